Context: an optimization exercise on an open-source flow, tuned for small area and a short achievable clock period. The choices shown serve that exercise and are no tape-out recipe.
At most, simulation tests tie the RTL to the original design; equivalence was not proved.
Runs are listed by start time; runs that overlapped did not see each other's results, and the first one shown may already differ from the original design.
Some runs may be left out. An edit can pass the tests and still lose a function that they never use.
No functional check of the RTL was part of runs 1 to 3, 8, 9, 16, 24 and 26.

==> design/flow/design.v <==
module fir_filter (
    input wire clk,
    input wire rst,
    input wire valid_in,
    input wire load,               
    input wire [63:0] coeff_in,    
    input wire [15:0] signal_in,   
    output reg valid_out,          
    output reg [31:0] signal_out   
);
    reg [15:0] coeffs [3:0];
    reg [15:0] signal_pipeline [3:0];
    reg [31:0] tap_out [3:0];
    always @(posedge clk or posedge rst) begin
        if (rst) begin
            coeffs[0] <= 16'd0;
            coeffs[1] <= 16'd0;
            coeffs[2] <= 16'd0;
            coeffs[3] <= 16'd0;
        end else if (load) begin
            coeffs[0] <= coeff_in[15:0];
            coeffs[1] <= coeff_in[31:16];
            coeffs[2] <= coeff_in[47:32];
            coeffs[3] <= coeff_in[63:48];
        end
    end
    always @(posedge clk or posedge rst) begin
        if (rst) begin
            signal_pipeline[0] <= 16'd0;
            signal_pipeline[1] <= 16'd0;
            signal_pipeline[2] <= 16'd0;
            signal_pipeline[3] <= 16'd0;
            tap_out[0] <= 32'd0;
            tap_out[1] <= 32'd0;
            tap_out[2] <= 32'd0;
            tap_out[3] <= 32'd0;
        end else if (valid_in) begin
            signal_pipeline[0] <= signal_in;
            signal_pipeline[1] <= signal_pipeline[0];
            signal_pipeline[2] <= signal_pipeline[1];
            signal_pipeline[3] <= signal_pipeline[2];
            tap_out[0] <= coeffs[0] * signal_pipeline[0];
            tap_out[1] <= coeffs[1] * signal_pipeline[1];
            tap_out[2] <= coeffs[2] * signal_pipeline[2];
            tap_out[3] <= coeffs[3] * signal_pipeline[3];
        end
    end
    always @(posedge clk or posedge rst) begin
        if (rst) begin
            signal_out <= 32'd0;
            valid_out <= 1'b0;
        end else if (valid_in) begin
            signal_out <= tap_out[0] + tap_out[1] + tap_out[2] + tap_out[3];
            valid_out <= 1'b1;
        end else begin
            valid_out <= 1'b0;
        end
    end
endmodule
==> design/flow/run.sh <==
#!/bin/bash
# synth_recipe.tcl (not shown) runs the flow's synth.tcl, then flattens the netlist and writes it again
# the make line also repeats each setting of config.mk as NAME=value (left out here)
make -C /OpenROAD-flow-scripts/flow DESIGN_CONFIG=/design/flow/config.mk WORK_HOME=/design/flow/orfs CLKGATE_MAP_FILE= SYNTH_SCRIPT=/design/flow/synth_recipe.tcl finish
==> design/flow/config.mk <==
export PLATFORM = sky130hd
export DESIGN_NAME = fir_filter
export DESIGN_NICKNAME = fir_filter
export VERILOG_FILES = /design/flow/design.v
export SDC_FILE = /design/flow/constraint.sdc
export NUM_CORES = 4
export LEC_CHECK = 0
export CAP_MARGIN = 20
export CORE_MARGIN = 2
export CORE_UTILIZATION = 40
export SLEW_MARGIN = 20
==> design/flow/constraint.sdc <==
create_clock -name core_clock -period 6.5 [get_ports {clk}]
set_input_delay 1.3000 -clock core_clock [delete_from_list [all_inputs] [get_ports {clk}]]
set_output_delay 1.3000 -clock core_clock [all_outputs]
set_load 0.01 [all_outputs]
==> results by group, run 1 <==
Floorplan
  • Die width: 346.7 microns
  • Die H: 346.7 microns
  • Starting Density: 40.37%
  • CORE AREA: 0.1164 sq mm
  • Cell Rows: 125
  • Die ar.: 0.1202 sq mm
  • Top Ports: 117

Yosys
  • Synth Area in Simple Gates: 13.77%
  • Ys async rst share: 100.0%
  • Post-Syn Instances: 4,832
  • Most frequent cell after synthesis: inv_1
  • Post-Syn Area: 0.04698 sq mm
  • Synth top area cells: fa_1 36%, dfrtp_1 15%, ha_1 12%
  • Synth Warn #: 4
  • Commonest register cell after synthesis: dfrtp_1
  • Largest family of logic cells by synthesized area: adder cells
  • #FFs+latches synth: 289
  • Post-synth top area share: 35.71%
  • Sequential area share after synthesis: 15.39%
  • Compound-gate portion of the synthesized area: 5.966%
  • Most frequent cells after synthesis: 924 x inv_1, 838 x fa_1, 646 x nand2_1, 465 x and2_1, 447 x ha_1
  • Area leader, netlist: fa_1
  • Mapped Avg Cell Area: 9.723 sq um
  • Xor and xnor area share after synthesis: 2.405%
  • Number of synthesized flops with an enable pin: 0
  • Synth cell types: 65
  • Multiplexer share of the synthesized area: 5.918%
  • Synth Area in Adders: 47.61%

Job
  • Max-cap violations: 0

Clock tree
  • Root Driver: clkbuf_16
  • H-tree lvl count: 2
  • CTS max path bufs: 3
  • TritonCTS clock tree: built
  • Clock latency on the worst-skew pair: 0.64 ns
  • # hold bufs at CTS: 0
  • Total CTS buffers: 42
  • Clk sinks: 289
  • CTS clk-pin slew, worst paths: 0.06 ns

Worst hold path
  • Hold WC Path Type: reg2reg

Placed design
  • Port Buffers: 116
  • Gpl congestion: 0.8835
  • Post-DP HPWL: 101.8 mm

Setup path
  • Crit-path max FO: 16
  • Largest stage delay, worst path: 0.59 ns
  • Worst setup EP type: flop
  • WP data arrival: 6.77 ns
  • Req. time, crit path: 6.98 ns
  • WS Path Type: reg2reg
  • Slowest-stage cell, CP: fa_1
  • Critical path, cell by cell: buf_4, nand2_1, fa_1, fa_1, fa_1, fa_1, inv_1, fa_1, inv_1, fa_1, inv_1, ha_1, and3_1, a221o_1, a31oi_2, o211ai_1, a31oi_2, o21bai_1, o31a_1, xnor2_1, a21oi_1
  • Critical path launch point type: flop
  • CP dominant cell by count: fa_1

Cells and area
  • Reg area: 0.007277 sq mm
  • # fillers: 11,220
  • Share of layout cells above drive strength 1: 11.30%
  • Ant diodes: 0
  • Area grow syn2layout: 11.37%
  • Final core occ: 44.97%
  • Nets: 6,357
  • Multi-input logic area: 0.03563 sq mm

GRT
  • GRT Total Usage: 21.09%
  • Largest net degree at the start of global routing: 102
  • Initial antenna violation count: 2
  • Global route total overflow: 0
  • Vias in the first global route: 35,600
  • First-pass GRT wire length: 200.9 mm

Drt
  • Wire per inst: 18.76 microns
  • Drt drc: 0
  • DR vias: 33,190
  • DR iter-0 viols: 1,889
  • First-pass DRT Iterations: 7
  • Final ANT Viol Nets: 0
  • Routed vias/inst: 5.073
  • Routed wire length: 122.8 mm

Timing
  • Final max-slew violation count: 0
  • Final setup vio count: 0
  • Slew at the pin closest to its max-slew limit: 0.9362 ns
  • Fin crit share: 96.79%
  • Final Critical Period: 6.291 ns
  • WHS: 0.4846 ns
  • Final hold vios: 0
  • Fmax: 0.1590 GHz
  • Clock Skews: 0.04716 ns
  • Slew HR: 37.59%

Status
  • Status: timing/DRC/antenna clean
flip-flops by register name (all words and copies together), names as in the netlist:
register and count:
coeffs 64, signal_out 32, signal_pipeline 64, tap_out 128, valid_out 1
final timing paths:
check,depth (start not counted),slack [ns],from,endpoint
max,21,0.21,coeffs[2][7],tap_out[2][29]
min,2,0.48,signal_out[27],signal_out[27]
max reg2reg,21,0.21,coeffs[2][7],tap_out[2][29]
min reg2reg,2,0.48,signal_out[27],signal_out[27]
max in group asynchronous,3,4.25,rst,signal_pipeline[1][7]
min in group asynchronous,2,1.16,rst,signal_out[19]
cell type report:
type                            count  share of cell area (%)
Multi-Input combinational cell   3428                   68.10
Sequential cell                   289                   13.91
Inverter                          924                   6.636
Timing Repair Buffer              303                   5.027
Tap cell                         1524                   3.644
Clock buffer                       53                   2.202
Clock inverter                     22                  0.4830
cell usage in the layout (no fill, tap or decap), drive strengths merged, types with 5 or more instances in the layout:
cell type,n
inv,924
fa,838
nand2,646
and2,465
ha,447
dfrtp,289
mux2,243
buf,189
a21oi,141
clkdlybuf4s50,114
xnor2,102
o21ai,77
nor2,75
a21o,62
clkbuf,53
nand3,29
xor2,27
nor3,23
a31oi,22
o21bai,20
nand2b,19
o21a,17
a211oi,17
and3,16
clkinv,16
nand4,15
nor2b,14
o31ai,13
or3,11
a211o,8
o211ai,6
o31a,5
a31o,5
through the flow:
stage / setup slack, ns / std cells / area (sq um) / TNS (ns)
after floorplan: 0.3761 / 4832 / 46980 / 0
after global placement: 0.09397 / 6462 / 50750 / 0
after detailed placement: 0.1168 / 6462 / 50750 / 0
after CTS: 0.09081 / 6537 / 52150 / 0
after global routing: -0.04180 / 6543 / 52320 / -0.06284
final: 0.2089 / 6543 / 52320 / 0
critical path: cells and delay by family (launching register included):
kind | cells | cell delay (ns)
AO/OA/AOI/OAI | 7 | 1.54
XOR/XNOR | 1 | 0.14
adder cells (fa/ha/maj) | 7 | 3.36
buffers and inverters | 4 | 0.43
flip-flops | 1 | 0.38
AND/OR/NAND/NOR | 2 | 0.30
repair_timing:
action | in CTS | in global routing
buffers inserted | 0 | 6
resized for setup | 0 | 56
endpoints found under the setup margin | 0 | 35
logic make-up after synthesis:
group,Yosys count
xor+xnor,129
mux,247
flops,289
compound gates,437
fa+ha+maj,1285
simple gates,1330
buf+inv,1115
routing by layer:
| metal | wire length (microns) | GRT usage [%] |
|---|---|---|
| met1 | 54860 | 29.02 |
| met2 | 60460 | 36.04 |
| met3 | 5061 | 2.127 |
| met4 | 2396 | 4.490 |
| met5 | 0 | 0 |
Power of run 1 is left out: the tool's default activity adds up to more than one toggle a clock period on the data nets, which glitch-free logic cannot reach.
## Run 2: large edit since run 1, in outline
design/flow/design.v: 59 -> 2041 lines; modules unchanged: 0
  fir_fa: new, 10 lines
  fir_ha: new, 9 lines
  fir_filter: edited, 59 -> 2022 lines, shown in part
==> module fir_fa as of run 2 <==
module fir_fa (
    input wire a,
    input wire b,
    input wire ci,
    output wire s,
    output wire co
);
    assign s = a ^ b ^ ci;
    assign co = (a & b) | (a & ci) | (b & ci);
endmodule
==> module fir_ha as of run 2 <==
module fir_ha (
    input wire a,
    input wire b,
    output wire s,
    output wire co
);
    assign s = a ^ b;
    assign co = a & b;
endmodule
==> module fir_filter, changes in run 2, first 53 of 2060 lines <==
@@ -4,22 +4,23 @@
     input wire valid_in,
-    input wire load,               
-    input wire [63:0] coeff_in,    
-    input wire [15:0] signal_in,   
-    output reg valid_out,          
-    output reg [31:0] signal_out   
+    input wire load,
+    input wire [63:0] coeff_in,
+    input wire [15:0] signal_in,
+    output reg valid_out,
+    output reg [31:0] signal_out
 );
-    reg [15:0] coeffs [3:0];
-    reg [15:0] signal_pipeline [3:0];
-    reg [31:0] tap_out [3:0];
+    reg [15:0] c0, c1, c2, c3;
+    reg [15:0] x0, x1, x2, x3;
+    reg [120:0] mid;
+    reg started;
     always @(posedge clk or posedge rst) begin
         if (rst) begin
-            coeffs[0] <= 16'd0;
-            coeffs[1] <= 16'd0;
-            coeffs[2] <= 16'd0;
-            coeffs[3] <= 16'd0;
+            c0 <= 16'd0;
+            c1 <= 16'd0;
+            c2 <= 16'd0;
+            c3 <= 16'd0;
         end else if (load) begin
-            coeffs[0] <= coeff_in[15:0];
-            coeffs[1] <= coeff_in[31:16];
-            coeffs[2] <= coeff_in[47:32];
-            coeffs[3] <= coeff_in[63:48];
+            c0 <= coeff_in[15:0];
+            c1 <= coeff_in[31:16];
+            c2 <= coeff_in[47:32];
+            c3 <= coeff_in[63:48];
         end
@@ -28,31 +29,1993 @@
         if (rst) begin
-            signal_pipeline[0] <= 16'd0;
-            signal_pipeline[1] <= 16'd0;
-            signal_pipeline[2] <= 16'd0;
-            signal_pipeline[3] <= 16'd0;
-            tap_out[0] <= 32'd0;
-            tap_out[1] <= 32'd0;
-            tap_out[2] <= 32'd0;
-            tap_out[3] <= 32'd0;
-        end else if (valid_in) begin
-            signal_pipeline[0] <= signal_in;
-            signal_pipeline[1] <= signal_pipeline[0];
==> run 2 against run 1 <==
Net effect: via count shrank 19%; setup slack gained 1.5 ns; critical endpoint is now mid[39]; first-iteration DRC count grew 35%; register-to-register slack gained 1.5 ns; flip-flop and latch count shrank 6; die area shrank 15%; sequential share of layout area grew 3.5 points; largest cell class unchanged; synthesized area shrank 16%; cell count shrank 21%; routed wire length grew 6.5%.
==> results by group, run 2 <==
Yosys
  • Ys async rst share: 45.94%
  • #FFs+latches synth: 283
  • Mapped Avg Cell Area: 10.37 sq um
  • Commonest register cell after synthesis: dfrtp_1
  • Sequential area share after synthesis: 19.00%
  • Most frequent cells after synthesis: 958 x fa_1, 951 x inv_1, 565 x nand2_1, 505 x and2_1, 152 x clkbuf_1
  • Synth Warn #: 1
  • Largest family of logic cells by synthesized area: adder cells
  • Synth top area cells: fa_1 48%, edfxtp_1 9.2%, inv_1 9.0%
  • Xor and xnor area share after synthesis: 0.4200%
  • Multiplexer share of the synthesized area: 3.891%
  • Post-synth top area share: 48.41%
  • Most frequent cell after synthesis: fa_1
  • Post-Syn Area: 0.03962 sq mm
  • Area leader, netlist: fa_1
  • Synth cell types: 46
  • Synth Area in Adders: 49.86%
  • Compound-gate portion of the synthesized area: 1.705%
  • Synth Area in Simple Gates: 14.52%
  • Number of synthesized flops with an enable pin: 121
  • Post-Syn Instances: 3,821

Drt
  • Wire per inst: 25.32 microns
  • Drt drc: 0
  • DR iter-0 viols: 2,547
  • DR vias: 26,800
  • Routed vias/inst: 5.191
  • Final ANT Viol Nets: 0
  • Routed wire length: 130.7 mm
  • First-pass DRT Iterations: 5

Clock tree
  • H-tree lvl count: 2
  • TritonCTS clock tree: built
  • Clk sinks: 283
  • Total CTS buffers: 38
  • # hold bufs at CTS: 0
  • Gates resized, CTS repair: 0
  • CTS clk-pin slew, worst paths: 0.06 ns
  • Root Driver: clkbuf_16
  • Post-CTS Setup Bufs: 0
  • CTS max path bufs: 3
  • Clock latency on the worst-skew pair: 0.59 ns

GRT
  • M1 GR Usage: 36.46%
  • Global route total overflow: 0
  • Vias in the first global route: 29,000
  • GR peak layer: met2
  • Initial antenna violation count: 2
  • First-pass GRT wire length: 196.5 mm
  • Met3 GRT Util: 9.438%
  • GRT Total Usage: 26.65%
  • Largest net degree at the start of global routing: 103
  • Met2 Use GR: 39.90%

Setup path
  • Critical path, cell by cell: nand2_1, fa_1, fa_1, fa_1, fa_1, fa_1, inv_1, fa_1
  • Crit-path max FO: 17
  • Worst setup EP type: flop
  • Critical path launch point type: flop
  • Slowest-stage cell, CP: dfrtp_1
  • WP data arrival: 5.15 ns
  • Largest stage delay, worst path: 1.08 ns
  • CP dominant cell by count: fa_1
  • Crit path buffers/inverters: 1
  • CP delay by family, top: adder cells
  • WS Path Type: reg2reg
  • Req. time, crit path: 6.81 ns
  • R2R Setup Slk: 1.66 ns

Cells and area
  • Final core occ: 43.96%
  • Largest register FFs: 121
  • Most frequent cells in the layout: 958 x fa_1, 950 x inv_1, 565 x nand2_1
  • Most common cell after layout, fill and taps aside: fa_1
  • Non-filler instance count after layout: 5,163
  • Share of layout cells above drive strength 1: 5.935%
  • Largest Register: mid
  • Largest registers: mid: 121 flops, signal_out: 32 flops
  • Area grow syn2layout: 9.061%
  • Nets: 4,936

Floorplan
  • Cell Rows: 115
  • Die ar.: 0.1016 sq mm
  • Die width: 318.7 microns
  • Starting Density: 40.31%
  • CORE AREA: 0.09828 sq mm
  • Top Ports: 117
  • Die H: 318.7 microns

Job
  • Max-cap violations: 0

Timing
  • Slew HR: 24.37%
  • Fin Setup TNS: 0 ns
  • Fin crit share: 74.45%
  • Final setup vio count: 0
  • Slew at the pin closest to its max-slew limit: 1.134 ns
  • Fmax: 0.2066 GHz
  • Clock Skews: 0.02952 ns
  • RSZ-0062 raised after global routing: no
  • Final max-slew violation count: 0
  • Final Critical Period: 4.839 ns
  • Final hold vios: 0

Worst hold path
  • Hold WC Path Type: reg2reg

Placed design
  • Gpl congestion: 0.9485
  • Post-Place Cells: 5,095
  • Post-DP HPWL: 103.2 mm
  • Port Buffers: 116

Status
  • Status: timing/DRC/antenna clean
## run 2: layer usage
metal  share of wire (%)  routed length, microns  up-vias
met4                 3.5                    4575        4
met1                  40                   52870    14020
met3                  13                   16890      296
met5               0.021                      27        -
met2                  43                   56350     1498
li1                    -                       -    10980
## run 2: cells by family (layout without fill, tap and decap cells)
group / Yosys count / in the layout
flip-flops: 283 / 283
other: 0 / 1
adder cells (fa/ha/maj): 1004 / 1004
AO/OA/AOI/OAI: 102 / 102
buffers and inverters: 1111 / 1165
XOR/XNOR: 19 / 19
AND/OR/NAND/NOR: 1164 / 1164
multiplexers: 138 / 138
## run 2: layout make-up
type	count	area, sq um
diodes	1	2.502
clock buffers	48	1039
flip-flops and latches	283	7527
repair buffers	147	1408
well taps	1287	1610
multi-input cells	2427	27900
fillers	9378	55070
inverters	951	3575
clock inverters	19	146.4
## run 2: path summary, 6_finish.rpt
| path | cells after the start | from | to |
|---|---|---|---|
| worst max-delay path | 8 | c3[9] | mid[39] |
| worst min-delay path | 1 | x2[3] | x2[3] |
| worst max register to register | 8 | c3[9] | mid[39] |
| worst min register to register | 1 | x2[3] | x2[3] |
| max in group asynchronous | 3 | rst | c3[2] |
| min in group asynchronous | 2 | rst | c0[0] |
## run 2: stage by stage
step / worst slack [ns] / hold WS (ns) / cell area, sq um
floorplan: 1.731 / 0.5391 / 39620
global placement: 1.796 / 0.4949 / 42010
detailed placement: 1.708 / 0.5028 / 42010
CTS: 1.688 / 0.5163 / 43200
global route: 1.552 / 0.5235 / 43200
finish: 1.661 / 0.5150 / 43210
Power of run 2 is left out for the same reason.
## Run 3: large edit since run 2, in outline
design/flow/design.v: 2041 -> 2045 lines; modules unchanged: 2
  fir_filter: edited, 2022 -> 2026 lines, shown in part
==> module fir_filter, changes in run 3, first 33 of 2731 lines <==
@@ -12,3 +12,3 @@
     reg [15:0] x0, x1, x2, x3;
-    reg [120:0] mid;
+    reg [93:0] mid;
     reg started;
@@ -216,1799 +216,1803 @@
     fir_fa u_fa75 (.a(fc110), .b(fs153), .ci(fc112), .s(fs157), .co(fc158));
-    wire fs159, fc160;
-    fir_fa u_fa76 (.a(pp0[112]), .b(pp0[22]), .ci(pp0[37]), .s(fs159), .co(fc160));
+    wire hs159, hc160;
+    fir_ha u_ha5 (.a(fs155), .b(hc114), .s(hs159), .co(hc160));
     wire fs161, fc162;
-    fir_fa u_fa77 (.a(pp0[52]), .b(pp0[67]), .ci(pp0[7]), .s(fs161), .co(fc162));
+    fir_fa u_fa76 (.a(pp0[112]), .b(pp0[22]), .ci(pp0[37]), .s(fs161), .co(fc162));
     wire fs163, fc164;
-    fir_fa u_fa78 (.a(pp0[82]), .b(pp0[97]), .ci(pp1[112]), .s(fs163), .co(fc164));
+    fir_fa u_fa77 (.a(pp0[52]), .b(pp0[67]), .ci(pp0[7]), .s(fs163), .co(fc164));
     wire fs165, fc166;
-    fir_fa u_fa79 (.a(pp1[22]), .b(pp1[37]), .ci(pp1[52]), .s(fs165), .co(fc166));
+    fir_fa u_fa78 (.a(pp0[82]), .b(pp0[97]), .ci(pp1[112]), .s(fs165), .co(fc166));
     wire fs167, fc168;
-    fir_fa u_fa80 (.a(pp1[67]), .b(pp1[7]), .ci(pp1[82]), .s(fs167), .co(fc168));
+    fir_fa u_fa79 (.a(pp1[22]), .b(pp1[37]), .ci(pp1[52]), .s(fs167), .co(fc168));
     wire fs169, fc170;
-    fir_fa u_fa81 (.a(pp1[97]), .b(pp2[112]), .ci(pp2[22]), .s(fs169), .co(fc170));
+    fir_fa u_fa80 (.a(pp1[67]), .b(pp1[7]), .ci(pp1[82]), .s(fs169), .co(fc170));
     wire fs171, fc172;
-    fir_fa u_fa82 (.a(pp2[37]), .b(pp2[52]), .ci(pp2[67]), .s(fs171), .co(fc172));
+    fir_fa u_fa81 (.a(pp1[97]), .b(pp2[112]), .ci(pp2[22]), .s(fs171), .co(fc172));
     wire fs173, fc174;
-    fir_fa u_fa83 (.a(pp2[7]), .b(pp2[82]), .ci(pp2[97]), .s(fs173), .co(fc174));
+    fir_fa u_fa82 (.a(pp2[37]), .b(pp2[52]), .ci(pp2[67]), .s(fs173), .co(fc174));
     wire fs175, fc176;
==> run 3 against run 2 <==
Net effect: clock-buffer cell count is 1 higher; core utilization is 0.39 points higher; clock skew is 0.0068 ns higher; critical endpoint is now mid[35]; non-clock buffer count is 10 higher; critical path depth is 4 higher; global-route usage is 0.38 points higher; setup slack worse by 0.44 ns; routed wire length is 1.9% lower; register-to-register slack worse by 0.44 ns; die area is 2.7% lower; flip-flop and latch count is 27 lower.
==> results by group, run 3 <==
Setup path
  • WP data arrival: 5.60 ns
  • Worst setup EP type: flop
  • Req. time, crit path: 6.82 ns
  • Critical path launch point type: flop
  • R2R Setup Slk: 1.22 ns
  • Crit-path max FO: 17
  • WS Path Type: reg2reg

Floorplan
  • Starting Density: 40.46%
  • Die ar.: 0.09888 sq mm
  • Cell Rows: 113
  • Die width: 314.5 microns
  • Die H: 314.5 microns
  • Top Ports: 117
  • CORE AREA: 0.09529 sq mm

GRT
  • Initial antenna violation count: 2
  • First-pass GRT wire length: 192.6 mm
  • Vias in the first global route: 28,570
  • Global route total overflow: 0
  • GRT Total Usage: 27.03%
  • Largest net degree at the start of global routing: 91

Drt
  • Drt drc: 0
  • Final ANT Viol Nets: 0
  • Wire per inst: 25.31 microns
  • Routed wire length: 128.3 mm
  • First-pass DRT Iterations: 5
  • DR iter-0 viols: 2,323
  • DR vias: 26,250
  • Routed vias/inst: 5.180

Cells and area
  • Share of layout cells above drive strength 1: 6.181%
  • Largest register FFs: 94
  • Final instance area: 0.04227 sq mm
  • Largest Register: mid
  • Largest registers: mid: 94 flops, signal_out: 32 flops
  • Most frequent cells in the layout: 956 x fa_1, 924 x inv_1, 555 x nand2_1
  • Nets: 4,866
  • Area grow syn2layout: 9.645%
  • Most common cell after layout, fill and taps aside: fa_1

Yosys
  • Synth Warn #: 1
  • Synth top area cells: fa_1 50%, inv_1 9.0%, dfrtp_1 8.4%
  • Most frequent cells after synthesis: 956 x fa_1, 925 x inv_1, 555 x nand2_1, 499 x and2_1, 159 x clkbuf_1
  • Post-synth top area share: 49.64%
  • Most frequent cell after synthesis: fa_1
  • #FFs+latches synth: 256
  • Number of synthesized flops with an enable pin: 94
  • Area leader, netlist: fa_1
  • Mapped Avg Cell Area: 10.31 sq um
  • Synth cell types: 46
  • Post-Syn Instances: 3,740
  • Ys async rst share: 50.78%
  • Commonest register cell after synthesis: dfrtp_1
  • Sequential area share after synthesis: 17.42%
  • Post-Syn Area: 0.03855 sq mm

Timing
  • Final hold vios: 0
  • Fin Setup TNS: 0 ns
  • Worst setup margin: 1.219 ns
  • Final Critical Period: 5.281 ns
  • Fin crit share: 81.25%
  • Fmax: 0.1893 GHz
  • Final max-slew violation count: 0
  • WHS: 0.7045 ns
  • RSZ-0062 raised after global routing: no
  • Final setup vio count: 0
  • Slew at the pin closest to its max-slew limit: 1.146 ns
  • Clock Skews: 0.03631 ns
  • Slew HR: 23.58%

Clock tree
  • Total CTS buffers: 36
  • Clock latency on the worst-skew pair: 0.61 ns
  • # hold bufs at CTS: 0
  • CTS clk-pin slew, worst paths: 0.06 ns
  • Post-CTS Setup Bufs: 0
  • CTS max path bufs: 3
  • Clk sinks: 256
  • Root Driver: clkbuf_16
  • TritonCTS clock tree: built
  • Gates resized, CTS repair: 0
  • H-tree lvl count: 2

Placed design
  • Port Buffers: 116
  • Post-DP HPWL: 101.9 mm
  • Placed Instance Area: 0.04102 sq mm
  • Gpl congestion: 0.9477
  • Post-place setup slack: 1.269 ns

Status
  • Status: timing/DRC/antenna clean

Job
  • Max-cap violations: 0

Worst hold path
  • Hold WC Path Type: reg2reg
## run 3: path summary, 6_finish.rpt
| path | cells after the start | from | to |
|---|---|---|---|
| min in group asynchronous | 2 | rst | x1[9] |
| worst min-delay path | 3 | mid[5] | signal_out[2] |
| max in group asynchronous | 3 | rst | x3[14] |
| worst max register to register | 12 | x3[4] | mid[35] |
| worst max-delay path | 12 | x3[4] | mid[35] |
| worst min register to register | 3 | mid[5] | signal_out[2] |
## run 3: cell type report
type / instances / area, sq um
Multi-Input combinational cell: 2399 / 27760
Antenna cell: 1 / 2.502
Clock inverter: 15 / 158.9
Clock buffer: 49 / 1086
Tap cell: 1265 / 1583
Fill cell: 9149 / 53020
Inverter: 926 / 3481
Sequential cell: 256 / 6716
Timing Repair Buffer: 157 / 1480
## run 3: worst max-delay path, stage by stage (launching register included)
cell and delay [ns]:
dfrtp_1 1.10, and2_1 0.28, fa_1 0.42, inv_1 0.08, fa_1 0.45, fa_1 0.53
fa_1 0.57, inv_1 0.07, fa_1 0.54, inv_1 0.06, fa_1 0.42, inv_1 0.09
fa_1 0.40
## run 3: logic make-up (layout without fill, tap and decap cells)
kind of cell | count (synthesis) | after routing | share of synthesized area [%]
adder cells (fa/ha/maj) | 1006 | 1006 | 51.26
flip-flops | 256 | 256 | 17.42
multiplexers | 134 | 134 | 3.894
AO/OA/AOI/OAI | 104 | 104 | 1.766
AND/OR/NAND/NOR | 1132 | 1132 | 14.57
buffers and inverters | 1085 | 1147 | 10.56
other | 0 | 1 | 0
XOR/XNOR | 23 | 23 | 0.5225
## run 3: metrics by stage
step | utilization (%) | std cells
finish | 44.36 | 5068
global route | 44.36 | 5068
CTS | 44.36 | 5067
detailed placement | 43.05 | 5003
global placement | 43.05 | 5003
floorplan | - | 3740
## run 3: routing by layer
layer	routed length (microns)	GRT usage (%)	part of all wire [%]
met1	52930	37.20	41
met3	16460	10.34	13
met2	54930	39.90	43
met4	3961	7.587	3.1
met5	0	0	0
Power of run 3 is left out for the same reason.
## Run 4: large edit since run 3, in outline
design/flow/design.v: 2045 -> 2036 lines; modules unchanged: 1
  fir_filter: edited, 2026 -> 2026 lines, shown in part
  removed: fir_ha
==> module fir_filter, changes in run 4, first 55 of 2802 lines <==
@@ -12,11 +12,6 @@
     reg [15:0] x0, x1, x2, x3;
-    reg [93:0] mid;
-    reg started;
-    always @(posedge clk or posedge rst) begin
-        if (rst) begin
-            c0 <= 16'd0;
-            c1 <= 16'd0;
-            c2 <= 16'd0;
-            c3 <= 16'd0;
-        end else if (load) begin
+    reg [120:0] mid;
+    reg loaded, loaded_mid;
+    always @(posedge clk) begin
+        if (load) begin
             c0 <= coeff_in[15:0];
@@ -29,2 +24,13 @@
         if (rst) begin
+            loaded <= 1'b0;
+            loaded_mid <= 1'b0;
+        end else begin
+            if (load)
+                loaded <= 1'b1;
+            if (valid_in)
+                loaded_mid <= loaded;
+        end
+    end
+    always @(posedge clk or posedge rst) begin
+        if (rst) begin
             x0 <= 16'd0;
@@ -33,3 +39,2 @@
             x3 <= 16'd0;
-            started <= 1'b0;
             valid_out <= 1'b0;
@@ -41,3 +46,2 @@
                 x3 <= x2;
-                started <= 1'b1;
             end
@@ -51,6 +55,6 @@
             for (gb = 0; gb < 16; gb = gb + 1) begin : g_b
-                assign pp0[ga*16+gb] = c0[ga] & x0[gb];
-                assign pp1[ga*16+gb] = c1[ga] & x1[gb];
-                assign pp2[ga*16+gb] = c2[ga] & x2[gb];
-                assign pp3[ga*16+gb] = c3[ga] & x3[gb];
+                assign pp0[ga*16+gb] = ~(c0[ga] & x0[gb]);
+                assign pp1[ga*16+gb] = ~(c1[ga] & x1[gb]);
+                assign pp2[ga*16+gb] = ~(c2[ga] & x2[gb]);
+                assign pp3[ga*16+gb] = ~(c3[ga] & x3[gb]);
             end
@@ -67,3 +71,3 @@
     wire hs9, hc10;
-    fir_ha u_ha1 (.a(fs3), .b(fs5), .s(hs9), .co(hc10));
+    fir_fa u_ha1 (.a(fs3), .b(fs5), .ci(1'b1), .s(hs9), .co(hc10));
     wire fs11, fc12;
@@ -103,3 +107,3 @@
--- a/design/flow/config.mk
+++ b/design/flow/config.mk
@@ -10,2 +10,4 @@
 export CORE_UTILIZATION = 40
+export SETUP_SLACK_MARGIN = 2.5
 export SLEW_MARGIN = 20
+export SYNTH_HIERARCHICAL = 1
==> run 4 against run 3 <==
Net effect: die area shrank 9.0%; routed wire length grew 5.1%; cell area grew 4.3%; core utilization grew 6.5 points; global-route usage grew 2.5 points; first-iteration DRC count grew 52%; synthesized cell count shrank 22%; via count shrank 1.1%.
==> results by group, run 4 <==
Status
  • Status: timing/DRC/antenna clean

Placed design
  • Port Buffers: 116
  • Post-DP HPWL: 91.02 mm
  • Gpl congestion: 1.007

Drt
  • Routed wire length: 134.8 mm
  • DR vias: 25,980
  • DR iter-0 viols: 3,532
  • Drt drc: 0
  • First-pass DRT Iterations: 7
  • Final ANT Viol Nets: 0
  • Routed vias/inst: 5.890
  • Wire per inst: 30.56 microns

Yosys
  • Post-Syn Area: 0.03504 sq mm
  • Synth cell types: 59
  • Post-synth top area share: 55.82%
  • Mapped Avg Cell Area: 12.00 sq um
  • Most frequent cell after synthesis: nand2_1
  • #FFs+latches synth: 284
  • Post-Syn Instances: 2,920
  • Synth Warn #: 7
  • Area leader, netlist: fa_1
  • Most frequent cells after synthesis: 1,061 x nand2_1, 977 x fa_1, 252 x clkbuf_1, 185 x edfxtp_1, 67 x dfrtp_1
  • Synth top area cells: fa_1 56%, edfxtp_1 16%, nand2_1 11%
  • Commonest register cell after synthesis: edfxtp_1
  • Ys async rst share: 23.59%
  • Sequential area share after synthesis: 22.47%
  • Number of synthesized flops with an enable pin: 185

Clock tree
  • TritonCTS clock tree: built
  • H-tree lvl count: 2
  • Clk sinks: 284
  • CTS max path bufs: 3
  • Total CTS buffers: 38
  • Clock latency on the worst-skew pair: 0.61 ns
  • Root Driver: clkbuf_16
  • CTS clk-pin slew, worst paths: 0.07 ns
  • # hold bufs at CTS: 0

Setup path
  • WP data arrival: 4.56 ns
  • Crit-path max FO: 7
  • Largest stage delay, worst path: 0.62 ns
  • Critical path, cell by cell: clkbuf_4, nand2_1, fa_1, fa_2, fa_2, fa_2, fa_1, fa_2
  • Worst setup EP type: flop
  • Crit path buffers/inverters: 1
  • CP dominant cell by count: fa_2
  • Critical path launch point type: flop
  • Levels on crit path: 8
  • Slowest-stage cell, CP: fa_2
  • R2R Setup Slk: 2.27 ns
  • CP delay by family, top: adder cells
  • Req. time, crit path: 6.83 ns
  • R2R depth: 8
  • WS Path Type: reg2reg

Job
  • Max-cap violations: 0

Timing
  • Final max-slew violation count: 0
  • Final Critical Period: 4.227 ns
  • Final setup vio count: 0
  • Fmax: 0.2366 GHz
  • RSZ-0062 raised after global routing: yes
  • Slew HR: 15.88%
  • Final hold vios: 0
  • Fin Setup TNS: 0 ns
  • Slew at the pin closest to its max-slew limit: 1.259 ns
  • Clock Skews: 0.02713 ns
  • Fin crit share: 65.03%

Cells and area
  • Area grow syn2layout: 25.82%
  • Largest Register: mid
  • Multi-input logic area: 0.02705 sq mm
  • Most frequent cells in the layout: 1,047 x nand2_1, 754 x fa_1, 223 x fa_2
  • Reg area: 0.008093 sq mm
  • Share of layout cells above drive strength 1: 26.99%
  • Largest registers: mid: 121 flops, signal_out: 32 flops
  • Nets: 4,315
  • # fillers: 7,300
  • Most common cell after layout, fill and taps aside: nand2_1
  • Largest register FFs: 121

Floorplan
  • Top Ports: 117
  • CORE AREA: 0.08675 sq mm
  • Starting Density: 40.39%
  • Die ar.: 0.08998 sq mm
  • Cell Rows: 108
  • Die width: 300.0 microns
  • Die H: 300.0 microns

GRT
  • GRT Total Usage: 29.56%
  • Vias in the first global route: 27,270
  • Largest net degree at the start of global routing: 134
  • First-pass GRT wire length: 189.3 mm
  • Global route total overflow: 0
  • Initial antenna violation count: 1

Worst hold path
  • Hold WC Path Type: reg2reg
  • Hold depth: 1
## run 4: cell families after synthesis
family	count (synthesis)	share of synthesized area [%]
fa+ha+maj	1008	56.93
mux	73	2.314
compound gates	119	2.318
simple gates	1141	12.60
other cells	1	0.01070
buf+inv	282	3.067
flops	284	22.47
xor+xnor	12	0.2999
## run 4: timing repair
| action | CTS | global route |
|---|---|---|
| setup endpoints to repair | 114 | 71 |
| pin swaps | 33 | 123 |
| gates cloned | 1 | 3 |
| setup buffers | 311 | 58 |
| gates resized for setup | 227 | 246 |
## run 4: final timing paths
path                            to    from
setup / recovery           mid[55]  x1[13]
hold / removal              loaded  loaded
setup reg to reg           mid[55]  x1[13]
hold reg to reg             loaded  loaded
max in group asynchronous    x3[2]     rst
min in group asynchronous    x0[6]     rst
## run 4: Yosys stat by module, one instance, submodules excluded
module | cell area [sq um] | cells inside | flops+latches
fir_fa | 20.02 | 1 | 0
fir_filter | 15500 | 1944 | 284
## run 4: layout make-up
class / count / share of cell area (%)
flip-flops and latches: 284 / 18.36
multi-input cells: 2371 / 61.37
clock buffers: 47 / 2.282
clock inverters: 23 / 0.6982
diodes: 2 / 0.01135
repair buffers: 522 / 13.95
well taps: 1155 / 3.278
inverters: 6 / 0.05392
## run 4: stage by stage
step | area, sq um | instances | utilization [%] | setup slack (ns) | hold WS [ns]
after floorplan | 35240 | 2937 | - | 2.498 | 0.4399
after global placement | 36950 | 3964 | 42.59 | 1.954 | 0.4556
after detailed placement | 36980 | 3965 | 42.62 | 1.883 | 0.4570
after CTS | 42690 | 4347 | 49.21 | 2.287 | 0.4716
after global routing | 44080 | 4408 | 50.81 | 2.218 | 0.4904
final | 44090 | 4410 | 50.82 | 2.273 | 0.4675
## run 4: routing by layer
metal	global-route usage, %	routed length [microns]	vias to the layer above
met5	0	56	-
met4	13.24	9108	4
met3	15.40	23850	659
met2	41.28	54150	2544
met1	38.19	47600	13120
li1	-	-	9649
Power of run 4 is left out for the same reason.
==> inputs of run 5 (changes only) <==
--- a/design/flow/config.mk
+++ b/design/flow/config.mk
@@ -7,2 +7,3 @@
 export LEC_CHECK = 0
+export ABC_CLOCK_PERIOD_IN_PS = 2000
 export CAP_MARGIN = 20
@@ -10,3 +11,3 @@
 export CORE_UTILIZATION = 40
-export SETUP_SLACK_MARGIN = 2.5
+export SETUP_SLACK_MARGIN = 1.2
 export SLEW_MARGIN = 20
==> run 5 against run 4 <==
Net effect: fmax down 12%; die area unchanged; cell count down 8.7%; non-clock buffer count down 376; global-route usage down 2.1 points; still clean on timing, DRC and antenna.
==> results by group, run 5 <==
Status
  • Status: timing/DRC/antenna clean

Timing
  • Final max-slew violation count: 0
  • Slew at the pin closest to its max-slew limit: 1.270 ns
  • RSZ-0062 raised after global routing: no
  • Final Critical Period: 4.812 ns
  • Clock Skews: 0.03045 ns
  • Fin crit share: 74.02%
  • Final hold vios: 0
  • Fin Setup TNS: 0 ns
  • Fmax: 0.2078 GHz
  • Final setup vio count: 0
  • Slew HR: 15.31%

Drt
  • Routed vias/inst: 5.851
  • Routed wire length: 121.1 mm
  • DR iter-0 viols: 2,834
  • Drt drc: 0
  • Final ANT Viol Nets: 0
  • First-pass DRT Iterations: 7
  • Wire per inst: 30.09 microns
  • DR vias: 23,560

Setup path
  • Critical path, cell by cell: nand2_1, fa_1, fa_1, fa_1, fa_1, fa_1, fa_1
  • CP delay by family, top: adder cells
  • Crit-path max FO: 18
  • WS Path Type: reg2reg
  • Slowest-stage cell, CP: dfrtp_1
  • Crit path buffers/inverters: 0
  • R2R Setup Slk: 1.69 ns
  • Worst setup EP type: flop
  • Critical path launch point type: flop
  • WP data arrival: 5.13 ns
  • Largest stage delay, worst path: 1.11 ns
  • CP dominant cell by count: fa_1
  • Req. time, crit path: 6.82 ns

Yosys
  • Synth top area cells: fa_1 56%, edfxtp_1 16%, nand2_1 11%
  • Post-Syn Instances: 2,920
  • Sequential area share after synthesis: 22.47%
  • #FFs+latches synth: 284
  • Synth cell types: 59
  • Synth Warn #: 7
  • Post-synth top area share: 55.82%
  • Area leader, netlist: fa_1
  • Mapped Avg Cell Area: 12.00 sq um
  • Most frequent cells after synthesis: 1,061 x nand2_1, 977 x fa_1, 252 x clkbuf_1, 185 x edfxtp_1, 67 x dfrtp_1
  • Most frequent cell after synthesis: nand2_1
  • Commonest register cell after synthesis: edfxtp_1
  • Post-Syn Area: 0.03504 sq mm
  • Ys async rst share: 23.59%
  • Number of synthesized flops with an enable pin: 185

Placed design
  • Gpl congestion: 0.9730
  • Port Buffers: 116
  • Post-DP HPWL: 90.85 mm

Cells and area
  • Largest registers: mid: 121 flops, signal_out: 32 flops
  • Share of layout cells above drive strength 1: 5.784%
  • Largest register FFs: 121
  • Nets: 3,936
  • Most common cell after layout, fill and taps aside: nand2_1
  • # fillers: 7,938
  • Largest Register: mid
  • Most frequent cells in the layout: 1,061 x nand2_1, 977 x fa_1, 185 x edfxtp_1
  • Area grow syn2layout: 8.552%

Floorplan
  • Die H: 300.0 microns
  • Cell Rows: 108
  • Die ar.: 0.08998 sq mm
  • Top Ports: 117
  • Die width: 300.0 microns
  • Starting Density: 40.39%
  • CORE AREA: 0.08675 sq mm

Clock tree
  • TritonCTS clock tree: built
  • Root Driver: clkbuf_16
  • Post-CTS Setup Bufs: 0
  • Clock latency on the worst-skew pair: 0.59 ns
  • # hold bufs at CTS: 0
  • CTS max path bufs: 3
  • Total CTS buffers: 35
  • Gates resized, CTS repair: 0
  • CTS clk-pin slew, worst paths: 0.06 ns
  • H-tree lvl count: 2
  • Clk sinks: 284

GRT
  • Vias in the first global route: 25,220
  • First-pass GRT wire length: 176.4 mm
  • Global route total overflow: 0
  • Initial antenna violation count: 5
  • Largest net degree at the start of global routing: 125
  • GRT Total Usage: 27.42%

Job
  • Max-cap violations: 0

Worst hold path
  • Hold WC Path Type: reg2reg
## run 5: cell counts after synthesis
No cell type changed its count.
## run 5: through the flow
| step | utilization [%] | hold WS [ns] | instances | worst slack, ns | area (sq um) |
|---|---|---|---|---|---|
| 3_5_place_dp | 42.53 | 0.4617 | 3962 | 1.869 | 36900 |
| 6_report | 43.84 | 0.4756 | 4026 | 1.688 | 38040 |
| 5_1_grt | 43.84 | 0.4903 | 4025 | 1.627 | 38030 |
| 3_3_place_gp | 42.53 | 0.4601 | 3962 | 1.913 | 36900 |
| 2_1_floorplan | - | 0.4399 | 2937 | 2.403 | 35100 |
| 4_1_cts | 43.84 | 0.4743 | 4025 | 1.871 | 38030 |
## run 5: area by class of cell
class	count	area, sq um	share of cell area [%]
diodes	1	2.502	0.006579
clock buffers	40	925.9	2.434
clock inverters	23	206.4	0.5428
inverters	6	23.77	0.06250
multi-input cells	2371	26160	68.77
flip-flops and latches	284	7873	20.70
well taps	1155	1445	3.799
repair buffers	146	1404	3.691
## run 5: kinds of logic after synthesis
group	after synthesis	share of synthesized area (%)
xor gates and xnor gates	12	0.2999
AOI/OAI and AO/OA	119	2.318
adders and majority gates	1008	56.93
other	1	0.01070
and+or+nand+nor	1141	12.60
buffers and inverters	282	3.067
DFF	284	22.47
muxes	73	2.314
## run 5: worst paths after layout
check,from,end,depth (start not counted)
max,x0[12],mid[39],7
min,loaded,loaded,1
max reg2reg,x0[12],mid[39],7
min reg2reg,loaded,loaded,1
max in group asynchronous,rst,valid_out,3
min in group asynchronous,rst,x0[2],3
## run 5: per-module statistics from Yosys (local to each module, per instance)
module      times used  area, sq um
fir_filter           1        15500
fir_fa             976        20.02
## run 5: metal layers
metal  part of all wire, %  GRT usage [%]
met5                  0.15          1.005
met4                   4.0          8.738
met3                    17          14.30
met2                    40          37.35
met1                    38          37.63
Power of run 5 is left out for the same reason.
==> inputs of run 6 (changes only) <==
--- a/design/flow/config.mk
+++ b/design/flow/config.mk
@@ -7,3 +7,2 @@
 export LEC_CHECK = 0
-export ABC_CLOCK_PERIOD_IN_PS = 2000
 export CAP_MARGIN = 20
@@ -11,3 +10,2 @@
 export CORE_UTILIZATION = 40
-export SETUP_SLACK_MARGIN = 1.2
 export SLEW_MARGIN = 20
==> run 6 against run 5 <==
Net effect: still clean on timing, DRC and antenna; core utilization is the same; cell count unchanged; fmax unchanged; clock-buffer cell count stayed put; synthesized area stayed put; global-route usage did not move; hold slack unchanged; routed wire length is the same; via count unchanged; setup slack unchanged; highest routed layer unchanged.
==> results by group, run 6 <==
Setup path
  • Slowest-stage cell, CP: dfrtp_1
  • Worst setup EP type: flop
  • Critical path, cell by cell: nand2_1, fa_1, fa_1, fa_1, fa_1, fa_1, fa_1
  • WS Path Type: reg2reg
  • CP dominant cell by count: fa_1
  • Crit-path max FO: 18
  • Largest stage delay, worst path: 1.11 ns
  • WP data arrival: 5.13 ns
  • Req. time, crit path: 6.82 ns
  • Critical path launch point type: flop

Yosys
  • Ys async rst share: 23.59%
  • Largest family of logic cells by synthesized area: adder cells
  • Number of synthesized flops with an enable pin: 185
  • Most frequent cells after synthesis: 1,061 x nand2_1, 977 x fa_1, 252 x clkbuf_1, 185 x edfxtp_1, 67 x dfrtp_1
  • Post-Syn Area: 0.03504 sq mm
  • Post-synth top area share: 55.82%
  • Sequential area share after synthesis: 22.47%
  • Compound-gate portion of the synthesized area: 2.317%
  • #FFs+latches synth: 284
  • Synth Area in Adders: 56.93%
  • Synth Area in Simple Gates: 12.60%
  • Most frequent cell after synthesis: nand2_1
  • Multiplexer share of the synthesized area: 2.314%
  • Commonest register cell after synthesis: edfxtp_1
  • Mapped Avg Cell Area: 12.00 sq um
  • Synth top area cells: fa_1 56%, edfxtp_1 16%, nand2_1 11%
  • Xor and xnor area share after synthesis: 0.2999%
  • Area leader, netlist: fa_1
  • Post-Syn Instances: 2,920
  • Synth cell types: 59
  • Synth Warn #: 7

Timing
  • Final hold vios: 0
  • RSZ-0062 raised after global routing: no
  • Fin Setup TNS: 0 ns
  • Final Critical Period: 4.812 ns
  • Slew HR: 15.31%
  • Final setup vio count: 0
  • Fmax: 0.2078 GHz
  • Final max-slew violation count: 0
  • Slew at the pin closest to its max-slew limit: 1.270 ns
  • Clock Skews: 0.03045 ns
  • Fin crit share: 74.02%
  • Worst setup margin: 1.688 ns

GRT
  • Largest net degree at the start of global routing: 125
  • Vias in the first global route: 25,220
  • First-pass GRT wire length: 176.4 mm
  • GRT Total Usage: 27.42%
  • Global route total overflow: 0
  • Initial antenna violation count: 5

Cells and area
  • Final instance area: 0.03804 sq mm
  • Largest registers: mid: 121 flops, signal_out: 32 flops
  • Most frequent cells in the layout: 1,061 x nand2_1, 977 x fa_1, 185 x edfxtp_1
  • Share of layout cells above drive strength 1: 5.784%
  • Area grow syn2layout: 8.552%
  • Nets: 3,936
  • Largest Register: mid
  • Most common cell after layout, fill and taps aside: nand2_1
  • Largest register FFs: 121

Clock tree
  • Root Driver: clkbuf_16
  • Gates resized, CTS repair: 0
  • TritonCTS clock tree: built
  • Clk sinks: 284
  • CTS clk-pin slew, worst paths: 0.06 ns
  • Total CTS buffers: 35
  • # hold bufs at CTS: 0
  • H-tree lvl count: 2
  • CTS max path bufs: 3
  • Post-CTS Setup Bufs: 0
  • Clock latency on the worst-skew pair: 0.59 ns

Floorplan
  • CORE AREA: 0.08675 sq mm
  • Die width: 300.0 microns
  • Cell Rows: 108
  • Starting Density: 40.39%
  • Die ar.: 0.08998 sq mm
  • Top Ports: 117
  • Die H: 300.0 microns

Drt
  • Drt drc: 0
  • First-pass DRT Iterations: 7
  • Routed wire length: 121.1 mm
  • Final ANT Viol Nets: 0
  • Wire per inst: 30.09 microns
  • DR vias: 23,560
  • DR iter-0 viols: 2,834
  • Routed vias/inst: 5.851

Placed design
  • Post-place setup slack: 1.869 ns
  • Gpl congestion: 0.9730
  • Placed Instance Area: 0.03690 sq mm
  • Post-DP HPWL: 90.85 mm
  • Port Buffers: 116

Job
  • Max-cap violations: 0

Worst hold path
  • Hold WC Path Type: reg2reg

Status
  • Status: timing/DRC/antenna clean
==> run 6: cell counts after synthesis <==
Identical to the previous run, type by type.
==> run 6: final cells by class <==
class                   count  area (sq um)
well taps                1155          1445
clock inverters            23         206.4
flip-flops and latches    284          7873
clock buffers              40         925.9
fillers                  7938         48720
multi-input cells        2371         26160
diodes                      1         2.502
inverters                   6         23.77
repair buffers            146          1404
==> run 6: per-module statistics from Yosys (local to each module, per instance) <==
module / times used / flops+latches / cell area, sq um
fir_filter: 1 / 284 / 15500
fir_fa: 976 / 0 / 20.02
==> run 6: final timing paths <==
path                             end  cells after the start   start  slack [ns]
setup / recovery             mid[39]                      7  x0[12]        1.69
hold / removal                loaded                      1  loaded        0.48
setup reg to reg             mid[39]                      7  x0[12]        1.69
hold reg to reg               loaded                      1  loaded        0.48
max in group asynchronous  valid_out                      3     rst        4.70
min in group asynchronous      x0[2]                      3     rst        1.23
==> run 6: critical path: cells and delay by family (launching register included) <==
kind                       cells  cell delay, ns
adders and majority gates      6            3.23
DFF                            1            1.11
and+or+nand+nor                1            0.19
==> run 6: per-stage QoR <==
step	hold slack, ns	utilization, %	cells
2_1_floorplan	0.4399	-	2937
3_3_place_gp	0.4601	42.53	3962
3_5_place_dp	0.4617	42.53	3962
4_1_cts	0.4743	43.84	4025
5_1_grt	0.4903	43.84	4025
6_report	0.4756	43.84	4026
==> run 6: cell families (layout without fill, tap and decap cells) <==
logic type | Yosys count | after routing
AND/OR/NAND/NOR | 1141 | 1141
multiplexers | 73 | 73
other | 1 | 19
AO/OA/AOI/OAI | 119 | 119
adder cells (fa/ha/maj) | 1008 | 1008
flip-flops | 284 | 284
buffers and inverters | 282 | 215
XOR/XNOR | 12 | 12
==> run 6: routing by layer <==
metal  share of wire [%]  GRT usage [%]  wire (microns)
met3                  17          14.30           20890
met2                  40          37.35           48680
met5                0.15          1.005             176
met1                  38          37.63           46600
met4                 4.0          8.738            4795
Power of run 6 is left out for the same reason.
==> inputs of run 7 (changes only) <==
--- a/design/flow/config.mk
+++ b/design/flow/config.mk
@@ -10,2 +10,3 @@
 export CORE_UTILIZATION = 40
+export SETUP_SLACK_MARGIN = 2.0
 export SLEW_MARGIN = 20
==> run 7 against run 6 <==
Net effect: critical path depth is the same; still clean; first-iteration DRC count grew 3.1%; cell area up 4.4%; highest routed layer unchanged.
==> results by group, run 7 <==
Yosys
  • Most frequent cells after synthesis: 1,061 x nand2_1, 977 x fa_1, 252 x clkbuf_1, 185 x edfxtp_1, 67 x dfrtp_1
  • Ys async rst share: 23.59%
  • Most frequent cell after synthesis: nand2_1
  • Post-Syn Area: 0.03504 sq mm
  • Commonest register cell after synthesis: edfxtp_1
  • Post-Syn Instances: 2,920
  • #FFs+latches synth: 284
  • Number of synthesized flops with an enable pin: 185
  • Mapped Avg Cell Area: 12.00 sq um
  • Area leader, netlist: fa_1
  • Post-synth top area share: 55.82%
  • Synth cell types: 59
  • Sequential area share after synthesis: 22.47%
  • Synth top area cells: fa_1 56%, edfxtp_1 16%, nand2_1 11%
  • Synth Warn #: 7

Cells and area
  • Most common cell after layout, fill and taps aside: nand2_1
  • Share of layout cells above drive strength 1: 11.46%
  • Final core occ: 45.76%
  • Most frequent cells in the layout: 1,061 x nand2_1, 976 x fa_1, 185 x edfxtp_1
  • Largest register FFs: 121
  • # fillers: 7,806
  • Area grow syn2layout: 13.30%
  • Final instance area: 0.03970 sq mm
  • Reg area: 0.007941 sq mm
  • Largest Register: mid
  • Largest registers: mid: 121 flops, signal_out: 32 flops
  • Multi-input logic area: 0.02618 sq mm
  • Nets: 4,051
  • Ant diodes: 0

Clock tree
  • CTS clk-pin slew, worst paths: 0.06 ns
  • Clock latency on the worst-skew pair: 0.58 ns
  • Clk sinks: 284
  • H-tree lvl count: 2
  • TritonCTS clock tree: built
  • CTS max path bufs: 3
  • Total CTS buffers: 35
  • Root Driver: clkbuf_16

Timing
  • Final max-slew violation count: 0
  • Fin crit share: 68.83%
  • Slew at the pin closest to its max-slew limit: 0.9373 ns
  • WHS: 0.4756 ns
  • Final Critical Period: 4.474 ns
  • Fin Setup TNS: 0 ns
  • Clock Skews: 0.02977 ns
  • Slew HR: 37.51%
  • RSZ-0062 raised after global routing: no
  • Fmax: 0.2235 GHz
  • Final hold vios: 0
  • Final setup vio count: 0

Worst hold path
  • Hold Crit Start: loaded
  • Hold depth: 1
  • Hold WC Path Type: reg2reg

Setup path
  • Req. time, crit path: 6.77 ns
  • WS Path Type: reg2reg
  • Worst setup EP type: flop
  • Reg-to-reg startpoint: c3[15]
  • WP data arrival: 4.74 ns
  • Crit-path max FO: 11
  • Critical path launch point type: flop
  • R2R Setup Slk: 2.03 ns
  • R2R depth: 7
  • Crit path from: c3[15]

Floorplan
  • Die width: 300.0 microns
  • Cell Rows: 108
  • Top Ports: 117
  • Die H: 300.0 microns
  • CORE AREA: 0.08675 sq mm
  • Starting Density: 40.39%
  • Die ar.: 0.08998 sq mm

GRT
  • First-pass GRT wire length: 177.2 mm
  • Largest net degree at the start of global routing: 125
  • GRT Total Usage: 27.56%
  • Global route total overflow: 0
  • Vias in the first global route: 25,400
  • Initial antenna violation count: 4

Drt
  • DR vias: 24,070
  • Routed vias/inst: 5.814
  • First-pass DRT Iterations: 6
  • Drt drc: 0
  • Wire per inst: 29.54 microns
  • Routed wire length: 122.3 mm
  • DR iter-0 viols: 2,923
  • Final ANT Viol Nets: 0

Status
  • Status: timing/DRC/antenna clean

Placed design
  • Post-DP HPWL: 90.85 mm
  • Gpl congestion: 0.9730
  • Port Buffers: 116
  • Placed Instance Area: 0.03690 sq mm

Job
  • Max-cap violations: 0
-- run 7: changes by cell type in the layout (fill, tap and decap cells not counted), moves of 3 or more --
cell,previous run,this run
buf_12,1,58
buf_4,29,87
dfrtp_1,67,12
dfrtp_2,0,55
ha_1,31,28
ha_2,0,3
-- run 7: stage by stage --
step	instances	setup slack (ns)
final	4140	2.026
after detailed placement	3962	1.869
after floorplan	2937	2.403
after global placement	3962	1.913
after CTS	4059	1.982
after global routing	4140	2.004
-- run 7: area by class of cell --
class                   count  share of cell area [%]
repair buffers            261                   7.507
clock inverters            23                  0.5200
inverters                   6                 0.05988
clock buffers              40                   2.332
well taps                1155                   3.640
flip-flops and latches    284                   20.00
multi-input cells        2371                   65.94
-- run 7: cell families after synthesis --
kind of cell / after synthesis / synth area share (%)
xor+xnor: 12 / 0.2999
mux: 73 / 2.314
compound gates: 119 / 2.318
simple gates: 1141 / 12.60
buf+inv: 282 / 3.067
fa+ha+maj: 1008 / 56.93
flops: 284 / 22.47
other cells: 1 / 0.01070
-- run 7: per-layer routing --
layer / global-route usage (%) / part of all wire, % / vias to the layer above
met2: 38.01 / 40 / 2064
met5: 0 / 0.060 / -
met1: 37.64 / 38 / 12460
li1: - / - / 9110
met3: 14.02 / 18 / 426
met4: 9.000 / 4.5 / 8
-- run 7: Yosys stat by module, one instance, submodules excluded --
module | cells | flops+latches
fir_fa | 1 | 0
fir_filter | 1944 | 284
-- run 7: final timing paths --
kind | endpoint
setup / recovery | mid[78]
hold / removal | loaded
setup reg to reg | mid[78]
hold reg to reg | loaded
max in group asynchronous | x3[9]
min in group asynchronous | x0[2]
-- run 7: worst max-delay path, cell delays in order, from the launching register on --
cell,delay [ns]
edfxtp_1,0.88
nand2_1,0.18
fa_1,0.56
fa_1,0.47
fa_1,0.47
fa_1,0.52
fa_1,0.47
fa_1,0.60
-- run 7: timing repair --
item / CTS / global route
gates resized for setup: 31 / 32
hold buffers: 0 / 0
buffers inserted: 34 / 81
setup endpoints to repair: 41 / 60
Power of run 7 is left out for the same reason.
==> run 8: too many edits to list; what changed since run 7 <==
design/flow/design.v: 2036 -> 2103 lines; modules unchanged: 1
  fir_ks: new, 30 lines
  fir_filter: edited, 2026 -> 2063 lines, shown in part
==> module fir_ks as of run 8 <==
module fir_ks #(
    parameter N = 24
) (
    input wire [N-1:0] a,
    input wire [N-1:0] b,
    input wire ci,
    output wire [N-1:0] s
);
    localparam L = $clog2(N);
    wire [N-1:0] p = a ^ b;
    wire [N-1:0] g [0:L];
    wire [N-1:0] q [0:L];
    assign g[0] = (a & b) | {{(N-1){1'b0}}, p[0] & ci};
    assign q[0] = p;
    genvar l, i;
    generate
        for (l = 0; l < L; l = l + 1) begin : g_l
            for (i = 0; i < N; i = i + 1) begin : g_i
                if (i >= (1 << l)) begin : g_c
                    assign g[l+1][i] = g[l][i] | (q[l][i] & g[l][i-(1<<l)]);
                    assign q[l+1][i] = q[l][i] & q[l][i-(1<<l)];
                end else begin : g_p
                    assign g[l+1][i] = g[l][i];
                    assign q[l+1][i] = q[l][i];
                end
            end
        end
    endgenerate
    assign s = p ^ {g[L][N-2:0], ci};
endmodule
==> module fir_filter, changes in run 8, first 53 of 3032 lines <==
@@ -8,3 +8,3 @@
     output reg valid_out,
-    output reg [31:0] signal_out
+    output wire [31:0] signal_out
 );
@@ -12,4 +12,6 @@
     reg [15:0] x0, x1, x2, x3;
-    reg [120:0] mid;
-    reg loaded, loaded_mid;
+    reg loaded, loaded_mid, loaded_row;
+    reg [224:0] mid;
+    reg [16:0] lo;
+    reg [31:16] rowa, rowb;
     always @(posedge clk) begin
@@ -24,13 +26,2 @@
         if (rst) begin
-            loaded <= 1'b0;
-            loaded_mid <= 1'b0;
-        end else begin
-            if (load)
-                loaded <= 1'b1;
-            if (valid_in)
-                loaded_mid <= loaded;
-        end
-    end
-    always @(posedge clk or posedge rst) begin
-        if (rst) begin
             x0 <= 16'd0;
@@ -39,2 +30,4 @@
             x3 <= 16'd0;
+            loaded <= 1'b0;
+            loaded_mid <= 1'b0;
             valid_out <= 1'b0;
@@ -46,3 +39,6 @@
                 x3 <= x2;
+                loaded_mid <= loaded;
             end
+            if (load)
+                loaded <= 1'b1;
             valid_out <= valid_in;
@@ -70,1950 +66,1950 @@
     fir_fa u_fa4 (.a(pp3[16]), .b(pp3[1]), .ci(fc2), .s(fs7), .co(fc8));
-    wire hs9, hc10;
-    fir_fa u_ha1 (.a(fs3), .b(fs5), .ci(1'b1), .s(hs9), .co(hc10));
+    wire fs9, fc10;
+    fir_fa u_fa5 (.a(fs3), .b(fs5), .ci(1'b1), .s(fs9), .co(fc10));
     wire fs11, fc12;
-    fir_fa u_fa5 (.a(pp0[17]), .b(pp0[2]), .ci(pp0[32]), .s(fs11), .co(fc12));
+    fir_fa u_fa6 (.a(pp0[17]), .b(pp0[2]), .ci(pp0[32]), .s(fs11), .co(fc12));
     wire fs13, fc14;
-    fir_fa u_fa6 (.a(pp1[17]), .b(pp1[2]), .ci(pp1[32]), .s(fs13), .co(fc14));
+    fir_fa u_fa7 (.a(pp1[17]), .b(pp1[2]), .ci(pp1[32]), .s(fs13), .co(fc14));
     wire fs15, fc16;
--- a/design/flow/config.mk
+++ b/design/flow/config.mk
@@ -10,3 +10,2 @@
 export CORE_UTILIZATION = 40
-export SETUP_SLACK_MARGIN = 2.0
 export SLEW_MARGIN = 20
==> run 8 against run 7 <==
Net effect: still clean on timing, DRC and antenna; hold slack lost 0.11 ns; first-iteration DRC count is 4.4% lower; routed wire length is 1.2% higher; non-clock buffer count decreased by 123; die area increased by 9.1%; critical path depth increased by 4; clock skew shrank 0.00075 ns; global-route usage is 1.7 points lower; sequential share of layout area is 7.1 points higher.
==> results by group, run 8 <==
GRT
  • GRT Total Usage: 25.86%
  • Vias in the first global route: 26,870
  • Largest net degree at the start of global routing: 116
  • Initial antenna violation count: 5
  • Global route total overflow: 0
  • First-pass GRT wire length: 181.7 mm

Timing
  • Final Critical Period: 4.974 ns
  • Fin crit share: 76.52%
  • Fin Setup TNS: 0 ns
  • Final max-slew violation count: 0
  • Final setup vio count: 0
  • WHS: 0.3649 ns
  • Final hold vios: 0
  • Slew at the pin closest to its max-slew limit: 1.310 ns
  • Clock Skews: 0.02902 ns
  • Fmax: 0.2010 GHz
  • RSZ-0062 raised after global routing: no
  • Slew HR: 12.69%

Worst hold path
  • Hold WC Path Type: reg2reg
  • Hold depth: 0

Placed design
  • Gpl congestion: 0.9677
  • Post-Place Cells: 4,149
  • Port Buffers: 116
  • Post-DP HPWL: 90.15 mm

Yosys
  • Post-Syn Area: 0.03829 sq mm
  • Most frequent cells after synthesis: 1,035 x nand2_1, 980 x fa_1, 289 x edfxtp_1, 251 x clkbuf_1, 67 x dfrtp_1
  • Sequential area share after synthesis: 29.66%
  • #FFs+latches synth: 406
  • Area leader, netlist: fa_1
  • Number of synthesized flops with an enable pin: 289
  • Ys async rst share: 16.50%
  • Commonest register cell after synthesis: edfxtp_1
  • Post-Syn Instances: 3,001
  • Synth top area cells: fa_1 51%, edfxtp_1 23%, nand2_1 10%
  • Synth Warn #: 8
  • Mapped Avg Cell Area: 12.76 sq um
  • Synth cell types: 58
  • Post-synth top area share: 51.24%
  • Most frequent cell after synthesis: nand2_1

Setup path
  • R2R depth: 12
  • Crit-path max FO: 3
  • Worst setup EP type: output port
  • WS Path Type: reg2out
  • Req. time, crit path: 5.20 ns
  • WP data arrival: 3.67 ns
  • Critical path launch point type: flop

Clock tree
  • H-tree lvl count: 2
  • Post-CTS Setup Bufs: 0
  • Gates resized, CTS repair: 0
  • # hold bufs at CTS: 0
  • CTS max path bufs: 3
  • Clock latency on the worst-skew pair: 0.63 ns
  • Total CTS buffers: 45
  • TritonCTS clock tree: built
  • Root Driver: clkbuf_16
  • Clk sinks: 406
  • CTS clk-pin slew, worst paths: 0.06 ns

Drt
  • Wire per inst: 29.21 microns
  • Routed wire length: 123.8 mm
  • DR vias: 24,310
  • Final ANT Viol Nets: 0
  • DR iter-0 viols: 2,795
  • First-pass DRT Iterations: 6
  • Routed vias/inst: 5.736
  • Drt drc: 0

Cells and area
  • Non-filler instance count after layout: 4,239
  • Most common cell after layout, fill and taps aside: nand2_1
  • Largest registers: mid: 225 flops, lo: 17 flops
  • Largest register FFs: 225
  • Nets: 4,025
  • Most frequent cells in the layout: 1,035 x nand2_1, 980 x fa_1, 289 x edfxtp_1
  • Area grow syn2layout: 9.470%
  • Share of layout cells above drive strength 1: 6.292%
  • Largest Register: mid

Status
  • Status: timing/DRC/antenna clean

Floorplan
  • Top Ports: 117
  • CORE AREA: 0.09487 sq mm
  • Die H: 313.4 microns
  • Die width: 313.4 microns
  • Starting Density: 40.36%
  • Die ar.: 0.09821 sq mm
  • Cell Rows: 113

Job
  • Max-cap violations: 0
[run 8: cell type report]
type | count | area, sq um
diodes | 2 | 5.005
clock buffers | 55 | 1194
clock inverters | 29 | 416.7
fillers | 8576 | 52950
inverters | 65 | 245.2
multi-input cells | 2279 | 25740
flip-flops and latches | 406 | 11360
well taps | 1265 | 1583
repair buffers | 138 | 1371
[run 8: path summary, 6_finish.rpt]
check	startpoint	endpoint	slack (ns)
worst max register to register	mid[46]	lo[14]	2.36
worst max-delay path	rowa[16]	signal_out[26]	1.53
max in group asynchronous	rst	x3[2]	4.50
worst min-delay path	loaded_mid	loaded_row	0.36
min in group asynchronous	rst	x0[14]	1.30
worst min register to register	loaded_mid	loaded_row	0.36
[run 8: logic make-up after synthesis]
family	Yosys count	synth area share, %
AO/OA/AOI/OAI	62	1.193
AND/OR/NAND/NOR	1105	11.30
flip-flops	406	29.66
XOR/XNOR	24	0.5490
multiplexers	66	1.938
adder cells (fa/ha/maj)	1006	52.09
other	1	0.009794
buffers and inverters	331	3.264
[run 8: through the flow]
stage | cell area [sq um] | utilization, % | setup WS, ns
after detailed placement | 40230 | 42.41 | 2.066
final | 41920 | 44.18 | 1.526
after global routing | 41910 | 44.18 | 1.245
after CTS | 41850 | 44.11 | 1.392
after global placement | 40230 | 42.41 | 2.055
after floorplan | 38350 | - | 2.512
[run 8: critical path: stages (launching register included)]
cell	delay, ns
dfxtp_1	0.30
inv_1	0.05
fa_1	0.55
inv_1	0.11
fa_1	0.20
nor2b_1	0.07
o2111ai_1	0.42
nand2_1	0.19
a31oi_1	0.35
xnor2_1	0.15
and2_1	0.13
clkdlybuf4s50_1	0.53
[run 8: per-module statistics from Yosys (local to each module, per instance), excerpt]
| module | cell area (sq um) | cells inside | flops+latches |
|---|---|---|---|
| fir_filter | 17970 | 1927 | 406 |
| fir_fa | 20.02 | 1 | 0 |
[run 8: metal layers]
metal | vias to the layer above | GRT usage, % | wire, microns
met2 | 1954 | 38.11 | 53490
met3 | 476 | 10.98 | 18190
met5 | - | 0 | 70
met1 | 12790 | 33.73 | 45780
met4 | 10 | 10.71 | 6290
li1 | 9084 | - | -
Power of run 8 is left out for the same reason.
--- run 9: outline of the changes from run 8 ---
design/flow/design.v: 2103 -> 2107 lines; modules unchanged: 2
  fir_filter: edited, 2063 -> 2067 lines, shown in part
==> module fir_filter, changes in run 9, first 33 of 2897 lines <==
@@ -13,3 +13,3 @@
     reg loaded, loaded_mid, loaded_row;
-    reg [224:0] mid;
+    reg [160:0] mid;
     reg [16:0] lo;
@@ -133,951 +133,951 @@
     wire fs75, fc76;
-    fir_fa u_fa38 (.a(pp0[20]), .b(pp0[35]), .ci(pp0[50]), .s(fs75), .co(fc76));
+    fir_fa u_fa38 (.a(fc46), .b(fs71), .ci(1'b1), .s(fs75), .co(fc76));
     wire fs77, fc78;
-    fir_fa u_fa39 (.a(pp0[5]), .b(pp0[65]), .ci(pp0[80]), .s(fs77), .co(fc78));
+    fir_fa u_fa39 (.a(pp0[20]), .b(pp0[35]), .ci(pp0[50]), .s(fs77), .co(fc78));
     wire fs79, fc80;
-    fir_fa u_fa40 (.a(pp1[20]), .b(pp1[35]), .ci(pp1[50]), .s(fs79), .co(fc80));
+    fir_fa u_fa40 (.a(pp0[5]), .b(pp0[65]), .ci(pp0[80]), .s(fs79), .co(fc80));
     wire fs81, fc82;
-    fir_fa u_fa41 (.a(pp1[5]), .b(pp1[65]), .ci(pp1[80]), .s(fs81), .co(fc82));
+    fir_fa u_fa41 (.a(pp1[20]), .b(pp1[35]), .ci(pp1[50]), .s(fs81), .co(fc82));
     wire fs83, fc84;
-    fir_fa u_fa42 (.a(pp2[20]), .b(pp2[35]), .ci(pp2[50]), .s(fs83), .co(fc84));
+    fir_fa u_fa42 (.a(pp1[5]), .b(pp1[65]), .ci(pp1[80]), .s(fs83), .co(fc84));
     wire fs85, fc86;
-    fir_fa u_fa43 (.a(pp2[5]), .b(pp2[65]), .ci(pp2[80]), .s(fs85), .co(fc86));
+    fir_fa u_fa43 (.a(pp2[20]), .b(pp2[35]), .ci(pp2[50]), .s(fs85), .co(fc86));
     wire fs87, fc88;
-    fir_fa u_fa44 (.a(pp3[20]), .b(pp3[35]), .ci(pp3[50]), .s(fs87), .co(fc88));
+    fir_fa u_fa44 (.a(pp2[5]), .b(pp2[65]), .ci(pp2[80]), .s(fs87), .co(fc88));
     wire fs89, fc90;
-    fir_fa u_fa45 (.a(pp3[5]), .b(pp3[65]), .ci(pp3[80]), .s(fs89), .co(fc90));
+    fir_fa u_fa45 (.a(pp3[20]), .b(pp3[35]), .ci(pp3[50]), .s(fs89), .co(fc90));
     wire fs91, fc92;
-    fir_fa u_fa46 (.a(fc48), .b(fc50), .ci(fc52), .s(fs91), .co(fc92));
+    fir_fa u_fa46 (.a(pp3[5]), .b(pp3[65]), .ci(pp3[80]), .s(fs91), .co(fc92));
==> run 9 against run 8 <==
Net effect: setup slack improved by 0.18 ns; first-iteration DRC count is 7.8% lower; non-clock buffer count increased by 18; synthesized area fell by 4.4%; critical endpoint is now signal_out[28]; cell count decreased by 2.5%; highest routed layer unchanged; core utilization about the same; clock skew up 0.0096 ns; via count shrank 4.6%.
==> results by group, run 9 <==
Yosys
  • Post-Syn Instances: 2,979
  • Synth Warn #: 8
  • Compound-gate portion of the synthesized area: 1.343%
  • Post-Syn Area: 0.03660 sq mm
  • Mapped Avg Cell Area: 12.29 sq um
  • Multiplexer share of the synthesized area: 2.085%
  • Synth Area in Adders: 54.70%
  • Most frequent cell after synthesis: nand2_1
  • Xor and xnor area share after synthesis: 0.5743%
  • Commonest register cell after synthesis: edfxtp_1
  • Synth cell types: 60
  • Largest family of logic cells by synthesized area: adder cells
  • Ys async rst share: 19.59%
  • #FFs+latches synth: 342
  • Number of synthesized flops with an enable pin: 225
  • Area leader, netlist: fa_1
  • Most frequent cells after synthesis: 1,041 x nand2_1, 982 x fa_1, 252 x clkbuf_1, 225 x edfxtp_1, 73 x inv_1
  • Post-synth top area share: 53.71%
  • Sequential area share after synthesis: 25.77%
  • Synth Area in Simple Gates: 11.98%
  • Synth top area cells: fa_1 54%, edfxtp_1 18%, nand2_1 11%

Drt
  • Routed wire length: 116.6 mm
  • DR iter-0 viols: 2,577
  • First-pass DRT Iterations: 6
  • Final ANT Viol Nets: 0
  • DR vias: 23,210
  • Drt drc: 0
  • Routed vias/inst: 5.615
  • Wire per inst: 28.20 microns

Clock tree
  • H-tree lvl count: 2
  • # hold bufs at CTS: 0
  • TritonCTS clock tree: built
  • CTS clk-pin slew, worst paths: 0.06 ns
  • CTS max path bufs: 3
  • Gates resized, CTS repair: 0
  • Post-CTS Setup Bufs: 0
  • Clk sinks: 342
  • Clock latency on the worst-skew pair: 0.60 ns
  • Total CTS buffers: 39
  • Root Driver: clkbuf_16

Floorplan
  • Die width: 306.5 microns
  • CORE AREA: 0.09029 sq mm
  • Top Ports: 117
  • Cell Rows: 110
  • Starting Density: 40.54%
  • Die ar.: 0.09395 sq mm
  • Die H: 306.5 microns

Cells and area
  • Share of layout cells above drive strength 1: 6.290%
  • Largest register FFs: 161
  • Largest Register: mid
  • Nets: 4,022
  • Most common cell after layout, fill and taps aside: nand2_1
  • Final instance area: 0.03985 sq mm
  • Most frequent cells in the layout: 1,041 x nand2_1, 982 x fa_1, 225 x edfxtp_1
  • # fillers: 8,266
  • Largest registers: mid: 161 flops, lo: 17 flops
  • Area grow syn2layout: 8.877%
  • Ant diodes: 0

Setup path
  • WP data arrival: 3.49 ns
  • CP dominant cell by count: fa_1
  • Critical path, cell by cell: fa_1, inv_1, fa_1, nor2b_1, o2111ai_1, nand2_1, a31oi_1, a311oi_1, and2_1, clkdlybuf4s50_1
  • Critical path launch point type: flop
  • Worst setup EP type: output port
  • Slowest-stage cell, CP: clkdlybuf4s50_1
  • WS Path Type: reg2out
  • Req. time, crit path: 5.20 ns
  • Largest stage delay, worst path: 0.53 ns
  • Crit-path max FO: 3

Placed design
  • Port Buffers: 116
  • Gpl congestion: 1.011
  • Placed Instance Area: 0.03861 sq mm
  • Post-DP HPWL: 91.34 mm

Timing
  • Clock Skews: 0.03862 ns
  • Fmax: 0.2087 GHz
  • Fin crit share: 73.73%
  • RSZ-0062 raised after global routing: no
  • Slew at the pin closest to its max-slew limit: 1.237 ns
  • Fin Setup TNS: 0 ns
  • Final Critical Period: 4.792 ns
  • WHS: 0.3674 ns
  • Final setup vio count: 0
  • Final max-slew violation count: 0
  • Slew HR: 17.50%
  • Final hold vios: 0

Status
  • Status: timing/DRC/antenna clean

GRT
  • First-pass GRT wire length: 172.1 mm
  • Largest net degree at the start of global routing: 131
  • Global route total overflow: 0
  • GRT Total Usage: 25.49%
  • Vias in the first global route: 25,370
  • Initial antenna violation count: 3

Worst hold path
  • Hold WC Path Type: reg2reg

Job
  • Max-cap violations: 0
-- run 9: changes by cell type after synthesis, moves of 5 or more --
cell | previous run | this run
a21oi_1 | 17 | 27
edfxtp_1 | 289 | 225
inv_1 | 65 | 73
nand2_1 | 1035 | 1041
nor2_1 | 8 | 14
o21ai_1 | 1 | 6
-- run 9: cell families after synthesis --
| group | count (synthesis) |
|---|---|
| buffers and inverters | 342 |
| flip-flops | 342 |
| XOR/XNOR | 24 |
| other | 1 |
| AO/OA/AOI/OAI | 70 |
| AND/OR/NAND/NOR | 1121 |
| adder cells (fa/ha/maj) | 1011 |
| multiplexers | 68 |
-- run 9: final timing paths --
kind / end / slack [ns] / from / cells past startpoint
worst max-delay path: signal_out[28] / 1.71 / lo[16] / 10
worst min-delay path: loaded_row / 0.37 / loaded_mid / 0
worst max register to register: mid[151] / 2.15 / x2[10] / 7
worst min register to register: loaded_row / 0.37 / loaded_mid / 0
max in group asynchronous: x3[7] / 4.62 / rst / 3
min in group asynchronous: x0[9] / 1.29 / rst / 3
-- run 9: modules after synthesis (local to each module, per instance), excerpt --
module      area, sq um  flops+latches  times used  cells
fir_filter        16250            342           1   1903
fir_fa            20.02              0         979      1
-- run 9: critical path: cells and delay by family, from the launching register on --
family          cells  cell delay (ns)
flops               1             0.45
simple gates        3             0.53
buf+inv             2             0.58
compound gates      3             0.69
fa+ha+maj           2             0.63
-- run 9: final cells by class --
class / instances / area [sq um] / share of cell area, %
Tap cell: 1176 / 1471 / 3.692
Multi-Input combinational cell: 2315 / 25950 / 65.12
Clock buffer: 50 / 1027 / 2.578
Inverter: 73 / 275.3 / 0.6907
Timing Repair Buffer: 156 / 1476 / 3.705
Clock inverter: 21 / 216.5 / 0.5431
Sequential cell: 342 / 9435 / 23.68
-- run 9: per-layer routing --
layer / vias to the layer above / global-route usage, % / wire [microns]
li1: 8983 / - / -
met1: 12220 / 35.38 / 45570
met2: 1680 / 36.03 / 48640
met3: 317 / 10.26 / 17140
met4: 4 / 9.508 / 5172
met5: - / 0 / 43
-- run 9: through the flow --
stage               utilization, %  worst slack, ns  cells
CTS                          44.14            1.459   4133
detailed placement           42.76            2.105   4062
global route                 44.14            1.344   4133
finish                       44.14            1.708   4133
floorplan                        -            2.546   2999
global placement             42.76            2.077   4062
Power of run 9 is not shown: the default activity estimate is doubtful for this run.
==> inputs of run 10 (changes only) <==
==> design/flow/design.v: back to that of run 4 <==
==> design/flow/flow/run.sh (new file) <==
#!/bin/bash
# Own layout flow: the standard layout (standard.sh), with smaller port
# buffers and stronger drivers on the registers that feed the partial products.
set -euo pipefail
here=$(pwd)
export FIX_FANOUT=12
bash standard.sh finish \
  "BUFFER_PORTS_ARGS=-buffer_cell sky130_fd_sc_hd__buf_2" \
  "POST_RESIZE_TCL=$here/flow/post_resize.tcl" \
  > "$here/standard.log" 2>&1
==> design/flow/flow/post_resize.tcl (new file) <==
# Give the registers that drive the partial products (16 or more loads each)
# a stronger output: a larger flip-flop where the library has one, else a buffer.
set nfix 0
foreach inst [get_cells *] {
  set ref [get_property $inst ref_name]
  if {![string match "sky130_fd_sc_hd__*df*" $ref]} { continue }
  set q [get_pins -quiet [get_full_name $inst]/Q]
  if {[llength $q] == 0} { continue }
  set net [get_nets -of_objects $q]
  set loads [get_pins -of_objects $net -filter "direction==input"]
  if {[llength $loads] < $::env(FIX_FANOUT)} { continue }
  if {$ref eq "sky130_fd_sc_hd__dfrtp_1"} {
    replace_cell $inst sky130_fd_sc_hd__dfrtp_4
  } elseif {$ref eq "sky130_fd_sc_hd__dfxtp_1"} {
    replace_cell $inst sky130_fd_sc_hd__dfxtp_4
  } else {
    insert_buffer -buffer_cell sky130_fd_sc_hd__buf_4 -net [get_full_name $net]
  }
  incr nfix
}
puts "post_resize: strengthened $nfix register outputs"
==> design/flow/standard.sh (new file) <==
#!/bin/bash
# synth_recipe.tcl (not shown) runs the flow's synth.tcl, then flattens the netlist and writes it again
# the make line also repeats each setting of config.mk as NAME=value (left out here)
make -C /OpenROAD-flow-scripts/flow DESIGN_CONFIG=/design/flow/config.mk WORK_HOME=/design/flow/orfs CLKGATE_MAP_FILE= SYNTH_SCRIPT=/design/flow/synth_recipe.tcl "${@:-finish}"
removed: design/flow/run.sh
==> run 10 against run 9 <==
Net effect: still clean on timing, DRC and antenna; first-iteration DRC count is 2.6% higher; register-to-register slack worse by 0.22 ns; global-route usage is 2.0 points higher; clock-buffer cell count is 1 lower; die area is 4.2% lower; via count is 2.5% higher; routed wire length is 4.1% higher; critical path depth is 2 lower; core utilization hardly changed; flip-flop and latch count is 58 lower; critical path type is now reg2reg.
==> results by group, run 10 <==
Drt
  • Final ANT Viol Nets: 0
  • DR iter-0 viols: 2,644
  • First-pass DRT Iterations: 6
  • Routed vias/inst: 5.812
  • Wire per inst: 29.63 microns
  • Drt drc: 0
  • DR vias: 23,790
  • Routed wire length: 121.3 mm

Setup path
  • Worst setup EP type: flop
  • CP dominant cell by count: fa_1
  • R2r endpoint: mid[73]
  • Reg-to-reg startpoint: c3[14]
  • WS Path Type: reg2reg
  • Largest stage delay, worst path: 0.89 ns
  • R2R depth: 8
  • Crit-path max FO: 11
  • R2R Setup Slk: 1.93 ns
  • Critical path, cell by cell: buf_4, nand2_1, fa_1, fa_1, fa_1, fa_1, fa_1, fa_1
  • Req. time, crit path: 6.80 ns
  • WP data arrival: 4.87 ns
  • CP delay by family, top: adder cells
  • Crit path buffers/inverters: 1
  • Critical path launch point type: flop
  • Slowest-stage cell, CP: edfxtp_1

Yosys
  • Post-Syn Area: 0.03504 sq mm
  • Ys async rst share: 23.59%
  • Sequential area share after synthesis: 22.47%
  • Synth top area cells: fa_1 56%, edfxtp_1 16%, nand2_1 11%
  • Synth cell types: 59
  • Largest family of logic cells by synthesized area: adder cells
  • Xor and xnor area share after synthesis: 0.2999%
  • Multiplexer share of the synthesized area: 2.314%
  • Mapped Avg Cell Area: 12.00 sq um
  • Area leader, netlist: fa_1
  • Synth Warn #: 7
  • Commonest register cell after synthesis: edfxtp_1
  • Post-synth top area share: 55.82%
  • Most frequent cell after synthesis: nand2_1
  • Synth Area in Simple Gates: 12.60%
  • #FFs+latches synth: 284
  • Compound-gate portion of the synthesized area: 2.317%
  • Most frequent cells after synthesis: 1,061 x nand2_1, 977 x fa_1, 252 x clkbuf_1, 185 x edfxtp_1, 67 x dfrtp_1
  • Number of synthesized flops with an enable pin: 185
  • Post-Syn Instances: 2,920
  • Synth Area in Adders: 56.93%

Status
  • Status: timing/DRC/antenna clean

Cells and area
  • Most frequent cells in the layout: 1,061 x nand2_1, 977 x fa_1, 185 x edfxtp_1
  • Most common cell after layout, fill and taps aside: nand2_1
  • Share of layout cells above drive strength 1: 13.51%
  • Largest register FFs: 121
  • Ant diodes: 0
  • # fillers: 7,996
  • Area grow syn2layout: 9.256%
  • Largest registers: mid: 121 flops, signal_out: 32 flops
  • Nets: 4,003
  • Largest Register: mid
  • Final core occ: 44.13%

Floorplan
  • Starting Density: 40.39%
  • CORE AREA: 0.08675 sq mm
  • Cell Rows: 108
  • Top Ports: 117
  • Die ar.: 0.08998 sq mm
  • Die width: 300.0 microns
  • Die H: 300.0 microns

Clock tree
  • Total CTS buffers: 39
  • Root Driver: clkbuf_16
  • Clock latency on the worst-skew pair: 0.59 ns
  • CTS clk-pin slew, worst paths: 0.06 ns
  • CTS max path bufs: 3
  • # hold bufs at CTS: 0
  • H-tree lvl count: 2
  • Clk sinks: 284
  • TritonCTS clock tree: built
  • Post-CTS Setup Bufs: 0
  • Gates resized, CTS repair: 0

Timing
  • Slew at the pin closest to its max-slew limit: 0.9033 ns
  • Final hold vios: 0
  • Fin Setup TNS: 0 ns
  • Final Critical Period: 4.567 ns
  • Fmax: 0.2190 GHz
  • RSZ-0062 raised after global routing: no
  • Final max-slew violation count: 0
  • Fin crit share: 70.26%
  • Final setup vio count: 0
  • Clock Skews: 0.03538 ns
  • Slew HR: 39.78%

Placed design
  • Gpl congestion: 0.9933
  • Port Buffers: 116
  • Post-DP HPWL: 92.97 mm

Worst hold path
  • Hold depth: 1
  • Hold WC Path Type: reg2reg
  • Hold Crit Start: loaded
  • Hold EP: loaded

GRT
  • Global route total overflow: 0
  • First-pass GRT wire length: 177.1 mm
  • Largest net degree at the start of global routing: 134
  • Initial antenna violation count: 1
  • Vias in the first global route: 25,450
  • GRT Total Usage: 27.51%

Job
  • Max-cap violations: 0
[run 10: changes by cell type in the layout (fill, tap and decap cells not counted), sizes merged, moves of 20 or more]
cell,before,now
edfxtp,225,185
clkdlybuf4s50,114,0
nand2,1041,1061
buf,42,208
and2,34,4
inv,76,10
[run 10: area by class of cell]
cell class	instances	area, sq um	share of cell area, %
repair buffers	209	1323	3.455
clock inverters	20	232.7	0.6079
inverters	6	23.77	0.06210
well taps	1155	1445	3.775
multi-input cells	2371	26160	68.32
flip-flops and latches	284	8079	21.10
clock buffers	49	1023	2.673
[run 10: kinds of logic (layout without fill, tap and decap cells)]
| kind of cell | count (synthesis) | after routing |
|---|---|---|
| buffers and inverters | 282 | 284 |
| flip-flops | 284 | 284 |
| adder cells (fa/ha/maj) | 1008 | 1008 |
| AO/OA/AOI/OAI | 119 | 119 |
| other | 1 | 18 |
| multiplexers | 73 | 73 |
| XOR/XNOR | 12 | 12 |
| AND/OR/NAND/NOR | 1141 | 1141 |
[run 10: metrics by stage]
stage	cells	area, sq um	hold WS [ns]	worst slack, ns
6_report	4094	38280	0.4866	1.933
5_1_grt	4094	38280	0.5115	1.782
4_1_cts	4094	38280	0.4930	1.971
3_5_place_dp	4025	37030	0.4807	1.993
3_3_place_gp	3963	36330	0.4539	1.906
2_1_floorplan	2937	35100	0.4399	2.403
[run 10: worst register-to-register path: cells and delay by family, from the launching register on]
family,cells,cell delay [ns]
fa+ha+maj,6,3.00
flops,1,0.89
simple gates,1,0.08
buf+inv,1,0.30
[run 10: worst max-delay path by stage]
| stage | startpoint | slack (ns) | cells after the start | to |
|---|---|---|---|---|
| 3_5_place_dp | mid[56] | 1.99 | 11 | signal_out[28] |
| 6_report | c3[14] | 1.93 | 8 | mid[73] |
| 5_1_grt | mid[56] | 1.78 | 11 | signal_out[28] |
| 2_1_floorplan | x0[8] | 2.40 | 9 | mid[55] |
| 3_3_place_gp | c0[8] | 1.91 | 7 | mid[50] |
| 4_1_cts | mid[56] | 1.97 | 11 | signal_out[28] |
[run 10: per-module statistics from Yosys, one instance, submodules excluded]
| module | area [sq um] | copies in the design | cells |
|---|---|---|---|
| fir_filter | 15500 | 1 | 1944 |
| fir_fa | 20.02 | 976 | 1 |
[run 10: layer usage]
metal	track usage, %	share of wire [%]	vias to the layer above
met1	37.95	39	12500
li1	-	-	9003
met2	37.49	40	1962
met3	14.61	17	327
met4	7.845	3.4	4
met5	0.9524	0.11	-
Power of run 10 is left out: the tool's default activity adds up to more than one toggle a clock period on the data nets, which glitch-free logic cannot reach.
==> inputs of run 11 (changes only) <==
--- a/design/flow/flow/run.sh
+++ b/design/flow/flow/run.sh
@@ -5,3 +5,3 @@
 here=$(pwd)
-export FIX_FANOUT=12
+export FIX_FANOUT=6
 bash standard.sh finish \
==> run 11 against run 10 <==
Net effect: via count shrank 0.15%; synthesized area is the same; sequential share of layout area is essentially flat; register-to-register slack gained 0.06 ns; cell area grew 0.20%; hold slack lost 0.0090 ns; critical path type unchanged; highest routed layer unchanged.
==> results by group, run 11 <==
Placed design
  • Post-Place Cells: 4,028
  • Port Buffers: 116
  • Post-DP HPWL: 92.70 mm
  • Gpl congestion: 0.9933
  • Post-place setup slack: 1.939 ns
  • Placed Instance Area: 0.03708 sq mm

Yosys
  • Sequential area share after synthesis: 22.47%
  • Post-Syn Instances: 2,920
  • Commonest register cell after synthesis: edfxtp_1
  • Synth cell types: 59
  • Post-synth top area share: 55.82%
  • Synth Warn #: 7
  • #FFs+latches synth: 284
  • Number of synthesized flops with an enable pin: 185
  • Area leader, netlist: fa_1
  • Ys async rst share: 23.59%
  • Mapped Avg Cell Area: 12.00 sq um
  • Post-Syn Area: 0.03504 sq mm
  • Synth top area cells: fa_1 56%, edfxtp_1 16%, nand2_1 11%
  • Most frequent cells after synthesis: 1,061 x nand2_1, 977 x fa_1, 252 x clkbuf_1, 185 x edfxtp_1, 67 x dfrtp_1
  • Most frequent cell after synthesis: nand2_1

Cells and area
  • Share of layout cells above drive strength 1: 14.00%
  • Largest register FFs: 121
  • Area grow syn2layout: 9.477%
  • Nets: 4,005
  • Ant diodes: 0
  • Largest Register: mid
  • Non-filler instance count after layout: 4,097
  • Largest registers: mid: 121 flops, signal_out: 32 flops
  • Final instance area: 0.03836 sq mm
  • Most common cell after layout, fill and taps aside: nand2_1
  • Most frequent cells in the layout: 1,061 x nand2_1, 977 x fa_1, 185 x edfxtp_1

Clock tree
  • # hold bufs at CTS: 0
  • Post-CTS Setup Bufs: 0
  • Total CTS buffers: 38
  • CTS clk-pin slew, worst paths: 0.06 ns
  • H-tree lvl count: 2
  • TritonCTS clock tree: built
  • Clock latency on the worst-skew pair: 0.60 ns
  • Root Driver: clkbuf_16
  • Clk sinks: 284
  • Gates resized, CTS repair: 0
  • CTS max path bufs: 3

Floorplan
  • CORE AREA: 0.08675 sq mm
  • Starting Density: 40.39%
  • Cell Rows: 108
  • Die H: 300.0 microns
  • Die ar.: 0.08998 sq mm
  • Die width: 300.0 microns
  • Top Ports: 117

GRT
  • Vias in the first global route: 25,460
  • GRT Total Usage: 27.41%
  • Initial antenna violation count: 2
  • Global route total overflow: 0
  • Largest net degree at the start of global routing: 134
  • First-pass GRT wire length: 176.7 mm

Setup path
  • Req. time, crit path: 6.99 ns
  • Worst setup EP type: flop
  • Critical path launch point type: flop
  • CP delay by family, top: adder cells
  • WP data arrival: 5.00 ns
  • CP dominant cell by count: fa_1
  • WS Path Type: reg2reg
  • Largest stage delay, worst path: 0.65 ns
  • R2R Setup Slk: 1.99 ns
  • Critical path, cell by cell: fa_1, fa_1, fa_1, fa_1, ha_1, a21oi_1, o21bai_1, a2111oi_0, o31ai_1, a21oi_1, mux2i_1
  • Slowest-stage cell, CP: a2111oi_0
  • Crit path buffers/inverters: 0
  • Crit-path max FO: 7

Drt
  • Routed wire length: 120.7 mm
  • First-pass DRT Iterations: 5
  • DR vias: 23,760
  • Routed vias/inst: 5.799
  • Final ANT Viol Nets: 0
  • DR iter-0 viols: 2,934
  • Wire per inst: 29.46 microns
  • Drt drc: 0

Timing
  • Final Critical Period: 4.509 ns
  • RSZ-0062 raised after global routing: no
  • Slew at the pin closest to its max-slew limit: 0.9002 ns
  • Fmax: 0.2218 GHz
  • Final hold vios: 0
  • Fin crit share: 69.37%
  • Slew HR: 39.99%
  • Final max-slew violation count: 0
  • Fin Setup TNS: 0 ns
  • Clock Skews: 0.04252 ns
  • Final setup vio count: 0
  • Worst setup margin: 1.991 ns

Status
  • Status: timing/DRC/antenna clean

Worst hold path
  • Hold WC Path Type: reg2reg

Job
  • Max-cap violations: 0
==> run 11: cells by family after synthesis <==
family,count (synthesis),synth area share (%)
AOI/OAI and AO/OA,119,2.318
xor gates and xnor gates,12,0.2999
adders and majority gates,1008,56.93
buffers and inverters,282,3.067
DFF,284,22.47
muxes,73,2.314
other,1,0.01070
and+or+nand+nor,1141,12.60
==> run 11: worst reg2reg max path: cells and delay by family, from the launching register on <==
kind                     cells  cell delay [ns]
flip-flops                   1             0.39
adder cells (fa/ha/maj)      5             2.31
AO/OA/AOI/OAI                5             1.50
multiplexers                 1             0.24
==> run 11: area by class of cell <==
class                   count  area [sq um]
fillers                  8008         48390
multi-input cells        2371         26160
flip-flops and latches    284          8109
well taps                1155          1445
repair buffers            212          1345
clock buffers              44         994.7
clock inverters            25         286.5
inverters                   6         23.77
==> run 11: final timing paths <==
check / from / end / cells after the start
min in group asynchronous: rst / x0[1] / 3
min reg2reg: loaded / loaded / 1
max reg2reg: mid[56] / signal_out[28] / 11
max: mid[56] / signal_out[28] / 11
min: loaded / loaded / 1
max in group asynchronous: rst / x3[11] / 4
==> run 11: per-module statistics from Yosys, one instance, submodules excluded <==
| module | flip-flops and latches | times used |
|---|---|---|
| fir_fa | 0 | 976 |
| fir_filter | 284 | 1 |
==> run 11: through the flow <==
stage | hold WS [ns] | util (%)
finish | 0.4776 | 44.22
detailed placement | 0.4729 | 42.74
global route | 0.5137 | 44.22
global placement | 0.4539 | 41.88
floorplan | 0.4399 | -
CTS | 0.4856 | 44.22
==> run 11: metal layers <==
| metal | GRT usage (%) | part of all wire (%) | wire length, microns | vias up |
|---|---|---|---|---|
| met5 | 0.6349 | 0.094 | 113 | - |
| met4 | 7.488 | 3.4 | 4141 | 6 |
| met3 | 14.73 | 18 | 21720 | 337 |
| met2 | 37.52 | 40 | 48150 | 2045 |
| met1 | 37.69 | 39 | 46580 | 12360 |
| li1 | - | - | - | 9009 |
Power of run 11 is left out for the same reason.
==> inputs of run 12 (changes only) <==
--- a/design/flow/flow/run.sh
+++ b/design/flow/flow/run.sh
@@ -6,2 +6,3 @@
 export FIX_FANOUT=6
+export FIX_MARGIN=3.0
 bash standard.sh finish \
--- a/design/flow/flow/post_resize.tcl
+++ b/design/flow/flow/post_resize.tcl
@@ -21 +21,5 @@
 puts "post_resize: strengthened $nfix register outputs"
+if {[info exists ::env(FIX_MARGIN)]} {
+  estimate_parasitics -placement
+  repair_timing -setup -setup_margin $::env(FIX_MARGIN) -sequence "sizeup,swap" -skip_buffering -match_cell_footprint -verbose
+}
==> run 12 against run 11 <==
Net effect: core utilization rose by 2.8 points; first-iteration DRC count fell by 2.4%; setup slack improved by 0.32 ns; die area did not move; global-route usage rose by 0.40 points; clock-buffer cell count rose by 1; fmax rose by 7.6%; routed wire length rose by 1.6%; via count rose by 0.67%; clock skew fell by 0.0075 ns; non-clock buffer count did not move; critical endpoint is now signal_out[31]; largest cell class unchanged.
==> results by group, run 12 <==
Cells and area
  • Nets: 4,006
  • Non-filler instance count after layout: 4,095
  • Share of layout cells above drive strength 1: 41.70%
  • Final instance area: 0.04075 sq mm
  • Largest register FFs: 121
  • Largest registers: mid: 121 flops, signal_out: 32 flops
  • Largest Register: mid
  • Most frequent cells in the layout: 804 x nand2_1, 526 x fa_2, 451 x fa_1
  • Most common cell after layout, fill and taps aside: nand2_1
  • Ant diodes: 0
  • # fillers: 7,653
  • Area grow syn2layout: 16.29%

Yosys
  • Commonest register cell after synthesis: edfxtp_1
  • Number of synthesized flops with an enable pin: 185
  • Synth Area in Simple Gates: 12.60%
  • Post-synth top area share: 55.82%
  • Ys async rst share: 23.59%
  • Multiplexer share of the synthesized area: 2.314%
  • Largest family of logic cells by synthesized area: adder cells
  • Most frequent cells after synthesis: 1,061 x nand2_1, 977 x fa_1, 252 x clkbuf_1, 185 x edfxtp_1, 67 x dfrtp_1
  • Synth top area cells: fa_1 56%, edfxtp_1 16%, nand2_1 11%
  • Synth Area in Adders: 56.93%
  • Compound-gate portion of the synthesized area: 2.317%
  • #FFs+latches synth: 284
  • Most frequent cell after synthesis: nand2_1
  • Xor and xnor area share after synthesis: 0.2999%
  • Post-Syn Instances: 2,920
  • Sequential area share after synthesis: 22.47%
  • Mapped Avg Cell Area: 12.00 sq um
  • Synth Warn #: 7
  • Area leader, netlist: fa_1
  • Post-Syn Area: 0.03504 sq mm
  • Synth cell types: 59

Clock tree
  • H-tree lvl count: 2
  • # hold bufs at CTS: 0
  • Post-CTS Setup Bufs: 0
  • Clk sinks: 284
  • Root Driver: clkbuf_16
  • CTS max path bufs: 3
  • Gates resized, CTS repair: 0
  • Total CTS buffers: 39
  • TritonCTS clock tree: built
  • Clock latency on the worst-skew pair: 0.60 ns
  • CTS clk-pin slew, worst paths: 0.06 ns

Timing
  • Final setup vio count: 0
  • Slew HR: 43.36%
  • Final Critical Period: 4.189 ns
  • Fmax: 0.2387 GHz
  • Final hold vios: 0
  • Clock Skews: 0.03506 ns
  • Fin crit share: 64.44%
  • Slew at the pin closest to its max-slew limit: 0.8496 ns
  • Final max-slew violation count: 0
  • RSZ-0062 raised after global routing: no
  • Fin Setup TNS: 0 ns

Drt
  • Drt drc: 0
  • Final ANT Viol Nets: 0
  • Routed wire length: 122.6 mm
  • DR vias: 23,920
  • First-pass DRT Iterations: 6
  • DR iter-0 viols: 2,865
  • Routed vias/inst: 5.841
  • Wire per inst: 29.94 microns

Setup path
  • Worst setup EP type: flop
  • Slowest-stage cell, CP: fa_1
  • Critical path launch point type: flop
  • Crit path buffers/inverters: 0
  • Largest stage delay, worst path: 0.53 ns
  • Req. time, crit path: 6.99 ns
  • Critical path, cell by cell: fa_1, fa_1, fa_1, fa_1, ha_4, and2_4, a2111oi_4, o31ai_2, a2111o_1, o311a_1, a31oi_1
  • Crit-path max FO: 7
  • WS Path Type: reg2reg
  • CP dominant cell by count: fa_1
  • CP delay by family, top: adder cells
  • WP data arrival: 4.68 ns

Floorplan
  • Die width: 300.0 microns
  • Die ar.: 0.08998 sq mm
  • Die H: 300.0 microns
  • Cell Rows: 108
  • Top Ports: 117
  • Starting Density: 40.39%
  • CORE AREA: 0.08675 sq mm

GRT
  • First-pass GRT wire length: 178.9 mm
  • Vias in the first global route: 25,610
  • Largest net degree at the start of global routing: 134
  • Global route total overflow: 0
  • Initial antenna violation count: 2
  • GRT Total Usage: 27.81%

Status
  • Status: timing/DRC/antenna clean

Worst hold path
  • Hold WC Path Type: reg2reg

Placed design
  • Gpl congestion: 0.9933
  • Port Buffers: 116
  • Post-DP HPWL: 94.33 mm
  • Post-Place Cells: 4,028
  • Placed Instance Area: 0.03955 sq mm

Job
  • Max-cap violations: 0
run 12: cell counts after synthesis:
No cell type changed its count.
run 12: cells by family after synthesis:
| family | Yosys count |
|---|---|
| fa+ha+maj | 1008 |
| buf+inv | 282 |
| other cells | 1 |
| simple gates | 1141 |
| xor+xnor | 12 |
| compound gates | 119 |
| flops | 284 |
| mux | 73 |
run 12: Yosys stat by module (local to each module, per instance):
| module | flip-flops and latches | copies in the design | cells inside |
|---|---|---|---|
| fir_filter | 284 | 1 | 1944 |
| fir_fa | 0 | 976 | 1 |
run 12: worst paths after layout:
kind,slack (ns),from,cells past startpoint,endpoint
worst max register to register,2.31,mid[61],11,signal_out[31]
worst max-delay path,2.31,mid[61],11,signal_out[31]
worst min register to register,0.48,loaded,1,loaded
max in group asynchronous,4.97,rst,4,x3[8]
min in group asynchronous,0.84,rst,3,x2[8]
worst min-delay path,0.48,loaded,1,loaded
run 12: metal layers:
layer / track usage, % / vias to the layer above / routed length [microns]
met5: 0 / - / 30
met4: 6.893 / 4 / 4048
met3: 13.79 / 330 / 20360
met2: 38.92 / 1966 / 50050
met1: 38.61 / 12600 / 48110
li1: - / 9015 / -
run 12: per-stage QoR:
stage	worst slack (ns)	hold slack [ns]	util [%]
floorplan	2.403	0.4399	-
global placement	1.906	0.4539	41.88
detailed placement	2.287	0.4666	45.59
CTS	2.277	0.4784	46.97
global route	2.105	0.5042	46.97
finish	2.311	0.4763	46.97
run 12: cell type report:
type | count | area (sq um) | area share [%]
Clock buffer | 45 | 1040 | 2.552
Clock inverter | 22 | 156.4 | 0.3838
Inverter | 6 | 23.77 | 0.05834
Multi-Input combinational cell | 2371 | 28360 | 69.60
Sequential cell | 284 | 8109 | 19.90
Tap cell | 1155 | 1445 | 3.547
Timing Repair Buffer | 212 | 1614 | 3.961
Power of run 12 is left out for the same reason.
==> inputs of run 13 (changes only) <==
--- a/design/flow/config.mk
+++ b/design/flow/config.mk
@@ -10,2 +10,3 @@
 export CORE_UTILIZATION = 40
+export CTS_BUF_LIST = sky130_fd_sc_hd__clkbuf_4 sky130_fd_sc_hd__clkbuf_8
 export SLEW_MARGIN = 20
==> run 13 against run 12 <==
Net effect: clock-buffer cell count rose by 24; die area did not move; critical endpoint is now mid[39]; clock skew increased by 0.028 ns; via count rose by 0.16%; routed wire length increased by 0.57%; setup slack worse by 0.068 ns.
==> results by group, run 13 <==
Drt
  • Routed vias/inst: 5.791
  • Final ANT Viol Nets: 0
  • DR vias: 23,960
  • First-pass DRT Iterations: 5
  • DR iter-0 viols: 3,100
  • Drt drc: 0
  • Wire per inst: 29.80 microns
  • Routed wire length: 123.3 mm

Yosys
  • Mapped Avg Cell Area: 12.00 sq um
  • Post-Syn Area: 0.03504 sq mm
  • Most frequent cell after synthesis: nand2_1
  • Synth cell types: 59
  • Post-synth top area share: 55.82%
  • Ys async rst share: 23.59%
  • Commonest register cell after synthesis: edfxtp_1
  • Post-Syn Instances: 2,920
  • Area leader, netlist: fa_1
  • Sequential area share after synthesis: 22.47%
  • Synth top area cells: fa_1 56%, edfxtp_1 16%, nand2_1 11%
  • #FFs+latches synth: 284
  • Most frequent cells after synthesis: 1,061 x nand2_1, 977 x fa_1, 252 x clkbuf_1, 185 x edfxtp_1, 67 x dfrtp_1
  • Synth Warn #: 7
  • Number of synthesized flops with an enable pin: 185

Floorplan
  • CORE AREA: 0.08675 sq mm
  • Cell Rows: 108
  • Top Ports: 117
  • Die H: 300.0 microns
  • Die ar.: 0.08998 sq mm
  • Die width: 300.0 microns
  • Starting Density: 40.39%

Clock tree
  • CTS max path bufs: 3
  • Root Driver: clkbuf_8
  • Gates resized, CTS repair: 0
  • Post-CTS Setup Bufs: 0
  • TritonCTS clock tree: built
  • CTS clk-pin slew, worst paths: 0.06 ns
  • Clock latency on the worst-skew pair: 0.73 ns
  • H-tree lvl count: 2
  • Total CTS buffers: 57
  • Clk sinks: 284
  • # hold bufs at CTS: 0

Cells and area
  • Non-filler instance count after layout: 4,137
  • Reg area: 0.008109 sq mm
  • Share of layout cells above drive strength 1: 42.50%
  • Most frequent cells in the layout: 804 x nand2_1, 526 x fa_2, 451 x fa_1
  • Largest register FFs: 121
  • Largest Register: mid
  • # fillers: 7,660
  • Nets: 4,024
  • Multi-input logic area: 0.02836 sq mm
  • Area grow syn2layout: 16.56%
  • Most common cell after layout, fill and taps aside: nand2_1
  • Largest registers: mid: 121 flops, signal_out: 32 flops

Setup path
  • Crit path from: x1[13]
  • Crit-path max FO: 18
  • R2r endpoint: mid[39]
  • R2R depth: 7
  • WS Path Type: reg2reg
  • Worst setup EP type: flop
  • Req. time, crit path: 6.93 ns
  • WP data arrival: 4.69 ns
  • Reg-to-reg startpoint: x1[13]
  • Critical path launch point type: flop
  • R2R Setup Slk: 2.24 ns

Timing
  • Final hold vios: 0
  • Final max-slew violation count: 0
  • RSZ-0062 raised after global routing: no
  • Clock Skews: 0.06274 ns
  • Final Critical Period: 4.257 ns
  • Fin Setup TNS: 0 ns
  • Final setup vio count: 0
  • Fmax: 0.2349 GHz
  • Slew at the pin closest to its max-slew limit: 0.8833 ns
  • Slew HR: 41.12%
  • Fin crit share: 65.49%

Worst hold path
  • Hold depth: 1
  • Hold Crit Start: loaded
  • Hold WC Path Type: reg2reg
  • Hold EP: loaded

Placed design
  • Post-Place Cells: 4,028
  • Post-DP HPWL: 94.33 mm
  • Gpl congestion: 0.9933
  • Port Buffers: 116

GRT
  • Vias in the first global route: 25,870
  • Global route total overflow: 0
  • First-pass GRT wire length: 180.0 mm
  • Initial antenna violation count: 2
  • GRT Total Usage: 27.93%
  • Largest net degree at the start of global routing: 134

Job
  • Max-cap violations: 0

Status
  • Status: timing/DRC/antenna clean
## run 13: cell counts after synthesis
Identical to the previous run, type by type.
## run 13: cell families (layout without fill, tap and decap cells)
family | after synthesis | in the layout | synth area share, %
AO/OA/AOI/OAI | 119 | 119 | 2.318
AND/OR/NAND/NOR | 1141 | 1141 | 12.60
flip-flops | 284 | 284 | 22.47
XOR/XNOR | 12 | 12 | 0.2999
other | 1 | 19 | 0.01070
multiplexers | 73 | 73 | 2.314
buffers and inverters | 282 | 326 | 3.067
adder cells (fa/ha/maj) | 1008 | 1008 | 56.93
## run 13: metrics by stage
| stage | hold slack, ns | area [sq um] | setup WS (ns) | utilization [%] |
|---|---|---|---|---|
| floorplan | 0.4399 | 35100 | 2.403 | - |
| global placement | 0.4539 | 36330 | 1.906 | 41.88 |
| detailed placement | 0.4666 | 39550 | 2.287 | 45.59 |
| CTS | 0.4804 | 40840 | 2.249 | 47.08 |
| global route | 0.5068 | 40840 | 2.102 | 47.08 |
| finish | 0.4750 | 40840 | 2.243 | 47.08 |
## run 13: final cells by class
class | count | share of cell area (%)
Clock buffer | 69 | 2.203
Timing Repair Buffer | 212 | 3.952
Sequential cell | 284 | 19.85
Multi-Input combinational cell | 2371 | 69.43
Antenna cell | 1 | 0.006127
Clock inverter | 39 | 0.9588
Tap cell | 1155 | 3.538
Inverter | 6 | 0.05820
## run 13: metal layers
layer	routed length, microns	vias to the layer above	GRT usage, %
met1	48170	12580	38.42
met3	20600	347	14.09
met4	4330	2	7.417
met5	16	-	0
li1	-	9054	-
met2	50180	1976	39.08
## run 13: Yosys stat by module, one instance, submodules excluded
module | flip-flops and latches | cells inside | area (sq um)
fir_filter | 284 | 1944 | 15500
fir_fa | 0 | 1 | 20.02
## run 13: worst max-delay path: stages (launching register included)
cell,delay [ns]
dfrtp_4,0.66
nand2_2,0.10
fa_1,0.64
fa_2,0.50
fa_2,0.63
fa_2,0.45
fa_2,0.54
fa_2,0.42
## run 13: worst max-delay path by stage
| stage | to | slack (ns) | cells past startpoint |
|---|---|---|---|
| floorplan | mid[55] | 2.40 | 9 |
| global placement | mid[50] | 1.91 | 7 |
| finish | mid[39] | 2.24 | 7 |
| global route | signal_out[29] | 2.10 | 11 |
| CTS | signal_out[31] | 2.25 | 11 |
| detailed placement | signal_out[31] | 2.29 | 11 |
Power of run 13 is left out for the same reason.
==> inputs of run 14 (changes only) <==
--- a/design/flow/flow/run.sh
+++ b/design/flow/flow/run.sh
@@ -6,3 +6,3 @@
 export FIX_FANOUT=6
-export FIX_MARGIN=3.0
+export FIX_MARGIN=2.3
 bash standard.sh finish \
--- a/design/flow/config.mk
+++ b/design/flow/config.mk
@@ -10,3 +10,2 @@
 export CORE_UTILIZATION = 40
-export CTS_BUF_LIST = sky130_fd_sc_hd__clkbuf_4 sky130_fd_sc_hd__clkbuf_8
 export SLEW_MARGIN = 20
==> run 14 against run 13 <==
Net effect: register-to-register slack worse by 0.02 ns; synthesized area unchanged; global-route usage down 0.49 points; clock-buffer cell count down 23; setup slack worse by 0.016 ns; non-clock buffer count unchanged; fmax down 0.38%; routed wire length down 1.9%; die area unchanged; critical path depth unchanged; largest cell class unchanged.
==> results by group, run 14 <==
Clock tree
  • TritonCTS clock tree: built
  • CTS clk-pin slew, worst paths: 0.06 ns
  • Gates resized, CTS repair: 0
  • Root Driver: clkbuf_16
  • Clock latency on the worst-skew pair: 0.59 ns
  • Clk sinks: 284
  • # hold bufs at CTS: 0
  • Total CTS buffers: 38
  • CTS max path bufs: 3
  • Post-CTS Setup Bufs: 0
  • H-tree lvl count: 2

GRT
  • GRT Total Usage: 27.44%
  • Initial antenna violation count: 2
  • Vias in the first global route: 25,520
  • Global route total overflow: 0
  • Largest net degree at the start of global routing: 134
  • First-pass GRT wire length: 176.8 mm

Cells and area
  • Largest Register: mid
  • Nets: 4,005
  • Area grow syn2layout: 9.595%
  • Largest register FFs: 121
  • Most common cell after layout, fill and taps aside: nand2_1
  • Ant diodes: 0
  • # fillers: 8,009
  • Largest registers: mid: 121 flops, signal_out: 32 flops
  • Final core occ: 44.27%
  • Most frequent cells in the layout: 1,061 x nand2_1, 974 x fa_1, 185 x edfxtp_1
  • Share of layout cells above drive strength 1: 14.32%

Timing
  • Final max-slew violation count: 0
  • Final Critical Period: 4.273 ns
  • Clock Skews: 0.03478 ns
  • Slew at the pin closest to its max-slew limit: 0.8681 ns
  • Worst setup margin: 2.227 ns
  • WHS: 0.4879 ns
  • Final setup vio count: 0
  • Fin crit share: 65.74%
  • Final hold vios: 0
  • Fmax: 0.2340 GHz
  • Fin Setup TNS: 0 ns
  • RSZ-0062 raised after global routing: no
  • Slew HR: 42.13%

Floorplan
  • Top Ports: 117
  • Cell Rows: 108
  • CORE AREA: 0.08675 sq mm
  • Starting Density: 40.39%
  • Die ar.: 0.08998 sq mm
  • Die H: 300.0 microns
  • Die width: 300.0 microns

Yosys
  • Synth Area in Simple Gates: 12.60%
  • Post-Syn Instances: 2,920
  • Synth cell types: 59
  • Largest family of logic cells by synthesized area: adder cells
  • Ys async rst share: 23.59%
  • Synth Area in Adders: 56.93%
  • Synth Warn #: 7
  • #FFs+latches synth: 284
  • Commonest register cell after synthesis: edfxtp_1
  • Xor and xnor area share after synthesis: 0.2999%
  • Mapped Avg Cell Area: 12.00 sq um
  • Synth top area cells: fa_1 56%, edfxtp_1 16%, nand2_1 11%
  • Post-Syn Area: 0.03504 sq mm
  • Compound-gate portion of the synthesized area: 2.317%
  • Post-synth top area share: 55.82%
  • Area leader, netlist: fa_1
  • Multiplexer share of the synthesized area: 2.314%
  • Most frequent cell after synthesis: nand2_1
  • Number of synthesized flops with an enable pin: 185
  • Most frequent cells after synthesis: 1,061 x nand2_1, 977 x fa_1, 252 x clkbuf_1, 185 x edfxtp_1, 67 x dfrtp_1
  • Sequential area share after synthesis: 22.47%

Drt
  • Routed vias/inst: 5.794
  • Wire per inst: 29.54 microns
  • First-pass DRT Iterations: 5
  • Routed wire length: 121.0 mm
  • DR iter-0 viols: 2,613
  • Final ANT Viol Nets: 0
  • Drt drc: 0
  • DR vias: 23,730

Worst hold path
  • Hold EP: loaded
  • Hold Crit Start: loaded
  • Hold depth: 1
  • Hold WC Path Type: reg2reg

Placed design
  • Post-place setup slack: 2.286 ns
  • Port Buffers: 116
  • Post-DP HPWL: 93.06 mm
  • Gpl congestion: 0.9933

Setup path
  • WP data arrival: 4.57 ns
  • WS Path Type: reg2reg
  • R2r endpoint: mid[78]
  • Critical path launch point type: flop
  • Reg-to-reg startpoint: x0[12]
  • Crit path from: x0[12]
  • R2R Setup Slk: 2.23 ns
  • Req. time, crit path: 6.80 ns
  • R2R depth: 7
  • Crit-path max FO: 18
  • Worst setup EP type: flop

Job
  • Max-cap violations: 0

Status
  • Status: timing/DRC/antenna clean
-- run 14: how the worst max path moves through the flow --
stage,to,slack [ns],cells after the start
6_report,mid[78],2.23,7
5_1_grt,signal_out[29],1.98,11
4_1_cts,signal_out[29],2.29,11
3_5_place_dp,signal_out[29],2.29,11
3_3_place_gp,mid[50],1.91,7
2_1_floorplan,mid[55],2.40,9
-- run 14: logic make-up (layout without fill, tap and decap cells) --
family                   count (synthesis)  count (layout)
AND/OR/NAND/NOR                       1141            1141
flip-flops                             284             284
buffers and inverters                  282             285
adder cells (fa/ha/maj)               1008            1008
multiplexers                            73              73
other                                    1              18
XOR/XNOR                                12              12
AO/OA/AOI/OAI                          119             119
-- run 14: worst max-delay path: stages (launching register included) --
cell,delay (ns)
dfrtp_4,0.66
nand2_1,0.14
fa_1,0.47
fa_1,0.58
fa_1,0.66
fa_1,0.47
fa_1,0.52
fa_1,0.47
-- run 14: per-module statistics from Yosys (local to each module, per instance) --
| module | times used | flops+latches |
|---|---|---|
| fir_fa | 976 | 0 |
| fir_filter | 1 | 284 |
-- run 14: layer usage --
layer  routed length (microns)  global-route usage [%]  up-vias
met5                        87                  0.4762        -
met1                     47290                   37.97    12460
met3                     20830                   13.89      311
li1                          -                       -     9002
met4                      3987                   7.488        6
met2                     48790                   37.98     1945
-- run 14: stage by stage --
step,cells,area [sq um]
2_1_floorplan,2937,35100
6_report,4095,38400
4_1_cts,4095,38400
3_5_place_dp,4028,37150
3_3_place_gp,3963,36330
5_1_grt,4095,38400
-- run 14: final cells by class --
type                       count  area, sq um  area share (%)
clock inverter                21        244.0          0.6353
timing repair buffer         212         1345           3.503
sequential                   284         8109           21.12
tap                         1155         1445           3.763
clock buffer                  46         1012           2.636
inverter                       6        23.77         0.06191
multi-input combinational   2371        26220           68.28
Power of run 14 is left out for the same reason.
==> inputs of run 15 (changes only) <==
--- a/design/flow/config.mk
+++ b/design/flow/config.mk
@@ -9,3 +9,4 @@
 export CORE_MARGIN = 2
-export CORE_UTILIZATION = 40
+export CORE_UTILIZATION = 55
+export PLACE_DENSITY = 0.72
 export SLEW_MARGIN = 20
==> run 15 against run 14 <==
Net effect: critical path depth is 1 higher; hold slack worse by 0.011 ns; core utilization is 16 points higher; sequential share of layout area is 0.25 points higher; global-route usage is 12 points higher; clock-buffer cell count is 4 lower; flip-flop and latch count stayed put; synthesized cell count stayed put; cell count is 7.5% lower; routed wire length is 4.8% higher; setup slack worse by 0.085 ns.
==> results by group, run 15 <==
Status
  • Status: timing/DRC/antenna clean

Clock tree
  • Total CTS buffers: 37
  • CTS clk-pin slew, worst paths: 0.06 ns
  • Clock latency on the worst-skew pair: 0.59 ns
  • Root Driver: clkbuf_16
  • H-tree lvl count: 2
  • TritonCTS clock tree: built
  • # hold bufs at CTS: 0
  • CTS max path bufs: 3
  • Clk sinks: 284
  • Gates resized, CTS repair: 0
  • Post-CTS Setup Bufs: 0

Placed design
  • Gpl congestion: 1.070
  • Post-DP HPWL: 96.14 mm
  • Port Buffers: 116

Yosys
  • Mapped Avg Cell Area: 12.00 sq um
  • Commonest register cell after synthesis: edfxtp_1
  • Xor and xnor area share after synthesis: 0.2999%
  • Number of synthesized flops with an enable pin: 185
  • Ys async rst share: 23.59%
  • Compound-gate portion of the synthesized area: 2.317%
  • #FFs+latches synth: 284
  • Area leader, netlist: fa_1
  • Multiplexer share of the synthesized area: 2.314%
  • Synth Warn #: 7
  • Post-synth top area share: 55.82%
  • Largest family of logic cells by synthesized area: adder cells
  • Synth Area in Adders: 56.93%
  • Synth top area cells: fa_1 56%, edfxtp_1 16%, nand2_1 11%
  • Sequential area share after synthesis: 22.47%
  • Most frequent cell after synthesis: nand2_1
  • Synth cell types: 59
  • Post-Syn Instances: 2,920
  • Synth Area in Simple Gates: 12.60%
  • Post-Syn Area: 0.03504 sq mm
  • Most frequent cells after synthesis: 1,061 x nand2_1, 977 x fa_1, 252 x clkbuf_1, 185 x edfxtp_1, 67 x dfrtp_1

Setup path
  • WP data arrival: 4.65 ns
  • Crit path buffers/inverters: 1
  • Slowest-stage cell, CP: fa_1
  • Levels on crit path: 8
  • Worst setup EP type: flop
  • Req. time, crit path: 6.79 ns
  • Largest stage delay, worst path: 0.59 ns
  • Critical path launch point type: flop
  • CP dominant cell by count: fa_1
  • CP delay by family, top: adder cells
  • R2R depth: 8
  • Critical path, cell by cell: buf_4, nand2_1, fa_1, fa_1, fa_1, fa_1, fa_1, fa_1
  • WS Path Type: reg2reg
  • Crit-path max FO: 11

Timing
  • RSZ-0062 raised after global routing: no
  • Fin Setup TNS: 0 ns
  • Fmax: 0.2294 GHz
  • Final hold vios: 0
  • Slew HR: 35.78%
  • WHS: 0.4773 ns
  • Final max-slew violation count: 0
  • Slew at the pin closest to its max-slew limit: 0.9615 ns
  • Clock Skews: 0.04691 ns
  • Final setup vio count: 0
  • Final Critical Period: 4.358 ns
  • Fin crit share: 67.05%

GRT
  • Largest net degree at the start of global routing: 93
  • Vias in the first global route: 26,650
  • GRT Total Usage: 39.53%
  • Initial antenna violation count: 2
  • Global route total overflow: 0
  • First-pass GRT wire length: 183.5 mm

Floorplan
  • Starting Density: 55.55%
  • Die ar.: 0.06574 sq mm
  • Die width: 256.4 microns
  • Cell Rows: 92
  • CORE AREA: 0.06308 sq mm
  • Die H: 256.4 microns
  • Top Ports: 117

Cells and area
  • Largest registers: mid: 121 flops, signal_out: 32 flops
  • Most common cell after layout, fill and taps aside: nand2_1
  • Area grow syn2layout: 8.234%
  • Largest register FFs: 121
  • Most frequent cells in the layout: 1,061 x nand2_1, 972 x fa_1, 185 x edfxtp_1
  • # fillers: 5,160
  • Largest Register: mid
  • Ant diodes: 0
  • Nets: 4,005
  • Share of layout cells above drive strength 1: 14.28%

Drt
  • DR vias: 24,730
  • Drt drc: 0
  • First-pass DRT Iterations: 8
  • Routed wire length: 126.7 mm
  • Routed vias/inst: 6.529
  • Wire per inst: 33.46 microns
  • DR iter-0 viols: 3,815
  • Final ANT Viol Nets: 0

Worst hold path
  • Hold WC Path Type: reg2reg
  • Hold depth: 1

Job
  • Max-cap violations: 0
## run 15: stage by stage
stage / worst slack, ns / util, % / area (sq um) / std cells
CTS: 2.147 / 60.12 / 37920 / 3788
global route: 1.985 / 60.12 / 37930 / 3788
global placement: 1.892 / 57.02 / 35970 / 3658
floorplan: 2.403 / - / 35100 / 2937
detailed placement: 2.173 / 58.22 / 36730 / 3720
finish: 2.142 / 60.12 / 37930 / 3788
## run 15: area by class of cell
| class | count | area, sq um | area share (%) |
|---|---|---|---|
| clock buffer | 42 | 944.7 | 2.491 |
| clock inverter | 26 | 250.2 | 0.6598 |
| inverter | 6 | 23.77 | 0.06268 |
| multi-input combinational | 2371 | 26220 | 69.13 |
| sequential | 284 | 8102 | 21.36 |
| tap | 846 | 1059 | 2.791 |
| timing repair buffer | 213 | 1328 | 3.500 |
## run 15: logic make-up (layout without fill, tap and decap cells)
logic type	after synthesis	in the layout
AOI/OAI and AO/OA	119	119
adders and majority gates	1008	1008
muxes	73	73
other	1	18
xor gates and xnor gates	12	12
and+or+nand+nor	1141	1141
buffers and inverters	282	287
DFF	284	284
## run 15: path summary, 6_finish.rpt
check / startpoint / endpoint / slack [ns]
max: x2[7] / mid[68] / 2.14
min: loaded / loaded / 0.48
max reg2reg: x2[7] / mid[68] / 2.14
min reg2reg: loaded / loaded / 0.48
max in group asynchronous: rst / x3[12] / 4.88
min in group asynchronous: rst / x2[8] / 0.94
## run 15: layer usage
layer	track usage, %	wire (microns)	vias to the layer above
met1	51.68	44280	12960
met3	25.02	25430	438
met4	10.16	4756	6
met5	0	57	-
li1	-	-	9016
met2	55.32	52220	2314
## run 15: worst register-to-register path, cell delays in order, from the launching register on
cell and delay (ns):
dfrtp_4 0.56, buf_4 0.29, nand2_1 0.12, fa_1 0.57, fa_1 0.42, fa_1 0.59
fa_1 0.56, fa_1 0.54, fa_1 0.42
## run 15: modules after synthesis, one instance, submodules excluded
module	cell area [sq um]	copies in the design	flip-flops and latches
fir_fa	20.02	976	0
fir_filter	15500	1	284
Power of run 15 is left out for the same reason.
--- run 16: outline of the changes from run 15 ---
design/flow/design.v: 2036 -> 2038 lines; modules unchanged: 1
  fir_filter: edited, 2026 -> 2028 lines, shown in part
==> module fir_filter, changes in run 16, first 35 of 2570 lines <==
@@ -12,3 +12,3 @@
     reg [15:0] x0, x1, x2, x3;
-    reg [120:0] mid;
+    reg [111:0] mid;
     reg loaded, loaded_mid;
@@ -85,3 +85,3 @@
     wire fs23, fc24;
-    fir_fa u_fa11 (.a(hc10), .b(fc8), .ci(fs19), .s(fs23), .co(fc24));
+    fir_fa u_fa11 (.a(fc8), .b(hc10), .ci(fs19), .s(fs23), .co(fc24));
     wire fs25, fc26;
@@ -271,3 +271,3 @@
     wire fs209, fc210;
-    fir_fa u_fa101 (.a(fs205), .b(fc156), .ci(fs207), .s(fs209), .co(fc210));
+    fir_fa u_fa101 (.a(fc156), .b(fs205), .ci(fs207), .s(fs209), .co(fc210));
     wire fs211, fc212;
@@ -331,1287 +331,1287 @@
     wire fs269, fc270;
-    fir_fa u_fa131 (.a(pp0[114]), .b(pp0[129]), .ci(pp0[144]), .s(fs269), .co(fc270));
+    fir_fa u_fa131 (.a(fc208), .b(fs265), .ci(fs267), .s(fs269), .co(fc270));
     wire fs271, fc272;
-    fir_fa u_fa132 (.a(pp0[24]), .b(pp0[39]), .ci(pp0[54]), .s(fs271), .co(fc272));
+    fir_fa u_fa132 (.a(pp0[114]), .b(pp0[129]), .ci(pp0[144]), .s(fs271), .co(fc272));
     wire fs273, fc274;
-    fir_fa u_fa133 (.a(pp0[69]), .b(pp0[84]), .ci(pp0[99]), .s(fs273), .co(fc274));
+    fir_fa u_fa133 (.a(pp0[24]), .b(pp0[39]), .ci(pp0[54]), .s(fs273), .co(fc274));
     wire fs275, fc276;
-    fir_fa u_fa134 (.a(pp0[9]), .b(pp1[114]), .ci(pp1[129]), .s(fs275), .co(fc276));
+    fir_fa u_fa134 (.a(pp0[69]), .b(pp0[84]), .ci(pp0[99]), .s(fs275), .co(fc276));
     wire fs277, fc278;
-    fir_fa u_fa135 (.a(pp1[144]), .b(pp1[24]), .ci(pp1[39]), .s(fs277), .co(fc278));
+    fir_fa u_fa135 (.a(pp0[9]), .b(pp1[114]), .ci(pp1[129]), .s(fs277), .co(fc278));
     wire fs279, fc280;
-    fir_fa u_fa136 (.a(pp1[54]), .b(pp1[69]), .ci(pp1[84]), .s(fs279), .co(fc280));
+    fir_fa u_fa136 (.a(pp1[144]), .b(pp1[24]), .ci(pp1[39]), .s(fs279), .co(fc280));
     wire fs281, fc282;
--- a/design/flow/config.mk
+++ b/design/flow/config.mk
@@ -9,4 +9,3 @@
 export CORE_MARGIN = 2
-export CORE_UTILIZATION = 55
-export PLACE_DENSITY = 0.72
+export CORE_UTILIZATION = 40
 export SLEW_MARGIN = 20
==> run 16 against run 15 <==
Net effect: fmax grew 0.41%; critical path depth grew 3; first-iteration DRC count is 19% lower; still clean; setup slack gained 0.018 ns; critical endpoint is now signal_out[28]; flip-flop and latch count down 9.
==> results by group, run 16 <==
Cells and area
  • Largest registers: mid: 112 flops, signal_out: 32 flops
  • Share of layout cells above drive strength 1: 17.28%
  • Largest register FFs: 112
  • # fillers: 7,989
  • Most common cell after layout, fill and taps aside: nand2_1
  • Ant diodes: 0
  • Final instance area: 0.03847 sq mm
  • Area grow syn2layout: 10.46%
  • Most frequent cells in the layout: 1,051 x nand2_1, 900 x fa_1, 176 x edfxtp_1
  • Largest Register: mid
  • Nets: 3,994

Yosys
  • Synth top area cells: fa_1 56%, edfxtp_1 15%, nand2_1 11%
  • Number of synthesized flops with an enable pin: 176
  • Most frequent cells after synthesis: 1,062 x nand2_1, 978 x fa_1, 262 x clkbuf_1, 176 x edfxtp_1, 67 x dfrtp_1
  • Most frequent cell after synthesis: nand2_1
  • Sequential area share after synthesis: 21.83%
  • Area leader, netlist: fa_1
  • Ys async rst share: 24.36%
  • Synth Warn #: 7
  • Post-Syn Instances: 2,912
  • #FFs+latches synth: 275
  • Synth cell types: 59
  • Commonest register cell after synthesis: edfxtp_1
  • Post-synth top area share: 56.22%
  • Mapped Avg Cell Area: 11.96 sq um
  • Post-Syn Area: 0.03482 sq mm

Floorplan
  • Die width: 299.1 microns
  • Top Ports: 117
  • Die H: 299.1 microns
  • Starting Density: 40.27%
  • Die ar.: 0.08944 sq mm
  • Cell Rows: 108
  • CORE AREA: 0.08648 sq mm

Drt
  • DR vias: 23,900
  • Routed wire length: 122.9 mm
  • Routed vias/inst: 5.853
  • Final ANT Viol Nets: 0
  • DR iter-0 viols: 3,108
  • Wire per inst: 30.11 microns
  • First-pass DRT Iterations: 6
  • Drt drc: 0

Timing
  • Fin Setup TNS: 0 ns
  • RSZ-0062 raised after global routing: no
  • Final Critical Period: 4.340 ns
  • Final hold vios: 0
  • Fin crit share: 66.78%
  • Final max-slew violation count: 0
  • Fmax: 0.2304 GHz
  • Slew HR: 26.40%
  • Final setup vio count: 0
  • Clock Skews: 0.03001 ns
  • Slew at the pin closest to its max-slew limit: 1.104 ns

Placed design
  • Port Buffers: 116
  • Placed Instance Area: 0.03718 sq mm
  • Gpl congestion: 0.9742
  • Post-DP HPWL: 93.84 mm

Setup path
  • WS Path Type: reg2reg
  • Crit-path max FO: 9
  • End point of the critical path: signal_out[28]
  • Critical path launch point type: flop
  • WP data arrival: 4.78 ns
  • Reg-to-reg startpoint: mid[41]
  • Worst setup EP type: flop
  • Req. time, crit path: 6.94 ns
  • Crit path from: mid[41]
  • R2r endpoint: signal_out[28]
  • R2R depth: 11
  • R2R Setup Slk: 2.16 ns

Clock tree
  • Root Driver: clkbuf_16
  • Gates resized, CTS repair: 0
  • Clk sinks: 275
  • CTS clk-pin slew, worst paths: 0.06 ns
  • Clock latency on the worst-skew pair: 0.58 ns
  • Total CTS buffers: 36
  • TritonCTS clock tree: built
  • CTS max path bufs: 3
  • Post-CTS Setup Bufs: 0
  • # hold bufs at CTS: 0
  • H-tree lvl count: 2

GRT
  • Global route total overflow: 0
  • Largest net degree at the start of global routing: 114
  • Initial antenna violation count: 1
  • Vias in the first global route: 25,770
  • GRT Total Usage: 28.03%
  • First-pass GRT wire length: 179.3 mm

Worst hold path
  • Hold WC Path Type: reg2reg

Job
  • Max-cap violations: 0

Status
  • Status: timing/DRC/antenna clean
## run 16: cell count changes after synthesis, sizes merged
cell / before / now
and2b: 1 / 0
buf: 24 / 14
clkbuf: 252 / 262
edfxtp: 185 / 176
fa: 977 / 978
nand2: 1061 / 1062
nand4: 7 / 6
nor2b: 0 / 1
## run 16: per-module statistics from Yosys, one instance, submodules excluded
module	cells inside	flops+latches	area, sq um	times used
fir_fa	1	0	20.02	977
fir_filter	1935	275	15270	1
## run 16: how the worst min path moves through the flow
stage / cells past startpoint / startpoint / to
2_1_floorplan: 1 / loaded / loaded
3_3_place_gp: 1 / loaded / loaded
3_5_place_dp: 1 / loaded / loaded
4_1_cts: 1 / loaded / loaded
5_1_grt: 1 / loaded / loaded
6_report: 1 / loaded / loaded
## run 16: layer usage
layer | routed length (microns) | track usage, % | vias to the layer above
met5 | 8 | 0 | -
met4 | 5068 | 9.060 | 2
met3 | 19390 | 12.50 | 386
met2 | 51630 | 40.22 | 1957
met1 | 46860 | 38.16 | 12590
li1 | - | - | 8964
## run 16: cell families after synthesis
logic type / synth area share (%)
simple gates: 12.66
flops: 21.83
fa+ha+maj: 57.33
compound gates: 2.407
buf+inv: 3.126
xor+xnor: 0.3018
other cells: 0.01077
mux: 2.328
## run 16: critical path: stages (launching register included)
cell	delay (ns)
edfxtp_1	0.39
fa_1	0.57
fa_1	0.44
fa_1	0.44
fa_2	0.46
ha_1	0.47
nand2_1	0.16
nor2_1	0.18
nand4_1	0.11
o21ai_1	0.60
a21oi_1	0.22
mux2i_1	0.18
## run 16: per-stage QoR
step | setup slack [ns] | cells | hold slack (ns) | util (%)
floorplan | 2.136 | 2930 | 0.4399 | -
finish | 2.160 | 4083 | 0.4763 | 44.48
global placement | 1.608 | 3956 | 0.4601 | 41.75
global route | 2.024 | 4083 | 0.5074 | 44.48
CTS | 2.174 | 4083 | 0.4803 | 44.48
detailed placement | 2.168 | 4018 | 0.4656 | 43.00
## run 16: cell type report
class                   instances  area, sq um  area share [%]
multi-input cells            2373        26480           68.83
flip-flops and latches        275         7840           20.38
well taps                    1155         1445           3.757
repair buffers                209         1396           3.630
clock buffers                  46        979.7           2.547
clock inverters                19        304.0          0.7904
inverters                       6        23.77         0.06180
Power of run 16 is left out for the same reason.
==> inputs of run 17 (changes only) <==
==> design/flow/design.v: back to that of run 4 <==
--- a/design/flow/flow/run.sh
+++ b/design/flow/flow/run.sh
@@ -6,3 +6,3 @@
 export FIX_FANOUT=6
-export FIX_MARGIN=2.3
+export FIX_MARGIN=2.6
 bash standard.sh finish \
==> run 17 against run 16 <==
Net effect: synthesized cell count is 0.27% higher; clock-buffer cell count up 6; setup slack better by 0.12 ns; die area increased by 0.61%; sequential share of layout area is 0.17 points higher; cell count is 0.39% higher; critical path type unchanged; critical endpoint is now signal_out[31]; largest cell class unchanged.
==> results by group, run 17 <==
Status
  • Status: timing/DRC/antenna clean

Clock tree
  • Total CTS buffers: 39
  • CTS clk-pin slew, worst paths: 0.06 ns
  • Post-CTS Setup Bufs: 0
  • Root Driver: clkbuf_16
  • Clock latency on the worst-skew pair: 0.61 ns
  • CTS max path bufs: 3
  • TritonCTS clock tree: built
  • Gates resized, CTS repair: 0
  • H-tree lvl count: 2
  • Clk sinks: 284
  • # hold bufs at CTS: 0

Timing
  • Final setup vio count: 0
  • Final hold vios: 0
  • Fin Setup TNS: 0 ns
  • Fmax: 0.2370 GHz
  • RSZ-0062 raised after global routing: no
  • Fin crit share: 64.93%
  • Final max-slew violation count: 0
  • Slew HR: 41.38%
  • Final Critical Period: 4.220 ns
  • Slew at the pin closest to its max-slew limit: 0.8793 ns
  • Clock Skews: 0.04232 ns

Drt
  • Routed wire length: 121.7 mm
  • Wire per inst: 29.69 microns
  • DR vias: 23,880
  • DR iter-0 viols: 3,126
  • Drt drc: 0
  • Routed vias/inst: 5.826
  • First-pass DRT Iterations: 6
  • Final ANT Viol Nets: 0

GRT
  • Global route total overflow: 0
  • Vias in the first global route: 25,460
  • Largest net degree at the start of global routing: 134
  • First-pass GRT wire length: 178.3 mm
  • GRT Total Usage: 27.65%
  • Initial antenna violation count: 1

Yosys
  • Most frequent cells after synthesis: 1,061 x nand2_1, 977 x fa_1, 252 x clkbuf_1, 185 x edfxtp_1, 67 x dfrtp_1
  • Ys async rst share: 23.59%
  • Synth Warn #: 7
  • Commonest register cell after synthesis: edfxtp_1
  • Synth cell types: 59
  • Mapped Avg Cell Area: 12.00 sq um
  • Area leader, netlist: fa_1
  • Number of synthesized flops with an enable pin: 185
  • Sequential area share after synthesis: 22.47%
  • Post-Syn Instances: 2,920
  • #FFs+latches synth: 284
  • Most frequent cell after synthesis: nand2_1
  • Post-synth top area share: 55.82%
  • Post-Syn Area: 0.03504 sq mm
  • Synth top area cells: fa_1 56%, edfxtp_1 16%, nand2_1 11%

Cells and area
  • Area grow syn2layout: 12.62%
  • Final core occ: 45.49%
  • Nets: 4,006
  • Most frequent cells in the layout: 965 x nand2_1, 759 x fa_1, 218 x fa_2
  • Non-filler instance count after layout: 4,099
  • Largest Register: mid
  • Most common cell after layout, fill and taps aside: nand2_1
  • Largest register FFs: 121
  • Largest registers: mid: 121 flops, signal_out: 32 flops
  • Final instance area: 0.03946 sq mm
  • Ant diodes: 0
  • Share of layout cells above drive strength 1: 25.41%

Floorplan
  • Top Ports: 117
  • Starting Density: 40.39%
  • CORE AREA: 0.08675 sq mm
  • Die ar.: 0.08998 sq mm
  • Cell Rows: 108
  • Die H: 300.0 microns
  • Die width: 300.0 microns

Worst hold path
  • Hold WC Path Type: reg2reg

Setup path
  • R2R depth: 11
  • Reg-to-reg startpoint: mid[56]
  • Critical path launch point type: flop
  • R2r endpoint: signal_out[31]
  • WS Path Type: reg2reg
  • Req. time, crit path: 6.98 ns
  • Crit-path max FO: 7
  • End point of the critical path: signal_out[31]
  • R2R Setup Slk: 2.28 ns
  • Worst setup EP type: flop
  • WP data arrival: 4.70 ns
  • Crit path from: mid[56]

Placed design
  • Post-DP HPWL: 93.10 mm
  • Placed Instance Area: 0.03818 sq mm
  • Gpl congestion: 0.9933
  • Port Buffers: 116
  • Post-Place Cells: 4,028

Job
  • Max-cap violations: 0
==> run 17: cells by family after synthesis <==
logic type / Yosys count / share of synthesized area (%)
fa+ha+maj: 1008 / 56.93
xor+xnor: 12 / 0.2999
buf+inv: 282 / 3.067
simple gates: 1141 / 12.60
flops: 284 / 22.47
compound gates: 119 / 2.318
mux: 73 / 2.314
other cells: 1 / 0.01070
==> run 17: area by class of cell <==
cell class	instances	area, sq um
Clock buffer	52	1086
Inverter	6	23.77
Clock inverter	19	191.4
Sequential cell	284	8109
Multi-Input combinational cell	2371	27080
Fill cell	7845	47290
Timing Repair Buffer	212	1525
Tap cell	1155	1445
==> run 17: how the worst min path moves through the flow <==
stage / startpoint / end / slack, ns / cells past startpoint
floorplan: loaded / loaded / 0.44 / 1
global placement: loaded / loaded / 0.45 / 1
detailed placement: loaded / loaded / 0.48 / 1
CTS: loaded / loaded / 0.49 / 1
global route: loaded / loaded / 0.50 / 1
finish: loaded / loaded / 0.49 / 1
==> run 17: modules after synthesis, one instance, submodules excluded <==
module / cells inside / flops+latches / copies in the design / cell area [sq um]
fir_fa: 1 / 0 / 976 / 20.02
fir_filter: 1944 / 284 / 1 / 15500
==> run 17: metal layers <==
layer | vias to the layer above | part of all wire, % | GRT usage [%]
li1 | 9018 | - | -
met1 | 12520 | 39 | 38.40
met2 | 1994 | 40 | 38.02
met3 | 343 | 17 | 14.26
met4 | 2 | 3.5 | 7.333
met5 | - | 0.011 | 0.05291
==> run 17: critical path, stage by stage (launching register included) <==
cell and delay [ns]:
edfxtp_1 0.39, fa_1 0.56, fa_1 0.43, fa_1 0.46, fa_1 0.54, ha_4 0.24, and2_4 0.17, a2111oi_4 0.35
o31ai_2 0.10, a2111o_1 0.39, o311a_1 0.30, a31oi_1 0.19
==> run 17: metrics by stage <==
step,hold slack (ns),setup WS (ns)
6_report,0.4877,2.280
5_1_grt,0.5037,2.051
4_1_cts,0.4940,2.231
3_5_place_dp,0.4820,2.257
3_3_place_gp,0.4539,1.906
2_1_floorplan,0.4399,2.403
Power of run 17 is left out for the same reason.
==> inputs of run 18 (changes only) <==
--- a/design/flow/flow/run.sh
+++ b/design/flow/flow/run.sh
@@ -6,3 +6,3 @@
 export FIX_FANOUT=6
-export FIX_MARGIN=2.6
+export FIX_MARGIN=2.3
 bash standard.sh finish \
@@ -10,2 +10,3 @@
   "POST_RESIZE_TCL=$here/flow/post_resize.tcl" \
+  "SETUP_SLACK_MARGIN=2.3" "SETUP_MOVE_SEQUENCE=sizeup,swap" \
   > "$here/standard.log" 2>&1
==> run 18 against run 17 <==
Net effect: still clean on timing, DRC and antenna; global-route usage decreased by 0.20 points; via count is 0.46% lower; flip-flop and latch count stayed put; register-to-register slack gained 0.04 ns; fmax increased by 1.0%; die area unchanged; setup slack improved by 0.043 ns; first-iteration DRC count decreased by 14%; non-clock buffer count did not move.
==> results by group, run 18 <==
Yosys
  • Most frequent cells after synthesis: 1,061 x nand2_1, 977 x fa_1, 252 x clkbuf_1, 185 x edfxtp_1, 67 x dfrtp_1
  • Post-Syn Instances: 2,920
  • Sequential area share after synthesis: 22.47%
  • Synth top area cells: fa_1 56%, edfxtp_1 16%, nand2_1 11%
  • Post-Syn Area: 0.03504 sq mm
  • Largest family of logic cells by synthesized area: adder cells
  • Compound-gate portion of the synthesized area: 2.317%
  • Synth Warn #: 7
  • Post-synth top area share: 55.82%
  • Commonest register cell after synthesis: edfxtp_1
  • #FFs+latches synth: 284
  • Most frequent cell after synthesis: nand2_1
  • Mapped Avg Cell Area: 12.00 sq um
  • Xor and xnor area share after synthesis: 0.2999%
  • Number of synthesized flops with an enable pin: 185
  • Synth Area in Adders: 56.93%
  • Synth Area in Simple Gates: 12.60%
  • Multiplexer share of the synthesized area: 2.314%
  • Area leader, netlist: fa_1
  • Ys async rst share: 23.59%
  • Synth cell types: 59

Drt
  • Routed wire length: 121.0 mm
  • DR iter-0 viols: 2,702
  • Routed vias/inst: 5.804
  • Drt drc: 0
  • First-pass DRT Iterations: 6
  • Wire per inst: 29.55 microns
  • DR vias: 23,770
  • Final ANT Viol Nets: 0

GRT
  • GRT Total Usage: 27.44%
  • Initial antenna violation count: 1
  • Largest net degree at the start of global routing: 134
  • First-pass GRT wire length: 176.8 mm
  • Vias in the first global route: 25,520
  • Global route total overflow: 0

Timing
  • Final Critical Period: 4.177 ns
  • Fmax: 0.2394 GHz
  • Slew HR: 41.85%
  • RSZ-0062 raised after global routing: yes
  • Final hold vios: 0
  • Slew at the pin closest to its max-slew limit: 0.8722 ns
  • Clock Skews: 0.03348 ns
  • Fin Setup TNS: 0 ns
  • Final setup vio count: 0
  • Final max-slew violation count: 0
  • Fin crit share: 64.26%

Setup path
  • Largest stage delay, worst path: 0.78 ns
  • R2R depth: 7
  • Critical path, cell by cell: nand2_1, fa_1, fa_1, fa_1, fa_1, fa_1, fa_1
  • Worst setup EP type: flop
  • CP dominant cell by count: fa_1
  • WP data arrival: 4.48 ns
  • Levels on crit path: 7
  • R2R Setup Slk: 2.32 ns
  • Crit path buffers/inverters: 0
  • Critical path launch point type: flop
  • WS Path Type: reg2reg
  • Crit-path max FO: 18
  • CP delay by family, top: adder cells
  • Req. time, crit path: 6.80 ns
  • Slowest-stage cell, CP: fa_1

Cells and area
  • Most frequent cells in the layout: 1,058 x nand2_1, 945 x fa_1, 185 x edfxtp_1
  • Final instance area: 0.03861 sq mm
  • Non-filler instance count after layout: 4,095
  • Share of layout cells above drive strength 1: 15.78%
  • Ant diodes: 0
  • Most common cell after layout, fill and taps aside: nand2_1
  • Nets: 4,005
  • Largest registers: mid: 121 flops, signal_out: 32 flops
  • Area grow syn2layout: 10.19%
  • Largest Register: mid
  • Largest register FFs: 121

Floorplan
  • Starting Density: 40.39%
  • Die H: 300.0 microns
  • Die ar.: 0.08998 sq mm
  • CORE AREA: 0.08675 sq mm
  • Die width: 300.0 microns
  • Cell Rows: 108
  • Top Ports: 117

Clock tree
  • TritonCTS clock tree: built
  • CTS clk-pin slew, worst paths: 0.06 ns
  • CTS max path bufs: 3
  • Post-CTS Setup Bufs: 0
  • Clk sinks: 284
  • Root Driver: clkbuf_16
  • # hold bufs at CTS: 0
  • Total CTS buffers: 38
  • Clock latency on the worst-skew pair: 0.59 ns
  • H-tree lvl count: 2

Worst hold path
  • Hold depth: 1
  • Hold WC Path Type: reg2reg

Placed design
  • Post-DP HPWL: 93.06 mm
  • Post-Place Cells: 4,028
  • Gpl congestion: 0.9933
  • Placed Instance Area: 0.03715 sq mm
  • Port Buffers: 116

Status
  • Status: timing/DRC/antenna clean

Job
  • Max-cap violations: 0
[run 18: cell counts after synthesis]
Identical to the previous run, type by type.
[run 18: logic make-up (layout without fill, tap and decap cells)]
family,after synthesis,in the layout
mux,73,73
flops,284,284
buf+inv,282,285
xor+xnor,12,12
compound gates,119,119
simple gates,1141,1141
fa+ha+maj,1008,1008
other cells,1,18
[run 18: modules after synthesis (local to each module, per instance)]
| module | cells | cell area, sq um | copies in the design |
|---|---|---|---|
| fir_fa | 1 | 20.02 | 976 |
| fir_filter | 1944 | 15500 | 1 |
[run 18: layer usage]
| layer | GRT usage [%] | wire (microns) |
|---|---|---|
| met4 | 7.488 | 4152 |
| met3 | 13.89 | 20810 |
| met2 | 37.98 | 48940 |
| met1 | 37.97 | 46950 |
| met5 | 0.4762 | 172 |
[run 18: through the flow]
stage / hold slack, ns / setup WS (ns) / utilization, %
after detailed placement: 0.4818 / 2.286 / 42.82
after CTS: 0.4944 / 2.302 / 44.27
after global routing: 0.5091 / 2.206 / 44.51
after global placement: 0.4539 / 1.906 / 41.88
final: 0.4880 / 2.323 / 44.51
after floorplan: 0.4399 / 2.403 / -
[run 18: area by class of cell]
cell class	instances	area [sq um]
Tap cell	1155	1445
Multi-Input combinational cell	2371	26360
Clock inverter	21	244.0
Timing Repair Buffer	212	1420
Clock buffer	46	1012
Fill cell	7988	48140
Inverter	6	23.77
Sequential cell	284	8109
[run 18: repair_timing]
| item | 4_1_cts | 5_1_grt |
|---|---|---|
| endpoints found under the setup margin | 1 | 35 |
| resized for setup | 1 | 66 |
| pin swaps | 0 | 10 |
| cloned | 0 | 0 |
[run 18: worst reg2reg max path, cell delays in order, from the launching register on]
cell     delay (ns)
dfrtp_4        0.63
nand2_1        0.16
fa_1           0.53
fa_1           0.46
fa_1           0.78
fa_1           0.48
fa_1           0.42
fa_1           0.43
[run 18: worst paths after layout]
check | start | to
max | x0[13] | mid[68]
min | loaded | loaded
max reg2reg | x0[13] | mid[68]
min reg2reg | loaded | loaded
max in group asynchronous | rst | x3[14]
min in group asynchronous | rst | x0[1]
Power of run 18 is left out for the same reason.
==> inputs of run 19 (changes only) <==
--- a/design/flow/flow/run.sh
+++ b/design/flow/flow/run.sh
@@ -6,3 +6,3 @@
 export FIX_FANOUT=6
-export FIX_MARGIN=2.3
+export FIX_MARGIN=2.0
 bash standard.sh finish \
@@ -10,3 +10,2 @@
   "POST_RESIZE_TCL=$here/flow/post_resize.tcl" \
-  "SETUP_SLACK_MARGIN=2.3" "SETUP_MOVE_SEQUENCE=sizeup,swap" \
   > "$here/standard.log" 2>&1
==> run 19 against run 18 <==
Net effect: synthesized area unchanged; flip-flop and latch count unchanged; synthesized cell count unchanged; global-route usage hardly changed; die area unchanged; setup slack lost 0.33 ns; clock-buffer cell count down 2; hold slack lost 0.010 ns; critical endpoint is now signal_out[28]; non-clock buffer count is the same; core utilization down 0.29 points; cell area shrank 0.65%.
==> results by group, run 19 <==
Yosys
  • Most frequent cell after synthesis: nand2_1
  • Sequential area share after synthesis: 22.47%
  • Ys async rst share: 23.59%
  • Post-Syn Instances: 2,920
  • Synth cell types: 59
  • #FFs+latches synth: 284
  • Area leader, netlist: fa_1
  • Most frequent cells after synthesis: 1,061 x nand2_1, 977 x fa_1, 252 x clkbuf_1, 185 x edfxtp_1, 67 x dfrtp_1
  • Synth Warn #: 7
  • Synth top area cells: fa_1 56%, edfxtp_1 16%, nand2_1 11%
  • Mapped Avg Cell Area: 12.00 sq um
  • Post-synth top area share: 55.82%
  • Commonest register cell after synthesis: edfxtp_1
  • Post-Syn Area: 0.03504 sq mm
  • Number of synthesized flops with an enable pin: 185

Setup path
  • Levels on crit path: 11
  • WP data arrival: 5.00 ns
  • Worst setup EP type: flop
  • R2R depth: 11
  • Crit path buffers/inverters: 0
  • Largest stage delay, worst path: 0.65 ns
  • Crit-path max FO: 7
  • Req. time, crit path: 6.99 ns
  • WS Path Type: reg2reg
  • Critical path launch point type: flop
  • CP delay by family, top: adder cells
  • Reg-to-reg startpoint: mid[56]
  • Slowest-stage cell, CP: a2111oi_0
  • R2r endpoint: signal_out[28]
  • R2R Setup Slk: 1.99 ns
  • CP dominant cell by count: fa_1
  • Critical path, cell by cell: fa_1, fa_1, fa_1, fa_1, ha_1, a21oi_1, o21bai_1, a2111oi_0, o31ai_1, a21oi_1, mux2i_1

Placed design
  • Post-DP HPWL: 92.70 mm
  • Port Buffers: 116
  • Placed Instance Area: 0.03708 sq mm
  • Gpl congestion: 0.9933

Drt
  • Drt drc: 0
  • DR iter-0 viols: 2,934
  • First-pass DRT Iterations: 5
  • Routed wire length: 120.7 mm
  • DR vias: 23,760
  • Wire per inst: 29.46 microns
  • Final ANT Viol Nets: 0
  • Routed vias/inst: 5.799

GRT
  • GRT Total Usage: 27.41%
  • Vias in the first global route: 25,460
  • Largest net degree at the start of global routing: 134
  • Global route total overflow: 0
  • First-pass GRT wire length: 176.7 mm
  • Initial antenna violation count: 2

Clock tree
  • Clk sinks: 284
  • CTS clk-pin slew, worst paths: 0.06 ns
  • H-tree lvl count: 2
  • Total CTS buffers: 38
  • TritonCTS clock tree: built
  • Root Driver: clkbuf_16
  • Clock latency on the worst-skew pair: 0.60 ns
  • CTS max path bufs: 3
  • # hold bufs at CTS: 0
  • Post-CTS Setup Bufs: 0
  • Gates resized, CTS repair: 0

Floorplan
  • Die H: 300.0 microns
  • Starting Density: 40.39%
  • Top Ports: 117
  • Die ar.: 0.08998 sq mm
  • Die width: 300.0 microns
  • Cell Rows: 108
  • CORE AREA: 0.08675 sq mm

Cells and area
  • # fillers: 8,008
  • Most common cell after layout, fill and taps aside: nand2_1
  • Ant diodes: 0
  • Most frequent cells in the layout: 1,061 x nand2_1, 977 x fa_1, 185 x edfxtp_1
  • Largest registers: mid: 121 flops, signal_out: 32 flops
  • Nets: 4,005
  • Largest register FFs: 121
  • Largest Register: mid
  • Area grow syn2layout: 9.477%
  • Final core occ: 44.22%
  • Final instance area: 0.03836 sq mm
  • Share of layout cells above drive strength 1: 14.00%

Worst hold path
  • Hold EP: loaded
  • Hold WC Path Type: reg2reg
  • Hold Crit Start: loaded
  • Hold depth: 1

Timing
  • RSZ-0062 raised after global routing: no
  • Final hold vios: 0
  • Slew HR: 39.99%
  • Fin Setup TNS: 0 ns
  • Clock Skews: 0.04252 ns
  • Fin crit share: 69.37%
  • Final max-slew violation count: 0
  • Fmax: 0.2218 GHz
  • Final Critical Period: 4.509 ns
  • Slew at the pin closest to its max-slew limit: 0.9002 ns
  • Final setup vio count: 0

Job
  • Max-cap violations: 0

Status
  • Status: timing/DRC/antenna clean
run 19: cell counts after synthesis:
Identical to the previous run, type by type.
run 19: worst max-delay path by stage:
stage               startpoint             end
floorplan                x0[8]         mid[55]
global placement         c0[8]         mid[50]
detailed placement     mid[56]  signal_out[28]
CTS                    mid[56]  signal_out[28]
global route           mid[56]  signal_out[28]
finish                 mid[56]  signal_out[28]
run 19: layout make-up:
class                           instances  area (sq um)  share of cell area, %
Multi-Input combinational cell       2371         26160                  68.19
Clock buffer                           44         994.7                  2.593
Sequential cell                       284          8109                  21.14
Inverter                                6         23.77                0.06197
Clock inverter                         25         286.5                 0.7469
Tap cell                             1155          1445                  3.767
Timing Repair Buffer                  212          1345                  3.506
run 19: stage by stage:
step | std cells | setup WS (ns) | hold WS (ns)
2_1_floorplan | 2937 | 2.403 | 0.4399
3_3_place_gp | 3963 | 1.906 | 0.4539
3_5_place_dp | 4028 | 1.939 | 0.4729
4_1_cts | 4097 | 1.922 | 0.4856
5_1_grt | 4097 | 1.721 | 0.5137
6_report | 4097 | 1.991 | 0.4776
run 19: cell families after synthesis:
family | Yosys count | share of synthesized area [%]
AOI/OAI and AO/OA | 119 | 2.318
xor gates and xnor gates | 12 | 0.2999
adders and majority gates | 1008 | 56.93
buffers and inverters | 282 | 3.067
DFF | 284 | 22.47
muxes | 73 | 2.314
other | 1 | 0.01070
and+or+nand+nor | 1141 | 12.60
run 19: Yosys stat by module, one instance, submodules excluded:
| module | times used | area [sq um] |
|---|---|---|
| fir_filter | 1 | 15500 |
| fir_fa | 976 | 20.02 |
run 19: worst reg2reg max path, stage by stage (launching register included):
cell	delay, ns
edfxtp_1	0.39
fa_1	0.56
fa_1	0.42
fa_1	0.52
fa_1	0.43
ha_1	0.38
a21oi_1	0.29
o21bai_1	0.16
a2111oi_0	0.65
o31ai_1	0.19
a21oi_1	0.21
mux2i_1	0.24
run 19: per-layer routing:
layer / GRT usage, % / up-vias / routed length [microns]
li1: - / 9009 / -
met1: 37.69 / 12360 / 46580
met2: 37.52 / 2045 / 48150
met3: 14.73 / 337 / 21720
met4: 7.488 / 6 / 4141
met5: 0.6349 / - / 113
Power of run 19 is left out for the same reason.
==> inputs of run 20 (changes only) <==
--- a/design/flow/flow/run.sh
+++ b/design/flow/flow/run.sh
@@ -6,3 +6,3 @@
 export FIX_FANOUT=6
-export FIX_MARGIN=2.0
+export FIX_MARGIN=2.3
 bash standard.sh finish \
@@ -10,2 +10,3 @@
   "POST_RESIZE_TCL=$here/flow/post_resize.tcl" \
+  "SETUP_SLACK_MARGIN=2.6" "SETUP_MOVE_SEQUENCE=sizeup,swap" \
   > "$here/standard.log" 2>&1
==> run 20 against run 19 <==
Net effect: clock-buffer cell count increased by 2; die area unchanged; synthesized cell count unchanged; routed wire length increased by 0.82%; critical path depth shrank 4; flip-flop and latch count unchanged; cell count fell by 0.15%; setup slack better by 0.30 ns; sequential share of layout area decreased by 1.3 points; global-route usage grew 0.34 points; hold slack lost 0.0061 ns; synthesized area stayed put; critical endpoint is now mid[39]; largest cell class unchanged.
==> results by group, run 20 <==
Yosys
  • Synth cell types: 59
  • #FFs+latches synth: 284
  • Commonest register cell after synthesis: edfxtp_1
  • Number of synthesized flops with an enable pin: 185
  • Synth Warn #: 7
  • Most frequent cell after synthesis: nand2_1
  • Post-Syn Area: 0.03504 sq mm
  • Post-Syn Instances: 2,920
  • Ys async rst share: 23.59%
  • Area leader, netlist: fa_1
  • Most frequent cells after synthesis: 1,061 x nand2_1, 977 x fa_1, 252 x clkbuf_1, 185 x edfxtp_1, 67 x dfrtp_1
  • Post-synth top area share: 55.82%
  • Sequential area share after synthesis: 22.47%
  • Synth top area cells: fa_1 56%, edfxtp_1 16%, nand2_1 11%
  • Mapped Avg Cell Area: 12.00 sq um

Placed design
  • Gpl congestion: 0.9712
  • Port Buffers: 116
  • Placed Instance Area: 0.03709 sq mm
  • Post-DP HPWL: 93.57 mm

Timing
  • Fin Setup TNS: 0 ns
  • Final max-slew violation count: 0
  • Final Critical Period: 4.207 ns
  • Slew HR: 28.72%
  • Fmax: 0.2377 GHz
  • Clock Skews: 0.05582 ns
  • Final hold vios: 0
  • Final setup vio count: 0
  • Fin crit share: 64.73%
  • Slew at the pin closest to its max-slew limit: 1.067 ns
  • RSZ-0062 raised after global routing: yes

GRT
  • Global route total overflow: 0
  • GRT Total Usage: 27.75%
  • Largest net degree at the start of global routing: 123
  • First-pass GRT wire length: 179.1 mm
  • Initial antenna violation count: 2
  • Vias in the first global route: 25,670

Drt
  • DR iter-0 viols: 2,731
  • Routed wl met2: 50.45 mm
  • Met1 Routed Length: 47.73 mm
  • Final ANT Viol Nets: 0
  • Met3 WL: 19.80 mm
  • Drt drc: 0
  • DR vias: 23,600
  • First-pass DRT Iterations: 6
  • Routed wire length: 121.7 mm
  • Top Layer Used: met5
  • Routed vias/inst: 5.768
  • Wire per inst: 29.74 microns

Cells and area
  • Largest Register: mid
  • Ant diodes: 0
  • Largest registers: mid: 121 flops, signal_out: 32 flops
  • Final core occ: 46.99%
  • Most common cell after layout, fill and taps aside: nand2_1
  • # fillers: 7,789
  • Area grow syn2layout: 16.35%
  • Final instance area: 0.04077 sq mm
  • Share of layout cells above drive strength 1: 38.66%
  • Largest register FFs: 121
  • Most frequent cells in the layout: 808 x nand2_1, 529 x fa_1, 448 x fa_2
  • Nets: 4,000

Floorplan
  • Top Ports: 117
  • Die H: 300.0 microns
  • Die width: 300.0 microns
  • Die ar.: 0.08998 sq mm
  • Cell Rows: 108
  • CORE AREA: 0.08675 sq mm
  • Starting Density: 40.39%

Clock tree
  • # hold bufs at CTS: 0
  • Clock latency on the worst-skew pair: 0.62 ns
  • CTS clk-pin slew, worst paths: 0.07 ns
  • Root Driver: clkbuf_16
  • Clk sinks: 284
  • CTS max path bufs: 3
  • TritonCTS clock tree: built
  • Post-CTS Setup Bufs: 0
  • Total CTS buffers: 38
  • H-tree lvl count: 2

Setup path
  • Critical path launch point type: flop
  • Worst setup EP type: flop
  • Crit-path max FO: 18
  • WP data arrival: 4.53 ns
  • Req. time, crit path: 6.82 ns
  • WS Path Type: reg2reg

Status
  • Status: timing/DRC/antenna clean

Job
  • Max-cap violations: 0

Worst hold path
  • Hold WC Path Type: reg2reg
## run 20: cell counts after synthesis
Identical to the previous run, type by type.
## run 20: worst max-delay path, stage by stage, from the launching register on
cell and delay [ns]:
dfrtp_4 0.76, nand2_4 0.08, fa_2 0.60, fa_2 0.46, fa_2 0.62, fa_1 0.43, fa_1 0.52, fa_2 0.44
## run 20: repair_timing
action / 4_1_cts / 5_1_grt
pin swaps: 209 / 167
gates resized for setup: 537 / 318
cloned: 0 / 0
setup endpoints to repair: 91 / 86
## run 20: layer usage
metal	GRT usage (%)	vias to the layer above
li1	-	8994
met1	38.78	12430
met2	38.89	1887
met3	12.89	285
met4	7.595	2
met5	0	-
## run 20: logic make-up after synthesis
logic type                 count (synthesis)  synth area share [%]
and+or+nand+nor                         1141                 12.60
other                                      1               0.01070
buffers and inverters                    282                 3.067
AOI/OAI and AO/OA                        119                 2.318
xor gates and xnor gates                  12                0.2999
adders and majority gates               1008                 56.93
DFF                                      284                 22.47
muxes                                     73                 2.314
## run 20: final timing paths
check                            start  endpoint  slack [ns]  cells after the start
worst max-delay path             x0[7]   mid[39]        2.29                      7
worst min-delay path            loaded    loaded        0.47                      1
worst max register to register   x0[7]   mid[39]        2.29                      7
worst min register to register  loaded    loaded        0.47                      1
max in group asynchronous          rst     x3[8]        5.00                      4
min in group asynchronous          rst     x1[8]        0.82                      3
## run 20: area by class of cell
cell class	instances	area (sq um)	share of cell area (%)
Sequential cell	284	8103	19.87
Timing Repair Buffer	207	1655	4.060
Tap cell	1155	1445	3.545
Clock inverter	22	252.7	0.6199
Multi-Input combinational cell	2371	28290	69.39
Inverter	6	23.77	0.05831
Clock buffer	46	1001	2.455
## run 20: per-module statistics from Yosys (local to each module, per instance)
| module | area [sq um] | cells | copies in the design | flops+latches |
|---|---|---|---|---|
| fir_filter | 15500 | 1944 | 1 | 284 |
| fir_fa | 20.02 | 1 | 976 | 0 |
## run 20: through the flow
stage               hold WS [ns]  cells  setup WS [ns]
floorplan                 0.4399   2937          2.594
global route              0.4892   4091          2.227
finish                    0.4715   4091          2.293
detailed placement        0.4592   4023          2.270
global placement          0.4521   3958          1.945
CTS                       0.4720   4091          2.317
Power of run 20 is left out for the same reason.
==> inputs of run 21 (changes only) <==
--- a/design/flow/flow/run.sh
+++ b/design/flow/flow/run.sh
@@ -6,3 +6,3 @@
 export FIX_FANOUT=6
-export FIX_MARGIN=2.3
+export FIX_MARGIN=2.6
 bash standard.sh finish \
==> run 21 against run 20 <==
Net effect: still clean; synthesized area stayed put; clock-buffer cell count fell by 2; cell count is essentially flat; fmax rose by 0.34%; core utilization rose by 0.21 points; cell area rose by 0.45%; die area unchanged; setup slack gained 0.014 ns; synthesized cell count did not move; hold slack better by 0.0042 ns; routed wire length grew 0.48%; critical path type unchanged; critical endpoint unchanged.
==> results by group, run 21 <==
Timing
  • Fmax: 0.2385 GHz
  • Final max-slew violation count: 0
  • Final setup vio count: 0
  • Final Critical Period: 4.193 ns
  • Fin Setup TNS: 0 ns
  • Fin crit share: 64.51%
  • Final hold vios: 0
  • RSZ-0062 raised after global routing: yes
  • Slew HR: 26.63%
  • Clock Skews: 0.04525 ns
  • Slew at the pin closest to its max-slew limit: 1.098 ns

Status
  • Status: timing/DRC/antenna clean

Worst hold path
  • Hold EP: loaded
  • Hold WC Path Type: reg2reg
  • Hold Crit Start: loaded
  • Hold depth: 1

Yosys
  • Commonest register cell after synthesis: edfxtp_1
  • Post-Syn Area: 0.03504 sq mm
  • #FFs+latches synth: 284
  • Sequential area share after synthesis: 22.47%
  • Synth top area cells: fa_1 56%, edfxtp_1 16%, nand2_1 11%
  • Synth cell types: 59
  • Area leader, netlist: fa_1
  • Most frequent cell after synthesis: nand2_1
  • Ys async rst share: 23.59%
  • Post-synth top area share: 55.82%
  • Most frequent cells after synthesis: 1,061 x nand2_1, 977 x fa_1, 252 x clkbuf_1, 185 x edfxtp_1, 67 x dfrtp_1
  • Post-Syn Instances: 2,920
  • Number of synthesized flops with an enable pin: 185
  • Synth Warn #: 7
  • Mapped Avg Cell Area: 12.00 sq um

Drt
  • First-pass DRT Iterations: 6
  • Drt drc: 0
  • DR vias: 23,700
  • Routed vias/inst: 5.794
  • Wire per inst: 29.89 microns
  • Final ANT Viol Nets: 0
  • DR iter-0 viols: 2,709
  • Routed wire length: 122.3 mm

Setup path
  • Critical path launch point type: flop
  • R2R Setup Slk: 2.31 ns
  • CP dominant cell by count: fa_2
  • CP delay by family, top: adder cells
  • WS Path Type: reg2reg
  • Reg-to-reg startpoint: x0[8]
  • Largest stage delay, worst path: 0.71 ns
  • Slowest-stage cell, CP: dfrtp_4
  • Req. time, crit path: 6.80 ns
  • R2R depth: 7
  • Crit path buffers/inverters: 0
  • Worst setup EP type: flop
  • WP data arrival: 4.49 ns
  • Crit-path max FO: 18
  • Critical path, cell by cell: nand2_2, fa_2, fa_2, fa_2, fa_2, fa_1, fa_2
  • R2r endpoint: mid[39]

Clock tree
  • Clk sinks: 284
  • H-tree lvl count: 2
  • Root Driver: clkbuf_16
  • CTS max path bufs: 3
  • Clock latency on the worst-skew pair: 0.59 ns
  • Total CTS buffers: 37
  • TritonCTS clock tree: built
  • # hold bufs at CTS: 0
  • CTS clk-pin slew, worst paths: 0.06 ns
  • Post-CTS Setup Bufs: 0

Floorplan
  • Cell Rows: 108
  • Starting Density: 40.39%
  • Top Ports: 117
  • Die H: 300.0 microns
  • Die ar.: 0.08998 sq mm
  • CORE AREA: 0.08675 sq mm
  • Die width: 300.0 microns

GRT
  • Initial antenna violation count: 1
  • GRT Total Usage: 27.69%
  • Largest net degree at the start of global routing: 123
  • Vias in the first global route: 25,690
  • Global route total overflow: 0
  • First-pass GRT wire length: 179.0 mm

Cells and area
  • Most frequent cells in the layout: 753 x nand2_1, 520 x fa_1, 457 x fa_2
  • Final instance area: 0.04095 sq mm
  • Area grow syn2layout: 16.88%
  • Most common cell after layout, fill and taps aside: nand2_1
  • Nets: 3,999
  • Largest Register: mid
  • Share of layout cells above drive strength 1: 41.09%
  • Ant diodes: 0
  • Largest registers: mid: 121 flops, signal_out: 32 flops
  • Final core occ: 47.21%
  • Largest register FFs: 121

Placed design
  • Placed Instance Area: 0.03824 sq mm
  • Port Buffers: 116
  • Post-DP HPWL: 94.30 mm
  • Gpl congestion: 0.9712

Job
  • Max-cap violations: 0
==> run 21: cell count changes in the layout (fill, tap and decap cells not counted), moves of 6 or more <==
cell / previous run / this run
nand2_1: 808 / 753
nand2_2: 227 / 275
fa_1: 529 / 520
fa_2: 448 / 457
buf_6: 44 / 51
nand2_4: 26 / 33
buf_12: 9 / 3
==> run 21: worst register-to-register path: cells and delay by family, from the launching register on <==
| family | cells | cell delay (ns) |
|---|---|---|
| adders and majority gates | 6 | 3.07 |
| DFF | 1 | 0.71 |
| and+or+nand+nor | 1 | 0.13 |
==> run 21: metrics by stage <==
step,std cells,worst slack (ns),hold WS [ns]
after floorplan,2937,2.594,0.4399
after global placement,3958,1.945,0.4521
after detailed placement,4023,2.305,0.4592
after CTS,4090,2.339,0.4722
after global routing,4090,2.233,0.4892
final,4090,2.307,0.4757
==> run 21: routing by layer <==
metal | track usage [%] | vias to the layer above | part of all wire, %
met5 | 0.9524 | - | 0.096
met4 | 6.762 | 2 | 3.2
met3 | 14.23 | 312 | 17
met2 | 39.18 | 1960 | 41
met1 | 37.70 | 12430 | 38
li1 | - | 8999 | -
==> run 21: layout make-up <==
type	instances	area (sq um)
tap	1155	1445
timing repair buffer	207	1599
fill	7726	45800
inverter	6	23.77
clock buffer	44	983.4
multi-input combinational	2371	28550
clock inverter	23	251.5
sequential	284	8103
==> run 21: kinds of logic after synthesis <==
| group | after synthesis | share of synthesized area [%] |
|---|---|---|
| xor gates and xnor gates | 12 | 0.2999 |
| other | 1 | 0.01070 |
| muxes | 73 | 2.314 |
| adders and majority gates | 1008 | 56.93 |
| AOI/OAI and AO/OA | 119 | 2.318 |
| and+or+nand+nor | 1141 | 12.60 |
| DFF | 284 | 22.47 |
| buffers and inverters | 282 | 3.067 |
==> run 21: how the worst max path moves through the flow <==
stage,end,start,cells after the start,slack (ns)
6_report,mid[39],x0[8],7,2.31
3_5_place_dp,signal_out[31],mid[56],11,2.31
4_1_cts,signal_out[31],mid[48],11,2.34
3_3_place_gp,mid[73],x3[2],7,1.95
5_1_grt,signal_out[29],mid[63],11,2.23
2_1_floorplan,mid[55],x0[8],9,2.59
==> run 21: Yosys stat by module (local to each module, per instance) <==
| module | cells inside | flip-flops and latches | times used | area [sq um] |
|---|---|---|---|---|
| fir_filter | 1944 | 284 | 1 | 15500 |
| fir_fa | 1 | 0 | 976 | 20.02 |
==> run 21: what timing repair did <==
| item | 4_1_cts | 5_1_grt |
|---|---|---|
| cloned | 0 | 0 |
| resized for setup | 224 | 291 |
| setup endpoints to repair | 61 | 86 |
| pin swaps | 159 | 169 |
Power of run 21 is left out for the same reason.
==> inputs of run 22 (changes only) <==
--- a/design/flow/flow/run.sh
+++ b/design/flow/flow/run.sh
@@ -6,3 +6,3 @@
 export FIX_FANOUT=6
-export FIX_MARGIN=2.6
+export FIX_MARGIN=2.3
 bash standard.sh finish \
@@ -10,3 +10,3 @@
   "POST_RESIZE_TCL=$here/flow/post_resize.tcl" \
-  "SETUP_SLACK_MARGIN=2.6" "SETUP_MOVE_SEQUENCE=sizeup,swap" \
+  "SETUP_SLACK_MARGIN=2.3" "SETUP_MOVE_SEQUENCE=sizeup,swap" \
   > "$here/standard.log" 2>&1
--- a/design/flow/config.mk
+++ b/design/flow/config.mk
@@ -10,2 +10,4 @@
 export CORE_UTILIZATION = 40
+export CTS_CLUSTER_DIAMETER = 80
+export CTS_CLUSTER_SIZE = 30
 export SLEW_MARGIN = 20
==> run 22 against run 21 <==
Net effect: synthesized area unchanged; critical endpoint is now signal_out[31]; cell count down 0.24%; hold slack better by 0.019 ns; global-route usage down 0.47 points; clock skew down 0.010 ns.
==> results by group, run 22 <==
Yosys
  • Post-Syn Area: 0.03504 sq mm
  • Synth Warn #: 7
  • Mapped Avg Cell Area: 12.00 sq um
  • Area leader, netlist: fa_1
  • Number of synthesized flops with an enable pin: 185
  • Commonest register cell after synthesis: edfxtp_1
  • Most frequent cells after synthesis: 1,061 x nand2_1, 977 x fa_1, 252 x clkbuf_1, 185 x edfxtp_1, 67 x dfrtp_1
  • #FFs+latches synth: 284
  • Ys async rst share: 23.59%
  • Post-Syn Instances: 2,920
  • Most frequent cell after synthesis: nand2_1
  • Post-synth top area share: 55.82%
  • Sequential area share after synthesis: 22.47%
  • Synth top area cells: fa_1 56%, edfxtp_1 16%, nand2_1 11%
  • Synth cell types: 59

GRT
  • Global route total overflow: 0
  • Initial antenna violation count: 1
  • GRT Total Usage: 27.23%
  • First-pass GRT wire length: 176.1 mm
  • Largest net degree at the start of global routing: 134
  • Vias in the first global route: 25,380

Placed design
  • Post-place setup slack: 2.286 ns
  • Gpl congestion: 0.9933
  • Port Buffers: 116
  • Post-DP HPWL: 93.06 mm

Drt
  • DR iter-0 viols: 2,752
  • Routed wire length: 120.6 mm
  • Drt drc: 0
  • First-pass DRT Iterations: 6
  • Wire per inst: 29.56 microns
  • DR vias: 23,720
  • Final ANT Viol Nets: 0
  • Routed vias/inst: 5.813

Timing
  • Final setup vio count: 0
  • RSZ-0062 raised after global routing: yes
  • Fmax: 0.2381 GHz
  • Final max-slew violation count: 0
  • Worst setup margin: 2.300 ns
  • Clock Skews: 0.03492 ns
  • Final hold vios: 0
  • Slew at the pin closest to its max-slew limit: 0.8781 ns
  • Final Critical Period: 4.200 ns
  • Slew HR: 41.46%
  • Fin crit share: 64.61%
  • Fin Setup TNS: 0 ns

Floorplan
  • Die H: 300.0 microns
  • Top Ports: 117
  • CORE AREA: 0.08675 sq mm
  • Starting Density: 40.39%
  • Die width: 300.0 microns
  • Die ar.: 0.08998 sq mm
  • Cell Rows: 108

Worst hold path
  • Hold WC Path Type: reg2reg

Clock tree
  • Root Driver: clkbuf_16
  • Clock latency on the worst-skew pair: 0.64 ns
  • CTS clk-pin slew, worst paths: 0.09 ns
  • Total CTS buffers: 28
  • H-tree lvl count: 1
  • Clk sinks: 284
  • # hold bufs at CTS: 0
  • CTS max path bufs: 3
  • Post-CTS Setup Bufs: 0
  • TritonCTS clock tree: built

Setup path
  • Crit-path max FO: 7
  • Req. time, crit path: 7.04 ns
  • WP data arrival: 4.74 ns
  • Largest stage delay, worst path: 0.56 ns
  • Worst setup EP type: flop
  • Slowest-stage cell, CP: fa_1
  • Critical path, cell by cell: fa_1, fa_1, fa_1, fa_1, ha_4, and2_4, a2111oi_4, o31ai_2, a2111o_1, o311a_1, a31oi_1
  • Critical path launch point type: flop
  • WS Path Type: reg2reg
  • CP dominant cell by count: fa_1

Cells and area
  • Most frequent cells in the layout: 1,059 x nand2_1, 944 x fa_1, 185 x edfxtp_1
  • Ant diodes: 0
  • Largest registers: mid: 121 flops, signal_out: 32 flops
  • Area grow syn2layout: 10.06%
  • Nets: 3,995
  • Largest Register: mid
  • Final core occ: 44.45%
  • Share of layout cells above drive strength 1: 15.66%
  • Most common cell after layout, fill and taps aside: nand2_1
  • Largest register FFs: 121
  • # fillers: 7,975

Job
  • Max-cap violations: 0

Status
  • Status: timing/DRC/antenna clean
run 22: cell counts after synthesis:
Identical to the previous run, type by type.
run 22: cell families (layout without fill, tap and decap cells):
kind of cell	count (synthesis)	count (layout)	synth area share, %
AOI/OAI and AO/OA	119	119	2.318
adders and majority gates	1008	1008	56.93
xor gates and xnor gates	12	12	0.2999
DFF	284	284	22.47
muxes	73	73	2.314
buffers and inverters	282	270	3.067
other	1	18	0.01070
and+or+nand+nor	1141	1141	12.60
run 22: worst paths after layout:
kind                          from             end  slack, ns  cells after the start
max                        mid[56]  signal_out[31]       2.30                     11
min                         loaded          loaded       0.49                      1
max reg2reg                mid[56]  signal_out[31]       2.30                     11
min reg2reg                 loaded          loaded       0.49                      1
max in group asynchronous      rst          x3[14]       5.00                      4
min in group asynchronous      rst           x0[1]       0.79                      3
run 22: final cells by class:
cell class,instances,area (sq um),share of cell area [%]
multi-input combinational,2371,26370,68.38
sequential,284,8109,21.03
clock inverter,23,490.5,1.272
inverter,6,23.77,0.06165
clock buffer,29,725.7,1.882
timing repair buffer,212,1401,3.634
tap,1155,1445,3.747
run 22: worst max-delay path, delay by kind of cell (launching register included):
family | cells | cell delay (ns)
AOI/OAI and AO/OA | 5 | 1.30
adders and majority gates | 5 | 2.22
and+or+nand+nor | 1 | 0.18
DFF | 1 | 0.40
run 22: Yosys stat by module (local to each module, per instance):
module / cell area (sq um) / times used / cells / flip-flops and latches
fir_filter: 15500 / 1 / 1944 / 284
fir_fa: 20.02 / 976 / 1 / 0
run 22: through the flow:
step           area, sq um  cells  hold WS (ns)
2_1_floorplan        35100   2937        0.4399
3_3_place_gp         36330   3963        0.4539
3_5_place_dp         37150   4028        0.4818
4_1_cts              38380   4080        0.4999
5_1_grt              38560   4080        0.5146
6_report             38560   4080        0.4946
run 22: what timing repair did:
action | 4_1_cts | 5_1_grt
resized for setup | 2 | 62
pin swaps | 1 | 3
setup endpoints to repair | 3 | 35
run 22: layer usage:
metal  vias up  routed length [microns]  GRT usage (%)
met1     12470                    46890          38.14
met5         -                      145         0.2646
met2      1971                    48710          37.64
met4         6                     3937          6.940
li1       8963                        -              -
met3       310                    20920          13.46
Power of run 22 is left out for the same reason.
==> inputs of run 23 (changes only) <==
==> design/flow/design.v (replaced) <==
module fir_fa (
    input wire a,
    input wire b,
    input wire ci,
    output wire s,
    output wire co
);
    assign s = a ^ b ^ ci;
    assign co = (a & b) | (a & ci) | (b & ci);
endmodule
module fir_dec (
    input wire [1:0] d,
    output wire one,
    output wire two,
    output wire three
);
    assign one = d[0] & ~d[1];
    assign two = d[1] & ~d[0];
    assign three = d[1] & d[0];
endmodule
module fir_filter (
    input wire clk,
    input wire rst,
    input wire valid_in,
    input wire load,
    input wire [63:0] coeff_in,
    input wire [15:0] signal_in,
    output reg valid_out,
    output reg [31:0] signal_out
);
    reg [15:0] c0, c1, c2, c3;
    reg [17:0] t0, t1, t2, t3;
    reg [15:0] x0, x1, x2, x3;
    reg loaded, loaded_mid;
    reg [113:0] mid;
    always @(posedge clk) begin
        if (load) begin
            c0 <= coeff_in[15:0];
            c1 <= coeff_in[31:16];
            c2 <= coeff_in[47:32];
            c3 <= coeff_in[63:48];
            t0 <= {2'b00, coeff_in[15:0]} + {1'b0, coeff_in[15:0], 1'b0};
            t1 <= {2'b00, coeff_in[31:16]} + {1'b0, coeff_in[31:16], 1'b0};
            t2 <= {2'b00, coeff_in[47:32]} + {1'b0, coeff_in[47:32], 1'b0};
            t3 <= {2'b00, coeff_in[63:48]} + {1'b0, coeff_in[63:48], 1'b0};
        end
    end
    always @(posedge clk or posedge rst) begin
        if (rst) begin
            loaded <= 1'b0;
            loaded_mid <= 1'b0;
        end else begin
            if (load)
                loaded <= 1'b1;
            if (valid_in)
                loaded_mid <= loaded;
        end
    end
    always @(posedge clk or posedge rst) begin
        if (rst) begin
            x0 <= 16'd0;
            x1 <= 16'd0;
            x2 <= 16'd0;
            x3 <= 16'd0;
            valid_out <= 1'b0;
        end else begin
            if (valid_in) begin
                x0 <= signal_in;
                x1 <= x0;
                x2 <= x1;
                x3 <= x2;
            end
            valid_out <= valid_in;
        end
    end
    wire [17:0] pp0_0, pp0_1, pp0_2, pp0_3, pp0_4, pp0_5, pp0_6, pp0_7;
    wire [17:0] pp1_0, pp1_1, pp1_2, pp1_3, pp1_4, pp1_5, pp1_6, pp1_7;
    wire [17:0] pp2_0, pp2_1, pp2_2, pp2_3, pp2_4, pp2_5, pp2_6, pp2_7;
    wire [17:0] pp3_0, pp3_1, pp3_2, pp3_3, pp3_4, pp3_5, pp3_6, pp3_7;
    wire [7:0] one0, two0, three0;
    wire [7:0] one1, two1, three1;
    wire [7:0] one2, two2, three2;
    wire [7:0] one3, two3, three3;
    fir_dec u_dec0_0 (.d(x0[1:0]), .one(one0[0]), .two(two0[0]), .three(three0[0]));
    assign pp0_0 = ~(({18{one0[0]}} & {2'b00, c0}) | ({18{two0[0]}} & {1'b0, c0, 1'b0}) | ({18{three0[0]}} & t0));
    fir_dec u_dec0_1 (.d(x0[3:2]), .one(one0[1]), .two(two0[1]), .three(three0[1]));
    assign pp0_1 = ~(({18{one0[1]}} & {2'b00, c0}) | ({18{two0[1]}} & {1'b0, c0, 1'b0}) | ({18{three0[1]}} & t0));
    fir_dec u_dec0_2 (.d(x0[5:4]), .one(one0[2]), .two(two0[2]), .three(three0[2]));
    assign pp0_2 = ~(({18{one0[2]}} & {2'b00, c0}) | ({18{two0[2]}} & {1'b0, c0, 1'b0}) | ({18{three0[2]}} & t0));
    fir_dec u_dec0_3 (.d(x0[7:6]), .one(one0[3]), .two(two0[3]), .three(three0[3]));
    assign pp0_3 = ~(({18{one0[3]}} & {2'b00, c0}) | ({18{two0[3]}} & {1'b0, c0, 1'b0}) | ({18{three0[3]}} & t0));
    fir_dec u_dec0_4 (.d(x0[9:8]), .one(one0[4]), .two(two0[4]), .three(three0[4]));
    assign pp0_4 = ~(({18{one0[4]}} & {2'b00, c0}) | ({18{two0[4]}} & {1'b0, c0, 1'b0}) | ({18{three0[4]}} & t0));
    fir_dec u_dec0_5 (.d(x0[11:10]), .one(one0[5]), .two(two0[5]), .three(three0[5]));
    assign pp0_5 = ~(({18{one0[5]}} & {2'b00, c0}) | ({18{two0[5]}} & {1'b0, c0, 1'b0}) | ({18{three0[5]}} & t0));
    fir_dec u_dec0_6 (.d(x0[13:12]), .one(one0[6]), .two(two0[6]), .three(three0[6]));
    assign pp0_6 = ~(({18{one0[6]}} & {2'b00, c0}) | ({18{two0[6]}} & {1'b0, c0, 1'b0}) | ({18{three0[6]}} & t0));
    fir_dec u_dec0_7 (.d(x0[15:14]), .one(one0[7]), .two(two0[7]), .three(three0[7]));
    assign pp0_7 = ~(({18{one0[7]}} & {2'b00, c0}) | ({18{two0[7]}} & {1'b0, c0, 1'b0}) | ({18{three0[7]}} & t0));
    fir_dec u_dec1_0 (.d(x1[1:0]), .one(one1[0]), .two(two1[0]), .three(three1[0]));
    assign pp1_0 = ~(({18{one1[0]}} & {2'b00, c1}) | ({18{two1[0]}} & {1'b0, c1, 1'b0}) | ({18{three1[0]}} & t1));
    fir_dec u_dec1_1 (.d(x1[3:2]), .one(one1[1]), .two(two1[1]), .three(three1[1]));
    assign pp1_1 = ~(({18{one1[1]}} & {2'b00, c1}) | ({18{two1[1]}} & {1'b0, c1, 1'b0}) | ({18{three1[1]}} & t1));
    fir_dec u_dec1_2 (.d(x1[5:4]), .one(one1[2]), .two(two1[2]), .three(three1[2]));
    assign pp1_2 = ~(({18{one1[2]}} & {2'b00, c1}) | ({18{two1[2]}} & {1'b0, c1, 1'b0}) | ({18{three1[2]}} & t1));
    fir_dec u_dec1_3 (.d(x1[7:6]), .one(one1[3]), .two(two1[3]), .three(three1[3]));
    assign pp1_3 = ~(({18{one1[3]}} & {2'b00, c1}) | ({18{two1[3]}} & {1'b0, c1, 1'b0}) | ({18{three1[3]}} & t1));
    fir_dec u_dec1_4 (.d(x1[9:8]), .one(one1[4]), .two(two1[4]), .three(three1[4]));
    assign pp1_4 = ~(({18{one1[4]}} & {2'b00, c1}) | ({18{two1[4]}} & {1'b0, c1, 1'b0}) | ({18{three1[4]}} & t1));
    fir_dec u_dec1_5 (.d(x1[11:10]), .one(one1[5]), .two(two1[5]), .three(three1[5]));
    assign pp1_5 = ~(({18{one1[5]}} & {2'b00, c1}) | ({18{two1[5]}} & {1'b0, c1, 1'b0}) | ({18{three1[5]}} & t1));
    fir_dec u_dec1_6 (.d(x1[13:12]), .one(one1[6]), .two(two1[6]), .three(three1[6]));
    assign pp1_6 = ~(({18{one1[6]}} & {2'b00, c1}) | ({18{two1[6]}} & {1'b0, c1, 1'b0}) | ({18{three1[6]}} & t1));
    fir_dec u_dec1_7 (.d(x1[15:14]), .one(one1[7]), .two(two1[7]), .three(three1[7]));
    assign pp1_7 = ~(({18{one1[7]}} & {2'b00, c1}) | ({18{two1[7]}} & {1'b0, c1, 1'b0}) | ({18{three1[7]}} & t1));
    fir_dec u_dec2_0 (.d(x2[1:0]), .one(one2[0]), .two(two2[0]), .three(three2[0]));
    assign pp2_0 = ~(({18{one2[0]}} & {2'b00, c2}) | ({18{two2[0]}} & {1'b0, c2, 1'b0}) | ({18{three2[0]}} & t2));
    fir_dec u_dec2_1 (.d(x2[3:2]), .one(one2[1]), .two(two2[1]), .three(three2[1]));
    assign pp2_1 = ~(({18{one2[1]}} & {2'b00, c2}) | ({18{two2[1]}} & {1'b0, c2, 1'b0}) | ({18{three2[1]}} & t2));
    fir_dec u_dec2_2 (.d(x2[5:4]), .one(one2[2]), .two(two2[2]), .three(three2[2]));
    assign pp2_2 = ~(({18{one2[2]}} & {2'b00, c2}) | ({18{two2[2]}} & {1'b0, c2, 1'b0}) | ({18{three2[2]}} & t2));
    fir_dec u_dec2_3 (.d(x2[7:6]), .one(one2[3]), .two(two2[3]), .three(three2[3]));
    assign pp2_3 = ~(({18{one2[3]}} & {2'b00, c2}) | ({18{two2[3]}} & {1'b0, c2, 1'b0}) | ({18{three2[3]}} & t2));
    fir_dec u_dec2_4 (.d(x2[9:8]), .one(one2[4]), .two(two2[4]), .three(three2[4]));
    assign pp2_4 = ~(({18{one2[4]}} & {2'b00, c2}) | ({18{two2[4]}} & {1'b0, c2, 1'b0}) | ({18{three2[4]}} & t2));
    fir_dec u_dec2_5 (.d(x2[11:10]), .one(one2[5]), .two(two2[5]), .three(three2[5]));
    assign pp2_5 = ~(({18{one2[5]}} & {2'b00, c2}) | ({18{two2[5]}} & {1'b0, c2, 1'b0}) | ({18{three2[5]}} & t2));
    fir_dec u_dec2_6 (.d(x2[13:12]), .one(one2[6]), .two(two2[6]), .three(three2[6]));
    assign pp2_6 = ~(({18{one2[6]}} & {2'b00, c2}) | ({18{two2[6]}} & {1'b0, c2, 1'b0}) | ({18{three2[6]}} & t2));
    fir_dec u_dec2_7 (.d(x2[15:14]), .one(one2[7]), .two(two2[7]), .three(three2[7]));
    assign pp2_7 = ~(({18{one2[7]}} & {2'b00, c2}) | ({18{two2[7]}} & {1'b0, c2, 1'b0}) | ({18{three2[7]}} & t2));
    fir_dec u_dec3_0 (.d(x3[1:0]), .one(one3[0]), .two(two3[0]), .three(three3[0]));
    assign pp3_0 = ~(({18{one3[0]}} & {2'b00, c3}) | ({18{two3[0]}} & {1'b0, c3, 1'b0}) | ({18{three3[0]}} & t3));
    fir_dec u_dec3_1 (.d(x3[3:2]), .one(one3[1]), .two(two3[1]), .three(three3[1]));
    assign pp3_1 = ~(({18{one3[1]}} & {2'b00, c3}) | ({18{two3[1]}} & {1'b0, c3, 1'b0}) | ({18{three3[1]}} & t3));
    fir_dec u_dec3_2 (.d(x3[5:4]), .one(one3[2]), .two(two3[2]), .three(three3[2]));
    assign pp3_2 = ~(({18{one3[2]}} & {2'b00, c3}) | ({18{two3[2]}} & {1'b0, c3, 1'b0}) | ({18{three3[2]}} & t3));
    fir_dec u_dec3_3 (.d(x3[7:6]), .one(one3[3]), .two(two3[3]), .three(three3[3]));
    assign pp3_3 = ~(({18{one3[3]}} & {2'b00, c3}) | ({18{two3[3]}} & {1'b0, c3, 1'b0}) | ({18{three3[3]}} & t3));
    fir_dec u_dec3_4 (.d(x3[9:8]), .one(one3[4]), .two(two3[4]), .three(three3[4]));
    assign pp3_4 = ~(({18{one3[4]}} & {2'b00, c3}) | ({18{two3[4]}} & {1'b0, c3, 1'b0}) | ({18{three3[4]}} & t3));
    fir_dec u_dec3_5 (.d(x3[11:10]), .one(one3[5]), .two(two3[5]), .three(three3[5]));
    assign pp3_5 = ~(({18{one3[5]}} & {2'b00, c3}) | ({18{two3[5]}} & {1'b0, c3, 1'b0}) | ({18{three3[5]}} & t3));
    fir_dec u_dec3_6 (.d(x3[13:12]), .one(one3[6]), .two(two3[6]), .three(three3[6]));
    assign pp3_6 = ~(({18{one3[6]}} & {2'b00, c3}) | ({18{two3[6]}} & {1'b0, c3, 1'b0}) | ({18{three3[6]}} & t3));
    fir_dec u_dec3_7 (.d(x3[15:14]), .one(one3[7]), .two(two3[7]), .three(three3[7]));
    assign pp3_7 = ~(({18{one3[7]}} & {2'b00, c3}) | ({18{two3[7]}} & {1'b0, c3, 1'b0}) | ({18{three3[7]}} & t3));
    wire fs1, fc2;
    fir_fa u_fa1 (.a(pp0_0[0]), .b(pp1_0[0]), .ci(pp2_0[0]), .s(fs1), .co(fc2));
    wire fs3, fc4;
    fir_fa u_fa2 (.a(pp0_0[1]), .b(pp1_0[1]), .ci(pp2_0[1]), .s(fs3), .co(fc4));
    wire fs5, fc6;
    fir_fa u_fa3 (.a(pp3_0[1]), .b(fc2), .ci(1'b1), .s(fs5), .co(fc6));
    wire fs7, fc8;
    fir_fa u_fa4 (.a(pp0_0[2]), .b(pp0_1[0]), .ci(pp1_0[2]), .s(fs7), .co(fc8));
    wire fs9, fc10;
    fir_fa u_fa5 (.a(pp1_1[0]), .b(pp2_0[2]), .ci(pp2_1[0]), .s(fs9), .co(fc10));
    wire fs11, fc12;
    fir_fa u_fa6 (.a(pp3_0[2]), .b(pp3_1[0]), .ci(fc4), .s(fs11), .co(fc12));
    wire fs13, fc14;
    fir_fa u_fa7 (.a(fs7), .b(fs9), .ci(fc6), .s(fs13), .co(fc14));
    wire fs15, fc16;
    fir_fa u_fa8 (.a(pp0_0[3]), .b(pp0_1[1]), .ci(pp1_0[3]), .s(fs15), .co(fc16));
    wire fs17, fc18;
    fir_fa u_fa9 (.a(pp1_1[1]), .b(pp2_0[3]), .ci(pp2_1[1]), .s(fs17), .co(fc18));
    wire fs19, fc20;
    fir_fa u_fa10 (.a(pp3_0[3]), .b(pp3_1[1]), .ci(fc10), .s(fs19), .co(fc20));
    wire fs21, fc22;
    fir_fa u_fa11 (.a(fc8), .b(fs15), .ci(fs17), .s(fs21), .co(fc22));
    wire fs23, fc24;
    fir_fa u_fa12 (.a(fc12), .b(fs19), .ci(fs21), .s(fs23), .co(fc24));
    wire fs25, fc26;
    fir_fa u_fa13 (.a(pp0_0[4]), .b(pp0_1[2]), .ci(pp0_2[0]), .s(fs25), .co(fc26));
    wire fs27, fc28;
    fir_fa u_fa14 (.a(pp1_0[4]), .b(pp1_1[2]), .ci(pp1_2[0]), .s(fs27), .co(fc28));
    wire fs29, fc30;
    fir_fa u_fa15 (.a(pp2_0[4]), .b(pp2_1[2]), .ci(pp2_2[0]), .s(fs29), .co(fc30));
    wire fs31, fc32;
    fir_fa u_fa16 (.a(pp3_0[4]), .b(pp3_1[2]), .ci(pp3_2[0]), .s(fs31), .co(fc32));
    wire fs33, fc34;
    fir_fa u_fa17 (.a(fc16), .b(fc18), .ci(fs25), .s(fs33), .co(fc34));
    wire fs35, fc36;
    fir_fa u_fa18 (.a(fs27), .b(fs29), .ci(fs31), .s(fs35), .co(fc36));
    wire fs37, fc38;
    fir_fa u_fa19 (.a(fc20), .b(fc22), .ci(fs33), .s(fs37), .co(fc38));
    wire fs39, fc40;
    fir_fa u_fa20 (.a(fs35), .b(fc24), .ci(1'b1), .s(fs39), .co(fc40));
    wire fs41, fc42;
    fir_fa u_fa21 (.a(pp0_0[5]), .b(pp0_1[3]), .ci(pp0_2[1]), .s(fs41), .co(fc42));
    wire fs43, fc44;
    fir_fa u_fa22 (.a(pp1_0[5]), .b(pp1_1[3]), .ci(pp1_2[1]), .s(fs43), .co(fc44));
    wire fs45, fc46;
    fir_fa u_fa23 (.a(pp2_0[5]), .b(pp2_1[3]), .ci(pp2_2[1]), .s(fs45), .co(fc46));
    wire fs47, fc48;
    fir_fa u_fa24 (.a(pp3_0[5]), .b(pp3_1[3]), .ci(pp3_2[1]), .s(fs47), .co(fc48));
    wire fs49, fc50;
    fir_fa u_fa25 (.a(fc26), .b(fc28), .ci(fc30), .s(fs49), .co(fc50));
    wire fs51, fc52;
    fir_fa u_fa26 (.a(fc32), .b(fs41), .ci(fs43), .s(fs51), .co(fc52));
    wire fs53, fc54;
    fir_fa u_fa27 (.a(fs45), .b(fs47), .ci(fc34), .s(fs53), .co(fc54));
    wire fs55, fc56;
    fir_fa u_fa28 (.a(fc36), .b(fs49), .ci(fs51), .s(fs55), .co(fc56));
    wire fs57, fc58;
    fir_fa u_fa29 (.a(fc38), .b(fs53), .ci(fs55), .s(fs57), .co(fc58));
    wire fs59, fc60;
    fir_fa u_fa30 (.a(pp0_0[6]), .b(pp0_1[4]), .ci(pp0_2[2]), .s(fs59), .co(fc60));
    wire fs61, fc62;
    fir_fa u_fa31 (.a(pp0_3[0]), .b(pp1_0[6]), .ci(pp1_1[4]), .s(fs61), .co(fc62));
    wire fs63, fc64;
    fir_fa u_fa32 (.a(pp1_2[2]), .b(pp1_3[0]), .ci(pp2_0[6]), .s(fs63), .co(fc64));
    wire fs65, fc66;
    fir_fa u_fa33 (.a(pp2_1[4]), .b(pp2_2[2]), .ci(pp2_3[0]), .s(fs65), .co(fc66));
    wire fs67, fc68;
    fir_fa u_fa34 (.a(pp3_0[6]), .b(pp3_1[4]), .ci(pp3_2[2]), .s(fs67), .co(fc68));
    wire fs69, fc70;
    fir_fa u_fa35 (.a(pp3_3[0]), .b(fc42), .ci(fc44), .s(fs69), .co(fc70));
    wire fs71, fc72;
    fir_fa u_fa36 (.a(fc46), .b(fc48), .ci(fs59), .s(fs71), .co(fc72));
    wire fs73, fc74;
    fir_fa u_fa37 (.a(fs61), .b(fs63), .ci(fs65), .s(fs73), .co(fc74));
    wire fs75, fc76;
    fir_fa u_fa38 (.a(fs67), .b(fc50), .ci(fc52), .s(fs75), .co(fc76));
    wire fs77, fc78;
    fir_fa u_fa39 (.a(fs69), .b(fs71), .ci(fs73), .s(fs77), .co(fc78));
    wire fs79, fc80;
    fir_fa u_fa40 (.a(fc54), .b(fc56), .ci(fs75), .s(fs79), .co(fc80));
    wire fs81, fc82;
    fir_fa u_fa41 (.a(pp0_0[7]), .b(pp0_1[5]), .ci(pp0_2[3]), .s(fs81), .co(fc82));
    wire fs83, fc84;
    fir_fa u_fa42 (.a(pp0_3[1]), .b(pp1_0[7]), .ci(pp1_1[5]), .s(fs83), .co(fc84));
    wire fs85, fc86;
    fir_fa u_fa43 (.a(pp1_2[3]), .b(pp1_3[1]), .ci(pp2_0[7]), .s(fs85), .co(fc86));
    wire fs87, fc88;
    fir_fa u_fa44 (.a(pp2_1[5]), .b(pp2_2[3]), .ci(pp2_3[1]), .s(fs87), .co(fc88));
    wire fs89, fc90;
    fir_fa u_fa45 (.a(pp3_0[7]), .b(pp3_1[5]), .ci(pp3_2[3]), .s(fs89), .co(fc90));
    wire fs91, fc92;
    fir_fa u_fa46 (.a(pp3_3[1]), .b(fc60), .ci(fc62), .s(fs91), .co(fc92));
    wire fs93, fc94;
    fir_fa u_fa47 (.a(fc64), .b(fc66), .ci(fc68), .s(fs93), .co(fc94));
    wire fs95, fc96;
    fir_fa u_fa48 (.a(fs81), .b(fs83), .ci(fs85), .s(fs95), .co(fc96));
    wire fs97, fc98;
    fir_fa u_fa49 (.a(fs87), .b(fs89), .ci(fc70), .s(fs97), .co(fc98));
    wire fs99, fc100;
    fir_fa u_fa50 (.a(fc72), .b(fc74), .ci(fs91), .s(fs99), .co(fc100));
    wire fs101, fc102;
    fir_fa u_fa51 (.a(fs93), .b(fs95), .ci(fc76), .s(fs101), .co(fc102));
    wire fs103, fc104;
    fir_fa u_fa52 (.a(fs97), .b(fc78), .ci(fs99), .s(fs103), .co(fc104));
    wire fs105, fc106;
    fir_fa u_fa53 (.a(fc80), .b(fs101), .ci(1'b1), .s(fs105), .co(fc106));
    wire fs107, fc108;
    fir_fa u_fa54 (.a(pp0_0[8]), .b(pp0_1[6]), .ci(pp0_2[4]), .s(fs107), .co(fc108));
    wire fs109, fc110;
    fir_fa u_fa55 (.a(pp0_3[2]), .b(pp0_4[0]), .ci(pp1_0[8]), .s(fs109), .co(fc110));
    wire fs111, fc112;
    fir_fa u_fa56 (.a(pp1_1[6]), .b(pp1_2[4]), .ci(pp1_3[2]), .s(fs111), .co(fc112));
    wire fs113, fc114;
    fir_fa u_fa57 (.a(pp1_4[0]), .b(pp2_0[8]), .ci(pp2_1[6]), .s(fs113), .co(fc114));
    wire fs115, fc116;
    fir_fa u_fa58 (.a(pp2_2[4]), .b(pp2_3[2]), .ci(pp2_4[0]), .s(fs115), .co(fc116));
    wire fs117, fc118;
    fir_fa u_fa59 (.a(pp3_0[8]), .b(pp3_1[6]), .ci(pp3_2[4]), .s(fs117), .co(fc118));
    wire fs119, fc120;
    fir_fa u_fa60 (.a(pp3_3[2]), .b(pp3_4[0]), .ci(fc82), .s(fs119), .co(fc120));
    wire fs121, fc122;
    fir_fa u_fa61 (.a(fc84), .b(fc86), .ci(fc88), .s(fs121), .co(fc122));
    wire fs123, fc124;
    fir_fa u_fa62 (.a(fc90), .b(fs107), .ci(fs109), .s(fs123), .co(fc124));
    wire fs125, fc126;
    fir_fa u_fa63 (.a(fs111), .b(fs113), .ci(fs115), .s(fs125), .co(fc126));
    wire fs127, fc128;
    fir_fa u_fa64 (.a(fs117), .b(fc92), .ci(fc94), .s(fs127), .co(fc128));
    wire fs129, fc130;
    fir_fa u_fa65 (.a(fc96), .b(fs119), .ci(fs121), .s(fs129), .co(fc130));
    wire fs131, fc132;
    fir_fa u_fa66 (.a(fs123), .b(fs125), .ci(fc98), .s(fs131), .co(fc132));
    wire fs133, fc134;
    fir_fa u_fa67 (.a(fc100), .b(fs127), .ci(fs129), .s(fs133), .co(fc134));
    wire fs135, fc136;
    fir_fa u_fa68 (.a(fc102), .b(fs131), .ci(fc104), .s(fs135), .co(fc136));
    wire fs137, fc138;
    fir_fa u_fa69 (.a(pp0_0[9]), .b(pp0_1[7]), .ci(pp0_2[5]), .s(fs137), .co(fc138));
    wire fs139, fc140;
    fir_fa u_fa70 (.a(pp0_3[3]), .b(pp0_4[1]), .ci(pp1_0[9]), .s(fs139), .co(fc140));
    wire fs141, fc142;
    fir_fa u_fa71 (.a(pp1_1[7]), .b(pp1_2[5]), .ci(pp1_3[3]), .s(fs141), .co(fc142));
    wire fs143, fc144;
    fir_fa u_fa72 (.a(pp1_4[1]), .b(pp2_0[9]), .ci(pp2_1[7]), .s(fs143), .co(fc144));
    wire fs145, fc146;
    fir_fa u_fa73 (.a(pp2_2[5]), .b(pp2_3[3]), .ci(pp2_4[1]), .s(fs145), .co(fc146));
    wire fs147, fc148;
    fir_fa u_fa74 (.a(pp3_0[9]), .b(pp3_1[7]), .ci(pp3_2[5]), .s(fs147), .co(fc148));
    wire fs149, fc150;
    fir_fa u_fa75 (.a(pp3_3[3]), .b(pp3_4[1]), .ci(fc108), .s(fs149), .co(fc150));
    wire fs151, fc152;
    fir_fa u_fa76 (.a(fc110), .b(fc112), .ci(fc114), .s(fs151), .co(fc152));
    wire fs153, fc154;
    fir_fa u_fa77 (.a(fc116), .b(fc118), .ci(fs137), .s(fs153), .co(fc154));
    wire fs155, fc156;
    fir_fa u_fa78 (.a(fs139), .b(fs141), .ci(fs143), .s(fs155), .co(fc156));
    wire fs157, fc158;
    fir_fa u_fa79 (.a(fs145), .b(fs147), .ci(fc120), .s(fs157), .co(fc158));
    wire fs159, fc160;
    fir_fa u_fa80 (.a(fc122), .b(fc124), .ci(fc126), .s(fs159), .co(fc160));
    wire fs161, fc162;
    fir_fa u_fa81 (.a(fs149), .b(fs151), .ci(fs153), .s(fs161), .co(fc162));
    wire fs163, fc164;
    fir_fa u_fa82 (.a(fs155), .b(fc128), .ci(fc130), .s(fs163), .co(fc164));
    wire fs165, fc166;
    fir_fa u_fa83 (.a(fs157), .b(fs159), .ci(fs161), .s(fs165), .co(fc166));
    wire fs167, fc168;
    fir_fa u_fa84 (.a(fc132), .b(fc134), .ci(fs163), .s(fs167), .co(fc168));
    wire fs169, fc170;
    fir_fa u_fa85 (.a(pp0_0[10]), .b(pp0_1[8]), .ci(pp0_2[6]), .s(fs169), .co(fc170));
    wire fs171, fc172;
    fir_fa u_fa86 (.a(pp0_3[4]), .b(pp0_4[2]), .ci(pp0_5[0]), .s(fs171), .co(fc172));
    wire fs173, fc174;
    fir_fa u_fa87 (.a(pp1_0[10]), .b(pp1_1[8]), .ci(pp1_2[6]), .s(fs173), .co(fc174));
    wire fs175, fc176;
    fir_fa u_fa88 (.a(pp1_3[4]), .b(pp1_4[2]), .ci(pp1_5[0]), .s(fs175), .co(fc176));
    wire fs177, fc178;
    fir_fa u_fa89 (.a(pp2_0[10]), .b(pp2_1[8]), .ci(pp2_2[6]), .s(fs177), .co(fc178));
    wire fs179, fc180;
    fir_fa u_fa90 (.a(pp2_3[4]), .b(pp2_4[2]), .ci(pp2_5[0]), .s(fs179), .co(fc180));
    wire fs181, fc182;
    fir_fa u_fa91 (.a(pp3_0[10]), .b(pp3_1[8]), .ci(pp3_2[6]), .s(fs181), .co(fc182));
    wire fs183, fc184;
    fir_fa u_fa92 (.a(pp3_3[4]), .b(pp3_4[2]), .ci(pp3_5[0]), .s(fs183), .co(fc184));
    wire fs185, fc186;
    fir_fa u_fa93 (.a(fc138), .b(fc140), .ci(fc142), .s(fs185), .co(fc186));
    wire fs187, fc188;
    fir_fa u_fa94 (.a(fc144), .b(fc146), .ci(fc148), .s(fs187), .co(fc188));
    wire fs189, fc190;
    fir_fa u_fa95 (.a(fs169), .b(fs171), .ci(fs173), .s(fs189), .co(fc190));
    wire fs191, fc192;
    fir_fa u_fa96 (.a(fs175), .b(fs177), .ci(fs179), .s(fs191), .co(fc192));
    wire fs193, fc194;
    fir_fa u_fa97 (.a(fs181), .b(fs183), .ci(fc150), .s(fs193), .co(fc194));
    wire fs195, fc196;
    fir_fa u_fa98 (.a(fc152), .b(fc154), .ci(fc156), .s(fs195), .co(fc196));
    wire fs197, fc198;
    fir_fa u_fa99 (.a(fs185), .b(fs187), .ci(fs189), .s(fs197), .co(fc198));
    wire fs199, fc200;
    fir_fa u_fa100 (.a(fs191), .b(fc158), .ci(fc160), .s(fs199), .co(fc200));
    wire fs201, fc202;
    fir_fa u_fa101 (.a(fs193), .b(fc162), .ci(fs195), .s(fs201), .co(fc202));
    wire fs203, fc204;
    fir_fa u_fa102 (.a(fs197), .b(fc164), .ci(fs199), .s(fs203), .co(fc204));
    wire fs205, fc206;
    fir_fa u_fa103 (.a(pp0_0[11]), .b(pp0_1[9]), .ci(pp0_2[7]), .s(fs205), .co(fc206));
    wire fs207, fc208;
    fir_fa u_fa104 (.a(pp0_3[5]), .b(pp0_4[3]), .ci(pp0_5[1]), .s(fs207), .co(fc208));
    wire fs209, fc210;
    fir_fa u_fa105 (.a(pp1_0[11]), .b(pp1_1[9]), .ci(pp1_2[7]), .s(fs209), .co(fc210));
    wire fs211, fc212;
    fir_fa u_fa106 (.a(pp1_3[5]), .b(pp1_4[3]), .ci(pp1_5[1]), .s(fs211), .co(fc212));
    wire fs213, fc214;
    fir_fa u_fa107 (.a(pp2_0[11]), .b(pp2_1[9]), .ci(pp2_2[7]), .s(fs213), .co(fc214));
    wire fs215, fc216;
    fir_fa u_fa108 (.a(pp2_3[5]), .b(pp2_4[3]), .ci(pp2_5[1]), .s(fs215), .co(fc216));
    wire fs217, fc218;
    fir_fa u_fa109 (.a(pp3_0[11]), .b(pp3_1[9]), .ci(pp3_2[7]), .s(fs217), .co(fc218));
    wire fs219, fc220;
    fir_fa u_fa110 (.a(pp3_3[5]), .b(pp3_4[3]), .ci(pp3_5[1]), .s(fs219), .co(fc220));
    wire fs221, fc222;
    fir_fa u_fa111 (.a(fc170), .b(fc172), .ci(fc174), .s(fs221), .co(fc222));
    wire fs223, fc224;
    fir_fa u_fa112 (.a(fc176), .b(fc178), .ci(fc180), .s(fs223), .co(fc224));
    wire fs225, fc226;
    fir_fa u_fa113 (.a(fc182), .b(fc184), .ci(fs205), .s(fs225), .co(fc226));
    wire fs227, fc228;
    fir_fa u_fa114 (.a(fs207), .b(fs209), .ci(fs211), .s(fs227), .co(fc228));
    wire fs229, fc230;
    fir_fa u_fa115 (.a(fs213), .b(fs215), .ci(fs217), .s(fs229), .co(fc230));
    wire fs231, fc232;
    fir_fa u_fa116 (.a(fs219), .b(fc186), .ci(fc188), .s(fs231), .co(fc232));
    wire fs233, fc234;
    fir_fa u_fa117 (.a(fc190), .b(fc192), .ci(fs221), .s(fs233), .co(fc234));
    wire fs235, fc236;
    fir_fa u_fa118 (.a(fs223), .b(fs225), .ci(fs227), .s(fs235), .co(fc236));
    wire fs237, fc238;
    fir_fa u_fa119 (.a(fs229), .b(fc194), .ci(fc196), .s(fs237), .co(fc238));
    wire fs239, fc240;
    fir_fa u_fa120 (.a(fs231), .b(fc198), .ci(fs233), .s(fs239), .co(fc240));
    wire fs241, fc242;
    fir_fa u_fa121 (.a(fs235), .b(fc200), .ci(fc202), .s(fs241), .co(fc242));
    wire fs243, fc244;
    fir_fa u_fa122 (.a(pp0_0[12]), .b(pp0_1[10]), .ci(pp0_2[8]), .s(fs243), .co(fc244));
    wire fs245, fc246;
    fir_fa u_fa123 (.a(pp0_3[6]), .b(pp0_4[4]), .ci(pp0_5[2]), .s(fs245), .co(fc246));
    wire fs247, fc248;
    fir_fa u_fa124 (.a(pp0_6[0]), .b(pp1_0[12]), .ci(pp1_1[10]), .s(fs247), .co(fc248));
    wire fs249, fc250;
    fir_fa u_fa125 (.a(pp1_2[8]), .b(pp1_3[6]), .ci(pp1_4[4]), .s(fs249), .co(fc250));
    wire fs251, fc252;
    fir_fa u_fa126 (.a(pp1_5[2]), .b(pp1_6[0]), .ci(pp2_0[12]), .s(fs251), .co(fc252));
    wire fs253, fc254;
    fir_fa u_fa127 (.a(pp2_1[10]), .b(pp2_2[8]), .ci(pp2_3[6]), .s(fs253), .co(fc254));
    wire fs255, fc256;
    fir_fa u_fa128 (.a(pp2_4[4]), .b(pp2_5[2]), .ci(pp2_6[0]), .s(fs255), .co(fc256));
    wire fs257, fc258;
    fir_fa u_fa129 (.a(pp3_0[12]), .b(pp3_1[10]), .ci(pp3_2[8]), .s(fs257), .co(fc258));
    wire fs259, fc260;
    fir_fa u_fa130 (.a(pp3_3[6]), .b(pp3_4[4]), .ci(pp3_5[2]), .s(fs259), .co(fc260));
    wire fs261, fc262;
    fir_fa u_fa131 (.a(pp3_6[0]), .b(fc206), .ci(fc208), .s(fs261), .co(fc262));
    wire fs263, fc264;
    fir_fa u_fa132 (.a(fc210), .b(fc212), .ci(fc214), .s(fs263), .co(fc264));
    wire fs265, fc266;
    fir_fa u_fa133 (.a(fc216), .b(fc218), .ci(fc220), .s(fs265), .co(fc266));
    wire fs267, fc268;
    fir_fa u_fa134 (.a(fs243), .b(fs245), .ci(fs247), .s(fs267), .co(fc268));
    wire fs269, fc270;
    fir_fa u_fa135 (.a(fs249), .b(fs251), .ci(fs253), .s(fs269), .co(fc270));
    wire fs271, fc272;
    fir_fa u_fa136 (.a(fs255), .b(fs257), .ci(fs259), .s(fs271), .co(fc272));
    wire fs273, fc274;
    fir_fa u_fa137 (.a(fc222), .b(fc224), .ci(fc226), .s(fs273), .co(fc274));
    wire fs275, fc276;
    fir_fa u_fa138 (.a(fc228), .b(fc230), .ci(fs261), .s(fs275), .co(fc276));
    wire fs277, fc278;
    fir_fa u_fa139 (.a(fs263), .b(fs265), .ci(fs267), .s(fs277), .co(fc278));
    wire fs279, fc280;
    fir_fa u_fa140 (.a(fs269), .b(fs271), .ci(fc232), .s(fs279), .co(fc280));
    wire fs281, fc282;
    fir_fa u_fa141 (.a(fc234), .b(fc236), .ci(fs273), .s(fs281), .co(fc282));
    wire fs283, fc284;
    fir_fa u_fa142 (.a(fs275), .b(fs277), .ci(fc238), .s(fs283), .co(fc284));
    wire fs285, fc286;
    fir_fa u_fa143 (.a(pp0_0[13]), .b(pp0_1[11]), .ci(pp0_2[9]), .s(fs285), .co(fc286));
    wire fs287, fc288;
    fir_fa u_fa144 (.a(pp0_3[7]), .b(pp0_4[5]), .ci(pp0_5[3]), .s(fs287), .co(fc288));
    wire fs289, fc290;
    fir_fa u_fa145 (.a(pp0_6[1]), .b(pp1_0[13]), .ci(pp1_1[11]), .s(fs289), .co(fc290));
    wire fs291, fc292;
    fir_fa u_fa146 (.a(pp1_2[9]), .b(pp1_3[7]), .ci(pp1_4[5]), .s(fs291), .co(fc292));
    wire fs293, fc294;
    fir_fa u_fa147 (.a(pp1_5[3]), .b(pp1_6[1]), .ci(pp2_0[13]), .s(fs293), .co(fc294));
    wire fs295, fc296;
    fir_fa u_fa148 (.a(pp2_1[11]), .b(pp2_2[9]), .ci(pp2_3[7]), .s(fs295), .co(fc296));
    wire fs297, fc298;
    fir_fa u_fa149 (.a(pp2_4[5]), .b(pp2_5[3]), .ci(pp2_6[1]), .s(fs297), .co(fc298));
    wire fs299, fc300;
    fir_fa u_fa150 (.a(pp3_0[13]), .b(pp3_1[11]), .ci(pp3_2[9]), .s(fs299), .co(fc300));
    wire fs301, fc302;
    fir_fa u_fa151 (.a(pp3_3[7]), .b(pp3_4[5]), .ci(pp3_5[3]), .s(fs301), .co(fc302));
    wire fs303, fc304;
    fir_fa u_fa152 (.a(pp3_6[1]), .b(fc244), .ci(fc246), .s(fs303), .co(fc304));
    wire fs305, fc306;
    fir_fa u_fa153 (.a(fc248), .b(fc250), .ci(fc252), .s(fs305), .co(fc306));
    wire fs307, fc308;
    fir_fa u_fa154 (.a(fc254), .b(fc256), .ci(fc258), .s(fs307), .co(fc308));
    wire fs309, fc310;
    fir_fa u_fa155 (.a(fc260), .b(fs285), .ci(fs287), .s(fs309), .co(fc310));
    wire fs311, fc312;
    fir_fa u_fa156 (.a(fs289), .b(fs291), .ci(fs293), .s(fs311), .co(fc312));
    wire fs313, fc314;
    fir_fa u_fa157 (.a(fs295), .b(fs297), .ci(fs299), .s(fs313), .co(fc314));
    wire fs315, fc316;
    fir_fa u_fa158 (.a(fs301), .b(fc262), .ci(fc264), .s(fs315), .co(fc316));
    wire fs317, fc318;
    fir_fa u_fa159 (.a(fc266), .b(fc268), .ci(fc270), .s(fs317), .co(fc318));
    wire fs319, fc320;
    fir_fa u_fa160 (.a(fc272), .b(fs303), .ci(fs305), .s(fs319), .co(fc320));
    wire fs321, fc322;
    fir_fa u_fa161 (.a(fs307), .b(fs309), .ci(fs311), .s(fs321), .co(fc322));
    wire fs323, fc324;
    fir_fa u_fa162 (.a(fs313), .b(fc274), .ci(fc276), .s(fs323), .co(fc324));
    wire fs325, fc326;
    fir_fa u_fa163 (.a(fs315), .b(fc278), .ci(fs317), .s(fs325), .co(fc326));
    wire fs327, fc328;
    fir_fa u_fa164 (.a(fs319), .b(fs321), .ci(fc280), .s(fs327), .co(fc328));
    wire fs329, fc330;
    fir_fa u_fa165 (.a(pp0_0[14]), .b(pp0_1[12]), .ci(pp0_2[10]), .s(fs329), .co(fc330));
    wire fs331, fc332;
    fir_fa u_fa166 (.a(pp0_3[8]), .b(pp0_4[6]), .ci(pp0_5[4]), .s(fs331), .co(fc332));
    wire fs333, fc334;
    fir_fa u_fa167 (.a(pp0_6[2]), .b(pp0_7[0]), .ci(pp1_0[14]), .s(fs333), .co(fc334));
    wire fs335, fc336;
    fir_fa u_fa168 (.a(pp1_1[12]), .b(pp1_2[10]), .ci(pp1_3[8]), .s(fs335), .co(fc336));
    wire fs337, fc338;
    fir_fa u_fa169 (.a(pp1_4[6]), .b(pp1_5[4]), .ci(pp1_6[2]), .s(fs337), .co(fc338));
    wire fs339, fc340;
    fir_fa u_fa170 (.a(pp1_7[0]), .b(pp2_0[14]), .ci(pp2_1[12]), .s(fs339), .co(fc340));
    wire fs341, fc342;
    fir_fa u_fa171 (.a(pp2_2[10]), .b(pp2_3[8]), .ci(pp2_4[6]), .s(fs341), .co(fc342));
    wire fs343, fc344;
    fir_fa u_fa172 (.a(pp2_5[4]), .b(pp2_6[2]), .ci(pp2_7[0]), .s(fs343), .co(fc344));
    wire fs345, fc346;
    fir_fa u_fa173 (.a(pp3_0[14]), .b(pp3_1[12]), .ci(pp3_2[10]), .s(fs345), .co(fc346));
    wire fs347, fc348;
    fir_fa u_fa174 (.a(pp3_3[8]), .b(pp3_4[6]), .ci(pp3_5[4]), .s(fs347), .co(fc348));
    wire fs349, fc350;
    fir_fa u_fa175 (.a(pp3_6[2]), .b(pp3_7[0]), .ci(fc286), .s(fs349), .co(fc350));
    wire fs351, fc352;
    fir_fa u_fa176 (.a(fc288), .b(fc290), .ci(fc292), .s(fs351), .co(fc352));
    wire fs353, fc354;
    fir_fa u_fa177 (.a(fc294), .b(fc296), .ci(fc298), .s(fs353), .co(fc354));
    wire fs355, fc356;
    fir_fa u_fa178 (.a(fc300), .b(fc302), .ci(fs329), .s(fs355), .co(fc356));
    wire fs357, fc358;
    fir_fa u_fa179 (.a(fs331), .b(fs333), .ci(fs335), .s(fs357), .co(fc358));
    wire fs359, fc360;
    fir_fa u_fa180 (.a(fs337), .b(fs339), .ci(fs341), .s(fs359), .co(fc360));
    wire fs361, fc362;
    fir_fa u_fa181 (.a(fs343), .b(fs345), .ci(fs347), .s(fs361), .co(fc362));
    wire fs363, fc364;
    fir_fa u_fa182 (.a(fc304), .b(fc306), .ci(fc308), .s(fs363), .co(fc364));
    wire fs365, fc366;
    fir_fa u_fa183 (.a(fc310), .b(fc312), .ci(fc314), .s(fs365), .co(fc366));
    wire fs367, fc368;
    fir_fa u_fa184 (.a(fs349), .b(fs351), .ci(fs353), .s(fs367), .co(fc368));
    wire fs369, fc370;
    fir_fa u_fa185 (.a(fs355), .b(fs357), .ci(fs359), .s(fs369), .co(fc370));
    wire fs371, fc372;
    fir_fa u_fa186 (.a(fs361), .b(fc316), .ci(fc318), .s(fs371), .co(fc372));
    wire fs373, fc374;
    fir_fa u_fa187 (.a(fc320), .b(fs363), .ci(fc322), .s(fs373), .co(fc374));
    wire fs375, fc376;
    fir_fa u_fa188 (.a(fs365), .b(fs367), .ci(fs369), .s(fs375), .co(fc376));
    wire fs377, fc378;
    fir_fa u_fa189 (.a(fc324), .b(fc326), .ci(fs371), .s(fs377), .co(fc378));
    wire fs379, fc380;
    fir_fa u_fa190 (.a(pp0_0[15]), .b(pp0_1[13]), .ci(pp0_2[11]), .s(fs379), .co(fc380));
    wire fs381, fc382;
    fir_fa u_fa191 (.a(pp0_3[9]), .b(pp0_4[7]), .ci(pp0_5[5]), .s(fs381), .co(fc382));
    wire fs383, fc384;
    fir_fa u_fa192 (.a(pp0_6[3]), .b(pp0_7[1]), .ci(pp1_0[15]), .s(fs383), .co(fc384));
    wire fs385, fc386;
    fir_fa u_fa193 (.a(pp1_1[13]), .b(pp1_2[11]), .ci(pp1_3[9]), .s(fs385), .co(fc386));
    wire fs387, fc388;
    fir_fa u_fa194 (.a(pp1_4[7]), .b(pp1_5[5]), .ci(pp1_6[3]), .s(fs387), .co(fc388));
    wire fs389, fc390;
    fir_fa u_fa195 (.a(pp1_7[1]), .b(pp2_0[15]), .ci(pp2_1[13]), .s(fs389), .co(fc390));
    wire fs391, fc392;
    fir_fa u_fa196 (.a(pp2_2[11]), .b(pp2_3[9]), .ci(pp2_4[7]), .s(fs391), .co(fc392));
    wire fs393, fc394;
    fir_fa u_fa197 (.a(pp2_5[5]), .b(pp2_6[3]), .ci(pp2_7[1]), .s(fs393), .co(fc394));
    wire fs395, fc396;
    fir_fa u_fa198 (.a(pp3_0[15]), .b(pp3_1[13]), .ci(pp3_2[11]), .s(fs395), .co(fc396));
    wire fs397, fc398;
    fir_fa u_fa199 (.a(pp3_3[9]), .b(pp3_4[7]), .ci(pp3_5[5]), .s(fs397), .co(fc398));
    wire fs399, fc400;
    fir_fa u_fa200 (.a(pp3_6[3]), .b(pp3_7[1]), .ci(fc330), .s(fs399), .co(fc400));
    wire fs401, fc402;
    fir_fa u_fa201 (.a(fc332), .b(fc334), .ci(fc336), .s(fs401), .co(fc402));
    wire fs403, fc404;
    fir_fa u_fa202 (.a(fc338), .b(fc340), .ci(fc342), .s(fs403), .co(fc404));
    wire fs405, fc406;
    fir_fa u_fa203 (.a(fc344), .b(fc346), .ci(fc348), .s(fs405), .co(fc406));
    wire fs407, fc408;
    fir_fa u_fa204 (.a(fs379), .b(fs381), .ci(fs383), .s(fs407), .co(fc408));
    wire fs409, fc410;
    fir_fa u_fa205 (.a(fs385), .b(fs387), .ci(fs389), .s(fs409), .co(fc410));
    wire fs411, fc412;
    fir_fa u_fa206 (.a(fs391), .b(fs393), .ci(fs395), .s(fs411), .co(fc412));
    wire fs413, fc414;
    fir_fa u_fa207 (.a(fs397), .b(fc350), .ci(fc352), .s(fs413), .co(fc414));
    wire fs415, fc416;
    fir_fa u_fa208 (.a(fc354), .b(fc356), .ci(fc358), .s(fs415), .co(fc416));
    wire fs417, fc418;
    fir_fa u_fa209 (.a(fc360), .b(fc362), .ci(fs399), .s(fs417), .co(fc418));
    wire fs419, fc420;
    fir_fa u_fa210 (.a(fs401), .b(fs403), .ci(fs405), .s(fs419), .co(fc420));
    wire fs421, fc422;
    fir_fa u_fa211 (.a(fs407), .b(fs409), .ci(fs411), .s(fs421), .co(fc422));
    wire fs423, fc424;
    fir_fa u_fa212 (.a(fc364), .b(fc366), .ci(fc368), .s(fs423), .co(fc424));
    wire fs425, fc426;
    fir_fa u_fa213 (.a(fs413), .b(fc370), .ci(fs415), .s(fs425), .co(fc426));
    wire fs427, fc428;
    fir_fa u_fa214 (.a(fs417), .b(fs419), .ci(fs421), .s(fs427), .co(fc428));
    wire fs429, fc430;
    fir_fa u_fa215 (.a(fc372), .b(fc374), .ci(fs423), .s(fs429), .co(fc430));
    wire fs431, fc432;
    fir_fa u_fa216 (.a(pp0_0[16]), .b(pp0_1[14]), .ci(pp0_2[12]), .s(fs431), .co(fc432));
    wire fs433, fc434;
    fir_fa u_fa217 (.a(pp0_3[10]), .b(pp0_4[8]), .ci(pp0_5[6]), .s(fs433), .co(fc434));
    wire fs435, fc436;
    fir_fa u_fa218 (.a(pp0_6[4]), .b(pp0_7[2]), .ci(pp1_0[16]), .s(fs435), .co(fc436));
    wire fs437, fc438;
    fir_fa u_fa219 (.a(pp1_1[14]), .b(pp1_2[12]), .ci(pp1_3[10]), .s(fs437), .co(fc438));
    wire fs439, fc440;
    fir_fa u_fa220 (.a(pp1_4[8]), .b(pp1_5[6]), .ci(pp1_6[4]), .s(fs439), .co(fc440));
    wire fs441, fc442;
    fir_fa u_fa221 (.a(pp1_7[2]), .b(pp2_0[16]), .ci(pp2_1[14]), .s(fs441), .co(fc442));
    wire fs443, fc444;
    fir_fa u_fa222 (.a(pp2_2[12]), .b(pp2_3[10]), .ci(pp2_4[8]), .s(fs443), .co(fc444));
    wire fs445, fc446;
    fir_fa u_fa223 (.a(pp2_5[6]), .b(pp2_6[4]), .ci(pp2_7[2]), .s(fs445), .co(fc446));
    wire fs447, fc448;
    fir_fa u_fa224 (.a(pp3_0[16]), .b(pp3_1[14]), .ci(pp3_2[12]), .s(fs447), .co(fc448));
    wire fs449, fc450;
    fir_fa u_fa225 (.a(pp3_3[10]), .b(pp3_4[8]), .ci(pp3_5[6]), .s(fs449), .co(fc450));
    wire fs451, fc452;
    fir_fa u_fa226 (.a(pp3_6[4]), .b(pp3_7[2]), .ci(fc380), .s(fs451), .co(fc452));
    wire fs453, fc454;
    fir_fa u_fa227 (.a(fc382), .b(fc384), .ci(fc386), .s(fs453), .co(fc454));
    wire fs455, fc456;
    fir_fa u_fa228 (.a(fc388), .b(fc390), .ci(fc392), .s(fs455), .co(fc456));
    wire fs457, fc458;
    fir_fa u_fa229 (.a(fc394), .b(fc396), .ci(fc398), .s(fs457), .co(fc458));
    wire fs459, fc460;
    fir_fa u_fa230 (.a(fs431), .b(fs433), .ci(fs435), .s(fs459), .co(fc460));
    wire fs461, fc462;
    fir_fa u_fa231 (.a(fs437), .b(fs439), .ci(fs441), .s(fs461), .co(fc462));
    wire fs463, fc464;
    fir_fa u_fa232 (.a(fs443), .b(fs445), .ci(fs447), .s(fs463), .co(fc464));
    wire fs465, fc466;
    fir_fa u_fa233 (.a(fs449), .b(fc400), .ci(fc402), .s(fs465), .co(fc466));
    wire fs467, fc468;
    fir_fa u_fa234 (.a(fc404), .b(fc406), .ci(fc408), .s(fs467), .co(fc468));
    wire fs469, fc470;
    fir_fa u_fa235 (.a(fc410), .b(fc412), .ci(fs451), .s(fs469), .co(fc470));
    wire fs471, fc472;
    fir_fa u_fa236 (.a(fs453), .b(fs455), .ci(fs457), .s(fs471), .co(fc472));
    wire fs473, fc474;
    fir_fa u_fa237 (.a(fs459), .b(fs461), .ci(fs463), .s(fs473), .co(fc474));
    wire fs475, fc476;
    fir_fa u_fa238 (.a(fc414), .b(fc416), .ci(fc418), .s(fs475), .co(fc476));
    wire fs477, fc478;
    fir_fa u_fa239 (.a(fc420), .b(fs465), .ci(fc422), .s(fs477), .co(fc478));
    wire fs479, fc480;
    fir_fa u_fa240 (.a(fs467), .b(fs469), .ci(fs471), .s(fs479), .co(fc480));
    wire fs481, fc482;
    fir_fa u_fa241 (.a(fs473), .b(fc424), .ci(fc426), .s(fs481), .co(fc482));
    wire fs483, fc484;
    fir_fa u_fa242 (.a(pp0_0[17]), .b(pp0_1[15]), .ci(pp0_2[13]), .s(fs483), .co(fc484));
    wire fs485, fc486;
    fir_fa u_fa243 (.a(pp0_3[11]), .b(pp0_4[9]), .ci(pp0_5[7]), .s(fs485), .co(fc486));
    wire fs487, fc488;
    fir_fa u_fa244 (.a(pp0_6[5]), .b(pp0_7[3]), .ci(pp1_0[17]), .s(fs487), .co(fc488));
    wire fs489, fc490;
    fir_fa u_fa245 (.a(pp1_1[15]), .b(pp1_2[13]), .ci(pp1_3[11]), .s(fs489), .co(fc490));
    wire fs491, fc492;
    fir_fa u_fa246 (.a(pp1_4[9]), .b(pp1_5[7]), .ci(pp1_6[5]), .s(fs491), .co(fc492));
    wire fs493, fc494;
    fir_fa u_fa247 (.a(pp1_7[3]), .b(pp2_0[17]), .ci(pp2_1[15]), .s(fs493), .co(fc494));
    wire fs495, fc496;
    fir_fa u_fa248 (.a(pp2_2[13]), .b(pp2_3[11]), .ci(pp2_4[9]), .s(fs495), .co(fc496));
    wire fs497, fc498;
    fir_fa u_fa249 (.a(pp2_5[7]), .b(pp2_6[5]), .ci(pp2_7[3]), .s(fs497), .co(fc498));
    wire fs499, fc500;
    fir_fa u_fa250 (.a(pp3_0[17]), .b(pp3_1[15]), .ci(pp3_2[13]), .s(fs499), .co(fc500));
    wire fs501, fc502;
    fir_fa u_fa251 (.a(pp3_3[11]), .b(pp3_4[9]), .ci(pp3_5[7]), .s(fs501), .co(fc502));
    wire fs503, fc504;
    fir_fa u_fa252 (.a(pp3_6[5]), .b(pp3_7[3]), .ci(fc432), .s(fs503), .co(fc504));
    wire fs505, fc506;
    fir_fa u_fa253 (.a(fc434), .b(fc436), .ci(fc438), .s(fs505), .co(fc506));
    wire fs507, fc508;
    fir_fa u_fa254 (.a(fc440), .b(fc442), .ci(fc444), .s(fs507), .co(fc508));
    wire fs509, fc510;
    fir_fa u_fa255 (.a(fc446), .b(fc448), .ci(fc450), .s(fs509), .co(fc510));
    wire fs511, fc512;
    fir_fa u_fa256 (.a(fs483), .b(fs485), .ci(fs487), .s(fs511), .co(fc512));
    wire fs513, fc514;
    fir_fa u_fa257 (.a(fs489), .b(fs491), .ci(fs493), .s(fs513), .co(fc514));
    wire fs515, fc516;
    fir_fa u_fa258 (.a(fs495), .b(fs497), .ci(fs499), .s(fs515), .co(fc516));
    wire fs517, fc518;
    fir_fa u_fa259 (.a(fs501), .b(fc452), .ci(fc454), .s(fs517), .co(fc518));
    wire fs519, fc520;
    fir_fa u_fa260 (.a(fc456), .b(fc458), .ci(fc460), .s(fs519), .co(fc520));
    wire fs521, fc522;
    fir_fa u_fa261 (.a(fc462), .b(fc464), .ci(fs503), .s(fs521), .co(fc522));
    wire fs523, fc524;
    fir_fa u_fa262 (.a(fs505), .b(fs507), .ci(fs509), .s(fs523), .co(fc524));
    wire fs525, fc526;
    fir_fa u_fa263 (.a(fs511), .b(fs513), .ci(fs515), .s(fs525), .co(fc526));
    wire fs527, fc528;
    fir_fa u_fa264 (.a(fc466), .b(fc468), .ci(fc470), .s(fs527), .co(fc528));
    wire fs529, fc530;
    fir_fa u_fa265 (.a(fc472), .b(fs517), .ci(fc474), .s(fs529), .co(fc530));
    wire fs531, fc532;
    fir_fa u_fa266 (.a(fs519), .b(fs521), .ci(fs523), .s(fs531), .co(fc532));
    wire fs533, fc534;
    fir_fa u_fa267 (.a(fs525), .b(fc476), .ci(fc478), .s(fs533), .co(fc534));
    wire fs535, fc536;
    fir_fa u_fa268 (.a(pp0_1[16]), .b(pp0_2[14]), .ci(pp0_3[12]), .s(fs535), .co(fc536));
    wire fs537, fc538;
    fir_fa u_fa269 (.a(pp0_4[10]), .b(pp0_5[8]), .ci(pp0_6[6]), .s(fs537), .co(fc538));
    wire fs539, fc540;
    fir_fa u_fa270 (.a(pp0_7[4]), .b(pp1_1[16]), .ci(pp1_2[14]), .s(fs539), .co(fc540));
    wire fs541, fc542;
    fir_fa u_fa271 (.a(pp1_3[12]), .b(pp1_4[10]), .ci(pp1_5[8]), .s(fs541), .co(fc542));
    wire fs543, fc544;
    fir_fa u_fa272 (.a(pp1_6[6]), .b(pp1_7[4]), .ci(pp2_1[16]), .s(fs543), .co(fc544));
    wire fs545, fc546;
    fir_fa u_fa273 (.a(pp2_2[14]), .b(pp2_3[12]), .ci(pp2_4[10]), .s(fs545), .co(fc546));
    wire fs547, fc548;
    fir_fa u_fa274 (.a(pp2_5[8]), .b(pp2_6[6]), .ci(pp2_7[4]), .s(fs547), .co(fc548));
    wire fs549, fc550;
    fir_fa u_fa275 (.a(pp3_1[16]), .b(pp3_2[14]), .ci(pp3_3[12]), .s(fs549), .co(fc550));
    wire fs551, fc552;
    fir_fa u_fa276 (.a(pp3_4[10]), .b(pp3_5[8]), .ci(pp3_6[6]), .s(fs551), .co(fc552));
    wire fs553, fc554;
    fir_fa u_fa277 (.a(pp3_7[4]), .b(fc484), .ci(fc486), .s(fs553), .co(fc554));
    wire fs555, fc556;
    fir_fa u_fa278 (.a(fc488), .b(fc490), .ci(fc492), .s(fs555), .co(fc556));
    wire fs557, fc558;
    fir_fa u_fa279 (.a(fc494), .b(fc496), .ci(fc498), .s(fs557), .co(fc558));
    wire fs559, fc560;
    fir_fa u_fa280 (.a(fc500), .b(fc502), .ci(fs535), .s(fs559), .co(fc560));
    wire fs561, fc562;
    fir_fa u_fa281 (.a(fs537), .b(fs539), .ci(fs541), .s(fs561), .co(fc562));
    wire fs563, fc564;
    fir_fa u_fa282 (.a(fs543), .b(fs545), .ci(fs547), .s(fs563), .co(fc564));
    wire fs565, fc566;
    fir_fa u_fa283 (.a(fs549), .b(fs551), .ci(fc504), .s(fs565), .co(fc566));
    wire fs567, fc568;
    fir_fa u_fa284 (.a(fc506), .b(fc508), .ci(fc510), .s(fs567), .co(fc568));
    wire fs569, fc570;
    fir_fa u_fa285 (.a(fc512), .b(fc514), .ci(fc516), .s(fs569), .co(fc570));
    wire fs571, fc572;
    fir_fa u_fa286 (.a(fs553), .b(fs555), .ci(fs557), .s(fs571), .co(fc572));
    wire fs573, fc574;
    fir_fa u_fa287 (.a(fs559), .b(fs561), .ci(fs563), .s(fs573), .co(fc574));
    wire fs575, fc576;
    fir_fa u_fa288 (.a(fc518), .b(fc520), .ci(fc522), .s(fs575), .co(fc576));
    wire fs577, fc578;
    fir_fa u_fa289 (.a(fc524), .b(fs565), .ci(fs567), .s(fs577), .co(fc578));
    wire fs579, fc580;
    fir_fa u_fa290 (.a(fc526), .b(fs569), .ci(fs571), .s(fs579), .co(fc580));
    wire fs581, fc582;
    fir_fa u_fa291 (.a(fs573), .b(fc528), .ci(fc530), .s(fs581), .co(fc582));
    wire fs583, fc584;
    fir_fa u_fa292 (.a(fc532), .b(fs575), .ci(fs577), .s(fs583), .co(fc584));
    wire fs585, fc586;
    fir_fa u_fa293 (.a(pp0_1[17]), .b(pp0_2[15]), .ci(pp0_3[13]), .s(fs585), .co(fc586));
    wire fs587, fc588;
    fir_fa u_fa294 (.a(pp0_4[11]), .b(pp0_5[9]), .ci(pp0_6[7]), .s(fs587), .co(fc588));
    wire fs589, fc590;
    fir_fa u_fa295 (.a(pp0_7[5]), .b(pp1_1[17]), .ci(pp1_2[15]), .s(fs589), .co(fc590));
    wire fs591, fc592;
    fir_fa u_fa296 (.a(pp1_3[13]), .b(pp1_4[11]), .ci(pp1_5[9]), .s(fs591), .co(fc592));
    wire fs593, fc594;
    fir_fa u_fa297 (.a(pp1_6[7]), .b(pp1_7[5]), .ci(pp2_1[17]), .s(fs593), .co(fc594));
    wire fs595, fc596;
    fir_fa u_fa298 (.a(pp2_2[15]), .b(pp2_3[13]), .ci(pp2_4[11]), .s(fs595), .co(fc596));
    wire fs597, fc598;
    fir_fa u_fa299 (.a(pp2_5[9]), .b(pp2_6[7]), .ci(pp2_7[5]), .s(fs597), .co(fc598));
    wire fs599, fc600;
    fir_fa u_fa300 (.a(pp3_1[17]), .b(pp3_2[15]), .ci(pp3_3[13]), .s(fs599), .co(fc600));
    wire fs601, fc602;
    fir_fa u_fa301 (.a(pp3_4[11]), .b(pp3_5[9]), .ci(pp3_6[7]), .s(fs601), .co(fc602));
    wire fs603, fc604;
    fir_fa u_fa302 (.a(pp3_7[5]), .b(fc536), .ci(fc538), .s(fs603), .co(fc604));
    wire fs605, fc606;
    fir_fa u_fa303 (.a(fc540), .b(fc542), .ci(fc544), .s(fs605), .co(fc606));
    wire fs607, fc608;
    fir_fa u_fa304 (.a(fc546), .b(fc548), .ci(fc550), .s(fs607), .co(fc608));
    wire fs609, fc610;
    fir_fa u_fa305 (.a(fc552), .b(fs585), .ci(fs587), .s(fs609), .co(fc610));
    wire fs611, fc612;
    fir_fa u_fa306 (.a(fs589), .b(fs591), .ci(fs593), .s(fs611), .co(fc612));
    wire fs613, fc614;
    fir_fa u_fa307 (.a(fs595), .b(fs597), .ci(fs599), .s(fs613), .co(fc614));
    wire fs615, fc616;
    fir_fa u_fa308 (.a(fs601), .b(fc554), .ci(fc556), .s(fs615), .co(fc616));
    wire fs617, fc618;
    fir_fa u_fa309 (.a(fc558), .b(fc560), .ci(fc562), .s(fs617), .co(fc618));
    wire fs619, fc620;
    fir_fa u_fa310 (.a(fc564), .b(fs603), .ci(fs605), .s(fs619), .co(fc620));
    wire fs621, fc622;
    fir_fa u_fa311 (.a(fs607), .b(fs609), .ci(fs611), .s(fs621), .co(fc622));
    wire fs623, fc624;
    fir_fa u_fa312 (.a(fs613), .b(fc566), .ci(fc568), .s(fs623), .co(fc624));
    wire fs625, fc626;
    fir_fa u_fa313 (.a(fc570), .b(fc572), .ci(fs615), .s(fs625), .co(fc626));
    wire fs627, fc628;
    fir_fa u_fa314 (.a(fc574), .b(fs617), .ci(fs619), .s(fs627), .co(fc628));
    wire fs629, fc630;
    fir_fa u_fa315 (.a(fs621), .b(fc576), .ci(fc578), .s(fs629), .co(fc630));
    wire fs631, fc632;
    fir_fa u_fa316 (.a(fs623), .b(fc580), .ci(fs625), .s(fs631), .co(fc632));
    wire fs633, fc634;
    fir_fa u_fa317 (.a(pp0_2[16]), .b(pp0_3[14]), .ci(pp0_4[12]), .s(fs633), .co(fc634));
    wire fs635, fc636;
    fir_fa u_fa318 (.a(pp0_5[10]), .b(pp0_6[8]), .ci(pp0_7[6]), .s(fs635), .co(fc636));
    wire fs637, fc638;
    fir_fa u_fa319 (.a(pp1_2[16]), .b(pp1_3[14]), .ci(pp1_4[12]), .s(fs637), .co(fc638));
    wire fs639, fc640;
    fir_fa u_fa320 (.a(pp1_5[10]), .b(pp1_6[8]), .ci(pp1_7[6]), .s(fs639), .co(fc640));
    wire fs641, fc642;
    fir_fa u_fa321 (.a(pp2_2[16]), .b(pp2_3[14]), .ci(pp2_4[12]), .s(fs641), .co(fc642));
    wire fs643, fc644;
    fir_fa u_fa322 (.a(pp2_5[10]), .b(pp2_6[8]), .ci(pp2_7[6]), .s(fs643), .co(fc644));
    wire fs645, fc646;
    fir_fa u_fa323 (.a(pp3_2[16]), .b(pp3_3[14]), .ci(pp3_4[12]), .s(fs645), .co(fc646));
    wire fs647, fc648;
    fir_fa u_fa324 (.a(pp3_5[10]), .b(pp3_6[8]), .ci(pp3_7[6]), .s(fs647), .co(fc648));
    wire fs649, fc650;
    fir_fa u_fa325 (.a(fc586), .b(fc588), .ci(fc590), .s(fs649), .co(fc650));
    wire fs651, fc652;
    fir_fa u_fa326 (.a(fc592), .b(fc594), .ci(fc596), .s(fs651), .co(fc652));
    wire fs653, fc654;
    fir_fa u_fa327 (.a(fc598), .b(fc600), .ci(fc602), .s(fs653), .co(fc654));
    wire fs655, fc656;
    fir_fa u_fa328 (.a(fs633), .b(fs635), .ci(fs637), .s(fs655), .co(fc656));
    wire fs657, fc658;
    fir_fa u_fa329 (.a(fs639), .b(fs641), .ci(fs643), .s(fs657), .co(fc658));
    wire fs659, fc660;
    fir_fa u_fa330 (.a(fs645), .b(fs647), .ci(fc604), .s(fs659), .co(fc660));
    wire fs661, fc662;
    fir_fa u_fa331 (.a(fc606), .b(fc608), .ci(fc610), .s(fs661), .co(fc662));
    wire fs663, fc664;
    fir_fa u_fa332 (.a(fc612), .b(fc614), .ci(fs649), .s(fs663), .co(fc664));
    wire fs665, fc666;
    fir_fa u_fa333 (.a(fs651), .b(fs653), .ci(fs655), .s(fs665), .co(fc666));
    wire fs667, fc668;
    fir_fa u_fa334 (.a(fs657), .b(fc616), .ci(fc618), .s(fs667), .co(fc668));
    wire fs669, fc670;
    fir_fa u_fa335 (.a(fc620), .b(fs659), .ci(fc622), .s(fs669), .co(fc670));
    wire fs671, fc672;
    fir_fa u_fa336 (.a(fs661), .b(fs663), .ci(fs665), .s(fs671), .co(fc672));
    wire fs673, fc674;
    fir_fa u_fa337 (.a(fc624), .b(fc626), .ci(fc628), .s(fs673), .co(fc674));
    wire fs675, fc676;
    fir_fa u_fa338 (.a(pp0_2[17]), .b(pp0_3[15]), .ci(pp0_4[13]), .s(fs675), .co(fc676));
    wire fs677, fc678;
    fir_fa u_fa339 (.a(pp0_5[11]), .b(pp0_6[9]), .ci(pp0_7[7]), .s(fs677), .co(fc678));
    wire fs679, fc680;
    fir_fa u_fa340 (.a(pp1_2[17]), .b(pp1_3[15]), .ci(pp1_4[13]), .s(fs679), .co(fc680));
    wire fs681, fc682;
    fir_fa u_fa341 (.a(pp1_5[11]), .b(pp1_6[9]), .ci(pp1_7[7]), .s(fs681), .co(fc682));
    wire fs683, fc684;
    fir_fa u_fa342 (.a(pp2_2[17]), .b(pp2_3[15]), .ci(pp2_4[13]), .s(fs683), .co(fc684));
    wire fs685, fc686;
    fir_fa u_fa343 (.a(pp2_5[11]), .b(pp2_6[9]), .ci(pp2_7[7]), .s(fs685), .co(fc686));
    wire fs687, fc688;
    fir_fa u_fa344 (.a(pp3_2[17]), .b(pp3_3[15]), .ci(pp3_4[13]), .s(fs687), .co(fc688));
    wire fs689, fc690;
    fir_fa u_fa345 (.a(pp3_5[11]), .b(pp3_6[9]), .ci(pp3_7[7]), .s(fs689), .co(fc690));
    wire fs691, fc692;
    fir_fa u_fa346 (.a(fc634), .b(fc636), .ci(fc638), .s(fs691), .co(fc692));
    wire fs693, fc694;
    fir_fa u_fa347 (.a(fc640), .b(fc642), .ci(fc644), .s(fs693), .co(fc694));
    wire fs695, fc696;
    fir_fa u_fa348 (.a(fc646), .b(fc648), .ci(fs675), .s(fs695), .co(fc696));
    wire fs697, fc698;
    fir_fa u_fa349 (.a(fs677), .b(fs679), .ci(fs681), .s(fs697), .co(fc698));
    wire fs699, fc700;
    fir_fa u_fa350 (.a(fs683), .b(fs685), .ci(fs687), .s(fs699), .co(fc700));
    wire fs701, fc702;
    fir_fa u_fa351 (.a(fs689), .b(fc650), .ci(fc652), .s(fs701), .co(fc702));
    wire fs703, fc704;
    fir_fa u_fa352 (.a(fc654), .b(fc656), .ci(fc658), .s(fs703), .co(fc704));
    wire fs705, fc706;
    fir_fa u_fa353 (.a(fs691), .b(fs693), .ci(fs695), .s(fs705), .co(fc706));
    wire fs707, fc708;
    fir_fa u_fa354 (.a(fs697), .b(fs699), .ci(fc660), .s(fs707), .co(fc708));
    wire fs709, fc710;
    fir_fa u_fa355 (.a(fc662), .b(fc664), .ci(fs701), .s(fs709), .co(fc710));
    wire fs711, fc712;
    fir_fa u_fa356 (.a(fc666), .b(fs703), .ci(fs705), .s(fs711), .co(fc712));
    wire fs713, fc714;
    fir_fa u_fa357 (.a(fc668), .b(fs707), .ci(fc670), .s(fs713), .co(fc714));
    wire fs715, fc716;
    fir_fa u_fa358 (.a(pp0_3[16]), .b(pp0_4[14]), .ci(pp0_5[12]), .s(fs715), .co(fc716));
    wire fs717, fc718;
    fir_fa u_fa359 (.a(pp0_6[10]), .b(pp0_7[8]), .ci(pp1_3[16]), .s(fs717), .co(fc718));
    wire fs719, fc720;
    fir_fa u_fa360 (.a(pp1_4[14]), .b(pp1_5[12]), .ci(pp1_6[10]), .s(fs719), .co(fc720));
    wire fs721, fc722;
    fir_fa u_fa361 (.a(pp1_7[8]), .b(pp2_3[16]), .ci(pp2_4[14]), .s(fs721), .co(fc722));
    wire fs723, fc724;
    fir_fa u_fa362 (.a(pp2_5[12]), .b(pp2_6[10]), .ci(pp2_7[8]), .s(fs723), .co(fc724));
    wire fs725, fc726;
    fir_fa u_fa363 (.a(pp3_3[16]), .b(pp3_4[14]), .ci(pp3_5[12]), .s(fs725), .co(fc726));
    wire fs727, fc728;
    fir_fa u_fa364 (.a(pp3_6[10]), .b(pp3_7[8]), .ci(fc676), .s(fs727), .co(fc728));
    wire fs729, fc730;
    fir_fa u_fa365 (.a(fc678), .b(fc680), .ci(fc682), .s(fs729), .co(fc730));
    wire fs731, fc732;
    fir_fa u_fa366 (.a(fc684), .b(fc686), .ci(fc688), .s(fs731), .co(fc732));
    wire fs733, fc734;
    fir_fa u_fa367 (.a(fc690), .b(fs715), .ci(fs717), .s(fs733), .co(fc734));
    wire fs735, fc736;
    fir_fa u_fa368 (.a(fs719), .b(fs721), .ci(fs723), .s(fs735), .co(fc736));
    wire fs737, fc738;
    fir_fa u_fa369 (.a(fs725), .b(fc692), .ci(fc694), .s(fs737), .co(fc738));
    wire fs739, fc740;
    fir_fa u_fa370 (.a(fc696), .b(fc698), .ci(fc700), .s(fs739), .co(fc740));
    wire fs741, fc742;
    fir_fa u_fa371 (.a(fs727), .b(fs729), .ci(fs731), .s(fs741), .co(fc742));
    wire fs743, fc744;
    fir_fa u_fa372 (.a(fs733), .b(fs735), .ci(fc702), .s(fs743), .co(fc744));
    wire fs745, fc746;
    fir_fa u_fa373 (.a(fc704), .b(fs737), .ci(fc706), .s(fs745), .co(fc746));
    wire fs747, fc748;
    fir_fa u_fa374 (.a(fs739), .b(fs741), .ci(fc708), .s(fs747), .co(fc748));
    wire fs749, fc750;
    fir_fa u_fa375 (.a(pp0_3[17]), .b(pp0_4[15]), .ci(pp0_5[13]), .s(fs749), .co(fc750));
    wire fs751, fc752;
    fir_fa u_fa376 (.a(pp0_6[11]), .b(pp0_7[9]), .ci(pp1_3[17]), .s(fs751), .co(fc752));
    wire fs753, fc754;
    fir_fa u_fa377 (.a(pp1_4[15]), .b(pp1_5[13]), .ci(pp1_6[11]), .s(fs753), .co(fc754));
    wire fs755, fc756;
    fir_fa u_fa378 (.a(pp1_7[9]), .b(pp2_3[17]), .ci(pp2_4[15]), .s(fs755), .co(fc756));
    wire fs757, fc758;
    fir_fa u_fa379 (.a(pp2_5[13]), .b(pp2_6[11]), .ci(pp2_7[9]), .s(fs757), .co(fc758));
    wire fs759, fc760;
    fir_fa u_fa380 (.a(pp3_3[17]), .b(pp3_4[15]), .ci(pp3_5[13]), .s(fs759), .co(fc760));
    wire fs761, fc762;
    fir_fa u_fa381 (.a(pp3_6[11]), .b(pp3_7[9]), .ci(fc716), .s(fs761), .co(fc762));
    wire fs763, fc764;
    fir_fa u_fa382 (.a(fc718), .b(fc720), .ci(fc722), .s(fs763), .co(fc764));
    wire fs765, fc766;
    fir_fa u_fa383 (.a(fc724), .b(fc726), .ci(fs749), .s(fs765), .co(fc766));
    wire fs767, fc768;
    fir_fa u_fa384 (.a(fs751), .b(fs753), .ci(fs755), .s(fs767), .co(fc768));
    wire fs769, fc770;
    fir_fa u_fa385 (.a(fs757), .b(fs759), .ci(fc728), .s(fs769), .co(fc770));
    wire fs771, fc772;
    fir_fa u_fa386 (.a(fc730), .b(fc732), .ci(fc734), .s(fs771), .co(fc772));
    wire fs773, fc774;
    fir_fa u_fa387 (.a(fc736), .b(fs761), .ci(fs763), .s(fs773), .co(fc774));
    wire fs775, fc776;
    fir_fa u_fa388 (.a(fs765), .b(fs767), .ci(fc738), .s(fs775), .co(fc776));
    wire fs777, fc778;
    fir_fa u_fa389 (.a(fc740), .b(fc742), .ci(fs769), .s(fs777), .co(fc778));
    wire fs779, fc780;
    fir_fa u_fa390 (.a(fs771), .b(fs773), .ci(fc744), .s(fs779), .co(fc780));
    wire fs781, fc782;
    fir_fa u_fa391 (.a(fs775), .b(fc746), .ci(fs777), .s(fs781), .co(fc782));
    wire fs783, fc784;
    fir_fa u_fa392 (.a(pp0_4[16]), .b(pp0_5[14]), .ci(pp0_6[12]), .s(fs783), .co(fc784));
    wire fs785, fc786;
    fir_fa u_fa393 (.a(pp0_7[10]), .b(pp1_4[16]), .ci(pp1_5[14]), .s(fs785), .co(fc786));
    wire fs787, fc788;
    fir_fa u_fa394 (.a(pp1_6[12]), .b(pp1_7[10]), .ci(pp2_4[16]), .s(fs787), .co(fc788));
    wire fs789, fc790;
    fir_fa u_fa395 (.a(pp2_5[14]), .b(pp2_6[12]), .ci(pp2_7[10]), .s(fs789), .co(fc790));
    wire fs791, fc792;
    fir_fa u_fa396 (.a(pp3_4[16]), .b(pp3_5[14]), .ci(pp3_6[12]), .s(fs791), .co(fc792));
    wire fs793, fc794;
    fir_fa u_fa397 (.a(pp3_7[10]), .b(fc750), .ci(fc752), .s(fs793), .co(fc794));
    wire fs795, fc796;
    fir_fa u_fa398 (.a(fc754), .b(fc756), .ci(fc758), .s(fs795), .co(fc796));
    wire fs797, fc798;
    fir_fa u_fa399 (.a(fc760), .b(fs783), .ci(fs785), .s(fs797), .co(fc798));
    wire fs799, fc800;
    fir_fa u_fa400 (.a(fs787), .b(fs789), .ci(fs791), .s(fs799), .co(fc800));
    wire fs801, fc802;
    fir_fa u_fa401 (.a(fc762), .b(fc764), .ci(fc766), .s(fs801), .co(fc802));
    wire fs803, fc804;
    fir_fa u_fa402 (.a(fc768), .b(fs793), .ci(fs795), .s(fs803), .co(fc804));
    wire fs805, fc806;
    fir_fa u_fa403 (.a(fs797), .b(fs799), .ci(fc770), .s(fs805), .co(fc806));
    wire fs807, fc808;
    fir_fa u_fa404 (.a(fc772), .b(fc774), .ci(fs801), .s(fs807), .co(fc808));
    wire fs809, fc810;
    fir_fa u_fa405 (.a(fs803), .b(fc776), .ci(fc778), .s(fs809), .co(fc810));
    wire fs811, fc812;
    fir_fa u_fa406 (.a(pp0_4[17]), .b(pp0_5[15]), .ci(pp0_6[13]), .s(fs811), .co(fc812));
    wire fs813, fc814;
    fir_fa u_fa407 (.a(pp0_7[11]), .b(pp1_4[17]), .ci(pp1_5[15]), .s(fs813), .co(fc814));
    wire fs815, fc816;
    fir_fa u_fa408 (.a(pp1_6[13]), .b(pp1_7[11]), .ci(pp2_4[17]), .s(fs815), .co(fc816));
    wire fs817, fc818;
    fir_fa u_fa409 (.a(pp2_5[15]), .b(pp2_6[13]), .ci(pp2_7[11]), .s(fs817), .co(fc818));
    wire fs819, fc820;
    fir_fa u_fa410 (.a(pp3_4[17]), .b(pp3_5[15]), .ci(pp3_6[13]), .s(fs819), .co(fc820));
    wire fs821, fc822;
    fir_fa u_fa411 (.a(pp3_7[11]), .b(fc784), .ci(fc786), .s(fs821), .co(fc822));
    wire fs823, fc824;
    fir_fa u_fa412 (.a(fc788), .b(fc790), .ci(fc792), .s(fs823), .co(fc824));
    wire fs825, fc826;
    fir_fa u_fa413 (.a(fs811), .b(fs813), .ci(fs815), .s(fs825), .co(fc826));
    wire fs827, fc828;
    fir_fa u_fa414 (.a(fs817), .b(fs819), .ci(fc794), .s(fs827), .co(fc828));
    wire fs829, fc830;
    fir_fa u_fa415 (.a(fc796), .b(fc798), .ci(fc800), .s(fs829), .co(fc830));
    wire fs831, fc832;
    fir_fa u_fa416 (.a(fs821), .b(fs823), .ci(fs825), .s(fs831), .co(fc832));
    wire fs833, fc834;
    fir_fa u_fa417 (.a(fc802), .b(fc804), .ci(fs827), .s(fs833), .co(fc834));
    wire fs835, fc836;
    fir_fa u_fa418 (.a(fs829), .b(fs831), .ci(fc806), .s(fs835), .co(fc836));
    wire fs837, fc838;
    fir_fa u_fa419 (.a(pp0_5[16]), .b(pp0_6[14]), .ci(pp0_7[12]), .s(fs837), .co(fc838));
    wire fs839, fc840;
    fir_fa u_fa420 (.a(pp1_5[16]), .b(pp1_6[14]), .ci(pp1_7[12]), .s(fs839), .co(fc840));
    wire fs841, fc842;
    fir_fa u_fa421 (.a(pp2_5[16]), .b(pp2_6[14]), .ci(pp2_7[12]), .s(fs841), .co(fc842));
    wire fs843, fc844;
    fir_fa u_fa422 (.a(pp3_5[16]), .b(pp3_6[14]), .ci(pp3_7[12]), .s(fs843), .co(fc844));
    wire fs845, fc846;
    fir_fa u_fa423 (.a(fc812), .b(fc814), .ci(fc816), .s(fs845), .co(fc846));
    wire fs847, fc848;
    fir_fa u_fa424 (.a(fc818), .b(fc820), .ci(fs837), .s(fs847), .co(fc848));
    wire fs849, fc850;
    fir_fa u_fa425 (.a(fs839), .b(fs841), .ci(fs843), .s(fs849), .co(fc850));
    wire fs851, fc852;
    fir_fa u_fa426 (.a(fc822), .b(fc824), .ci(fc826), .s(fs851), .co(fc852));
    wire fs853, fc854;
    fir_fa u_fa427 (.a(fs845), .b(fs847), .ci(fs849), .s(fs853), .co(fc854));
    wire fs855, fc856;
    fir_fa u_fa428 (.a(fc828), .b(fc830), .ci(fc832), .s(fs855), .co(fc856));
    wire fs857, fc858;
    fir_fa u_fa429 (.a(fs851), .b(fs853), .ci(fc834), .s(fs857), .co(fc858));
    wire fs859, fc860;
    fir_fa u_fa430 (.a(fs855), .b(fc836), .ci(1'b1), .s(fs859), .co(fc860));
    wire fs861, fc862;
    fir_fa u_fa431 (.a(pp0_5[17]), .b(pp0_6[15]), .ci(pp0_7[13]), .s(fs861), .co(fc862));
    wire fs863, fc864;
    fir_fa u_fa432 (.a(pp1_5[17]), .b(pp1_6[15]), .ci(pp1_7[13]), .s(fs863), .co(fc864));
    wire fs865, fc866;
    fir_fa u_fa433 (.a(pp2_5[17]), .b(pp2_6[15]), .ci(pp2_7[13]), .s(fs865), .co(fc866));
    wire fs867, fc868;
    fir_fa u_fa434 (.a(pp3_5[17]), .b(pp3_6[15]), .ci(pp3_7[13]), .s(fs867), .co(fc868));
    wire fs869, fc870;
    fir_fa u_fa435 (.a(fc838), .b(fc840), .ci(fc842), .s(fs869), .co(fc870));
    wire fs871, fc872;
    fir_fa u_fa436 (.a(fc844), .b(fs861), .ci(fs863), .s(fs871), .co(fc872));
    wire fs873, fc874;
    fir_fa u_fa437 (.a(fs865), .b(fs867), .ci(fc846), .s(fs873), .co(fc874));
    wire fs875, fc876;
    fir_fa u_fa438 (.a(fc848), .b(fc850), .ci(fs869), .s(fs875), .co(fc876));
    wire fs877, fc878;
    fir_fa u_fa439 (.a(fs871), .b(fc852), .ci(fs873), .s(fs877), .co(fc878));
    wire fs879, fc880;
    fir_fa u_fa440 (.a(fc854), .b(fs875), .ci(fc856), .s(fs879), .co(fc880));
    wire fs881, fc882;
    fir_fa u_fa441 (.a(pp0_6[16]), .b(pp0_7[14]), .ci(pp1_6[16]), .s(fs881), .co(fc882));
    wire fs883, fc884;
    fir_fa u_fa442 (.a(pp1_7[14]), .b(pp2_6[16]), .ci(pp2_7[14]), .s(fs883), .co(fc884));
    wire fs885, fc886;
    fir_fa u_fa443 (.a(pp3_6[16]), .b(pp3_7[14]), .ci(fc862), .s(fs885), .co(fc886));
    wire fs887, fc888;
    fir_fa u_fa444 (.a(fc864), .b(fc866), .ci(fc868), .s(fs887), .co(fc888));
    wire fs889, fc890;
    fir_fa u_fa445 (.a(fs881), .b(fs883), .ci(fc870), .s(fs889), .co(fc890));
    wire fs891, fc892;
    fir_fa u_fa446 (.a(fc872), .b(fs885), .ci(fs887), .s(fs891), .co(fc892));
    wire fs893, fc894;
    fir_fa u_fa447 (.a(fc874), .b(fc876), .ci(fs889), .s(fs893), .co(fc894));
    wire fs895, fc896;
    fir_fa u_fa448 (.a(fs891), .b(fc878), .ci(fs893), .s(fs895), .co(fc896));
    wire fs897, fc898;
    fir_fa u_fa449 (.a(pp0_6[17]), .b(pp0_7[15]), .ci(pp1_6[17]), .s(fs897), .co(fc898));
    wire fs899, fc900;
    fir_fa u_fa450 (.a(pp1_7[15]), .b(pp2_6[17]), .ci(pp2_7[15]), .s(fs899), .co(fc900));
    wire fs901, fc902;
    fir_fa u_fa451 (.a(pp3_6[17]), .b(pp3_7[15]), .ci(fc882), .s(fs901), .co(fc902));
    wire fs903, fc904;
    fir_fa u_fa452 (.a(fc884), .b(fs897), .ci(fs899), .s(fs903), .co(fc904));
    wire fs905, fc906;
    fir_fa u_fa453 (.a(fc886), .b(fc888), .ci(fs901), .s(fs905), .co(fc906));
    wire fs907, fc908;
    fir_fa u_fa454 (.a(fs903), .b(fc890), .ci(fc892), .s(fs907), .co(fc908));
    wire fs909, fc910;
    fir_fa u_fa455 (.a(fs905), .b(fc894), .ci(fs907), .s(fs909), .co(fc910));
    wire fs911, fc912;
    fir_fa u_fa456 (.a(pp0_7[16]), .b(pp1_7[16]), .ci(pp2_7[16]), .s(fs911), .co(fc912));
    wire fs913, fc914;
    fir_fa u_fa457 (.a(pp3_7[16]), .b(fc898), .ci(fc900), .s(fs913), .co(fc914));
    wire fs915, fc916;
    fir_fa u_fa458 (.a(fs911), .b(fc902), .ci(fc904), .s(fs915), .co(fc916));
    wire fs917, fc918;
    fir_fa u_fa459 (.a(fs913), .b(fc906), .ci(fs915), .s(fs917), .co(fc918));
    wire fs919, fc920;
    fir_fa u_fa460 (.a(fc908), .b(fs917), .ci(1'b1), .s(fs919), .co(fc920));
    wire fs921, fc922;
    fir_fa u_fa461 (.a(pp0_7[17]), .b(pp1_7[17]), .ci(pp2_7[17]), .s(fs921), .co(fc922));
    wire fs923, fc924;
    fir_fa u_fa462 (.a(pp3_7[17]), .b(fc912), .ci(fs921), .s(fs923), .co(fc924));
    wire fs925, fc926;
    fir_fa u_fa463 (.a(fc914), .b(fs923), .ci(fc916), .s(fs925), .co(fc926));
    wire fs927, fc928;
    fir_fa u_fa464 (.a(fc918), .b(fs925), .ci(1'b1), .s(fs927), .co(fc928));
    wire fs929, fc930;
    fir_fa u_fa465 (.a(mid[12]), .b(mid[13]), .ci(mid[14]), .s(fs929), .co(fc930));
    wire fs931, fc932;
    fir_fa u_fa466 (.a(mid[15]), .b(mid[16]), .ci(1'b1), .s(fs931), .co(fc932));
    wire fs933, fc934;
    fir_fa u_fa467 (.a(mid[17]), .b(mid[18]), .ci(mid[19]), .s(fs933), .co(fc934));
    wire fs935, fc936;
    fir_fa u_fa468 (.a(mid[20]), .b(mid[21]), .ci(mid[22]), .s(fs935), .co(fc936));
    wire fs937, fc938;
    fir_fa u_fa469 (.a(mid[23]), .b(mid[24]), .ci(mid[25]), .s(fs937), .co(fc938));
    wire fs939, fc940;
    fir_fa u_fa470 (.a(mid[26]), .b(fc936), .ci(1'b1), .s(fs939), .co(fc940));
    wire fs941, fc942;
    fir_fa u_fa471 (.a(mid[27]), .b(mid[28]), .ci(mid[29]), .s(fs941), .co(fc942));
    wire fs943, fc944;
    fir_fa u_fa472 (.a(mid[30]), .b(fc938), .ci(fs941), .s(fs943), .co(fc944));
    wire fs945, fc946;
    fir_fa u_fa473 (.a(mid[31]), .b(mid[32]), .ci(mid[33]), .s(fs945), .co(fc946));
    wire fs947, fc948;
    fir_fa u_fa474 (.a(mid[34]), .b(mid[35]), .ci(fc942), .s(fs947), .co(fc948));
    wire fs949, fc950;
    fir_fa u_fa475 (.a(fs945), .b(fc944), .ci(fs947), .s(fs949), .co(fc950));
    wire fs951, fc952;
    fir_fa u_fa476 (.a(mid[36]), .b(mid[37]), .ci(mid[38]), .s(fs951), .co(fc952));
    wire fs953, fc954;
    fir_fa u_fa477 (.a(mid[39]), .b(mid[40]), .ci(fc946), .s(fs953), .co(fc954));
    wire fs955, fc956;
    fir_fa u_fa478 (.a(fs951), .b(fc948), .ci(fs953), .s(fs955), .co(fc956));
    wire fs957, fc958;
    fir_fa u_fa479 (.a(mid[41]), .b(mid[42]), .ci(mid[43]), .s(fs957), .co(fc958));
    wire fs959, fc960;
    fir_fa u_fa480 (.a(mid[44]), .b(fc952), .ci(fs957), .s(fs959), .co(fc960));
    wire fs961, fc962;
    fir_fa u_fa481 (.a(fc954), .b(fs959), .ci(1'b1), .s(fs961), .co(fc962));
    wire fs963, fc964;
    fir_fa u_fa482 (.a(mid[45]), .b(mid[46]), .ci(mid[47]), .s(fs963), .co(fc964));
    wire fs965, fc966;
    fir_fa u_fa483 (.a(mid[48]), .b(mid[49]), .ci(fc958), .s(fs965), .co(fc966));
    wire fs967, fc968;
    fir_fa u_fa484 (.a(fs963), .b(fc960), .ci(fs965), .s(fs967), .co(fc968));
    wire fs969, fc970;
    fir_fa u_fa485 (.a(mid[50]), .b(mid[51]), .ci(mid[52]), .s(fs969), .co(fc970));
    wire fs971, fc972;
    fir_fa u_fa486 (.a(mid[53]), .b(mid[54]), .ci(mid[55]), .s(fs971), .co(fc972));
    wire fs973, fc974;
    fir_fa u_fa487 (.a(fc964), .b(fs969), .ci(fs971), .s(fs973), .co(fc974));
    wire fs975, fc976;
    fir_fa u_fa488 (.a(fc966), .b(fs973), .ci(1'b1), .s(fs975), .co(fc976));
    wire fs977, fc978;
    fir_fa u_fa489 (.a(mid[56]), .b(mid[57]), .ci(mid[58]), .s(fs977), .co(fc978));
    wire fs979, fc980;
    fir_fa u_fa490 (.a(mid[59]), .b(mid[60]), .ci(mid[61]), .s(fs979), .co(fc980));
    wire fs981, fc982;
    fir_fa u_fa491 (.a(fc970), .b(fc972), .ci(fs977), .s(fs981), .co(fc982));
    wire fs983, fc984;
    fir_fa u_fa492 (.a(fs979), .b(fc974), .ci(fs981), .s(fs983), .co(fc984));
    wire fs985, fc986;
    fir_fa u_fa493 (.a(mid[62]), .b(mid[63]), .ci(mid[64]), .s(fs985), .co(fc986));
    wire fs987, fc988;
    fir_fa u_fa494 (.a(mid[65]), .b(fc978), .ci(fc980), .s(fs987), .co(fc988));
    wire fs989, fc990;
    fir_fa u_fa495 (.a(fs985), .b(fc982), .ci(fs987), .s(fs989), .co(fc990));
    wire fs991, fc992;
    fir_fa u_fa496 (.a(mid[66]), .b(mid[67]), .ci(mid[68]), .s(fs991), .co(fc992));
    wire fs993, fc994;
    fir_fa u_fa497 (.a(mid[69]), .b(mid[70]), .ci(fc986), .s(fs993), .co(fc994));
    wire fs995, fc996;
    fir_fa u_fa498 (.a(fs991), .b(fc988), .ci(fs993), .s(fs995), .co(fc996));
    wire fs997, fc998;
    fir_fa u_fa499 (.a(mid[71]), .b(mid[72]), .ci(mid[73]), .s(fs997), .co(fc998));
    wire fs999, fc1000;
    fir_fa u_fa500 (.a(mid[74]), .b(mid[75]), .ci(mid[76]), .s(fs999), .co(fc1000));
    wire fs1001, fc1002;
    fir_fa u_fa501 (.a(fc992), .b(fs997), .ci(fs999), .s(fs1001), .co(fc1002));
    wire fs1003, fc1004;
    fir_fa u_fa502 (.a(fc994), .b(fs1001), .ci(1'b1), .s(fs1003), .co(fc1004));
    wire fs1005, fc1006;
    fir_fa u_fa503 (.a(mid[77]), .b(mid[78]), .ci(mid[79]), .s(fs1005), .co(fc1006));
    wire fs1007, fc1008;
    fir_fa u_fa504 (.a(mid[80]), .b(mid[81]), .ci(fc1000), .s(fs1007), .co(fc1008));
    wire fs1009, fc1010;
    fir_fa u_fa505 (.a(fc998), .b(fs1005), .ci(fc1002), .s(fs1009), .co(fc1010));
    wire fs1011, fc1012;
    fir_fa u_fa506 (.a(fs1007), .b(fc1004), .ci(1'b1), .s(fs1011), .co(fc1012));
    wire fs1013, fc1014;
    fir_fa u_fa507 (.a(mid[82]), .b(mid[83]), .ci(mid[84]), .s(fs1013), .co(fc1014));
    wire fs1015, fc1016;
    fir_fa u_fa508 (.a(mid[85]), .b(mid[86]), .ci(mid[87]), .s(fs1015), .co(fc1016));
    wire fs1017, fc1018;
    fir_fa u_fa509 (.a(fc1006), .b(fs1013), .ci(fs1015), .s(fs1017), .co(fc1018));
    wire fs1019, fc1020;
    fir_fa u_fa510 (.a(fc1008), .b(fs1017), .ci(fc1010), .s(fs1019), .co(fc1020));
    wire fs1021, fc1022;
    fir_fa u_fa511 (.a(mid[88]), .b(mid[89]), .ci(mid[90]), .s(fs1021), .co(fc1022));
    wire fs1023, fc1024;
    fir_fa u_fa512 (.a(fc1014), .b(fc1016), .ci(fs1021), .s(fs1023), .co(fc1024));
    wire fs1025, fc1026;
    fir_fa u_fa513 (.a(fc1018), .b(fs1023), .ci(1'b1), .s(fs1025), .co(fc1026));
    wire fs1027, fc1028;
    fir_fa u_fa514 (.a(mid[91]), .b(mid[92]), .ci(mid[93]), .s(fs1027), .co(fc1028));
    wire fs1029, fc1030;
    fir_fa u_fa515 (.a(mid[94]), .b(mid[95]), .ci(fc1022), .s(fs1029), .co(fc1030));
    wire fs1031, fc1032;
    fir_fa u_fa516 (.a(fs1027), .b(fc1024), .ci(fs1029), .s(fs1031), .co(fc1032));
    wire fs1033, fc1034;
    fir_fa u_fa517 (.a(mid[96]), .b(mid[97]), .ci(mid[98]), .s(fs1033), .co(fc1034));
    wire fs1035, fc1036;
    fir_fa u_fa518 (.a(mid[99]), .b(fc1028), .ci(fs1033), .s(fs1035), .co(fc1036));
    wire fs1037, fc1038;
    fir_fa u_fa519 (.a(fc1030), .b(fs1035), .ci(1'b1), .s(fs1037), .co(fc1038));
    wire fs1039, fc1040;
    fir_fa u_fa520 (.a(mid[100]), .b(mid[101]), .ci(fc1034), .s(fs1039), .co(fc1040));
    wire fs1041, fc1042;
    fir_fa u_fa521 (.a(fc1036), .b(fs1039), .ci(1'b1), .s(fs1041), .co(fc1042));
    wire fs1043, fc1044;
    fir_fa u_fa522 (.a(mid[102]), .b(mid[103]), .ci(mid[104]), .s(fs1043), .co(fc1044));
    wire fs1045, fc1046;
    fir_fa u_fa523 (.a(mid[105]), .b(fs1043), .ci(fc1040), .s(fs1045), .co(fc1046));
    wire fs1047, fc1048;
    fir_fa u_fa524 (.a(mid[106]), .b(mid[107]), .ci(fc1044), .s(fs1047), .co(fc1048));
    wire fs1049, fc1050;
    fir_fa u_fa525 (.a(mid[108]), .b(mid[109]), .ci(1'b1), .s(fs1049), .co(fc1050));
    wire fs1051, fc1052;
    fir_fa u_fa526 (.a(mid[110]), .b(mid[111]), .ci(1'b1), .s(fs1051), .co(fc1052));
    wire fs1053, fc1054;
    fir_fa u_fa527 (.a(mid[112]), .b(mid[113]), .ci(1'b1), .s(fs1053), .co(fc1054));
    wire [113:0] mid_d = {fc920, fs927, fs919, fc910, fs909, fc896, fs895, fc880, fs879, fc860, fc858, fs877, fs859, fs857, fs835, fc810, fs833, fc808, fs809, fc782, fc780, fs807, fs805, fs781, fs779, fc748, fc714, fs747, fs745, fc712, fs743, fc710, fs713, fc674, fs711, fc672, fs709, fs673, fc632, fc630, fs671, fs669, fs667, fs631, fs629, fc584, fc582, fs627, fs583, fs581, fc534, fs579, fs533, fc482, fs531, fs529, fs527, fc480, fs481, fc430, fs479, fs477, fc428, fs475, fs429, fc378, fs427, fs425, fc376, fs377, fs375, fc328, fs373, fs327, fc284, fs325, fs323, fc282, fs283, fc242, fs281, fc240, fs279, fs241, fc204, fs239, fs237, fs203, fc168, fs201, fc166, fs167, fc136, fs165, fs135, fc106, fs133, fs105, fs103, fs79, fc58, fs77, fs57, fc40, fs39, fs37, fs23, fc14, fs13, fs11, fs5, fs3, fs1, pp3_0[0]};
    wire [31:0] row_a = {fc1052, fc1050, fs1049, fs1047, fc1042, fs1041, fc1032, fc1026, fs1025, fc1012, fs1009, fc996, fc990, fc984, fc976, fc968, fc962, fc956, fc950, fs949, fc940, fs937, fc934, fc932, fs931, fs929, mid[10], mid[8], mid[6], mid[4], mid[2], mid[0]};
    wire [31:0] row_b = {fs1053, fs1051, fc1048, fc1046, fs1045, fc1038, fs1037, fs1031, fc1020, fs1019, fs1011, fs1003, fs995, fs989, fs983, fs975, fs967, fs961, fs955, 1'b1, fs943, fs939, fs935, fs933, fc930, 1'b1, mid[11], mid[9], mid[7], mid[5], mid[3], mid[1]};
    wire [32:0] sum_n = {row_a, 1'b1} + {row_b, 1'b1};
    always @(posedge clk) begin
        if (valid_in)
            mid <= mid_d;
    end
    always @(posedge clk) begin
        signal_out <= loaded_mid ? ~sum_n[32:1] : 32'd0;
    end
endmodule
--- a/design/flow/config.mk
+++ b/design/flow/config.mk
@@ -10,4 +10,2 @@
 export CORE_UTILIZATION = 40
-export CTS_CLUSTER_DIAMETER = 80
-export CTS_CLUSTER_SIZE = 30
 export SLEW_MARGIN = 20
==> run 23 against run 22 <==
Net effect: hold slack worse by 0.016 ns; clock skew up 0.0055 ns; highest routed layer is now met4; flip-flop and latch count up 61; critical path depth decreased by 4; global-route usage grew 5.0 points; register-to-register slack about the same; still clean on timing, DRC and antenna; critical endpoint is now mid[30].
==> results by group, run 23 <==
Status
  • Status: timing/DRC/antenna clean

Clock tree
  • Clk sinks: 345
  • CTS clk-pin slew, worst paths: 0.06 ns
  • Clock latency on the worst-skew pair: 0.61 ns
  • Root Driver: clkbuf_16
  • Post-CTS Setup Bufs: 0
  • Total CTS buffers: 40
  • H-tree lvl count: 2
  • # hold bufs at CTS: 0
  • CTS max path bufs: 3
  • TritonCTS clock tree: built

Cells and area
  • Largest Register: mid
  • Ant diodes: 0
  • Largest registers: mid: 114 flops, signal_out: 32 flops, t0: 18 flops
  • Nets: 3,361
  • Most frequent cells in the layout: 514 x fa_1, 480 x a222oi_1, 246 x edfxtp_1
  • Share of layout cells above drive strength 1: 19.82%
  • Most common cell after layout, fill and taps aside: fa_1
  • Area grow syn2layout: 11.02%
  • Largest register FFs: 114

Timing
  • RSZ-0062 raised after global routing: yes
  • Slew at the pin closest to its max-slew limit: 1.134 ns
  • Fin crit share: 64.80%
  • Final max-slew violation count: 0
  • Fmax: 0.2374 GHz
  • Final hold vios: 0
  • Final setup vio count: 0
  • Clock Skews: 0.04043 ns
  • Slew HR: 24.15%
  • Final Critical Period: 4.212 ns
  • Fin Setup TNS: 0 ns

Floorplan
  • Cell Rows: 105
  • Starting Density: 40.35%
  • Die ar.: 0.08501 sq mm
  • Top Ports: 117
  • Die width: 291.6 microns
  • Die H: 291.6 microns
  • CORE AREA: 0.08198 sq mm

Setup path
  • Req. time, crit path: 6.81 ns
  • Crit-path max FO: 16
  • WP data arrival: 4.52 ns
  • Largest stage delay, worst path: 0.81 ns
  • WS Path Type: reg2reg
  • Worst setup EP type: flop
  • Slowest-stage cell, CP: a222oi_1
  • Critical path launch point type: flop
  • CP dominant cell by count: fa_1
  • Critical path, cell by cell: and2b_4, a222oi_1, fa_1, fa_1, fa_1, fa_1, fa_1

Yosys
  • Area leader, netlist: fa_1
  • Post-Syn Area: 0.03308 sq mm
  • Mapped Avg Cell Area: 12.73 sq um
  • Number of synthesized flops with an enable pin: 246
  • Most frequent cells after synthesis: 532 x fa_1, 480 x a222oi_1, 246 x edfxtp_1, 212 x clkbuf_1, 98 x ha_1
  • Synth Warn #: 7
  • Commonest register cell after synthesis: edfxtp_1
  • Sequential area share after synthesis: 29.34%
  • Most frequent cell after synthesis: fa_1
  • Ys async rst share: 19.42%
  • Post-Syn Instances: 2,598
  • #FFs+latches synth: 345
  • Post-synth top area share: 32.20%
  • Synth top area cells: fa_1 32%, edfxtp_1 22%, a222oi_1 15%
  • Synth cell types: 72

GRT
  • GRT Total Usage: 32.26%
  • First-pass GRT wire length: 199.7 mm
  • Global route total overflow: 0
  • Largest net degree at the start of global routing: 79
  • Initial antenna violation count: 1
  • Vias in the first global route: 27,510

Drt
  • Drt drc: 0
  • DR iter-0 viols: 7,539
  • Routed wire length: 138.2 mm
  • First-pass DRT Iterations: 17
  • Final ANT Viol Nets: 0
  • Wire per inst: 36.87 microns
  • DR vias: 27,120
  • Routed vias/inst: 7.234

Worst hold path
  • Hold WC Path Type: reg2reg

Job
  • Max-cap violations: 0

Placed design
  • Gpl congestion: 1.057
  • Port Buffers: 116
  • Post-DP HPWL: 106.5 mm
run 23: cell types whose count changed in the layout (fill, tap and decap cells not counted), moves of 62 or more:
cell and delta:
dfrtp_4 -62, fa_1 -430, o21ai_0 +67, buf_4 +81, ha_1 +69, nand2_1 -969
a222oi_1 +480
run 23: area by class of cell:
cell class | count | area, sq um
fill | 7446 | 45250
clock inverter | 24 | 231.5
clock buffer | 50 | 1070
tap | 1070 | 1339
inverter | 33 | 123.9
timing repair buffer | 279 | 1821
sequential | 345 | 9716
multi-input combinational | 1948 | 22420
run 23: cell families (layout without fill, tap and decap cells):
logic type	count (synthesis)	after routing	synth area share (%)
AOI/OAI and AO/OA	801	801	20.83
xor gates and xnor gates	66	66	1.748
adders and majority gates	630	630	35.90
buffers and inverters	322	386	3.677
DFF	345	345	29.34
muxes	74	74	2.481
other	1	18	0.01134
and+or+nand+nor	359	359	6.014
run 23: metal layers:
layer  up-vias  wire length, microns  track usage [%]  share of wire (%)
met2      2357                 59540            48.82                 43
li1      10540                     -                -                  -
met5         -                     0           0.3971                  0
met1     13740                 50350            41.61                 36
met3       490                 16760            7.809                 12
met4         0                 11580            20.54                8.4
run 23: worst paths after layout:
kind,start,to,cells past startpoint,slack [ns]
max,x0[1],mid[30],7,2.29
min reg2reg,loaded,loaded,1,0.48
min,loaded,loaded,1,0.48
max in group asynchronous,rst,x1[15],3,4.64
min in group asynchronous,rst,loaded_mid,2,0.70
max reg2reg,x0[1],mid[30],7,2.29
run 23: worst max-delay path, delay by kind of cell, from the launching register on:
family	cells	cell delay, ns
adder cells (fa/ha/maj)	5	2.39
AO/OA/AOI/OAI	1	0.81
AND/OR/NAND/NOR	1	0.29
flip-flops	1	0.45
run 23: per-stage QoR:
step | cells | instance area, sq um | utilization [%] | setup WS (ns) | hold WS [ns]
5_1_grt | 3749 | 36720 | 44.80 | 2.255 | 0.4888
4_1_cts | 3749 | 36620 | 44.67 | 2.304 | 0.4772
3_3_place_gp | 3545 | 34240 | 41.77 | 1.861 | 0.4542
6_report | 3749 | 36720 | 44.80 | 2.288 | 0.4784
3_5_place_dp | 3675 | 35290 | 43.05 | 2.248 | 0.4648
2_1_floorplan | 2615 | 33140 | - | 2.480 | 0.4399
run 23: Yosys stat by module (local to each module, per instance):
module | cell area [sq um] | cells
fir_filter | 21810 | 1975
fir_dec | 22.52 | 3
fir_fa | 20.02 | 1
run 23: what timing repair did:
action,CTS,global route
endpoints found under the hold margin,0,0
pin swaps,10,38
gates resized for setup,9,42
endpoints found under the setup margin,8,34
Power of run 23 is left out for the same reason.
==> inputs of run 24 (changes only) <==
--- a/design/flow/design.v
+++ b/design/flow/design.v
@@ -31,3 +31,3 @@
     reg [15:0] c0, c1, c2, c3;
-    reg [17:0] t0, t1, t2, t3;
+    reg [17:1] t0, t1, t2, t3;
     reg [15:0] x0, x1, x2, x3;
@@ -41,6 +41,6 @@
             c3 <= coeff_in[63:48];
-            t0 <= {2'b00, coeff_in[15:0]} + {1'b0, coeff_in[15:0], 1'b0};
-            t1 <= {2'b00, coeff_in[31:16]} + {1'b0, coeff_in[31:16], 1'b0};
-            t2 <= {2'b00, coeff_in[47:32]} + {1'b0, coeff_in[47:32], 1'b0};
-            t3 <= {2'b00, coeff_in[63:48]} + {1'b0, coeff_in[63:48], 1'b0};
+            t0 <= coeff_in[15:1] + {1'b0, coeff_in[15:0]};
+            t1 <= coeff_in[31:17] + {1'b0, coeff_in[31:16]};
+            t2 <= coeff_in[47:33] + {1'b0, coeff_in[47:32]};
+            t3 <= coeff_in[63:49] + {1'b0, coeff_in[63:48]};
         end
@@ -84,65 +84,65 @@
     fir_dec u_dec0_0 (.d(x0[1:0]), .one(one0[0]), .two(two0[0]), .three(three0[0]));
-    assign pp0_0 = ~(({18{one0[0]}} & {2'b00, c0}) | ({18{two0[0]}} & {1'b0, c0, 1'b0}) | ({18{three0[0]}} & t0));
+    assign pp0_0 = ~(({18{one0[0]}} & {2'b00, c0}) | ({18{two0[0]}} & {1'b0, c0, 1'b0}) | ({18{three0[0]}} & {t0, c0[0]}));
     fir_dec u_dec0_1 (.d(x0[3:2]), .one(one0[1]), .two(two0[1]), .three(three0[1]));
-    assign pp0_1 = ~(({18{one0[1]}} & {2'b00, c0}) | ({18{two0[1]}} & {1'b0, c0, 1'b0}) | ({18{three0[1]}} & t0));
+    assign pp0_1 = ~(({18{one0[1]}} & {2'b00, c0}) | ({18{two0[1]}} & {1'b0, c0, 1'b0}) | ({18{three0[1]}} & {t0, c0[0]}));
     fir_dec u_dec0_2 (.d(x0[5:4]), .one(one0[2]), .two(two0[2]), .three(three0[2]));
-    assign pp0_2 = ~(({18{one0[2]}} & {2'b00, c0}) | ({18{two0[2]}} & {1'b0, c0, 1'b0}) | ({18{three0[2]}} & t0));
+    assign pp0_2 = ~(({18{one0[2]}} & {2'b00, c0}) | ({18{two0[2]}} & {1'b0, c0, 1'b0}) | ({18{three0[2]}} & {t0, c0[0]}));
     fir_dec u_dec0_3 (.d(x0[7:6]), .one(one0[3]), .two(two0[3]), .three(three0[3]));
-    assign pp0_3 = ~(({18{one0[3]}} & {2'b00, c0}) | ({18{two0[3]}} & {1'b0, c0, 1'b0}) | ({18{three0[3]}} & t0));
+    assign pp0_3 = ~(({18{one0[3]}} & {2'b00, c0}) | ({18{two0[3]}} & {1'b0, c0, 1'b0}) | ({18{three0[3]}} & {t0, c0[0]}));
     fir_dec u_dec0_4 (.d(x0[9:8]), .one(one0[4]), .two(two0[4]), .three(three0[4]));
-    assign pp0_4 = ~(({18{one0[4]}} & {2'b00, c0}) | ({18{two0[4]}} & {1'b0, c0, 1'b0}) | ({18{three0[4]}} & t0));
+    assign pp0_4 = ~(({18{one0[4]}} & {2'b00, c0}) | ({18{two0[4]}} & {1'b0, c0, 1'b0}) | ({18{three0[4]}} & {t0, c0[0]}));
     fir_dec u_dec0_5 (.d(x0[11:10]), .one(one0[5]), .two(two0[5]), .three(three0[5]));
-    assign pp0_5 = ~(({18{one0[5]}} & {2'b00, c0}) | ({18{two0[5]}} & {1'b0, c0, 1'b0}) | ({18{three0[5]}} & t0));
+    assign pp0_5 = ~(({18{one0[5]}} & {2'b00, c0}) | ({18{two0[5]}} & {1'b0, c0, 1'b0}) | ({18{three0[5]}} & {t0, c0[0]}));
     fir_dec u_dec0_6 (.d(x0[13:12]), .one(one0[6]), .two(two0[6]), .three(three0[6]));
-    assign pp0_6 = ~(({18{one0[6]}} & {2'b00, c0}) | ({18{two0[6]}} & {1'b0, c0, 1'b0}) | ({18{three0[6]}} & t0));
+    assign pp0_6 = ~(({18{one0[6]}} & {2'b00, c0}) | ({18{two0[6]}} & {1'b0, c0, 1'b0}) | ({18{three0[6]}} & {t0, c0[0]}));
     fir_dec u_dec0_7 (.d(x0[15:14]), .one(one0[7]), .two(two0[7]), .three(three0[7]));
-    assign pp0_7 = ~(({18{one0[7]}} & {2'b00, c0}) | ({18{two0[7]}} & {1'b0, c0, 1'b0}) | ({18{three0[7]}} & t0));
+    assign pp0_7 = ~(({18{one0[7]}} & {2'b00, c0}) | ({18{two0[7]}} & {1'b0, c0, 1'b0}) | ({18{three0[7]}} & {t0, c0[0]}));
     fir_dec u_dec1_0 (.d(x1[1:0]), .one(one1[0]), .two(two1[0]), .three(three1[0]));
-    assign pp1_0 = ~(({18{one1[0]}} & {2'b00, c1}) | ({18{two1[0]}} & {1'b0, c1, 1'b0}) | ({18{three1[0]}} & t1));
+    assign pp1_0 = ~(({18{one1[0]}} & {2'b00, c1}) | ({18{two1[0]}} & {1'b0, c1, 1'b0}) | ({18{three1[0]}} & {t1, c1[0]}));
     fir_dec u_dec1_1 (.d(x1[3:2]), .one(one1[1]), .two(two1[1]), .three(three1[1]));
-    assign pp1_1 = ~(({18{one1[1]}} & {2'b00, c1}) | ({18{two1[1]}} & {1'b0, c1, 1'b0}) | ({18{three1[1]}} & t1));
+    assign pp1_1 = ~(({18{one1[1]}} & {2'b00, c1}) | ({18{two1[1]}} & {1'b0, c1, 1'b0}) | ({18{three1[1]}} & {t1, c1[0]}));
     fir_dec u_dec1_2 (.d(x1[5:4]), .one(one1[2]), .two(two1[2]), .three(three1[2]));
-    assign pp1_2 = ~(({18{one1[2]}} & {2'b00, c1}) | ({18{two1[2]}} & {1'b0, c1, 1'b0}) | ({18{three1[2]}} & t1));
+    assign pp1_2 = ~(({18{one1[2]}} & {2'b00, c1}) | ({18{two1[2]}} & {1'b0, c1, 1'b0}) | ({18{three1[2]}} & {t1, c1[0]}));
     fir_dec u_dec1_3 (.d(x1[7:6]), .one(one1[3]), .two(two1[3]), .three(three1[3]));
-    assign pp1_3 = ~(({18{one1[3]}} & {2'b00, c1}) | ({18{two1[3]}} & {1'b0, c1, 1'b0}) | ({18{three1[3]}} & t1));
+    assign pp1_3 = ~(({18{one1[3]}} & {2'b00, c1}) | ({18{two1[3]}} & {1'b0, c1, 1'b0}) | ({18{three1[3]}} & {t1, c1[0]}));
     fir_dec u_dec1_4 (.d(x1[9:8]), .one(one1[4]), .two(two1[4]), .three(three1[4]));
-    assign pp1_4 = ~(({18{one1[4]}} & {2'b00, c1}) | ({18{two1[4]}} & {1'b0, c1, 1'b0}) | ({18{three1[4]}} & t1));
+    assign pp1_4 = ~(({18{one1[4]}} & {2'b00, c1}) | ({18{two1[4]}} & {1'b0, c1, 1'b0}) | ({18{three1[4]}} & {t1, c1[0]}));
     fir_dec u_dec1_5 (.d(x1[11:10]), .one(one1[5]), .two(two1[5]), .three(three1[5]));
-    assign pp1_5 = ~(({18{one1[5]}} & {2'b00, c1}) | ({18{two1[5]}} & {1'b0, c1, 1'b0}) | ({18{three1[5]}} & t1));
+    assign pp1_5 = ~(({18{one1[5]}} & {2'b00, c1}) | ({18{two1[5]}} & {1'b0, c1, 1'b0}) | ({18{three1[5]}} & {t1, c1[0]}));
     fir_dec u_dec1_6 (.d(x1[13:12]), .one(one1[6]), .two(two1[6]), .three(three1[6]));
-    assign pp1_6 = ~(({18{one1[6]}} & {2'b00, c1}) | ({18{two1[6]}} & {1'b0, c1, 1'b0}) | ({18{three1[6]}} & t1));
+    assign pp1_6 = ~(({18{one1[6]}} & {2'b00, c1}) | ({18{two1[6]}} & {1'b0, c1, 1'b0}) | ({18{three1[6]}} & {t1, c1[0]}));
     fir_dec u_dec1_7 (.d(x1[15:14]), .one(one1[7]), .two(two1[7]), .three(three1[7]));
-    assign pp1_7 = ~(({18{one1[7]}} & {2'b00, c1}) | ({18{two1[7]}} & {1'b0, c1, 1'b0}) | ({18{three1[7]}} & t1));
+    assign pp1_7 = ~(({18{one1[7]}} & {2'b00, c1}) | ({18{two1[7]}} & {1'b0, c1, 1'b0}) | ({18{three1[7]}} & {t1, c1[0]}));
     fir_dec u_dec2_0 (.d(x2[1:0]), .one(one2[0]), .two(two2[0]), .three(three2[0]));
-    assign pp2_0 = ~(({18{one2[0]}} & {2'b00, c2}) | ({18{two2[0]}} & {1'b0, c2, 1'b0}) | ({18{three2[0]}} & t2));
+    assign pp2_0 = ~(({18{one2[0]}} & {2'b00, c2}) | ({18{two2[0]}} & {1'b0, c2, 1'b0}) | ({18{three2[0]}} & {t2, c2[0]}));
     fir_dec u_dec2_1 (.d(x2[3:2]), .one(one2[1]), .two(two2[1]), .three(three2[1]));
-    assign pp2_1 = ~(({18{one2[1]}} & {2'b00, c2}) | ({18{two2[1]}} & {1'b0, c2, 1'b0}) | ({18{three2[1]}} & t2));
+    assign pp2_1 = ~(({18{one2[1]}} & {2'b00, c2}) | ({18{two2[1]}} & {1'b0, c2, 1'b0}) | ({18{three2[1]}} & {t2, c2[0]}));
     fir_dec u_dec2_2 (.d(x2[5:4]), .one(one2[2]), .two(two2[2]), .three(three2[2]));
-    assign pp2_2 = ~(({18{one2[2]}} & {2'b00, c2}) | ({18{two2[2]}} & {1'b0, c2, 1'b0}) | ({18{three2[2]}} & t2));
+    assign pp2_2 = ~(({18{one2[2]}} & {2'b00, c2}) | ({18{two2[2]}} & {1'b0, c2, 1'b0}) | ({18{three2[2]}} & {t2, c2[0]}));
     fir_dec u_dec2_3 (.d(x2[7:6]), .one(one2[3]), .two(two2[3]), .three(three2[3]));
-    assign pp2_3 = ~(({18{one2[3]}} & {2'b00, c2}) | ({18{two2[3]}} & {1'b0, c2, 1'b0}) | ({18{three2[3]}} & t2));
+    assign pp2_3 = ~(({18{one2[3]}} & {2'b00, c2}) | ({18{two2[3]}} & {1'b0, c2, 1'b0}) | ({18{three2[3]}} & {t2, c2[0]}));
     fir_dec u_dec2_4 (.d(x2[9:8]), .one(one2[4]), .two(two2[4]), .three(three2[4]));
-    assign pp2_4 = ~(({18{one2[4]}} & {2'b00, c2}) | ({18{two2[4]}} & {1'b0, c2, 1'b0}) | ({18{three2[4]}} & t2));
+    assign pp2_4 = ~(({18{one2[4]}} & {2'b00, c2}) | ({18{two2[4]}} & {1'b0, c2, 1'b0}) | ({18{three2[4]}} & {t2, c2[0]}));
     fir_dec u_dec2_5 (.d(x2[11:10]), .one(one2[5]), .two(two2[5]), .three(three2[5]));
-    assign pp2_5 = ~(({18{one2[5]}} & {2'b00, c2}) | ({18{two2[5]}} & {1'b0, c2, 1'b0}) | ({18{three2[5]}} & t2));
+    assign pp2_5 = ~(({18{one2[5]}} & {2'b00, c2}) | ({18{two2[5]}} & {1'b0, c2, 1'b0}) | ({18{three2[5]}} & {t2, c2[0]}));
     fir_dec u_dec2_6 (.d(x2[13:12]), .one(one2[6]), .two(two2[6]), .three(three2[6]));
-    assign pp2_6 = ~(({18{one2[6]}} & {2'b00, c2}) | ({18{two2[6]}} & {1'b0, c2, 1'b0}) | ({18{three2[6]}} & t2));
+    assign pp2_6 = ~(({18{one2[6]}} & {2'b00, c2}) | ({18{two2[6]}} & {1'b0, c2, 1'b0}) | ({18{three2[6]}} & {t2, c2[0]}));
     fir_dec u_dec2_7 (.d(x2[15:14]), .one(one2[7]), .two(two2[7]), .three(three2[7]));
-    assign pp2_7 = ~(({18{one2[7]}} & {2'b00, c2}) | ({18{two2[7]}} & {1'b0, c2, 1'b0}) | ({18{three2[7]}} & t2));
+    assign pp2_7 = ~(({18{one2[7]}} & {2'b00, c2}) | ({18{two2[7]}} & {1'b0, c2, 1'b0}) | ({18{three2[7]}} & {t2, c2[0]}));
     fir_dec u_dec3_0 (.d(x3[1:0]), .one(one3[0]), .two(two3[0]), .three(three3[0]));
-    assign pp3_0 = ~(({18{one3[0]}} & {2'b00, c3}) | ({18{two3[0]}} & {1'b0, c3, 1'b0}) | ({18{three3[0]}} & t3));
+    assign pp3_0 = ~(({18{one3[0]}} & {2'b00, c3}) | ({18{two3[0]}} & {1'b0, c3, 1'b0}) | ({18{three3[0]}} & {t3, c3[0]}));
     fir_dec u_dec3_1 (.d(x3[3:2]), .one(one3[1]), .two(two3[1]), .three(three3[1]));
-    assign pp3_1 = ~(({18{one3[1]}} & {2'b00, c3}) | ({18{two3[1]}} & {1'b0, c3, 1'b0}) | ({18{three3[1]}} & t3));
+    assign pp3_1 = ~(({18{one3[1]}} & {2'b00, c3}) | ({18{two3[1]}} & {1'b0, c3, 1'b0}) | ({18{three3[1]}} & {t3, c3[0]}));
     fir_dec u_dec3_2 (.d(x3[5:4]), .one(one3[2]), .two(two3[2]), .three(three3[2]));
-    assign pp3_2 = ~(({18{one3[2]}} & {2'b00, c3}) | ({18{two3[2]}} & {1'b0, c3, 1'b0}) | ({18{three3[2]}} & t3));
+    assign pp3_2 = ~(({18{one3[2]}} & {2'b00, c3}) | ({18{two3[2]}} & {1'b0, c3, 1'b0}) | ({18{three3[2]}} & {t3, c3[0]}));
     fir_dec u_dec3_3 (.d(x3[7:6]), .one(one3[3]), .two(two3[3]), .three(three3[3]));
-    assign pp3_3 = ~(({18{one3[3]}} & {2'b00, c3}) | ({18{two3[3]}} & {1'b0, c3, 1'b0}) | ({18{three3[3]}} & t3));
+    assign pp3_3 = ~(({18{one3[3]}} & {2'b00, c3}) | ({18{two3[3]}} & {1'b0, c3, 1'b0}) | ({18{three3[3]}} & {t3, c3[0]}));
     fir_dec u_dec3_4 (.d(x3[9:8]), .one(one3[4]), .two(two3[4]), .three(three3[4]));
-    assign pp3_4 = ~(({18{one3[4]}} & {2'b00, c3}) | ({18{two3[4]}} & {1'b0, c3, 1'b0}) | ({18{three3[4]}} & t3));
+    assign pp3_4 = ~(({18{one3[4]}} & {2'b00, c3}) | ({18{two3[4]}} & {1'b0, c3, 1'b0}) | ({18{three3[4]}} & {t3, c3[0]}));
     fir_dec u_dec3_5 (.d(x3[11:10]), .one(one3[5]), .two(two3[5]), .three(three3[5]));
-    assign pp3_5 = ~(({18{one3[5]}} & {2'b00, c3}) | ({18{two3[5]}} & {1'b0, c3, 1'b0}) | ({18{three3[5]}} & t3));
+    assign pp3_5 = ~(({18{one3[5]}} & {2'b00, c3}) | ({18{two3[5]}} & {1'b0, c3, 1'b0}) | ({18{three3[5]}} & {t3, c3[0]}));
     fir_dec u_dec3_6 (.d(x3[13:12]), .one(one3[6]), .two(two3[6]), .three(three3[6]));
-    assign pp3_6 = ~(({18{one3[6]}} & {2'b00, c3}) | ({18{two3[6]}} & {1'b0, c3, 1'b0}) | ({18{three3[6]}} & t3));
+    assign pp3_6 = ~(({18{one3[6]}} & {2'b00, c3}) | ({18{two3[6]}} & {1'b0, c3, 1'b0}) | ({18{three3[6]}} & {t3, c3[0]}));
     fir_dec u_dec3_7 (.d(x3[15:14]), .one(one3[7]), .two(two3[7]), .three(three3[7]));
-    assign pp3_7 = ~(({18{one3[7]}} & {2'b00, c3}) | ({18{two3[7]}} & {1'b0, c3, 1'b0}) | ({18{three3[7]}} & t3));
+    assign pp3_7 = ~(({18{one3[7]}} & {2'b00, c3}) | ({18{two3[7]}} & {1'b0, c3, 1'b0}) | ({18{three3[7]}} & {t3, c3[0]}));
     wire fs1, fc2;
--- a/design/flow/config.mk
+++ b/design/flow/config.mk
@@ -8,4 +8,7 @@
 export CAP_MARGIN = 20
+export CELL_PAD_IN_SITES_DETAIL_PLACEMENT = 1
+export CELL_PAD_IN_SITES_GLOBAL_PLACEMENT = 1
 export CORE_MARGIN = 2
 export CORE_UTILIZATION = 40
+export PLACE_DENSITY = 0.5
 export SLEW_MARGIN = 20
==> run 24 against run 23 <==
Net effect: hold slack worse by 0.00080 ns; die area stayed put; synthesized cell count stayed put; first-iteration DRC count is 14% lower; clock-buffer cell count is 9 higher; largest cell class unchanged.
==> results by group, run 24 <==
Status
  • Status: timing/DRC/antenna clean

Drt
  • Final ANT Viol Nets: 0
  • DR vias: 26,680
  • Routed wire length: 144.0 mm
  • Wire per inst: 38.25 microns
  • DR iter-0 viols: 6,502
  • Routed vias/inst: 7.089
  • First-pass DRT Iterations: 17
  • Drt drc: 0

Yosys
  • Post-Syn Area: 0.03308 sq mm
  • Area leader, netlist: fa_1
  • Post-synth top area share: 32.20%
  • Most frequent cell after synthesis: fa_1
  • Synth Warn #: 7
  • Mapped Avg Cell Area: 12.73 sq um
  • Number of synthesized flops with an enable pin: 246
  • Commonest register cell after synthesis: edfxtp_1
  • Synth top area cells: fa_1 32%, edfxtp_1 22%, a222oi_1 15%
  • Ys async rst share: 19.42%
  • Most frequent cells after synthesis: 532 x fa_1, 480 x a222oi_1, 246 x edfxtp_1, 213 x clkbuf_1, 98 x ha_1
  • #FFs+latches synth: 345
  • Synth cell types: 72
  • Sequential area share after synthesis: 29.34%
  • Post-Syn Instances: 2,598

Timing
  • Slew at the pin closest to its max-slew limit: 1.211 ns
  • Final max-slew violation count: 0
  • Final hold vios: 0
  • Final setup vio count: 0
  • RSZ-0062 raised after global routing: yes
  • Final Critical Period: 4.278 ns
  • Slew HR: 19.28%
  • Fmax: 0.2338 GHz
  • Clock Skews: 0.02242 ns
  • Fin crit share: 65.81%
  • Fin Setup TNS: 0 ns

Setup path
  • Req. time, crit path: 6.84 ns
  • Critical path, cell by cell: and2b_4, a222oi_1, fa_1, fa_2, fa_1, fa_2, fa_1
  • Crit-path max FO: 16
  • Largest stage delay, worst path: 0.96 ns
  • Critical path launch point type: flop
  • Worst setup EP type: flop
  • WS Path Type: reg2reg
  • WP data arrival: 4.62 ns
  • Slowest-stage cell, CP: a222oi_1
  • CP dominant cell by count: fa_1

Floorplan
  • CORE AREA: 0.08198 sq mm
  • Top Ports: 117
  • Die width: 291.6 microns
  • Die H: 291.6 microns
  • Die ar.: 0.08501 sq mm
  • Starting Density: 40.35%
  • Cell Rows: 105

Clock tree
  • CTS max path bufs: 3
  • Root Driver: clkbuf_16
  • Clk sinks: 345
  • H-tree lvl count: 2
  • Clock latency on the worst-skew pair: 0.61 ns
  • TritonCTS clock tree: built
  • Total CTS buffers: 45
  • Post-CTS Setup Bufs: 0
  • CTS clk-pin slew, worst paths: 0.06 ns
  • # hold bufs at CTS: 0

Cells and area
  • Largest Register: mid
  • Nets: 3,371
  • Most common cell after layout, fill and taps aside: fa_1
  • Share of layout cells above drive strength 1: 20.01%
  • Largest registers: mid: 114 flops, signal_out: 32 flops
  • Largest register FFs: 114
  • Ant diodes: 0
  • Most frequent cells in the layout: 517 x fa_1, 480 x a222oi_1, 246 x edfxtp_1
  • Area grow syn2layout: 11.35%

GRT
  • First-pass GRT wire length: 209.2 mm
  • Vias in the first global route: 28,740
  • Initial antenna violation count: 0
  • Largest net degree at the start of global routing: 102
  • GRT Total Usage: 33.89%
  • Global route total overflow: 0

Placed design
  • Port Buffers: 116
  • Post-DP HPWL: 114.2 mm
  • Gpl congestion: 0.9397

Job
  • Max-cap violations: 0

Worst hold path
  • Hold WC Path Type: reg2reg
run 24: kinds of logic (layout without fill, tap and decap cells):
family / after synthesis / count (layout) / synth area share, %
AO/OA/AOI/OAI: 801 / 801 / 20.83
adder cells (fa/ha/maj): 630 / 630 / 35.90
AND/OR/NAND/NOR: 359 / 359 / 6.014
flip-flops: 345 / 345 / 29.34
buffers and inverters: 322 / 401 / 3.677
multiplexers: 74 / 74 / 2.481
XOR/XNOR: 66 / 66 / 1.748
other: 1 / 18 / 0.01134
run 24: per-module statistics from Yosys (local to each module, per instance):
module	times used	cell area, sq um
fir_dec	32	22.52
fir_fa	527	20.02
fir_filter	1	21810
run 24: final cells by class:
class	count	area, sq um
tap	1070	1339
clock buffer	59	1229
sequential	345	9717
fill	8425	45150
multi-input combinational	1948	22390
timing repair buffer	284	1871
inverter	33	123.9
clock inverter	25	161.4
run 24: critical path: cells and delay by family (launching register included):
family	cells	cell delay (ns)
adder cells (fa/ha/maj)	5	2.38
AO/OA/AOI/OAI	1	0.96
flip-flops	1	0.44
AND/OR/NAND/NOR	1	0.25
run 24: what timing repair did:
action / 4_1_cts / 5_1_grt
gates resized for setup: 8 / 47
setup endpoints to repair: 8 / 40
pin swaps: 11 / 44
run 24: worst paths after layout:
kind	start	end	slack [ns]	cells past startpoint
max in group asynchronous	rst	x1[15]	4.99	3
min in group asynchronous	rst	valid_out	0.90	3
max reg2reg	x1[15]	mid[111]	2.22	7
max	x1[15]	mid[111]	2.22	7
min	loaded	loaded	0.48	1
min reg2reg	loaded	loaded	0.48	1
run 24: stage by stage:
| stage | util (%) | setup WS, ns | area (sq um) | hold WS, ns | std cells |
|---|---|---|---|---|---|
| detailed placement | 43.08 | 2.251 | 35320 | 0.4603 | 3680 |
| global placement | 41.81 | 1.970 | 34280 | 0.4543 | 3550 |
| CTS | 44.80 | 2.271 | 36730 | 0.4901 | 3764 |
| global route | 44.93 | 2.223 | 36830 | 0.5233 | 3764 |
| finish | 44.93 | 2.222 | 36830 | 0.4776 | 3764 |
| floorplan | - | 2.480 | 33140 | 0.4399 | 2615 |
run 24: metal layers:
| metal | part of all wire, % | up-vias | GRT usage [%] |
|---|---|---|---|
| met5 | 0 | - | 0 |
| met4 | 8.1 | 0 | 22.30 |
| met3 | 9.6 | 341 | 5.830 |
| met2 | 46 | 1934 | 54.30 |
| met1 | 36 | 13850 | 42.37 |
| li1 | - | 10560 | - |
Power of run 24 is left out for the same reason.
==> inputs of run 25 (changes only) <==
==> design/flow/design.v: back to that of run 23 <==
--- a/design/flow/flow/run.sh
+++ b/design/flow/flow/run.sh
@@ -1,4 +1,11 @@
 #!/bin/bash
-# Own layout flow: the standard layout (standard.sh), with smaller port
-# buffers and stronger drivers on the registers that feed the partial products.
+# Own layout flow: the standard layout (standard.sh), with three changes:
+# - the ports get sky130_fd_sc_hd__buf_2 buffers (the standard flow picks a
+#   slow delay cell for them);
+# - after placement resizing (post_resize.tcl), the registers that drive the
+#   partial products get a larger flip-flop or a buffer, and cells on paths
+#   with less than FIX_MARGIN ns of slack are sized up;
+# - the timing repairs after clock-tree synthesis and global routing only
+#   size cells and swap pins, aiming at 2.3 ns of slack.
+# make's output goes to standard.log; each tool's log is under orfs/logs.
 set -euo pipefail
--- a/design/flow/flow/post_resize.tcl
+++ b/design/flow/flow/post_resize.tcl
@@ -1,2 +1,3 @@
-# Give the registers that drive the partial products (16 or more loads each)
+# Give the registers that drive many loads (FIX_FANOUT or more: those that feed
+# the partial products)
 # a stronger output: a larger flip-flop where the library has one, else a buffer.
--- a/design/flow/config.mk
+++ b/design/flow/config.mk
@@ -8,7 +8,4 @@
 export CAP_MARGIN = 20
-export CELL_PAD_IN_SITES_DETAIL_PLACEMENT = 1
-export CELL_PAD_IN_SITES_GLOBAL_PLACEMENT = 1
 export CORE_MARGIN = 2
 export CORE_UTILIZATION = 40
-export PLACE_DENSITY = 0.5
 export SLEW_MARGIN = 20
==> run 25 against run 24 <==
Net effect: still clean; routed wire length shrank 4.0%; fmax grew 1.6%; via count increased by 1.6%.
==> results by group, run 25 <==
Cells and area
  • Ant diodes: 0
  • Most frequent cells in the layout: 514 x fa_1, 480 x a222oi_1, 246 x edfxtp_1
  • Largest Register: mid
  • Largest registers: mid: 114 flops, signal_out: 32 flops, t0: 18 flops
  • Largest register FFs: 114
  • Final core occ: 44.80%
  • # fillers: 7,446
  • Most common cell after layout, fill and taps aside: fa_1
  • Nets: 3,361
  • Area grow syn2layout: 11.02%
  • Share of layout cells above drive strength 1: 19.82%

Floorplan
  • Die H: 291.6 microns
  • Starting Density: 40.35%
  • CORE AREA: 0.08198 sq mm
  • Cell Rows: 105
  • Die ar.: 0.08501 sq mm
  • Die width: 291.6 microns
  • Top Ports: 117

Setup path
  • Critical path launch point type: flop
  • WS Path Type: reg2reg
  • CP dominant cell by count: fa_1
  • Crit path buffers/inverters: 0
  • WP data arrival: 4.52 ns
  • Worst setup EP type: flop
  • Largest stage delay, worst path: 0.81 ns
  • Req. time, crit path: 6.81 ns
  • Slowest-stage cell, CP: a222oi_1
  • Crit-path max FO: 16
  • CP delay by family, top: adder cells
  • Critical path, cell by cell: and2b_4, a222oi_1, fa_1, fa_1, fa_1, fa_1, fa_1

Yosys
  • Compound-gate portion of the synthesized area: 20.83%
  • Most frequent cell after synthesis: fa_1
  • Sequential area share after synthesis: 29.34%
  • Commonest register cell after synthesis: edfxtp_1
  • Post-Syn Instances: 2,598
  • Synth Area in Simple Gates: 6.014%
  • Synth Warn #: 7
  • Mapped Avg Cell Area: 12.73 sq um
  • Multiplexer share of the synthesized area: 2.481%
  • Synth Area in Adders: 35.90%
  • Largest family of logic cells by synthesized area: adder cells
  • Number of synthesized flops with an enable pin: 246
  • Xor and xnor area share after synthesis: 1.748%
  • Post-synth top area share: 32.20%
  • Post-Syn Area: 0.03308 sq mm
  • Synth cell types: 72
  • #FFs+latches synth: 345
  • Synth top area cells: fa_1 32%, edfxtp_1 22%, a222oi_1 15%
  • Ys async rst share: 19.42%
  • Area leader, netlist: fa_1
  • Most frequent cells after synthesis: 532 x fa_1, 480 x a222oi_1, 246 x edfxtp_1, 212 x clkbuf_1, 98 x ha_1

Clock tree
  • CTS clk-pin slew, worst paths: 0.06 ns
  • TritonCTS clock tree: built
  • CTS max path bufs: 3
  • Root Driver: clkbuf_16
  • # hold bufs at CTS: 0
  • Post-CTS Setup Bufs: 0
  • Clock latency on the worst-skew pair: 0.61 ns
  • Total CTS buffers: 40
  • H-tree lvl count: 2
  • Clk sinks: 345

GRT
  • Global route total overflow: 0
  • Vias in the first global route: 27,510
  • GRT Total Usage: 32.26%
  • Largest net degree at the start of global routing: 79
  • First-pass GRT wire length: 199.7 mm
  • Initial antenna violation count: 1

Drt
  • DR vias: 27,120
  • Drt drc: 0
  • Met3 WL: 16.76 mm
  • Top Layer Used: met4
  • DR iter-0 viols: 7,539
  • Wire per inst: 36.87 microns
  • Routed vias/inst: 7.234
  • Met1 Routed Length: 50.35 mm
  • Final ANT Viol Nets: 0
  • Routed wl met2: 59.54 mm
  • First-pass DRT Iterations: 17
  • Routed wire length: 138.2 mm

Placed design
  • Post-DP HPWL: 106.5 mm
  • Gpl congestion: 1.057
  • Port Buffers: 116
  • Post-place setup slack: 2.248 ns

Timing
  • Worst setup margin: 2.288 ns
  • Final max-slew violation count: 0
  • Final Critical Period: 4.212 ns
  • Fin crit share: 64.80%
  • Fin Setup TNS: 0 ns
  • RSZ-0062 raised after global routing: yes
  • Final hold vios: 0
  • Slew at the pin closest to its max-slew limit: 1.134 ns
  • Fmax: 0.2374 GHz
  • Slew HR: 24.15%
  • Clock Skews: 0.04043 ns
  • Final setup vio count: 0

Worst hold path
  • Hold WC Path Type: reg2reg

Status
  • Status: timing/DRC/antenna clean

Job
  • Max-cap violations: 0
==> run 25: cell types whose count changed in the layout (fill, tap and decap cells not counted), sizes merged <==
cell / change
clkinvlp: +1
inv: +1
clkbuf: -9
bufinv: +3
buf: -5
clkinv: -6
==> run 25: cell families (layout without fill, tap and decap cells) <==
group,Yosys count,count (layout)
AOI/OAI and AO/OA,801,801
adders and majority gates,630,630
and+or+nand+nor,359,359
DFF,345,345
buffers and inverters,322,386
muxes,74,74
xor gates and xnor gates,66,66
other,1,18
==> run 25: worst register-to-register path, cell delays in order, from the launching register on <==
cell and delay (ns):
dfrtp_1 0.45, and2b_4 0.29, a222oi_1 0.82, fa_1 0.64
fa_1 0.44, fa_1 0.48, fa_1 0.39, fa_1 0.44
==> run 25: path summary, 6_finish.rpt <==
check,depth (start not counted),to,slack (ns),from
setup reg to reg,7,mid[30],2.29,x0[1]
max in group asynchronous,3,x1[15],4.64,rst
setup / recovery,7,mid[30],2.29,x0[1]
hold / removal,1,loaded,0.48,loaded
min in group asynchronous,2,loaded_mid,0.70,rst
hold reg to reg,1,loaded,0.48,loaded
==> run 25: per-layer routing <==
layer / up-vias / global-route usage (%)
met5: - / 0.3971
met3: 490 / 7.809
met4: 0 / 20.54
met2: 2357 / 48.82
li1: 10540 / -
met1: 13740 / 41.61
==> run 25: layout make-up <==
type                       instances  area [sq um]  share of cell area (%)
multi-input combinational       1948         22420                   61.06
sequential                       345          9716                   26.46
timing repair buffer             279          1821                   4.957
tap                             1070          1339                   3.646
clock buffer                      50          1070                   2.913
clock inverter                    24         231.5                  0.6303
inverter                          33         123.9                  0.3373
==> run 25: modules after synthesis, one instance, submodules excluded <==
module	area [sq um]	cells	copies in the design	flops+latches
fir_filter	21810	1975	1	345
fir_fa	20.02	1	527	0
fir_dec	22.52	3	32	0
==> run 25: through the flow <==
stage	instance area, sq um	cells	hold WS (ns)
floorplan	33140	2615	0.4399
global placement	34240	3545	0.4542
detailed placement	35290	3675	0.4648
CTS	36620	3749	0.4772
global route	36720	3749	0.4888
finish	36720	3749	0.4784
==> run 25: repair_timing <==
action	4_1_cts	5_1_grt
resized for setup	9	42
setup endpoints to repair	8	34
pin swaps	10	38
Power of run 25 is left out for the same reason.
==> inputs of run 26 (changes only) <==
==> design/flow/design.v (replaced) <==
module fir_fa (
    input wire a,
    input wire b,
    input wire ci,
    output wire s,
    output wire co
);
    assign s = a ^ b ^ ci;
    assign co = (a & b) | (a & ci) | (b & ci);
endmodule
module fir_dec (
    input wire [1:0] d,
    output wire one,
    output wire two,
    output wire three
);
    assign one = d[0] & ~d[1];
    assign two = d[1] & ~d[0];
    assign three = d[1] & d[0];
endmodule
module fir_filter (
    input wire clk,
    input wire rst,
    input wire valid_in,
    input wire load,
    input wire [63:0] coeff_in,
    input wire [15:0] signal_in,
    output reg valid_out,
    output reg [31:0] signal_out
);
    reg [15:0] c0, c1, c2, c3;
    reg [17:1] t0, t1, t2, t3;
    reg [15:0] x0, x1, x2, x3;
    reg loaded, loaded_mid;
    reg [101:0] mid;
    always @(posedge clk) begin
        if (load) begin
            c0 <= coeff_in[15:0];
            c1 <= coeff_in[31:16];
            c2 <= coeff_in[47:32];
            c3 <= coeff_in[63:48];
            t0 <= coeff_in[15:1] + {1'b0, coeff_in[15:0]};
            t1 <= coeff_in[31:17] + {1'b0, coeff_in[31:16]};
            t2 <= coeff_in[47:33] + {1'b0, coeff_in[47:32]};
            t3 <= coeff_in[63:49] + {1'b0, coeff_in[63:48]};
        end
    end
    always @(posedge clk or posedge rst) begin
        if (rst) begin
            loaded <= 1'b0;
            loaded_mid <= 1'b0;
        end else begin
            if (load)
                loaded <= 1'b1;
            if (valid_in)
                loaded_mid <= loaded;
        end
    end
    always @(posedge clk or posedge rst) begin
        if (rst) begin
            x0 <= 16'd0;
            x1 <= 16'd0;
            x2 <= 16'd0;
            x3 <= 16'd0;
            valid_out <= 1'b0;
        end else begin
            if (valid_in) begin
                x0 <= signal_in;
                x1 <= x0;
                x2 <= x1;
                x3 <= x2;
            end
            valid_out <= valid_in;
        end
    end
    wire [17:0] pp0_0, pp0_1, pp0_2, pp0_3, pp0_4, pp0_5, pp0_6, pp0_7;
    wire [17:0] pp1_0, pp1_1, pp1_2, pp1_3, pp1_4, pp1_5, pp1_6, pp1_7;
    wire [17:0] pp2_0, pp2_1, pp2_2, pp2_3, pp2_4, pp2_5, pp2_6, pp2_7;
    wire [17:0] pp3_0, pp3_1, pp3_2, pp3_3, pp3_4, pp3_5, pp3_6, pp3_7;
    wire [7:0] one0, two0, three0;
    wire [7:0] one1, two1, three1;
    wire [7:0] one2, two2, three2;
    wire [7:0] one3, two3, three3;
    fir_dec u_dec0_0 (.d(x0[1:0]), .one(one0[0]), .two(two0[0]), .three(three0[0]));
    assign pp0_0 = ~(({18{one0[0]}} & {2'b00, c0}) | ({18{two0[0]}} & {1'b0, c0, 1'b0}) | ({18{three0[0]}} & {t0, c0[0]}));
    fir_dec u_dec0_1 (.d(x0[3:2]), .one(one0[1]), .two(two0[1]), .three(three0[1]));
    assign pp0_1 = ~(({18{one0[1]}} & {2'b00, c0}) | ({18{two0[1]}} & {1'b0, c0, 1'b0}) | ({18{three0[1]}} & {t0, c0[0]}));
    fir_dec u_dec0_2 (.d(x0[5:4]), .one(one0[2]), .two(two0[2]), .three(three0[2]));
    assign pp0_2 = ~(({18{one0[2]}} & {2'b00, c0}) | ({18{two0[2]}} & {1'b0, c0, 1'b0}) | ({18{three0[2]}} & {t0, c0[0]}));
    fir_dec u_dec0_3 (.d(x0[7:6]), .one(one0[3]), .two(two0[3]), .three(three0[3]));
    assign pp0_3 = ~(({18{one0[3]}} & {2'b00, c0}) | ({18{two0[3]}} & {1'b0, c0, 1'b0}) | ({18{three0[3]}} & {t0, c0[0]}));
    fir_dec u_dec0_4 (.d(x0[9:8]), .one(one0[4]), .two(two0[4]), .three(three0[4]));
    assign pp0_4 = ~(({18{one0[4]}} & {2'b00, c0}) | ({18{two0[4]}} & {1'b0, c0, 1'b0}) | ({18{three0[4]}} & {t0, c0[0]}));
    fir_dec u_dec0_5 (.d(x0[11:10]), .one(one0[5]), .two(two0[5]), .three(three0[5]));
    assign pp0_5 = ~(({18{one0[5]}} & {2'b00, c0}) | ({18{two0[5]}} & {1'b0, c0, 1'b0}) | ({18{three0[5]}} & {t0, c0[0]}));
    fir_dec u_dec0_6 (.d(x0[13:12]), .one(one0[6]), .two(two0[6]), .three(three0[6]));
    assign pp0_6 = ~(({18{one0[6]}} & {2'b00, c0}) | ({18{two0[6]}} & {1'b0, c0, 1'b0}) | ({18{three0[6]}} & {t0, c0[0]}));
    fir_dec u_dec0_7 (.d(x0[15:14]), .one(one0[7]), .two(two0[7]), .three(three0[7]));
    assign pp0_7 = ~(({18{one0[7]}} & {2'b00, c0}) | ({18{two0[7]}} & {1'b0, c0, 1'b0}) | ({18{three0[7]}} & {t0, c0[0]}));
    fir_dec u_dec1_0 (.d(x1[1:0]), .one(one1[0]), .two(two1[0]), .three(three1[0]));
    assign pp1_0 = ~(({18{one1[0]}} & {2'b00, c1}) | ({18{two1[0]}} & {1'b0, c1, 1'b0}) | ({18{three1[0]}} & {t1, c1[0]}));
    fir_dec u_dec1_1 (.d(x1[3:2]), .one(one1[1]), .two(two1[1]), .three(three1[1]));
    assign pp1_1 = ~(({18{one1[1]}} & {2'b00, c1}) | ({18{two1[1]}} & {1'b0, c1, 1'b0}) | ({18{three1[1]}} & {t1, c1[0]}));
    fir_dec u_dec1_2 (.d(x1[5:4]), .one(one1[2]), .two(two1[2]), .three(three1[2]));
    assign pp1_2 = ~(({18{one1[2]}} & {2'b00, c1}) | ({18{two1[2]}} & {1'b0, c1, 1'b0}) | ({18{three1[2]}} & {t1, c1[0]}));
    fir_dec u_dec1_3 (.d(x1[7:6]), .one(one1[3]), .two(two1[3]), .three(three1[3]));
    assign pp1_3 = ~(({18{one1[3]}} & {2'b00, c1}) | ({18{two1[3]}} & {1'b0, c1, 1'b0}) | ({18{three1[3]}} & {t1, c1[0]}));
    fir_dec u_dec1_4 (.d(x1[9:8]), .one(one1[4]), .two(two1[4]), .three(three1[4]));
    assign pp1_4 = ~(({18{one1[4]}} & {2'b00, c1}) | ({18{two1[4]}} & {1'b0, c1, 1'b0}) | ({18{three1[4]}} & {t1, c1[0]}));
    fir_dec u_dec1_5 (.d(x1[11:10]), .one(one1[5]), .two(two1[5]), .three(three1[5]));
    assign pp1_5 = ~(({18{one1[5]}} & {2'b00, c1}) | ({18{two1[5]}} & {1'b0, c1, 1'b0}) | ({18{three1[5]}} & {t1, c1[0]}));
    fir_dec u_dec1_6 (.d(x1[13:12]), .one(one1[6]), .two(two1[6]), .three(three1[6]));
    assign pp1_6 = ~(({18{one1[6]}} & {2'b00, c1}) | ({18{two1[6]}} & {1'b0, c1, 1'b0}) | ({18{three1[6]}} & {t1, c1[0]}));
    fir_dec u_dec1_7 (.d(x1[15:14]), .one(one1[7]), .two(two1[7]), .three(three1[7]));
    assign pp1_7 = ~(({18{one1[7]}} & {2'b00, c1}) | ({18{two1[7]}} & {1'b0, c1, 1'b0}) | ({18{three1[7]}} & {t1, c1[0]}));
    fir_dec u_dec2_0 (.d(x2[1:0]), .one(one2[0]), .two(two2[0]), .three(three2[0]));
    assign pp2_0 = ~(({18{one2[0]}} & {2'b00, c2}) | ({18{two2[0]}} & {1'b0, c2, 1'b0}) | ({18{three2[0]}} & {t2, c2[0]}));
    fir_dec u_dec2_1 (.d(x2[3:2]), .one(one2[1]), .two(two2[1]), .three(three2[1]));
    assign pp2_1 = ~(({18{one2[1]}} & {2'b00, c2}) | ({18{two2[1]}} & {1'b0, c2, 1'b0}) | ({18{three2[1]}} & {t2, c2[0]}));
    fir_dec u_dec2_2 (.d(x2[5:4]), .one(one2[2]), .two(two2[2]), .three(three2[2]));
    assign pp2_2 = ~(({18{one2[2]}} & {2'b00, c2}) | ({18{two2[2]}} & {1'b0, c2, 1'b0}) | ({18{three2[2]}} & {t2, c2[0]}));
    fir_dec u_dec2_3 (.d(x2[7:6]), .one(one2[3]), .two(two2[3]), .three(three2[3]));
    assign pp2_3 = ~(({18{one2[3]}} & {2'b00, c2}) | ({18{two2[3]}} & {1'b0, c2, 1'b0}) | ({18{three2[3]}} & {t2, c2[0]}));
    fir_dec u_dec2_4 (.d(x2[9:8]), .one(one2[4]), .two(two2[4]), .three(three2[4]));
    assign pp2_4 = ~(({18{one2[4]}} & {2'b00, c2}) | ({18{two2[4]}} & {1'b0, c2, 1'b0}) | ({18{three2[4]}} & {t2, c2[0]}));
    fir_dec u_dec2_5 (.d(x2[11:10]), .one(one2[5]), .two(two2[5]), .three(three2[5]));
    assign pp2_5 = ~(({18{one2[5]}} & {2'b00, c2}) | ({18{two2[5]}} & {1'b0, c2, 1'b0}) | ({18{three2[5]}} & {t2, c2[0]}));
    fir_dec u_dec2_6 (.d(x2[13:12]), .one(one2[6]), .two(two2[6]), .three(three2[6]));
    assign pp2_6 = ~(({18{one2[6]}} & {2'b00, c2}) | ({18{two2[6]}} & {1'b0, c2, 1'b0}) | ({18{three2[6]}} & {t2, c2[0]}));
    fir_dec u_dec2_7 (.d(x2[15:14]), .one(one2[7]), .two(two2[7]), .three(three2[7]));
    assign pp2_7 = ~(({18{one2[7]}} & {2'b00, c2}) | ({18{two2[7]}} & {1'b0, c2, 1'b0}) | ({18{three2[7]}} & {t2, c2[0]}));
    fir_dec u_dec3_0 (.d(x3[1:0]), .one(one3[0]), .two(two3[0]), .three(three3[0]));
    assign pp3_0 = ~(({18{one3[0]}} & {2'b00, c3}) | ({18{two3[0]}} & {1'b0, c3, 1'b0}) | ({18{three3[0]}} & {t3, c3[0]}));
    fir_dec u_dec3_1 (.d(x3[3:2]), .one(one3[1]), .two(two3[1]), .three(three3[1]));
    assign pp3_1 = ~(({18{one3[1]}} & {2'b00, c3}) | ({18{two3[1]}} & {1'b0, c3, 1'b0}) | ({18{three3[1]}} & {t3, c3[0]}));
    fir_dec u_dec3_2 (.d(x3[5:4]), .one(one3[2]), .two(two3[2]), .three(three3[2]));
    assign pp3_2 = ~(({18{one3[2]}} & {2'b00, c3}) | ({18{two3[2]}} & {1'b0, c3, 1'b0}) | ({18{three3[2]}} & {t3, c3[0]}));
    fir_dec u_dec3_3 (.d(x3[7:6]), .one(one3[3]), .two(two3[3]), .three(three3[3]));
    assign pp3_3 = ~(({18{one3[3]}} & {2'b00, c3}) | ({18{two3[3]}} & {1'b0, c3, 1'b0}) | ({18{three3[3]}} & {t3, c3[0]}));
    fir_dec u_dec3_4 (.d(x3[9:8]), .one(one3[4]), .two(two3[4]), .three(three3[4]));
    assign pp3_4 = ~(({18{one3[4]}} & {2'b00, c3}) | ({18{two3[4]}} & {1'b0, c3, 1'b0}) | ({18{three3[4]}} & {t3, c3[0]}));
    fir_dec u_dec3_5 (.d(x3[11:10]), .one(one3[5]), .two(two3[5]), .three(three3[5]));
    assign pp3_5 = ~(({18{one3[5]}} & {2'b00, c3}) | ({18{two3[5]}} & {1'b0, c3, 1'b0}) | ({18{three3[5]}} & {t3, c3[0]}));
    fir_dec u_dec3_6 (.d(x3[13:12]), .one(one3[6]), .two(two3[6]), .three(three3[6]));
    assign pp3_6 = ~(({18{one3[6]}} & {2'b00, c3}) | ({18{two3[6]}} & {1'b0, c3, 1'b0}) | ({18{three3[6]}} & {t3, c3[0]}));
    fir_dec u_dec3_7 (.d(x3[15:14]), .one(one3[7]), .two(two3[7]), .three(three3[7]));
    assign pp3_7 = ~(({18{one3[7]}} & {2'b00, c3}) | ({18{two3[7]}} & {1'b0, c3, 1'b0}) | ({18{three3[7]}} & {t3, c3[0]}));
    wire fs1, fc2;
    fir_fa u_fa1 (.a(pp0_0[0]), .b(pp1_0[0]), .ci(pp2_0[0]), .s(fs1), .co(fc2));
    wire fs3, fc4;
    fir_fa u_fa2 (.a(pp0_0[1]), .b(pp1_0[1]), .ci(pp2_0[1]), .s(fs3), .co(fc4));
    wire fs5, fc6;
    fir_fa u_fa3 (.a(pp3_0[1]), .b(fc2), .ci(1'b1), .s(fs5), .co(fc6));
    wire fs7, fc8;
    fir_fa u_fa4 (.a(pp0_0[2]), .b(pp0_1[0]), .ci(pp1_0[2]), .s(fs7), .co(fc8));
    wire fs9, fc10;
    fir_fa u_fa5 (.a(pp1_1[0]), .b(pp2_0[2]), .ci(pp2_1[0]), .s(fs9), .co(fc10));
    wire fs11, fc12;
    fir_fa u_fa6 (.a(pp3_0[2]), .b(pp3_1[0]), .ci(fc4), .s(fs11), .co(fc12));
    wire fs13, fc14;
    fir_fa u_fa7 (.a(fs7), .b(fs9), .ci(fc6), .s(fs13), .co(fc14));
    wire fs15, fc16;
    fir_fa u_fa8 (.a(pp0_0[3]), .b(pp0_1[1]), .ci(pp1_0[3]), .s(fs15), .co(fc16));
    wire fs17, fc18;
    fir_fa u_fa9 (.a(pp1_1[1]), .b(pp2_0[3]), .ci(pp2_1[1]), .s(fs17), .co(fc18));
    wire fs19, fc20;
    fir_fa u_fa10 (.a(pp3_0[3]), .b(pp3_1[1]), .ci(fc10), .s(fs19), .co(fc20));
    wire fs21, fc22;
    fir_fa u_fa11 (.a(fc8), .b(fs15), .ci(fs17), .s(fs21), .co(fc22));
    wire fs23, fc24;
    fir_fa u_fa12 (.a(fc12), .b(fs19), .ci(fs21), .s(fs23), .co(fc24));
    wire fs25, fc26;
    fir_fa u_fa13 (.a(pp0_0[4]), .b(pp0_1[2]), .ci(pp0_2[0]), .s(fs25), .co(fc26));
    wire fs27, fc28;
    fir_fa u_fa14 (.a(pp1_0[4]), .b(pp1_1[2]), .ci(pp1_2[0]), .s(fs27), .co(fc28));
    wire fs29, fc30;
    fir_fa u_fa15 (.a(pp2_0[4]), .b(pp2_1[2]), .ci(pp2_2[0]), .s(fs29), .co(fc30));
    wire fs31, fc32;
    fir_fa u_fa16 (.a(pp3_0[4]), .b(pp3_1[2]), .ci(pp3_2[0]), .s(fs31), .co(fc32));
    wire fs33, fc34;
    fir_fa u_fa17 (.a(fc16), .b(fc18), .ci(fs25), .s(fs33), .co(fc34));
    wire fs35, fc36;
    fir_fa u_fa18 (.a(fs27), .b(fs29), .ci(fs31), .s(fs35), .co(fc36));
    wire fs37, fc38;
    fir_fa u_fa19 (.a(fc20), .b(fc22), .ci(fs33), .s(fs37), .co(fc38));
    wire fs39, fc40;
    fir_fa u_fa20 (.a(fs35), .b(fc24), .ci(1'b1), .s(fs39), .co(fc40));
    wire fs41, fc42;
    fir_fa u_fa21 (.a(pp0_0[5]), .b(pp0_1[3]), .ci(pp0_2[1]), .s(fs41), .co(fc42));
    wire fs43, fc44;
    fir_fa u_fa22 (.a(pp1_0[5]), .b(pp1_1[3]), .ci(pp1_2[1]), .s(fs43), .co(fc44));
    wire fs45, fc46;
    fir_fa u_fa23 (.a(pp2_0[5]), .b(pp2_1[3]), .ci(pp2_2[1]), .s(fs45), .co(fc46));
    wire fs47, fc48;
    fir_fa u_fa24 (.a(pp3_0[5]), .b(pp3_1[3]), .ci(pp3_2[1]), .s(fs47), .co(fc48));
    wire fs49, fc50;
    fir_fa u_fa25 (.a(fc26), .b(fc28), .ci(fc30), .s(fs49), .co(fc50));
    wire fs51, fc52;
    fir_fa u_fa26 (.a(fc32), .b(fs41), .ci(fs43), .s(fs51), .co(fc52));
    wire fs53, fc54;
    fir_fa u_fa27 (.a(fs45), .b(fs47), .ci(fc34), .s(fs53), .co(fc54));
    wire fs55, fc56;
    fir_fa u_fa28 (.a(fc36), .b(fs49), .ci(fs51), .s(fs55), .co(fc56));
    wire fs57, fc58;
    fir_fa u_fa29 (.a(fc38), .b(fs53), .ci(fs55), .s(fs57), .co(fc58));
    wire fs59, fc60;
    fir_fa u_fa30 (.a(pp0_0[6]), .b(pp0_1[4]), .ci(pp0_2[2]), .s(fs59), .co(fc60));
    wire fs61, fc62;
    fir_fa u_fa31 (.a(pp0_3[0]), .b(pp1_0[6]), .ci(pp1_1[4]), .s(fs61), .co(fc62));
    wire fs63, fc64;
    fir_fa u_fa32 (.a(pp1_2[2]), .b(pp1_3[0]), .ci(pp2_0[6]), .s(fs63), .co(fc64));
    wire fs65, fc66;
    fir_fa u_fa33 (.a(pp2_1[4]), .b(pp2_2[2]), .ci(pp2_3[0]), .s(fs65), .co(fc66));
    wire fs67, fc68;
    fir_fa u_fa34 (.a(pp3_0[6]), .b(pp3_1[4]), .ci(pp3_2[2]), .s(fs67), .co(fc68));
    wire fs69, fc70;
    fir_fa u_fa35 (.a(pp3_3[0]), .b(fc42), .ci(fc44), .s(fs69), .co(fc70));
    wire fs71, fc72;
    fir_fa u_fa36 (.a(fc46), .b(fc48), .ci(fs59), .s(fs71), .co(fc72));
    wire fs73, fc74;
    fir_fa u_fa37 (.a(fs61), .b(fs63), .ci(fs65), .s(fs73), .co(fc74));
    wire fs75, fc76;
    fir_fa u_fa38 (.a(fs67), .b(fc50), .ci(fc52), .s(fs75), .co(fc76));
    wire fs77, fc78;
    fir_fa u_fa39 (.a(fs69), .b(fs71), .ci(fs73), .s(fs77), .co(fc78));
    wire fs79, fc80;
    fir_fa u_fa40 (.a(fc54), .b(fc56), .ci(fs75), .s(fs79), .co(fc80));
    wire fs81, fc82;
    fir_fa u_fa41 (.a(fs77), .b(fc58), .ci(fs79), .s(fs81), .co(fc82));
    wire fs83, fc84;
    fir_fa u_fa42 (.a(pp0_0[7]), .b(pp0_1[5]), .ci(pp0_2[3]), .s(fs83), .co(fc84));
    wire fs85, fc86;
    fir_fa u_fa43 (.a(pp0_3[1]), .b(pp1_0[7]), .ci(pp1_1[5]), .s(fs85), .co(fc86));
    wire fs87, fc88;
    fir_fa u_fa44 (.a(pp1_2[3]), .b(pp1_3[1]), .ci(pp2_0[7]), .s(fs87), .co(fc88));
    wire fs89, fc90;
    fir_fa u_fa45 (.a(pp2_1[5]), .b(pp2_2[3]), .ci(pp2_3[1]), .s(fs89), .co(fc90));
    wire fs91, fc92;
    fir_fa u_fa46 (.a(pp3_0[7]), .b(pp3_1[5]), .ci(pp3_2[3]), .s(fs91), .co(fc92));
    wire fs93, fc94;
    fir_fa u_fa47 (.a(pp3_3[1]), .b(fc60), .ci(fc62), .s(fs93), .co(fc94));
    wire fs95, fc96;
    fir_fa u_fa48 (.a(fc64), .b(fc66), .ci(fc68), .s(fs95), .co(fc96));
    wire fs97, fc98;
    fir_fa u_fa49 (.a(fs83), .b(fs85), .ci(fs87), .s(fs97), .co(fc98));
    wire fs99, fc100;
    fir_fa u_fa50 (.a(fs89), .b(fs91), .ci(fc70), .s(fs99), .co(fc100));
    wire fs101, fc102;
    fir_fa u_fa51 (.a(fc72), .b(fc74), .ci(fs93), .s(fs101), .co(fc102));
    wire fs103, fc104;
    fir_fa u_fa52 (.a(fs95), .b(fs97), .ci(fc76), .s(fs103), .co(fc104));
    wire fs105, fc106;
    fir_fa u_fa53 (.a(fs99), .b(fc78), .ci(fs101), .s(fs105), .co(fc106));
    wire fs107, fc108;
    fir_fa u_fa54 (.a(fc80), .b(fs103), .ci(fs105), .s(fs107), .co(fc108));
    wire fs109, fc110;
    fir_fa u_fa55 (.a(pp0_0[8]), .b(pp0_1[6]), .ci(pp0_2[4]), .s(fs109), .co(fc110));
    wire fs111, fc112;
    fir_fa u_fa56 (.a(pp0_3[2]), .b(pp0_4[0]), .ci(pp1_0[8]), .s(fs111), .co(fc112));
    wire fs113, fc114;
    fir_fa u_fa57 (.a(pp1_1[6]), .b(pp1_2[4]), .ci(pp1_3[2]), .s(fs113), .co(fc114));
    wire fs115, fc116;
    fir_fa u_fa58 (.a(pp1_4[0]), .b(pp2_0[8]), .ci(pp2_1[6]), .s(fs115), .co(fc116));
    wire fs117, fc118;
    fir_fa u_fa59 (.a(pp2_2[4]), .b(pp2_3[2]), .ci(pp2_4[0]), .s(fs117), .co(fc118));
    wire fs119, fc120;
    fir_fa u_fa60 (.a(pp3_0[8]), .b(pp3_1[6]), .ci(pp3_2[4]), .s(fs119), .co(fc120));
    wire fs121, fc122;
    fir_fa u_fa61 (.a(pp3_3[2]), .b(pp3_4[0]), .ci(fc84), .s(fs121), .co(fc122));
    wire fs123, fc124;
    fir_fa u_fa62 (.a(fc86), .b(fc88), .ci(fc90), .s(fs123), .co(fc124));
    wire fs125, fc126;
    fir_fa u_fa63 (.a(fc92), .b(fs109), .ci(fs111), .s(fs125), .co(fc126));
    wire fs127, fc128;
    fir_fa u_fa64 (.a(fs113), .b(fs115), .ci(fs117), .s(fs127), .co(fc128));
    wire fs129, fc130;
    fir_fa u_fa65 (.a(fs119), .b(fc94), .ci(fc96), .s(fs129), .co(fc130));
    wire fs131, fc132;
    fir_fa u_fa66 (.a(fc98), .b(fs121), .ci(fs123), .s(fs131), .co(fc132));
    wire fs133, fc134;
    fir_fa u_fa67 (.a(fs125), .b(fs127), .ci(fc100), .s(fs133), .co(fc134));
    wire fs135, fc136;
    fir_fa u_fa68 (.a(fc102), .b(fs129), .ci(fs131), .s(fs135), .co(fc136));
    wire fs137, fc138;
    fir_fa u_fa69 (.a(fc104), .b(fs133), .ci(fc106), .s(fs137), .co(fc138));
    wire fs139, fc140;
    fir_fa u_fa70 (.a(pp0_0[9]), .b(pp0_1[7]), .ci(pp0_2[5]), .s(fs139), .co(fc140));
    wire fs141, fc142;
    fir_fa u_fa71 (.a(pp0_3[3]), .b(pp0_4[1]), .ci(pp1_0[9]), .s(fs141), .co(fc142));
    wire fs143, fc144;
    fir_fa u_fa72 (.a(pp1_1[7]), .b(pp1_2[5]), .ci(pp1_3[3]), .s(fs143), .co(fc144));
    wire fs145, fc146;
    fir_fa u_fa73 (.a(pp1_4[1]), .b(pp2_0[9]), .ci(pp2_1[7]), .s(fs145), .co(fc146));
    wire fs147, fc148;
    fir_fa u_fa74 (.a(pp2_2[5]), .b(pp2_3[3]), .ci(pp2_4[1]), .s(fs147), .co(fc148));
    wire fs149, fc150;
    fir_fa u_fa75 (.a(pp3_0[9]), .b(pp3_1[7]), .ci(pp3_2[5]), .s(fs149), .co(fc150));
    wire fs151, fc152;
    fir_fa u_fa76 (.a(pp3_3[3]), .b(pp3_4[1]), .ci(fc110), .s(fs151), .co(fc152));
    wire fs153, fc154;
    fir_fa u_fa77 (.a(fc112), .b(fc114), .ci(fc116), .s(fs153), .co(fc154));
    wire fs155, fc156;
    fir_fa u_fa78 (.a(fc118), .b(fc120), .ci(fs139), .s(fs155), .co(fc156));
    wire fs157, fc158;
    fir_fa u_fa79 (.a(fs141), .b(fs143), .ci(fs145), .s(fs157), .co(fc158));
    wire fs159, fc160;
    fir_fa u_fa80 (.a(fs147), .b(fs149), .ci(fc122), .s(fs159), .co(fc160));
    wire fs161, fc162;
    fir_fa u_fa81 (.a(fc124), .b(fc126), .ci(fc128), .s(fs161), .co(fc162));
    wire fs163, fc164;
    fir_fa u_fa82 (.a(fs151), .b(fs153), .ci(fs155), .s(fs163), .co(fc164));
    wire fs165, fc166;
    fir_fa u_fa83 (.a(fs157), .b(fc130), .ci(fc132), .s(fs165), .co(fc166));
    wire fs167, fc168;
    fir_fa u_fa84 (.a(fs159), .b(fs161), .ci(fs163), .s(fs167), .co(fc168));
    wire fs169, fc170;
    fir_fa u_fa85 (.a(fc134), .b(fc136), .ci(fs165), .s(fs169), .co(fc170));
    wire fs171, fc172;
    fir_fa u_fa86 (.a(fs167), .b(fc138), .ci(1'b1), .s(fs171), .co(fc172));
    wire fs173, fc174;
    fir_fa u_fa87 (.a(pp0_0[10]), .b(pp0_1[8]), .ci(pp0_2[6]), .s(fs173), .co(fc174));
    wire fs175, fc176;
    fir_fa u_fa88 (.a(pp0_3[4]), .b(pp0_4[2]), .ci(pp0_5[0]), .s(fs175), .co(fc176));
    wire fs177, fc178;
    fir_fa u_fa89 (.a(pp1_0[10]), .b(pp1_1[8]), .ci(pp1_2[6]), .s(fs177), .co(fc178));
    wire fs179, fc180;
    fir_fa u_fa90 (.a(pp1_3[4]), .b(pp1_4[2]), .ci(pp1_5[0]), .s(fs179), .co(fc180));
    wire fs181, fc182;
    fir_fa u_fa91 (.a(pp2_0[10]), .b(pp2_1[8]), .ci(pp2_2[6]), .s(fs181), .co(fc182));
    wire fs183, fc184;
    fir_fa u_fa92 (.a(pp2_3[4]), .b(pp2_4[2]), .ci(pp2_5[0]), .s(fs183), .co(fc184));
    wire fs185, fc186;
    fir_fa u_fa93 (.a(pp3_0[10]), .b(pp3_1[8]), .ci(pp3_2[6]), .s(fs185), .co(fc186));
    wire fs187, fc188;
    fir_fa u_fa94 (.a(pp3_3[4]), .b(pp3_4[2]), .ci(pp3_5[0]), .s(fs187), .co(fc188));
    wire fs189, fc190;
    fir_fa u_fa95 (.a(fc140), .b(fc142), .ci(fc144), .s(fs189), .co(fc190));
    wire fs191, fc192;
    fir_fa u_fa96 (.a(fc146), .b(fc148), .ci(fc150), .s(fs191), .co(fc192));
    wire fs193, fc194;
    fir_fa u_fa97 (.a(fs173), .b(fs175), .ci(fs177), .s(fs193), .co(fc194));
    wire fs195, fc196;
    fir_fa u_fa98 (.a(fs179), .b(fs181), .ci(fs183), .s(fs195), .co(fc196));
    wire fs197, fc198;
    fir_fa u_fa99 (.a(fs185), .b(fs187), .ci(fc152), .s(fs197), .co(fc198));
    wire fs199, fc200;
    fir_fa u_fa100 (.a(fc154), .b(fc156), .ci(fc158), .s(fs199), .co(fc200));
    wire fs201, fc202;
    fir_fa u_fa101 (.a(fs189), .b(fs191), .ci(fs193), .s(fs201), .co(fc202));
    wire fs203, fc204;
    fir_fa u_fa102 (.a(fs195), .b(fc160), .ci(fc162), .s(fs203), .co(fc204));
    wire fs205, fc206;
    fir_fa u_fa103 (.a(fs197), .b(fc164), .ci(fs199), .s(fs205), .co(fc206));
    wire fs207, fc208;
    fir_fa u_fa104 (.a(fs201), .b(fc166), .ci(fs203), .s(fs207), .co(fc208));
    wire fs209, fc210;
    fir_fa u_fa105 (.a(pp0_0[11]), .b(pp0_1[9]), .ci(pp0_2[7]), .s(fs209), .co(fc210));
    wire fs211, fc212;
    fir_fa u_fa106 (.a(pp0_3[5]), .b(pp0_4[3]), .ci(pp0_5[1]), .s(fs211), .co(fc212));
    wire fs213, fc214;
    fir_fa u_fa107 (.a(pp1_0[11]), .b(pp1_1[9]), .ci(pp1_2[7]), .s(fs213), .co(fc214));
    wire fs215, fc216;
    fir_fa u_fa108 (.a(pp1_3[5]), .b(pp1_4[3]), .ci(pp1_5[1]), .s(fs215), .co(fc216));
    wire fs217, fc218;
    fir_fa u_fa109 (.a(pp2_0[11]), .b(pp2_1[9]), .ci(pp2_2[7]), .s(fs217), .co(fc218));
    wire fs219, fc220;
    fir_fa u_fa110 (.a(pp2_3[5]), .b(pp2_4[3]), .ci(pp2_5[1]), .s(fs219), .co(fc220));
    wire fs221, fc222;
    fir_fa u_fa111 (.a(pp3_0[11]), .b(pp3_1[9]), .ci(pp3_2[7]), .s(fs221), .co(fc222));
    wire fs223, fc224;
    fir_fa u_fa112 (.a(pp3_3[5]), .b(pp3_4[3]), .ci(pp3_5[1]), .s(fs223), .co(fc224));
    wire fs225, fc226;
    fir_fa u_fa113 (.a(fc174), .b(fc176), .ci(fc178), .s(fs225), .co(fc226));
    wire fs227, fc228;
    fir_fa u_fa114 (.a(fc180), .b(fc182), .ci(fc184), .s(fs227), .co(fc228));
    wire fs229, fc230;
    fir_fa u_fa115 (.a(fc186), .b(fc188), .ci(fs209), .s(fs229), .co(fc230));
    wire fs231, fc232;
    fir_fa u_fa116 (.a(fs211), .b(fs213), .ci(fs215), .s(fs231), .co(fc232));
    wire fs233, fc234;
    fir_fa u_fa117 (.a(fs217), .b(fs219), .ci(fs221), .s(fs233), .co(fc234));
    wire fs235, fc236;
    fir_fa u_fa118 (.a(fs223), .b(fc190), .ci(fc192), .s(fs235), .co(fc236));
    wire fs237, fc238;
    fir_fa u_fa119 (.a(fc194), .b(fc196), .ci(fs225), .s(fs237), .co(fc238));
    wire fs239, fc240;
    fir_fa u_fa120 (.a(fs227), .b(fs229), .ci(fs231), .s(fs239), .co(fc240));
    wire fs241, fc242;
    fir_fa u_fa121 (.a(fs233), .b(fc198), .ci(fc200), .s(fs241), .co(fc242));
    wire fs243, fc244;
    fir_fa u_fa122 (.a(fs235), .b(fc202), .ci(fs237), .s(fs243), .co(fc244));
    wire fs245, fc246;
    fir_fa u_fa123 (.a(fs239), .b(fc204), .ci(fc206), .s(fs245), .co(fc246));
    wire fs247, fc248;
    fir_fa u_fa124 (.a(pp0_0[12]), .b(pp0_1[10]), .ci(pp0_2[8]), .s(fs247), .co(fc248));
    wire fs249, fc250;
    fir_fa u_fa125 (.a(pp0_3[6]), .b(pp0_4[4]), .ci(pp0_5[2]), .s(fs249), .co(fc250));
    wire fs251, fc252;
    fir_fa u_fa126 (.a(pp0_6[0]), .b(pp1_0[12]), .ci(pp1_1[10]), .s(fs251), .co(fc252));
    wire fs253, fc254;
    fir_fa u_fa127 (.a(pp1_2[8]), .b(pp1_3[6]), .ci(pp1_4[4]), .s(fs253), .co(fc254));
    wire fs255, fc256;
    fir_fa u_fa128 (.a(pp1_5[2]), .b(pp1_6[0]), .ci(pp2_0[12]), .s(fs255), .co(fc256));
    wire fs257, fc258;
    fir_fa u_fa129 (.a(pp2_1[10]), .b(pp2_2[8]), .ci(pp2_3[6]), .s(fs257), .co(fc258));
    wire fs259, fc260;
    fir_fa u_fa130 (.a(pp2_4[4]), .b(pp2_5[2]), .ci(pp2_6[0]), .s(fs259), .co(fc260));
    wire fs261, fc262;
    fir_fa u_fa131 (.a(pp3_0[12]), .b(pp3_1[10]), .ci(pp3_2[8]), .s(fs261), .co(fc262));
    wire fs263, fc264;
    fir_fa u_fa132 (.a(pp3_3[6]), .b(pp3_4[4]), .ci(pp3_5[2]), .s(fs263), .co(fc264));
    wire fs265, fc266;
    fir_fa u_fa133 (.a(pp3_6[0]), .b(fc210), .ci(fc212), .s(fs265), .co(fc266));
    wire fs267, fc268;
    fir_fa u_fa134 (.a(fc214), .b(fc216), .ci(fc218), .s(fs267), .co(fc268));
    wire fs269, fc270;
    fir_fa u_fa135 (.a(fc220), .b(fc222), .ci(fc224), .s(fs269), .co(fc270));
    wire fs271, fc272;
    fir_fa u_fa136 (.a(fs247), .b(fs249), .ci(fs251), .s(fs271), .co(fc272));
    wire fs273, fc274;
    fir_fa u_fa137 (.a(fs253), .b(fs255), .ci(fs257), .s(fs273), .co(fc274));
    wire fs275, fc276;
    fir_fa u_fa138 (.a(fs259), .b(fs261), .ci(fs263), .s(fs275), .co(fc276));
    wire fs277, fc278;
    fir_fa u_fa139 (.a(fc226), .b(fc228), .ci(fc230), .s(fs277), .co(fc278));
    wire fs279, fc280;
    fir_fa u_fa140 (.a(fc232), .b(fc234), .ci(fs265), .s(fs279), .co(fc280));
    wire fs281, fc282;
    fir_fa u_fa141 (.a(fs267), .b(fs269), .ci(fs271), .s(fs281), .co(fc282));
    wire fs283, fc284;
    fir_fa u_fa142 (.a(fs273), .b(fs275), .ci(fc236), .s(fs283), .co(fc284));
    wire fs285, fc286;
    fir_fa u_fa143 (.a(fc238), .b(fc240), .ci(fs277), .s(fs285), .co(fc286));
    wire fs287, fc288;
    fir_fa u_fa144 (.a(fs279), .b(fs281), .ci(fc242), .s(fs287), .co(fc288));
    wire fs289, fc290;
    fir_fa u_fa145 (.a(fs283), .b(fc244), .ci(fs285), .s(fs289), .co(fc290));
    wire fs291, fc292;
    fir_fa u_fa146 (.a(fc246), .b(fs287), .ci(1'b1), .s(fs291), .co(fc292));
    wire fs293, fc294;
    fir_fa u_fa147 (.a(pp0_0[13]), .b(pp0_1[11]), .ci(pp0_2[9]), .s(fs293), .co(fc294));
    wire fs295, fc296;
    fir_fa u_fa148 (.a(pp0_3[7]), .b(pp0_4[5]), .ci(pp0_5[3]), .s(fs295), .co(fc296));
    wire fs297, fc298;
    fir_fa u_fa149 (.a(pp0_6[1]), .b(pp1_0[13]), .ci(pp1_1[11]), .s(fs297), .co(fc298));
    wire fs299, fc300;
    fir_fa u_fa150 (.a(pp1_2[9]), .b(pp1_3[7]), .ci(pp1_4[5]), .s(fs299), .co(fc300));
    wire fs301, fc302;
    fir_fa u_fa151 (.a(pp1_5[3]), .b(pp1_6[1]), .ci(pp2_0[13]), .s(fs301), .co(fc302));
    wire fs303, fc304;
    fir_fa u_fa152 (.a(pp2_1[11]), .b(pp2_2[9]), .ci(pp2_3[7]), .s(fs303), .co(fc304));
    wire fs305, fc306;
    fir_fa u_fa153 (.a(pp2_4[5]), .b(pp2_5[3]), .ci(pp2_6[1]), .s(fs305), .co(fc306));
    wire fs307, fc308;
    fir_fa u_fa154 (.a(pp3_0[13]), .b(pp3_1[11]), .ci(pp3_2[9]), .s(fs307), .co(fc308));
    wire fs309, fc310;
    fir_fa u_fa155 (.a(pp3_3[7]), .b(pp3_4[5]), .ci(pp3_5[3]), .s(fs309), .co(fc310));
    wire fs311, fc312;
    fir_fa u_fa156 (.a(pp3_6[1]), .b(fc248), .ci(fc250), .s(fs311), .co(fc312));
    wire fs313, fc314;
    fir_fa u_fa157 (.a(fc252), .b(fc254), .ci(fc256), .s(fs313), .co(fc314));
    wire fs315, fc316;
    fir_fa u_fa158 (.a(fc258), .b(fc260), .ci(fc262), .s(fs315), .co(fc316));
    wire fs317, fc318;
    fir_fa u_fa159 (.a(fc264), .b(fs293), .ci(fs295), .s(fs317), .co(fc318));
    wire fs319, fc320;
    fir_fa u_fa160 (.a(fs297), .b(fs299), .ci(fs301), .s(fs319), .co(fc320));
    wire fs321, fc322;
    fir_fa u_fa161 (.a(fs303), .b(fs305), .ci(fs307), .s(fs321), .co(fc322));
    wire fs323, fc324;
    fir_fa u_fa162 (.a(fs309), .b(fc266), .ci(fc268), .s(fs323), .co(fc324));
    wire fs325, fc326;
    fir_fa u_fa163 (.a(fc270), .b(fc272), .ci(fc274), .s(fs325), .co(fc326));
    wire fs327, fc328;
    fir_fa u_fa164 (.a(fc276), .b(fs311), .ci(fs313), .s(fs327), .co(fc328));
    wire fs329, fc330;
    fir_fa u_fa165 (.a(fs315), .b(fs317), .ci(fs319), .s(fs329), .co(fc330));
    wire fs331, fc332;
    fir_fa u_fa166 (.a(fs321), .b(fc278), .ci(fc280), .s(fs331), .co(fc332));
    wire fs333, fc334;
    fir_fa u_fa167 (.a(fs323), .b(fc282), .ci(fs325), .s(fs333), .co(fc334));
    wire fs335, fc336;
    fir_fa u_fa168 (.a(fs327), .b(fs329), .ci(fc284), .s(fs335), .co(fc336));
    wire fs337, fc338;
    fir_fa u_fa169 (.a(fc286), .b(fs331), .ci(fs333), .s(fs337), .co(fc338));
    wire fs339, fc340;
    fir_fa u_fa170 (.a(pp0_0[14]), .b(pp0_1[12]), .ci(pp0_2[10]), .s(fs339), .co(fc340));
    wire fs341, fc342;
    fir_fa u_fa171 (.a(pp0_3[8]), .b(pp0_4[6]), .ci(pp0_5[4]), .s(fs341), .co(fc342));
    wire fs343, fc344;
    fir_fa u_fa172 (.a(pp0_6[2]), .b(pp0_7[0]), .ci(pp1_0[14]), .s(fs343), .co(fc344));
    wire fs345, fc346;
    fir_fa u_fa173 (.a(pp1_1[12]), .b(pp1_2[10]), .ci(pp1_3[8]), .s(fs345), .co(fc346));
    wire fs347, fc348;
    fir_fa u_fa174 (.a(pp1_4[6]), .b(pp1_5[4]), .ci(pp1_6[2]), .s(fs347), .co(fc348));
    wire fs349, fc350;
    fir_fa u_fa175 (.a(pp1_7[0]), .b(pp2_0[14]), .ci(pp2_1[12]), .s(fs349), .co(fc350));
    wire fs351, fc352;
    fir_fa u_fa176 (.a(pp2_2[10]), .b(pp2_3[8]), .ci(pp2_4[6]), .s(fs351), .co(fc352));
    wire fs353, fc354;
    fir_fa u_fa177 (.a(pp2_5[4]), .b(pp2_6[2]), .ci(pp2_7[0]), .s(fs353), .co(fc354));
    wire fs355, fc356;
    fir_fa u_fa178 (.a(pp3_0[14]), .b(pp3_1[12]), .ci(pp3_2[10]), .s(fs355), .co(fc356));
    wire fs357, fc358;
    fir_fa u_fa179 (.a(pp3_3[8]), .b(pp3_4[6]), .ci(pp3_5[4]), .s(fs357), .co(fc358));
    wire fs359, fc360;
    fir_fa u_fa180 (.a(pp3_6[2]), .b(pp3_7[0]), .ci(fc294), .s(fs359), .co(fc360));
    wire fs361, fc362;
    fir_fa u_fa181 (.a(fc296), .b(fc298), .ci(fc300), .s(fs361), .co(fc362));
    wire fs363, fc364;
    fir_fa u_fa182 (.a(fc302), .b(fc304), .ci(fc306), .s(fs363), .co(fc364));
    wire fs365, fc366;
    fir_fa u_fa183 (.a(fc308), .b(fc310), .ci(fs339), .s(fs365), .co(fc366));
    wire fs367, fc368;
    fir_fa u_fa184 (.a(fs341), .b(fs343), .ci(fs345), .s(fs367), .co(fc368));
    wire fs369, fc370;
    fir_fa u_fa185 (.a(fs347), .b(fs349), .ci(fs351), .s(fs369), .co(fc370));
    wire fs371, fc372;
    fir_fa u_fa186 (.a(fs353), .b(fs355), .ci(fs357), .s(fs371), .co(fc372));
    wire fs373, fc374;
    fir_fa u_fa187 (.a(fc312), .b(fc314), .ci(fc316), .s(fs373), .co(fc374));
    wire fs375, fc376;
    fir_fa u_fa188 (.a(fc318), .b(fc320), .ci(fc322), .s(fs375), .co(fc376));
    wire fs377, fc378;
    fir_fa u_fa189 (.a(fs359), .b(fs361), .ci(fs363), .s(fs377), .co(fc378));
    wire fs379, fc380;
    fir_fa u_fa190 (.a(fs365), .b(fs367), .ci(fs369), .s(fs379), .co(fc380));
    wire fs381, fc382;
    fir_fa u_fa191 (.a(fs371), .b(fc324), .ci(fc326), .s(fs381), .co(fc382));
    wire fs383, fc384;
    fir_fa u_fa192 (.a(fc328), .b(fs373), .ci(fc330), .s(fs383), .co(fc384));
    wire fs385, fc386;
    fir_fa u_fa193 (.a(fs375), .b(fs377), .ci(fs379), .s(fs385), .co(fc386));
    wire fs387, fc388;
    fir_fa u_fa194 (.a(fc332), .b(fc334), .ci(fs381), .s(fs387), .co(fc388));
    wire fs389, fc390;
    fir_fa u_fa195 (.a(fs383), .b(fc336), .ci(fs385), .s(fs389), .co(fc390));
    wire fs391, fc392;
    fir_fa u_fa196 (.a(pp0_0[15]), .b(pp0_1[13]), .ci(pp0_2[11]), .s(fs391), .co(fc392));
    wire fs393, fc394;
    fir_fa u_fa197 (.a(pp0_3[9]), .b(pp0_4[7]), .ci(pp0_5[5]), .s(fs393), .co(fc394));
    wire fs395, fc396;
    fir_fa u_fa198 (.a(pp0_6[3]), .b(pp0_7[1]), .ci(pp1_0[15]), .s(fs395), .co(fc396));
    wire fs397, fc398;
    fir_fa u_fa199 (.a(pp1_1[13]), .b(pp1_2[11]), .ci(pp1_3[9]), .s(fs397), .co(fc398));
    wire fs399, fc400;
    fir_fa u_fa200 (.a(pp1_4[7]), .b(pp1_5[5]), .ci(pp1_6[3]), .s(fs399), .co(fc400));
    wire fs401, fc402;
    fir_fa u_fa201 (.a(pp1_7[1]), .b(pp2_0[15]), .ci(pp2_1[13]), .s(fs401), .co(fc402));
    wire fs403, fc404;
    fir_fa u_fa202 (.a(pp2_2[11]), .b(pp2_3[9]), .ci(pp2_4[7]), .s(fs403), .co(fc404));
    wire fs405, fc406;
    fir_fa u_fa203 (.a(pp2_5[5]), .b(pp2_6[3]), .ci(pp2_7[1]), .s(fs405), .co(fc406));
    wire fs407, fc408;
    fir_fa u_fa204 (.a(pp3_0[15]), .b(pp3_1[13]), .ci(pp3_2[11]), .s(fs407), .co(fc408));
    wire fs409, fc410;
    fir_fa u_fa205 (.a(pp3_3[9]), .b(pp3_4[7]), .ci(pp3_5[5]), .s(fs409), .co(fc410));
    wire fs411, fc412;
    fir_fa u_fa206 (.a(pp3_6[3]), .b(pp3_7[1]), .ci(fc340), .s(fs411), .co(fc412));
    wire fs413, fc414;
    fir_fa u_fa207 (.a(fc342), .b(fc344), .ci(fc346), .s(fs413), .co(fc414));
    wire fs415, fc416;
    fir_fa u_fa208 (.a(fc348), .b(fc350), .ci(fc352), .s(fs415), .co(fc416));
    wire fs417, fc418;
    fir_fa u_fa209 (.a(fc354), .b(fc356), .ci(fc358), .s(fs417), .co(fc418));
    wire fs419, fc420;
    fir_fa u_fa210 (.a(fs391), .b(fs393), .ci(fs395), .s(fs419), .co(fc420));
    wire fs421, fc422;
    fir_fa u_fa211 (.a(fs397), .b(fs399), .ci(fs401), .s(fs421), .co(fc422));
    wire fs423, fc424;
    fir_fa u_fa212 (.a(fs403), .b(fs405), .ci(fs407), .s(fs423), .co(fc424));
    wire fs425, fc426;
    fir_fa u_fa213 (.a(fs409), .b(fc360), .ci(fc362), .s(fs425), .co(fc426));
    wire fs427, fc428;
    fir_fa u_fa214 (.a(fc364), .b(fc366), .ci(fc368), .s(fs427), .co(fc428));
    wire fs429, fc430;
    fir_fa u_fa215 (.a(fc370), .b(fc372), .ci(fs411), .s(fs429), .co(fc430));
    wire fs431, fc432;
    fir_fa u_fa216 (.a(fs413), .b(fs415), .ci(fs417), .s(fs431), .co(fc432));
    wire fs433, fc434;
    fir_fa u_fa217 (.a(fs419), .b(fs421), .ci(fs423), .s(fs433), .co(fc434));
    wire fs435, fc436;
    fir_fa u_fa218 (.a(fc374), .b(fc376), .ci(fc378), .s(fs435), .co(fc436));
    wire fs437, fc438;
    fir_fa u_fa219 (.a(fs425), .b(fc380), .ci(fs427), .s(fs437), .co(fc438));
    wire fs439, fc440;
    fir_fa u_fa220 (.a(fs429), .b(fs431), .ci(fs433), .s(fs439), .co(fc440));
    wire fs441, fc442;
    fir_fa u_fa221 (.a(fc382), .b(fc384), .ci(fs435), .s(fs441), .co(fc442));
    wire fs443, fc444;
    fir_fa u_fa222 (.a(fc386), .b(fs437), .ci(fs439), .s(fs443), .co(fc444));
    wire fs445, fc446;
    fir_fa u_fa223 (.a(pp0_0[16]), .b(pp0_1[14]), .ci(pp0_2[12]), .s(fs445), .co(fc446));
    wire fs447, fc448;
    fir_fa u_fa224 (.a(pp0_3[10]), .b(pp0_4[8]), .ci(pp0_5[6]), .s(fs447), .co(fc448));
    wire fs449, fc450;
    fir_fa u_fa225 (.a(pp0_6[4]), .b(pp0_7[2]), .ci(pp1_0[16]), .s(fs449), .co(fc450));
    wire fs451, fc452;
    fir_fa u_fa226 (.a(pp1_1[14]), .b(pp1_2[12]), .ci(pp1_3[10]), .s(fs451), .co(fc452));
    wire fs453, fc454;
    fir_fa u_fa227 (.a(pp1_4[8]), .b(pp1_5[6]), .ci(pp1_6[4]), .s(fs453), .co(fc454));
    wire fs455, fc456;
    fir_fa u_fa228 (.a(pp1_7[2]), .b(pp2_0[16]), .ci(pp2_1[14]), .s(fs455), .co(fc456));
    wire fs457, fc458;
    fir_fa u_fa229 (.a(pp2_2[12]), .b(pp2_3[10]), .ci(pp2_4[8]), .s(fs457), .co(fc458));
    wire fs459, fc460;
    fir_fa u_fa230 (.a(pp2_5[6]), .b(pp2_6[4]), .ci(pp2_7[2]), .s(fs459), .co(fc460));
    wire fs461, fc462;
    fir_fa u_fa231 (.a(pp3_0[16]), .b(pp3_1[14]), .ci(pp3_2[12]), .s(fs461), .co(fc462));
    wire fs463, fc464;
    fir_fa u_fa232 (.a(pp3_3[10]), .b(pp3_4[8]), .ci(pp3_5[6]), .s(fs463), .co(fc464));
    wire fs465, fc466;
    fir_fa u_fa233 (.a(pp3_6[4]), .b(pp3_7[2]), .ci(fc392), .s(fs465), .co(fc466));
    wire fs467, fc468;
    fir_fa u_fa234 (.a(fc394), .b(fc396), .ci(fc398), .s(fs467), .co(fc468));
    wire fs469, fc470;
    fir_fa u_fa235 (.a(fc400), .b(fc402), .ci(fc404), .s(fs469), .co(fc470));
    wire fs471, fc472;
    fir_fa u_fa236 (.a(fc406), .b(fc408), .ci(fc410), .s(fs471), .co(fc472));
    wire fs473, fc474;
    fir_fa u_fa237 (.a(fs445), .b(fs447), .ci(fs449), .s(fs473), .co(fc474));
    wire fs475, fc476;
    fir_fa u_fa238 (.a(fs451), .b(fs453), .ci(fs455), .s(fs475), .co(fc476));
    wire fs477, fc478;
    fir_fa u_fa239 (.a(fs457), .b(fs459), .ci(fs461), .s(fs477), .co(fc478));
    wire fs479, fc480;
    fir_fa u_fa240 (.a(fs463), .b(fc412), .ci(fc414), .s(fs479), .co(fc480));
    wire fs481, fc482;
    fir_fa u_fa241 (.a(fc416), .b(fc418), .ci(fc420), .s(fs481), .co(fc482));
    wire fs483, fc484;
    fir_fa u_fa242 (.a(fc422), .b(fc424), .ci(fs465), .s(fs483), .co(fc484));
    wire fs485, fc486;
    fir_fa u_fa243 (.a(fs467), .b(fs469), .ci(fs471), .s(fs485), .co(fc486));
    wire fs487, fc488;
    fir_fa u_fa244 (.a(fs473), .b(fs475), .ci(fs477), .s(fs487), .co(fc488));
    wire fs489, fc490;
    fir_fa u_fa245 (.a(fc426), .b(fc428), .ci(fc430), .s(fs489), .co(fc490));
    wire fs491, fc492;
    fir_fa u_fa246 (.a(fc432), .b(fs479), .ci(fc434), .s(fs491), .co(fc492));
    wire fs493, fc494;
    fir_fa u_fa247 (.a(fs481), .b(fs483), .ci(fs485), .s(fs493), .co(fc494));
    wire fs495, fc496;
    fir_fa u_fa248 (.a(fs487), .b(fc436), .ci(fc438), .s(fs495), .co(fc496));
    wire fs497, fc498;
    fir_fa u_fa249 (.a(fs489), .b(fc440), .ci(fs491), .s(fs497), .co(fc498));
    wire fs499, fc500;
    fir_fa u_fa250 (.a(pp0_0[17]), .b(pp0_1[15]), .ci(pp0_2[13]), .s(fs499), .co(fc500));
    wire fs501, fc502;
    fir_fa u_fa251 (.a(pp0_3[11]), .b(pp0_4[9]), .ci(pp0_5[7]), .s(fs501), .co(fc502));
    wire fs503, fc504;
    fir_fa u_fa252 (.a(pp0_6[5]), .b(pp0_7[3]), .ci(pp1_0[17]), .s(fs503), .co(fc504));
    wire fs505, fc506;
    fir_fa u_fa253 (.a(pp1_1[15]), .b(pp1_2[13]), .ci(pp1_3[11]), .s(fs505), .co(fc506));
    wire fs507, fc508;
    fir_fa u_fa254 (.a(pp1_4[9]), .b(pp1_5[7]), .ci(pp1_6[5]), .s(fs507), .co(fc508));
    wire fs509, fc510;
    fir_fa u_fa255 (.a(pp1_7[3]), .b(pp2_0[17]), .ci(pp2_1[15]), .s(fs509), .co(fc510));
    wire fs511, fc512;
    fir_fa u_fa256 (.a(pp2_2[13]), .b(pp2_3[11]), .ci(pp2_4[9]), .s(fs511), .co(fc512));
    wire fs513, fc514;
    fir_fa u_fa257 (.a(pp2_5[7]), .b(pp2_6[5]), .ci(pp2_7[3]), .s(fs513), .co(fc514));
    wire fs515, fc516;
    fir_fa u_fa258 (.a(pp3_0[17]), .b(pp3_1[15]), .ci(pp3_2[13]), .s(fs515), .co(fc516));
    wire fs517, fc518;
    fir_fa u_fa259 (.a(pp3_3[11]), .b(pp3_4[9]), .ci(pp3_5[7]), .s(fs517), .co(fc518));
    wire fs519, fc520;
    fir_fa u_fa260 (.a(pp3_6[5]), .b(pp3_7[3]), .ci(fc446), .s(fs519), .co(fc520));
    wire fs521, fc522;
    fir_fa u_fa261 (.a(fc448), .b(fc450), .ci(fc452), .s(fs521), .co(fc522));
    wire fs523, fc524;
    fir_fa u_fa262 (.a(fc454), .b(fc456), .ci(fc458), .s(fs523), .co(fc524));
    wire fs525, fc526;
    fir_fa u_fa263 (.a(fc460), .b(fc462), .ci(fc464), .s(fs525), .co(fc526));
    wire fs527, fc528;
    fir_fa u_fa264 (.a(fs499), .b(fs501), .ci(fs503), .s(fs527), .co(fc528));
    wire fs529, fc530;
    fir_fa u_fa265 (.a(fs505), .b(fs507), .ci(fs509), .s(fs529), .co(fc530));
    wire fs531, fc532;
    fir_fa u_fa266 (.a(fs511), .b(fs513), .ci(fs515), .s(fs531), .co(fc532));
    wire fs533, fc534;
    fir_fa u_fa267 (.a(fs517), .b(fc466), .ci(fc468), .s(fs533), .co(fc534));
    wire fs535, fc536;
    fir_fa u_fa268 (.a(fc470), .b(fc472), .ci(fc474), .s(fs535), .co(fc536));
    wire fs537, fc538;
    fir_fa u_fa269 (.a(fc476), .b(fc478), .ci(fs519), .s(fs537), .co(fc538));
    wire fs539, fc540;
    fir_fa u_fa270 (.a(fs521), .b(fs523), .ci(fs525), .s(fs539), .co(fc540));
    wire fs541, fc542;
    fir_fa u_fa271 (.a(fs527), .b(fs529), .ci(fs531), .s(fs541), .co(fc542));
    wire fs543, fc544;
    fir_fa u_fa272 (.a(fc480), .b(fc482), .ci(fc484), .s(fs543), .co(fc544));
    wire fs545, fc546;
    fir_fa u_fa273 (.a(fc486), .b(fs533), .ci(fc488), .s(fs545), .co(fc546));
    wire fs547, fc548;
    fir_fa u_fa274 (.a(fs535), .b(fs537), .ci(fs539), .s(fs547), .co(fc548));
    wire fs549, fc550;
    fir_fa u_fa275 (.a(fs541), .b(fc490), .ci(fc492), .s(fs549), .co(fc550));
    wire fs551, fc552;
    fir_fa u_fa276 (.a(fc494), .b(fs543), .ci(fs545), .s(fs551), .co(fc552));
    wire fs553, fc554;
    fir_fa u_fa277 (.a(pp0_1[16]), .b(pp0_2[14]), .ci(pp0_3[12]), .s(fs553), .co(fc554));
    wire fs555, fc556;
    fir_fa u_fa278 (.a(pp0_4[10]), .b(pp0_5[8]), .ci(pp0_6[6]), .s(fs555), .co(fc556));
    wire fs557, fc558;
    fir_fa u_fa279 (.a(pp0_7[4]), .b(pp1_1[16]), .ci(pp1_2[14]), .s(fs557), .co(fc558));
    wire fs559, fc560;
    fir_fa u_fa280 (.a(pp1_3[12]), .b(pp1_4[10]), .ci(pp1_5[8]), .s(fs559), .co(fc560));
    wire fs561, fc562;
    fir_fa u_fa281 (.a(pp1_6[6]), .b(pp1_7[4]), .ci(pp2_1[16]), .s(fs561), .co(fc562));
    wire fs563, fc564;
    fir_fa u_fa282 (.a(pp2_2[14]), .b(pp2_3[12]), .ci(pp2_4[10]), .s(fs563), .co(fc564));
    wire fs565, fc566;
    fir_fa u_fa283 (.a(pp2_5[8]), .b(pp2_6[6]), .ci(pp2_7[4]), .s(fs565), .co(fc566));
    wire fs567, fc568;
    fir_fa u_fa284 (.a(pp3_1[16]), .b(pp3_2[14]), .ci(pp3_3[12]), .s(fs567), .co(fc568));
    wire fs569, fc570;
    fir_fa u_fa285 (.a(pp3_4[10]), .b(pp3_5[8]), .ci(pp3_6[6]), .s(fs569), .co(fc570));
    wire fs571, fc572;
    fir_fa u_fa286 (.a(pp3_7[4]), .b(fc500), .ci(fc502), .s(fs571), .co(fc572));
    wire fs573, fc574;
    fir_fa u_fa287 (.a(fc504), .b(fc506), .ci(fc508), .s(fs573), .co(fc574));
    wire fs575, fc576;
    fir_fa u_fa288 (.a(fc510), .b(fc512), .ci(fc514), .s(fs575), .co(fc576));
    wire fs577, fc578;
    fir_fa u_fa289 (.a(fc516), .b(fc518), .ci(fs553), .s(fs577), .co(fc578));
    wire fs579, fc580;
    fir_fa u_fa290 (.a(fs555), .b(fs557), .ci(fs559), .s(fs579), .co(fc580));
    wire fs581, fc582;
    fir_fa u_fa291 (.a(fs561), .b(fs563), .ci(fs565), .s(fs581), .co(fc582));
    wire fs583, fc584;
    fir_fa u_fa292 (.a(fs567), .b(fs569), .ci(fc520), .s(fs583), .co(fc584));
    wire fs585, fc586;
    fir_fa u_fa293 (.a(fc522), .b(fc524), .ci(fc526), .s(fs585), .co(fc586));
    wire fs587, fc588;
    fir_fa u_fa294 (.a(fc528), .b(fc530), .ci(fc532), .s(fs587), .co(fc588));
    wire fs589, fc590;
    fir_fa u_fa295 (.a(fs571), .b(fs573), .ci(fs575), .s(fs589), .co(fc590));
    wire fs591, fc592;
    fir_fa u_fa296 (.a(fs577), .b(fs579), .ci(fs581), .s(fs591), .co(fc592));
    wire fs593, fc594;
    fir_fa u_fa297 (.a(fc534), .b(fc536), .ci(fc538), .s(fs593), .co(fc594));
    wire fs595, fc596;
    fir_fa u_fa298 (.a(fc540), .b(fs583), .ci(fs585), .s(fs595), .co(fc596));
    wire fs597, fc598;
    fir_fa u_fa299 (.a(fc542), .b(fs587), .ci(fs589), .s(fs597), .co(fc598));
    wire fs599, fc600;
    fir_fa u_fa300 (.a(fs591), .b(fc544), .ci(fc546), .s(fs599), .co(fc600));
    wire fs601, fc602;
    fir_fa u_fa301 (.a(fc548), .b(fs593), .ci(fs595), .s(fs601), .co(fc602));
    wire fs603, fc604;
    fir_fa u_fa302 (.a(pp0_1[17]), .b(pp0_2[15]), .ci(pp0_3[13]), .s(fs603), .co(fc604));
    wire fs605, fc606;
    fir_fa u_fa303 (.a(pp0_4[11]), .b(pp0_5[9]), .ci(pp0_6[7]), .s(fs605), .co(fc606));
    wire fs607, fc608;
    fir_fa u_fa304 (.a(pp0_7[5]), .b(pp1_1[17]), .ci(pp1_2[15]), .s(fs607), .co(fc608));
    wire fs609, fc610;
    fir_fa u_fa305 (.a(pp1_3[13]), .b(pp1_4[11]), .ci(pp1_5[9]), .s(fs609), .co(fc610));
    wire fs611, fc612;
    fir_fa u_fa306 (.a(pp1_6[7]), .b(pp1_7[5]), .ci(pp2_1[17]), .s(fs611), .co(fc612));
    wire fs613, fc614;
    fir_fa u_fa307 (.a(pp2_2[15]), .b(pp2_3[13]), .ci(pp2_4[11]), .s(fs613), .co(fc614));
    wire fs615, fc616;
    fir_fa u_fa308 (.a(pp2_5[9]), .b(pp2_6[7]), .ci(pp2_7[5]), .s(fs615), .co(fc616));
    wire fs617, fc618;
    fir_fa u_fa309 (.a(pp3_1[17]), .b(pp3_2[15]), .ci(pp3_3[13]), .s(fs617), .co(fc618));
    wire fs619, fc620;
    fir_fa u_fa310 (.a(pp3_4[11]), .b(pp3_5[9]), .ci(pp3_6[7]), .s(fs619), .co(fc620));
    wire fs621, fc622;
    fir_fa u_fa311 (.a(pp3_7[5]), .b(fc554), .ci(fc556), .s(fs621), .co(fc622));
    wire fs623, fc624;
    fir_fa u_fa312 (.a(fc558), .b(fc560), .ci(fc562), .s(fs623), .co(fc624));
    wire fs625, fc626;
    fir_fa u_fa313 (.a(fc564), .b(fc566), .ci(fc568), .s(fs625), .co(fc626));
    wire fs627, fc628;
    fir_fa u_fa314 (.a(fc570), .b(fs603), .ci(fs605), .s(fs627), .co(fc628));
    wire fs629, fc630;
    fir_fa u_fa315 (.a(fs607), .b(fs609), .ci(fs611), .s(fs629), .co(fc630));
    wire fs631, fc632;
    fir_fa u_fa316 (.a(fs613), .b(fs615), .ci(fs617), .s(fs631), .co(fc632));
    wire fs633, fc634;
    fir_fa u_fa317 (.a(fs619), .b(fc572), .ci(fc574), .s(fs633), .co(fc634));
    wire fs635, fc636;
    fir_fa u_fa318 (.a(fc576), .b(fc578), .ci(fc580), .s(fs635), .co(fc636));
    wire fs637, fc638;
    fir_fa u_fa319 (.a(fc582), .b(fs621), .ci(fs623), .s(fs637), .co(fc638));
    wire fs639, fc640;
    fir_fa u_fa320 (.a(fs625), .b(fs627), .ci(fs629), .s(fs639), .co(fc640));
    wire fs641, fc642;
    fir_fa u_fa321 (.a(fs631), .b(fc584), .ci(fc586), .s(fs641), .co(fc642));
    wire fs643, fc644;
    fir_fa u_fa322 (.a(fc588), .b(fc590), .ci(fs633), .s(fs643), .co(fc644));
    wire fs645, fc646;
    fir_fa u_fa323 (.a(fc592), .b(fs635), .ci(fs637), .s(fs645), .co(fc646));
    wire fs647, fc648;
    fir_fa u_fa324 (.a(fs639), .b(fc594), .ci(fc596), .s(fs647), .co(fc648));
    wire fs649, fc650;
    fir_fa u_fa325 (.a(fs641), .b(fc598), .ci(fs643), .s(fs649), .co(fc650));
    wire fs651, fc652;
    fir_fa u_fa326 (.a(pp0_2[16]), .b(pp0_3[14]), .ci(pp0_4[12]), .s(fs651), .co(fc652));
    wire fs653, fc654;
    fir_fa u_fa327 (.a(pp0_5[10]), .b(pp0_6[8]), .ci(pp0_7[6]), .s(fs653), .co(fc654));
    wire fs655, fc656;
    fir_fa u_fa328 (.a(pp1_2[16]), .b(pp1_3[14]), .ci(pp1_4[12]), .s(fs655), .co(fc656));
    wire fs657, fc658;
    fir_fa u_fa329 (.a(pp1_5[10]), .b(pp1_6[8]), .ci(pp1_7[6]), .s(fs657), .co(fc658));
    wire fs659, fc660;
    fir_fa u_fa330 (.a(pp2_2[16]), .b(pp2_3[14]), .ci(pp2_4[12]), .s(fs659), .co(fc660));
    wire fs661, fc662;
    fir_fa u_fa331 (.a(pp2_5[10]), .b(pp2_6[8]), .ci(pp2_7[6]), .s(fs661), .co(fc662));
    wire fs663, fc664;
    fir_fa u_fa332 (.a(pp3_2[16]), .b(pp3_3[14]), .ci(pp3_4[12]), .s(fs663), .co(fc664));
    wire fs665, fc666;
    fir_fa u_fa333 (.a(pp3_5[10]), .b(pp3_6[8]), .ci(pp3_7[6]), .s(fs665), .co(fc666));
    wire fs667, fc668;
    fir_fa u_fa334 (.a(fc604), .b(fc606), .ci(fc608), .s(fs667), .co(fc668));
    wire fs669, fc670;
    fir_fa u_fa335 (.a(fc610), .b(fc612), .ci(fc614), .s(fs669), .co(fc670));
    wire fs671, fc672;
    fir_fa u_fa336 (.a(fc616), .b(fc618), .ci(fc620), .s(fs671), .co(fc672));
    wire fs673, fc674;
    fir_fa u_fa337 (.a(fs651), .b(fs653), .ci(fs655), .s(fs673), .co(fc674));
    wire fs675, fc676;
    fir_fa u_fa338 (.a(fs657), .b(fs659), .ci(fs661), .s(fs675), .co(fc676));
    wire fs677, fc678;
    fir_fa u_fa339 (.a(fs663), .b(fs665), .ci(fc622), .s(fs677), .co(fc678));
    wire fs679, fc680;
    fir_fa u_fa340 (.a(fc624), .b(fc626), .ci(fc628), .s(fs679), .co(fc680));
    wire fs681, fc682;
    fir_fa u_fa341 (.a(fc630), .b(fc632), .ci(fs667), .s(fs681), .co(fc682));
    wire fs683, fc684;
    fir_fa u_fa342 (.a(fs669), .b(fs671), .ci(fs673), .s(fs683), .co(fc684));
    wire fs685, fc686;
    fir_fa u_fa343 (.a(fs675), .b(fc634), .ci(fc636), .s(fs685), .co(fc686));
    wire fs687, fc688;
    fir_fa u_fa344 (.a(fc638), .b(fs677), .ci(fc640), .s(fs687), .co(fc688));
    wire fs689, fc690;
    fir_fa u_fa345 (.a(fs679), .b(fs681), .ci(fs683), .s(fs689), .co(fc690));
    wire fs691, fc692;
    fir_fa u_fa346 (.a(fc642), .b(fc644), .ci(fc646), .s(fs691), .co(fc692));
    wire fs693, fc694;
    fir_fa u_fa347 (.a(fs685), .b(fs687), .ci(fs689), .s(fs693), .co(fc694));
    wire fs695, fc696;
    fir_fa u_fa348 (.a(pp0_2[17]), .b(pp0_3[15]), .ci(pp0_4[13]), .s(fs695), .co(fc696));
    wire fs697, fc698;
    fir_fa u_fa349 (.a(pp0_5[11]), .b(pp0_6[9]), .ci(pp0_7[7]), .s(fs697), .co(fc698));
    wire fs699, fc700;
    fir_fa u_fa350 (.a(pp1_2[17]), .b(pp1_3[15]), .ci(pp1_4[13]), .s(fs699), .co(fc700));
    wire fs701, fc702;
    fir_fa u_fa351 (.a(pp1_5[11]), .b(pp1_6[9]), .ci(pp1_7[7]), .s(fs701), .co(fc702));
    wire fs703, fc704;
    fir_fa u_fa352 (.a(pp2_2[17]), .b(pp2_3[15]), .ci(pp2_4[13]), .s(fs703), .co(fc704));
    wire fs705, fc706;
    fir_fa u_fa353 (.a(pp2_5[11]), .b(pp2_6[9]), .ci(pp2_7[7]), .s(fs705), .co(fc706));
    wire fs707, fc708;
    fir_fa u_fa354 (.a(pp3_2[17]), .b(pp3_3[15]), .ci(pp3_4[13]), .s(fs707), .co(fc708));
    wire fs709, fc710;
    fir_fa u_fa355 (.a(pp3_5[11]), .b(pp3_6[9]), .ci(pp3_7[7]), .s(fs709), .co(fc710));
    wire fs711, fc712;
    fir_fa u_fa356 (.a(fc652), .b(fc654), .ci(fc656), .s(fs711), .co(fc712));
    wire fs713, fc714;
    fir_fa u_fa357 (.a(fc658), .b(fc660), .ci(fc662), .s(fs713), .co(fc714));
    wire fs715, fc716;
    fir_fa u_fa358 (.a(fc664), .b(fc666), .ci(fs695), .s(fs715), .co(fc716));
    wire fs717, fc718;
    fir_fa u_fa359 (.a(fs697), .b(fs699), .ci(fs701), .s(fs717), .co(fc718));
    wire fs719, fc720;
    fir_fa u_fa360 (.a(fs703), .b(fs705), .ci(fs707), .s(fs719), .co(fc720));
    wire fs721, fc722;
    fir_fa u_fa361 (.a(fs709), .b(fc668), .ci(fc670), .s(fs721), .co(fc722));
    wire fs723, fc724;
    fir_fa u_fa362 (.a(fc672), .b(fc674), .ci(fc676), .s(fs723), .co(fc724));
    wire fs725, fc726;
    fir_fa u_fa363 (.a(fs711), .b(fs713), .ci(fs715), .s(fs725), .co(fc726));
    wire fs727, fc728;
    fir_fa u_fa364 (.a(fs717), .b(fs719), .ci(fc678), .s(fs727), .co(fc728));
    wire fs729, fc730;
    fir_fa u_fa365 (.a(fc680), .b(fc682), .ci(fs721), .s(fs729), .co(fc730));
    wire fs731, fc732;
    fir_fa u_fa366 (.a(fc684), .b(fs723), .ci(fs725), .s(fs731), .co(fc732));
    wire fs733, fc734;
    fir_fa u_fa367 (.a(fc686), .b(fs727), .ci(fc688), .s(fs733), .co(fc734));
    wire fs735, fc736;
    fir_fa u_fa368 (.a(fs729), .b(fc690), .ci(fs731), .s(fs735), .co(fc736));
    wire fs737, fc738;
    fir_fa u_fa369 (.a(pp0_3[16]), .b(pp0_4[14]), .ci(pp0_5[12]), .s(fs737), .co(fc738));
    wire fs739, fc740;
    fir_fa u_fa370 (.a(pp0_6[10]), .b(pp0_7[8]), .ci(pp1_3[16]), .s(fs739), .co(fc740));
    wire fs741, fc742;
    fir_fa u_fa371 (.a(pp1_4[14]), .b(pp1_5[12]), .ci(pp1_6[10]), .s(fs741), .co(fc742));
    wire fs743, fc744;
    fir_fa u_fa372 (.a(pp1_7[8]), .b(pp2_3[16]), .ci(pp2_4[14]), .s(fs743), .co(fc744));
    wire fs745, fc746;
    fir_fa u_fa373 (.a(pp2_5[12]), .b(pp2_6[10]), .ci(pp2_7[8]), .s(fs745), .co(fc746));
    wire fs747, fc748;
    fir_fa u_fa374 (.a(pp3_3[16]), .b(pp3_4[14]), .ci(pp3_5[12]), .s(fs747), .co(fc748));
    wire fs749, fc750;
    fir_fa u_fa375 (.a(pp3_6[10]), .b(pp3_7[8]), .ci(fc696), .s(fs749), .co(fc750));
    wire fs751, fc752;
    fir_fa u_fa376 (.a(fc698), .b(fc700), .ci(fc702), .s(fs751), .co(fc752));
    wire fs753, fc754;
    fir_fa u_fa377 (.a(fc704), .b(fc706), .ci(fc708), .s(fs753), .co(fc754));
    wire fs755, fc756;
    fir_fa u_fa378 (.a(fc710), .b(fs737), .ci(fs739), .s(fs755), .co(fc756));
    wire fs757, fc758;
    fir_fa u_fa379 (.a(fs741), .b(fs743), .ci(fs745), .s(fs757), .co(fc758));
    wire fs759, fc760;
    fir_fa u_fa380 (.a(fs747), .b(fc712), .ci(fc714), .s(fs759), .co(fc760));
    wire fs761, fc762;
    fir_fa u_fa381 (.a(fc716), .b(fc718), .ci(fc720), .s(fs761), .co(fc762));
    wire fs763, fc764;
    fir_fa u_fa382 (.a(fs749), .b(fs751), .ci(fs753), .s(fs763), .co(fc764));
    wire fs765, fc766;
    fir_fa u_fa383 (.a(fs755), .b(fs757), .ci(fc722), .s(fs765), .co(fc766));
    wire fs767, fc768;
    fir_fa u_fa384 (.a(fc724), .b(fs759), .ci(fc726), .s(fs767), .co(fc768));
    wire fs769, fc770;
    fir_fa u_fa385 (.a(fs761), .b(fs763), .ci(fc728), .s(fs769), .co(fc770));
    wire fs771, fc772;
    fir_fa u_fa386 (.a(fc730), .b(fs765), .ci(fc732), .s(fs771), .co(fc772));
    wire fs773, fc774;
    fir_fa u_fa387 (.a(pp0_3[17]), .b(pp0_4[15]), .ci(pp0_5[13]), .s(fs773), .co(fc774));
    wire fs775, fc776;
    fir_fa u_fa388 (.a(pp0_6[11]), .b(pp0_7[9]), .ci(pp1_3[17]), .s(fs775), .co(fc776));
    wire fs777, fc778;
    fir_fa u_fa389 (.a(pp1_4[15]), .b(pp1_5[13]), .ci(pp1_6[11]), .s(fs777), .co(fc778));
    wire fs779, fc780;
    fir_fa u_fa390 (.a(pp1_7[9]), .b(pp2_3[17]), .ci(pp2_4[15]), .s(fs779), .co(fc780));
    wire fs781, fc782;
    fir_fa u_fa391 (.a(pp2_5[13]), .b(pp2_6[11]), .ci(pp2_7[9]), .s(fs781), .co(fc782));
    wire fs783, fc784;
    fir_fa u_fa392 (.a(pp3_3[17]), .b(pp3_4[15]), .ci(pp3_5[13]), .s(fs783), .co(fc784));
    wire fs785, fc786;
    fir_fa u_fa393 (.a(pp3_6[11]), .b(pp3_7[9]), .ci(fc738), .s(fs785), .co(fc786));
    wire fs787, fc788;
    fir_fa u_fa394 (.a(fc740), .b(fc742), .ci(fc744), .s(fs787), .co(fc788));
    wire fs789, fc790;
    fir_fa u_fa395 (.a(fc746), .b(fc748), .ci(fs773), .s(fs789), .co(fc790));
    wire fs791, fc792;
    fir_fa u_fa396 (.a(fs775), .b(fs777), .ci(fs779), .s(fs791), .co(fc792));
    wire fs793, fc794;
    fir_fa u_fa397 (.a(fs781), .b(fs783), .ci(fc750), .s(fs793), .co(fc794));
    wire fs795, fc796;
    fir_fa u_fa398 (.a(fc752), .b(fc754), .ci(fc756), .s(fs795), .co(fc796));
    wire fs797, fc798;
    fir_fa u_fa399 (.a(fc758), .b(fs785), .ci(fs787), .s(fs797), .co(fc798));
    wire fs799, fc800;
    fir_fa u_fa400 (.a(fs789), .b(fs791), .ci(fc760), .s(fs799), .co(fc800));
    wire fs801, fc802;
    fir_fa u_fa401 (.a(fc762), .b(fc764), .ci(fs793), .s(fs801), .co(fc802));
    wire fs803, fc804;
    fir_fa u_fa402 (.a(fs795), .b(fs797), .ci(fc766), .s(fs803), .co(fc804));
    wire fs805, fc806;
    fir_fa u_fa403 (.a(fs799), .b(fc768), .ci(fs801), .s(fs805), .co(fc806));
    wire fs807, fc808;
    fir_fa u_fa404 (.a(pp0_4[16]), .b(pp0_5[14]), .ci(pp0_6[12]), .s(fs807), .co(fc808));
    wire fs809, fc810;
    fir_fa u_fa405 (.a(pp0_7[10]), .b(pp1_4[16]), .ci(pp1_5[14]), .s(fs809), .co(fc810));
    wire fs811, fc812;
    fir_fa u_fa406 (.a(pp1_6[12]), .b(pp1_7[10]), .ci(pp2_4[16]), .s(fs811), .co(fc812));
    wire fs813, fc814;
    fir_fa u_fa407 (.a(pp2_5[14]), .b(pp2_6[12]), .ci(pp2_7[10]), .s(fs813), .co(fc814));
    wire fs815, fc816;
    fir_fa u_fa408 (.a(pp3_4[16]), .b(pp3_5[14]), .ci(pp3_6[12]), .s(fs815), .co(fc816));
    wire fs817, fc818;
    fir_fa u_fa409 (.a(pp3_7[10]), .b(fc774), .ci(fc776), .s(fs817), .co(fc818));
    wire fs819, fc820;
    fir_fa u_fa410 (.a(fc778), .b(fc780), .ci(fc782), .s(fs819), .co(fc820));
    wire fs821, fc822;
    fir_fa u_fa411 (.a(fc784), .b(fs807), .ci(fs809), .s(fs821), .co(fc822));
    wire fs823, fc824;
    fir_fa u_fa412 (.a(fs811), .b(fs813), .ci(fs815), .s(fs823), .co(fc824));
    wire fs825, fc826;
    fir_fa u_fa413 (.a(fc786), .b(fc788), .ci(fc790), .s(fs825), .co(fc826));
    wire fs827, fc828;
    fir_fa u_fa414 (.a(fc792), .b(fs817), .ci(fs819), .s(fs827), .co(fc828));
    wire fs829, fc830;
    fir_fa u_fa415 (.a(fs821), .b(fs823), .ci(fc794), .s(fs829), .co(fc830));
    wire fs831, fc832;
    fir_fa u_fa416 (.a(fc796), .b(fc798), .ci(fs825), .s(fs831), .co(fc832));
    wire fs833, fc834;
    fir_fa u_fa417 (.a(fs827), .b(fc800), .ci(fc802), .s(fs833), .co(fc834));
    wire fs835, fc836;
    fir_fa u_fa418 (.a(fs829), .b(fs831), .ci(fc804), .s(fs835), .co(fc836));
    wire fs837, fc838;
    fir_fa u_fa419 (.a(fc806), .b(fs833), .ci(1'b1), .s(fs837), .co(fc838));
    wire fs839, fc840;
    fir_fa u_fa420 (.a(pp0_4[17]), .b(pp0_5[15]), .ci(pp0_6[13]), .s(fs839), .co(fc840));
    wire fs841, fc842;
    fir_fa u_fa421 (.a(pp0_7[11]), .b(pp1_4[17]), .ci(pp1_5[15]), .s(fs841), .co(fc842));
    wire fs843, fc844;
    fir_fa u_fa422 (.a(pp1_6[13]), .b(pp1_7[11]), .ci(pp2_4[17]), .s(fs843), .co(fc844));
    wire fs845, fc846;
    fir_fa u_fa423 (.a(pp2_5[15]), .b(pp2_6[13]), .ci(pp2_7[11]), .s(fs845), .co(fc846));
    wire fs847, fc848;
    fir_fa u_fa424 (.a(pp3_4[17]), .b(pp3_5[15]), .ci(pp3_6[13]), .s(fs847), .co(fc848));
    wire fs849, fc850;
    fir_fa u_fa425 (.a(pp3_7[11]), .b(fc808), .ci(fc810), .s(fs849), .co(fc850));
    wire fs851, fc852;
    fir_fa u_fa426 (.a(fc812), .b(fc814), .ci(fc816), .s(fs851), .co(fc852));
    wire fs853, fc854;
    fir_fa u_fa427 (.a(fs839), .b(fs841), .ci(fs843), .s(fs853), .co(fc854));
    wire fs855, fc856;
    fir_fa u_fa428 (.a(fs845), .b(fs847), .ci(fc818), .s(fs855), .co(fc856));
    wire fs857, fc858;
    fir_fa u_fa429 (.a(fc820), .b(fc822), .ci(fc824), .s(fs857), .co(fc858));
    wire fs859, fc860;
    fir_fa u_fa430 (.a(fs849), .b(fs851), .ci(fs853), .s(fs859), .co(fc860));
    wire fs861, fc862;
    fir_fa u_fa431 (.a(fc826), .b(fc828), .ci(fs855), .s(fs861), .co(fc862));
    wire fs863, fc864;
    fir_fa u_fa432 (.a(fs857), .b(fs859), .ci(fc830), .s(fs863), .co(fc864));
    wire fs865, fc866;
    fir_fa u_fa433 (.a(pp0_5[16]), .b(pp0_6[14]), .ci(pp0_7[12]), .s(fs865), .co(fc866));
    wire fs867, fc868;
    fir_fa u_fa434 (.a(pp1_5[16]), .b(pp1_6[14]), .ci(pp1_7[12]), .s(fs867), .co(fc868));
    wire fs869, fc870;
    fir_fa u_fa435 (.a(pp2_5[16]), .b(pp2_6[14]), .ci(pp2_7[12]), .s(fs869), .co(fc870));
    wire fs871, fc872;
    fir_fa u_fa436 (.a(pp3_5[16]), .b(pp3_6[14]), .ci(pp3_7[12]), .s(fs871), .co(fc872));
    wire fs873, fc874;
    fir_fa u_fa437 (.a(fc840), .b(fc842), .ci(fc844), .s(fs873), .co(fc874));
    wire fs875, fc876;
    fir_fa u_fa438 (.a(fc846), .b(fc848), .ci(fs865), .s(fs875), .co(fc876));
    wire fs877, fc878;
    fir_fa u_fa439 (.a(fs867), .b(fs869), .ci(fs871), .s(fs877), .co(fc878));
    wire fs879, fc880;
    fir_fa u_fa440 (.a(fc850), .b(fc852), .ci(fc854), .s(fs879), .co(fc880));
    wire fs881, fc882;
    fir_fa u_fa441 (.a(fs873), .b(fs875), .ci(fs877), .s(fs881), .co(fc882));
    wire fs883, fc884;
    fir_fa u_fa442 (.a(fc856), .b(fc858), .ci(fc860), .s(fs883), .co(fc884));
    wire fs885, fc886;
    fir_fa u_fa443 (.a(fs879), .b(fs881), .ci(fc862), .s(fs885), .co(fc886));
    wire fs887, fc888;
    fir_fa u_fa444 (.a(fs883), .b(fc864), .ci(1'b1), .s(fs887), .co(fc888));
    wire fs889, fc890;
    fir_fa u_fa445 (.a(pp0_5[17]), .b(pp0_6[15]), .ci(pp0_7[13]), .s(fs889), .co(fc890));
    wire fs891, fc892;
    fir_fa u_fa446 (.a(pp1_5[17]), .b(pp1_6[15]), .ci(pp1_7[13]), .s(fs891), .co(fc892));
    wire fs893, fc894;
    fir_fa u_fa447 (.a(pp2_5[17]), .b(pp2_6[15]), .ci(pp2_7[13]), .s(fs893), .co(fc894));
    wire fs895, fc896;
    fir_fa u_fa448 (.a(pp3_5[17]), .b(pp3_6[15]), .ci(pp3_7[13]), .s(fs895), .co(fc896));
    wire fs897, fc898;
    fir_fa u_fa449 (.a(fc866), .b(fc868), .ci(fc870), .s(fs897), .co(fc898));
    wire fs899, fc900;
    fir_fa u_fa450 (.a(fc872), .b(fs889), .ci(fs891), .s(fs899), .co(fc900));
    wire fs901, fc902;
    fir_fa u_fa451 (.a(fs893), .b(fs895), .ci(fc874), .s(fs901), .co(fc902));
    wire fs903, fc904;
    fir_fa u_fa452 (.a(fc876), .b(fc878), .ci(fs897), .s(fs903), .co(fc904));
    wire fs905, fc906;
    fir_fa u_fa453 (.a(fs899), .b(fc880), .ci(fs901), .s(fs905), .co(fc906));
    wire fs907, fc908;
    fir_fa u_fa454 (.a(fc882), .b(fs903), .ci(fc884), .s(fs907), .co(fc908));
    wire fs909, fc910;
    fir_fa u_fa455 (.a(pp0_6[16]), .b(pp0_7[14]), .ci(pp1_6[16]), .s(fs909), .co(fc910));
    wire fs911, fc912;
    fir_fa u_fa456 (.a(pp1_7[14]), .b(pp2_6[16]), .ci(pp2_7[14]), .s(fs911), .co(fc912));
    wire fs913, fc914;
    fir_fa u_fa457 (.a(pp3_6[16]), .b(pp3_7[14]), .ci(fc890), .s(fs913), .co(fc914));
    wire fs915, fc916;
    fir_fa u_fa458 (.a(fc892), .b(fc894), .ci(fc896), .s(fs915), .co(fc916));
    wire fs917, fc918;
    fir_fa u_fa459 (.a(fs909), .b(fs911), .ci(fc898), .s(fs917), .co(fc918));
    wire fs919, fc920;
    fir_fa u_fa460 (.a(fc900), .b(fs913), .ci(fs915), .s(fs919), .co(fc920));
    wire fs921, fc922;
    fir_fa u_fa461 (.a(fc902), .b(fc904), .ci(fs917), .s(fs921), .co(fc922));
    wire fs923, fc924;
    fir_fa u_fa462 (.a(fs919), .b(fc906), .ci(fs921), .s(fs923), .co(fc924));
    wire fs925, fc926;
    fir_fa u_fa463 (.a(pp0_6[17]), .b(pp0_7[15]), .ci(pp1_6[17]), .s(fs925), .co(fc926));
    wire fs927, fc928;
    fir_fa u_fa464 (.a(pp1_7[15]), .b(pp2_6[17]), .ci(pp2_7[15]), .s(fs927), .co(fc928));
    wire fs929, fc930;
    fir_fa u_fa465 (.a(pp3_6[17]), .b(pp3_7[15]), .ci(fc910), .s(fs929), .co(fc930));
    wire fs931, fc932;
    fir_fa u_fa466 (.a(fc912), .b(fs925), .ci(fs927), .s(fs931), .co(fc932));
    wire fs933, fc934;
    fir_fa u_fa467 (.a(fc914), .b(fc916), .ci(fs929), .s(fs933), .co(fc934));
    wire fs935, fc936;
    fir_fa u_fa468 (.a(fs931), .b(fc918), .ci(fc920), .s(fs935), .co(fc936));
    wire fs937, fc938;
    fir_fa u_fa469 (.a(fs933), .b(fc922), .ci(fs935), .s(fs937), .co(fc938));
    wire fs939, fc940;
    fir_fa u_fa470 (.a(pp0_7[16]), .b(pp1_7[16]), .ci(pp2_7[16]), .s(fs939), .co(fc940));
    wire fs941, fc942;
    fir_fa u_fa471 (.a(pp3_7[16]), .b(fc926), .ci(fc928), .s(fs941), .co(fc942));
    wire fs943, fc944;
    fir_fa u_fa472 (.a(fs939), .b(fc930), .ci(fc932), .s(fs943), .co(fc944));
    wire fs945, fc946;
    fir_fa u_fa473 (.a(fs941), .b(fc934), .ci(fs943), .s(fs945), .co(fc946));
    wire fs947, fc948;
    fir_fa u_fa474 (.a(fc936), .b(fs945), .ci(1'b1), .s(fs947), .co(fc948));
    wire fs949, fc950;
    fir_fa u_fa475 (.a(pp0_7[17]), .b(pp1_7[17]), .ci(pp2_7[17]), .s(fs949), .co(fc950));
    wire fs951, fc952;
    fir_fa u_fa476 (.a(pp3_7[17]), .b(fc940), .ci(fs949), .s(fs951), .co(fc952));
    wire fs953, fc954;
    fir_fa u_fa477 (.a(fc942), .b(fs951), .ci(fc944), .s(fs953), .co(fc954));
    wire fs955, fc956;
    fir_fa u_fa478 (.a(fc946), .b(fs953), .ci(1'b1), .s(fs955), .co(fc956));
    wire fs957, fc958;
    fir_fa u_fa479 (.a(mid[15]), .b(mid[16]), .ci(mid[17]), .s(fs957), .co(fc958));
    wire fs959, fc960;
    fir_fa u_fa480 (.a(mid[18]), .b(mid[19]), .ci(1'b1), .s(fs959), .co(fc960));
    wire fs961, fc962;
    fir_fa u_fa481 (.a(mid[20]), .b(mid[21]), .ci(mid[22]), .s(fs961), .co(fc962));
    wire fs963, fc964;
    fir_fa u_fa482 (.a(mid[23]), .b(mid[24]), .ci(fc960), .s(fs963), .co(fc964));
    wire fs965, fc966;
    fir_fa u_fa483 (.a(mid[25]), .b(mid[26]), .ci(mid[27]), .s(fs965), .co(fc966));
    wire fs967, fc968;
    fir_fa u_fa484 (.a(mid[28]), .b(fc962), .ci(fs965), .s(fs967), .co(fc968));
    wire fs969, fc970;
    fir_fa u_fa485 (.a(mid[29]), .b(mid[30]), .ci(fc966), .s(fs969), .co(fc970));
    wire fs971, fc972;
    fir_fa u_fa486 (.a(mid[31]), .b(mid[32]), .ci(mid[33]), .s(fs971), .co(fc972));
    wire fs973, fc974;
    fir_fa u_fa487 (.a(mid[34]), .b(mid[35]), .ci(fs971), .s(fs973), .co(fc974));
    wire fs975, fc976;
    fir_fa u_fa488 (.a(mid[36]), .b(mid[37]), .ci(mid[38]), .s(fs975), .co(fc976));
    wire fs977, fc978;
    fir_fa u_fa489 (.a(fc972), .b(fs975), .ci(1'b1), .s(fs977), .co(fc978));
    wire fs979, fc980;
    fir_fa u_fa490 (.a(mid[39]), .b(mid[40]), .ci(mid[41]), .s(fs979), .co(fc980));
    wire fs981, fc982;
    fir_fa u_fa491 (.a(mid[42]), .b(fc976), .ci(fs979), .s(fs981), .co(fc982));
    wire fs983, fc984;
    fir_fa u_fa492 (.a(mid[43]), .b(mid[44]), .ci(mid[45]), .s(fs983), .co(fc984));
    wire fs985, fc986;
    fir_fa u_fa493 (.a(mid[46]), .b(mid[47]), .ci(fc980), .s(fs985), .co(fc986));
    wire fs987, fc988;
    fir_fa u_fa494 (.a(fs983), .b(fc982), .ci(fs985), .s(fs987), .co(fc988));
    wire fs989, fc990;
    fir_fa u_fa495 (.a(mid[48]), .b(mid[49]), .ci(mid[50]), .s(fs989), .co(fc990));
    wire fs991, fc992;
    fir_fa u_fa496 (.a(mid[51]), .b(mid[52]), .ci(fc984), .s(fs991), .co(fc992));
    wire fs993, fc994;
    fir_fa u_fa497 (.a(fs989), .b(fc986), .ci(fs991), .s(fs993), .co(fc994));
    wire fs995, fc996;
    fir_fa u_fa498 (.a(mid[53]), .b(mid[54]), .ci(mid[55]), .s(fs995), .co(fc996));
    wire fs997, fc998;
    fir_fa u_fa499 (.a(mid[56]), .b(mid[57]), .ci(fc990), .s(fs997), .co(fc998));
    wire fs999, fc1000;
    fir_fa u_fa500 (.a(fs995), .b(fc992), .ci(fs997), .s(fs999), .co(fc1000));
    wire fs1001, fc1002;
    fir_fa u_fa501 (.a(mid[58]), .b(mid[59]), .ci(mid[60]), .s(fs1001), .co(fc1002));
    wire fs1003, fc1004;
    fir_fa u_fa502 (.a(mid[61]), .b(mid[62]), .ci(fc996), .s(fs1003), .co(fc1004));
    wire fs1005, fc1006;
    fir_fa u_fa503 (.a(fs1001), .b(fc998), .ci(fs1003), .s(fs1005), .co(fc1006));
    wire fs1007, fc1008;
    fir_fa u_fa504 (.a(mid[63]), .b(mid[64]), .ci(mid[65]), .s(fs1007), .co(fc1008));
    wire fs1009, fc1010;
    fir_fa u_fa505 (.a(mid[66]), .b(fc1002), .ci(fs1007), .s(fs1009), .co(fc1010));
    wire fs1011, fc1012;
    fir_fa u_fa506 (.a(fc1004), .b(fs1009), .ci(1'b1), .s(fs1011), .co(fc1012));
    wire fs1013, fc1014;
    fir_fa u_fa507 (.a(mid[67]), .b(mid[68]), .ci(mid[69]), .s(fs1013), .co(fc1014));
    wire fs1015, fc1016;
    fir_fa u_fa508 (.a(mid[70]), .b(fc1008), .ci(fs1013), .s(fs1015), .co(fc1016));
    wire fs1017, fc1018;
    fir_fa u_fa509 (.a(fc1010), .b(fs1015), .ci(1'b1), .s(fs1017), .co(fc1018));
    wire fs1019, fc1020;
    fir_fa u_fa510 (.a(mid[71]), .b(mid[72]), .ci(mid[73]), .s(fs1019), .co(fc1020));
    wire fs1021, fc1022;
    fir_fa u_fa511 (.a(mid[74]), .b(mid[75]), .ci(fc1014), .s(fs1021), .co(fc1022));
    wire fs1023, fc1024;
    fir_fa u_fa512 (.a(fs1019), .b(fc1016), .ci(fs1021), .s(fs1023), .co(fc1024));
    wire fs1025, fc1026;
    fir_fa u_fa513 (.a(mid[76]), .b(mid[77]), .ci(mid[78]), .s(fs1025), .co(fc1026));
    wire fs1027, fc1028;
    fir_fa u_fa514 (.a(mid[79]), .b(fc1020), .ci(fs1025), .s(fs1027), .co(fc1028));
    wire fs1029, fc1030;
    fir_fa u_fa515 (.a(fc1022), .b(fs1027), .ci(1'b1), .s(fs1029), .co(fc1030));
    wire fs1031, fc1032;
    fir_fa u_fa516 (.a(mid[80]), .b(mid[81]), .ci(fc1026), .s(fs1031), .co(fc1032));
    wire fs1033, fc1034;
    fir_fa u_fa517 (.a(fc1028), .b(fs1031), .ci(1'b1), .s(fs1033), .co(fc1034));
    wire fs1035, fc1036;
    fir_fa u_fa518 (.a(mid[82]), .b(mid[83]), .ci(mid[84]), .s(fs1035), .co(fc1036));
    wire fs1037, fc1038;
    fir_fa u_fa519 (.a(mid[85]), .b(mid[86]), .ci(mid[87]), .s(fs1037), .co(fc1038));
    wire fs1039, fc1040;
    fir_fa u_fa520 (.a(fs1035), .b(fs1037), .ci(fc1032), .s(fs1039), .co(fc1040));
    wire fs1041, fc1042;
    fir_fa u_fa521 (.a(mid[88]), .b(mid[89]), .ci(fc1036), .s(fs1041), .co(fc1042));
    wire fs1043, fc1044;
    fir_fa u_fa522 (.a(fc1038), .b(fs1041), .ci(1'b1), .s(fs1043), .co(fc1044));
    wire fs1045, fc1046;
    fir_fa u_fa523 (.a(mid[90]), .b(mid[91]), .ci(mid[92]), .s(fs1045), .co(fc1046));
    wire fs1047, fc1048;
    fir_fa u_fa524 (.a(mid[93]), .b(fs1045), .ci(fc1042), .s(fs1047), .co(fc1048));
    wire fs1049, fc1050;
    fir_fa u_fa525 (.a(mid[94]), .b(mid[95]), .ci(fc1046), .s(fs1049), .co(fc1050));
    wire fs1051, fc1052;
    fir_fa u_fa526 (.a(mid[96]), .b(mid[97]), .ci(1'b1), .s(fs1051), .co(fc1052));
    wire fs1053, fc1054;
    fir_fa u_fa527 (.a(mid[98]), .b(mid[99]), .ci(1'b1), .s(fs1053), .co(fc1054));
    wire fs1055, fc1056;
    fir_fa u_fa528 (.a(mid[100]), .b(mid[101]), .ci(1'b1), .s(fs1055), .co(fc1056));
    wire [101:0] mid_d = {fc948, fs955, fs947, fc938, fs937, fc924, fs923, fc908, fs907, fc888, fc886, fs905, fs887, fs885, fc838, fc836, fs863, fc834, fs861, fc832, fs837, fs835, fs805, fc772, fs803, fc770, fs771, fc736, fc734, fs769, fs767, fs735, fc694, fs733, fc692, fs693, fs691, fc650, fc648, fs649, fs647, fc602, fc600, fs645, fs601, fs599, fc552, fc550, fs597, fs551, fs549, fc498, fc496, fs547, fs497, fc444, fs495, fc442, fs493, fs443, fc390, fs441, fc388, fs389, fs387, fc338, fc292, fs337, fc290, fs335, fc288, fs291, fs289, fs245, fc208, fs243, fs241, fc172, fs207, fc170, fs205, fc168, fs171, fs169, fs137, fc108, fs135, fs107, fc82, fs81, fs57, fc40, fs39, fs37, fs23, fc14, fs13, fs11, fs5, fs3, fs1, pp3_0[0]};
    wire [31:0] row_a = {fc1054, fc1052, fs1051, fs1049, fc1044, fs1043, fc1034, fs1033, fc1024, fc1018, fc1012, fc1006, fc1000, fc994, fc988, fs987, fc978, fs977, fc970, fc968, fc964, fs961, fs959, fs957, mid[13], mid[12], mid[10], mid[8], mid[6], mid[4], mid[2], mid[0]};
    wire [31:0] row_b = {fs1055, fs1053, fc1050, fc1048, fs1047, fc1040, fs1039, fc1030, fs1029, fs1023, fs1017, fs1011, fs1005, fs999, fs993, 1'b1, fs981, fc974, fs973, fs969, fs967, fs963, fc958, 1'b1, mid[14], 1'b1, mid[11], mid[9], mid[7], mid[5], mid[3], mid[1]};
    wire [32:0] sum_n = {row_a, 1'b1} + {row_b, 1'b1};
    always @(posedge clk) begin
        if (valid_in)
            mid <= mid_d;
    end
    always @(posedge clk) begin
        signal_out <= loaded_mid ? ~sum_n[32:1] : 32'd0;
    end
endmodule
--- a/design/flow/config.mk
+++ b/design/flow/config.mk
@@ -8,4 +8,7 @@
 export CAP_MARGIN = 20
+export CELL_PAD_IN_SITES_DETAIL_PLACEMENT = 1
+export CELL_PAD_IN_SITES_GLOBAL_PLACEMENT = 1
 export CORE_MARGIN = 2
 export CORE_UTILIZATION = 40
+export PLACE_DENSITY = 0.5
 export SLEW_MARGIN = 20
==> run 26 against run 25 <==
Net effect: still clean; fmax is 9.2% lower; routed wire length is 2.2% higher; flip-flop and latch count is 12 lower; die area is 2.4% lower; cell area is 1.5% lower; synthesized cell count is 3.2% lower; critical endpoint is now mid[70]; largest cell class unchanged.
==> results by group, run 26 <==
Status
  • Status: timing/DRC/antenna clean

Timing
  • Fin Setup TNS: 0 ns
  • Fin crit share: 71.34%
  • RSZ-0062 raised after global routing: yes
  • Final hold vios: 0
  • Clock Skews: 0.02848 ns
  • Final setup vio count: 0
  • Fmax: 0.2157 GHz
  • Final max-slew violation count: 0
  • Slew at the pin closest to its max-slew limit: 1.137 ns
  • Slew HR: 24.22%
  • Final Critical Period: 4.637 ns

Drt
  • Final ANT Viol Nets: 0
  • Routed wl met2: 64.53 mm
  • Top Layer Used: met4
  • Routed wire length: 141.3 mm
  • Wire per inst: 38.60 microns
  • Met3 WL: 13.32 mm
  • First-pass DRT Iterations: 22
  • Met1 Routed Length: 53.12 mm
  • DR iter-0 viols: 6,111
  • Routed vias/inst: 7.120
  • Drt drc: 0
  • DR vias: 26,060

Setup path
  • Crit path buffers/inverters: 0
  • Largest stage delay, worst path: 0.99 ns
  • WP data arrival: 4.95 ns
  • WS Path Type: reg2reg
  • R2r endpoint: mid[70]
  • Worst setup EP type: flop
  • CP delay by family, top: adder cells
  • Reg-to-reg startpoint: x0[7]
  • R2R depth: 7
  • End point of the critical path: mid[70]
  • Crit path from: x0[7]
  • Slowest-stage cell, CP: a222oi_1
  • Critical path, cell by cell: and2b_4, a222oi_1, fa_2, fa_2, fa_2, fa_2, fa_2
  • Crit-path max FO: 16
  • R2R Setup Slk: 1.86 ns
  • Levels on crit path: 7
  • CP dominant cell by count: fa_2
  • Req. time, crit path: 6.81 ns
  • Critical path launch point type: flop

Clock tree
  • Root Driver: clkbuf_16
  • CTS clk-pin slew, worst paths: 0.06 ns
  • TritonCTS clock tree: built
  • # hold bufs at CTS: 0
  • Post-CTS Setup Bufs: 0
  • Total CTS buffers: 42
  • Clk sinks: 333
  • Clock latency on the worst-skew pair: 0.59 ns
  • H-tree lvl count: 2
  • CTS max path bufs: 3

Yosys
  • Sequential area share after synthesis: 28.94%
  • Ys async rst share: 20.12%
  • Post-synth top area share: 33.05%
  • Synth top area cells: fa_1 33%, edfxtp_1 22%, a222oi_1 15%
  • #FFs+latches synth: 333
  • Most frequent cell after synthesis: fa_1
  • Synth cell types: 66
  • Number of synthesized flops with an enable pin: 234
  • Commonest register cell after synthesis: edfxtp_1
  • Mapped Avg Cell Area: 12.84 sq um
  • Most frequent cells after synthesis: 533 x fa_1, 480 x a222oi_1, 234 x edfxtp_1, 217 x clkbuf_1, 97 x ha_1
  • Post-Syn Instances: 2,514
  • Synth Warn #: 7
  • Area leader, netlist: fa_1
  • Post-Syn Area: 0.03228 sq mm

Cells and area
  • Most frequent cells in the layout: 490 x fa_1, 480 x a222oi_1, 234 x edfxtp_1
  • Area grow syn2layout: 12.08%
  • Largest register FFs: 102
  • Nets: 3,280
  • Share of layout cells above drive strength 1: 21.32%
  • Largest registers: mid: 102 flops, signal_out: 32 flops
  • Largest Register: mid
  • Most common cell after layout, fill and taps aside: fa_1

Placed design
  • Post-DP HPWL: 110.2 mm
  • Gpl congestion: 0.9673
  • Port Buffers: 116

GRT
  • First-pass GRT wire length: 202.5 mm
  • Global route total overflow: 0
  • Largest net degree at the start of global routing: 102
  • GRT Total Usage: 34.12%
  • Vias in the first global route: 27,470
  • Initial antenna violation count: 0

Job
  • Max-cap violations: 0

Floorplan
  • Starting Density: 40.27%
  • CORE AREA: 0.08016 sq mm
  • Top Ports: 117
  • Cell Rows: 104
  • Die width: 288.1 microns
  • Die H: 288.1 microns
  • Die ar.: 0.08299 sq mm

Worst hold path
  • Hold WC Path Type: reg2reg
  • Hold Crit Start: loaded
[run 26: cell types whose count changed after synthesis, moves of 9 or more]
cell | previous run | this run
nand2_1 | 91 | 73
edfxtp_1 | 246 | 234
mux2i_1 | 10 | 1
o21ai_0 | 84 | 69
nor3_1 | 20 | 8
a21oi_1 | 78 | 65
[run 26: logic make-up after synthesis]
| kind of cell | Yosys count | synth area share (%) |
|---|---|---|
| other | 1 | 0.01162 |
| multiplexers | 65 | 2.263 |
| AO/OA/AOI/OAI | 769 | 20.63 |
| AND/OR/NAND/NOR | 323 | 5.601 |
| adder cells (fa/ha/maj) | 630 | 36.81 |
| flip-flops | 333 | 28.94 |
| XOR/XNOR | 75 | 2.035 |
| buffers and inverters | 318 | 3.698 |
[run 26: worst min path at each step]
stage	endpoint	slack [ns]	cells past startpoint
6_report	loaded	0.48	1
5_1_grt	loaded	0.49	1
4_1_cts	loaded	0.48	1
3_5_place_dp	loaded	0.46	1
3_3_place_gp	loaded	0.45	1
2_1_floorplan	loaded	0.44	1
[run 26: repair_timing]
item / 4_1_cts / 5_1_grt
hold endpoints to repair: 0 / 0
pin swaps: 31 / 68
cloned: 0 / 0
setup endpoints to repair: 17 / 52
resized for setup: 31 / 61
[run 26: Yosys stat by module, one instance, submodules excluded]
module / times used / area (sq um) / cells inside
fir_fa: 528 / 20.02 / 1
fir_filter: 1 / 20990 / 1890
fir_dec: 32 / 22.52 / 3
[run 26: per-stage QoR]
step / hold slack [ns] / cells / instance area, sq um / utilization, % / setup WS, ns
detailed placement: 0.4633 / 3582 / 34510 / 43.06 / 2.013
finish: 0.4801 / 3660 / 36180 / 45.14 / 1.863
global route: 0.4933 / 3659 / 36180 / 45.13 / 1.936
CTS: 0.4774 / 3659 / 36050 / 44.97 / 2.003
global placement: 0.4535 / 3453 / 33470 / 41.76 / 1.704
floorplan: 0.4399 / 2531 / 32360 / - / 2.304
[run 26: final cells by class]
type                    count  area, sq um
fillers                  8186        43980
multi-input cells        1880        22070
flip-flops and latches    333         9363
repair buffers            278         1826
well taps                1060         1326
clock buffers              58         1226
clock inverters            19        247.7
inverters                  31        116.4
diodes                      1        2.502
[run 26: per-layer routing]
| metal | GRT usage, % | vias up |
|---|---|---|
| li1 | - | 10170 |
| met1 | 44.16 | 13660 |
| met2 | 54.12 | 1865 |
| met3 | 5.824 | 367 |
| met4 | 19.81 | 0 |
| met5 | 0 | - |
Power of run 26 is left out for the same reason.

-- what the ideal ports hide --
No port has a modelled driver above. Below, the same layouts with a new extraction and two added sets of constraints.
Step 1 assumes that a clkbuf_16 drives the clock port and a buf_2 every other input.
Step 2 times the ports against the registers' clock, not the clock port: input delays grow and output delays shrink by t, the midpoint of the rising clock arrivals with the driver on.
a / b / c = ideal ports / drivers / drivers and shift; a / b = the first two.
run	t (ns)	setup slack, ns	worst setup path at the end	worst register clock-pin slew, ns	worst data-port slew with drivers (ns)
run 1	0.688	0.209 / 0.209 / 0.209	register to register	0.07 / 0.07	0.05
run 2	0.641	1.661 / 1.661 / 1.661	register to register	0.07 / 0.07	0.09
run 3	0.651	1.219 / 1.219 / 1.219	register to register	0.07 / 0.07	0.11
run 4	0.659	2.273 / 2.273 / 2.273	register to register	0.07 / 0.07	0.05
run 5	0.641	1.688 / 1.688 / 1.688	register to register	0.06 / 0.06	0.08
run 6	0.641	1.688 / 1.688 / 1.688	register to register	0.06 / 0.06	0.08
run 7	0.631	2.026 / 2.026 / 2.026	register to register	0.07 / 0.07	0.08
run 8	0.680	1.526 / 1.457 / 2.138	register to output	0.07 / 0.07	0.07
run 9	0.648	1.708 / 1.641 / 2.146	register to register	0.08 / 0.08	0.10
run 10	0.641	1.933 / 1.933 / 1.933	register to register	0.07 / 0.07	0.06
run 11	0.643	1.991 / 1.991 / 1.991	register to register	0.07 / 0.07	0.07
run 12	0.645	2.311 / 2.311 / 2.311	register to register	0.07 / 0.07	0.07
run 13	0.764	2.243 / 2.243 / 2.243	register to register	0.07 / 0.07	0.07
run 14	0.635	2.227 / 2.227 / 2.227	register to register	0.07 / 0.07	0.07
run 15	0.636	2.142 / 2.142 / 2.142	register to register	0.08 / 0.08	0.05
run 16	0.635	2.160 / 2.160 / 2.160	register to register	0.07 / 0.07	0.05
run 17	0.650	2.280 / 2.280 / 2.280	register to register	0.08 / 0.08	0.07
run 18	0.635	2.323 / 2.323 / 2.323	register to register	0.07 / 0.07	0.06
run 19	0.643	1.991 / 1.991 / 1.991	register to register	0.07 / 0.07	0.07
run 20	0.657	2.293 / 2.293 / 2.293	register to register	0.07 / 0.07	0.07
run 21	0.636	2.307 / 2.307 / 2.307	register to register	0.07 / 0.07	0.06
run 22	0.686	2.300 / 2.300 / 2.300	register to register	0.10 / 0.10	0.07
run 23	0.655	2.288 / 2.288 / 2.288	register to register	0.07 / 0.07	0.08
run 24	0.669	2.222 / 2.222 / 2.222	register to register	0.06 / 0.06	0.04
run 25	0.655	2.288 / 2.288 / 2.288	register to register	0.07 / 0.07	0.08
run 26	0.647	1.863 / 1.863 / 1.863	register to register	0.07 / 0.07	0.06
After both steps setup and hold are still met in every run listed.
